Background: an optimization exercise with open tools, aiming at small area and a short achievable clock period. Do not read the settings as production practice. RTL that was checked went through simulation tests only; none was proved equivalent to the original. Runs are listed by start time; runs that overlapped did not see each other's results, and the first one shown may already differ from the original design. The series may have gaps, and a smaller design here may also do less where the tests do not look. Function not checked in runs 2 to 8, 25 to 31, 33 to 43, 46, 52 and 53: the RTL went through the layout flow alone. Power is estimated from default activity; no workload was simulated. The clock port is modelled as an ideal driver; clocking choices that lean on that would not hold on a real chip.

### flow/design.v
module decoder (
    input  logic [2:0] q,
    output logic [7:0] data_t
);
    always_comb begin
        case (q)
            3'b000: data_t = 8'b10101010;
            3'b001: data_t = 8'b01010101;
            3'b010: data_t = 8'b11110000;
            3'b011: data_t = 8'b00001111;
            3'b100: data_t = 8'b00000000;
            3'b101: data_t = 8'b11111111;
            3'b110: data_t = 8'b11001100;
            default: data_t = 8'b00110011;
        endcase
    end
endmodule
module multiplexer #(parameter WIDTH = 8) (
    input  logic [WIDTH-1:0] normal_in,
    input  logic [WIDTH-1:0] bist_in,
    input  logic             NbarT,
    output logic [WIDTH-1:0] out
);
    assign out = NbarT ? bist_in : normal_in;
endmodule
module sram (
    input  logic [5:0] ramaddr,
    input  logic [7:0] ramin,
    input  logic       rwbar,
    input  logic       clk,
    input  logic       cs,
    output logic [7:0] ramout
);
    logic [7:0] ram [0:63];
    logic [5:0] addr_reg;
    always_ff @(posedge clk) begin
        if (cs) begin
            addr_reg <= ramaddr;
            if (!rwbar)
                ram[ramaddr] <= ramin;
        end
    end
    assign ramout = (cs && rwbar) ? ram[addr_reg] : 8'h00;
endmodule
module controller (
    input  logic clk,
    input  logic rst,
    input  logic start,
    input  logic cout,
    output logic NbarT,
    output logic ld
);
    typedef enum logic {RESET = 1'b0, TEST = 1'b1} state_t;
    state_t state;
    always_ff @(posedge clk) begin
        if (rst)
            state <= RESET;
        else begin
            case (state)
                RESET: state <= start ? TEST : RESET;
                TEST:  state <= cout  ? RESET : TEST;
            endcase
        end
    end
    assign NbarT = (state == TEST);
    assign ld    = (state == RESET);
endmodule
module comparator (
    input  logic [7:0] data_t,
    input  logic [7:0] ramout,
    output logic       gt,
    output logic       eq,
    output logic       lt
);
    assign gt = (data_t > ramout);
    assign eq = (data_t == ramout);
    assign lt = (data_t < ramout);
endmodule
module counter #(parameter length = 10) (
    input  logic              clk,
    input  logic              cen,
    input  logic              ld,
    input  logic              u_d,
    input  logic [length-1:0] d_in,
    output logic [length-1:0] q,
    output logic              cout
);
    always_ff @(posedge clk) begin
        if (cen) begin
            if (ld)
                q <= d_in;
            else if (u_d)
                q <= q + 1;
            else
                q <= q - 1;
        end
    end
    assign cout = (u_d) ? (&q) : (~|q);
endmodule
module bist #(
    parameter size   = 6,
    parameter length = 8
) (
    input  logic             clk,
    input  logic             rst,
    input  logic             start,
    input  logic             csin,
    input  logic             rwbarin,
    input  logic             opr,
    input  logic [size-1:0]  address,
    input  logic [length-1:0] datain,
    output logic [length-1:0] dataout,
    output logic              fail
);
    logic       cen;    
    logic       u_d;    
    logic [9:0] d_in;   
    assign cen  = 1'b1;
    assign u_d  = 1'b1;
    assign d_in = 10'b0;
    logic [9:0] q;
    logic       cout;
    logic       NbarT;
    logic       ld;
    logic [7:0] data_t;
    logic [5:0] addr_mux;
    logic [7:0] data_mux;
    logic [7:0] ramout;
    logic       eq, gt, lt;
    logic rwbar_temp;  
    logic cs_wire;     
    assign rwbar_temp = NbarT ? q[6] : rwbarin;
    assign cs_wire    = NbarT ? 1'b1 : csin;
    controller ctrl (
        .clk   (clk),
        .rst   (rst),
        .start (start),
        .cout  (cout),
        .NbarT (NbarT),
        .ld    (ld)
    );
    counter #(.length(10)) cnt (
        .clk  (clk),
        .cen  (cen),
        .ld   (ld),
        .u_d  (u_d),
        .d_in (d_in),
        .q    (q),
        .cout (cout)
    );
    decoder dec (
        .q      (q[9:7]),
        .data_t (data_t)
    );
    multiplexer #(.WIDTH(size)) mux_a (
        .normal_in (address),
        .bist_in   (q[5:0]),
        .NbarT     (NbarT),
        .out       (addr_mux)
    );
    multiplexer #(.WIDTH(length)) mux_d (
        .normal_in (datain),
        .bist_in   (data_t),
        .NbarT     (NbarT),
        .out       (data_mux)
    );
    sram mem (
        .clk     (clk),
        .cs      (cs_wire),
        .rwbar   (rwbar_temp),
        .ramaddr (addr_mux),
        .ramin   (data_mux),
        .ramout  (ramout)
    );
    comparator cmp (
        .data_t (data_t),
        .ramout (ramout),
        .gt     (gt),
        .eq     (eq),
        .lt     (lt)
    );
    always_ff @(posedge clk) begin
        if (NbarT && rwbar_temp && ~eq && opr)
            fail <= 1'b1;
        else
            fail <= 1'b0;
    end
    assign dataout = ramout;
endmodule
### flow/run.sh
#!/bin/bash
# synth_recipe.tcl (not shown) runs the flow's synth.tcl, then flattens the netlist and writes it again
# the make line also repeats each setting of config.mk as NAME=value (left out here)
make -C /OpenROAD-flow-scripts/flow DESIGN_CONFIG=/design/flow/config.mk WORK_HOME=/design/flow/orfs CLKGATE_MAP_FILE= SYNTH_SCRIPT=/design/flow/synth_recipe.tcl finish
### flow/config.mk
export PLATFORM = sky130hd
export DESIGN_NAME = bist
export DESIGN_NICKNAME = bist
export VERILOG_FILES = /design/flow/design.v
export SDC_FILE = /design/flow/constraint.sdc
export NUM_CORES = 4
export LEC_CHECK = 0
export CAP_MARGIN = 20
export CORE_MARGIN = 2
export CORE_UTILIZATION = 40
export SLEW_MARGIN = 20
### flow/constraint.sdc
create_clock -name core_clock -period 5.5 [get_ports {clk}]
set_input_delay 1.1000 -clock core_clock [delete_from_list [all_inputs] [get_ports {clk}]]
set_output_delay 1.1000 -clock core_clock [all_outputs]
set_load 0.01 [all_outputs]
==> results_tabular.tex, run 1 <==
\begin{tabular}{lr}
\hline
Metric & Value \\
\hline
\multicolumn{2}{l}{\textbf{Yosys}} \\
Main synth FF type & edfxtp\_1 \\
Number of standard cells after synthesis & approximately 1100 \\
Number of warnings issued by yosys & 5 \\
Unique masters post-synth & 54 \\
Syn avg cell area & 19.98 um2 \\
Leading cell types by count after synthesis & 518 x edfxtp\_1, 131 x mux4\_2, 89 x nor2\_1 \\
Post-synth top area cell & edfxtp\_1 \\
Synthesized Nets & 1087 \\
Area contributors post-synth & edfxtp\_1 73\%, mux4\_2 14\%, mux2i\_1 1.9\% \\
Cell with the most instances after synthesis & edfxtp\_1 \\
Share of synthesized flip-flops with an asynchronous set or reset & 0\% \\
Synthesis-stage register bit count & $\sim$540 \\
Sequential-to-total area share from yosys stat & 74.73\% \\
Count of flip-flops with a built-in enable after synthesis & a little over 500 \\
Yosys top cell area share & between 70\% and 80\% \\
Area of the mapped netlist & roughly 21000 um2 \\
\multicolumn{2}{l}{\textbf{STA}} \\
Final clock skew & approximately 0.009 ns \\
Worst hold slack & between 0.4 and 0.5 ns \\
Shortest clock period the worst path allows after layout & between 5 and 6 ns \\
Least-Margin Pin Slew & 1.089 ns \\
Final hold violations & 0 \\
\# setup viols final & 0 \\
Share of the clock period used by the worst path & 92.49\% \\
Maximum frequency from static timing analysis & just under 200 MHz \\
Sum Neg Setup Slack & 0 ns \\
Final max-slew violation count & 0 \\
Worst max-slew margin expressed relative to the limit & a little over a quarter \\
RSZ-0062 raised after global routing & no \\
\multicolumn{2}{l}{\textbf{Final layout}} \\
Area Overhead vs Synth & 13.24\% \\
Ratio of cells with drive above 1 in the final layout & a little over a fifth \\
Post-route core utilization & 45.89\% \\
Inserted Diodes & 0 \\
Max reg flops & 512 \\
Nets & 1143 \\
Total non-filler cell area in the finished layout & between 20000 and 25000 um2 \\
\multicolumn{2}{l}{\textbf{Setup path}} \\
Number of buffer and inverter instances along the worst setup path & 3 \\
Gate family responsible for the most delay along the worst path & buffers and inverters \\
Required time of the critical path & approximately 4.4 ns \\
Reg-to-reg slack, setup & $\sim$1.6 ns \\
Startpoint type of the worst setup path & flop \\
Critical Path Sink Type & output port \\
Biggest fanout along the worst timing path & 40 \\
Arrival time worst endpoint & 3.99 ns \\
Cell with the biggest individual delay on the critical path & dfxtp\_4 \\
Reg-to-reg critical path endpoint & fail \\
Reg2Reg Depth & 8 \\
WS Path Type & reg2out \\
Biggest cell delay along the critical path & approximately 0.89 ns \\
Cell chain of the critical path & buf\_12 > mux4\_2 > mux2i\_1 > a21oi\_1 > a32oi\_1 > inv\_1 > clkdlybuf4s50\_1 \\
\multicolumn{2}{l}{\textbf{Power and ir drop}} \\
Worst IR drop on VDD & $\sim$0.00022 V \\
Leakage & roughly 7.5 nW \\
Power, Total & $\sim$8.9 mW \\
Power density over cell area & about 370 nW/um2 \\
\multicolumn{2}{l}{\textbf{Placement}} \\
Quantity of I/O buffers inserted on ports & 28 \\
Routability congestion estimate & between 0.8 and 0.9 \\
Total placed instance area & between 20000 and 25000 um2 \\
Total half-perimeter wirelength after legalization and detailed placement & between 30 and 40 mm \\
\multicolumn{2}{l}{\textbf{Detailed routing}} \\
Post-route ant nets & 0 \\
Average detailed-routed wire length per instance & around 27 um \\
Total wire length & about 50 mm \\
Number of vias in the routed layout & around 10000 \\
TritonRoute pass-1 iters & 5 \\
Via-to-Cell Ratio & $\sim$5.6 \\
DRT iter0 DRCs & $\sim$1200 \\
Number of remaining DRC errors & 0 \\
\multicolumn{2}{l}{\textbf{Floorplan}} \\
Effective utilization at floorplan & between 40 and 50\% \\
Cell row count & 84 \\
Full die area & 55100 um2 \\
Width of the die & 234.7 um \\
Placeable core region & about 53000 um2 \\
Floorplan die height & $\sim$230 um \\
I/O pin count & 29 \\
\multicolumn{2}{l}{\textbf{Clock tree}} \\
H-tree levels & 2 \\
Quantity of gates resized following cts & 0 \\
Total of hold buffers inserted after clock tree synthesis & 0 \\
Latest clock arrival within the worst-skew pair & a little under 0.6 ns \\
TritonCTS sink count & 536 \\
Post-CTS setup buffer count & 0 \\
TritonCTS clock tree & done \\
Number of buffers created by CTS & between 50 and 60 \\
Cell chosen for the clock root & clkbuf\_16 \\
Clock transition time at the flip-flop clock pins of the worst setup and hold paths & 0.06 ns \\
Buffer levels on the longest clock path & 3 \\
\multicolumn{2}{l}{\textbf{Min path}} \\
Count of cells along the worst hold path & 2 \\
Worst Hold Class & reg2reg \\
Critical hold path startpoint & mem.addr\_reg[2] \\
\multicolumn{2}{l}{\textbf{Outcome}} \\
Status & timing/DRC/antenna clean \\
\multicolumn{2}{l}{\textbf{Global route}} \\
Wire length of the first global-routing pass & 73.46 mm \\
Overall fraction of global-route tracks in use & 18.18\% \\
Number of antenna violations at the first check in global routing & 0 \\
Aggregate global routing overflow & 0 \\
Largest net degree at the start of global routing & between 60 and 70 \\
Vias in the first global route & about 11000 \\
\multicolumn{2}{l}{\textbf{Run}} \\
Max-cap violations & 0 \\
\hline
\end{tabular}
[kinds of logic (layout without fill, tap and decap cells)]
family / after synthesis / count (layout) / share of synthesized area (%)
xor gates and xnor gates: 18 / 18 / 0.7403
AOI/OAI and AO/OA: 81 / 81 / 2.597
adders and majority gates: 1 / 1 / 0.05874
buffers and inverters: 61 / 157 / 1.528
DFF: 536 / 536 / 74.73
and+or+nand+nor: 192 / 192 / 4.224
muxes: 177 / 177 / 16.12
[metal layers]
| layer | share of wire, % | vias up | GRT usage [%] |
|---|---|---|---|
| li1 | - | 4503 | - |
| met1 | 43 | 5508 | 26.00 |
| met2 | 48 | 343 | 28.81 |
| met3 | 6.0 | 64 | 3.219 |
| met4 | 2.4 | 0 | 5.102 |
| met5 | 0 | - | 0 |
[where the power goes]
group / internal, mW / switching, mW / total [mW]
clock network: 2.01 / 1.47 / 3.48
registers: 4.54 / 0.0848 / 4.63
logic: 0.341 / 0.457 / 0.798
total: 6.90 / 2.01 / 8.90
[per-stage QoR]
step / std cells / worst slack [ns]
2_1_floorplan: 1066 / 1.882
3_3_place_gp: 1754 / 0.8698
3_5_place_dp: 1754 / 0.8321
4_1_cts: 1850 / 0.2570
5_1_grt: 1850 / 0.08661
6_report: 1850 / 0.4131
[placed cells by master, fill, tap and decap left out, types with 3 or more instances in the layout]
| cell type | n |
|---|---|
| dfxtp_1 | 14 |
| nor2_1 | 89 |
| edfxtp_1 | 518 |
| clkdlybuf4s50_1 | 28 |
| a21boi_0 | 3 |
| a211oi_1 | 7 |
| mux4_2 | 131 |
| clkinv_2 | 6 |
| xnor2_1 | 15 |
| clkbuf_1 | 15 |
| nand3_1 | 19 |
| a21oi_4 | 5 |
| nand3b_1 | 4 |
| and3b_1 | 3 |
| clkbuf_16 | 57 |
| a21oi_1 | 16 |
| nand2b_1 | 3 |
| nor2b_1 | 9 |
| o211ai_1 | 3 |
| o22ai_1 | 9 |
| clkbuf_8 | 3 |
| mux2_2 | 4 |
| buf_12 | 4 |
| a22oi_1 | 21 |
| and2_1 | 12 |
| and3_1 | 4 |
| inv_1 | 10 |
| buf_4 | 19 |
| dfxtp_4 | 3 |
| xor2_1 | 3 |
| nand2_1 | 32 |
| mux2i_1 | 40 |
| o21ai_0 | 3 |
| clkinv_1 | 11 |
[worst min-delay path, stage by stage (launching register included)]
cell and delay [ns]:
edfxtp_1 0.32, nor2_1 0.04, a21oi_1 0.09
[cell type report]
cell class                 count  area [um2]
fill                        4427       28430
timing repair buffer          51       503.0
tap                          688       860.8
clock inverter                21       146.4
inverter                      10       37.54
multi-input combinational    469        5116
sequential                   536       15930
clock buffer                  75        1524
[how the worst max path moves through the flow]
stage	from	to	cells past startpoint
2_1_floorplan	ctrl.state	mem.ram[0][1]	5
3_3_place_gp	csin	dataout[6]	7
3_5_place_dp	rwbarin	dataout[6]	7
4_1_cts	flop	dataout[6]	6
5_1_grt	flop	dataout[7]	7
6_report	flop	dataout[7]	7
==> run 2: changes to the inputs <==
==> flow/design.v (replaced) <==
module bist #(
    parameter size   = 6,
    parameter length = 8
) (
    input  logic             clk,
    input  logic             rst,
    input  logic             start,
    input  logic             csin,
    input  logic             rwbarin,
    input  logic             opr,
    input  logic [size-1:0]  address,
    input  logic [length-1:0] datain,
    output logic [length-1:0] dataout,
    output logic              fail
);
    logic       test;
    logic [9:0] k;
    always_ff @(posedge clk) begin
        if (rst)
            test <= 1'b0;
        else if (!test)
            test <= start;
        else if (&k)
            test <= 1'b0;
        k <= test ? k + 10'd1 : 10'd0;
    end
    logic [7:0] pat;
    always_comb begin
        case (k[9:7])
            3'd0: pat = 8'hAA;
            3'd1: pat = 8'h55;
            3'd2: pat = 8'hF0;
            3'd3: pat = 8'h0F;
            3'd4: pat = 8'h00;
            3'd5: pat = 8'hFF;
            3'd6: pat = 8'hCC;
            default: pat = 8'h33;
        endcase
    end
    logic       cs, rw;
    logic [5:0] addr;
    logic [7:0] din;
    assign cs   = test | csin;
    assign rw   = test ? k[6] : rwbarin;
    assign addr = test ? k[5:0] : address;
    assign din  = test ? pat : datain;
    logic [63:0] sel;
    always_comb
        for (int w = 0; w < 64; w++)
            sel[w] = (addr == w[5:0]);
    logic [7:0] mem [0:63];
    always_ff @(posedge clk)
        for (int w = 0; w < 64; w++)
            if (cs && !rw && sel[w])
                mem[w] <= din;
    logic [7:0] rd;
    always_comb begin
        rd = 8'h00;
        for (int w = 0; w < 64; w++)
            rd = rd | (mem[w] & {8{sel[w]}});
    end
    logic [7:0] rdata;
    always_ff @(posedge clk)
        if (cs)
            rdata <= rw ? rd : din;
    assign dataout = (cs && rw) ? rdata : 8'h00;
    always_ff @(posedge clk)
        fail <= test && k[6] && opr && (rdata != pat);
endmodule
==> results_tabular.tex, run 2 <==
\begin{tabular}{lr}
\hline
Metric & Value \\
\hline
\multicolumn{2}{l}{\textbf{Power and ir drop}} \\
Leakage & about 7.8 nW \\
Worst IR drop on VDD & around 0.00022 V \\
Cell-internal power & just under 7 mW \\
Switching fraction of total power & between 20\% and 30\% \\
Power share of the sequential group & roughly 51\% \\
Switching power & approximately 2 mW \\
\multicolumn{2}{l}{\textbf{Global route}} \\
Wire length of the first global-routing pass & roughly 120 mm \\
Largest net degree at the start of global routing & 66 \\
Overall fraction of global-route tracks in use & 31.44\% \\
Vias in the first global route & about 14000 \\
Number of antenna violations at the first check in global routing & 4 \\
Aggregate global routing overflow & 0 \\
\multicolumn{2}{l}{\textbf{STA}} \\
Final clock skew & approximately 0.028 ns \\
Maximum frequency from static timing analysis & $\sim$230 MHz \\
Worst hold slack & 0.5681 ns \\
Final max-slew violation count & 0 \\
\# setup viols final & 0 \\
Share of the clock period used by the worst path & 78.45\% \\
Final hold violations & 0 \\
\multicolumn{2}{l}{\textbf{Final layout}} \\
Footprint of the flip-flops and latches & 15860 um2 \\
Most frequent standard cell in the layout excluding fill and tap cells & edfxtp\_1 \\
Max reg flops & 512 \\
Number of fillers in the final layout & approximately 4400 \\
Inserted Diodes & 0 \\
Total area of multi-input combinational cells & 4775 um2 \\
Area Overhead vs Synth & 17.66\% \\
Nets & 1468 \\
\multicolumn{2}{l}{\textbf{Floorplan}} \\
Placeable core region & between 50000 and 60000 um2 \\
Effective utilization at floorplan & 40.62\% \\
Floorplan die height & 232.9 um \\
I/O pin count & 29 \\
Width of the die & about 230 um \\
Cell row count & between 80 and 90 \\
Full die area & roughly 54000 um2 \\
\multicolumn{2}{l}{\textbf{Detailed routing}} \\
Post-route ant nets & 0 \\
Average detailed-routed wire length per instance & 38.97 um \\
Number of vias in the routed layout & about 15000 \\
DRT iter0 DRCs & 3419 \\
Total wire length & 84.60 mm \\
Via-to-Cell Ratio & $\sim$7 \\
\multicolumn{2}{l}{\textbf{Setup path}} \\
Startpoint type of the worst setup path & primary input \\
WS Path Type & in2reg \\
Arrival time worst endpoint & approximately 4.7 ns \\
Biggest fanout along the worst timing path & 11 \\
Critical Path Sink Type & flop \\
\multicolumn{2}{l}{\textbf{Outcome}} \\
Status & timing/DRC/antenna clean \\
\multicolumn{2}{l}{\textbf{Clock tree}} \\
Quantity of gates resized following cts & 0 \\
H-tree levels & 2 \\
TritonCTS clock tree & done \\
Number of buffers created by CTS & 54 \\
Total of hold buffers inserted after clock tree synthesis & 0 \\
Buffer levels on the longest clock path & 3 \\
TritonCTS sink count & 532 \\
Post-CTS setup buffer count & 0 \\
\multicolumn{2}{l}{\textbf{Yosys}} \\
Synthesized Nets & roughly 1300 \\
Sequential-to-total area share from yosys stat & $\sim$76\% \\
Compound-Gate Fraction of Synth Area & a little over an eighth \\
Area contributors post-synth & edfxtp\_1 74\%, a22oi\_1 4.0\%, a22o\_1 1.9\% \\
Number of standard cells after synthesis & between 1000 and 1500 \\
Synthesis-stage register bit count & around 530 \\
Area of the mapped netlist & about 21000 um2 \\
XOR/XNOR share of the synthesized area & less than 1\% \\
Syn avg cell area & 15.99 um2 \\
Main synth FF type & edfxtp\_1 \\
Yosys top cell area share & roughly three quarters \\
Number of warnings issued by yosys & 2 \\
Simple-Gate Fraction of Synth Area & 7.967\% \\
Post-synth top area cell & edfxtp\_1 \\
\multicolumn{2}{l}{\textbf{Run}} \\
Max-cap violations & 0 \\
\multicolumn{2}{l}{\textbf{Placement}} \\
Total half-perimeter wirelength after legalization and detailed placement & approximately 58 mm \\
Quantity of I/O buffers inserted on ports & 28 \\
\hline
\end{tabular}
run 2: cell types whose count changed after synthesis, moves of 17 or more:
cell / delta
mux4_2: -131
nand2_1: +37
a22o_1: +45
a222oi_1: +34
a221oi_1: +41
a32oi_1: +22
mux2i_1: -38
and2_1: +17
nand4_1: +34
and3_1: +19
nor2_1: -24
clkbuf_1: +33
a22oi_1: +91
run 2: path summary, 6_finish.rpt:
path	startpoint	endpoint	slack, ns	cells past startpoint
worst max-delay path	address[4]	rdata[0]	1.19	9
worst min-delay path	k[0]	k[0]	0.57	1
worst max register to register	test	rdata[0]	1.31	8
worst min register to register	k[0]	k[0]	0.57	1
run 2: cell type report:
class | instances | area share [%]
clock buffers | 68 | 5.777
clock inverters | 33 | 1.501
inverters | 7 | 0.1065
multi-input cells | 686 | 19.36
flip-flops and latches | 532 | 64.29
well taps | 680 | 3.449
repair buffers | 165 | 5.519
run 2: metal layers:
| layer | track usage, % | wire length [um] |
|---|---|---|
| met2 | 44.26 | 35180 |
| met4 | 20.00 | 6515 |
| met5 | 0 | 36 |
| met3 | 10.45 | 12750 |
| met1 | 41.68 | 30110 |
run 2: worst max-delay path, cell delays in order:
cell and delay [ns]:
clkdlybuf4s50_1 0.45, nand3b_1 0.42, nand2_1 0.55, buf_4 0.39, a22o_1 0.26, a32oi_1 0.34
nand4_1 0.29, or4_1 0.58, o32a_1 0.29
run 2: power by group through the flow:
stage / Combinational, mW / Clock, mW / Sequential (mW)
final: 0.529 / 3.78 / 4.55
after global routing: 0.534 / 3.95 / 4.55
after CTS: 0.502 / 3.79 / 4.55
after detailed placement: 0.501 / 0 / 4.63
after global placement: 0.492 / 0 / 4.63
after floorplan: 0.237 / 0 / 4.62
run 2: per-stage QoR:
step                      instances  instance area [um2]  total power, mW  util (%)  setup slack, ns
after global placement         2068                22820            5.123     44.22           0.6219
after detailed placement       2070                22870            5.132     44.30           0.6886
after CTS                      2171                24660            8.833     47.78            1.092
after global routing           2171                24670            9.029     47.79            1.177
after floorplan                1311                20970            4.852         -            1.797
final                          2171                24670            8.855     47.79            1.186
run 2: cells by family after synthesis:
kind of cell             Yosys count
AND/OR/NAND/NOR                  319
adder cells (fa/ha/maj)            2
buffers and inverters             93
flip-flops                       532
AO/OA/AOI/OAI                    345
multiplexers                       5
XOR/XNOR                          15
==> run 3: changes to the inputs <==
--- a/flow/design.v
+++ b/flow/design.v
@@ -1,2 +1,17 @@
+module decoder (
+    input  logic [5:0]  addr,
+    output logic [63:0] sel
+);
+    always_comb
+        for (int w = 0; w < 64; w++)
+            sel[w] = (addr == w[5:0]);
+endmodule
+module multiplexer (
+    input  logic [63:0] d,
+    input  logic [63:0] sel,
+    output logic        out
+);
+    assign out = |(d & sel);
+endmodule
 module bist #(
     parameter size   = 6,
@@ -46,7 +61,5 @@
     assign din  = test ? pat : datain;
     logic [63:0] sel;
-    always_comb
-        for (int w = 0; w < 64; w++)
-            sel[w] = (addr == w[5:0]);
+    decoder dec (.addr(addr), .sel(sel));
     logic [7:0] mem [0:63];
     always_ff @(posedge clk)
@@ -55,8 +68,10 @@
                 mem[w] <= din;
     logic [7:0] rd;
-    always_comb begin
-        rd = 8'h00;
-        for (int w = 0; w < 64; w++)
-            rd = rd | (mem[w] & {8{sel[w]}});
+    for (genvar b = 0; b < 8; b++) begin : g_rd
+        logic [63:0] col;
+        for (genvar w = 0; w < 64; w++) begin : g_w
+            assign col[w] = mem[w][b];
+        end
+        multiplexer mux (.d(col), .sel(sel), .out(rd[b]));
     end
     logic [7:0] rdata;
--- a/flow/config.mk
+++ b/flow/config.mk
@@ -9,3 +9,6 @@
 export CORE_MARGIN = 2
 export CORE_UTILIZATION = 40
+export CTS_BUF_LIST = sky130_fd_sc_hd__clkbuf_4 sky130_fd_sc_hd__clkbuf_8
+export SETUP_SLACK_MARGIN = 2.5
 export SLEW_MARGIN = 20
+export SYNTH_HIERARCHICAL = 1
==> results_tabular.tex, run 3 <==
\begin{tabular}{lr}
\hline
Metric & Value \\
\hline
\multicolumn{2}{l}{\textbf{Yosys}} \\
Post-synth top area cell & edfxtp\_1 \\
Sequential-to-total area share from yosys stat & a little under 80\% \\
Number of standard cells after synthesis & 1117 \\
Simple-Gate Fraction of Synth Area & 6.841\% \\
XOR/XNOR share of the synthesized area & 0.7243\% \\
Synth Area in Adders & less than 1\% \\
Leading cell types by count after synthesis & 520 x edfxtp\_1, 129 x a22o\_1, 81 x and2\_1 \\
Compound-Gate Fraction of Synth Area & $\sim$14\% \\
Largest family of logic cells by synthesized area & compound AO/OA/AOI/OAI gates \\
Yosys top cell area share & between 70\% and 80\% \\
Synthesized Nets & approximately 1100 \\
Main synth FF type & edfxtp\_1 \\
Cell with the most instances after synthesis & edfxtp\_1 \\
Area contributors post-synth & edfxtp\_1 76\%, a22o\_1 5.5\%, a221oi\_2 4.7\% \\
Unique masters post-synth & 47 \\
Share of synthesized flip-flops with an asynchronous set or reset & 0\% \\
\multicolumn{2}{l}{\textbf{Setup path}} \\
Critical Path Sink Type & flop \\
WS Path Type & in2reg \\
Arrival time worst endpoint & 3.72 ns \\
Reg-to-reg critical path startpoint & test \\
Cell chain of the critical path & buf\_8 > mux2\_4 > or4b\_4 > nor2\_4 > a22o\_1 > a221oi\_2 > nand4\_1 > or4\_4 > mux2\_4 \\
Number of buffer and inverter instances along the worst setup path & 1 \\
Startpoint type of the worst setup path & primary input \\
Gate family responsible for the most delay along the worst path & simple AND/OR/NAND/NOR gates \\
CP most frequent cell & mux2\_4 \\
\multicolumn{2}{l}{\textbf{Floorplan}} \\
Width of the die & around 230 um \\
Floorplan die height & about 230 um \\
Full die area & 53220 um2 \\
Effective utilization at floorplan & between 40\% and 50\% \\
Cell row count & between 80 and 90 \\
I/O pin count & 29 \\
\multicolumn{2}{l}{\textbf{Global route}} \\
Global Route met1 Usage & 26.44\% \\
Vias in the first global route & roughly 12000 \\
Largest net degree at the start of global routing & between 60 and 70 \\
GRT met2 Usage & roughly 30\% \\
Number of antenna violations at the first check in global routing & 0 \\
Overall fraction of global-route tracks in use & 19.49\% \\
\multicolumn{2}{l}{\textbf{Clock tree}} \\
Buffer levels on the longest clock path & 3 \\
Latest clock arrival within the worst-skew pair & 0.65 ns \\
TritonCTS clock tree & done \\
Total of hold buffers inserted after clock tree synthesis & 0 \\
TritonCTS sink count & 532 \\
\multicolumn{2}{l}{\textbf{Min path}} \\
Critical hold path startpoint & k[0] \\
Worst Hold Class & reg2reg \\
\multicolumn{2}{l}{\textbf{Final layout}} \\
Footprint of the flip-flops and latches & approximately 16000 um2 \\
Leading cell types in the layout, fill and taps excluded & 520 x edfxtp\_1, 128 x a22o\_1, 102 x a221oi\_2 \\
Ratio of cells with drive above 1 in the final layout & approximately a third \\
Nets & around 1300 \\
Most frequent standard cell in the layout excluding fill and tap cells & edfxtp\_1 \\
Area Overhead vs Synth & 20.40\% \\
Max reg flops & slightly above 500 \\
Number of fillers in the final layout & 4311 \\
\multicolumn{2}{l}{\textbf{STA}} \\
RSZ-0062 raised after global routing & yes \\
Share of the clock period used by the worst path & between 60\% and 70\% \\
Final max-slew violation count & 0 \\
\# setup viols final & 0 \\
Final hold violations & 0 \\
\multicolumn{2}{l}{\textbf{Power and ir drop}} \\
Switching fraction of total power & around 23\% \\
Switching power & $\sim$1.9 mW \\
Power density over cell area & approximately 340 nW/um2 \\
Gate power share & 6.3\% \\
Power share of the sequential group & 54.6\% \\
\multicolumn{2}{l}{\textbf{Detailed routing}} \\
TritonRoute pass-1 iters & 5 \\
Number of vias in the routed layout & roughly 12000 \\
Average detailed-routed wire length per instance & approximately 26 um \\
Total wire length & about 53 mm \\
DRT iter0 DRCs & 970 \\
Number of remaining DRC errors & 0 \\
\multicolumn{2}{l}{\textbf{Outcome}} \\
Status & timing/DRC/antenna clean \\
\multicolumn{2}{l}{\textbf{Run}} \\
Max-cap violations & 0 \\
\multicolumn{2}{l}{\textbf{Placement}} \\
Total half-perimeter wirelength after legalization and detailed placement & around 31 mm \\
\hline
\end{tabular}
==> run 3: cell count changes after synthesis, moves of 23 or more <==
cell | previous run | this run
and2_1 | 29 | 81
nand3_1 | 28 | 5
nand2_1 | 69 | 4
a22o_1 | 45 | 129
a32oi_1 | 23 | 0
a222oi_1 | 34 | 0
a221oi_2 | 0 | 64
clkbuf_1 | 47 | 18
a22oi_1 | 112 | 0
==> run 3: kinds of logic after synthesis <==
| group | count (synthesis) |
|---|---|
| xor+xnor | 17 |
| flops | 532 |
| buf+inv | 32 |
| fa+ha+maj | 2 |
| simple gates | 241 |
| mux | 17 |
| compound gates | 276 |
==> run 3: per-stage QoR <==
stage / setup slack, ns / cell area [um2] / cells / utilization, % / power (mW)
global placement: 0.9005 / 21910 / 1816 / 42.88 / 5.042
floorplan: 2.033 / 20740 / 1117 / - / 4.853
detailed placement: 0.8875 / 21910 / 1816 / 42.88 / 5.048
CTS: 2.286 / 24510 / 2009 / 47.96 / 8.376
global route: 2.250 / 24750 / 2019 / 48.44 / 8.608
finish: 2.176 / 24750 / 2020 / 48.44 / 8.336
==> run 3: layout make-up <==
| cell class | count | area share [%] |
|---|---|---|
| well taps | 680 | 3.438 |
| repair buffers | 90 | 3.660 |
| flip-flops and latches | 532 | 64.08 |
| inverters | 5 | 0.07583 |
| diodes | 1 | 0.01011 |
| clock buffers | 111 | 5.667 |
| clock inverters | 38 | 0.8746 |
| multi-input cells | 563 | 22.20 |
==> run 3: metal layers <==
metal	vias to the layer above	part of all wire, %
met5	-	0
met4	0	2.5
met3	79	7.7
met2	435	46
met1	5965	44
li1	5116	-
==> run 3: power by group through the flow <==
stage	Sequential, mW	Clock (mW)	Combinational, mW
after detailed placement	4.64	0	0.406
after global placement	4.64	0	0.401
after floorplan	4.63	0	0.226
final	4.55	3.25	0.527
after CTS	4.55	3.33	0.496
after global routing	4.55	3.50	0.553
==> run 3: final timing paths <==
kind / end / slack [ns] / cells after the start
max: rdata[7] / 2.18 / 9
min: k[0] / 0.49 / 1
max reg2reg: rdata[7] / 2.25 / 10
min reg2reg: k[0] / 0.49 / 1
==> run 3: timing repair <==
item	CTS	global route
pin swaps	43	27
setup buffers	36	7
gates cloned	8	3
endpoints found under the setup margin	528	113
hold endpoints to repair	0	0
resized for setup	188	43
==> run 3: modules after synthesis (local to each module, per instance) <==
module       times used  flops+latches  cell area (um2)  cells inside
decoder               1              0            465.4            95
bist                  1            532            17190           726
multiplexer           8              0            362.8            37
==> run 4: changes to the inputs <==
--- a/flow/config.mk
+++ b/flow/config.mk
@@ -9,6 +9,5 @@
 export CORE_MARGIN = 2
 export CORE_UTILIZATION = 40
-export CTS_BUF_LIST = sky130_fd_sc_hd__clkbuf_4 sky130_fd_sc_hd__clkbuf_8
-export SETUP_SLACK_MARGIN = 2.5
+export SETUP_SLACK_MARGIN = 1.5
 export SLEW_MARGIN = 20
 export SYNTH_HIERARCHICAL = 1
==> results_tabular.tex, run 4 <==
\begin{tabular}{lr}
\hline
Metric & Value \\
\hline
\multicolumn{2}{l}{\textbf{Setup path}} \\
Critical Path Sink Type & flop \\
Required time of the critical path & 5.85 ns \\
Arrival time worst endpoint & 4.32 ns \\
Reg-to-reg critical path startpoint & test \\
Cell with the biggest individual delay on the critical path & or4\_1 \\
Biggest fanout along the worst timing path & 16 \\
CP most frequent cell & mux2\_2 \\
Reg2Reg Depth & 8 \\
WS Path Type & in2reg \\
Reg-to-reg critical path endpoint & rdata[3] \\
Cell chain of the critical path & clkdlybuf4s50\_1 > mux2\_2 > or4b\_1 > nor2\_1 > a22o\_1 > a221oi\_2 > nand4\_1 > or4\_1 > mux2\_2 \\
\multicolumn{2}{l}{\textbf{Power and ir drop}} \\
Leakage & 7.363 nW \\
Clock power share & slightly above 40\% \\
Power share of the sequential group & a little over half \\
Power density over cell area & around 360 nW/um2 \\
Switching fraction of total power & between 20\% and 30\% \\
Gate power share & 4.8\% \\
Switching power & around 1.8 mW \\
\multicolumn{2}{l}{\textbf{Clock tree}} \\
Number of buffers created by CTS & 51 \\
TritonCTS clock tree & done \\
Cell chosen for the clock root & clkbuf\_16 \\
H-tree levels & 2 \\
Buffer levels on the longest clock path & 3 \\
\multicolumn{2}{l}{\textbf{Min path}} \\
Critical hold path startpoint & k[0] \\
Count of cells along the worst hold path & 1 \\
\multicolumn{2}{l}{\textbf{STA}} \\
Final clock skew & 0.02354 ns \\
\# setup viols final & 0 \\
Least-Margin Pin Slew & roughly 1.1 ns \\
Final max-slew violation count & 0 \\
Worst hold slack & around 0.46 ns \\
Sum Neg Setup Slack & 0 ns \\
RSZ-0062 raised after global routing & yes \\
Maximum frequency from static timing analysis & between 200 and 300 MHz \\
Final hold violations & 0 \\
Shortest clock period the worst path allows after layout & slightly below 4 ns \\
\multicolumn{2}{l}{\textbf{Final layout}} \\
Area Overhead vs Synth & 14.64\% \\
Leading cell types in the layout, fill and taps excluded & 520 x edfxtp\_1, 128 x a22o\_1, 81 x and2\_1 \\
Ratio of cells with drive above 1 in the final layout & between 15 and 20\% \\
Max reg flops & a little over 500 \\
\multicolumn{2}{l}{\textbf{Detailed routing}} \\
Post-route ant nets & 0 \\
Via-to-Cell Ratio & between 5 and 6 \\
Number of vias in the routed layout & between 10000 and 15000 \\
Average detailed-routed wire length per instance & roughly 26 um \\
DRT iter0 DRCs & $\sim$1300 \\
\multicolumn{2}{l}{\textbf{Yosys}} \\
Area of the mapped netlist & just over 20000 um2 \\
Cell with the most instances after synthesis & edfxtp\_1 \\
Unique masters post-synth & 47 \\
Count of flip-flops with a built-in enable after synthesis & 520 \\
Synthesized Nets & around 1100 \\
Main synth FF type & edfxtp\_1 \\
Area contributors post-synth & edfxtp\_1 76\%, a22o\_1 5.5\%, a221oi\_2 4.7\% \\
Number of standard cells after synthesis & 1117 \\
Synthesis-stage register bit count & approximately 530 \\
Leading cell types by count after synthesis & 520 x edfxtp\_1, 129 x a22o\_1, 81 x and2\_1 \\
Number of warnings issued by yosys & 9 \\
Share of synthesized flip-flops with an asynchronous set or reset & 0\% \\
Sequential-to-total area share from yosys stat & between 70\% and 80\% \\
Syn avg cell area & about 18 um2 \\
\multicolumn{2}{l}{\textbf{Global route}} \\
Wire length of the first global-routing pass & 73.27 mm \\
Aggregate global routing overflow & 0 \\
Overall fraction of global-route tracks in use & between 10\% and 20\% \\
Vias in the first global route & approximately 11000 \\
\multicolumn{2}{l}{\textbf{Placement}} \\
Total half-perimeter wirelength after legalization and detailed placement & approximately 32 mm \\
Quantity of I/O buffers inserted on ports & 28 \\
Routability congestion estimate & $\sim$0.84 \\
\multicolumn{2}{l}{\textbf{Floorplan}} \\
Floorplan die height & 230.7 um \\
Cell row count & 83 \\
Effective utilization at floorplan & between 40\% and 50\% \\
Full die area & roughly 53000 um2 \\
Width of the die & around 230 um \\
\multicolumn{2}{l}{\textbf{Outcome}} \\
Status & timing/DRC/antenna clean \\
\hline
\end{tabular}
==> run 4: cell counts after synthesis <==
No cell type changed its count.
==> run 4: layout make-up <==
type                            instances  share of cell area [%]
Sequential cell                       532                   67.29
Multi-Input combinational cell        553                   20.10
Clock buffer                           66                   5.654
Tap cell                              680                   3.610
Timing Repair Buffer                   52                   2.092
Clock inverter                         27                   1.173
Inverter                                5                 0.07964
==> run 4: cell families after synthesis <==
kind of cell,synth area share (%)
mux,0.9373
simple gates,6.841
compound gates,13.58
flops,77.13
xor+xnor,0.7243
buf+inv,0.6695
fa+ha+maj,0.1217
==> run 4: power groups by stage <==
stage / Sequential, mW / Combinational [mW] / Clock (mW)
floorplan: 4.63 / 0.208 / 0
global placement: 4.64 / 0.392 / 0
detailed placement: 4.64 / 0.398 / 0
CTS: 4.55 / 0.401 / 3.48
global route: 4.56 / 0.431 / 3.63
finish: 4.56 / 0.405 / 3.42
==> run 4: what timing repair did <==
action,4_1_cts,5_1_grt
resized for setup,6,13
buffers inserted,1,0
setup endpoints to repair,8,12
pin swaps,2,1
hold buffers,0,0
==> run 4: layer usage <==
layer  up-vias  GRT usage (%)  share of wire [%]
met3        73          3.730                6.5
li1       4921              -                  -
met2       335          28.81                 47
met1      5720          26.79                 45
met5         -              0                  0
met4         0          5.746                2.2
==> run 4: through the flow <==
step / cells / worst slack, ns / util, % / instance area (um2) / power (mW)
after floorplan: 1117 / 1.889 / - / 20560 / 4.838
after global placement: 1819 / 0.7493 / 42.72 / 21830 / 5.033
after detailed placement: 1819 / 0.7606 / 42.72 / 21830 / 5.040
after CTS: 1913 / 1.504 / 45.93 / 23470 / 8.432
after global routing: 1915 / 1.496 / 46.12 / 23570 / 8.621
final: 1915 / 1.531 / 46.12 / 23570 / 8.386
==> run 4: per-module statistics from Yosys, one instance, submodules excluded <==
module,area (um2),flops+latches
decoder,465.4,0
bist,17190,532
multiplexer,362.8,0
==> run 4: worst max-delay path by stage <==
stage / from / to / slack [ns] / cells after the start
global placement: address[1] / rdata[3] / 0.75 / 9
finish: address[4] / rdata[3] / 1.53 / 9
global route: address[1] / rdata[3] / 1.50 / 9
detailed placement: address[1] / rdata[3] / 0.76 / 9
floorplan: address[0] / rdata[5] / 1.89 / 10
CTS: address[1] / rdata[7] / 1.50 / 10
==> run 4: critical path, delay by kind of cell <==
kind            cells  cell delay, ns
simple gates        4            1.44
mux                 2            0.62
compound gates      2            0.62
buf+inv             1            0.53
==> run 5: changes to the inputs <==
==> flow/design.v (replaced) <==
module mux2i_gate (
    input  logic s,
    input  logic a0,
    input  logic a1,
    output logic y
);
    assign y = ~(s ? a1 : a0);
endmodule
module inv_gate (
    input  logic a,
    output logic y
);
    assign y = ~a;
endmodule
module predecoder (
    input  logic       test,
    input  logic [6:0] k,          
    input  logic       csin,
    input  logic       rwbarin,
    input  logic [5:0] address,
    output logic       wr,         
    output logic       idle,       
    output logic [7:0] lo_n,       
    output logic [7:0] hir_n,      
    output logic [7:0] hiw_n       
);
    logic       rd;
    logic [5:0] a, a_n;
    for (genvar i = 0; i < 6; i++) begin : g_a
        mux2i_gate m (.s(test), .a0(address[i]), .a1(k[i]), .y(a_n[i]));
        inv_gate   n (.a(a_n[i]), .y(a[i]));
    end
    rdwr rw (.test(test), .k6(k[6]), .csin(csin), .rwbarin(rwbarin),
             .rd(rd), .wr(wr), .idle(idle));
    for (genvar i = 0; i < 8; i++) begin : g_l
        nand3_gate l (
            .a(i[0] ? a[0] : a_n[0]),
            .b(i[1] ? a[1] : a_n[1]),
            .c(i[2] ? a[2] : a_n[2]),
            .y(lo_n[i])
        );
        nand4_gate r (
            .a(rd),
            .b(i[0] ? a[3] : a_n[3]),
            .c(i[1] ? a[4] : a_n[4]),
            .d(i[2] ? a[5] : a_n[5]),
            .y(hir_n[i])
        );
        nand4_gate w (
            .a(wr),
            .b(i[0] ? a[3] : a_n[3]),
            .c(i[1] ? a[4] : a_n[4]),
            .d(i[2] ? a[5] : a_n[5]),
            .y(hiw_n[i])
        );
    end
endmodule
module rdwr (
    input  logic test,
    input  logic k6,
    input  logic csin,
    input  logic rwbarin,
    output logic rd,
    output logic wr,
    output logic idle
);
    logic cs, rw;
    assign cs   = test | csin;
    assign rw   = test ? k6 : rwbarin;
    assign rd   = cs & rw;
    assign wr   = cs & ~rw;
    assign idle = ~cs;
endmodule
module decoder (
    input  logic [7:0]  lo_n,
    input  logic [7:0]  hir_n,
    input  logic [7:0]  hiw_n,
    output logic [63:0] rsel,      
    output logic [63:0] we         
);
    for (genvar w = 0; w < 64; w++) begin : g_w
        nor2_gate u_r (.a(hir_n[w / 8]), .b(lo_n[w % 8]), .y(rsel[w]));
        nor2_gate u_w (.a(hiw_n[w / 8]), .b(lo_n[w % 8]), .y(we[w]));
    end
endmodule
module aoi222_gate (
    input  logic a1, a2, b1, b2, c1, c2,
    output logic y
);
    assign y = ~((a1 & a2) | (b1 & b2) | (c1 & c2));
endmodule
module nand4_gate (
    input  logic a, b, c, d,
    output logic y
);
    assign y = ~(a & b & c & d);
endmodule
module nand2_gate (
    input  logic a, b,
    output logic y
);
    assign y = ~(a & b);
endmodule
module nand3_gate (
    input  logic a, b, c,
    output logic y
);
    assign y = ~(a & b & c);
endmodule
module nor2_gate (
    input  logic a,
    input  logic b,
    output logic y
);
    assign y = ~(a | b);
endmodule
module multiplexer (
    input  logic [63:0] d,
    input  logic [63:0] rsel,
    input  logic        din,
    input  logic        wr,
    input  logic        q,
    input  logic        idle,
    output logic        out
);
    logic [65:0] s, v;
    assign s = {idle, wr, rsel};
    assign v = {q, din, d};
    logic [21:0] t;      
    for (genvar i = 0; i < 22; i++) begin : g_t
        aoi222_gate u (
            .a1(s[3*i]),   .a2(v[3*i]),
            .b1(s[3*i+1]), .b2(v[3*i+1]),
            .c1(s[3*i+2]), .c2(v[3*i+2]),
            .y(t[i])
        );
    end
    logic [5:0] u;       
    for (genvar i = 0; i < 5; i++) begin : g_u
        nand4_gate g (.a(t[4*i]), .b(t[4*i+1]), .c(t[4*i+2]), .d(t[4*i+3]), .y(u[i]));
    end
    nand2_gate g_u5 (.a(t[20]), .b(t[21]), .y(u[5]));
    logic [2:0] x;       
    for (genvar i = 0; i < 3; i++) begin : g_x
        nor2_gate g (.a(u[2*i]), .b(u[2*i+1]), .y(x[i]));
    end
    nand3_gate g_out (.a(x[0]), .b(x[1]), .c(x[2]), .y(out));
endmodule
module bist #(
    parameter size   = 6,
    parameter length = 8
) (
    input  logic             clk,
    input  logic             rst,
    input  logic             start,
    input  logic             csin,
    input  logic             rwbarin,
    input  logic             opr,
    input  logic [size-1:0]  address,
    input  logic [length-1:0] datain,
    output logic [length-1:0] dataout,
    output logic              fail
);
    logic       test;
    logic [9:0] k;
    always_ff @(posedge clk) begin
        if (rst)
            test <= 1'b0;
        else if (!test)
            test <= start;
        else if (&k)
            test <= 1'b0;
        k <= test ? k + 10'd1 : 10'd0;
    end
    logic [7:0] pat;
    always_comb begin
        case (k[9:7])
            3'd0: pat = 8'hAA;
            3'd1: pat = 8'h55;
            3'd2: pat = 8'hF0;
            3'd3: pat = 8'h0F;
            3'd4: pat = 8'h00;
            3'd5: pat = 8'hFF;
            3'd6: pat = 8'hCC;
            default: pat = 8'h33;
        endcase
    end
    logic        wr, idle;
    logic [7:0]  lo_n, hir_n, hiw_n;
    logic [63:0] rsel, we;
    logic [7:0]  din;
    predecoder pdec (
        .test    (test),
        .k       (k[6:0]),
        .csin    (csin),
        .rwbarin (rwbarin),
        .address (address),
        .wr      (wr),
        .idle    (idle),
        .lo_n    (lo_n),
        .hir_n   (hir_n),
        .hiw_n   (hiw_n)
    );
    decoder dec (
        .lo_n  (lo_n),
        .hir_n (hir_n),
        .hiw_n (hiw_n),
        .rsel  (rsel),
        .we    (we)
    );
    assign din = test ? pat : datain;
    logic [7:0] mem [0:63];
    always_ff @(posedge clk)
        for (int w = 0; w < 64; w++)
            if (we[w])
                mem[w] <= din;
    logic [7:0] rdata, rdata_nx;
    for (genvar b = 0; b < 8; b++) begin : g_rd
        logic [63:0] col;
        for (genvar w = 0; w < 64; w++) begin : g_w
            assign col[w] = mem[w][b];
        end
        multiplexer mux (
            .d    (col),
            .rsel (rsel),
            .din  (din[b]),
            .wr   (wr),
            .q    (rdata[b]),
            .idle (idle),
            .out  (rdata_nx[b])
        );
    end
    always_ff @(posedge clk)
        rdata <= rdata_nx;
    logic rd;
    assign rd = test ? k[6] : (csin & rwbarin);
    assign dataout = rd ? rdata : 8'h00;
    always_ff @(posedge clk)
        fail <= test && k[6] && opr && (rdata != pat);
endmodule
--- a/flow/config.mk
+++ b/flow/config.mk
@@ -9,5 +9,7 @@
 export CORE_MARGIN = 2
 export CORE_UTILIZATION = 40
-export SETUP_SLACK_MARGIN = 1.5
+export CTS_CLUSTER_DIAMETER = 100
+export CTS_CLUSTER_SIZE = 30
+export SETUP_SLACK_MARGIN = 2.5
 export SLEW_MARGIN = 20
 export SYNTH_HIERARCHICAL = 1
==> results_tabular.tex, run 5 <==
\begin{tabular}{lr}
\hline
Metric & Value \\
\hline
\multicolumn{2}{l}{\textbf{Detailed routing}} \\
Number of remaining DRC errors & 0 \\
Number of vias in the routed layout & approximately 12000 \\
DRT iter0 DRCs & $\sim$2500 \\
TritonRoute pass-1 iters & 9 \\
Average detailed-routed wire length per instance & 28.92 um \\
Post-route ant nets & 0 \\
\multicolumn{2}{l}{\textbf{Yosys}} \\
Number of standard cells after synthesis & between 1000 and 1500 \\
Area of the mapped netlist & between 15000 and 20000 um2 \\
Count of flip-flops with a built-in enable after synthesis & 512 \\
Post-synth top area cell & edfxtp\_1 \\
Number of warnings issued by yosys & 8 \\
Cell with the most instances after synthesis & edfxtp\_1 \\
Synthesis-stage register bit count & $\sim$530 \\
Share of synthesized flip-flops with an asynchronous set or reset & 0\% \\
Sequential-to-total area share from yosys stat & slightly above 80\% \\
\multicolumn{2}{l}{\textbf{Global route}} \\
Global Route met1 Usage & 29.62\% \\
Number of antenna violations at the first check in global routing & 1 \\
Wire length of the first global-routing pass & 75.38 mm \\
GRT met2 Usage & about 32\% \\
Aggregate global routing overflow & 0 \\
Global Route met3 Usage & about 3.5\% \\
Overall fraction of global-route tracks in use & approximately a fifth \\
\multicolumn{2}{l}{\textbf{Clock tree}} \\
TritonCTS clock tree & done \\
Buffer levels on the longest clock path & 3 \\
Number of buffers created by CTS & 22 \\
Cell chosen for the clock root & clkbuf\_16 \\
Clock transition time at the flip-flop clock pins of the worst setup and hold paths & about 0.12 ns \\
TritonCTS sink count & 532 \\
Total of hold buffers inserted after clock tree synthesis & 0 \\
Latest clock arrival within the worst-skew pair & $\sim$0.57 ns \\
\multicolumn{2}{l}{\textbf{Power and ir drop}} \\
Leakage & 7.062 nW \\
Power density over cell area & roughly 300 nW/um2 \\
Power, Total & 7.063 mW \\
\multicolumn{2}{l}{\textbf{Setup path}} \\
Biggest fanout along the worst timing path & 3 \\
Reg-to-reg slack, setup & $\sim$2.6 ns \\
Reg-to-reg critical path startpoint & test \\
Reg-to-reg critical path endpoint & rdata[5] \\
Critical Path Sink Type & output port \\
\multicolumn{2}{l}{\textbf{Floorplan}} \\
Effective utilization at floorplan & 40.58\% \\
Cell row count & 80 \\
Full die area & around 50000 um2 \\
Floorplan die height & approximately 220 um \\
Placeable core region & between 40000 and 50000 um2 \\
\multicolumn{2}{l}{\textbf{Final layout}} \\
Footprint of the flip-flops and latches & $\sim$16000 um2 \\
Area Overhead vs Synth & 19.16\% \\
Total area of multi-input combinational cells & roughly 4200 um2 \\
Ratio of cells with drive above 1 in the final layout & approximately 27\% \\
Number of fillers in the final layout & 3882 \\
Total non-filler cell area in the finished layout & roughly 23000 um2 \\
Post-route core utilization & 48.36\% \\
Most frequent standard cell in the layout excluding fill and tap cells & edfxtp\_1 \\
Leading cell types in the layout, fill and taps excluded & 512 x edfxtp\_1, 176 x a222oi\_1, 114 x nor2\_2 \\
Post-Layout Cell Count & about 1900 \\
\multicolumn{2}{l}{\textbf{Placement}} \\
Total placed instance area & approximately 21000 um2 \\
Routability congestion estimate & roughly 0.82 \\
Placed Cells incl. Taps & approximately 1700 \\
Quantity of I/O buffers inserted on ports & 28 \\
Post-place setup slack & a little under 1 ns \\
Total half-perimeter wirelength after legalization and detailed placement & approximately 33 mm \\
\multicolumn{2}{l}{\textbf{STA}} \\
Final max-slew violation count & 0 \\
Maximum frequency from static timing analysis & about 330 MHz \\
Final hold violations & 0 \\
Final worst-path setup slack & roughly 2.4 ns \\
RSZ-0062 raised after global routing & yes \\
Worst hold slack & 0.5413 ns \\
Share of the clock period used by the worst path & between 50\% and 60\% \\
Shortest clock period the worst path allows after layout & 3.065 ns \\
\multicolumn{2}{l}{\textbf{Outcome}} \\
Status & timing/DRC/antenna clean \\
\multicolumn{2}{l}{\textbf{Run}} \\
Max-cap violations & 0 \\
\multicolumn{2}{l}{\textbf{Min path}} \\
End point of the worst hold path & k[0] \\
Count of cells along the worst hold path & 1 \\
\hline
\end{tabular}
run 5: cell types whose count changed after synthesis, moves of 22 or more:
cell      previous run  this run
a221oi_1            64         1
a221oi_2            64         0
a222oi_1             0       176
a22o_1             129         0
and2_1              81        15
nand4_1             35        57
nor2_1              72       162
run 5: cells by family (layout without fill, tap and decap cells):
| group | after synthesis | in the layout | synth area share (%) |
|---|---|---|---|
| DFF | 532 | 532 | 81.42 |
| AOI/OAI and AO/OA | 198 | 199 | 9.860 |
| muxes | 11 | 11 | 0.5876 |
| and+or+nand+nor | 287 | 287 | 6.858 |
| adders and majority gates | 5 | 5 | 0.3229 |
| xor gates and xnor gates | 13 | 13 | 0.5876 |
| buffers and inverters | 15 | 205 | 0.3681 |
run 5: Yosys stat by module (local to each module, per instance), a selection:
module / flops+latches / cells / area [um2]
nand3_gate: 0 / 1 / 5.005
mux2i_gate: 0 / 1 / 10.01
inv_gate: 0 / 1 / 3.754
bist: 532 / 635 / 16470
nand4_gate: 0 / 1 / 6.256
nand2_gate: 0 / 1 / 3.754
nor2_gate: 0 / 1 / 3.754
rdwr: 0 / 6 / 32.53
run 5: cell type report:
class	count	area share, %
Timing Repair Buffer	155	7.012
Tap cell	615	3.333
Multi-Input combinational cell	515	18.13
Clock inverter	3	0.1572
Inverter	10	0.2113
Clock buffer	37	2.813
Sequential cell	532	68.35
run 5: report_power, final:
group          internal [mW]  leakage, nW  total, mW  switching [mW]
Combinational          0.166         1.97      0.468           0.302
Clock                  0.838        0.331       2.05            1.21
Sequential              4.50         4.76       4.54          0.0427
Total                   5.51         7.06       7.06            1.56
run 5: how the worst max path moves through the flow:
stage	cells after the start	to	slack, ns	from
finish	8	dataout[2]	2.44	rwbarin
detailed placement	9	rdata[6]	0.97	address[4]
CTS	5	mem[50][6]	2.31	rwbarin
floorplan	7	rdata[5]	2.55	test
global placement	9	rdata[1]	1.06	address[4]
global route	8	dataout[2]	2.42	rwbarin
run 5: per-layer routing:
metal / share of wire, % / wire length [um]
met1: 40 / 21800
met2: 46 / 25060
met3: 11 / 5709
met4: 2.6 / 1407
met5: 0.017 / 9
run 5: worst max-delay path, cell delays in order:
cell and delay (ns):
buf_8 0.10, nand2_4 0.06, o21ai_2 0.06, buf_6 0.13, buf_6 0.13, buf_12 0.12
and2_4 0.15, buf_6 0.11
run 5: repair_timing:
action,in CTS,in global routing
setup endpoints to repair,545,275
pin swaps,43,49
gates cloned,2,2
setup buffers,52,42
resized for setup,177,94
==> run 6: changes to the inputs <==
--- a/flow/design.v
+++ b/flow/design.v
@@ -146,4 +146,13 @@
     end
     nand3_gate g_out (.a(x[0]), .b(x[1]), .c(x[2]), .y(out));
+endmodule
+module dout_gate (
+    input  logic t,
+    input  logic n,
+    input  logic csin,
+    input  logic rwbarin,
+    output logic y
+);
+    assign y = t | (n & csin & rwbarin);
 endmodule
 module bist #(
@@ -233,7 +242,11 @@
     always_ff @(posedge clk)
         rdata <= rdata_nx;
-    logic rd;
-    assign rd = test ? k[6] : (csin & rwbarin);
-    assign dataout = rd ? rdata : 8'h00;
+    logic [7:0] rdata_t, rdata_n;
+    assign rdata_t = rdata & {8{test & k[6]}};
+    assign rdata_n = rdata & {8{~test}};
+    for (genvar b = 0; b < 8; b++) begin : g_out
+        dout_gate u (.t(rdata_t[b]), .n(rdata_n[b]), .csin(csin), .rwbarin(rwbarin),
+                     .y(dataout[b]));
+    end
     always_ff @(posedge clk)
         fail <= test && k[6] && opr && (rdata != pat);
--- a/flow/config.mk
+++ b/flow/config.mk
@@ -8,8 +8,9 @@
 export CAP_MARGIN = 20
 export CORE_MARGIN = 2
-export CORE_UTILIZATION = 40
-export CTS_CLUSTER_DIAMETER = 100
-export CTS_CLUSTER_SIZE = 30
-export SETUP_SLACK_MARGIN = 2.5
+export CORE_UTILIZATION = 50
+export CTS_BUF_LIST = sky130_fd_sc_hd__clkbuf_8
+export CTS_CLUSTER_DIAMETER = 60
+export CTS_CLUSTER_SIZE = 20
+export SETUP_SLACK_MARGIN = 2.8
 export SLEW_MARGIN = 20
 export SYNTH_HIERARCHICAL = 1
==> results_tabular.tex, run 6 <==
\begin{tabular}{lr}
\hline
Metric & Value \\
\hline
\multicolumn{2}{l}{\textbf{Final layout}} \\
Max reg flops & between 500 and 600 \\
Number of fillers in the final layout & approximately 2900 \\
Inserted Diodes & 0 \\
Leading cell types in the layout, fill and taps excluded & 512 x edfxtp\_1, 176 x a222oi\_1, 76 x nor2\_2, 76 x buf\_4, 59 x nor2\_1 \\
Nets & 1290 \\
Ratio of cells with drive above 1 in the final layout & between 20\% and 30\% \\
\multicolumn{2}{l}{\textbf{Power and ir drop}} \\
Worst IR drop on VDD & 0.0002083 V \\
Power density over cell area & approximately 300 nW/um2 \\
\multicolumn{2}{l}{\textbf{Setup path}} \\
Critical Path Stages & 11 \\
Arrival time worst endpoint & 3.37 ns \\
Required time of the critical path & between 6 and 7 ns \\
Startpoint type of the worst setup path & primary input \\
Reg-to-reg critical path startpoint & test \\
Biggest fanout along the worst timing path & 7 \\
Biggest cell delay along the critical path & slightly above 0.6 ns \\
Cell with the biggest individual delay on the critical path & a222oi\_1 \\
Reg-to-reg critical path endpoint & rdata[2] \\
Number of buffer and inverter instances along the worst setup path & 4 \\
Gate family responsible for the most delay along the worst path & simple AND/OR/NAND/NOR gates \\
\multicolumn{2}{l}{\textbf{Detailed routing}} \\
Number of vias in the routed layout & around 12000 \\
DRT iter0 DRCs & about 2400 \\
Total wire length & about 52 mm \\
Average detailed-routed wire length per instance & $\sim$29 um \\
Number of remaining DRC errors & 0 \\
Post-route ant nets & 0 \\
Via-to-Cell Ratio & 6.688 \\
\multicolumn{2}{l}{\textbf{Min path}} \\
Worst Hold Class & reg2reg \\
End point of the worst hold path & k[0] \\
Critical hold path startpoint & k[0] \\
\multicolumn{2}{l}{\textbf{Yosys}} \\
Count of flip-flops with a built-in enable after synthesis & around 500 \\
Synthesized Nets & around 1100 \\
Number of standard cells after synthesis & around 1100 \\
Number of warnings issued by yosys & 8 \\
Share of synthesized flip-flops with an asynchronous set or reset & 0\% \\
Area contributors post-synth & edfxtp\_1 79\%, a222oi\_1 9.0\%, nor2\_1 3.1\% \\
Unique masters post-synth & between 40 and 50 \\
Area of the mapped netlist & 19530 um2 \\
Post-synth top area cell & edfxtp\_1 \\
Leading cell types by count after synthesis & 512 x edfxtp\_1, 176 x a222oi\_1, 163 x nor2\_1 \\
\multicolumn{2}{l}{\textbf{Floorplan}} \\
Full die area & approximately 41000 um2 \\
Width of the die & between 200 and 250 um \\
I/O pin count & 29 \\
Placeable core region & approximately 39000 um2 \\
Effective utilization at floorplan & about half \\
\multicolumn{2}{l}{\textbf{STA}} \\
Shortest clock period the worst path allows after layout & about 2.9 ns \\
Final max-slew violation count & 0 \\
\# setup viols final & 0 \\
Final clock skew & approximately 0.016 ns \\
Worst max-slew margin expressed relative to the limit & a little under a third \\
Sum Neg Setup Slack & 0 ns \\
Share of the clock period used by the worst path & between 50\% and 60\% \\
RSZ-0062 raised after global routing & yes \\
Final worst-path setup slack & 2.638 ns \\
\multicolumn{2}{l}{\textbf{Global route}} \\
Global Route met1 Usage & 35.79\% \\
GRT met2 Usage & between 30\% and 40\% \\
Global route hottest layer & met2 \\
Global Route met3 Usage & 4.600\% \\
Overall fraction of global-route tracks in use & between 20\% and 30\% \\
Aggregate global routing overflow & 0 \\
Number of antenna violations at the first check in global routing & 0 \\
\multicolumn{2}{l}{\textbf{Outcome}} \\
Status & timing/DRC/antenna clean \\
\multicolumn{2}{l}{\textbf{Clock tree}} \\
Latest clock arrival within the worst-skew pair & 0.62 ns \\
Clock transition time at the flip-flop clock pins of the worst setup and hold paths & roughly 0.11 ns \\
TritonCTS clock tree & done \\
Number of buffers created by CTS & 36 \\
Total of hold buffers inserted after clock tree synthesis & 0 \\
TritonCTS sink count & 532 \\
Cell chosen for the clock root & clkbuf\_8 \\
\multicolumn{2}{l}{\textbf{Placement}} \\
Routability congestion estimate & $\sim$0.84 \\
Quantity of I/O buffers inserted on ports & 28 \\
Total half-perimeter wirelength after legalization and detailed placement & about 30 mm \\
\hline
\end{tabular}
run 6: cell types whose count changed after synthesis, moves of 2 or more:
cell / previous run / this run
o21bai_1: 2 / 0
and2_1: 15 / 7
nor2b_1: 1 / 12
and3_1: 0 / 10
a31o_1: 0 / 8
clkbuf_1: 2 / 5
o21a_1: 0 / 2
nand2_1: 19 / 13
run 6: modules after synthesis (local to each module, per instance), a selection:
module	cells inside	flops+latches	times used	area (um2)
inv_gate	1	0	6	3.754
rdwr	6	0	1	32.53
aoi222_gate	1	0	176	10.01
nor2_gate	1	0	152	3.754
nand2_gate	1	0	8	3.754
nand3_gate	1	0	16	5.005
bist	650	532	1	16550
dout_gate	1	0	8	8.758
mux2i_gate	1	0	6	10.01
run 6: logic make-up after synthesis:
group / synth area share (%)
AND/OR/NAND/NOR: 7.093
XOR/XNOR: 0.4934
flip-flops: 80.78
AO/OA/AOI/OAI: 10.25
adder cells (fa/ha/maj): 0.3203
multiplexers: 0.6343
buffers and inverters: 0.4292
run 6: stage by stage:
stage	hold WS, ns	cells	instance area, um2	utilization, %
CTS	0.5156	1776	22610	58.63
floorplan	0.4452	1084	19650	-
detailed placement	0.4749	1643	20730	53.77
global route	0.5703	1803	23120	59.97
finish	0.5196	1803	23120	59.97
global placement	0.4677	1643	20730	53.77
run 6: cell type report:
class                   count  area (um2)  area share [%]
flip-flops and latches    532       15780           68.26
multi-input cells         534        4384           18.96
well taps                 518       648.1           2.803
clock buffers              38       523.0           2.262
repair buffers            149        1536           6.645
inverters                  12       58.81          0.2543
clock inverters            20       187.7          0.8117
run 6: report_power, final:
group	leakage (nW)	switching, mW	total (mW)	internal (mW)
Combinational	1.99	0.306	0.475	0.169
Sequential	4.76	0.0343	4.54	4.50
Clock	0.370	1.23	2.00	0.763
run 6: repair_timing:
item | 4_1_cts | 5_1_grt
pin swaps | 61 | 76
setup buffers | 71 | 25
resized for setup | 185 | 80
cloned | 4 | 1
setup endpoints to repair | 606 | 322
run 6: how the worst max path moves through the flow:
stage,slack [ns],to,startpoint
2_1_floorplan,2.61,mem[0][0],rwbarin
3_5_place_dp,1.08,rdata[2],address[1]
4_1_cts,2.51,mem[43][7],rwbarin
5_1_grt,2.60,rdata[2],test
6_report,2.64,rdata[2],address[3]
3_3_place_gp,1.12,rdata[2],address[2]
run 6: layer usage:
layer	routed length (um)	up-vias
li1	-	5090
met1	20850	6097
met2	23610	774
met3	5424	98
met4	1722	0
met5	0	-
==> run 7: changes to the inputs <==
==> flow/config.mk (replaced) <==
export PLATFORM = sky130hd
export DESIGN_NAME = bist
export DESIGN_NICKNAME = bist
export VERILOG_FILES = /design/flow/design.v
export SDC_FILE = /design/flow/constraint.sdc
export NUM_CORES = 4
export LEC_CHECK = 0
export CAP_MARGIN = 20
export CORE_MARGIN = 2
export CORE_UTILIZATION = 40
export CTS_CLUSTER_DIAMETER = 100
export CTS_CLUSTER_SIZE = 30
export SETUP_SLACK_MARGIN = 2.5
export SLEW_MARGIN = 20
export SYNTH_HIERARCHICAL = 1
==> results_tabular.tex, run 7 <==
\begin{tabular}{lr}
\hline
Metric & Value \\
\hline
\multicolumn{2}{l}{\textbf{Yosys}} \\
Syn avg cell area & about 18 um2 \\
Yosys top cell area share & about four fifths \\
Unique masters post-synth & 43 \\
Synthesized Nets & about 1100 \\
Post-synth top area cell & edfxtp\_1 \\
Leading cell types by count after synthesis & 512 x edfxtp\_1, 176 x a222oi\_1, 163 x nor2\_1 \\
Area of the mapped netlist & about 20000 um2 \\
Cell with the most instances after synthesis & edfxtp\_1 \\
Main synth FF type & edfxtp\_1 \\
Sequential-to-total area share from yosys stat & between 80\% and 90\% \\
\multicolumn{2}{l}{\textbf{Floorplan}} \\
Floorplan die height & 225.0 um \\
Cell row count & 80 \\
I/O pin count & 29 \\
Full die area & 50600 um2 \\
Effective utilization at floorplan & between 40\% and 50\% \\
Width of the die & between 200 and 250 um \\
Placeable core region & roughly 48000 um2 \\
\multicolumn{2}{l}{\textbf{Setup path}} \\
Critical Path Sink Type & flop \\
Biggest cell delay along the critical path & about 0.42 ns \\
Required time of the critical path & around 6 ns \\
Gate family responsible for the most delay along the worst path & compound AO/OA/AOI/OAI gates \\
Biggest fanout along the worst timing path & 44 \\
Arrival time worst endpoint & between 3 and 4 ns \\
WS Path Type & reg2reg \\
Number of buffer and inverter instances along the worst setup path & 2 \\
Cell chain of the critical path & inv\_1 > ha\_1 > nor2\_4 > a221oi\_2 > a21oi\_4 > buf\_4 > a222oi\_1 > nand2\_1 > nor2\_1 > nand3\_1 \\
\multicolumn{2}{l}{\textbf{Clock tree}} \\
TritonCTS clock tree & done \\
Clock transition time at the flip-flop clock pins of the worst setup and hold paths & 0.11 ns \\
Buffer levels on the longest clock path & 3 \\
Cell chosen for the clock root & clkbuf\_16 \\
Number of buffers created by CTS & 21 \\
Total of hold buffers inserted after clock tree synthesis & 0 \\
\multicolumn{2}{l}{\textbf{Final layout}} \\
Post-Layout Cell Count & around 1800 \\
Nets & around 1200 \\
Max reg flops & between 500 and 600 \\
Inserted Diodes & 0 \\
Most frequent standard cell in the layout excluding fill and tap cells & edfxtp\_1 \\
Area Overhead vs Synth & 15.86\% \\
Number of fillers in the final layout & $\sim$4000 \\
\multicolumn{2}{l}{\textbf{Detailed routing}} \\
Total wire length & approximately 50 mm \\
Via-to-Cell Ratio & approximately 6.3 \\
Average detailed-routed wire length per instance & 27.52 um \\
Number of remaining DRC errors & 0 \\
DRT iter0 DRCs & 2050 \\
Post-route ant nets & 0 \\
TritonRoute pass-1 iters & 8 \\
\multicolumn{2}{l}{\textbf{STA}} \\
Final max-slew violation count & 0 \\
Sum Neg Setup Slack & 0 ns \\
Final worst-path setup slack & about 2.5 ns \\
Worst max-slew margin expressed relative to the limit & about a third \\
Share of the clock period used by the worst path & between 50\% and 60\% \\
Shortest clock period the worst path allows after layout & 2.955 ns \\
\# setup viols final & 0 \\
Maximum frequency from static timing analysis & between 300 and 400 MHz \\
Final hold violations & 0 \\
\multicolumn{2}{l}{\textbf{Placement}} \\
Quantity of I/O buffers inserted on ports & 28 \\
Total half-perimeter wirelength after legalization and detailed placement & 31.28 mm \\
Placed Cells incl. Taps & $\sim$1700 \\
Post-place setup slack & just over 0.8 ns \\
Total placed instance area & between 20000 and 25000 um2 \\
Routability congestion estimate & between 0.8 and 0.9 \\
\multicolumn{2}{l}{\textbf{Min path}} \\
Worst Hold Class & reg2reg \\
\multicolumn{2}{l}{\textbf{Outcome}} \\
Status & timing/DRC/antenna clean \\
\multicolumn{2}{l}{\textbf{Global route}} \\
Largest net degree at the start of global routing & 66 \\
Aggregate global routing overflow & 0 \\
Overall fraction of global-route tracks in use & 19.60\% \\
Number of antenna violations at the first check in global routing & 0 \\
\multicolumn{2}{l}{\textbf{Power and ir drop}} \\
Power density over cell area & between 300 and 400 nW/um2 \\
Power, Total & between 6 and 7 mW \\
Worst IR drop on VDD & 0.0002042 V \\
\multicolumn{2}{l}{\textbf{Run}} \\
Max-cap violations & 0 \\
\hline
\end{tabular}
run 7: layer usage:
metal / track usage, % / share of wire [%] / vias to the layer above / wire [um]
met5: 0 / 0 / - / 0
met4: 5.084 / 2.0 / 0 / 1019
met3: 2.099 / 8.1 / 54 / 4111
met2: 32.17 / 49 / 562 / 24920
met1: 28.12 / 41 / 5995 / 20810
li1: - / - / 4989 / -
run 7: cell type report:
| class | instances | area (um2) | share of cell area, % |
|---|---|---|---|
| clock buffers | 36 | 581.8 | 2.571 |
| inverters | 12 | 52.55 | 0.2322 |
| clock inverters | 1 | 8.758 | 0.03871 |
| multi-input cells | 533 | 4248 | 18.77 |
| repair buffers | 119 | 1181 | 5.220 |
| flip-flops and latches | 532 | 15790 | 69.76 |
| well taps | 615 | 769.5 | 3.401 |
run 7: path summary, 6_finish.rpt:
check	start	end	slack, ns	cells past startpoint
worst max-delay path	k[7]	rdata[4]	2.54	10
worst min-delay path	k[0]	k[0]	0.53	1
worst max register to register	k[7]	rdata[4]	2.54	10
worst min register to register	k[0]	k[0]	0.53	1
run 7: where the power goes:
| group | internal, mW | total (mW) | switching (mW) |
|---|---|---|---|
| Combinational | 0.141 | 0.432 | 0.291 |
| Clock | 0.738 | 1.86 | 1.13 |
| Sequential | 4.50 | 4.54 | 0.0360 |
run 7: cells by family (layout without fill, tap and decap cells):
| logic type | Yosys count | count (layout) | synth area share [%] |
|---|---|---|---|
| fa+ha+maj | 5 | 5 | 0.3203 |
| xor+xnor | 11 | 11 | 0.4934 |
| mux | 12 | 12 | 0.6343 |
| buf+inv | 20 | 168 | 0.4292 |
| compound gates | 209 | 209 | 10.25 |
| simple gates | 295 | 296 | 7.093 |
| flops | 532 | 532 | 80.78 |
run 7: timing repair:
| action | CTS | global route |
|---|---|---|
| buffers inserted | 48 | 14 |
| setup endpoints to repair | 528 | 78 |
| hold endpoints to repair | 0 | 0 |
| resized for setup | 169 | 53 |
| cloned | 2 | 1 |
| pin swaps | 52 | 28 |
run 7: modules after synthesis, one instance, submodules excluded, excerpt:
module / area, um2 / flip-flops and latches / cells inside
nand2_gate: 3.754 / 0 / 1
mux2i_gate: 10.01 / 0 / 1
rdwr: 32.53 / 0 / 6
nand3_gate: 5.005 / 0 / 1
nand4_gate: 6.256 / 0 / 1
inv_gate: 3.754 / 0 / 1
aoi222_gate: 10.01 / 0 / 1
dout_gate: 8.758 / 0 / 1
bist: 16550 / 532 / 650
==> run 8: changes to the inputs <==
--- a/flow/design.v
+++ b/flow/design.v
@@ -19,5 +19,6 @@
     input  logic       rwbarin,
     input  logic [5:0] address,
-    output logic       wr,         
+    output logic       wrt,        
+    output logic       wrn,        
     output logic       idle,       
     output logic [7:0] lo_n,       
@@ -25,5 +26,5 @@
     output logic [7:0] hiw_n       
 );
-    logic       rd;
+    logic       rd, wr;
     logic [5:0] a, a_n;
     for (genvar i = 0; i < 6; i++) begin : g_a
@@ -32,5 +33,5 @@
     end
     rdwr rw (.test(test), .k6(k[6]), .csin(csin), .rwbarin(rwbarin),
-             .rd(rd), .wr(wr), .idle(idle));
+             .rd(rd), .wr(wr), .wrt(wrt), .wrn(wrn), .idle(idle));
     for (genvar i = 0; i < 8; i++) begin : g_l
         nand3_gate l (
@@ -63,12 +64,38 @@
     output logic rd,
     output logic wr,
-    output logic idle
-);
-    logic cs, rw;
-    assign cs   = test | csin;
-    assign rw   = test ? k6 : rwbarin;
-    assign rd   = cs & rw;
-    assign wr   = cs & ~rw;
-    assign idle = ~cs;
+    output logic wrt,      
+    output logic wrn,      
+    output logic idle      
+);
+    assign rd   = test ? k6 : (csin & rwbarin);
+    assign wrt  = test & ~k6;
+    assign wrn  = ~test & csin & ~rwbarin;
+    assign wr   = test ? ~k6 : (csin & ~rwbarin);
+    assign idle = ~test & ~csin;
+endmodule
+module pattern (
+    input  logic [2:0] k,
+    output logic [7:0] pat
+);
+    always_comb begin
+        case (k)
+            3'd0: pat = 8'hAA;
+            3'd1: pat = 8'h55;
+            3'd2: pat = 8'hF0;
+            3'd3: pat = 8'h0F;
+            3'd4: pat = 8'h00;
+            3'd5: pat = 8'hFF;
+            3'd6: pat = 8'hCC;
+            default: pat = 8'h33;
+        endcase
+    end
+endmodule
+module dinmux (
+    input  logic       test,
+    input  logic [7:0] pat,
+    input  logic [7:0] datain,
+    output logic [7:0] din
+);
+    assign din = test ? pat : datain;
 endmodule
 module decoder (
@@ -90,4 +117,10 @@
     assign y = ~((a1 & a2) | (b1 & b2) | (c1 & c2));
 endmodule
+module aoi22_gate (
+    input  logic a1, a2, b1, b2,
+    output logic y
+);
+    assign y = ~((a1 & a2) | (b1 & b2));
+endmodule
 module nand4_gate (
     input  logic a, b, c, d,
@@ -96,4 +129,10 @@
     assign y = ~(a & b & c & d);
 endmodule
+module nand3_gate (
+    input  logic a, b, c,
+    output logic y
+);
+    assign y = ~(a & b & c);
+endmodule
 module nand2_gate (
     input  logic a, b,
@@ -102,9 +141,9 @@
     assign y = ~(a & b);
 endmodule
-module nand3_gate (
+module nor3_gate (
     input  logic a, b, c,
     output logic y
 );
-    assign y = ~(a & b & c);
+    assign y = ~(a | b | c);
 endmodule
 module nor2_gate (
@@ -115,35 +154,62 @@
     assign y = ~(a | b);
 endmodule
-module multiplexer (
+module multiplexer #(
+    parameter AOI3 = 1
+) (
     input  logic [63:0] d,
     input  logic [63:0] rsel,
-    input  logic        din,
-    input  logic        wr,
+    input  logic        pat,
+    input  logic        wrt,
+    input  logic        datain,
+    input  logic        wrn,
     input  logic        q,
     input  logic        idle,
     output logic        out
 );
-    logic [65:0] s, v;
-    assign s = {idle, wr, rsel};
-    assign v = {q, din, d};
-    logic [21:0] t;      
-    for (genvar i = 0; i < 22; i++) begin : g_t
-        aoi222_gate u (
-            .a1(s[3*i]),   .a2(v[3*i]),
-            .b1(s[3*i+1]), .b2(v[3*i+1]),
-            .c1(s[3*i+2]), .c2(v[3*i+2]),
-            .y(t[i])
-        );
-    end
-    logic [5:0] u;       
-    for (genvar i = 0; i < 5; i++) begin : g_u
-        nand4_gate g (.a(t[4*i]), .b(t[4*i+1]), .c(t[4*i+2]), .d(t[4*i+3]), .y(u[i]));
-    end
-    nand2_gate g_u5 (.a(t[20]), .b(t[21]), .y(u[5]));
-    logic [2:0] x;       
-    for (genvar i = 0; i < 3; i++) begin : g_x
-        nor2_gate g (.a(u[2*i]), .b(u[2*i+1]), .y(x[i]));
-    end
-    nand3_gate g_out (.a(x[0]), .b(x[1]), .c(x[2]), .y(out));
+    logic [66:0] s, v;
+    assign s = {idle, wrn, wrt, rsel};
+    assign v = {q, datain, pat, d};
+    if (AOI3) begin : g_aoi3
+        logic [22:0] t;      
+        for (genvar i = 0; i < 22; i++) begin : g_t
+            aoi222_gate u (
+                .a1(s[3*i]),   .a2(v[3*i]),
+                .b1(s[3*i+1]), .b2(v[3*i+1]),
+                .c1(s[3*i+2]), .c2(v[3*i+2]),
+                .y(t[i])
+            );
+        end
+        nand2_gate g_t22 (.a(s[66]), .b(v[66]), .y(t[22]));
+        logic [5:0] u;       
+        for (genvar i = 0; i < 5; i++) begin : g_u
+            nand4_gate g (.a(t[4*i]), .b(t[4*i+1]), .c(t[4*i+2]), .d(t[4*i+3]), .y(u[i]));
+        end
+        nand3_gate g_u5 (.a(t[20]), .b(t[21]), .c(t[22]), .y(u[5]));
+        logic [2:0] x;       
+        for (genvar i = 0; i < 3; i++) begin : g_x
+            nor2_gate g (.a(u[2*i]), .b(u[2*i+1]), .y(x[i]));
+        end
+        nand3_gate g_out (.a(x[0]), .b(x[1]), .c(x[2]), .y(out));
+    end else begin : g_aoi2
+        logic [33:0] t;      
+        for (genvar i = 0; i < 33; i++) begin : g_t
+            aoi22_gate u (
+                .a1(s[2*i]),   .a2(v[2*i]),
+                .b1(s[2*i+1]), .b2(v[2*i+1]),
+                .y(t[i])
+            );
+        end
+        nand2_gate g_t33 (.a(s[66]), .b(v[66]), .y(t[33]));
+        logic [8:0] u;       
+        for (genvar i = 0; i < 8; i++) begin : g_u
+            nand4_gate g (.a(t[4*i]), .b(t[4*i+1]), .c(t[4*i+2]), .d(t[4*i+3]), .y(u[i]));
+        end
+        nand2_gate g_u8 (.a(t[32]), .b(t[33]), .y(u[8]));
+        logic [2:0] x;       
+        for (genvar i = 0; i < 3; i++) begin : g_x
+            nor3_gate g (.a(u[3*i]), .b(u[3*i+1]), .c(u[3*i+2]), .y(x[i]));
+        end
+        nand3_gate g_out (.a(x[0]), .b(x[1]), .c(x[2]), .y(out));
+    end
 endmodule
 module dout_gate (
@@ -158,5 +224,6 @@
 module bist #(
     parameter size   = 6,
-    parameter length = 8
+    parameter length = 8,
+    parameter AOI3   = 0       
 ) (
     input  logic             clk,
@@ -183,17 +250,6 @@
     end
     logic [7:0] pat;
-    always_comb begin
-        case (k[9:7])
-            3'd0: pat = 8'hAA;
-            3'd1: pat = 8'h55;
-            3'd2: pat = 8'hF0;
-            3'd3: pat = 8'h0F;
-            3'd4: pat = 8'h00;
-            3'd5: pat = 8'hFF;
-            3'd6: pat = 8'hCC;
-            default: pat = 8'h33;
-        endcase
-    end
-    logic        wr, idle;
+    pattern pgen (.k(k[9:7]), .pat(pat));
+    logic        wrt, wrn, idle;
     logic [7:0]  lo_n, hir_n, hiw_n;
     logic [63:0] rsel, we;
@@ -205,5 +261,6 @@
         .rwbarin (rwbarin),
         .address (address),
-        .wr      (wr),
+        .wrt     (wrt),
+        .wrn     (wrn),
         .idle    (idle),
         .lo_n    (lo_n),
@@ -218,5 +275,5 @@
         .we    (we)
     );
-    assign din = test ? pat : datain;
+    dinmux dmux (.test(test), .pat(pat), .datain(datain), .din(din));
     logic [7:0] mem [0:63];
     always_ff @(posedge clk)
@@ -230,9 +287,11 @@
             assign col[w] = mem[w][b];
         end
-        multiplexer mux (
+        multiplexer #(.AOI3(AOI3)) mux (
             .d    (col),
             .rsel (rsel),
-            .din  (din[b]),
-            .wr   (wr),
+            .pat    (pat[b]),
+            .wrt    (wrt),
+            .datain (datain[b]),
+            .wrn    (wrn),
             .q    (rdata[b]),
             .idle (idle),
==> results_tabular.tex, run 8 <==
\begin{tabular}{lr}
\hline
Metric & Value \\
\hline
\multicolumn{2}{l}{\textbf{Outcome}} \\
Status & timing/DRC/antenna clean \\
\multicolumn{2}{l}{\textbf{STA}} \\
Sum Neg Setup Slack & 0 ns \\
Shortest clock period the worst path allows after layout & about 3.1 ns \\
Least-Margin Pin Slew & a little over 0.9 ns \\
Final hold violations & 0 \\
\# setup viols final & 0 \\
\multicolumn{2}{l}{\textbf{Power and ir drop}} \\
Leakage & roughly 6.8 nW \\
Power density over cell area & between 200 and 300 nW/um2 \\
Worst IR drop on VDD & 0.0001849 V \\
\multicolumn{2}{l}{\textbf{Final layout}} \\
Inserted Diodes & 0 \\
Most frequent standard cell in the layout excluding fill and tap cells & edfxtp\_1 \\
Post-route core utilization & roughly 46\% \\
Nets & 1299 \\
Max reg flops & approximately 510 \\
Number of fillers in the final layout & between 4000 and 5000 \\
Post-Layout Cell Count & between 1500 and 2000 \\
Footprint of the flip-flops and latches & approximately 16000 um2 \\
Total area of multi-input combinational cells & $\sim$6200 um2 \\
\multicolumn{2}{l}{\textbf{Placement}} \\
Placed Cells incl. Taps & 1900 \\
Routability congestion estimate & a little under 0.9 \\
\multicolumn{2}{l}{\textbf{Yosys}} \\
Count of flip-flops with a built-in enable after synthesis & between 500 and 600 \\
Area contributors post-synth & edfxtp\_1 72\%, a22oi\_2 16\%, nand4\_1 2.4\% \\
Sequential-to-total area share from yosys stat & 74.05\% \\
Number of standard cells after synthesis & 1178 \\
Leading cell types by count after synthesis & 512 x edfxtp\_1, 264 x a22oi\_2, 135 x nor2\_1 \\
Share of synthesized flip-flops with an asynchronous set or reset & 0\% \\
Synthesized Nets & between 1000 and 1500 \\
Syn avg cell area & roughly 18 um2 \\
Cell with the most instances after synthesis & edfxtp\_1 \\
Area of the mapped netlist & around 21000 um2 \\
Number of warnings issued by yosys & 9 \\
Yosys top cell area share & between 70 and 80\% \\
Unique masters post-synth & 33 \\
\multicolumn{2}{l}{\textbf{Global route}} \\
Overall fraction of global-route tracks in use & between 10\% and 20\% \\
Wire length of the first global-routing pass & 79.29 mm \\
Largest net degree at the start of global routing & 65 \\
Aggregate global routing overflow & 0 \\
Vias in the first global route & $\sim$11000 \\
\multicolumn{2}{l}{\textbf{Setup path}} \\
Reg2Reg Depth & 5 \\
Cell chain of the critical path & clkdlybuf4s50\_1 > mux2i\_4 > inv\_4 > nand3\_4 > buf\_4 > nor2\_4 > a22oi\_2 > nand4\_1 > nor3\_2 > nand3\_1 \\
Cell with the biggest individual delay on the critical path & clkdlybuf4s50\_1 \\
Launching instance or port of the critical path & address[0] \\
Reg-to-reg critical path endpoint & mem[45][3] \\
Biggest fanout along the worst timing path & 8 \\
WS Path Type & in2reg \\
Critical Path Sink Type & flop \\
Required time of the critical path & slightly below 6 ns \\
Critical Path Stages & 10 \\
Reg-to-reg slack, setup & about 2.4 ns \\
\multicolumn{2}{l}{\textbf{Detailed routing}} \\
Routed metal-1 wirelength & 23.96 mm \\
Total wire length & $\sim$54 mm \\
Number of remaining DRC errors & 0 \\
DRT iter0 DRCs & approximately 1300 \\
TritonRoute pass-1 iters & 6 \\
Highest signal layer in the routed design & met4 \\
Average detailed-routed wire length per instance & about 27 um \\
Via-to-Cell Ratio & slightly below 6 \\
Total length of routed met3 wires & 3.470 mm \\
\multicolumn{2}{l}{\textbf{Min path}} \\
Worst Hold Class & reg2reg \\
Count of cells along the worst hold path & 2 \\
\multicolumn{2}{l}{\textbf{Clock tree}} \\
Clock transition time at the flip-flop clock pins of the worst setup and hold paths & about 0.11 ns \\
Total of hold buffers inserted after clock tree synthesis & 0 \\
Number of buffers created by CTS & 21 \\
TritonCTS clock tree & done \\
\multicolumn{2}{l}{\textbf{Floorplan}} \\
Effective utilization at floorplan & about two fifths \\
Placeable core region & 52660 um2 \\
Full die area & 55120 um2 \\
Floorplan die height & around 230 um \\
Cell row count & between 80 and 90 \\
I/O pin count & 29 \\
\multicolumn{2}{l}{\textbf{Run}} \\
Max-cap violations & 0 \\
\hline
\end{tabular}
## run 8: how the worst min path moves through the flow
| stage | from | endpoint | slack [ns] |
|---|---|---|---|
| after floorplan | k[0] | k[0] | 0.45 |
| after global placement | k[0] | k[0] | 0.53 |
| after detailed placement | k[0] | k[0] | 0.51 |
| after CTS | k[0] | k[0] | 0.58 |
| after global routing | k[0] | k[0] | 0.60 |
| final | k[6] | fail | 0.58 |
## run 8: Yosys stat by module (local to each module, per instance), excerpt
module      flip-flops and latches  copies in the design  cells inside
bist                           532                     1           601
rdwr                             0                     1             7
dout_gate                        0                     8             1
nand3_gate                       0                    16             1
aoi22_gate                       0                   264             1
nor2_gate                        0                   128             1
nand4_gate                       0                    80             1
inv_gate                         0                     6             1
mux2i_gate                       0                     6             1
nor3_gate                        0                    24             1
nand2_gate                       0                    16             1
## run 8: logic make-up after synthesis
family,count (synthesis),share of synthesized area (%)
AO/OA/AOI/OAI,282,16.08
XOR/XNOR,18,0.7753
adder cells (fa/ha/maj),1,0.05872
buffers and inverters,15,0.3347
flip-flops,532,74.05
multiplexers,15,0.8928
AND/OR/NAND/NOR,315,7.806
## run 8: worst reg2reg max path: stages, from the launching register on
cell	delay, ns
dfxtp_4	0.44
buf_12	0.20
nor2b_4	0.37
or2_1	0.39
nand4_1	0.58
nor2_1	0.73
## run 8: what timing repair did
item                                    CTS  global route
endpoints found under the setup margin  528           208
buffers inserted                         36             7
endpoints found under the hold margin     0             0
pin swaps                                23            16
gates resized for setup                 144            54
## run 8: layout make-up
class                   count  share of cell area, %
flip-flops and latches    532                  65.04
repair buffers             83                  3.454
clock inverters             1                0.03609
well taps                 688                  3.547
multi-input cells         631                  25.36
clock buffers              36                  2.397
inverters                   9                 0.1701
## run 8: power by group
group,internal (mW),switching (mW)
combinational,0.118,0.283
sequential,4.49,0.0342
clock,0.739,1.16
## run 8: through the flow
step | area, um2 | worst slack (ns) | hold WS [ns]
finish | 24270 | 2.392 | 0.5823
global route | 24270 | 2.325 | 0.5954
CTS | 24010 | 2.417 | 0.5780
detailed placement | 22660 | 0.9393 | 0.5144
global placement | 22660 | 0.9832 | 0.5253
floorplan | 21460 | 2.503 | 0.4507
## run 8: per-layer routing
layer | up-vias | global-route usage, %
li1 | 5086 | -
met1 | 6119 | 28.29
met2 | 467 | 30.75
met3 | 57 | 2.091
met4 | 0 | 4.028
met5 | - | 0
==> run 9: changes to the inputs <==
--- a/flow/design.v
+++ b/flow/design.v
@@ -225,5 +225,5 @@
     parameter size   = 6,
     parameter length = 8,
-    parameter AOI3   = 0       
+    parameter AOI3   = 1       
 ) (
     input  logic             clk,
--- a/flow/config.mk
+++ b/flow/config.mk
@@ -8,8 +8,9 @@
 export CAP_MARGIN = 20
 export CORE_MARGIN = 2
-export CORE_UTILIZATION = 40
+export CORE_UTILIZATION = 60
 export CTS_CLUSTER_DIAMETER = 100
 export CTS_CLUSTER_SIZE = 30
-export SETUP_SLACK_MARGIN = 2.5
+export PLACE_DENSITY = 0.8
+export SETUP_SLACK_MARGIN = 2.7
 export SLEW_MARGIN = 20
 export SYNTH_HIERARCHICAL = 1
==> results_tabular.tex, run 9 <==
\begin{tabular}{lr}
\hline
Metric & Value \\
\hline
\multicolumn{2}{l}{\textbf{Outcome}} \\
Status & timing/DRC/antenna clean \\
\multicolumn{2}{l}{\textbf{Detailed routing}} \\
Average detailed-routed wire length per instance & 31.46 um \\
Number of remaining DRC errors & 0 \\
TritonRoute pass-1 iters & 9 \\
Post-route ant nets & 0 \\
Routed metal-1 wirelength & 17.72 mm \\
DRT iter0 DRCs & roughly 3000 \\
Total length of routed met3 wires & around 7.3 mm \\
Total wire length & 51.47 mm \\
Number of vias in the routed layout & around 13000 \\
Highest signal layer in the routed design & met4 \\
Length of routed met2 wiring & around 24 mm \\
Via-to-Cell Ratio & around 7.7 \\
\multicolumn{2}{l}{\textbf{Final layout}} \\
Post-Layout Cell Count & 1636 \\
Ratio of cells with drive above 1 in the final layout & between 20\% and 30\% \\
Leading cell types in the layout, fill and taps excluded & 512 x edfxtp\_1, 176 x a222oi\_1, 89 x nor2\_2 \\
Inserted Diodes & 0 \\
Area Overhead vs Synth & 15.12\% \\
Max reg flops & around 510 \\
Register containing the most flip-flops in the final layout & mem \\
Most frequent standard cell in the layout excluding fill and tap cells & edfxtp\_1 \\
Nets & between 1000 and 1500 \\
\multicolumn{2}{l}{\textbf{Setup path}} \\
Required time of the critical path & 5.93 ns \\
Reg-to-reg slack, setup & 2.44 ns \\
WS Path Type & reg2reg \\
Arrival time worst endpoint & roughly 3.5 ns \\
Critical Path Sink Type & flop \\
Biggest fanout along the worst timing path & 8 \\
Startpoint type of the worst setup path & flop \\
\multicolumn{2}{l}{\textbf{Global route}} \\
Aggregate global routing overflow & 0 \\
Overall fraction of global-route tracks in use & between 20\% and 30\% \\
Number of antenna violations at the first check in global routing & 0 \\
Vias in the first global route & 11370 \\
Wire length of the first global-routing pass & $\sim$73 mm \\
Largest net degree at the start of global routing & 65 \\
\multicolumn{2}{l}{\textbf{Yosys}} \\
Sequential-to-total area share from yosys stat & 81.02\% \\
Area contributors post-synth & edfxtp\_1 79\%, a222oi\_1 9.0\%, nor2\_1 3.1\% \\
Count of flip-flops with a built-in enable after synthesis & a little over 500 \\
Post-synth top area cell & edfxtp\_1 \\
Number of standard cells after synthesis & 1066 \\
Share of synthesized flip-flops with an asynchronous set or reset & 0\% \\
Cell with the most instances after synthesis & edfxtp\_1 \\
Leading cell types by count after synthesis & 512 x edfxtp\_1, 176 x a222oi\_1, 159 x nor2\_1 \\
Yosys top cell area share & 78.96\% \\
Number of warnings issued by yosys & 9 \\
Unique masters post-synth & 32 \\
Synthesized Nets & about 1100 \\
Synthesis-stage register bit count & between 500 and 600 \\
Syn avg cell area & between 15 and 20 um2 \\
Area of the mapped netlist & around 19000 um2 \\
Main synth FF type & edfxtp\_1 \\
\multicolumn{2}{l}{\textbf{Clock tree}} \\
Total of hold buffers inserted after clock tree synthesis & 0 \\
Clock transition time at the flip-flop clock pins of the worst setup and hold paths & 0.12 ns \\
Latest clock arrival within the worst-skew pair & between 0.5 and 0.6 ns \\
Number of buffers created by CTS & 21 \\
H-tree levels & 1 \\
Cell chosen for the clock root & clkbuf\_16 \\
TritonCTS clock tree & done \\
TritonCTS sink count & $\sim$530 \\
Buffer levels on the longest clock path & 3 \\
\multicolumn{2}{l}{\textbf{STA}} \\
Maximum frequency from static timing analysis & roughly 330 MHz \\
Least-Margin Pin Slew & 0.8463 ns \\
Final max-slew violation count & 0 \\
Final worst-path setup slack & approximately 2.4 ns \\
\# setup viols final & 0 \\
Final clock skew & 0.01905 ns \\
Worst max-slew margin expressed relative to the limit & between 40 and 50\% \\
Shortest clock period the worst path allows after layout & roughly 3.1 ns \\
Sum Neg Setup Slack & 0 ns \\
RSZ-0062 raised after global routing & yes \\
Final hold violations & 0 \\
Share of the clock period used by the worst path & $\sim$56\% \\
\multicolumn{2}{l}{\textbf{Power and ir drop}} \\
Power density over cell area & 304.1 nW/um2 \\
Worst IR drop on VDD & 0.0002377 V \\
Power, Total & 6.815 mW \\
Leakage & around 6.9 nW \\
\multicolumn{2}{l}{\textbf{Placement}} \\
Placed Cells incl. Taps & roughly 1500 \\
Routability congestion estimate & slightly below 0.9 \\
Quantity of I/O buffers inserted on ports & 28 \\
Total half-perimeter wirelength after legalization and detailed placement & 28.00 mm \\
Post-place setup slack & 1.074 ns \\
\multicolumn{2}{l}{\textbf{Floorplan}} \\
Effective utilization at floorplan & about three fifths \\
Full die area & around 34000 um2 \\
Cell row count & 65 \\
Floorplan die height & 184.1 um \\
Placeable core region & around 32000 um2 \\
Width of the die & roughly 180 um \\
I/O pin count & 29 \\
\multicolumn{2}{l}{\textbf{Min path}} \\
Worst Hold Class & reg2reg \\
\multicolumn{2}{l}{\textbf{Run}} \\
Max-cap violations & 0 \\
\hline
\end{tabular}
run 9: path summary, 6_finish.rpt:
path	startpoint	end	cells after the start
max	test	rdata[1]	12
min	k[0]	k[0]	1
max reg2reg	test	rdata[1]	12
min reg2reg	k[0]	k[0]	1
run 9: area by class of cell:
type	instances	area (um2)
Fill cell	1778	9303
Inverter	9	41.29
Tap cell	402	503.0
Clock buffer	36	581.8
Timing Repair Buffer	135	1277
Multi-Input combinational cell	520	4213
Sequential cell	532	15780
Clock inverter	2	17.52
run 9: per-stage QoR:
stage	utilization [%]	hold WS, ns	area (um2)
final	70.67	0.5503	22420
after detailed placement	64.13	0.4890	20340
after floorplan	-	0.4507	19480
after global routing	70.67	0.5850	22420
after global placement	64.13	0.4712	20340
after CTS	69.53	0.5411	22050
run 9: what timing repair did:
action	in CTS	in global routing
pin swaps	69	57
cloned	2	0
buffers inserted	58	33
endpoints found under the setup margin	528	357
resized for setup	206	48
run 9: report_power, final:
part | internal, mW | switching [mW]
Clock | 0.741 | 1.13
Combinational | 0.139 | 0.285
Sequential | 4.49 | 0.0296
run 9: per-layer routing:
metal,GRT usage [%],vias up
li1,-,4975
met1,40.79,6099
met2,45.65,1230
met3,6.837,244
met4,9.920,0
met5,0,-
run 9: critical path, stage by stage (launching register included):
cell and delay, ns:
dfxtp_4 0.38, buf_12 0.13, buf_16 0.12, mux2i_4 0.28, clkinvlp_4 0.18, buf_4 0.18, nand3_4 0.20, buf_4 0.17
nor2_2 0.09, a222oi_1 0.46, nand4_1 0.26, nor2_1 0.36, nand3_2 0.12
run 9: cell families (layout without fill, tap and decap cells):
family / count (synthesis) / after routing / synth area share, %
compound gates: 194 / 194 / 9.677
xor+xnor: 18 / 18 / 0.8482
fa+ha+maj: 1 / 1 / 0.06425
buf+inv: 15 / 182 / 0.3662
flops: 532 / 532 / 81.02
mux: 15 / 15 / 0.9768
simple gates: 291 / 292 / 7.049
run 9: per-module statistics from Yosys (local to each module, per instance), excerpt:
module       area [um2]  cells inside  flops+latches
dinmux            131.4             9              0
bist              16200           601            532
pattern           103.8            13              0
inv_gate          3.754             1              0
nand3_gate        5.005             1              0
aoi222_gate       10.01             1              0
mux2i_gate        10.01             1              0
nor2_gate         3.754             1              0
nand4_gate        6.256             1              0
nand2_gate        3.754             1              0
==> run 10: changes to the inputs <==
--- a/flow/config.mk
+++ b/flow/config.mk
@@ -12,5 +12,5 @@
 export CTS_CLUSTER_SIZE = 30
 export PLACE_DENSITY = 0.8
-export SETUP_SLACK_MARGIN = 2.7
+export SETUP_SLACK_MARGIN = 2.5
 export SLEW_MARGIN = 20
 export SYNTH_HIERARCHICAL = 1
==> results_tabular.tex, run 10 <==
\begin{tabular}{lr}
\hline
Metric & Value \\
\hline
\multicolumn{2}{l}{\textbf{Min path}} \\
Worst Hold Class & reg2reg \\
Count of cells along the worst hold path & 1 \\
Critical hold path startpoint & k[0] \\
End point of the worst hold path & k[0] \\
\multicolumn{2}{l}{\textbf{STA}} \\
Worst max-slew margin expressed relative to the limit & between 40 and 50\% \\
Least-Margin Pin Slew & roughly 0.86 ns \\
RSZ-0062 raised after global routing & yes \\
Final clock skew & 0.02132 ns \\
Final hold violations & 0 \\
Shortest clock period the worst path allows after layout & around 3.1 ns \\
\# setup viols final & 0 \\
\multicolumn{2}{l}{\textbf{Setup path}} \\
Reg-to-reg slack, setup & around 2.5 ns \\
Arrival time worst endpoint & around 3.6 ns \\
Reg2Reg Depth & 13 \\
Biggest fanout along the worst timing path & 8 \\
Critical Path Sink Type & flop \\
WS Path Type & in2reg \\
Startpoint type of the worst setup path & primary input \\
Reg-to-reg critical path startpoint & test \\
Required time of the critical path & roughly 6 ns \\
\multicolumn{2}{l}{\textbf{Global route}} \\
Global route hottest layer & met2 \\
GRT met2 Usage & 44.18\% \\
Aggregate global routing overflow & 0 \\
Global Route met3 Usage & between 6 and 7\% \\
Global Route met1 Usage & roughly two fifths \\
\multicolumn{2}{l}{\textbf{Power and ir drop}} \\
Leakage & about 7 nW \\
Gate power share & 6.6\% \\
Switching power & 1.461 mW \\
Power drawn by the sequential cells & 4.52 mW \\
Comb. pwr & roughly 0.45 mW \\
Worst IR drop on VDD & $\sim$0.00025 V \\
P\_clk & approximately 1.9 mW \\
Switching fraction of total power & approximately a fifth \\
Power group with the largest share & registers \\
\multicolumn{2}{l}{\textbf{Yosys}} \\
Syn avg cell area & between 15 and 20 um2 \\
Number of standard cells after synthesis & 1066 \\
Unique masters post-synth & 32 \\
Leading cell types by count after synthesis & 512 x edfxtp\_1, 176 x a222oi\_1, 159 x nor2\_1 \\
Count of flip-flops with a built-in enable after synthesis & 512 \\
Sequential-to-total area share from yosys stat & 81.02\% \\
Area of the mapped netlist & 19470 um2 \\
Area contributors post-synth & edfxtp\_1 79\%, a222oi\_1 9.0\%, nor2\_1 3.1\% \\
Number of warnings issued by yosys & 9 \\
Post-synth top area cell & edfxtp\_1 \\
\multicolumn{2}{l}{\textbf{Placement}} \\
Total half-perimeter wirelength after legalization and detailed placement & around 29 mm \\
Routability congestion estimate & about 1 \\
Placed Cells incl. Taps & around 1500 \\
Total placed instance area & 20330 um2 \\
Post-place setup slack & approximately 0.83 ns \\
\multicolumn{2}{l}{\textbf{Floorplan}} \\
Full die area & approximately 34000 um2 \\
Floorplan die height & 184.1 um \\
Effective utilization at floorplan & about three fifths \\
\multicolumn{2}{l}{\textbf{Detailed routing}} \\
DRT iter0 DRCs & 3269 \\
Post-route ant nets & 0 \\
Number of vias in the routed layout & approximately 13000 \\
Via-to-Cell Ratio & a little under 8 \\
Total wire length & $\sim$53 mm \\
\multicolumn{2}{l}{\textbf{Final layout}} \\
Nets & 1251 \\
Post-route core utilization & between 70\% and 80\% \\
Register containing the most flip-flops in the final layout & mem \\
Max reg flops & 512 \\
Total non-filler cell area in the finished layout & around 23000 um2 \\
Post-Layout Cell Count & $\sim$1600 \\
Ratio of cells with drive above 1 in the final layout & 24.38\% \\
Inserted Diodes & 0 \\
\multicolumn{2}{l}{\textbf{Clock tree}} \\
TritonCTS clock tree & done \\
TritonCTS sink count & approximately 530 \\
Latest clock arrival within the worst-skew pair & between 0.5 and 0.6 ns \\
Clock transition time at the flip-flop clock pins of the worst setup and hold paths & about 0.12 ns \\
\multicolumn{2}{l}{\textbf{Run}} \\
Max-cap violations & 0 \\
\multicolumn{2}{l}{\textbf{Outcome}} \\
Status & timing/DRC/antenna clean \\
\hline
\end{tabular}
## run 10: cell types whose count changed in the layout (fill, tap and decap cells not counted), moves of 3 or more
| cell | previous run | this run |
|---|---|---|
| buf_4 | 79 | 95 |
| buf_6 | 15 | 3 |
| buf_12 | 11 | 18 |
| nor2_1 | 41 | 34 |
| nor2_4 | 29 | 36 |
| dlygate4sd2_1 | 4 | 10 |
| buf_2 | 5 | 0 |
| clkbuf_2 | 5 | 0 |
| nand3_2 | 4 | 0 |
| nand3_4 | 5 | 9 |
| dlymetal6s2s_1 | 0 | 3 |
| inv_2 | 4 | 1 |
## run 10: cells by family after synthesis
group | synth area share [%]
AND/OR/NAND/NOR | 7.049
buffers and inverters | 0.3662
flip-flops | 81.02
AO/OA/AOI/OAI | 9.677
adder cells (fa/ha/maj) | 0.06425
XOR/XNOR | 0.8482
multiplexers | 0.9768
## run 10: per-layer routing
metal	share of wire [%]	vias up	wire, um
met1	33	6157	17730
li1	-	4990	-
met5	0	-	0
met2	45	1336	23780
met4	5.8	0	3101
met3	16	277	8449
## run 10: final cells by class
type / instances / area, um2 / share of cell area, %
Clock inverter: 2 / 12.51 / 0.05518
Clock buffer: 34 / 574.3 / 2.533
Sequential cell: 532 / 15780 / 69.59
Inverter: 9 / 52.55 / 0.2318
Multi-Input combinational cell: 520 / 4309 / 19.00
Tap cell: 402 / 503.0 / 2.218
Timing Repair Buffer: 146 / 1443 / 6.362
## run 10: how the worst max path moves through the flow
stage / from / end / slack, ns / cells after the start
CTS: address[0] / rdata[7] / 2.50 / 10
floorplan: address[5] / rdata[0] / 2.64 / 8
global placement: rwbarin / rdata[5] / 0.43 / 9
finish: address[3] / rdata[1] / 2.36 / 13
global route: address[2] / rdata[5] / 2.32 / 10
detailed placement: address[5] / rdata[7] / 0.83 / 9
## run 10: critical path, stage by stage
cell and delay (ns):
dlygate4sd2_1 0.23, mux2i_1 0.12, buf_4 0.18, clkinvlp_4 0.17, buf_4 0.18, nand4_1 0.06
buf_4 0.17, buf_4 0.14, nor2_1 0.13, a222oi_1 0.45, nand3_1 0.20, nor2_2 0.31
nand3_1 0.14
## run 10: repair_timing
action / CTS / global route
gates cloned: 0 / 3
hold buffers: 0 / 0
gates resized for setup: 216 / 51
setup endpoints to repair: 528 / 8
pin swaps: 53 / 51
buffers inserted: 47 / 54
==> run 11: changes to the inputs <==
--- a/flow/config.mk
+++ b/flow/config.mk
@@ -8,8 +8,7 @@
 export CAP_MARGIN = 20
 export CORE_MARGIN = 2
-export CORE_UTILIZATION = 60
+export CORE_UTILIZATION = 40
 export CTS_CLUSTER_DIAMETER = 100
 export CTS_CLUSTER_SIZE = 30
-export PLACE_DENSITY = 0.8
 export SETUP_SLACK_MARGIN = 2.5
 export SLEW_MARGIN = 20
==> results_tabular.tex, run 11 <==
\begin{tabular}{lr}
\hline
Metric & Value \\
\hline
\multicolumn{2}{l}{\textbf{Clock tree}} \\
Cell chosen for the clock root & clkbuf\_16 \\
H-tree levels & 1 \\
Buffer levels on the longest clock path & 3 \\
Clock transition time at the flip-flop clock pins of the worst setup and hold paths & 0.12 ns \\
Latest clock arrival within the worst-skew pair & 0.58 ns \\
\multicolumn{2}{l}{\textbf{Final layout}} \\
Post-Layout Cell Count & 1811 \\
Ratio of cells with drive above 1 in the final layout & 21.66\% \\
Max reg flops & 512 \\
Register containing the most flip-flops in the final layout & mem \\
Leading cell types in the layout, fill and taps excluded & 512 x edfxtp\_1, 176 x a222oi\_1, 97 x nor2\_2 \\
Inserted Diodes & 0 \\
Area Overhead vs Synth & 15.29\% \\
\multicolumn{2}{l}{\textbf{Global route}} \\
Aggregate global routing overflow & 0 \\
Wire length of the first global-routing pass & 73.59 mm \\
Number of antenna violations at the first check in global routing & 0 \\
Vias in the first global route & about 11000 \\
Largest net degree at the start of global routing & 65 \\
\multicolumn{2}{l}{\textbf{Yosys}} \\
Number of warnings issued by yosys & 9 \\
Synth Area in Adders & less than 1\% \\
Main synth FF type & edfxtp\_1 \\
Number of standard cells after synthesis & approximately 1100 \\
Post-synth top area cell & edfxtp\_1 \\
Simple-Gate Fraction of Synth Area & between 7 and 8\% \\
Largest family of logic cells by synthesized area & compound AO/OA/AOI/OAI gates \\
Compound-Gate Fraction of Synth Area & under 10\% \\
Yosys top cell area share & about 80\% \\
Area contributors post-synth & edfxtp\_1 79\%, a222oi\_1 9.0\%, nor2\_1 3.1\% \\
Count of flip-flops with a built-in enable after synthesis & slightly above 500 \\
Synthesis-stage register bit count & 532 \\
Cell with the most instances after synthesis & edfxtp\_1 \\
Mux share of post-synthesis cell area & less than 1\% \\
\multicolumn{2}{l}{\textbf{Setup path}} \\
Biggest cell delay along the critical path & approximately 0.58 ns \\
Reg2Reg Depth & 11 \\
Required time of the critical path & just under 6 ns \\
Startpoint type of the worst setup path & primary input \\
Arrival time worst endpoint & 3.40 ns \\
Reg-to-reg critical path startpoint & test \\
Critical Path Sink Type & flop \\
Cell chain of the critical path & dlygate4sd2\_1 > mux2i\_4 > inv\_2 > nand3\_4 > buf\_6 > nor2\_1 > a222oi\_1 > nand4\_1 > nor2\_4 > nand3\_2 \\
WS Path Type & in2reg \\
\multicolumn{2}{l}{\textbf{Floorplan}} \\
Width of the die & roughly 220 um \\
Full die area & 50460 um2 \\
Floorplan die height & 224.6 um \\
I/O pin count & 29 \\
Placeable core region & about 48000 um2 \\
\multicolumn{2}{l}{\textbf{Detailed routing}} \\
TritonRoute pass-1 iters & 9 \\
Number of vias in the routed layout & 11730 \\
Post-route ant nets & 0 \\
Total wire length & 50.89 mm \\
DRT iter0 DRCs & 2261 \\
Number of remaining DRC errors & 0 \\
\multicolumn{2}{l}{\textbf{Power and ir drop}} \\
Comb. pwr & 0.404 mW \\
Switching fraction of total power & between 20\% and 30\% \\
P\_clk & approximately 1.9 mW \\
Power group with the largest share & registers \\
Switching power & about 1.4 mW \\
Leakage & about 6.8 nW \\
Worst IR drop on VDD & $\sim$0.00018 V \\
\multicolumn{2}{l}{\textbf{STA}} \\
Maximum frequency from static timing analysis & approximately 340 MHz \\
Sum Neg Setup Slack & 0 ns \\
Worst max-slew margin expressed relative to the limit & about two fifths \\
Final max-slew violation count & 0 \\
Shortest clock period the worst path allows after layout & 2.938 ns \\
Least-Margin Pin Slew & between 0.8 and 0.9 ns \\
\multicolumn{2}{l}{\textbf{Placement}} \\
Placed Cells incl. Taps & 1715 \\
\multicolumn{2}{l}{\textbf{Min path}} \\
Worst Hold Class & reg2reg \\
Count of cells along the worst hold path & 1 \\
Critical hold path startpoint & k[0] \\
End point of the worst hold path & k[0] \\
\multicolumn{2}{l}{\textbf{Outcome}} \\
Status & timing/DRC/antenna clean \\
\multicolumn{2}{l}{\textbf{Run}} \\
Max-cap violations & 0 \\
\hline
\end{tabular}
[run 11: cells by family after synthesis]
kind of cell,after synthesis
AOI/OAI and AO/OA,194
and+or+nand+nor,291
xor gates and xnor gates,18
DFF,532
adders and majority gates,1
muxes,15
buffers and inverters,15
[run 11: routing by layer]
metal	vias to the layer above	track usage [%]	wire length, um
met1	6009	28.45	20510
li1	4909	-	-
met3	83	3.070	5136
met4	0	5.576	1462
met2	729	31.31	23790
met5	-	0	0
[run 11: timing repair]
action	CTS	global route
hold buffers	0	0
gates resized for setup	190	46
cloned	1	0
buffers inserted	50	15
pin swaps	41	17
setup endpoints to repair	528	224
[run 11: cell type report]
cell class	count	area (um2)	area share, %
Sequential cell	532	15790	70.33
Multi-Input combinational cell	519	4188	18.65
Timing Repair Buffer	106	1095	4.877
Tap cell	615	769.5	3.428
Clock buffer	29	555.5	2.475
Inverter	9	43.79	0.1951
Clock inverter	1	8.758	0.03901
[run 11: worst max path at each step]
stage	start	to	slack (ns)	cells past startpoint
5_1_grt	test	mem[33][4]	2.51	6
3_5_place_dp	rwbarin	rdata[7]	0.46	9
3_3_place_gp	rwbarin	rdata[5]	0.51	9
2_1_floorplan	address[5]	rdata[0]	2.64	8
4_1_cts	test	mem[46][7]	2.28	5
6_report	address[1]	rdata[4]	2.56	10
[run 11: Yosys stat by module (local to each module, per instance), a selection]
module	cells inside	flip-flops and latches	area, um2
inv_gate	1	0	3.754
mux2i_gate	1	0	10.01
dinmux	9	0	131.4
bist	601	532	16200
pattern	13	0	103.8
nand3_gate	1	0	5.005
aoi222_gate	1	0	10.01
nand2_gate	1	0	3.754
[run 11: critical path, delay by kind of cell]
kind                   cells  cell delay [ns]
buffers and inverters      3             0.59
muxes                      1             0.21
and+or+nand+nor            5             0.89
AOI/OAI and AO/OA          1             0.58
[run 11: metrics by stage]
step | setup slack [ns] | hold WS, ns | utilization, % | power, mW | area [um2]
2_1_floorplan | 2.641 | 0.4507 | - | 4.739 | 19470
3_3_place_gp | 0.5146 | 0.4773 | 43.00 | 4.910 | 20570
3_5_place_dp | 0.4611 | 0.4805 | 43.00 | 4.915 | 20570
4_1_cts | 2.278 | 0.5375 | 46.37 | 6.794 | 22190
5_1_grt | 2.511 | 0.5742 | 46.92 | 6.977 | 22450
6_report | 2.562 | 0.5294 | 46.92 | 6.784 | 22450
==> run 12: changes to the inputs <==
--- a/flow/config.mk
+++ b/flow/config.mk
@@ -11,5 +11,5 @@
 export CTS_CLUSTER_DIAMETER = 100
 export CTS_CLUSTER_SIZE = 30
-export SETUP_SLACK_MARGIN = 2.5
+export SETUP_SLACK_MARGIN = 2.7
 export SLEW_MARGIN = 20
 export SYNTH_HIERARCHICAL = 1
==> results_tabular.tex, run 12 <==
\begin{tabular}{lr}
\hline
Metric & Value \\
\hline
\multicolumn{2}{l}{\textbf{Final layout}} \\
Ratio of cells with drive above 1 in the final layout & around 25\% \\
Post-Layout Cell Count & between 1500 and 2000 \\
Nets & 1254 \\
Post-route core utilization & roughly 48\% \\
Area Overhead vs Synth & 17.22\% \\
Max reg flops & 512 \\
Register containing the most flip-flops in the final layout & mem \\
\multicolumn{2}{l}{\textbf{Floorplan}} \\
Effective utilization at floorplan & between 40 and 50\% \\
Placeable core region & 47850 um2 \\
Cell row count & 80 \\
Floorplan die height & $\sim$220 um \\
I/O pin count & 29 \\
\multicolumn{2}{l}{\textbf{Detailed routing}} \\
TritonRoute pass-1 iters & 9 \\
Average detailed-routed wire length per instance & around 27 um \\
Number of vias in the routed layout & between 10000 and 15000 \\
Via-to-Cell Ratio & 6.330 \\
Total wire length & roughly 51 mm \\
Post-route ant nets & 0 \\
Number of remaining DRC errors & 0 \\
DRT iter0 DRCs & around 2000 \\
\multicolumn{2}{l}{\textbf{STA}} \\
Maximum frequency from static timing analysis & about 350 MHz \\
Share of the clock period used by the worst path & between 50\% and 60\% \\
RSZ-0062 raised after global routing & yes \\
Sum Neg Setup Slack & 0 ns \\
Final clock skew & roughly 0.015 ns \\
\multicolumn{2}{l}{\textbf{Power and ir drop}} \\
Cell-internal power & around 5.4 mW \\
Power, Total & 6.829 mW \\
P\_clk & 1.87 mW \\
Power density over cell area & roughly 300 nW/um2 \\
Leakage & between 6 and 7 nW \\
Power drawn by the sequential cells & roughly 4.5 mW \\
Switching power & about 1.5 mW \\
Power share of the sequential group & between 60\% and 70\% \\
Comb. pwr & 0.434 mW \\
\multicolumn{2}{l}{\textbf{Clock tree}} \\
H-tree levels & 1 \\
Clock transition time at the flip-flop clock pins of the worst setup and hold paths & $\sim$0.11 ns \\
TritonCTS sink count & 532 \\
Number of buffers created by CTS & 21 \\
\multicolumn{2}{l}{\textbf{Global route}} \\
Largest net degree at the start of global routing & 65 \\
Vias in the first global route & 11180 \\
GRT met2 Usage & 31.23\% \\
Global Route met3 Usage & about 2.7\% \\
Number of antenna violations at the first check in global routing & 0 \\
Aggregate global routing overflow & 0 \\
\multicolumn{2}{l}{\textbf{Setup path}} \\
Startpoint type of the worst setup path & flop \\
Reg-to-reg critical path startpoint & test \\
Biggest fanout along the worst timing path & 8 \\
Reg-to-reg critical path endpoint & rdata[7] \\
Arrival time worst endpoint & about 3.3 ns \\
Reg-to-reg slack, setup & 2.63 ns \\
Reg2Reg Depth & 12 \\
\multicolumn{2}{l}{\textbf{Yosys}} \\
Area contributors post-synth & edfxtp\_1 79\%, a222oi\_1 9.0\%, nor2\_1 3.1\% \\
Area of the mapped netlist & about 20000 um2 \\
Yosys top cell area share & a little under 80\% \\
Share of synthesized flip-flops with an asynchronous set or reset & 0\% \\
Unique masters post-synth & 32 \\
Synthesized Nets & 1087 \\
Number of warnings issued by yosys & 9 \\
Sequential-to-total area share from yosys stat & between 80\% and 90\% \\
Synthesis-stage register bit count & between 500 and 600 \\
Cell with the most instances after synthesis & edfxtp\_1 \\
Post-synth top area cell & edfxtp\_1 \\
Main synth FF type & edfxtp\_1 \\
\multicolumn{2}{l}{\textbf{Placement}} \\
Total half-perimeter wirelength after legalization and detailed placement & a little under 30 mm \\
Routability congestion estimate & between 0.8 and 0.9 \\
Quantity of I/O buffers inserted on ports & 28 \\
\multicolumn{2}{l}{\textbf{Min path}} \\
Count of cells along the worst hold path & 1 \\
Worst Hold Class & reg2reg \\
Critical hold path startpoint & k[0] \\
\multicolumn{2}{l}{\textbf{Outcome}} \\
Status & timing/DRC/antenna clean \\
\multicolumn{2}{l}{\textbf{Run}} \\
Max-cap violations & 0 \\
\hline
\end{tabular}
-- run 12: cell counts after synthesis --
Identical to the previous run, type by type.
-- run 12: worst max path at each step --
stage / startpoint / end / slack (ns)
global placement: csin / mem[8][0] / 1.04
floorplan: address[0] / rdata[0] / 2.72
CTS: rwbarin / dataout[7] / 2.71
finish: test / rdata[7] / 2.63
detailed placement: csin / mem[8][0] / 0.95
global route: test / rdata[7] / 2.55
-- run 12: layout make-up --
class,instances,area [um2],share of cell area [%]
multi-input cells,519,4219,18.48
clock inverters,2,12.51,0.05482
well taps,615,769.5,3.371
inverters,9,47.55,0.2083
repair buffers,150,1414,6.195
clock buffers,35,578.1,2.533
flip-flops and latches,532,15780,69.15
-- run 12: per-stage QoR --
| stage | hold slack [ns] | cell area, um2 | worst slack, ns |
|---|---|---|---|
| 4_1_cts | 0.5518 | 22560 | 2.706 |
| 2_1_floorplan | 0.4507 | 19480 | 2.716 |
| 6_report | 0.5353 | 22820 | 2.631 |
| 3_3_place_gp | 0.4956 | 20620 | 1.043 |
| 5_1_grt | 0.5625 | 22820 | 2.554 |
| 3_5_place_dp | 0.4978 | 20620 | 0.9461 |
-- run 12: Yosys stat by module, one instance, submodules excluded, a selection --
| module | cells inside | flops+latches |
|---|---|---|
| nor2_gate | 1 | 0 |
| bist | 601 | 532 |
| aoi222_gate | 1 | 0 |
| dinmux | 9 | 0 |
| nand2_gate | 1 | 0 |
| dout_gate | 1 | 0 |
-- run 12: critical path: stages (launching register included) --
cell,delay [ns]
dfxtp_4,0.38
buf_12,0.14
buf_6,0.13
mux2i_4,0.20
buf_4,0.16
buf_4,0.14
nand3_4,0.16
buf_8,0.17
nor2_2,0.09
a222oi_1,0.51
nand4_1,0.29
nor2_2,0.25
nand3_1,0.11
-- run 12: timing repair --
action / in CTS / in global routing
pin swaps: 74 / 53
resized for setup: 244 / 32
cloned: 2 / 0
endpoints found under the setup margin: 528 / 433
buffers inserted: 80 / 24
-- run 12: cells by family (layout without fill, tap and decap cells) --
family,after synthesis,after routing,share of synthesized area (%)
buf+inv,15,196,0.3662
simple gates,291,291,7.049
xor+xnor,18,18,0.8482
mux,15,15,0.9768
flops,532,532,81.02
compound gates,194,194,9.677
fa+ha+maj,1,1,0.06425
==> run 13: changes to the inputs <==
==> flow/flow/run.sh (new file) <==
#!/bin/bash
# The standard layout (standard.sh), with plain buffers on the ports instead of
# the delay cells buffer_ports picks by default, and no dummy clock loads in CTS.
set -euo pipefail
export BUFFER_PORTS_ARGS="-buffer_cell sky130_fd_sc_hd__buf_2"
export CTS_ARGS="-sink_clustering_enable -repair_clock_nets -sink_clustering_size 30 -sink_clustering_max_diameter 100 -dont_use_dummy_load"
bash standard.sh > standard.log 2>&1
==> flow/standard.sh (new file) <==
#!/bin/bash
# synth_recipe.tcl (not shown) runs the flow's synth.tcl, then flattens the netlist and writes it again
# the make line also repeats each setting of config.mk as NAME=value (left out here)
make -C /OpenROAD-flow-scripts/flow DESIGN_CONFIG=/design/flow/config.mk WORK_HOME=/design/flow/orfs CLKGATE_MAP_FILE= SYNTH_SCRIPT=/design/flow/synth_recipe.tcl "${@:-finish}"
--- a/flow/config.mk
+++ b/flow/config.mk
@@ -11,5 +11,5 @@
 export CTS_CLUSTER_DIAMETER = 100
 export CTS_CLUSTER_SIZE = 30
-export SETUP_SLACK_MARGIN = 2.7
+export SETUP_SLACK_MARGIN = 2.5
 export SLEW_MARGIN = 20
 export SYNTH_HIERARCHICAL = 1
removed: flow/run.sh
==> results_tabular.tex, run 13 <==
\begin{tabular}{lr}
\hline
Metric & Value \\
\hline
\multicolumn{2}{l}{\textbf{Global route}} \\
Largest net degree at the start of global routing & 65 \\
Overall fraction of global-route tracks in use & 19.35\% \\
Wire length of the first global-routing pass & $\sim$73 mm \\
\multicolumn{2}{l}{\textbf{Power and ir drop}} \\
Switching fraction of total power & 20.98\% \\
Gate power share & between 5 and 6\% \\
Leakage & about 6.5 nW \\
Worst IR drop on VDD & about 0.00022 V \\
Cell-internal power & roughly 5.3 mW \\
P\_clk & between 1.5 and 2 mW \\
Power drawn by the sequential cells & 4.53 mW \\
Clock power share & between 20\% and 30\% \\
Power density over cell area & 307.7 nW/um2 \\
Power share of the sequential group & around 68\% \\
\multicolumn{2}{l}{\textbf{Floorplan}} \\
I/O pin count & 29 \\
Width of the die & between 200 and 250 um \\
Placeable core region & 47850 um2 \\
Cell row count & 80 \\
Floorplan die height & 224.6 um \\
Full die area & just over 50000 um2 \\
\multicolumn{2}{l}{\textbf{Clock tree}} \\
TritonCTS sink count & 532 \\
TritonCTS clock tree & done \\
Cell chosen for the clock root & clkbuf\_16 \\
Clock transition time at the flip-flop clock pins of the worst setup and hold paths & around 0.11 ns \\
H-tree levels & 1 \\
Number of buffers created by CTS & 22 \\
Total of hold buffers inserted after clock tree synthesis & 0 \\
\multicolumn{2}{l}{\textbf{Run}} \\
Max-cap violations & 0 \\
\multicolumn{2}{l}{\textbf{Setup path}} \\
Reg-to-reg critical path startpoint & test \\
Required time of the critical path & $\sim$6.0 ns \\
Cell chain of the critical path & buf\_2 > mux2i\_4 > inv\_2 > nand3\_4 > buf\_4 > nor2\_1 > a222oi\_1 > nand4\_1 > nor2\_1 > nand3\_1 \\
Arrival time worst endpoint & around 3.4 ns \\
Cell with the biggest individual delay on the critical path & a222oi\_1 \\
Gate family responsible for the most delay along the worst path & simple AND/OR/NAND/NOR gates \\
CP most frequent cell & nor2\_1 \\
Number of buffer and inverter instances along the worst setup path & 3 \\
Launching instance or port of the critical path & address[1] \\
Critical Path Sink Type & flop \\
\multicolumn{2}{l}{\textbf{Detailed routing}} \\
Number of remaining DRC errors & 0 \\
DRT iter0 DRCs & roughly 2100 \\
Via-to-Cell Ratio & 6.449 \\
Number of vias in the routed layout & approximately 11000 \\
Post-route ant nets & 0 \\
\multicolumn{2}{l}{\textbf{Yosys}} \\
Sequential-to-total area share from yosys stat & about four fifths \\
Post-synth top area cell & edfxtp\_1 \\
Cell with the most instances after synthesis & edfxtp\_1 \\
Synthesized Nets & about 1100 \\
Yosys top cell area share & just under 80\% \\
Area of the mapped netlist & a little under 20000 um2 \\
Number of standard cells after synthesis & 1066 \\
Share of synthesized flip-flops with an asynchronous set or reset & 0\% \\
Count of flip-flops with a built-in enable after synthesis & $\sim$510 \\
Synthesis-stage register bit count & about 530 \\
Number of warnings issued by yosys & 9 \\
\multicolumn{2}{l}{\textbf{Final layout}} \\
Ratio of cells with drive above 1 in the final layout & a little under a fifth \\
Area Overhead vs Synth & 11.99\% \\
Inserted Diodes & 0 \\
Nets & roughly 1200 \\
Most frequent standard cell in the layout excluding fill and tap cells & edfxtp\_1 \\
Number of fillers in the final layout & a little over 4000 \\
\multicolumn{2}{l}{\textbf{Outcome}} \\
Status & timing/DRC/antenna clean \\
\multicolumn{2}{l}{\textbf{STA}} \\
Sum Neg Setup Slack & 0 ns \\
Worst hold slack & roughly 0.56 ns \\
Share of the clock period used by the worst path & between 50 and 60\% \\
RSZ-0062 raised after global routing & yes \\
Final max-slew violation count & 0 \\
Worst max-slew margin expressed relative to the limit & roughly 42\% \\
Shortest clock period the worst path allows after layout & about 3 ns \\
Final hold violations & 0 \\
\multicolumn{2}{l}{\textbf{Placement}} \\
Quantity of I/O buffers inserted on ports & 28 \\
\multicolumn{2}{l}{\textbf{Min path}} \\
Worst Hold Class & reg2reg \\
Count of cells along the worst hold path & 1 \\
\hline
\end{tabular}
[run 13: changes by cell type in the layout (fill, tap and decap cells not counted), sizes merged]
cell           before  now
buf               130   85
bufbuf              2    0
clkbuf             37   22
clkdlybuf4s15       3    0
clkdlybuf4s50      12    0
clkinv              1    0
clkinvlp            2    1
dlygate4sd2         1    0
[run 13: cell type report]
| type | count | area [um2] | share of cell area (%) |
|---|---|---|---|
| inverter | 9 | 37.54 | 0.1721 |
| tap | 615 | 769.5 | 3.529 |
| timing repair buffer | 85 | 628.1 | 2.880 |
| sequential | 532 | 15780 | 72.36 |
| multi-input combinational | 519 | 4041 | 18.53 |
| clock buffer | 22 | 550.5 | 2.525 |
[run 13: what timing repair did]
item | CTS | global route
setup endpoints to repair | 528 | 354
buffers inserted | 16 | 24
gates resized for setup | 68 | 61
pin swaps | 17 | 26
[run 13: cell families (layout without fill, tap and decap cells)]
logic type,Yosys count,after routing,share of synthesized area [%]
DFF,532,532,81.02
xor gates and xnor gates,18,18,0.8482
and+or+nand+nor,291,291,7.049
AOI/OAI and AO/OA,194,194,9.677
buffers and inverters,15,116,0.3662
muxes,15,15,0.9768
adders and majority gates,1,1,0.06425
[run 13: worst paths after layout]
path	to
setup reg to reg	rdata[6]
hold / removal	k[0]
setup / recovery	rdata[1]
hold reg to reg	k[0]
[run 13: worst register-to-register path: stages, from the launching register on]
cell	delay [ns]
dfxtp_4	0.39
buf_8	0.19
mux2i_4	0.27
inv_1	0.16
nand3_2	0.24
buf_6	0.23
nor2_1	0.19
a222oi_1	0.58
nand4_1	0.27
nor2_4	0.21
nand3_1	0.11
[run 13: per-stage QoR]
| stage | instances | instance area, um2 | util (%) | power [mW] | worst slack, ns |
|---|---|---|---|---|---|
| 2_1_floorplan | 1066 | 19470 | - | 4.739 | 2.641 |
| 3_3_place_gp | 1720 | 20470 | 42.79 | 4.894 | 1.396 |
| 3_5_place_dp | 1720 | 20470 | 42.79 | 4.901 | 1.360 |
| 4_1_cts | 1758 | 21420 | 44.76 | 6.716 | 2.226 |
| 5_1_grt | 1782 | 21810 | 45.58 | 6.897 | 2.427 |
| 6_report | 1782 | 21810 | 45.58 | 6.710 | 2.538 |
[run 13: metal layers]
layer	track usage [%]	share of wire, %
met5	0	0
met4	4.700	2.1
met3	2.051	8.8
met2	30.62	47
met1	28.91	42
==> run 14: changes to the inputs <==
--- a/flow/design.v
+++ b/flow/design.v
@@ -15,16 +15,10 @@
 module predecoder (
     input  logic       test,
-    input  logic [6:0] k,          
-    input  logic       csin,
-    input  logic       rwbarin,
+    input  logic [5:0] k,          
     input  logic [5:0] address,
-    output logic       wrt,        
-    output logic       wrn,        
-    output logic       idle,       
+    input  logic       en,
     output logic [7:0] lo_n,       
-    output logic [7:0] hir_n,      
-    output logic [7:0] hiw_n       
+    output logic [7:0] hi_n        
 );
-    logic       rd, wr;
     logic [5:0] a, a_n;
     for (genvar i = 0; i < 6; i++) begin : g_a
@@ -32,6 +26,4 @@
         inv_gate   n (.a(a_n[i]), .y(a[i]));
     end
-    rdwr rw (.test(test), .k6(k[6]), .csin(csin), .rwbarin(rwbarin),
-             .rd(rd), .wr(wr), .wrt(wrt), .wrn(wrn), .idle(idle));
     for (genvar i = 0; i < 8; i++) begin : g_l
         nand3_gate l (
@@ -41,17 +33,10 @@
             .y(lo_n[i])
         );
-        nand4_gate r (
-            .a(rd),
-            .b(i[0] ? a[3] : a_n[3]),
-            .c(i[1] ? a[4] : a_n[4]),
-            .d(i[2] ? a[5] : a_n[5]),
-            .y(hir_n[i])
-        );
-        nand4_gate w (
-            .a(wr),
+        nand4_gate h (
+            .a(en),
             .b(i[0] ? a[3] : a_n[3]),
             .c(i[1] ? a[4] : a_n[4]),
             .d(i[2] ? a[5] : a_n[5]),
-            .y(hiw_n[i])
+            .y(hi_n[i])
         );
     end
@@ -100,13 +85,26 @@
 endmodule
 module decoder (
-    input  logic [7:0]  lo_n,
-    input  logic [7:0]  hir_n,
-    input  logic [7:0]  hiw_n,
+    input  logic        test,
+    input  logic [6:0]  k,         
+    input  logic        csin,
+    input  logic        rwbarin,
+    input  logic [5:0]  address,
+    output logic        wrt,       
+    output logic        wrn,       
+    output logic        idle,      
     output logic [63:0] rsel,      
     output logic [63:0] we         
 );
+    logic       rd, wr;
+    logic [7:0] lor_n, low_n, hir_n, hiw_n;
+    rdwr rw (.test(test), .k6(k[6]), .csin(csin), .rwbarin(rwbarin),
+             .rd(rd), .wr(wr), .wrt(wrt), .wrn(wrn), .idle(idle));
+    predecoder pr (.test(test), .k(k[5:0]), .address(address), .en(rd),
+                   .lo_n(lor_n), .hi_n(hir_n));
+    predecoder pw (.test(test), .k(k[5:0]), .address(address), .en(wr),
+                   .lo_n(low_n), .hi_n(hiw_n));
     for (genvar w = 0; w < 64; w++) begin : g_w
-        nor2_gate u_r (.a(hir_n[w / 8]), .b(lo_n[w % 8]), .y(rsel[w]));
-        nor2_gate u_w (.a(hiw_n[w / 8]), .b(lo_n[w % 8]), .y(we[w]));
+        nor2_gate u_r (.a(hir_n[w / 8]), .b(lor_n[w % 8]), .y(rsel[w]));
+        nor2_gate u_w (.a(hiw_n[w / 8]), .b(low_n[w % 8]), .y(we[w]));
     end
 endmodule
@@ -252,8 +250,7 @@
     pattern pgen (.k(k[9:7]), .pat(pat));
     logic        wrt, wrn, idle;
-    logic [7:0]  lo_n, hir_n, hiw_n;
     logic [63:0] rsel, we;
     logic [7:0]  din;
-    predecoder pdec (
+    decoder dec (
         .test    (test),
         .k       (k[6:0]),
@@ -264,14 +261,6 @@
         .wrn     (wrn),
         .idle    (idle),
-        .lo_n    (lo_n),
-        .hir_n   (hir_n),
-        .hiw_n   (hiw_n)
-    );
-    decoder dec (
-        .lo_n  (lo_n),
-        .hir_n (hir_n),
-        .hiw_n (hiw_n),
-        .rsel  (rsel),
-        .we    (we)
+        .rsel    (rsel),
+        .we      (we)
     );
     dinmux dmux (.test(test), .pat(pat), .datain(datain), .din(din));
--- a/flow/config.mk
+++ b/flow/config.mk
@@ -9,7 +9,5 @@
 export CORE_MARGIN = 2
 export CORE_UTILIZATION = 40
-export CTS_CLUSTER_DIAMETER = 100
-export CTS_CLUSTER_SIZE = 30
-export SETUP_SLACK_MARGIN = 2.5
+export SETUP_SLACK_MARGIN = 2.7
 export SLEW_MARGIN = 20
 export SYNTH_HIERARCHICAL = 1
==> results_tabular.tex, run 14 <==
\begin{tabular}{lr}
\hline
Metric & Value \\
\hline
\multicolumn{2}{l}{\textbf{Yosys}} \\
Count of flip-flops with a built-in enable after synthesis & slightly above 500 \\
Synthesized Nets & roughly 1100 \\
Unique masters post-synth & 32 \\
Area contributors post-synth & edfxtp\_1 78\%, a222oi\_1 9.0\%, nor2\_1 3.0\% \\
Post-synth top area cell & edfxtp\_1 \\
Sequential-to-total area share from yosys stat & 80.51\% \\
Leading cell types by count after synthesis & 512 x edfxtp\_1, 176 x a222oi\_1, 159 x nor2\_1 \\
Number of warnings issued by yosys & 9 \\
Cell with the most instances after synthesis & edfxtp\_1 \\
Yosys top cell area share & 78.47\% \\
Number of standard cells after synthesis & 1086 \\
Share of synthesized flip-flops with an asynchronous set or reset & 0\% \\
\multicolumn{2}{l}{\textbf{STA}} \\
Least-Margin Pin Slew & 1.006 ns \\
Share of the clock period used by the worst path & between 50\% and 60\% \\
Worst hold slack & roughly 0.58 ns \\
RSZ-0062 raised after global routing & yes \\
Worst max-slew margin expressed relative to the limit & 32.73\% \\
Final hold violations & 0 \\
Shortest clock period the worst path allows after layout & between 2 and 3 ns \\
Final max-slew violation count & 0 \\
Final clock skew & 0.04175 ns \\
Final worst-path setup slack & 2.501 ns \\
\multicolumn{2}{l}{\textbf{Global route}} \\
Number of antenna violations at the first check in global routing & 0 \\
Wire length of the first global-routing pass & 74.07 mm \\
Global Route met3 Usage & 2.764\% \\
GRT met2 Usage & 30.75\% \\
Overall fraction of global-route tracks in use & slightly below 20\% \\
Vias in the first global route & approximately 11000 \\
\multicolumn{2}{l}{\textbf{Power and ir drop}} \\
Comb. pwr & 0.393 mW \\
Switching fraction of total power & about a fifth \\
Worst IR drop on VDD & between 0.0002 and 0.00025 V \\
Power group with the largest share & registers \\
Clock power share & 26.9\% \\
Power drawn by the sequential cells & 4.52 mW \\
Gate power share & approximately 5.8\% \\
Power share of the sequential group & 67.2\% \\
\multicolumn{2}{l}{\textbf{Placement}} \\
Total half-perimeter wirelength after legalization and detailed placement & $\sim$32 mm \\
Post-place setup slack & between 1.5 and 2 ns \\
Quantity of I/O buffers inserted on ports & 28 \\
Routability congestion estimate & $\sim$0.86 \\
\multicolumn{2}{l}{\textbf{Clock tree}} \\
Number of buffers created by CTS & 21 \\
Latest clock arrival within the worst-skew pair & roughly 0.57 ns \\
Buffer levels on the longest clock path & 3 \\
TritonCTS clock tree & done \\
H-tree levels & 1 \\
Cell chosen for the clock root & clkbuf\_16 \\
Clock transition time at the flip-flop clock pins of the worst setup and hold paths & 0.12 ns \\
TritonCTS sink count & approximately 530 \\
\multicolumn{2}{l}{\textbf{Setup path}} \\
Arrival time worst endpoint & approximately 3.4 ns \\
Launching instance or port of the critical path & test \\
Worst setup path end & rdata[5] \\
Startpoint type of the worst setup path & flop \\
Required time of the critical path & 5.94 ns \\
Reg-to-reg critical path startpoint & test \\
\multicolumn{2}{l}{\textbf{Final layout}} \\
Inserted Diodes & 0 \\
Ratio of cells with drive above 1 in the final layout & between 20\% and 30\% \\
Most frequent standard cell in the layout excluding fill and tap cells & edfxtp\_1 \\
Area Overhead vs Synth & 14.09\% \\
Leading cell types in the layout, fill and taps excluded & 512 x edfxtp\_1, 176 x a222oi\_1, 80 x nor2\_2 \\
\multicolumn{2}{l}{\textbf{Detailed routing}} \\
Total wire length & 52.26 mm \\
Number of remaining DRC errors & 0 \\
TritonRoute pass-1 iters & 7 \\
Average detailed-routed wire length per instance & about 29 um \\
Highest signal layer in the routed design & met4 \\
Length of routed met2 wiring & $\sim$25 mm \\
\multicolumn{2}{l}{\textbf{Floorplan}} \\
Placeable core region & about 49000 um2 \\
Floorplan die height & roughly 230 um \\
Full die area & 50770 um2 \\
Width of the die & $\sim$230 um \\
\multicolumn{2}{l}{\textbf{Min path}} \\
Worst Hold Class & reg2reg \\
\multicolumn{2}{l}{\textbf{Outcome}} \\
Status & timing/DRC/antenna clean \\
\hline
\end{tabular}
## run 14: changes by cell type in the layout (fill, tap and decap cells not counted), moves of 4 or more
cell and change:
mux2i_1 +4, nor2_2 +22, buf_6 +8, nor2_4 +9, inv_1 +5, buf_12 +4
nor2_1 -31, buf_2 -5
## run 14: critical path, stage by stage (launching register included)
cell	delay (ns)
dfxtp_4	0.39
buf_4	0.16
clkbuf_16	0.15
buf_6	0.12
mux2i_4	0.20
buf_6	0.15
nand4_1	0.09
buf_6	0.16
buf_6	0.11
nor2_4	0.06
a222oi_1	0.68
nand4_1	0.24
nor2_2	0.24
nand3_1	0.10
## run 14: worst min path at each step
stage | startpoint | to | slack (ns) | cells after the start
after floorplan | k[0] | k[0] | 0.46 | 1
after global placement | k[0] | k[0] | 0.51 | 1
after detailed placement | k[0] | k[0] | 0.52 | 1
after CTS | k[0] | k[0] | 0.57 | 1
after global routing | k[0] | k[0] | 0.60 | 1
final | k[0] | k[0] | 0.58 | 1
## run 14: modules after synthesis (local to each module, per instance), excerpt
| module | flops+latches | cells | times used |
|---|---|---|---|
| bist | 532 | 601 | 1 |
| pattern | 0 | 13 | 1 |
| rdwr | 0 | 7 | 1 |
| dout_gate | 0 | 1 | 8 |
| nand4_gate | 0 | 1 | 56 |
| nand2_gate | 0 | 1 | 8 |
| nor2_gate | 0 | 1 | 152 |
## run 14: cells by family (layout without fill, tap and decap cells)
logic type               Yosys count  in the layout  synth area share (%)
AO/OA/AOI/OAI                    194            194                 9.617
XOR/XNOR                          18             18                0.8429
adder cells (fa/ha/maj)            1              1               0.06385
buffers and inverters             21            128                0.4789
flip-flops                       532            532                 80.51
multiplexers                      21             21                 1.277
AND/OR/NAND/NOR                  299            299                 7.209
## run 14: metrics by stage
stage	utilization [%]	std cells	area, um2	total power [mW]
after global routing	45.95	1815	22350	6.908
after CTS	44.64	1779	21710	6.696
after floorplan	-	1086	19590	4.748
after detailed placement	42.14	1733	20500	4.898
after global placement	42.14	1733	20500	4.891
final	45.95	1815	22350	6.720
## run 14: cell type report
cell class / instances / area [um2]
fillers: 4070 / 26290
repair buffers: 92 / 830.8
clock buffers: 21 / 525.5
multi-input cells: 533 / 4383
flip-flops and latches: 532 / 15780
inverters: 15 / 56.30
well taps: 622 / 778.2
## run 14: repair_timing
item,CTS,global route
gates resized for setup,117,85
pin swaps,28,37
hold buffers,0,0
endpoints found under the setup margin,528,353
setup buffers,24,33
gates cloned,1,3
==> run 15: changes to the inputs <==
--- a/flow/config.mk
+++ b/flow/config.mk
@@ -9,5 +9,5 @@
 export CORE_MARGIN = 2
 export CORE_UTILIZATION = 40
-export SETUP_SLACK_MARGIN = 2.7
+export SETUP_SLACK_MARGIN = 2.9
 export SLEW_MARGIN = 20
 export SYNTH_HIERARCHICAL = 1
==> results_tabular.tex, run 15 <==
\begin{tabular}{lr}
\hline
Metric & Value \\
\hline
\multicolumn{2}{l}{\textbf{Outcome}} \\
Status & timing/DRC/antenna clean \\
\multicolumn{2}{l}{\textbf{Setup path}} \\
Reg-to-reg critical path endpoint & rdata[5] \\
Reg2Reg Depth & 11 \\
Biggest fanout along the worst timing path & 5 \\
Gate family responsible for the most delay along the worst path & flip-flops \\
Required time of the critical path & 4.40 ns \\
Critical Path Sink Type & output port \\
Worst setup path end & dataout[4] \\
Number of buffer and inverter instances along the worst setup path & 3 \\
Biggest cell delay along the critical path & 0.39 ns \\
Startpoint type of the worst setup path & flop \\
\multicolumn{2}{l}{\textbf{Yosys}} \\
Syn avg cell area & 18.04 um2 \\
Mux share of post-synthesis cell area & $\sim$1.3\% \\
Simple-Gate Fraction of Synth Area & 7.209\% \\
Leading cell types by count after synthesis & 512 x edfxtp\_1, 176 x a222oi\_1, 159 x nor2\_1 \\
Main synth FF type & edfxtp\_1 \\
Largest family of logic cells by synthesized area & compound AO/OA/AOI/OAI gates \\
Area of the mapped netlist & between 15000 and 20000 um2 \\
XOR/XNOR share of the synthesized area & less than 1\% \\
Post-synth top area cell & edfxtp\_1 \\
Number of warnings issued by yosys & 9 \\
Share of synthesized flip-flops with an asynchronous set or reset & 0\% \\
Yosys top cell area share & approximately four fifths \\
\multicolumn{2}{l}{\textbf{Placement}} \\
Post-place setup slack & about 1.4 ns \\
Placed Cells incl. Taps & around 1700 \\
Quantity of I/O buffers inserted on ports & 28 \\
\multicolumn{2}{l}{\textbf{Detailed routing}} \\
Via-to-Cell Ratio & 6.507 \\
Number of vias in the routed layout & 11990 \\
Length of routed met2 wiring & around 24 mm \\
Total length of routed met3 wires & approximately 4.6 mm \\
TritonRoute pass-1 iters & 9 \\
DRT iter0 DRCs & between 2000 and 2500 \\
\multicolumn{2}{l}{\textbf{STA}} \\
Final hold violations & 0 \\
Share of the clock period used by the worst path & between 50\% and 60\% \\
Final max-slew violation count & 0 \\
Sum Neg Setup Slack & 0 ns \\
Least-Margin Pin Slew & 0.8413 ns \\
Shortest clock period the worst path allows after layout & between 2 and 3 ns \\
Final worst-path setup slack & 2.678 ns \\
\multicolumn{2}{l}{\textbf{Global route}} \\
Global Route met1 Usage & 29.00\% \\
Global Route met3 Usage & under 10\% \\
Overall fraction of global-route tracks in use & about a fifth \\
Vias in the first global route & approximately 11000 \\
GRT met2 Usage & 31.40\% \\
Aggregate global routing overflow & 0 \\
Wire length of the first global-routing pass & 74.74 mm \\
\multicolumn{2}{l}{\textbf{Floorplan}} \\
Placeable core region & just under 50000 um2 \\
Effective utilization at floorplan & between 40 and 50\% \\
Cell row count & 81 \\
Floorplan die height & between 200 and 250 um \\
I/O pin count & 29 \\
Width of the die & 225.3 um \\
Full die area & approximately 50000 um2 \\
\multicolumn{2}{l}{\textbf{Clock tree}} \\
TritonCTS sink count & 532 \\
H-tree levels & 1 \\
Clock transition time at the flip-flop clock pins of the worst setup and hold paths & 0.11 ns \\
Number of buffers created by CTS & 22 \\
Total of hold buffers inserted after clock tree synthesis & 0 \\
\multicolumn{2}{l}{\textbf{Power and ir drop}} \\
Worst IR drop on VDD & around 0.00019 V \\
Clock power share & between 20 and 30\% \\
Power, Total & 6.813 mW \\
Leakage & about 6.9 nW \\
Cell-internal power & $\sim$5.3 mW \\
Switching fraction of total power & between 20 and 25\% \\
Switching power & $\sim$1.5 mW \\
Power share of the sequential group & between 60\% and 70\% \\
\multicolumn{2}{l}{\textbf{Final layout}} \\
Leading cell types in the layout, fill and taps excluded & 512 x edfxtp\_1, 176 x a222oi\_1, 78 x nor2\_4 \\
Inserted Diodes & 0 \\
Max reg flops & about 510 \\
Register containing the most flip-flops in the final layout & mem \\
\multicolumn{2}{l}{\textbf{Run}} \\
Max-cap violations & 0 \\
\hline
\end{tabular}
[run 15: changes by cell type in the layout (fill, tap and decap cells not counted), moves of 3 or more]
| cell | before | now |
|---|---|---|
| nand3_1 | 23 | 19 |
| mux2i_1 | 7 | 4 |
| buf_4 | 47 | 56 |
| nor2_1 | 51 | 26 |
| buf_6 | 10 | 17 |
| nor2_4 | 28 | 78 |
| buf_12 | 7 | 21 |
| nor2_2 | 80 | 55 |
| nand3_2 | 5 | 1 |
| nand3_4 | 8 | 16 |
[run 15: logic make-up after synthesis]
kind of cell / after synthesis
flip-flops: 532
AND/OR/NAND/NOR: 299
AO/OA/AOI/OAI: 194
buffers and inverters: 21
multiplexers: 21
XOR/XNOR: 18
adder cells (fa/ha/maj): 1
[run 15: area by class of cell]
cell class / count / area [um2]
timing repair buffer: 118 / 1185
tap: 622 / 778.2
multi-input combinational: 533 / 4837
sequential: 532 / 15780
clock buffer: 22 / 550.5
fill: 4003 / 25450
inverter: 15 / 61.31
[run 15: power by group through the flow]
| stage | clock [mW] | combinational, mW | sequential (mW) |
|---|---|---|---|
| after floorplan | 0 | 0.151 | 4.60 |
| after global placement | 0 | 0.278 | 4.61 |
| after detailed placement | 0 | 0.282 | 4.61 |
| after CTS | 1.88 | 0.366 | 4.52 |
| after global routing | 2.00 | 0.465 | 4.52 |
| final | 1.85 | 0.444 | 4.52 |
[run 15: modules after synthesis, one instance, submodules excluded, excerpt]
| module | area, um2 | times used |
|---|---|---|
| dout_gate | 8.758 | 8 |
| nor2_gate | 3.754 | 152 |
| mux2i_gate | 10.01 | 12 |
| aoi222_gate | 10.01 | 176 |
| nand4_gate | 6.256 | 56 |
| pattern | 103.8 | 1 |
| bist | 16200 | 1 |
| nand2_gate | 3.754 | 8 |
| nand3_gate | 5.005 | 32 |
| dinmux | 131.4 | 1 |
| rdwr | 48.80 | 1 |
| inv_gate | 3.754 | 12 |
[run 15: how the worst min path moves through the flow]
stage,start,end,slack [ns],cells past startpoint
finish,k[9],k[9],0.60,2
global route,k[0],k[0],0.62,1
CTS,k[0],k[0],0.56,1
global placement,k[0],k[0],0.50,1
floorplan,k[0],k[0],0.46,1
detailed placement,k[0],k[0],0.51,1
[run 15: timing repair]
action	CTS	global route
buffers inserted	44	44
gates resized for setup	206	111
pin swaps	29	70
cloned	0	1
setup endpoints to repair	528	532
==> run 16: changes to the inputs <==
==> flow/run.sh (new file) <==
#!/bin/bash
# synth_recipe.tcl (not shown) runs the flow's synth.tcl, then flattens the netlist and writes it again
# the make line also repeats each setting of config.mk as NAME=value (left out here)
make -C /OpenROAD-flow-scripts/flow DESIGN_CONFIG=/design/flow/config.mk WORK_HOME=/design/flow/orfs CLKGATE_MAP_FILE= SYNTH_SCRIPT=/design/flow/synth_recipe.tcl finish
--- a/flow/config.mk
+++ b/flow/config.mk
@@ -9,5 +9,7 @@
 export CORE_MARGIN = 2
 export CORE_UTILIZATION = 40
-export SETUP_SLACK_MARGIN = 2.9
+export CTS_CLUSTER_DIAMETER = 100
+export CTS_CLUSTER_SIZE = 30
+export SETUP_SLACK_MARGIN = 2.7
 export SLEW_MARGIN = 20
 export SYNTH_HIERARCHICAL = 1
removed: flow/flow/run.sh
removed: flow/standard.sh
==> results_tabular.tex, run 16 <==
\begin{tabular}{lr}
\hline
Metric & Value \\
\hline
\multicolumn{2}{l}{\textbf{Clock tree}} \\
Clock transition time at the flip-flop clock pins of the worst setup and hold paths & around 0.12 ns \\
Cell chosen for the clock root & clkbuf\_16 \\
Number of buffers created by CTS & 21 \\
Quantity of gates resized following cts & approximately 220 \\
Post-CTS setup buffer count & 36 \\
TritonCTS clock tree & done \\
Total of hold buffers inserted after clock tree synthesis & 0 \\
\multicolumn{2}{l}{\textbf{Global route}} \\
Wire length of the first global-routing pass & slightly below 80 mm \\
Largest net degree at the start of global routing & 65 \\
Number of antenna violations at the first check in global routing & 0 \\
\multicolumn{2}{l}{\textbf{STA}} \\
Least-Margin Pin Slew & approximately 0.96 ns \\
Worst max-slew margin expressed relative to the limit & between 30 and 40\% \\
RSZ-0062 raised after global routing & yes \\
Final max-slew violation count & 0 \\
Sum Neg Setup Slack & 0 ns \\
Maximum frequency from static timing analysis & roughly 350 MHz \\
Final clock skew & $\sim$0.029 ns \\
\multicolumn{2}{l}{\textbf{Setup path}} \\
Reg2Reg Depth & 10 \\
CP most frequent cell & nand4\_1 \\
Reg-to-reg critical path startpoint & test \\
Number of buffer and inverter instances along the worst setup path & 2 \\
Biggest fanout along the worst timing path & 11 \\
Cell with the biggest individual delay on the critical path & nor2\_1 \\
Gate family responsible for the most delay along the worst path & simple AND/OR/NAND/NOR gates \\
WS Path Type & in2reg \\
Arrival time worst endpoint & roughly 3.4 ns \\
Critical Path Stages & 10 \\
Critical Path Sink Type & flop \\
Launching instance or port of the critical path & csin \\
\multicolumn{2}{l}{\textbf{Detailed routing}} \\
TritonRoute pass-1 iters & 9 \\
Post-route ant nets & 0 \\
Number of remaining DRC errors & 0 \\
Total wire length & 54.75 mm \\
Average detailed-routed wire length per instance & 30.12 um \\
\multicolumn{2}{l}{\textbf{Floorplan}} \\
Effective utilization at floorplan & approximately two fifths \\
Floorplan die height & roughly 230 um \\
Placeable core region & just under 50000 um2 \\
Width of the die & 225.3 um \\
\multicolumn{2}{l}{\textbf{Final layout}} \\
Max reg flops & approximately 510 \\
Ratio of cells with drive above 1 in the final layout & 19.31\% \\
Leading cell types in the layout, fill and taps excluded & 512 x edfxtp\_1, 176 x a222oi\_1, 79 x nor2\_2 \\
Most frequent standard cell in the layout excluding fill and tap cells & edfxtp\_1 \\
Post-route core utilization & between 40\% and 50\% \\
Inserted Diodes & 0 \\
Footprint of the flip-flops and latches & 15790 um2 \\
Nets & roughly 1200 \\
\multicolumn{2}{l}{\textbf{Power and ir drop}} \\
Switching fraction of total power & approximately 22\% \\
Worst IR drop on VDD & approximately 0.00018 V \\
Clock power share & 27.6\% \\
Leakage & about 6.6 nW \\
Gate power share & around 6.1\% \\
Power share of the sequential group & between 60\% and 70\% \\
Cell-internal power & between 5 and 6 mW \\
Power density over cell area & slightly above 300 nW/um2 \\
\multicolumn{2}{l}{\textbf{Yosys}} \\
Number of warnings issued by yosys & 9 \\
Synthesis-stage register bit count & roughly 530 \\
Syn avg cell area & 18.04 um2 \\
Area contributors post-synth & edfxtp\_1 78\%, a222oi\_1 9.0\%, nor2\_1 3.0\% \\
Main synth FF type & edfxtp\_1 \\
Leading cell types by count after synthesis & 512 x edfxtp\_1, 176 x a222oi\_1, 159 x nor2\_1 \\
Count of flip-flops with a built-in enable after synthesis & around 500 \\
Unique masters post-synth & 32 \\
Sequential-to-total area share from yosys stat & 80.51\% \\
Cell with the most instances after synthesis & edfxtp\_1 \\
Post-synth top area cell & edfxtp\_1 \\
Number of standard cells after synthesis & 1086 \\
\multicolumn{2}{l}{\textbf{Min path}} \\
Critical hold path startpoint & k[0] \\
Count of cells along the worst hold path & 1 \\
Worst Hold Class & reg2reg \\
\multicolumn{2}{l}{\textbf{Run}} \\
Max-cap violations & 0 \\
\multicolumn{2}{l}{\textbf{Outcome}} \\
Status & timing/DRC/antenna clean \\
\hline
\end{tabular}
run 16: changes by cell type in the layout (fill, tap and decap cells not counted), sizes merged:
cell and delta:
clkdlybuf4s50 +12, clkbuf +15, clkdlybuf4s15 +1, inv +1
buf -53
run 16: cell families (layout without fill, tap and decap cells):
group	after synthesis	after routing	share of synthesized area (%)
DFF	532	532	80.51
and+or+nand+nor	299	299	7.209
AOI/OAI and AO/OA	194	194	9.617
muxes	21	21	1.277
buffers and inverters	21	131	0.4789
xor gates and xnor gates	18	18	0.8429
adders and majority gates	1	1	0.06385
run 16: worst paths after layout:
path	to	slack (ns)
max	rdata[3]	2.65
min	k[0]	0.57
min reg2reg	k[0]	0.57
max reg2reg	rdata[3]	2.66
run 16: worst register-to-register path: cells and delay by family, from the launching register on:
family                 cells  cell delay, ns
AOI/OAI and AO/OA          1            0.54
muxes                      1            0.33
and+or+nand+nor            5            0.95
DFF                        1            0.43
buffers and inverters      3            0.49
run 16: power groups by stage:
stage | clock network [mW] | logic (mW) | registers, mW
after CTS | 1.92 | 0.398 | 4.53
after detailed placement | 0 | 0.319 | 4.62
final | 1.89 | 0.415 | 4.53
after floorplan | 0 | 0.151 | 4.60
after global placement | 0 | 0.317 | 4.62
after global routing | 2.06 | 0.432 | 4.53
run 16: modules after synthesis, one instance, submodules excluded, excerpt:
module       cells  flops+latches  area [um2]
inv_gate         1              0       3.754
bist           601            532       16200
aoi222_gate      1              0       10.01
pattern         13              0       103.8
mux2i_gate       1              0       10.01
nand4_gate       1              0       6.256
nand2_gate       1              0       3.754
nand3_gate       1              0       5.005
nor2_gate        1              0       3.754
dout_gate        1              0       8.758
rdwr             7              0       48.80
run 16: cell type report:
type,count,area share (%)
sequential,532,70.82
multi-input combinational,533,19.37
tap,622,3.491
timing repair buffer,79,3.401
clock buffer,36,2.610
inverter,15,0.2638
clock inverter,1,0.03929
run 16: per-layer routing:
metal | GRT usage, % | share of wire, % | up-vias
met2 | 33.55 | 47 | 808
met4 | 7.456 | 3.3 | 0
met5 | 0 | 0 | -
met3 | 3.507 | 10 | 110
met1 | 29.75 | 40 | 6089
li1 | - | - | 4923
run 16: stage by stage:
stage               hold WS (ns)  worst slack, ns  total power, mW  cells
detailed placement        0.4955           0.8618            4.939   1732
global route              0.6012            2.616            7.021   1818
finish                    0.5660            2.650            6.832   1818
CTS                       0.5573            2.683            6.843   1806
global placement          0.5079           0.7816            4.938   1732
floorplan                 0.4616            2.722            4.748   1086
==> run 17: changes to the inputs <==
--- a/flow/config.mk
+++ b/flow/config.mk
@@ -8,7 +8,8 @@
 export CAP_MARGIN = 20
 export CORE_MARGIN = 2
-export CORE_UTILIZATION = 40
+export CORE_UTILIZATION = 50
 export CTS_CLUSTER_DIAMETER = 100
 export CTS_CLUSTER_SIZE = 30
+export PLACE_DENSITY = 0.65
 export SETUP_SLACK_MARGIN = 2.7
 export SLEW_MARGIN = 20
==> results_tabular.tex, run 17 <==
\begin{tabular}{lr}
\hline
Metric & Value \\
\hline
\multicolumn{2}{l}{\textbf{Final layout}} \\
Footprint of the flip-flops and latches & 15780 um2 \\
Inserted Diodes & 0 \\
Register containing the most flip-flops in the final layout & mem \\
Area Overhead vs Synth & 14.43\% \\
Nets & $\sim$1200 \\
Most frequent standard cell in the layout excluding fill and tap cells & edfxtp\_1 \\
Number of fillers in the final layout & about 2900 \\
Ratio of cells with drive above 1 in the final layout & $\sim$23\% \\
Post-route core utilization & about 58\% \\
\multicolumn{2}{l}{\textbf{Yosys}} \\
Largest family of logic cells by synthesized area & compound AO/OA/AOI/OAI gates \\
Sequential-to-total area share from yosys stat & 80.51\% \\
Number of warnings issued by yosys & 9 \\
Number of standard cells after synthesis & around 1100 \\
Area contributors post-synth & edfxtp\_1 78\%, a222oi\_1 9.0\%, nor2\_1 3.0\% \\
Leading cell types by count after synthesis & 512 x edfxtp\_1, 176 x a222oi\_1, 159 x nor2\_1 \\
Simple-Gate Fraction of Synth Area & roughly 7.2\% \\
Post-synth top area cell & edfxtp\_1 \\
Area of the mapped netlist & roughly 20000 um2 \\
Synthesized Nets & about 1100 \\
Mux share of post-synthesis cell area & 1.277\% \\
Synthesis-stage register bit count & roughly 530 \\
Main synth FF type & edfxtp\_1 \\
Syn avg cell area & between 15 and 20 um2 \\
Yosys top cell area share & approximately four fifths \\
\multicolumn{2}{l}{\textbf{Detailed routing}} \\
Total wire length & roughly 50 mm \\
Number of remaining DRC errors & 0 \\
Number of vias in the routed layout & approximately 12000 \\
Via-to-Cell Ratio & $\sim$7 \\
Average detailed-routed wire length per instance & around 29 um \\
Post-route ant nets & 0 \\
\multicolumn{2}{l}{\textbf{Setup path}} \\
Startpoint type of the worst setup path & primary input \\
Arrival time worst endpoint & roughly 3.3 ns \\
WS Path Type & in2reg \\
Biggest fanout along the worst timing path & 8 \\
Reg-to-reg critical path startpoint & test \\
Reg-to-reg slack, setup & $\sim$2.7 ns \\
\multicolumn{2}{l}{\textbf{Clock tree}} \\
TritonCTS sink count & 532 \\
Number of buffers created by CTS & 21 \\
Cell chosen for the clock root & clkbuf\_16 \\
Total of hold buffers inserted after clock tree synthesis & 0 \\
Clock transition time at the flip-flop clock pins of the worst setup and hold paths & roughly 0.12 ns \\
TritonCTS clock tree & done \\
H-tree levels & 1 \\
\multicolumn{2}{l}{\textbf{STA}} \\
Shortest clock period the worst path allows after layout & 2.811 ns \\
Final worst-path setup slack & between 2 and 3 ns \\
RSZ-0062 raised after global routing & no \\
Final hold violations & 0 \\
Worst max-slew margin expressed relative to the limit & roughly 46\% \\
Maximum frequency from static timing analysis & 355.7 MHz \\
\multicolumn{2}{l}{\textbf{Run}} \\
Max-cap violations & 0 \\
\multicolumn{2}{l}{\textbf{Global route}} \\
Aggregate global routing overflow & 0 \\
Wire length of the first global-routing pass & 73.30 mm \\
Largest net degree at the start of global routing & 65 \\
Number of antenna violations at the first check in global routing & 0 \\
Vias in the first global route & 11120 \\
\multicolumn{2}{l}{\textbf{Power and ir drop}} \\
Gate power share & 6.0\% \\
Worst IR drop on VDD & between 0.0002 and 0.00025 V \\
Cell-internal power & around 5.3 mW \\
Power share of the sequential group & roughly two thirds \\
Leakage & roughly 6.7 nW \\
Switching power & 1.454 mW \\
\multicolumn{2}{l}{\textbf{Outcome}} \\
Status & timing/DRC/antenna clean \\
\multicolumn{2}{l}{\textbf{Floorplan}} \\
I/O pin count & 29 \\
Width of the die & just over 200 um \\
Placeable core region & approximately 39000 um2 \\
\multicolumn{2}{l}{\textbf{Min path}} \\
Critical hold path startpoint & k[0] \\
Worst Hold Class & reg2reg \\
\multicolumn{2}{l}{\textbf{Placement}} \\
Routability congestion estimate & 0.8476 \\
Post-place setup slack & about 0.81 ns \\
Quantity of I/O buffers inserted on ports & 28 \\
Total half-perimeter wirelength after legalization and detailed placement & $\sim$31 mm \\
\hline
\end{tabular}
-- run 17: cell counts after synthesis --
Identical to the previous run, type by type.
-- run 17: worst max-delay path: stages --
cell,delay (ns)
clkdlybuf4s15_1,0.24
mux2i_4,0.23
inv_4,0.10
nand3_4,0.15
buf_6,0.18
nor2_2,0.10
a222oi_1,0.58
nand4_1,0.25
nor2_2,0.21
nand3_1,0.10
-- run 17: worst paths after layout --
| check | end | cells past startpoint |
|---|---|---|
| setup / recovery | rdata[0] | 10 |
| hold / removal | k[0] | 1 |
| setup reg to reg | rdata[1] | 11 |
| hold reg to reg | k[0] | 1 |
-- run 17: layout make-up --
cell class / instances / area share, %
flip-flops and latches: 532 / 70.38
multi-input cells: 533 / 20.25
repair buffers: 89 / 3.560
well taps: 518 / 2.891
clock buffers: 36 / 2.595
inverters: 15 / 0.2846
clock inverters: 1 / 0.03906
-- run 17: power by group through the flow --
stage | clock [mW] | sequential [mW] | combinational [mW]
after global placement | 0 | 4.61 | 0.293
after floorplan | 0 | 4.60 | 0.151
after CTS | 1.89 | 4.52 | 0.385
final | 1.87 | 4.52 | 0.406
after global routing | 2.02 | 4.52 | 0.423
after detailed placement | 0 | 4.62 | 0.298
-- run 17: what timing repair did --
item / CTS / global route
resized for setup: 277 / 31
setup buffers: 39 / 16
pin swaps: 45 / 22
setup endpoints to repair: 528 / 165
-- run 17: per-module statistics from Yosys, one instance, submodules excluded, excerpt --
module,cells inside,cell area [um2],copies in the design,flops+latches
dinmux,9,131.4,1,0
inv_gate,1,3.754,12,0
rdwr,7,48.80,1,0
nand2_gate,1,3.754,8,0
aoi222_gate,1,10.01,176,0
bist,601,16200,1,532
mux2i_gate,1,10.01,12,0
dout_gate,1,8.758,8,0
nand3_gate,1,5.005,32,0
-- run 17: stage by stage --
stage | hold WS [ns] | total power [mW] | std cells
2_1_floorplan | 0.4616 | 4.748 | 1086
3_3_place_gp | 0.4912 | 4.907 | 1632
3_5_place_dp | 0.5374 | 4.913 | 1632
4_1_cts | 0.5988 | 6.795 | 1708
5_1_grt | 0.6210 | 6.967 | 1724
6_report | 0.5802 | 6.795 | 1724
-- run 17: per-layer routing --
layer / wire length, um / global-route usage (%)
met1: 20900 / 36.16
met5: 0 / 0
met4: 1241 / 6.355
met3: 4901 / 3.467
met2: 23760 / 38.03
==> run 18: changes to the inputs <==
==> flow/design.v (replaced) <==
module mux2i_gate (
    input  logic s,
    input  logic a0,
    input  logic a1,
    output logic y
);
    assign y = ~(s ? a1 : a0);
endmodule
module predecoder (
    input  logic       test,
    input  logic [5:0] k,          
    input  logic [5:0] address,
    input  logic       en,
    output logic [7:0] lo_n,       
    output logic [7:0] hi_n        
);
    logic [5:0] a, a_n;
    for (genvar i = 0; i < 6; i++) begin : g_a
        mux2i_gate m (.s(test), .a0(address[i]), .a1(k[i]), .y(a_n[i]));
        inv_gate   n (.a(a_n[i]), .y(a[i]));
    end
    for (genvar i = 0; i < 8; i++) begin : g_l
        nand3_gate l (
            .a(i[0] ? a[0] : a_n[0]),
            .b(i[1] ? a[1] : a_n[1]),
            .c(i[2] ? a[2] : a_n[2]),
            .y(lo_n[i])
        );
        nand4_gate h (
            .a(en),
            .b(i[0] ? a[3] : a_n[3]),
            .c(i[1] ? a[4] : a_n[4]),
            .d(i[2] ? a[5] : a_n[5]),
            .y(hi_n[i])
        );
    end
endmodule
module rdwr (
    input  logic test,
    input  logic k6,
    input  logic csin,
    input  logic rwbarin,
    output logic rd,
    output logic wr,
    output logic wrt_n,    
    output logic wrn_n,    
    output logic idle_n    
);
    assign rd   = test ? k6 : (csin & rwbarin);
    assign wrt_n  = ~(test & ~k6);
    assign wrn_n  = ~(~test & csin & ~rwbarin);
    assign wr   = test ? ~k6 : (csin & ~rwbarin);
    assign idle_n = test | csin;
endmodule
module pattern (
    input  logic [2:0] k,
    output logic [7:0] pat,
    output logic [7:0] pat_n
);
    assign pat_n = ~pat;
    always_comb begin
        case (k)
            3'd0: pat = 8'hAA;
            3'd1: pat = 8'h55;
            3'd2: pat = 8'hF0;
            3'd3: pat = 8'h0F;
            3'd4: pat = 8'h00;
            3'd5: pat = 8'hFF;
            3'd6: pat = 8'hCC;
            default: pat = 8'h33;
        endcase
    end
endmodule
module dinmux (
    input  logic       test,
    input  logic [7:0] pat,
    input  logic [7:0] datain,
    output logic [7:0] din_n
);
    for (genvar b = 0; b < 8; b++) begin : g_b
        mux2i_gate m (.s(test), .a0(datain[b]), .a1(pat[b]), .y(din_n[b]));
    end
endmodule
module decoder (
    input  logic        test,
    input  logic [6:0]  k,         
    input  logic        csin,
    input  logic        rwbarin,
    input  logic [5:0]  address,
    output logic        wrt_n,     
    output logic        wrn_n,     
    output logic        idle_n,    
    output logic [63:0] rsel_n,    
    output logic [63:0] we         
);
    logic       rd, wr;
    logic [7:0] lor_n, low_n, hir_n, hiw_n, lor, hir;
    rdwr rw (.test(test), .k6(k[6]), .csin(csin), .rwbarin(rwbarin),
             .rd(rd), .wr(wr), .wrt_n(wrt_n), .wrn_n(wrn_n), .idle_n(idle_n));
    predecoder pr (.test(test), .k(k[5:0]), .address(address), .en(rd),
                   .lo_n(lor_n), .hi_n(hir_n));
    predecoder pw (.test(test), .k(k[5:0]), .address(address), .en(wr),
                   .lo_n(low_n), .hi_n(hiw_n));
    for (genvar i = 0; i < 8; i++) begin : g_i
        inv_gate u_l (.a(lor_n[i]), .y(lor[i]));
        inv_gate u_h (.a(hir_n[i]), .y(hir[i]));
    end
    for (genvar w = 0; w < 64; w++) begin : g_w
        nand2_gate u_r (.a(hir[w / 8]), .b(lor[w % 8]), .y(rsel_n[w]));
        nor2_gate u_w (.a(hiw_n[w / 8]), .b(low_n[w % 8]), .y(we[w]));
    end
endmodule
module nand4_gate (
    input  logic a, b, c, d,
    output logic y
);
    assign y = ~(a & b & c & d);
endmodule
module nand3_gate (
    input  logic a, b, c,
    output logic y
);
    assign y = ~(a & b & c);
endmodule
module nand2_gate (
    input  logic a, b,
    output logic y
);
    assign y = ~(a & b);
endmodule
module nor2_gate (
    input  logic a,
    input  logic b,
    output logic y
);
    assign y = ~(a | b);
endmodule
module oai22_gate (
    input  logic a1, a2, b1, b2,
    output logic y
);
    assign y = ~((a1 | a2) & (b1 | b2));
endmodule
module inv_gate (
    input  logic a,
    output logic y
);
    assign y = ~a;
endmodule
module multiplexer (
    input  logic [63:0] d_n,       
    input  logic [63:0] rsel_n,
    input  logic        pat_n,
    input  logic        wrt_n,
    input  logic        datain_n,
    input  logic        wrn_n,
    input  logic        q_n,       
    input  logic        idle_n,
    output logic        out
);
    logic [66:0] s_n, v_n;
    assign s_n = {idle_n, wrn_n, wrt_n, rsel_n};
    assign v_n = {q_n, datain_n, pat_n, d_n};
    logic [33:0] t;      
    for (genvar i = 0; i < 33; i++) begin : g_t
        oai22_gate u (
            .a1(s_n[2*i]),   .a2(v_n[2*i]),
            .b1(s_n[2*i+1]), .b2(v_n[2*i+1]),
            .y(t[i])
        );
    end
    nor2_gate g_t33 (.a(s_n[66]), .b(v_n[66]), .y(t[33]));
    logic [16:0] x_n;    
    for (genvar i = 0; i < 17; i++) begin : g_x
        nor2_gate g (.a(t[2*i]), .b(t[2*i+1]), .y(x_n[i]));
    end
    logic [4:0] u;       
    for (genvar i = 0; i < 3; i++) begin : g_u
        nand4_gate g (.a(x_n[4*i]), .b(x_n[4*i+1]), .c(x_n[4*i+2]), .d(x_n[4*i+3]), .y(u[i]));
    end
    nand3_gate g_u3 (.a(x_n[12]), .b(x_n[13]), .c(x_n[14]), .y(u[3]));
    nand2_gate g_u4 (.a(x_n[15]), .b(x_n[16]), .y(u[4]));
    logic [2:0] y_n;     
    nor2_gate g_y0 (.a(u[0]), .b(u[1]), .y(y_n[0]));
    nor2_gate g_y1 (.a(u[2]), .b(u[3]), .y(y_n[1]));
    inv_gate  g_y2 (.a(u[4]), .y(y_n[2]));
    nand3_gate g_out (.a(y_n[0]), .b(y_n[1]), .c(y_n[2]), .y(out));
endmodule
module dout_gate (
    input  logic t,
    input  logic n,
    input  logic csin,
    input  logic rwbarin,
    output logic y
);
    assign y = t | (n & csin & rwbarin);
endmodule
module bist #(
    parameter size   = 6,
    parameter length = 8
) (
    input  logic             clk,
    input  logic             rst,
    input  logic             start,
    input  logic             csin,
    input  logic             rwbarin,
    input  logic             opr,
    input  logic [size-1:0]  address,
    input  logic [length-1:0] datain,
    output logic [length-1:0] dataout,
    output logic              fail
);
    logic       test;
    logic [9:0] k;
    always_ff @(posedge clk) begin
        if (rst)
            test <= 1'b0;
        else if (!test)
            test <= start;
        else if (&k)
            test <= 1'b0;
        k <= test ? k + 10'd1 : 10'd0;
    end
    logic [7:0] pat, pat_n;
    pattern pgen (.k(k[9:7]), .pat(pat), .pat_n(pat_n));
    logic        wrt_n, wrn_n, idle_n;
    logic [63:0] rsel_n, we;
    logic [7:0]  din_n;
    decoder dec (
        .test    (test),
        .k       (k[6:0]),
        .csin    (csin),
        .rwbarin (rwbarin),
        .address (address),
        .wrt_n   (wrt_n),
        .wrn_n   (wrn_n),
        .idle_n  (idle_n),
        .rsel_n  (rsel_n),
        .we      (we)
    );
    dinmux dmux (.test(test), .pat(pat), .datain(datain), .din_n(din_n));
    logic [7:0] mem_n [0:63];
    always_ff @(posedge clk)
        for (int w = 0; w < 64; w++)
            if (we[w])
                mem_n[w] <= din_n;
    logic [7:0] datain_n, rdata, rdata_n, rdata_nx;
    assign rdata_n = ~rdata;
    for (genvar b = 0; b < 8; b++) begin : g_rd
        logic [63:0] col_n;
        for (genvar w = 0; w < 64; w++) begin : g_w
            assign col_n[w] = mem_n[w][b];
        end
        inv_gate ui (.a(datain[b]), .y(datain_n[b]));
        multiplexer mux (
            .d_n      (col_n),
            .rsel_n   (rsel_n),
            .pat_n    (pat_n[b]),
            .wrt_n    (wrt_n),
            .datain_n (datain_n[b]),
            .wrn_n    (wrn_n),
            .q_n      (rdata_n[b]),
            .idle_n   (idle_n),
            .out      (rdata_nx[b])
        );
    end
    always_ff @(posedge clk)
        rdata <= rdata_nx;
    logic [7:0] rdata_t, rdata_i;
    assign rdata_t = rdata & {8{test & k[6]}};
    assign rdata_i = rdata & {8{~test}};
    for (genvar b = 0; b < 8; b++) begin : g_out
        dout_gate u (.t(rdata_t[b]), .n(rdata_i[b]), .csin(csin), .rwbarin(rwbarin),
                     .y(dataout[b]));
    end
    always_ff @(posedge clk)
        fail <= test && k[6] && opr && (rdata != pat);
endmodule
--- a/flow/config.mk
+++ b/flow/config.mk
@@ -8,8 +8,7 @@
 export CAP_MARGIN = 20
 export CORE_MARGIN = 2
-export CORE_UTILIZATION = 50
+export CORE_UTILIZATION = 40
 export CTS_CLUSTER_DIAMETER = 100
 export CTS_CLUSTER_SIZE = 30
-export PLACE_DENSITY = 0.65
 export SETUP_SLACK_MARGIN = 2.7
 export SLEW_MARGIN = 20
==> results_tabular.tex, run 18 <==
\begin{tabular}{lr}
\hline
Metric & Value \\
\hline
\multicolumn{2}{l}{\textbf{Yosys}} \\
Number of warnings issued by yosys & 9 \\
Synthesized Nets & between 1000 and 1500 \\
Share of synthesized flip-flops with an asynchronous set or reset & 0\% \\
Area of the mapped netlist & between 20000 and 25000 um2 \\
Synthesis-stage register bit count & 532 \\
Unique masters post-synth & 32 \\
Post-synth top area cell & edfxtp\_1 \\
Cell with the most instances after synthesis & edfxtp\_1 \\
Number of standard cells after synthesis & roughly 1300 \\
Main synth FF type & edfxtp\_1 \\
Yosys top cell area share & between 70\% and 80\% \\
Area contributors post-synth & edfxtp\_1 77\%, o22ai\_1 8.3\%, nor2\_1 4.6\% \\
Syn avg cell area & about 15 um2 \\
Leading cell types by count after synthesis & 512 x edfxtp\_1, 264 x o22ai\_1, 247 x nor2\_1 \\
Sequential-to-total area share from yosys stat & about four fifths \\
Count of flip-flops with a built-in enable after synthesis & 512 \\
\multicolumn{2}{l}{\textbf{Floorplan}} \\
Effective utilization at floorplan & between 40\% and 50\% \\
Placeable core region & around 49000 um2 \\
I/O pin count & 29 \\
Floorplan die height & roughly 230 um \\
Cell row count & 81 \\
Width of the die & 227.6 um \\
Full die area & a little over 50000 um2 \\
\multicolumn{2}{l}{\textbf{Power and ir drop}} \\
Leakage & 7.172 nW \\
Worst IR drop on VDD & about 0.00021 V \\
Power density over cell area & roughly 300 nW/um2 \\
Power, Total & $\sim$6.8 mW \\
\multicolumn{2}{l}{\textbf{Final layout}} \\
Max reg flops & $\sim$510 \\
Area Overhead vs Synth & 15.97\% \\
Post-Layout Cell Count & 2118 \\
Ratio of cells with drive above 1 in the final layout & 18.09\% \\
Leading cell types in the layout, fill and taps excluded & 512 x edfxtp\_1, 264 x o22ai\_1, 170 x nor2\_1 \\
Inserted Diodes & 0 \\
Most frequent standard cell in the layout excluding fill and tap cells & edfxtp\_1 \\
Number of fillers in the final layout & 4163 \\
Total non-filler cell area in the finished layout & roughly 23000 um2 \\
Register containing the most flip-flops in the final layout & mem\_n \\
Post-route core utilization & 47.20\% \\
Nets & approximately 1500 \\
\multicolumn{2}{l}{\textbf{Setup path}} \\
Arrival time worst endpoint & 3.28 ns \\
Biggest cell delay along the critical path & slightly above 0.3 ns \\
Critical Path Sink Type & flop \\
Cell chain of the critical path & dlygate4sd2\_1 > mux2i\_4 > buf\_12 > nand3\_1 > clkinvlp\_4 > buf\_12 > nand2\_2 > o22ai\_1 > nor2\_1 > nand4\_1 > nor2\_2 > nand3\_1 \\
Biggest fanout along the worst timing path & 8 \\
WS Path Type & in2reg \\
Reg2Reg Depth & 12 \\
Startpoint type of the worst setup path & primary input \\
Cell with the biggest individual delay on the critical path & dlygate4sd2\_1 \\
Required time of the critical path & between 5 and 6 ns \\
\multicolumn{2}{l}{\textbf{STA}} \\
Least-Margin Pin Slew & between 0.9 and 1 ns \\
RSZ-0062 raised after global routing & no \\
Final hold violations & 0 \\
Maximum frequency from static timing analysis & around 350 MHz \\
\# setup viols final & 0 \\
Final max-slew violation count & 0 \\
Final worst-path setup slack & $\sim$2.7 ns \\
Worst max-slew margin expressed relative to the limit & just under 40\% \\
Final clock skew & between 0.02 and 0.025 ns \\
Share of the clock period used by the worst path & around half \\
Worst hold slack & roughly 0.55 ns \\
Sum Neg Setup Slack & 0 ns \\
Shortest clock period the worst path allows after layout & 2.826 ns \\
\multicolumn{2}{l}{\textbf{Placement}} \\
Total placed instance area & about 21000 um2 \\
Placed Cells incl. Taps & 2042 \\
Post-place setup slack & roughly 1.4 ns \\
Total half-perimeter wirelength after legalization and detailed placement & approximately 32 mm \\
Quantity of I/O buffers inserted on ports & 28 \\
Routability congestion estimate & 0.8666 \\
\multicolumn{2}{l}{\textbf{Clock tree}} \\
TritonCTS clock tree & done \\
Number of buffers created by CTS & 21 \\
Latest clock arrival within the worst-skew pair & around 0.57 ns \\
H-tree levels & 1 \\
Cell chosen for the clock root & clkbuf\_16 \\
TritonCTS sink count & between 500 and 600 \\
Clock transition time at the flip-flop clock pins of the worst setup and hold paths & between 0.1 and 0.15 ns \\
Buffer levels on the longest clock path & 3 \\
Total of hold buffers inserted after clock tree synthesis & 0 \\
\multicolumn{2}{l}{\textbf{Run}} \\
Max-cap violations & 0 \\
\multicolumn{2}{l}{\textbf{Detailed routing}} \\
Post-route ant nets & 0 \\
TritonRoute pass-1 iters & 5 \\
Average detailed-routed wire length per instance & between 20 and 25 um \\
Total wire length & 51.82 mm \\
Via-to-Cell Ratio & 5.776 \\
DRT iter0 DRCs & between 1000 and 1500 \\
Number of remaining DRC errors & 0 \\
Number of vias in the routed layout & 12230 \\
\multicolumn{2}{l}{\textbf{Global route}} \\
Number of antenna violations at the first check in global routing & 0 \\
Overall fraction of global-route tracks in use & around 20\% \\
Wire length of the first global-routing pass & 76.07 mm \\
Aggregate global routing overflow & 0 \\
Vias in the first global route & $\sim$12000 \\
Largest net degree at the start of global routing & 65 \\
\multicolumn{2}{l}{\textbf{Min path}} \\
Count of cells along the worst hold path & 2 \\
Worst Hold Class & reg2reg \\
\multicolumn{2}{l}{\textbf{Outcome}} \\
Status & timing/DRC/antenna clean \\
\hline
\end{tabular}
-- run 18: worst max-delay path, delay by kind of cell --
kind,cells,cell delay (ns)
mux,1,0.13
simple gates,6,1.17
buf+inv,4,0.76
compound gates,1,0.11
-- run 18: Yosys stat by module (local to each module, per instance), excerpt --
module      flip-flops and latches  cells inside
nand2_gate                       0             1
inv_gate                         0             1
pattern                          0            22
nand4_gate                       0             1
nand3_gate                       0             1
mux2i_gate                       0             1
nor2_gate                        0             1
bist                           532           608
-- run 18: final timing paths --
kind                   start       end  slack (ns)
setup / recovery  address[2]  rdata[5]        2.67
hold / removal          k[6]      fail        0.55
setup reg to reg        test  rdata[5]        2.82
hold reg to reg         k[6]      fail        0.55
-- run 18: power breakdown --
part           internal (mW)  switching, mW  leakage (nW)
Clock                  0.738           1.14         0.281
Sequential              4.49         0.0179          4.77
Combinational          0.132          0.329          2.12
Total                   5.36           1.49          7.17
-- run 18: area by class of cell --
type,count,area (um2),share of cell area (%)
clock inverter,1,8.758,0.03775
timing repair buffer,79,912.1,3.932
inverter,58,262.8,1.133
clock buffer,36,581.8,2.508
sequential,532,15780,68.03
tap,664,830.8,3.581
multi-input combinational,748,4821,20.78
-- run 18: kinds of logic (layout without fill, tap and decap cells) --
kind of cell,after synthesis,after routing,synth area share (%)
buffers and inverters,62,174,1.207
AND/OR/NAND/NOR,421,421,8.932
flip-flops,532,532,78.86
AO/OA/AOI/OAI,281,281,8.844
multiplexers,21,22,1.051
adder cells (fa/ha/maj),1,1,0.06254
XOR/XNOR,23,23,1.045
-- run 18: timing repair --
item                       4_1_cts  5_1_grt
setup endpoints to repair      566      140
gates resized for setup        222       45
pin swaps                       12       15
cloned                           2        0
buffers inserted                33        3
-- run 18: layer usage --
metal	share of wire [%]	global-route usage [%]	up-vias
li1	-	-	5450
met1	42	28.33	6137
met2	46	32.25	561
met3	8.6	2.815	85
met4	3.3	6.620	0
met5	0	0	-
==> run 19: changes to the inputs <==
==> flow/flow/run.sh (new file) <==
#!/bin/bash
# The standard layout (standard.sh), with plain buffers on the ports instead of
# the delay cells buffer_ports picks by default, and no dummy clock loads in CTS.
set -euo pipefail
export BUFFER_PORTS_ARGS="-buffer_cell sky130_fd_sc_hd__buf_2"
export CTS_ARGS="-sink_clustering_enable -repair_clock_nets -sink_clustering_size 30 -sink_clustering_max_diameter 100 -dont_use_dummy_load"
bash standard.sh > standard.log 2>&1
==> flow/standard.sh (new file) <==
#!/bin/bash
# synth_recipe.tcl (not shown) runs the flow's synth.tcl, then flattens the netlist and writes it again
# the make line also repeats each setting of config.mk as NAME=value (left out here)
make -C /OpenROAD-flow-scripts/flow DESIGN_CONFIG=/design/flow/config.mk WORK_HOME=/design/flow/orfs CLKGATE_MAP_FILE= SYNTH_SCRIPT=/design/flow/synth_recipe.tcl "${@:-finish}"
--- a/flow/config.mk
+++ b/flow/config.mk
@@ -9,7 +9,5 @@
 export CORE_MARGIN = 2
 export CORE_UTILIZATION = 40
-export CTS_CLUSTER_DIAMETER = 100
-export CTS_CLUSTER_SIZE = 30
-export SETUP_SLACK_MARGIN = 2.7
+export SETUP_SLACK_MARGIN = 2.9
 export SLEW_MARGIN = 20
 export SYNTH_HIERARCHICAL = 1
removed: flow/run.sh
==> results_tabular.tex, run 19 <==
\begin{tabular}{lr}
\hline
Metric & Value \\
\hline
\multicolumn{2}{l}{\textbf{Power and ir drop}} \\
Power density over cell area & $\sim$290 nW/um2 \\
Leakage & approximately 7.3 nW \\
Worst IR drop on VDD & between 0.0002 and 0.00025 V \\
\multicolumn{2}{l}{\textbf{Floorplan}} \\
Width of the die & 227.6 um \\
Floorplan die height & 227.6 um \\
Placeable core region & about 49000 um2 \\
Effective utilization at floorplan & slightly above 40\% \\
Full die area & between 50000 and 60000 um2 \\
I/O pin count & 29 \\
Cell row count & 81 \\
\multicolumn{2}{l}{\textbf{Detailed routing}} \\
Number of vias in the routed layout & between 10000 and 15000 \\
Total wire length & 53.19 mm \\
TritonRoute pass-1 iters & 5 \\
DRT iter0 DRCs & 1395 \\
Average detailed-routed wire length per instance & 25.16 um \\
Post-route ant nets & 0 \\
Via-to-Cell Ratio & between 5 and 6 \\
Number of remaining DRC errors & 0 \\
\multicolumn{2}{l}{\textbf{Run}} \\
Max-cap violations & 0 \\
\multicolumn{2}{l}{\textbf{Yosys}} \\
Unique masters post-synth & 32 \\
Main synth FF type & edfxtp\_1 \\
Leading cell types by count after synthesis & 512 x edfxtp\_1, 264 x o22ai\_1, 247 x nor2\_1 \\
Sequential-to-total area share from yosys stat & between 70\% and 80\% \\
Syn avg cell area & 14.92 um2 \\
Area contributors post-synth & edfxtp\_1 77\%, o22ai\_1 8.3\%, nor2\_1 4.6\% \\
Share of synthesized flip-flops with an asynchronous set or reset & 0\% \\
Count of flip-flops with a built-in enable after synthesis & about 510 \\
Yosys top cell area share & between 70\% and 80\% \\
Synthesis-stage register bit count & 532 \\
Cell with the most instances after synthesis & edfxtp\_1 \\
Number of standard cells after synthesis & approximately 1300 \\
Synthesized Nets & roughly 1400 \\
Area of the mapped netlist & between 20000 and 25000 um2 \\
Post-synth top area cell & edfxtp\_1 \\
Number of warnings issued by yosys & 9 \\
\multicolumn{2}{l}{\textbf{Setup path}} \\
Startpoint type of the worst setup path & primary input \\
Gate family responsible for the most delay along the worst path & simple AND/OR/NAND/NOR gates \\
Biggest cell delay along the critical path & around 0.37 ns \\
Cell chain of the critical path & buf\_12 > buf\_6 > buf\_6 > nand2\_4 > o21ai\_4 > nand4\_1 > bufinv\_16 > nand2\_8 > o22ai\_1 > nor2\_1 > nand4\_1 > nor2\_2 > nand3\_1 \\
Required time of the critical path & roughly 6.0 ns \\
Biggest fanout along the worst timing path & 8 \\
Critical Path Sink Type & flop \\
Number of buffer and inverter instances along the worst setup path & 4 \\
WS Path Type & in2reg \\
Cell with the biggest individual delay on the critical path & bufinv\_16 \\
Arrival time worst endpoint & 3.28 ns \\
\multicolumn{2}{l}{\textbf{Global route}} \\
Vias in the first global route & around 12000 \\
Wire length of the first global-routing pass & 75.90 mm \\
Overall fraction of global-route tracks in use & 20.06\% \\
Largest net degree at the start of global routing & 65 \\
Aggregate global routing overflow & 0 \\
Number of antenna violations at the first check in global routing & 0 \\
\multicolumn{2}{l}{\textbf{Final layout}} \\
Inserted Diodes & 0 \\
Most frequent standard cell in the layout excluding fill and tap cells & edfxtp\_1 \\
Register containing the most flip-flops in the final layout & mem\_n \\
Max reg flops & $\sim$510 \\
Ratio of cells with drive above 1 in the final layout & 22.69\% \\
Leading cell types in the layout, fill and taps excluded & 512 x edfxtp\_1, 244 x o22ai\_1, 162 x nor2\_1 \\
Area Overhead vs Synth & 18.56\% \\
Post-Layout Cell Count & approximately 2100 \\
Nets & approximately 1500 \\
\multicolumn{2}{l}{\textbf{STA}} \\
Share of the clock period used by the worst path & 50.26\% \\
Sum Neg Setup Slack & 0 ns \\
\# setup viols final & 0 \\
Final worst-path setup slack & approximately 2.7 ns \\
Final clock skew & 0.02982 ns \\
Least-Margin Pin Slew & about 1 ns \\
Final hold violations & 0 \\
Maximum frequency from static timing analysis & roughly 360 MHz \\
Final max-slew violation count & 0 \\
Worst max-slew margin expressed relative to the limit & a little under a third \\
Shortest clock period the worst path allows after layout & 2.764 ns \\
RSZ-0062 raised after global routing & yes \\
\multicolumn{2}{l}{\textbf{Clock tree}} \\
Latest clock arrival within the worst-skew pair & 0.57 ns \\
TritonCTS sink count & roughly 530 \\
Number of buffers created by CTS & 21 \\
Buffer levels on the longest clock path & 3 \\
H-tree levels & 1 \\
Cell chosen for the clock root & clkbuf\_16 \\
TritonCTS clock tree & done \\
Clock transition time at the flip-flop clock pins of the worst setup and hold paths & approximately 0.12 ns \\
\multicolumn{2}{l}{\textbf{Placement}} \\
Placed Cells incl. Taps & between 2000 and 2500 \\
Routability congestion estimate & 0.8502 \\
Total half-perimeter wirelength after legalization and detailed placement & 33.80 mm \\
Post-place setup slack & 1.571 ns \\
Quantity of I/O buffers inserted on ports & 28 \\
\multicolumn{2}{l}{\textbf{Min path}} \\
Worst Hold Class & reg2reg \\
\multicolumn{2}{l}{\textbf{Outcome}} \\
Status & timing/DRC/antenna clean \\
\hline
\end{tabular}
[run 19: cell counts after synthesis]
No cell type changed its count.
[run 19: what timing repair did]
action	in CTS	in global routing
hold buffers	0	0
pin swaps	16	30
resized for setup	200	141
endpoints found under the setup margin	739	343
setup buffers	39	11
gates cloned	2	1
[run 19: tightest hold or removal path, cell delays in order (launching register included)]
cell,delay [ns]
dfxtp_4,0.39
nand3_1,0.07
a21oi_1,0.04
[run 19: final timing paths]
check / start / endpoint / slack [ns] / cells after the start
worst max-delay path: csin / rdata[5] / 2.74 / 13
worst min-delay path: k[6] / fail / 0.53 / 2
worst max register to register: test / rdata[5] / 2.86 / 11
worst min register to register: k[6] / fail / 0.53 / 2
[run 19: through the flow]
stage | total power, mW | util, % | hold WS, ns | cell area (um2)
5_1_grt | 6.986 | 48.25 | 0.5506 | 23720
4_1_cts | 6.791 | 46.59 | 0.5315 | 22900
6_report | 6.803 | 48.25 | 0.5322 | 23720
3_5_place_dp | 4.937 | 43.08 | 0.4932 | 21180
3_3_place_gp | 4.927 | 43.02 | 0.4858 | 21150
2_1_floorplan | 4.758 | - | 0.4616 | 20060
[run 19: area by class of cell]
type,count,area (um2)
multi-input cells,748,5353
well taps,664,830.8
inverters,58,299.0
clock buffers,21,525.5
repair buffers,91,925.9
flip-flops and latches,532,15780
fillers,4111,25440
[run 19: per-module statistics from Yosys, one instance, submodules excluded, excerpt]
module,cells inside,flops+latches
dout_gate,1,0
bist,608,532
inv_gate,1,0
nand4_gate,1,0
rdwr,7,0
nand3_gate,1,0
mux2i_gate,1,0
nor2_gate,1,0
oai22_gate,1,0
pattern,22,0
nand2_gate,1,0
[run 19: power by group]
group	leakage [nW]	internal [mW]	switching [mW]
sequential	4.77	4.49	0.0218
combinational	2.31	0.136	0.340
clock	0.259	0.693	1.12
total	7.34	5.32	1.49
[run 19: cell families after synthesis]
family / count (synthesis) / share of synthesized area, %
xor gates and xnor gates: 23 / 1.045
adders and majority gates: 1 / 0.06254
DFF: 532 / 78.86
AOI/OAI and AO/OA: 281 / 8.844
and+or+nand+nor: 421 / 8.932
muxes: 21 / 1.051
buffers and inverters: 62 / 1.207
[run 19: layer usage]
metal,share of wire (%),global-route usage (%),up-vias
met2,46,31.28,584
met3,8.9,4.114,71
met1,42,28.47,6228
met5,0,0,-
li1,-,-,5458
met4,2.9,6.156,0
==> run 20: changes to the inputs <==
--- a/flow/config.mk
+++ b/flow/config.mk
@@ -8,5 +8,6 @@
 export CAP_MARGIN = 20
 export CORE_MARGIN = 2
-export CORE_UTILIZATION = 40
+export CORE_UTILIZATION = 50
+export PLACE_DENSITY = 0.65
 export SETUP_SLACK_MARGIN = 2.9
 export SLEW_MARGIN = 20
==> results_tabular.tex, run 20 <==
\begin{tabular}{lr}
\hline
Metric & Value \\
\hline
\multicolumn{2}{l}{\textbf{Detailed routing}} \\
DRT iter0 DRCs & around 1400 \\
Average detailed-routed wire length per instance & 25.92 um \\
Total wire length & $\sim$51 mm \\
Length of routed met2 wiring & around 23 mm \\
Routed metal-1 wirelength & 21.29 mm \\
\multicolumn{2}{l}{\textbf{Min path}} \\
End point of the worst hold path & fail \\
Count of cells along the worst hold path & 2 \\
Critical hold path startpoint & k[6] \\
\multicolumn{2}{l}{\textbf{Floorplan}} \\
Cell row count & between 70 and 80 \\
Floorplan die height & 204.0 um \\
Effective utilization at floorplan & approximately half \\
Well-tap cell count & 525 \\
Full die area & $\sim$42000 um2 \\
Width of the die & 204.0 um \\
\multicolumn{2}{l}{\textbf{STA}} \\
Worst max-slew margin expressed relative to the limit & around a quarter \\
\# setup viols final & 0 \\
Final clock skew & roughly 0.027 ns \\
Least-Margin Pin Slew & approximately 1.1 ns \\
Final hold violations & 0 \\
Sum Neg Setup Slack & 0 ns \\
RSZ-0062 raised after global routing & yes \\
Final max-slew violation count & 0 \\
\multicolumn{2}{l}{\textbf{Final layout}} \\
Register containing the most flip-flops in the final layout & mem\_n \\
Leading cell types in the layout, fill and taps excluded & 512 x edfxtp\_1, 264 x o22ai\_1, 161 x nor2\_1 \\
Number of clock buffers in the layout & 21 \\
\#MultiIn Comb & $\sim$750 \\
Non-clock buffer count & 84 \\
Ratio of cells with drive above 1 in the final layout & 20.37\% \\
Most frequent standard cell in the layout excluding fill and tap cells & edfxtp\_1 \\
Area Overhead vs Synth & 13.80\% \\
Inserted Diodes & 0 \\
Sequential portion of the cell area & 69.32\% \\
\multicolumn{2}{l}{\textbf{Clock tree}} \\
Total of hold buffers inserted after clock tree synthesis & 0 \\
Cell chosen for the clock root & clkbuf\_16 \\
Number of buffers created by CTS & 21 \\
Buffer levels on the longest clock path & 3 \\
Latest clock arrival within the worst-skew pair & $\sim$0.56 ns \\
H-tree levels & 1 \\
\multicolumn{2}{l}{\textbf{Yosys}} \\
Count of flip-flops with a built-in enable after synthesis & just over 500 \\
Post-synth top area cell & edfxtp\_1 \\
Synthesis-stage register bit count & 532 \\
Area contributors post-synth & edfxtp\_1 77\%, o22ai\_1 8.3\%, nor2\_1 4.6\% \\
Number of standard cells after synthesis & between 1000 and 1500 \\
Sequential-to-total area share from yosys stat & around 80\% \\
Cell with the most instances after synthesis & edfxtp\_1 \\
Main synth FF type & edfxtp\_1 \\
Area of the mapped netlist & 20000 um2 \\
Synthesized Nets & 1362 \\
Unique masters post-synth & 32 \\
Yosys top cell area share & between 70\% and 80\% \\
Syn avg cell area & between 10 and 15 um2 \\
Leading cell types by count after synthesis & 512 x edfxtp\_1, 264 x o22ai\_1, 247 x nor2\_1 \\
\multicolumn{2}{l}{\textbf{Run}} \\
Max-cap violations & 0 \\
\multicolumn{2}{l}{\textbf{Placement}} \\
Total placed instance area & $\sim$21000 um2 \\
Routability congestion estimate & 0.9497 \\
Total half-perimeter wirelength after legalization and detailed placement & between 30 and 40 mm \\
Quantity of I/O buffers inserted on ports & 28 \\
\multicolumn{2}{l}{\textbf{Setup path}} \\
Reg-to-reg slack, setup & between 2 and 3 ns \\
Cell chain of the critical path & clkbuf\_4 > a31o\_1 > buf\_2 \\
Number of buffer and inverter instances along the worst setup path & 2 \\
Reg2Reg Depth & 12 \\
Startpoint type of the worst setup path & primary input \\
Biggest fanout along the worst timing path & 11 \\
Gate family responsible for the most delay along the worst path & buffers and inverters \\
\multicolumn{2}{l}{\textbf{Outcome}} \\
Status & timing/DRC/antenna clean \\
\multicolumn{2}{l}{\textbf{Power and ir drop}} \\
Power, Total & roughly 6.7 mW \\
Power density over cell area & 295.9 nW/um2 \\
Leakage & 7.081 nW \\
\multicolumn{2}{l}{\textbf{Global route}} \\
Largest net degree at the start of global routing & 65 \\
Vias in the first global route & between 10000 and 15000 \\
Aggregate global routing overflow & 0 \\
\hline
\end{tabular}
==> run 20: cell counts after synthesis <==
Identical to the previous run, type by type.
==> run 20: kinds of logic (layout without fill, tap and decap cells) <==
group,after synthesis,count (layout),share of synthesized area (%)
flip-flops,532,532,78.86
AND/OR/NAND/NOR,421,421,8.932
AO/OA/AOI/OAI,281,281,8.844
XOR/XNOR,23,23,1.045
buffers and inverters,62,163,1.207
adder cells (fa/ha/maj),1,1,0.06254
multiplexers,21,22,1.051
==> run 20: how the worst max path moves through the flow <==
stage,from,end,depth (start not counted)
final,csin,dataout[3],3
after global routing,test,dataout[5],5
after detailed placement,csin,rdata[7],11
after CTS,test,dataout[3],5
after floorplan,datain[0],mem_n[0][0],1
after global placement,csin,rdata[4],11
==> run 20: per-module statistics from Yosys, one instance, submodules excluded, a selection <==
module / times used / cells inside
bist: 1 / 608
inv_gate: 44 / 1
mux2i_gate: 20 / 1
nand2_gate: 72 / 1
nand3_gate: 32 / 1
nor2_gate: 224 / 1
oai22_gate: 264 / 1
pattern: 1 / 22
rdwr: 1 / 7
==> run 20: per-stage QoR <==
step           utilization, %  hold slack, ns  setup slack [ns]
2_1_floorplan               -          0.4616             2.774
6_report                57.43          0.5800             2.812
4_1_cts                 56.62          0.5693             2.628
3_3_place_gp            52.89          0.5018             1.754
5_1_grt                 57.43          0.6126             2.768
3_5_place_dp            52.89          0.5077             1.710
==> run 20: power breakdown <==
part	switching, mW	leakage, nW	internal, mW	total [mW]
registers	0.0232	4.77	4.49	4.51
clock network	1.10	0.259	0.692	1.80
logic	0.313	2.05	0.115	0.428
total	1.44	7.08	5.30	6.74
==> run 20: per-layer routing <==
| layer | global-route usage (%) | vias up |
|---|---|---|
| met5 | 0 | - |
| met1 | 36.88 | 6257 |
| li1 | - | 5428 |
| met4 | 6.884 | 0 |
| met3 | 3.858 | 89 |
| met2 | 36.97 | 642 |
==> run 20: worst reg2reg max path: stages, from the launching register on <==
cell and delay, ns:
dfxtp_4 0.44, buf_6 0.17, mux2i_4 0.29, inv_2 0.10, nand3_1 0.15, clkinvlp_4 0.21
buf_6 0.20, nand2_4 0.12, o22ai_1 0.09, nor2_1 0.15, nand4_1 0.27, nor2_2 0.25
nand3_1 0.10
==> run 20: what timing repair did <==
item                       4_1_cts  5_1_grt
cloned                           1        1
hold endpoints to repair         0        0
setup endpoints to repair      778      125
buffers inserted                33       13
gates resized for setup        179       51
pin swaps                       11       13
==> run 21: changes to the inputs <==
--- a/flow/config.mk
+++ b/flow/config.mk
@@ -10,5 +10,5 @@
 export CORE_UTILIZATION = 50
 export PLACE_DENSITY = 0.65
-export SETUP_SLACK_MARGIN = 2.9
+export SETUP_SLACK_MARGIN = 3.1
 export SLEW_MARGIN = 20
 export SYNTH_HIERARCHICAL = 1
==> results_tabular.tex, run 21 <==
\begin{tabular}{lr}
\hline
Metric & Value \\
\hline
\multicolumn{2}{l}{\textbf{Outcome}} \\
Status & timing/DRC/antenna clean \\
\multicolumn{2}{l}{\textbf{Floorplan}} \\
Width of the die & $\sim$200 um \\
Cell row count & 73 \\
I/O pin count & 29 \\
Placeable core region & between 30000 and 40000 um2 \\
Well-tap cell count & 525 \\
Full die area & around 42000 um2 \\
\multicolumn{2}{l}{\textbf{Setup path}} \\
Reg-to-reg critical path endpoint & rdata[7] \\
Startpoint type of the worst setup path & flop \\
Reg-to-reg slack, setup & 2.86 ns \\
Required time of the critical path & approximately 4.4 ns \\
Reg2Reg Depth & 14 \\
Arrival time worst endpoint & roughly 1.6 ns \\
Critical Path Sink Type & output port \\
WS Path Type & reg2out \\
\multicolumn{2}{l}{\textbf{Clock tree}} \\
Latest clock arrival within the worst-skew pair & around 0.55 ns \\
Post-CTS setup buffer count & 37 \\
Number of buffers created by CTS & 21 \\
TritonCTS clock tree & done \\
Quantity of gates resized following cts & $\sim$230 \\
TritonCTS sink count & approximately 530 \\
\multicolumn{2}{l}{\textbf{Yosys}} \\
Main synth FF type & edfxtp\_1 \\
Count of flip-flops with a built-in enable after synthesis & about 510 \\
Number of standard cells after synthesis & 1341 \\
Sequential-to-total area share from yosys stat & approximately 80\% \\
Area of the mapped netlist & about 20000 um2 \\
Leading cell types by count after synthesis & 512 x edfxtp\_1, 264 x o22ai\_1, 247 x nor2\_1 \\
Cell with the most instances after synthesis & edfxtp\_1 \\
Number of warnings issued by yosys & 9 \\
Synthesized Nets & $\sim$1400 \\
Share of synthesized flip-flops with an asynchronous set or reset & 0\% \\
Post-synth top area cell & edfxtp\_1 \\
Area contributors post-synth & edfxtp\_1 77\%, o22ai\_1 8.3\%, nor2\_1 4.6\% \\
Syn avg cell area & 14.92 um2 \\
\multicolumn{2}{l}{\textbf{Min path}} \\
Worst Hold Class & reg2reg \\
Count of cells along the worst hold path & 1 \\
\multicolumn{2}{l}{\textbf{Detailed routing}} \\
Post-route ant nets & 0 \\
Number of remaining DRC errors & 0 \\
DRT iter0 DRCs & about 1700 \\
Number of vias in the routed layout & 13030 \\
Average detailed-routed wire length per instance & around 28 um \\
\multicolumn{2}{l}{\textbf{STA}} \\
Sum Neg Setup Slack & 0 ns \\
Least-Margin Pin Slew & a little under 0.9 ns \\
\# setup viols final & 0 \\
Final max-slew violation count & 0 \\
Final clock skew & about 0.012 ns \\
Maximum frequency from static timing analysis & roughly 370 MHz \\
\multicolumn{2}{l}{\textbf{Final layout}} \\
Layout sequential cell count & 532 \\
Inserted Diodes & 0 \\
Count of non-CTS inverters in the layout & just under 60 \\
Area Overhead vs Synth & 25.36\% \\
Ratio of cells with drive above 1 in the final layout & a little under a third \\
Number of clock buffers in the layout & 21 \\
Footprint of the flip-flops and latches & between 15000 and 20000 um2 \\
Max reg flops & $\sim$500 \\
NonClk Buf Share & 6.546\% \\
Biggest Area Class & registers \\
Nets & roughly 1500 \\
Most frequent standard cell in the layout excluding fill and tap cells & edfxtp\_1 \\
\multicolumn{2}{l}{\textbf{Global route}} \\
Aggregate global routing overflow & 0 \\
Largest net degree at the start of global routing & 65 \\
Vias in the first global route & 12010 \\
Wire length of the first global-routing pass & roughly 80 mm \\
Global Route met1 Usage & a little over a third \\
Number of antenna violations at the first check in global routing & 1 \\
\multicolumn{2}{l}{\textbf{Placement}} \\
Quantity of I/O buffers inserted on ports & 28 \\
Routability congestion estimate & roughly 0.95 \\
\multicolumn{2}{l}{\textbf{Run}} \\
Max-cap violations & 0 \\
\multicolumn{2}{l}{\textbf{Power and ir drop}} \\
Leakage & between 7 and 8 nW \\
Worst IR drop on VDD & 0.0002072 V \\
Power density over cell area & around 280 nW/um2 \\
\hline
\end{tabular}
run 21: cell counts after synthesis:
Identical to the previous run, type by type.
run 21: per-stage QoR:
stage | setup WS (ns) | utilization (%) | power (mW) | hold WS [ns]
3_5_place_dp | 1.816 | 53.17 | 4.951 | 0.5344
6_report | 2.808 | 63.26 | 6.917 | 0.6253
5_1_grt | 2.786 | 63.26 | 7.071 | 0.6302
3_3_place_gp | 1.891 | 53.02 | 4.938 | 0.5055
4_1_cts | 2.832 | 57.73 | 6.780 | 0.5781
2_1_floorplan | 2.802 | - | 4.765 | 0.4616
run 21: cell families (layout without fill, tap and decap cells):
| logic type | after synthesis | after routing | share of synthesized area, % |
|---|---|---|---|
| fa+ha+maj | 1 | 1 | 0.06254 |
| flops | 532 | 532 | 78.86 |
| simple gates | 421 | 422 | 8.932 |
| mux | 21 | 24 | 1.051 |
| xor+xnor | 23 | 23 | 1.045 |
| compound gates | 281 | 281 | 8.844 |
| buf+inv | 62 | 224 | 1.207 |
run 21: modules after synthesis, one instance, submodules excluded, a selection:
module | area, um2 | times used | flops+latches
bist | 16190 | 1 | 532
dout_gate | 8.758 | 8 | 0
inv_gate | 3.754 | 44 | 0
mux2i_gate | 10.01 | 20 | 0
nand2_gate | 3.754 | 72 | 0
nand4_gate | 6.256 | 40 | 0
nor2_gate | 3.754 | 224 | 0
pattern | 163.9 | 1 | 0
rdwr | 43.79 | 1 | 0
run 21: per-layer routing:
metal | share of wire, % | vias up
met2 | 47 | 767
met4 | 4.9 | 0
li1 | - | 5585
met3 | 10 | 142
met5 | 0 | -
met1 | 38 | 6539
run 21: power breakdown:
part / internal (mW) / leakage, nW / total (mW) / switching (mW)
Sequential: 4.49 / 4.77 / 4.52 / 0.0339
Clock: 0.693 / 0.259 / 1.82 / 1.12
Combinational: 0.184 / 2.91 / 0.575 / 0.391
Total: 5.37 / 7.94 / 6.92 / 1.55
run 21: worst max path at each step:
stage / cells after the start / end / slack [ns]
2_1_floorplan: 4 / mem_n[0][0] / 2.80
3_3_place_gp: 5 / mem_n[30][4] / 1.89
3_5_place_dp: 5 / mem_n[50][4] / 1.82
4_1_cts: 3 / dataout[2] / 2.83
5_1_grt: 5 / dataout[4] / 2.79
6_report: 5 / dataout[4] / 2.81
run 21: worst max-delay path, stage by stage, from the launching register on:
cell and delay (ns):
dfxtp_4 0.41, buf_12 0.16, nand2_4 0.10, nor2_2 0.05, a31o_4 0.20, buf_6 0.11
==> run 22: changes to the inputs <==
--- a/flow/config.mk
+++ b/flow/config.mk
@@ -8,7 +8,7 @@
 export CAP_MARGIN = 20
 export CORE_MARGIN = 2
-export CORE_UTILIZATION = 50
-export PLACE_DENSITY = 0.65
-export SETUP_SLACK_MARGIN = 3.1
+export CORE_UTILIZATION = 60
+export PLACE_DENSITY = 0.7
+export SETUP_SLACK_MARGIN = 2.9
 export SLEW_MARGIN = 20
 export SYNTH_HIERARCHICAL = 1
==> results_tabular.tex, run 22 <==
\begin{tabular}{lr}
\hline
Metric & Value \\
\hline
\multicolumn{2}{l}{\textbf{Outcome}} \\
Status & timing/DRC/antenna clean \\
\multicolumn{2}{l}{\textbf{Final layout}} \\
Most frequent standard cell in the layout excluding fill and tap cells & edfxtp\_1 \\
Area Overhead vs Synth & 18.28\% \\
Number of fillers in the final layout & around 2000 \\
Register containing the most flip-flops in the final layout & mem\_n \\
Footprint of the flip-flops and latches & 15780 um2 \\
Leading cell types in the layout, fill and taps excluded & 512 x edfxtp\_1, 247 x o22ai\_1, 147 x nor2\_1 \\
Post-Layout Cell Count & $\sim$1900 \\
Nets & between 1000 and 1500 \\
Ratio of cells with drive above 1 in the final layout & between 20\% and 30\% \\
Total area of multi-input combinational cells & approximately 5400 um2 \\
Total non-filler cell area in the finished layout & 23660 um2 \\
\multicolumn{2}{l}{\textbf{Power and ir drop}} \\
Power share of the sequential group & about two thirds \\
Worst IR drop on VDD & 0.0002601 V \\
Comb. pwr & about 0.49 mW \\
P\_clk & between 1.5 and 2 mW \\
Power group with the largest share & registers \\
Switching fraction of total power & between 20\% and 30\% \\
Clock power share & a little over a quarter \\
Power, Total & just under 7 mW \\
Power density over cell area & between 200 and 300 nW/um2 \\
\multicolumn{2}{l}{\textbf{Placement}} \\
Total placed instance area & 20860 um2 \\
Post-place setup slack & 1.740 ns \\
Quantity of I/O buffers inserted on ports & 28 \\
Placed Cells incl. Taps & between 1500 and 2000 \\
Total half-perimeter wirelength after legalization and detailed placement & approximately 32 mm \\
Routability congestion estimate & just over 0.9 \\
\multicolumn{2}{l}{\textbf{STA}} \\
Final clock skew & approximately 0.019 ns \\
Shortest clock period the worst path allows after layout & about 2.8 ns \\
Final max-slew violation count & 0 \\
\# setup viols final & 0 \\
Worst max-slew margin expressed relative to the limit & about 46\% \\
Least-Margin Pin Slew & 0.7963 ns \\
Share of the clock period used by the worst path & a little over 50\% \\
Final worst-path setup slack & about 2.7 ns \\
Maximum frequency from static timing analysis & approximately 350 MHz \\
\multicolumn{2}{l}{\textbf{Yosys}} \\
Unique masters post-synth & 32 \\
Synthesized Nets & between 1000 and 1500 \\
Post-synth top area cell & edfxtp\_1 \\
Leading cell types by count after synthesis & 512 x edfxtp\_1, 264 x o22ai\_1, 247 x nor2\_1 \\
Main synth FF type & edfxtp\_1 \\
Yosys top cell area share & between 70\% and 80\% \\
Area of the mapped netlist & about 20000 um2 \\
\multicolumn{2}{l}{\textbf{Global route}} \\
Vias in the first global route & roughly 12000 \\
Wire length of the first global-routing pass & 76.02 mm \\
Largest net degree at the start of global routing & a little under 50 \\
\multicolumn{2}{l}{\textbf{Setup path}} \\
Launching instance or port of the critical path & test \\
Reg2Reg Depth & 13 \\
Reg-to-reg critical path startpoint & test \\
WS Path Type & reg2reg \\
Required time of the critical path & about 6 ns \\
Biggest fanout along the worst timing path & 8 \\
Critical Path Sink Type & flop \\
\multicolumn{2}{l}{\textbf{Clock tree}} \\
H-tree levels & 1 \\
TritonCTS clock tree & done \\
Clock transition time at the flip-flop clock pins of the worst setup and hold paths & $\sim$0.11 ns \\
TritonCTS sink count & around 530 \\
Latest clock arrival within the worst-skew pair & between 0.5 and 0.6 ns \\
Buffer levels on the longest clock path & 3 \\
Number of buffers created by CTS & 21 \\
\multicolumn{2}{l}{\textbf{Run}} \\
Max-cap violations & 0 \\
\multicolumn{2}{l}{\textbf{Floorplan}} \\
Cell row count & 66 \\
I/O pin count & 29 \\
Width of the die & roughly 190 um \\
Placeable core region & 32700 um2 \\
\multicolumn{2}{l}{\textbf{Detailed routing}} \\
DRT iter0 DRCs & between 1500 and 2000 \\
Average detailed-routed wire length per instance & 28.26 um \\
Number of vias in the routed layout & roughly 13000 \\
Total wire length & about 54 mm \\
TritonRoute pass-1 iters & 6 \\
\multicolumn{2}{l}{\textbf{Min path}} \\
Count of cells along the worst hold path & 2 \\
\hline
\end{tabular}
==> run 22: cell families (layout without fill, tap and decap cells) <==
logic type	Yosys count	count (layout)	share of synthesized area, %
flip-flops	532	532	78.86
multiplexers	21	25	1.051
AO/OA/AOI/OAI	281	281	8.844
XOR/XNOR	23	23	1.045
adder cells (fa/ha/maj)	1	1	0.06254
other	0	1	0
AND/OR/NAND/NOR	421	421	8.932
buffers and inverters	62	192	1.207
==> run 22: final timing paths <==
path / to / slack (ns)
worst min register to register: fail / 0.54
worst min-delay path: fail / 0.54
worst max-delay path: rdata[0] / 2.67
worst max register to register: rdata[0] / 2.67
==> run 22: routing by layer <==
layer,vias to the layer above,routed length (um),track usage [%]
met5,-,0,0
met4,0,2797,11.51
met3,184,5674,5.003
met2,782,25570,46.30
met1,6499,20170,42.25
li1,5526,-,-
==> run 22: modules after synthesis (local to each module, per instance), excerpt <==
module | times used | flip-flops and latches | cells inside | cell area (um2)
bist | 1 | 532 | 608 | 16190
pattern | 1 | 0 | 22 | 163.9
rdwr | 1 | 0 | 7 | 43.79
mux2i_gate | 20 | 0 | 1 | 10.01
dout_gate | 8 | 0 | 1 | 8.758
nand4_gate | 40 | 0 | 1 | 6.256
oai22_gate | 264 | 0 | 1 | 6.256
nand3_gate | 32 | 0 | 1 | 5.005
inv_gate | 44 | 0 | 1 | 3.754
nand2_gate | 72 | 0 | 1 | 3.754
nor2_gate | 224 | 0 | 1 | 3.754
==> run 22: repair_timing <==
action	in CTS	in global routing
hold endpoints to repair	0	0
setup endpoints to repair	828	656
gates resized for setup	143	213
gates cloned	2	2
pin swaps	17	68
setup buffers	50	26
==> run 22: layout make-up <==
type / count / share of cell area (%)
flip-flops and latches: 532 / 66.70
multi-input cells: 751 / 23.01
repair buffers: 113 / 4.558
well taps: 442 / 2.337
clock buffers: 21 / 2.221
inverters: 58 / 1.163
diodes: 1 / 0.01058
==> run 22: critical path: stages, from the launching register on <==
cell and delay, ns:
dfxtp_4 0.39, buf_12 0.14, buf_4 0.12, buf_8 0.10, buf_6 0.10, mux2i_4 0.32
nand4_1 0.35, inv_4 0.35, nand2_4 0.13, o22ai_1 0.28, nor2_1 0.12, nand4_1 0.24
nor2_4 0.08, nand3_2 0.07
==> run 23: changes to the inputs <==
--- a/flow/config.mk
+++ b/flow/config.mk
@@ -8,7 +8,7 @@
 export CAP_MARGIN = 20
 export CORE_MARGIN = 2
-export CORE_UTILIZATION = 60
-export PLACE_DENSITY = 0.7
-export SETUP_SLACK_MARGIN = 2.9
+export CORE_UTILIZATION = 50
+export PLACE_DENSITY = 0.65
+export SETUP_SLACK_MARGIN = 2.8
 export SLEW_MARGIN = 20
 export SYNTH_HIERARCHICAL = 1
==> results_tabular.tex, run 23 <==
\begin{tabular}{lr}
\hline
Metric & Value \\
\hline
\multicolumn{2}{l}{\textbf{Detailed routing}} \\
Number of vias in the routed layout & $\sim$12000 \\
Via-to-Cell Ratio & about 6.2 \\
DRT iter0 DRCs & 1852 \\
Post-route ant nets & 0 \\
Average detailed-routed wire length per instance & 25.81 um \\
Number of remaining DRC errors & 0 \\
TritonRoute pass-1 iters & 5 \\
Total wire length & 51.29 mm \\
\multicolumn{2}{l}{\textbf{Clock tree}} \\
Latest clock arrival within the worst-skew pair & roughly 0.56 ns \\
Clock transition time at the flip-flop clock pins of the worst setup and hold paths & 0.11 ns \\
TritonCTS clock tree & done \\
Buffer levels on the longest clock path & 3 \\
Number of buffers created by CTS & 21 \\
Cell chosen for the clock root & clkbuf\_16 \\
TritonCTS sink count & about 530 \\
H-tree levels & 1 \\
\multicolumn{2}{l}{\textbf{Global route}} \\
Overall fraction of global-route tracks in use & approximately 24\% \\
Vias in the first global route & around 12000 \\
Wire length of the first global-routing pass & roughly 74 mm \\
Largest net degree at the start of global routing & 65 \\
Aggregate global routing overflow & 0 \\
Number of antenna violations at the first check in global routing & 0 \\
\multicolumn{2}{l}{\textbf{Setup path}} \\
WS Path Type & reg2reg \\
Reg-to-reg critical path startpoint & test \\
Arrival time worst endpoint & roughly 3.3 ns \\
Reg-to-reg slack, setup & 2.63 ns \\
Startpoint type of the worst setup path & flop \\
Critical Path Sink Type & flop \\
Reg-to-reg critical path endpoint & rdata[3] \\
Required time of the critical path & $\sim$5.9 ns \\
Launching instance or port of the critical path & test \\
Reg2Reg Depth & 15 \\
Biggest fanout along the worst timing path & 8 \\
\multicolumn{2}{l}{\textbf{Floorplan}} \\
Width of the die & between 200 and 250 um \\
I/O pin count & 29 \\
Cell row count & 73 \\
Full die area & 41620 um2 \\
Floorplan die height & about 200 um \\
Effective utilization at floorplan & 50.46\% \\
Placeable core region & 39640 um2 \\
\multicolumn{2}{l}{\textbf{Min path}} \\
Worst Hold Class & reg2reg \\
Critical hold path startpoint & k[0] \\
End point of the worst hold path & k[0] \\
Count of cells along the worst hold path & 1 \\
\multicolumn{2}{l}{\textbf{Outcome}} \\
Status & timing/DRC/antenna clean \\
\multicolumn{2}{l}{\textbf{Run}} \\
Max-cap violations & 0 \\
\multicolumn{2}{l}{\textbf{Final layout}} \\
Most frequent standard cell in the layout excluding fill and tap cells & edfxtp\_1 \\
Post-Layout Cell Count & a little under 2000 \\
Leading cell types in the layout, fill and taps excluded & 512 x edfxtp\_1, 256 x o22ai\_1, 144 x nor2\_1 \\
Max reg flops & slightly above 500 \\
Ratio of cells with drive above 1 in the final layout & about 24\% \\
Nets & around 1500 \\
Inserted Diodes & 0 \\
Register containing the most flip-flops in the final layout & mem\_n \\
Number of fillers in the final layout & 2940 \\
Area Overhead vs Synth & 16.42\% \\
\multicolumn{2}{l}{\textbf{Yosys}} \\
Number of warnings issued by yosys & 9 \\
Share of synthesized flip-flops with an asynchronous set or reset & 0\% \\
Syn avg cell area & roughly 15 um2 \\
Synthesis-stage register bit count & approximately 530 \\
Sequential-to-total area share from yosys stat & between 70\% and 80\% \\
Leading cell types by count after synthesis & 512 x edfxtp\_1, 264 x o22ai\_1, 247 x nor2\_1 \\
Area of the mapped netlist & around 20000 um2 \\
Post-synth top area cell & edfxtp\_1 \\
Main synth FF type & edfxtp\_1 \\
Area contributors post-synth & edfxtp\_1 77\%, o22ai\_1 8.3\%, nor2\_1 4.6\% \\
Count of flip-flops with a built-in enable after synthesis & 512 \\
Cell with the most instances after synthesis & edfxtp\_1 \\
Unique masters post-synth & 32 \\
Yosys top cell area share & between 70\% and 80\% \\
Synthesized Nets & roughly 1400 \\
Number of standard cells after synthesis & roughly 1300 \\
\multicolumn{2}{l}{\textbf{STA}} \\
Final max-slew violation count & 0 \\
Shortest clock period the worst path allows after layout & 2.866 ns \\
Share of the clock period used by the worst path & between 50\% and 60\% \\
Worst max-slew margin expressed relative to the limit & a little under half \\
\# setup viols final & 0 \\
Least-Margin Pin Slew & $\sim$0.8 ns \\
Final clock skew & between 0.02 and 0.025 ns \\
Maximum frequency from static timing analysis & around 350 MHz \\
Sum Neg Setup Slack & 0 ns \\
Final hold violations & 0 \\
RSZ-0062 raised after global routing & yes \\
Worst hold slack & just over 0.6 ns \\
\multicolumn{2}{l}{\textbf{Placement}} \\
Placed Cells incl. Taps & roughly 1900 \\
Total half-perimeter wirelength after legalization and detailed placement & 31.89 mm \\
Routability congestion estimate & $\sim$0.95 \\
Quantity of I/O buffers inserted on ports & 28 \\
\multicolumn{2}{l}{\textbf{Power and ir drop}} \\
Worst IR drop on VDD & about 0.00018 V \\
Leakage & 7.384 nW \\
Power density over cell area & between 200 and 300 nW/um2 \\
Power, Total & slightly below 7 mW \\
\hline
\end{tabular}
-- run 23: how the worst max path moves through the flow --
stage               slack [ns]           end
global route              2.62      rdata[0]
finish                    2.63      rdata[3]
global placement          1.55      rdata[3]
detailed placement        1.47      rdata[3]
floorplan                 2.77   mem_n[0][0]
CTS                       2.62  mem_n[50][2]
-- run 23: modules after synthesis (local to each module, per instance), excerpt --
module,cells inside,cell area (um2)
rdwr,7,43.79
nand2_gate,1,3.754
dout_gate,1,8.758
mux2i_gate,1,10.01
inv_gate,1,3.754
pattern,22,163.9
nor2_gate,1,3.754
oai22_gate,1,6.256
nand4_gate,1,6.256
nand3_gate,1,5.005
bist,608,16190
-- run 23: kinds of logic after synthesis --
| family | share of synthesized area [%] |
|---|---|
| fa+ha+maj | 0.06254 |
| flops | 78.86 |
| buf+inv | 1.207 |
| simple gates | 8.932 |
| xor+xnor | 1.045 |
| mux | 1.051 |
| compound gates | 8.844 |
-- run 23: layout make-up --
cell class	instances	area, um2	share of cell area, %
clock buffer	21	525.5	2.256
inverter	58	287.8	1.236
multi-input combinational	748	5097	21.89
sequential	532	15780	67.77
tap	525	656.9	2.821
timing repair buffer	103	938.4	4.029
-- run 23: critical path, cell delays in order (launching register included) --
cell        delay (ns)
dfxtp_4           0.42
buf_8             0.12
buf_4             0.10
buf_6             0.10
buf_6             0.10
mux2i_4           0.27
inv_2             0.11
nand3_2           0.09
clkinvlp_4        0.26
buf_12            0.22
nand2_8           0.08
o22ai_2           0.08
nor2_1            0.09
nand4_1           0.32
nor2_2            0.28
nand3_1           0.09
-- run 23: metrics by stage --
stage / setup WS, ns / instance area [um2] / util, %
global placement: 1.552 / 20950 / 52.84
global route: 2.621 / 23290 / 58.75
CTS: 2.623 / 22370 / 56.43
finish: 2.634 / 23290 / 58.75
floorplan: 2.774 / 20040 / -
detailed placement: 1.466 / 20950 / 52.84
-- run 23: timing repair --
action | CTS | global route
setup endpoints to repair | 651 | 258
cloned | 2 | 0
gates resized for setup | 158 | 154
hold buffers | 0 | 0
buffers inserted | 39 | 26
pin swaps | 13 | 54
-- run 23: routing by layer --
layer  routed length (um)  part of all wire [%]  global-route usage, %
met1                21520                    42                  35.48
met2                22680                    44                  36.02
met3                 5425                    11                  5.835
met4                 1666                   3.2                  7.453
met5                    0                     0                      0
-- run 23: where the power goes --
group	internal, mW	switching [mW]
Clock	0.692	1.09
Combinational	0.133	0.329
Sequential	4.49	0.0301
==> run 24: changes to the inputs <==
--- a/flow/flow/run.sh
+++ b/flow/flow/run.sh
@@ -5,3 +5,4 @@
 export BUFFER_PORTS_ARGS="-buffer_cell sky130_fd_sc_hd__buf_2"
 export CTS_ARGS="-sink_clustering_enable -repair_clock_nets -sink_clustering_size 30 -sink_clustering_max_diameter 100 -dont_use_dummy_load"
+export RECOVER_POWER=100
 bash standard.sh > standard.log 2>&1
--- a/flow/config.mk
+++ b/flow/config.mk
@@ -10,5 +10,5 @@
 export CORE_UTILIZATION = 50
 export PLACE_DENSITY = 0.65
-export SETUP_SLACK_MARGIN = 2.8
+export SETUP_SLACK_MARGIN = 2.9
 export SLEW_MARGIN = 20
 export SYNTH_HIERARCHICAL = 1
==> results_tabular.tex, run 24 <==
\begin{tabular}{lr}
\hline
Metric & Value \\
\hline
\multicolumn{2}{l}{\textbf{Clock tree}} \\
TritonCTS sink count & approximately 530 \\
Number of buffers created by CTS & 21 \\
Latest clock arrival within the worst-skew pair & between 0.5 and 0.6 ns \\
TritonCTS clock tree & done \\
H-tree levels & 1 \\
\multicolumn{2}{l}{\textbf{Yosys}} \\
Largest family of logic cells by synthesized area & simple AND/OR/NAND/NOR gates \\
Synth Area in Adders & less than 1\% \\
Leading cell types by count after synthesis & 512 x edfxtp\_1, 264 x o22ai\_1, 247 x nor2\_1 \\
Simple-Gate Fraction of Synth Area & under 10\% \\
XOR/XNOR share of the synthesized area & about 1.0\% \\
Compound-Gate Fraction of Synth Area & slightly below 9\% \\
Synthesized Nets & 1362 \\
Unique masters post-synth & 32 \\
Main synth FF type & edfxtp\_1 \\
Area of the mapped netlist & around 20000 um2 \\
Post-synth top area cell & edfxtp\_1 \\
Syn avg cell area & 14.92 um2 \\
Mux share of post-synthesis cell area & 1.051\% \\
Cell with the most instances after synthesis & edfxtp\_1 \\
Share of synthesized flip-flops with an asynchronous set or reset & 0\% \\
Yosys top cell area share & just under 80\% \\
\multicolumn{2}{l}{\textbf{Setup path}} \\
Cell chain of the critical path & clkbuf\_1 > clkbuf\_1 > mux2i\_1 > buf\_6 \\
CP most frequent cell & clkbuf\_1 \\
WS Path Type & reg2reg \\
Cell with the biggest individual delay on the critical path & mux2i\_1 \\
Biggest fanout along the worst timing path & 48 \\
Biggest cell delay along the critical path & about 1.5 ns \\
Required time of the critical path & roughly 5.8 ns \\
Arrival time worst endpoint & between 4 and 5 ns \\
\multicolumn{2}{l}{\textbf{Floorplan}} \\
Cell row count & 73 \\
Effective utilization at floorplan & between 50\% and 60\% \\
Width of the die & roughly 200 um \\
Floorplan die height & just over 200 um \\
I/O pin count & 29 \\
\multicolumn{2}{l}{\textbf{Final layout}} \\
Leading cell types in the layout, fill and taps excluded & 512 x edfxtp\_1, 264 x o22ai\_1, 228 x nor2\_1 \\
Max reg flops & a little over 500 \\
Ratio of cells with drive above 1 in the final layout & 13.17\% \\
Nets & around 1500 \\
\multicolumn{2}{l}{\textbf{Placement}} \\
Post-place setup slack & 1.710 ns \\
Quantity of I/O buffers inserted on ports & 28 \\
Total half-perimeter wirelength after legalization and detailed placement & 31.64 mm \\
Routability congestion estimate & about 0.95 \\
\multicolumn{2}{l}{\textbf{STA}} \\
Worst hold slack & around 0.55 ns \\
Worst max-slew margin expressed relative to the limit & -19.19\% \\
Final max-slew violation count & 163 \\
Sum Neg Setup Slack & 0 ns \\
RSZ-0062 raised after global routing & yes \\
Share of the clock period used by the worst path & between 60\% and 70\% \\
Maximum frequency from static timing analysis & approximately 260 MHz \\
\multicolumn{2}{l}{\textbf{Power and ir drop}} \\
Leakage & 6.968 nW \\
Gate power share & roughly 5.9\% \\
Cell-internal power & around 5.3 mW \\
Switching fraction of total power & between 20\% and 30\% \\
Power density over cell area & 301.4 nW/um2 \\
Clock power share & 26.8\% \\
Power share of the sequential group & 67.3\% \\
Worst IR drop on VDD & $\sim$0.00021 V \\
Switching power & 1.425 mW \\
\multicolumn{2}{l}{\textbf{Global route}} \\
Number of antenna violations at the first check in global routing & 0 \\
Largest net degree at the start of global routing & 65 \\
Wire length of the first global-routing pass & around 74 mm \\
Vias in the first global route & 11570 \\
Aggregate global routing overflow & 0 \\
\multicolumn{2}{l}{\textbf{Detailed routing}} \\
TritonRoute pass-1 iters & 7 \\
Number of vias in the routed layout & about 12000 \\
Via-to-Cell Ratio & 6.256 \\
Number of remaining DRC errors & 0 \\
\multicolumn{2}{l}{\textbf{Min path}} \\
Worst Hold Class & reg2reg \\
\multicolumn{2}{l}{\textbf{Outcome}} \\
Failed Checks & capacitance limit, slew limit \\
Status & failed layout checks \\
\multicolumn{2}{l}{\textbf{Run}} \\
Max-cap violations & 4 \\
\hline
\end{tabular}
-- run 24: cell count changes in the layout (fill, tap and decap cells not counted), sizes merged --
cell      before  now
buf          102   56
bufinv         1    0
clkbuf        21   49
nand2         80   79
inv           45   47
mux2i         21   22
bufbuf         1    0
clkinvlp      11   10
-- run 24: cells by family after synthesis --
group | count (synthesis)
buffers and inverters | 62
adder cells (fa/ha/maj) | 1
AND/OR/NAND/NOR | 421
multiplexers | 21
AO/OA/AOI/OAI | 281
flip-flops | 532
XOR/XNOR | 23
-- run 24: layout make-up --
cell class              count  area [um2]
clock buffers              21       525.5
fillers                  3123       17380
inverters                  58       257.7
well taps                 525       656.9
flip-flops and latches    532       15780
multi-input cells         748        4451
repair buffers             84       590.6
-- run 24: modules after synthesis, one instance, submodules excluded, a selection --
module	area, um2	flops+latches	cells
dout_gate	8.758	0	1
pattern	163.9	0	22
bist	16190	532	608
nand4_gate	6.256	0	1
nand2_gate	3.754	0	1
mux2i_gate	10.01	0	1
rdwr	43.79	0	7
nor2_gate	3.754	0	1
nand3_gate	5.005	0	1
-- run 24: power groups by stage --
stage	logic (mW)	clock network [mW]	registers [mW]
3_5_place_dp	0.316	0	4.61
4_1_cts	0.390	1.82	4.51
5_1_grt	0.414	1.95	4.52
6_report	0.394	1.80	4.52
3_3_place_gp	0.309	0	4.61
2_1_floorplan	0.156	0	4.60
-- run 24: metrics by stage --
stage	utilization (%)	std cells	area (um2)	power [mW]
after global routing	56.15	1968	22260	6.883
after CTS	56.62	1954	22450	6.724
final	56.15	1968	22260	6.708
after detailed placement	52.89	1899	20970	4.922
after global placement	52.89	1899	20970	4.915
after floorplan	-	1341	20060	4.758
-- run 24: metal layers --
layer / track usage, % / wire [um] / vias to the layer above
met5: 0 / 0 / -
met4: 6.884 / 1317 / 0
met3: 3.858 / 5195 / 72
met2: 36.97 / 23240 / 617
met1: 36.88 / 21410 / 6201
li1: - / - / 5422
-- run 24: timing repair --
item                       CTS  global route
hold buffers                 0             0
setup buffers               33            13
gates resized for setup    179            51
setup endpoints to repair  778           125
pin swaps                   11            13
gates cloned                 1             1
-- run 24: worst min-delay path, stage by stage, from the launching register on --
cell	delay [ns]
dfxtp_2	0.38
nand3_1	0.09
a21oi_1	0.05
-- run 24: final timing paths --
kind	startpoint	end	slack, ns	cells past startpoint
max	test	mem_n[36][3]	1.69	4
min	k[6]	fail	0.55	2
max reg2reg	test	mem_n[36][3]	1.69	4
min reg2reg	k[6]	fail	0.55	2
==> run 25: changes to the inputs <==
--- a/flow/design.v
+++ b/flow/design.v
@@ -43,11 +43,9 @@
     output logic rd,
     output logic wr,
-    output logic wrt_n,    
-    output logic wrn_n,    
+    output logic wr_n,     
     output logic idle_n    
 );
     assign rd   = test ? k6 : (csin & rwbarin);
-    assign wrt_n  = ~(test & ~k6);
-    assign wrn_n  = ~(~test & csin & ~rwbarin);
+    assign wr_n   = test ? k6 : ~(csin & ~rwbarin);
     assign wr   = test ? ~k6 : (csin & ~rwbarin);
     assign idle_n = test | csin;
@@ -55,8 +53,6 @@
 module pattern (
     input  logic [2:0] k,
-    output logic [7:0] pat,
-    output logic [7:0] pat_n
-);
-    assign pat_n = ~pat;
+    output logic [7:0] pat
+);
     always_comb begin
         case (k)
@@ -88,6 +84,5 @@
     input  logic        rwbarin,
     input  logic [5:0]  address,
-    output logic        wrt_n,     
-    output logic        wrn_n,     
+    output logic        wr_n,      
     output logic        idle_n,    
     output logic [63:0] rsel_n,    
@@ -97,5 +92,5 @@
     logic [7:0] lor_n, low_n, hir_n, hiw_n, lor, hir;
     rdwr rw (.test(test), .k6(k[6]), .csin(csin), .rwbarin(rwbarin),
-             .rd(rd), .wr(wr), .wrt_n(wrt_n), .wrn_n(wrn_n), .idle_n(idle_n));
+             .rd(rd), .wr(wr), .wr_n(wr_n), .idle_n(idle_n));
     predecoder pr (.test(test), .k(k[5:0]), .address(address), .en(rd),
                    .lo_n(lor_n), .hi_n(hir_n));
@@ -151,16 +146,14 @@
     input  logic [63:0] d_n,       
     input  logic [63:0] rsel_n,
-    input  logic        pat_n,
-    input  logic        wrt_n,
-    input  logic        datain_n,
-    input  logic        wrn_n,
+    input  logic        din_n,     
+    input  logic        wr_n,
     input  logic        q_n,       
     input  logic        idle_n,
     output logic        out
 );
-    logic [66:0] s_n, v_n;
-    assign s_n = {idle_n, wrn_n, wrt_n, rsel_n};
-    assign v_n = {q_n, datain_n, pat_n, d_n};
-    logic [33:0] t;      
+    logic [65:0] s_n, v_n;
+    assign s_n = {idle_n, wr_n, rsel_n};
+    assign v_n = {q_n, din_n, d_n};
+    logic [32:0] t;      
     for (genvar i = 0; i < 33; i++) begin : g_t
         oai22_gate u (
@@ -170,9 +163,9 @@
         );
     end
-    nor2_gate g_t33 (.a(s_n[66]), .b(v_n[66]), .y(t[33]));
     logic [16:0] x_n;    
-    for (genvar i = 0; i < 17; i++) begin : g_x
+    for (genvar i = 0; i < 16; i++) begin : g_x
         nor2_gate g (.a(t[2*i]), .b(t[2*i+1]), .y(x_n[i]));
     end
+    inv_gate g_x16 (.a(t[32]), .y(x_n[16]));
     logic [4:0] u;       
     for (genvar i = 0; i < 3; i++) begin : g_u
@@ -222,7 +215,7 @@
         k <= test ? k + 10'd1 : 10'd0;
     end
-    logic [7:0] pat, pat_n;
-    pattern pgen (.k(k[9:7]), .pat(pat), .pat_n(pat_n));
-    logic        wrt_n, wrn_n, idle_n;
+    logic [7:0] pat;
+    pattern pgen (.k(k[9:7]), .pat(pat));
+    logic        wr_n, idle_n;
     logic [63:0] rsel_n, we;
     logic [7:0]  din_n;
@@ -233,6 +226,5 @@
         .rwbarin (rwbarin),
         .address (address),
-        .wrt_n   (wrt_n),
-        .wrn_n   (wrn_n),
+        .wr_n    (wr_n),
         .idle_n  (idle_n),
         .rsel_n  (rsel_n),
@@ -245,5 +237,5 @@
             if (we[w])
                 mem_n[w] <= din_n;
-    logic [7:0] datain_n, rdata, rdata_n, rdata_nx;
+    logic [7:0] rdata, rdata_n, rdata_nx;
     assign rdata_n = ~rdata;
     for (genvar b = 0; b < 8; b++) begin : g_rd
@@ -252,12 +244,9 @@
             assign col_n[w] = mem_n[w][b];
         end
-        inv_gate ui (.a(datain[b]), .y(datain_n[b]));
         multiplexer mux (
             .d_n      (col_n),
             .rsel_n   (rsel_n),
-            .pat_n    (pat_n[b]),
-            .wrt_n    (wrt_n),
-            .datain_n (datain_n[b]),
-            .wrn_n    (wrn_n),
+            .din_n    (din_n[b]),
+            .wr_n     (wr_n),
             .q_n      (rdata_n[b]),
             .idle_n   (idle_n),
--- a/flow/flow/run.sh
+++ b/flow/flow/run.sh
@@ -5,4 +5,3 @@
 export BUFFER_PORTS_ARGS="-buffer_cell sky130_fd_sc_hd__buf_2"
 export CTS_ARGS="-sink_clustering_enable -repair_clock_nets -sink_clustering_size 30 -sink_clustering_max_diameter 100 -dont_use_dummy_load"
-export RECOVER_POWER=100
 bash standard.sh > standard.log 2>&1
==> results_tabular.tex, run 25 <==
\begin{tabular}{lr}
\hline
Metric & Value \\
\hline
\multicolumn{2}{l}{\textbf{Outcome}} \\
Status & timing/DRC/antenna clean \\
\multicolumn{2}{l}{\textbf{Final layout}} \\
Area Overhead vs Synth & 14.81\% \\
Most frequent standard cell in the layout excluding fill and tap cells & edfxtp\_1 \\
Nets & between 1000 and 1500 \\
Max reg flops & approximately 510 \\
Post-Layout Cell Count & approximately 2000 \\
Leading cell types in the layout, fill and taps excluded & 512 x edfxtp\_1, 265 x o22ai\_1, 144 x nor2\_1 \\
Post-route core utilization & roughly 58\% \\
Ratio of cells with drive above 1 in the final layout & about 22\% \\
\multicolumn{2}{l}{\textbf{Yosys}} \\
Sequential-to-total area share from yosys stat & around 79\% \\
Synthesized Nets & between 1000 and 1500 \\
Cell with the most instances after synthesis & edfxtp\_1 \\
Share of synthesized flip-flops with an asynchronous set or reset & 0\% \\
Area contributors post-synth & edfxtp\_1 77\%, o22ai\_1 8.3\%, nor2\_1 4.4\% \\
Synth Area in Adders & less than 1\% \\
XOR/XNOR share of the synthesized area & less than 1\% \\
Simple-Gate Fraction of Synth Area & 8.605\% \\
Synthesis-stage register bit count & roughly 530 \\
Yosys top cell area share & 77.29\% \\
Leading cell types by count after synthesis & 512 x edfxtp\_1, 265 x o22ai\_1, 231 x nor2\_1 \\
Number of warnings issued by yosys & 9 \\
Post-synth top area cell & edfxtp\_1 \\
Largest family of logic cells by synthesized area & compound AO/OA/AOI/OAI gates \\
Area of the mapped netlist & between 15000 and 20000 um2 \\
\multicolumn{2}{l}{\textbf{Placement}} \\
Routability congestion estimate & 0.9056 \\
Total half-perimeter wirelength after legalization and detailed placement & 30.51 mm \\
Quantity of I/O buffers inserted on ports & 28 \\
\multicolumn{2}{l}{\textbf{Power and ir drop}} \\
Cell-internal power & about 5.3 mW \\
Switching power & between 1 and 1.5 mW \\
Power density over cell area & around 300 nW/um2 \\
Gate power share & 6.9\% \\
Power share of the sequential group & 66.7\% \\
Clock power share & between 20\% and 30\% \\
\multicolumn{2}{l}{\textbf{Setup path}} \\
Gate family responsible for the most delay along the worst path & simple AND/OR/NAND/NOR gates \\
Arrival time worst endpoint & between 3 and 4 ns \\
Biggest fanout along the worst timing path & 8 \\
Cell chain of the critical path & buf\_2 > mux2i\_1 > nand3\_2 > nor2\_2 \\
Reg-to-reg critical path startpoint & test \\
Biggest cell delay along the critical path & $\sim$0.67 ns \\
Number of buffer and inverter instances along the worst setup path & 1 \\
Required time of the critical path & $\sim$5.7 ns \\
WS Path Type & in2reg \\
Startpoint type of the worst setup path & primary input \\
Launching instance or port of the critical path & address[1] \\
\multicolumn{2}{l}{\textbf{Run}} \\
Max-cap violations & 0 \\
\multicolumn{2}{l}{\textbf{STA}} \\
\# setup viols final & 0 \\
Maximum frequency from static timing analysis & 356.7 MHz \\
Worst max-slew margin expressed relative to the limit & 35.03\% \\
Sum Neg Setup Slack & 0 ns \\
Final clock skew & around 0.011 ns \\
\multicolumn{2}{l}{\textbf{Floorplan}} \\
I/O pin count & 29 \\
Cell row count & 73 \\
Placeable core region & about 39000 um2 \\
Effective utilization at floorplan & around half \\
Width of the die & about 200 um \\
Full die area & about 41000 um2 \\
\multicolumn{2}{l}{\textbf{Clock tree}} \\
TritonCTS clock tree & done \\
H-tree levels & 1 \\
Latest clock arrival within the worst-skew pair & about 0.55 ns \\
TritonCTS sink count & approximately 530 \\
Number of buffers created by CTS & 21 \\
\multicolumn{2}{l}{\textbf{Detailed routing}} \\
Total wire length & between 50 and 60 mm \\
Number of vias in the routed layout & 12280 \\
TritonRoute pass-1 iters & 6 \\
Via-to-Cell Ratio & between 6 and 7 \\
\multicolumn{2}{l}{\textbf{Min path}} \\
Worst Hold Class & reg2reg \\
Critical hold path startpoint & k[0] \\
\multicolumn{2}{l}{\textbf{Global route}} \\
Wire length of the first global-routing pass & 73.00 mm \\
Vias in the first global route & between 10000 and 15000 \\
Largest net degree at the start of global routing & between 60 and 70 \\
Number of antenna violations at the first check in global routing & 4 \\
\hline
\end{tabular}
## run 25: cell types whose count changed in the layout (fill, tap and decap cells not counted), sizes merged, moves of 2 or more
cell    previous run  this run
buf               56        98
clkbuf            49        21
nor2             247       231
xnor2             13         6
xor2              10        12
## run 25: per-module statistics from Yosys (local to each module, per instance), excerpt
module / times used / flip-flops and latches
nand4_gate: 40 / 0
inv_gate: 44 / 0
nand3_gate: 32 / 0
nand2_gate: 72 / 0
bist: 1 / 532
pattern: 1 / 0
rdwr: 1 / 0
oai22_gate: 264 / 0
nor2_gate: 208 / 0
mux2i_gate: 20 / 0
dout_gate: 8 / 0
## run 25: through the flow
stage	hold slack (ns)	instance area (um2)	total power, mW	setup slack [ns]
after floorplan	0.4616	20000	4.766	2.866
after global placement	0.4971	20880	4.934	2.009
after detailed placement	0.5257	20880	4.938	1.945
after CTS	0.5475	22190	6.740	2.697
after global routing	0.6009	22840	6.949	2.676
final	0.5796	22840	6.762	2.696
## run 25: cell type report
type / instances / area (um2)
clock buffer: 21 / 525.5
antenna: 1 / 2.502
timing repair buffer: 98 / 945.9
multi-input combinational: 727 / 4677
sequential: 532 / 15780
fill: 3011 / 16620
inverter: 57 / 247.7
tap: 525 / 656.9
## run 25: power groups by stage
stage                     Sequential [mW]  Clock (mW)  Combinational [mW]
final                                4.51        1.78               0.468
after global routing                 4.51        1.95               0.490
after CTS                            4.51        1.82               0.405
after detailed placement             4.61           0               0.325
after global placement               4.61           0               0.322
after floorplan                      4.60           0               0.163
## run 25: worst paths after layout
check / cells past startpoint / end / slack (ns)
setup / recovery: 4 / mem_n[56][1] / 2.70
hold / removal: 1 / k[0] / 0.58
setup reg to reg: 4 / mem_n[56][1] / 2.71
hold reg to reg: 1 / k[0] / 0.58
## run 25: cell families (layout without fill, tap and decap cells)
family                   Yosys count  in the layout
flip-flops                       532            532
AND/OR/NAND/NOR                  402            403
AO/OA/AOI/OAI                    283            283
buffers and inverters             60            176
multiplexers                      21             22
XOR/XNOR                          18             18
adder cells (fa/ha/maj)            1              1
other                              0              1
## run 25: routing by layer
layer / track usage (%) / up-vias / routed length, um
met4: 7.299 / 6 / 1453
met2: 38.90 / 666 / 24110
met5: 0 / - / 43
met1: 33.96 / 6115 / 20290
met3: 3.963 / 95 / 4990
li1: - / 5398 / -
## run 25: what timing repair did
item	in CTS	in global routing
hold buffers	0	0
pin swaps	13	22
setup endpoints to repair	528	434
gates resized for setup	131	106
gates cloned	3	1
setup buffers	31	24
==> run 26: changes to the inputs <==
--- a/flow/config.mk
+++ b/flow/config.mk
@@ -10,5 +10,6 @@
 export CORE_UTILIZATION = 50
 export PLACE_DENSITY = 0.65
-export SETUP_SLACK_MARGIN = 2.9
+export SETUP_SLACK_MARGIN = 3.0
 export SLEW_MARGIN = 20
 export SYNTH_HIERARCHICAL = 1
+export TNS_END_PERCENT = 10
==> results_tabular.tex, run 26 <==
\begin{tabular}{lr}
\hline
Metric & Value \\
\hline
\multicolumn{2}{l}{\textbf{STA}} \\
RSZ-0062 raised after global routing & yes \\
\# setup viols final & 0 \\
Final clock skew & between 0.015 and 0.02 ns \\
Worst hold slack & approximately 0.56 ns \\
Shortest clock period the worst path allows after layout & 2.733 ns \\
Worst max-slew margin expressed relative to the limit & a little over a fifth \\
Final max-slew violation count & 0 \\
Maximum frequency from static timing analysis & $\sim$370 MHz \\
Final worst-path setup slack & approximately 2.8 ns \\
Sum Neg Setup Slack & 0 ns \\
\multicolumn{2}{l}{\textbf{Setup path}} \\
Gate family responsible for the most delay along the worst path & simple AND/OR/NAND/NOR gates \\
WS Path Type & reg2reg \\
Critical Path Sink Type & flop \\
Biggest cell delay along the critical path & roughly 0.47 ns \\
Cell with the biggest individual delay on the critical path & dfxtp\_4 \\
Cell chain of the critical path & buf\_8 > mux2i\_4 > inv\_1 > nand3\_1 > clkinvlp\_4 > buf\_4 > nand2\_2 > o22ai\_1 > nor2\_1 > nand4\_1 > nor2\_1 > nand3\_1 \\
Reg-to-reg slack, setup & about 2.8 ns \\
Launching instance or port of the critical path & test \\
Biggest fanout along the worst timing path & 8 \\
Critical Path Stages & 12 \\
Worst setup path end & rdata[3] \\
Reg-to-reg critical path startpoint & test \\
Startpoint type of the worst setup path & flop \\
\multicolumn{2}{l}{\textbf{Yosys}} \\
Yosys top cell area share & 77.29\% \\
Largest family of logic cells by synthesized area & compound AO/OA/AOI/OAI gates \\
Area contributors post-synth & edfxtp\_1 77\%, o22ai\_1 8.3\%, nor2\_1 4.4\% \\
Simple-Gate Fraction of Synth Area & around 8.6\% \\
Share of synthesized flip-flops with an asynchronous set or reset & 0\% \\
Count of flip-flops with a built-in enable after synthesis & between 500 and 600 \\
Unique masters post-synth & 31 \\
Syn avg cell area & between 15 and 20 um2 \\
Sequential-to-total area share from yosys stat & between 70\% and 80\% \\
Compound-Gate Fraction of Synth Area & roughly 9\% \\
Leading cell types by count after synthesis & 512 x edfxtp\_1, 265 x o22ai\_1, 231 x nor2\_1 \\
Synth Area in Adders & less than 1\% \\
Main synth FF type & edfxtp\_1 \\
Number of standard cells after synthesis & 1317 \\
Synthesis-stage register bit count & 532 \\
Area of the mapped netlist & 19890 um2 \\
Number of warnings issued by yosys & 9 \\
Cell with the most instances after synthesis & edfxtp\_1 \\
XOR/XNOR share of the synthesized area & less than 1\% \\
\multicolumn{2}{l}{\textbf{Final layout}} \\
Leading cell types in the layout, fill and taps excluded & 512 x edfxtp\_1, 265 x o22ai\_1, 155 x nor2\_1 \\
Max reg flops & between 500 and 600 \\
Number of fillers in the final layout & 3024 \\
Area Overhead vs Synth & 14.52\% \\
Inserted Diodes & 0 \\
Ratio of cells with drive above 1 in the final layout & between 20 and 25\% \\
\multicolumn{2}{l}{\textbf{Detailed routing}} \\
Number of remaining DRC errors & 0 \\
Via-to-Cell Ratio & $\sim$6.3 \\
Total wire length & 52.54 mm \\
Number of vias in the routed layout & 12320 \\
Post-route ant nets & 0 \\
Average detailed-routed wire length per instance & 26.87 um \\
\multicolumn{2}{l}{\textbf{Clock tree}} \\
H-tree levels & 1 \\
Cell chosen for the clock root & clkbuf\_16 \\
Clock transition time at the flip-flop clock pins of the worst setup and hold paths & around 0.11 ns \\
TritonCTS clock tree & done \\
\multicolumn{2}{l}{\textbf{Floorplan}} \\
Full die area & slightly above 40000 um2 \\
Cell row count & 73 \\
\multicolumn{2}{l}{\textbf{Global route}} \\
Number of antenna violations at the first check in global routing & 0 \\
Aggregate global routing overflow & 0 \\
Vias in the first global route & 11820 \\
Overall fraction of global-route tracks in use & $\sim$25\% \\
\multicolumn{2}{l}{\textbf{Power and ir drop}} \\
Power density over cell area & 297.3 nW/um2 \\
Clock power share & a little over a quarter \\
Switching power & about 1.5 mW \\
\multicolumn{2}{l}{\textbf{Placement}} \\
Post-place setup slack & roughly 2 ns \\
\multicolumn{2}{l}{\textbf{Outcome}} \\
Status & timing/DRC/antenna clean \\
\multicolumn{2}{l}{\textbf{Min path}} \\
Worst Hold Class & reg2reg \\
\multicolumn{2}{l}{\textbf{Run}} \\
Max-cap violations & 0 \\
\hline
\end{tabular}
-- run 26: cell counts after synthesis --
Identical to the previous run, type by type.
-- run 26: tightest hold or removal path, stage by stage, from the launching register on --
cell and delay, ns:
dfxtp_4 0.40, nand3_1 0.08, a21oi_1 0.05
-- run 26: final cells by class --
type | count | area, um2 | area share, %
sequential | 532 | 15780 | 69.29
multi-input combinational | 727 | 4716 | 20.70
timing repair buffer | 93 | 850.8 | 3.735
tap | 525 | 656.9 | 2.884
clock buffer | 21 | 525.5 | 2.307
inverter | 57 | 247.7 | 1.087
-- run 26: through the flow --
stage	util, %	instances	power (mW)
2_1_floorplan	-	1317	4.766
3_3_place_gp	52.98	1880	4.941
3_5_place_dp	53.05	1881	4.948
4_1_cts	57.00	1944	6.762
5_1_grt	57.73	1955	6.946
6_report	57.73	1955	6.773
-- run 26: per-module statistics from Yosys, one instance, submodules excluded, excerpt --
| module | copies in the design | flops+latches | cells inside |
|---|---|---|---|
| oai22_gate | 264 | 0 | 1 |
| nand4_gate | 40 | 0 | 1 |
| rdwr | 1 | 0 | 8 |
| bist | 1 | 532 | 608 |
| nand2_gate | 72 | 0 | 1 |
| pattern | 1 | 0 | 13 |
-- run 26: power by group through the flow --
stage	logic, mW	registers, mW	clock network, mW
finish	0.465	4.51	1.79
global route	0.484	4.52	1.95
CTS	0.435	4.51	1.82
detailed placement	0.340	4.61	0
global placement	0.332	4.61	0
floorplan	0.164	4.60	0
-- run 26: worst min path at each step --
stage | from | end | slack, ns | cells after the start
2_1_floorplan | k[0] | k[0] | 0.46 | 1
3_3_place_gp | k[0] | k[0] | 0.49 | 1
3_5_place_dp | k[0] | k[0] | 0.51 | 1
4_1_cts | k[6] | fail | 0.57 | 2
5_1_grt | k[6] | fail | 0.59 | 2
6_report | k[6] | fail | 0.56 | 2
-- run 26: what timing repair did --
item / CTS / global route
gates resized for setup: 180 / 48
pin swaps: 17 / 14
hold buffers: 0 / 0
setup buffers: 40 / 10
cloned: 2 / 0
endpoints found under the setup margin: 848 / 616
-- run 26: layer usage --
metal	track usage, %	part of all wire (%)	wire [um]	vias up
li1	-	-	-	5394
met1	35.84	40	20780	6088
met2	39.33	46	24170	704
met3	3.643	9.7	5112	134
met4	9.802	4.7	2478	0
met5	0.5952	0	0	-
==> run 27: changes to the inputs <==
--- a/flow/config.mk
+++ b/flow/config.mk
@@ -10,6 +10,6 @@
 export CORE_UTILIZATION = 50
 export PLACE_DENSITY = 0.65
-export SETUP_SLACK_MARGIN = 3.0
+export SETUP_SLACK_MARGIN = 2.9
 export SLEW_MARGIN = 20
 export SYNTH_HIERARCHICAL = 1
-export TNS_END_PERCENT = 10
+export TNS_END_PERCENT = 0
==> results_tabular.tex, run 27 <==
\begin{tabular}{lr}
\hline
Metric & Value \\
\hline
\multicolumn{2}{l}{\textbf{STA}} \\
Final max-slew violation count & 0 \\
Shortest clock period the worst path allows after layout & 2.737 ns \\
Maximum frequency from static timing analysis & between 300 and 400 MHz \\
Sum Neg Setup Slack & 0 ns \\
Final hold violations & 0 \\
RSZ-0062 raised after global routing & yes \\
Worst max-slew margin expressed relative to the limit & 30.80\% \\
Worst hold slack & 0.5873 ns \\
Final clock skew & about 0.043 ns \\
\multicolumn{2}{l}{\textbf{Yosys}} \\
Number of standard cells after synthesis & roughly 1300 \\
Unique masters post-synth & 31 \\
Cell with the most instances after synthesis & edfxtp\_1 \\
Area contributors post-synth & edfxtp\_1 77\%, o22ai\_1 8.3\%, nor2\_1 4.4\% \\
XOR/XNOR share of the synthesized area & less than 1\% \\
Synth Area in Adders & less than 1\% \\
Compound-Gate Fraction of Synth Area & about 9.0\% \\
Area of the mapped netlist & 19890 um2 \\
Largest family of logic cells by synthesized area & compound AO/OA/AOI/OAI gates \\
Syn avg cell area & around 15 um2 \\
Leading cell types by count after synthesis & 512 x edfxtp\_1, 265 x o22ai\_1, 231 x nor2\_1 \\
Share of synthesized flip-flops with an asynchronous set or reset & 0\% \\
\multicolumn{2}{l}{\textbf{Power and ir drop}} \\
Power, Total & about 6.7 mW \\
Worst IR drop on VDD & roughly 0.00018 V \\
Switching fraction of total power & a little over a fifth \\
Power density over cell area & approximately 300 nW/um2 \\
Switching power & approximately 1.4 mW \\
Gate power share & 6.4\% \\
\multicolumn{2}{l}{\textbf{Clock tree}} \\
Latest clock arrival within the worst-skew pair & between 0.5 and 0.6 ns \\
Number of buffers created by CTS & 21 \\
Cell chosen for the clock root & clkbuf\_16 \\
H-tree levels & 1 \\
Clock transition time at the flip-flop clock pins of the worst setup and hold paths & $\sim$0.11 ns \\
TritonCTS clock tree & done \\
Buffer levels on the longest clock path & 3 \\
\multicolumn{2}{l}{\textbf{Final layout}} \\
Max reg flops & between 500 and 600 \\
Leading cell types in the layout, fill and taps excluded & 512 x edfxtp\_1, 265 x o22ai\_1, 165 x nor2\_1 \\
Ratio of cells with drive above 1 in the final layout & about 17\% \\
Area Overhead vs Synth & 12.81\% \\
Inserted Diodes & 0 \\
Total non-filler cell area in the finished layout & around 22000 um2 \\
Post-Layout Cell Count & 1939 \\
\multicolumn{2}{l}{\textbf{Global route}} \\
Wire length of the first global-routing pass & about 73 mm \\
Number of antenna violations at the first check in global routing & 0 \\
Largest net degree at the start of global routing & 66 \\
\multicolumn{2}{l}{\textbf{Min path}} \\
Worst Hold Class & reg2reg \\
End point of the worst hold path & fail \\
\multicolumn{2}{l}{\textbf{Placement}} \\
Total half-perimeter wirelength after legalization and detailed placement & $\sim$31 mm \\
Routability congestion estimate & $\sim$0.93 \\
Post-place setup slack & $\sim$1.9 ns \\
Placed Cells incl. Taps & between 1500 and 2000 \\
Quantity of I/O buffers inserted on ports & 28 \\
\multicolumn{2}{l}{\textbf{Setup path}} \\
Reg2Reg Depth & 14 \\
Reg-to-reg slack, setup & about 2.8 ns \\
Critical Path Sink Type & output port \\
Arrival time worst endpoint & around 1.6 ns \\
Reg-to-reg critical path startpoint & test \\
Startpoint type of the worst setup path & primary input \\
Launching instance or port of the critical path & rwbarin \\
Biggest fanout along the worst timing path & 11 \\
Worst setup path end & dataout[3] \\
\multicolumn{2}{l}{\textbf{Outcome}} \\
Status & timing/DRC/antenna clean \\
\multicolumn{2}{l}{\textbf{Floorplan}} \\
Effective utilization at floorplan & between 50\% and 60\% \\
Cell row count & 73 \\
Full die area & roughly 41000 um2 \\
Placeable core region & between 30000 and 40000 um2 \\
\multicolumn{2}{l}{\textbf{Detailed routing}} \\
Total wire length & roughly 51 mm \\
Average detailed-routed wire length per instance & 26.24 um \\
Number of remaining DRC errors & 0 \\
Post-route ant nets & 0 \\
TritonRoute pass-1 iters & 5 \\
DRT iter0 DRCs & between 1500 and 2000 \\
\hline
\end{tabular}
-- run 27: cell types whose count changed in the layout (fill, tap and decap cells not counted), moves of 2 or more --
cell     delta
nand2_1    +19
nand2_4    -19
buf_4      -15
nor2_2     -14
nor2_1     +10
inv_1       +4
inv_2       -4
nor2_4      +4
mux2i_4     -3
buf_2       +2
mux2i_2     +2
-- run 27: layer usage --
metal / vias up / routed length, um / track usage, %
met3: 133 / 4384 / 3.579
met1: 6057 / 20750 / 34.43
li1: 5363 / - / -
met2: 616 / 23670 / 38.27
met4: 0 / 2071 / 9.437
met5: - / 0 / 0
-- run 27: timing repair --
item / in CTS / in global routing
setup endpoints to repair: 763 / 765
pin swaps: 1 / 2
buffers inserted: 8 / 28
cloned: 0 / 1
resized for setup: 83 / 85
-- run 27: per-module statistics from Yosys (local to each module, per instance), excerpt --
module / copies in the design / cell area (um2) / flops+latches
rdwr: 1 / 51.30 / 0
inv_gate: 44 / 3.754 / 0
bist: 1 / 16190 / 532
pattern: 1 / 103.8 / 0
nand2_gate: 72 / 3.754 / 0
dout_gate: 8 / 8.758 / 0
mux2i_gate: 20 / 10.01 / 0
nand3_gate: 32 / 5.005 / 0
nand4_gate: 40 / 6.256 / 0
oai22_gate: 264 / 6.256 / 0
nor2_gate: 208 / 3.754 / 0
-- run 27: layout make-up --
| type | count | area, um2 |
|---|---|---|
| multi-input cells | 726 | 4521 |
| fillers | 3089 | 17020 |
| flip-flops and latches | 532 | 15780 |
| clock buffers | 21 | 525.5 |
| well taps | 525 | 656.9 |
| repair buffers | 78 | 709.4 |
| inverters | 57 | 247.7 |
-- run 27: cell families after synthesis --
group | Yosys count
compound gates | 283
xor+xnor | 18
flops | 532
simple gates | 402
mux | 21
buf+inv | 60
fa+ha+maj | 1
-- run 27: power groups by stage --
stage | registers (mW) | logic (mW) | clock network [mW]
6_report | 4.51 | 0.433 | 1.78
5_1_grt | 4.52 | 0.454 | 1.93
4_1_cts | 4.51 | 0.358 | 1.81
3_5_place_dp | 4.61 | 0.335 | 0
3_3_place_gp | 4.61 | 0.331 | 0
2_1_floorplan | 4.60 | 0.163 | 0
-- run 27: worst max-delay path, cell delays in order --
cell	delay, ns
buf_2	0.17
a31o_1	0.24
buf_2	0.13
==> run 28: changes to the inputs <==
--- a/flow/config.mk
+++ b/flow/config.mk
@@ -10,5 +10,5 @@
 export CORE_UTILIZATION = 50
 export PLACE_DENSITY = 0.65
-export SETUP_SLACK_MARGIN = 2.9
+export SETUP_SLACK_MARGIN = 3.2
 export SLEW_MARGIN = 20
 export SYNTH_HIERARCHICAL = 1
==> results_tabular.tex, run 28 <==
\begin{tabular}{lr}
\hline
Metric & Value \\
\hline
\multicolumn{2}{l}{\textbf{Outcome}} \\
Status & timing/DRC/antenna clean \\
\multicolumn{2}{l}{\textbf{Yosys}} \\
Synthesis-stage register bit count & 532 \\
Syn avg cell area & between 15 and 20 um2 \\
Share of synthesized flip-flops with an asynchronous set or reset & 0\% \\
Area contributors post-synth & edfxtp\_1 77\%, o22ai\_1 8.3\%, nor2\_1 4.4\% \\
Area of the mapped netlist & 19890 um2 \\
Number of standard cells after synthesis & 1317 \\
Main synth FF type & edfxtp\_1 \\
Yosys top cell area share & about 77\% \\
Count of flip-flops with a built-in enable after synthesis & around 510 \\
Number of warnings issued by yosys & 9 \\
Post-synth top area cell & edfxtp\_1 \\
Leading cell types by count after synthesis & 512 x edfxtp\_1, 265 x o22ai\_1, 231 x nor2\_1 \\
Synthesized Nets & 1338 \\
\multicolumn{2}{l}{\textbf{Placement}} \\
Post-place setup slack & approximately 1.9 ns \\
Routability congestion estimate & $\sim$0.9 \\
Total half-perimeter wirelength after legalization and detailed placement & 31.75 mm \\
\multicolumn{2}{l}{\textbf{Setup path}} \\
Cell with the biggest individual delay on the critical path & dfxtp\_4 \\
Biggest fanout along the worst timing path & 8 \\
Arrival time worst endpoint & about 3.2 ns \\
Number of buffer and inverter instances along the worst setup path & 5 \\
Required time of the critical path & between 5 and 6 ns \\
Cell chain of the critical path & buf\_12 > buf\_8 > mux2i\_4 > inv\_2 > nand4\_1 > clkinvlp\_4 > buf\_6 > nand2\_4 > o22ai\_1 > nor2\_1 > nand4\_1 > nor2\_1 > nand3\_1 \\
\multicolumn{2}{l}{\textbf{Min path}} \\
Worst Hold Class & reg2reg \\
\multicolumn{2}{l}{\textbf{STA}} \\
Maximum frequency from static timing analysis & roughly 370 MHz \\
Worst max-slew margin expressed relative to the limit & $\sim$33\% \\
Worst hold slack & about 0.58 ns \\
Final clock skew & 0.03189 ns \\
Least-Margin Pin Slew & 0.9871 ns \\
Final worst-path setup slack & 2.794 ns \\
Final max-slew violation count & 0 \\
Shortest clock period the worst path allows after layout & between 2 and 3 ns \\
\multicolumn{2}{l}{\textbf{Final layout}} \\
Leading cell types in the layout, fill and taps excluded & 512 x edfxtp\_1, 265 x o22ai\_1, 152 x nor2\_1 \\
Inserted Diodes & 0 \\
Post-route core utilization & a little under three fifths \\
Register containing the most flip-flops in the final layout & mem\_n \\
Nets & about 1400 \\
Number of fillers in the final layout & between 3000 and 4000 \\
Max reg flops & around 510 \\
Total non-filler cell area in the finished layout & approximately 23000 um2 \\
Most frequent standard cell in the layout excluding fill and tap cells & edfxtp\_1 \\
\multicolumn{2}{l}{\textbf{Power and ir drop}} \\
Cell-internal power & 5.306 mW \\
Leakage & a little over 7 nW \\
Switching fraction of total power & between 20\% and 30\% \\
Worst IR drop on VDD & 0.0002652 V \\
Gate power share & 6.7\% \\
Power, Total & 6.761 mW \\
Power density over cell area & between 200 and 300 nW/um2 \\
\multicolumn{2}{l}{\textbf{Clock tree}} \\
H-tree levels & 1 \\
Cell chosen for the clock root & clkbuf\_16 \\
Buffer levels on the longest clock path & 3 \\
Number of buffers created by CTS & 21 \\
TritonCTS clock tree & done \\
\multicolumn{2}{l}{\textbf{Detailed routing}} \\
Number of remaining DRC errors & 0 \\
Via-to-Cell Ratio & around 6.3 \\
Post-route ant nets & 0 \\
DRT iter0 DRCs & around 1800 \\
TritonRoute pass-1 iters & 6 \\
Total wire length & between 50 and 60 mm \\
Number of vias in the routed layout & around 12000 \\
Average detailed-routed wire length per instance & between 20 and 30 um \\
\multicolumn{2}{l}{\textbf{Floorplan}} \\
Effective utilization at floorplan & between 50\% and 60\% \\
I/O pin count & 29 \\
Floorplan die height & 203.5 um \\
Width of the die & 203.5 um \\
Placeable core region & around 39000 um2 \\
Full die area & a little over 40000 um2 \\
\multicolumn{2}{l}{\textbf{Global route}} \\
Overall fraction of global-route tracks in use & approximately 25\% \\
Largest net degree at the start of global routing & 43 \\
Vias in the first global route & between 10000 and 15000 \\
\multicolumn{2}{l}{\textbf{Run}} \\
Max-cap violations & 0 \\
\hline
\end{tabular}
==> run 28: cell counts after synthesis <==
Identical to the previous run, type by type.
==> run 28: timing repair <==
action / 4_1_cts / 5_1_grt
endpoints found under the setup margin: 862 / 753
buffers inserted: 26 / 16
cloned: 1 / 0
hold buffers: 0 / 0
gates resized for setup: 142 / 75
endpoints found under the hold margin: 0 / 0
pin swaps: 6 / 17
==> run 28: per-module statistics from Yosys (local to each module, per instance), a selection <==
module,flip-flops and latches,copies in the design
bist,532,1
dout_gate,0,8
inv_gate,0,44
mux2i_gate,0,20
nand2_gate,0,72
nand3_gate,0,32
nand4_gate,0,40
nor2_gate,0,208
oai22_gate,0,264
pattern,0,1
rdwr,0,1
==> run 28: metal layers <==
layer	vias to the layer above	share of wire, %	global-route usage (%)
li1	5379	-	-
met1	6104	40	35.70
met3	119	9.8	4.298
met4	0	3.8	8.811
met2	675	46	38.71
met5	-	0	0
==> run 28: worst paths after layout <==
| check | startpoint | end | slack, ns | cells past startpoint |
|---|---|---|---|---|
| max | test | rdata[6] | 2.79 | 13 |
| min | k[0] | k[0] | 0.58 | 1 |
| max reg2reg | test | rdata[6] | 2.79 | 13 |
| min reg2reg | k[0] | k[0] | 0.58 | 1 |
==> run 28: layout make-up <==
cell class	count	area (um2)	area share, %
sequential	532	15780	69.51
multi-input combinational	726	4656	20.51
timing repair buffer	86	824.5	3.632
tap	525	656.9	2.893
clock buffer	21	525.5	2.315
inverter	57	259.0	1.141
==> run 28: cells by family after synthesis <==
kind of cell / after synthesis / synth area share [%]
compound gates: 283 / 8.970
xor+xnor: 18 / 0.8303
fa+ha+maj: 1 / 0.06289
buf+inv: 60 / 1.170
flops: 532 / 79.31
mux: 21 / 1.057
simple gates: 402 / 8.605
==> run 28: power by group through the flow <==
| stage | clock, mW | sequential, mW | combinational (mW) |
|---|---|---|---|
| 2_1_floorplan | 0 | 4.60 | 0.164 |
| 6_report | 1.80 | 4.51 | 0.453 |
| 3_3_place_gp | 0 | 4.61 | 0.332 |
| 5_1_grt | 1.94 | 4.52 | 0.473 |
| 3_5_place_dp | 0 | 4.61 | 0.346 |
| 4_1_cts | 1.82 | 4.51 | 0.408 |
==> run 29: changes to the inputs <==
--- a/flow/config.mk
+++ b/flow/config.mk
@@ -10,5 +10,5 @@
 export CORE_UTILIZATION = 50
 export PLACE_DENSITY = 0.65
-export SETUP_SLACK_MARGIN = 3.2
+export SETUP_SLACK_MARGIN = 3.0
 export SLEW_MARGIN = 20
 export SYNTH_HIERARCHICAL = 1
==> results_tabular.tex, run 29 <==
\begin{tabular}{lr}
\hline
Metric & Value \\
\hline
\multicolumn{2}{l}{\textbf{Final layout}} \\
Register containing the most flip-flops in the final layout & mem\_n \\
Inserted Diodes & 0 \\
Nets & $\sim$1500 \\
Total non-filler cell area in the finished layout & $\sim$23000 um2 \\
Leading cell types in the layout, fill and taps excluded & 512 x edfxtp\_1, 265 x o22ai\_1, 151 x nor2\_1 \\
Max reg flops & between 500 and 600 \\
Post-route core utilization & between 50\% and 60\% \\
\multicolumn{2}{l}{\textbf{Placement}} \\
Total placed instance area & roughly 21000 um2 \\
Quantity of I/O buffers inserted on ports & 28 \\
\multicolumn{2}{l}{\textbf{Yosys}} \\
Share of synthesized flip-flops with an asynchronous set or reset & 0\% \\
Area of the mapped netlist & about 20000 um2 \\
Cell with the most instances after synthesis & edfxtp\_1 \\
Yosys top cell area share & 77.29\% \\
Unique masters post-synth & 31 \\
Leading cell types by count after synthesis & 512 x edfxtp\_1, 265 x o22ai\_1, 231 x nor2\_1 \\
Synthesized Nets & roughly 1300 \\
Sequential-to-total area share from yosys stat & between 70\% and 80\% \\
Synthesis-stage register bit count & $\sim$530 \\
Count of flip-flops with a built-in enable after synthesis & between 500 and 600 \\
Post-synth top area cell & edfxtp\_1 \\
\multicolumn{2}{l}{\textbf{Detailed routing}} \\
Number of remaining DRC errors & 0 \\
Via-to-Cell Ratio & between 6 and 7 \\
TritonRoute pass-1 iters & 5 \\
Post-route ant nets & 0 \\
Average detailed-routed wire length per instance & about 27 um \\
Total wire length & around 52 mm \\
\multicolumn{2}{l}{\textbf{Setup path}} \\
Critical Path Sink Type & flop \\
Required time of the critical path & approximately 6.0 ns \\
Reg-to-reg critical path endpoint & rdata[5] \\
Cell with the biggest individual delay on the critical path & dfxtp\_4 \\
Reg-to-reg slack, setup & about 2.8 ns \\
Cell chain of the critical path & bufbuf\_16 > mux2i\_4 > inv\_1 > nand3\_1 > clkinvlp\_4 > buf\_12 > nand2\_4 > o22ai\_1 > nor2\_1 > nand4\_1 > nor2\_1 > nand3\_1 \\
Biggest fanout along the worst timing path & 8 \\
WS Path Type & reg2reg \\
\multicolumn{2}{l}{\textbf{Power and ir drop}} \\
Power share of the sequential group & roughly 67\% \\
Cell-internal power & roughly 5.3 mW \\
Gate power share & 6.9\% \\
Power group with the largest share & registers \\
Leakage & approximately 7 nW \\
Switching fraction of total power & between 20\% and 30\% \\
Worst IR drop on VDD & around 0.00019 V \\
P\_clk & between 1.5 and 2 mW \\
\multicolumn{2}{l}{\textbf{STA}} \\
Worst hold slack & slightly below 0.6 ns \\
Least-Margin Pin Slew & 0.9538 ns \\
\# setup viols final & 0 \\
Final hold violations & 0 \\
Share of the clock period used by the worst path & 48.92\% \\
Final clock skew & a little under 0.04 ns \\
Sum Neg Setup Slack & 0 ns \\
Shortest clock period the worst path allows after layout & 2.691 ns \\
Final max-slew violation count & 0 \\
Maximum frequency from static timing analysis & 371.6 MHz \\
\multicolumn{2}{l}{\textbf{Floorplan}} \\
Placeable core region & slightly below 40000 um2 \\
Effective utilization at floorplan & 50.41\% \\
Width of the die & 203.5 um \\
Floorplan die height & 203.5 um \\
Full die area & 41390 um2 \\
\multicolumn{2}{l}{\textbf{Min path}} \\
Critical hold path startpoint & k[0] \\
End point of the worst hold path & k[0] \\
Count of cells along the worst hold path & 1 \\
\multicolumn{2}{l}{\textbf{Outcome}} \\
Status & timing/DRC/antenna clean \\
\multicolumn{2}{l}{\textbf{Clock tree}} \\
H-tree levels & 1 \\
Clock transition time at the flip-flop clock pins of the worst setup and hold paths & 0.11 ns \\
Number of buffers created by CTS & 21 \\
Buffer levels on the longest clock path & 3 \\
Cell chosen for the clock root & clkbuf\_16 \\
TritonCTS sink count & 532 \\
\multicolumn{2}{l}{\textbf{Run}} \\
Max-cap violations & 0 \\
\multicolumn{2}{l}{\textbf{Global route}} \\
Largest net degree at the start of global routing & 66 \\
Vias in the first global route & 11710 \\
Overall fraction of global-route tracks in use & between 20\% and 30\% \\
\hline
\end{tabular}
[run 29: cell type report]
| type | instances | area, um2 | share of cell area (%) |
|---|---|---|---|
| well taps | 525 | 656.9 | 2.894 |
| multi-input cells | 727 | 4666 | 20.56 |
| clock buffers | 21 | 525.5 | 2.315 |
| flip-flops and latches | 532 | 15780 | 69.53 |
| inverters | 57 | 255.2 | 1.125 |
| repair buffers | 90 | 813.3 | 3.583 |
[run 29: worst max-delay path, delay by kind of cell, from the launching register on]
| family | cells | cell delay (ns) |
|---|---|---|
| buffers and inverters | 4 | 0.77 |
| AND/OR/NAND/NOR | 6 | 1.05 |
| AO/OA/AOI/OAI | 1 | 0.10 |
| flip-flops | 1 | 0.41 |
| multiplexers | 1 | 0.26 |
[run 29: stage by stage]
stage | setup WS (ns) | instances | power [mW]
after detailed placement | 1.924 | 1881 | 4.945
after CTS | 2.793 | 1929 | 6.720
after floorplan | 2.614 | 1317 | 4.766
after global placement | 1.951 | 1881 | 4.941
final | 2.809 | 1952 | 6.763
after global routing | 2.744 | 1952 | 6.931
[run 29: kinds of logic (layout without fill, tap and decap cells)]
group / Yosys count / in the layout / synth area share [%]
flops: 532 / 532 / 79.31
simple gates: 402 / 402 / 8.605
compound gates: 283 / 283 / 8.970
buf+inv: 60 / 168 / 1.170
mux: 21 / 23 / 1.057
xor+xnor: 18 / 18 / 0.8303
fa+ha+maj: 1 / 1 / 0.06289
[run 29: worst max path at each step]
stage	startpoint	endpoint	slack, ns	cells after the start
floorplan	datain[6]	rdata[6]	2.61	6
global placement	rwbarin	rdata[5]	1.95	11
detailed placement	address[0]	mem_n[26][0]	1.92	4
CTS	test	dataout[4]	2.79	5
global route	test	rdata[1]	2.74	13
finish	test	rdata[5]	2.81	12
[run 29: metal layers]
metal	GRT usage [%]	wire length, um	part of all wire (%)
met5	0	0	0
met4	8.785	2054	3.9
met3	4.219	5034	9.7
met2	38.94	24090	46
met1	34.95	20940	40
[run 29: timing repair]
item | CTS | global route
pin swaps | 3 | 21
gates resized for setup | 136 | 79
setup endpoints to repair | 794 | 701
hold buffers | 0 | 0
buffers inserted | 26 | 20
gates cloned | 1 | 3
[run 29: Yosys stat by module, one instance, submodules excluded, excerpt]
module,flops+latches,area [um2],copies in the design
rdwr,0,51.30,1
oai22_gate,0,6.256,264
nand3_gate,0,5.005,32
bist,532,16190,1
nand2_gate,0,3.754,72
inv_gate,0,3.754,44
nor2_gate,0,3.754,208
dout_gate,0,8.758,8
==> run 30: changes to the inputs <==
--- a/flow/design.v
+++ b/flow/design.v
@@ -12,5 +12,5 @@
     input  logic [5:0] address,
     input  logic       en,
-    output logic [7:0] lo_n,       
+    output logic [15:0] lo_n,      
     output logic [7:0] hi_n        
 );
@@ -21,10 +21,12 @@
     end
     for (genvar i = 0; i < 8; i++) begin : g_l
-        nand3_gate l (
-            .a(i[0] ? a[0] : a_n[0]),
-            .b(i[1] ? a[1] : a_n[1]),
-            .c(i[2] ? a[2] : a_n[2]),
-            .y(lo_n[i])
-        );
+        for (genvar c = 0; c < 2; c++) begin : g_c
+            nand3_gate l (
+                .a(i[0] ? a[0] : a_n[0]),
+                .b(i[1] ? a[1] : a_n[1]),
+                .c(i[2] ? a[2] : a_n[2]),
+                .y(lo_n[8*c+i])
+            );
+        end
         nand4_gate h (
             .a(en),
@@ -90,5 +92,6 @@
 );
     logic       rd, wr;
-    logic [7:0] lor_n, low_n, hir_n, hiw_n, lor, hir;
+    logic [15:0] lor_n, low_n, lor;
+    logic [7:0]  hir_n, hiw_n, hir;
     rdwr rw (.test(test), .k6(k[6]), .csin(csin), .rwbarin(rwbarin),
              .rd(rd), .wr(wr), .wr_n(wr_n), .idle_n(idle_n));
@@ -97,11 +100,13 @@
     predecoder pw (.test(test), .k(k[5:0]), .address(address), .en(wr),
                    .lo_n(low_n), .hi_n(hiw_n));
-    for (genvar i = 0; i < 8; i++) begin : g_i
+    for (genvar i = 0; i < 16; i++) begin : g_l
         inv_gate u_l (.a(lor_n[i]), .y(lor[i]));
+    end
+    for (genvar i = 0; i < 8; i++) begin : g_h
         inv_gate u_h (.a(hir_n[i]), .y(hir[i]));
     end
     for (genvar w = 0; w < 64; w++) begin : g_w
-        nand2_gate u_r (.a(hir[w / 8]), .b(lor[w % 8]), .y(rsel_n[w]));
-        nor2_gate u_w (.a(hiw_n[w / 8]), .b(low_n[w % 8]), .y(we[w]));
+        nand2_gate u_r (.a(hir[w / 8]), .b(lor[(w / 32) * 8 + w % 8]), .y(rsel_n[w]));
+        nor2_gate u_w (.a(hiw_n[w / 8]), .b(low_n[(w / 32) * 8 + w % 8]), .y(we[w]));
     end
 endmodule
--- a/flow/config.mk
+++ b/flow/config.mk
@@ -13,3 +13,3 @@
 export SLEW_MARGIN = 20
 export SYNTH_HIERARCHICAL = 1
-export TNS_END_PERCENT = 0
+export TNS_END_PERCENT = 10
==> results_tabular.tex, run 30 <==
\begin{tabular}{lr}
\hline
Metric & Value \\
\hline
\multicolumn{2}{l}{\textbf{Outcome}} \\
Status & timing/DRC/antenna clean \\
\multicolumn{2}{l}{\textbf{Setup path}} \\
Reg-to-reg critical path startpoint & test \\
Cell with the biggest individual delay on the critical path & dfxtp\_4 \\
Cell chain of the critical path & buf\_12 > buf\_4 > mux2i\_4 > inv\_4 > nand3\_2 > clkinvlp\_4 > buf\_12 > nand2\_4 > o22ai\_1 > nor2\_1 > nand4\_1 > nor2\_1 > nand3\_1 \\
Critical Path Stages & 13 \\
Launching instance or port of the critical path & test \\
Biggest fanout along the worst timing path & 8 \\
Startpoint type of the worst setup path & flop \\
Reg-to-reg critical path endpoint & rdata[5] \\
Arrival time worst endpoint & about 3.1 ns \\
Gate family responsible for the most delay along the worst path & simple AND/OR/NAND/NOR gates \\
Biggest cell delay along the critical path & around 0.44 ns \\
Reg2Reg Depth & 13 \\
\multicolumn{2}{l}{\textbf{Clock tree}} \\
H-tree levels & 1 \\
Cell chosen for the clock root & clkbuf\_16 \\
Latest clock arrival within the worst-skew pair & around 0.56 ns \\
TritonCTS clock tree & done \\
Number of buffers created by CTS & 21 \\
Total of hold buffers inserted after clock tree synthesis & 0 \\
Post-CTS setup buffer count & 28 \\
\multicolumn{2}{l}{\textbf{Yosys}} \\
Number of standard cells after synthesis & around 1300 \\
Main synth FF type & edfxtp\_1 \\
Leading cell types by count after synthesis & 512 x edfxtp\_1, 265 x o22ai\_1, 231 x nor2\_1 \\
Sequential-to-total area share from yosys stat & slightly below 80\% \\
Number of warnings issued by yosys & 9 \\
Post-synth top area cell & edfxtp\_1 \\
Cell with the most instances after synthesis & edfxtp\_1 \\
Synthesis-stage register bit count & 532 \\
Count of flip-flops with a built-in enable after synthesis & roughly 510 \\
Syn avg cell area & 14.92 um2 \\
Yosys top cell area share & 76.87\% \\
Unique masters post-synth & 31 \\
\multicolumn{2}{l}{\textbf{Final layout}} \\
Nets & roughly 1500 \\
Inserted Diodes & 0 \\
Register containing the most flip-flops in the final layout & mem\_n \\
Total non-filler cell area in the finished layout & between 20000 and 25000 um2 \\
Leading cell types in the layout, fill and taps excluded & 512 x edfxtp\_1, 256 x o22ai\_1, 146 x nor2\_1 \\
Area Overhead vs Synth & 15.19\% \\
Ratio of cells with drive above 1 in the final layout & 22.39\% \\
\multicolumn{2}{l}{\textbf{Floorplan}} \\
Cell row count & 73 \\
Floorplan die height & just over 200 um \\
Effective utilization at floorplan & 50.46\% \\
Placeable core region & approximately 40000 um2 \\
\multicolumn{2}{l}{\textbf{Min path}} \\
Count of cells along the worst hold path & 2 \\
Critical hold path startpoint & k[6] \\
End point of the worst hold path & k[6] \\
\multicolumn{2}{l}{\textbf{Global route}} \\
GRT met2 Usage & approximately 40\% \\
Number of antenna violations at the first check in global routing & 2 \\
Aggregate global routing overflow & 0 \\
Overall fraction of global-route tracks in use & 24.98\% \\
Vias in the first global route & roughly 12000 \\
\multicolumn{2}{l}{\textbf{Power and ir drop}} \\
Power density over cell area & approximately 300 nW/um2 \\
Worst IR drop on VDD & $\sim$0.00018 V \\
\multicolumn{2}{l}{\textbf{Run}} \\
Max-cap violations & 0 \\
\multicolumn{2}{l}{\textbf{STA}} \\
Worst max-slew margin expressed relative to the limit & between 30\% and 40\% \\
\# setup viols final & 0 \\
Maximum frequency from static timing analysis & 371.3 MHz \\
Share of the clock period used by the worst path & between 40\% and 50\% \\
Final hold violations & 0 \\
\multicolumn{2}{l}{\textbf{Detailed routing}} \\
DRT iter0 DRCs & 1761 \\
Total length of routed met3 wires & 4.847 mm \\
Via-to-Cell Ratio & around 6.4 \\
Number of remaining DRC errors & 0 \\
Length of routed met2 wiring & $\sim$24 mm \\
TritonRoute pass-1 iters & 6 \\
Routed metal-1 wirelength & $\sim$21 mm \\
Highest signal layer in the routed design & met4 \\
Number of vias in the routed layout & 12600 \\
\multicolumn{2}{l}{\textbf{Placement}} \\
Total half-perimeter wirelength after legalization and detailed placement & between 30 and 40 mm \\
Routability congestion estimate & a little under 1 \\
Total placed instance area & about 21000 um2 \\
\hline
\end{tabular}
## run 30: cell count changes in the layout (fill, tap and decap cells not counted), moves of 4 or more
cell	previous run	this run
nand2_4	13	31
nand3_1	28	42
nand2_1	26	14
nand2_2	37	28
o22ai_1	265	256
nand3_2	0	8
buf_4	45	38
nand3_4	8	2
o22ai_2	0	6
nor2_1	151	146
dfxtp_1	17	13
inv_2	3	7
## run 30: worst register-to-register path, cell delays in order (launching register included)
cell,delay (ns)
dfxtp_4,0.44
buf_12,0.17
buf_4,0.14
mux2i_4,0.32
inv_4,0.11
nand3_2,0.11
clkinvlp_4,0.11
buf_12,0.16
nand2_4,0.11
o22ai_1,0.10
nor2_1,0.28
nand4_1,0.16
nor2_1,0.27
nand3_1,0.11
## run 30: area by class of cell
cell class / count / area, um2
clock buffers: 21 / 525.5
fillers: 3011 / 16600
inverters: 65 / 286.5
multi-input cells: 743 / 4987
flip-flops and latches: 532 / 15790
well taps: 525 / 656.9
repair buffers: 86 / 795.8
## run 30: modules after synthesis, one instance, submodules excluded, excerpt
module	cells	times used
pattern	13	1
dout_gate	1	8
bist	608	1
nand2_gate	1	72
oai22_gate	1	264
nand3_gate	1	48
nor2_gate	1	208
nand4_gate	1	40
rdwr	8	1
mux2i_gate	1	20
inv_gate	1	52
## run 30: worst max path at each step
| stage | to | slack [ns] |
|---|---|---|
| after global routing | dataout[1] | 2.79 |
| final | rdata[5] | 2.81 |
| after global placement | mem_n[36][0] | 1.65 |
| after detailed placement | mem_n[37][0] | 1.64 |
| after CTS | dataout[7] | 2.84 |
| after floorplan | mem_n[0][0] | 2.86 |
## run 30: logic make-up after synthesis
family	synth area share, %
compound gates	8.920
xor+xnor	0.8257
fa+ha+maj	0.06254
buf+inv	1.314
flops	78.87
mux	1.051
simple gates	8.958
## run 30: metrics by stage
step | std cells | utilization (%) | total power, mW | setup WS [ns] | hold slack (ns)
after floorplan | 1341 | - | 4.776 | 2.864 | 0.4616
final | 1972 | 58.12 | 6.778 | 2.807 | 0.5891
after global placement | 1900 | 52.85 | 4.940 | 1.647 | 0.4989
after global routing | 1972 | 58.12 | 6.953 | 2.786 | 0.6189
after detailed placement | 1900 | 52.85 | 4.944 | 1.636 | 0.4992
after CTS | 1953 | 56.76 | 6.754 | 2.839 | 0.5359
## run 30: power breakdown
group	internal, mW	switching [mW]	total, mW
clock	0.692	1.11	1.80
combinational	0.125	0.329	0.454
sequential	4.49	0.0294	4.52
==> run 31: changes to the inputs <==
--- a/flow/config.mk
+++ b/flow/config.mk
@@ -13,3 +13,3 @@
 export SLEW_MARGIN = 20
 export SYNTH_HIERARCHICAL = 1
-export TNS_END_PERCENT = 10
+export TNS_END_PERCENT = 0
==> results_tabular.tex, run 31 <==
\begin{tabular}{lr}
\hline
Metric & Value \\
\hline
\multicolumn{2}{l}{\textbf{Outcome}} \\
Status & timing/DRC/antenna clean \\
\multicolumn{2}{l}{\textbf{Final layout}} \\
Total non-filler cell area in the finished layout & around 23000 um2 \\
Area Overhead vs Synth & 13.29\% \\
Nets & around 1500 \\
Ratio of cells with drive above 1 in the final layout & 18.12\% \\
Post-Layout Cell Count & 1962 \\
Most frequent standard cell in the layout excluding fill and tap cells & edfxtp\_1 \\
Max reg flops & 512 \\
Register containing the most flip-flops in the final layout & mem\_n \\
Leading cell types in the layout, fill and taps excluded & 512 x edfxtp\_1, 263 x o22ai\_1, 158 x nor2\_1 \\
\multicolumn{2}{l}{\textbf{Clock tree}} \\
Clock transition time at the flip-flop clock pins of the worst setup and hold paths & 0.12 ns \\
Latest clock arrival within the worst-skew pair & between 0.5 and 0.6 ns \\
TritonCTS sink count & approximately 530 \\
Buffer levels on the longest clock path & 3 \\
Quantity of gates resized following cts & 140 \\
Cell chosen for the clock root & clkbuf\_16 \\
TritonCTS clock tree & done \\
H-tree levels & 1 \\
Total of hold buffers inserted after clock tree synthesis & 0 \\
Post-CTS setup buffer count & 16 \\
Number of buffers created by CTS & 21 \\
\multicolumn{2}{l}{\textbf{Setup path}} \\
Critical Path Sink Type & flop \\
WS Path Type & reg2reg \\
Startpoint type of the worst setup path & flop \\
Biggest fanout along the worst timing path & 9 \\
Required time of the critical path & 5.72 ns \\
Arrival time worst endpoint & about 3 ns \\
\multicolumn{2}{l}{\textbf{Detailed routing}} \\
Average detailed-routed wire length per instance & about 26 um \\
Total wire length & between 50 and 60 mm \\
Number of remaining DRC errors & 0 \\
Number of vias in the routed layout & roughly 13000 \\
DRT iter0 DRCs & roughly 1700 \\
Post-route ant nets & 0 \\
Via-to-Cell Ratio & between 6 and 7 \\
TritonRoute pass-1 iters & 8 \\
\multicolumn{2}{l}{\textbf{Floorplan}} \\
Full die area & $\sim$42000 um2 \\
Effective utilization at floorplan & about half \\
Cell row count & 73 \\
I/O pin count & 29 \\
Floorplan die height & a little over 200 um \\
Width of the die & about 200 um \\
Placeable core region & 39640 um2 \\
\multicolumn{2}{l}{\textbf{Yosys}} \\
Unique masters post-synth & 31 \\
Cell with the most instances after synthesis & edfxtp\_1 \\
Number of warnings issued by yosys & 9 \\
Area contributors post-synth & edfxtp\_1 77\%, o22ai\_1 8.3\%, nor2\_1 4.3\% \\
Leading cell types by count after synthesis & 512 x edfxtp\_1, 265 x o22ai\_1, 231 x nor2\_1 \\
Count of flip-flops with a built-in enable after synthesis & between 500 and 600 \\
Main synth FF type & edfxtp\_1 \\
Share of synthesized flip-flops with an asynchronous set or reset & 0\% \\
Yosys top cell area share & 76.87\% \\
Area of the mapped netlist & about 20000 um2 \\
Post-synth top area cell & edfxtp\_1 \\
Number of standard cells after synthesis & around 1300 \\
Synthesis-stage register bit count & roughly 530 \\
Synthesized Nets & 1362 \\
Syn avg cell area & between 10 and 15 um2 \\
Sequential-to-total area share from yosys stat & approximately four fifths \\
\multicolumn{2}{l}{\textbf{Power and ir drop}} \\
Worst IR drop on VDD & 0.0002063 V \\
Leakage & approximately 7.2 nW \\
Power density over cell area & roughly 300 nW/um2 \\
\multicolumn{2}{l}{\textbf{STA}} \\
Maximum frequency from static timing analysis & 369.7 MHz \\
Least-Margin Pin Slew & slightly below 1 ns \\
Worst max-slew margin expressed relative to the limit & 34.33\% \\
Sum Neg Setup Slack & 0 ns \\
RSZ-0062 raised after global routing & yes \\
\# setup viols final & 0 \\
Shortest clock period the worst path allows after layout & around 2.7 ns \\
Final hold violations & 0 \\
Final clock skew & between 0.02 and 0.03 ns \\
Share of the clock period used by the worst path & just under 50\% \\
Final max-slew violation count & 0 \\
\multicolumn{2}{l}{\textbf{Global route}} \\
Largest net degree at the start of global routing & between 60 and 70 \\
Vias in the first global route & 11960 \\
Overall fraction of global-route tracks in use & between 20\% and 30\% \\
Number of antenna violations at the first check in global routing & 2 \\
Aggregate global routing overflow & 0 \\
Wire length of the first global-routing pass & about 75 mm \\
\multicolumn{2}{l}{\textbf{Min path}} \\
Worst Hold Class & reg2reg \\
\multicolumn{2}{l}{\textbf{Run}} \\
Max-cap violations & 0 \\
\multicolumn{2}{l}{\textbf{Placement}} \\
Routability congestion estimate & 0.9841 \\
Quantity of I/O buffers inserted on ports & 28 \\
Placed Cells incl. Taps & 1900 \\
Total half-perimeter wirelength after legalization and detailed placement & between 30 and 40 mm \\
Total placed instance area & about 21000 um2 \\
\hline
\end{tabular}
## run 31: cell counts after synthesis
No cell type changed its count.
## run 31: routing by layer
metal / share of wire [%] / vias up / global-route usage, %
li1: - / 5441 / -
met1: 41 / 6305 / 35.20
met2: 46 / 697 / 38.45
met3: 9.7 / 119 / 4.002
met4: 3.6 / 0 / 8.282
met5: 0 / - / 0
## run 31: power by group
part / switching (mW) / internal (mW)
clock network: 1.11 / 0.692
registers: 0.0291 / 4.49
logic: 0.311 / 0.113
total: 1.45 / 5.30
## run 31: final cells by class
| class | instances | area, um2 |
|---|---|---|
| well taps | 525 | 656.9 |
| inverters | 65 | 277.8 |
| flip-flops and latches | 532 | 15780 |
| multi-input cells | 742 | 4703 |
| clock buffers | 21 | 525.5 |
| diodes | 2 | 5.005 |
| repair buffers | 75 | 708.2 |
| fillers | 3049 | 16980 |
## run 31: cells by family after synthesis
kind of cell | synth area share (%)
AOI/OAI and AO/OA | 8.920
xor gates and xnor gates | 0.8257
adders and majority gates | 0.06254
buffers and inverters | 1.314
DFF | 78.87
muxes | 1.051
and+or+nand+nor | 8.958
## run 31: modules after synthesis (local to each module, per instance), a selection
module | flip-flops and latches | times used
bist | 532 | 1
dout_gate | 0 | 8
inv_gate | 0 | 52
mux2i_gate | 0 | 20
nand4_gate | 0 | 40
nor2_gate | 0 | 208
pattern | 0 | 1
rdwr | 0 | 1
## run 31: through the flow
stage | power [mW] | utilization [%] | worst slack, ns | hold slack, ns
2_1_floorplan | 4.776 | - | 2.864 | 0.4616
3_3_place_gp | 4.940 | 52.85 | 1.647 | 0.4989
3_5_place_dp | 4.944 | 52.85 | 1.636 | 0.4992
4_1_cts | 6.725 | 55.82 | 2.839 | 0.5359
5_1_grt | 6.924 | 57.17 | 2.753 | 0.5583
6_report | 6.744 | 57.17 | 2.795 | 0.5383
## run 31: path summary, 6_finish.rpt
check | startpoint | endpoint | slack (ns) | cells after the start
min reg2reg | k[6] | fail | 0.54 | 2
max reg2reg | test | mem_n[47][2] | 2.80 | 6
min | k[6] | fail | 0.54 | 2
max | test | mem_n[47][2] | 2.80 | 6
## run 31: worst max-delay path: stages (launching register included)
cell and delay, ns:
dfxtp_4 0.40, buf_12 0.16, buf_4 0.14, mux2i_2 0.23, inv_1 0.28, nand3_1 0.64, nor2_4 0.49
==> run 32: changes to the inputs <==
==> flow/design.v: back to that of run 18 <==
--- a/flow/config.mk
+++ b/flow/config.mk
@@ -13,3 +13,3 @@
 export SLEW_MARGIN = 20
 export SYNTH_HIERARCHICAL = 1
-export TNS_END_PERCENT = 0
+export TNS_END_PERCENT = 10
==> results_tabular.tex, run 32 <==
\begin{tabular}{lr}
\hline
Metric & Value \\
\hline
\multicolumn{2}{l}{\textbf{Outcome}} \\
Status & timing/DRC/antenna clean \\
\multicolumn{2}{l}{\textbf{Global route}} \\
Global Route met3 Usage & between 4 and 5\% \\
Largest net degree at the start of global routing & 65 \\
Global route hottest layer & met2 \\
Vias in the first global route & 12000 \\
GRT met2 Usage & between 30\% and 40\% \\
\multicolumn{2}{l}{\textbf{Setup path}} \\
Biggest cell delay along the critical path & 0.29 ns \\
Reg-to-reg slack, setup & between 2 and 3 ns \\
Startpoint type of the worst setup path & primary input \\
Cell with the biggest individual delay on the critical path & nand4\_1 \\
Reg-to-reg critical path endpoint & rdata[5] \\
Gate family responsible for the most delay along the worst path & simple AND/OR/NAND/NOR gates \\
Critical Path Sink Type & flop \\
Reg-to-reg critical path startpoint & test \\
Arrival time worst endpoint & approximately 3.2 ns \\
\multicolumn{2}{l}{\textbf{Floorplan}} \\
Full die area & about 42000 um2 \\
Floorplan die height & around 200 um \\
Effective utilization at floorplan & between 50\% and 60\% \\
Cell row count & 73 \\
Width of the die & around 200 um \\
\multicolumn{2}{l}{\textbf{Clock tree}} \\
Buffer levels on the longest clock path & 3 \\
Number of buffers created by CTS & 22 \\
Cell chosen for the clock root & clkbuf\_16 \\
TritonCTS clock tree & done \\
Total of hold buffers inserted after clock tree synthesis & 0 \\
Post-CTS setup buffer count & 46 \\
H-tree levels & 1 \\
TritonCTS sink count & approximately 530 \\
Quantity of gates resized following cts & about 270 \\
\multicolumn{2}{l}{\textbf{Final layout}} \\
Number of fillers in the final layout & 2966 \\
Inserted Diodes & 0 \\
Footprint of the flip-flops and latches & around 16000 um2 \\
Area Overhead vs Synth & 16.83\% \\
Most frequent standard cell in the layout excluding fill and tap cells & edfxtp\_1 \\
Total area of multi-input combinational cells & roughly 5200 um2 \\
Leading cell types in the layout, fill and taps excluded & 512 x edfxtp\_1, 255 x o22ai\_1, 162 x nor2\_1 \\
Nets & between 1000 and 1500 \\
\multicolumn{2}{l}{\textbf{Power and ir drop}} \\
Worst IR drop on VDD & 0.0001721 V \\
Leakage & roughly 7.3 nW \\
Power density over cell area & about 290 nW/um2 \\
\multicolumn{2}{l}{\textbf{Min path}} \\
End point of the worst hold path & k[0] \\
Count of cells along the worst hold path & 1 \\
Critical hold path startpoint & k[0] \\
\multicolumn{2}{l}{\textbf{STA}} \\
Sum Neg Setup Slack & 0 ns \\
Final clock skew & 0.04185 ns \\
Worst max-slew margin expressed relative to the limit & 33.35\% \\
Final hold violations & 0 \\
Final max-slew violation count & 0 \\
Maximum frequency from static timing analysis & $\sim$360 MHz \\
Share of the clock period used by the worst path & 50.09\% \\
Shortest clock period the worst path allows after layout & roughly 2.8 ns \\
RSZ-0062 raised after global routing & yes \\
\multicolumn{2}{l}{\textbf{Yosys}} \\
Main synth FF type & edfxtp\_1 \\
Yosys top cell area share & about three quarters \\
Sequential-to-total area share from yosys stat & 78.86\% \\
Number of standard cells after synthesis & around 1300 \\
Synthesis-stage register bit count & 532 \\
Syn avg cell area & 14.92 um2 \\
Area of the mapped netlist & roughly 20000 um2 \\
Unique masters post-synth & 32 \\
Synthesized Nets & 1362 \\
Post-synth top area cell & edfxtp\_1 \\
Number of warnings issued by yosys & 9 \\
Count of flip-flops with a built-in enable after synthesis & about 510 \\
\multicolumn{2}{l}{\textbf{Detailed routing}} \\
Total wire length & 52.75 mm \\
Post-route ant nets & 0 \\
TritonRoute pass-1 iters & 8 \\
Length of routed met2 wiring & approximately 23 mm \\
Total length of routed met3 wires & between 5 and 6 mm \\
Routed metal-1 wirelength & around 21 mm \\
DRT iter0 DRCs & approximately 1700 \\
\hline
\end{tabular}
==> run 32: changes by cell type after synthesis, moves of 2 or more <==
cell and delta:
inv_1 -8, nand3_1 -16, nor2_1 +16, xnor2_1 +7, xor2_1 -2
==> run 32: cells by family after synthesis <==
kind of cell,after synthesis,synth area share [%]
xor+xnor,23,1.045
buf+inv,62,1.207
fa+ha+maj,1,0.06254
mux,21,1.051
simple gates,421,8.932
flops,532,78.86
compound gates,281,8.844
==> run 32: power breakdown <==
part,leakage (nW),switching [mW],internal [mW]
logic,2.26,0.337,0.131
clock network,0.271,1.12,0.723
registers,4.77,0.0249,4.49
==> run 32: per-stage QoR <==
stage | cells | setup WS [ns] | util (%) | total power [mW]
final | 1982 | 2.745 | 58.96 | 6.823
after global routing | 1982 | 2.739 | 58.96 | 7.001
after CTS | 1969 | 2.732 | 58.02 | 6.818
after detailed placement | 1900 | 1.614 | 52.91 | 4.932
after floorplan | 1341 | 2.556 | - | 4.757
after global placement | 1899 | 1.661 | 52.84 | 4.924
==> run 32: layout make-up <==
cell class	instances	share of cell area (%)
Clock buffer	22	2.356
Inverter	58	1.258
Multi-Input combinational cell	748	22.29
Sequential cell	532	67.53
Tap cell	525	2.811
Timing Repair Buffer	97	3.753
==> run 32: worst reg2reg max path: cells and delay by family (launching register included) <==
family	cells	cell delay [ns]
flip-flops	1	0.41
buffers and inverters	6	0.81
multiplexers	1	0.27
AO/OA/AOI/OAI	1	0.09
AND/OR/NAND/NOR	6	1.07
==> run 32: worst max path at each step <==
stage                          start           end  slack, ns  cells past startpoint
after floorplan                 test   mem_n[0][0]       2.56                      1
after global placement          csin      rdata[6]       1.66                     11
after detailed placement        csin      rdata[6]       1.61                     11
after CTS                       csin  mem_n[63][3]       2.73                      5
after global routing            test      rdata[6]       2.74                     13
final                     address[2]      rdata[3]       2.75                     12
==> run 32: Yosys stat by module (local to each module, per instance), a selection <==
module	cells	times used	area, um2	flip-flops and latches
nand3_gate	1	32	5.005	0
bist	608	1	16190	532
oai22_gate	1	264	6.256	0
nand2_gate	1	72	3.754	0
rdwr	7	1	43.79	0
pattern	22	1	163.9	0
dout_gate	1	8	8.758	0
nand4_gate	1	40	6.256	0
nor2_gate	1	224	3.754	0
inv_gate	1	44	3.754	0
mux2i_gate	1	20	10.01	0
==> run 33: changes to the inputs <==
==> flow/design.v: back to that of run 25 <==
--- a/flow/config.mk
+++ b/flow/config.mk
@@ -9,4 +9,5 @@
 export CORE_MARGIN = 2
 export CORE_UTILIZATION = 50
+export GPL_ROUTABILITY_DRIVEN = 0
 export PLACE_DENSITY = 0.65
 export SETUP_SLACK_MARGIN = 3.0
==> results_tabular.tex, run 33 <==
\begin{tabular}{lr}
\hline
Metric & Value \\
\hline
\multicolumn{2}{l}{\textbf{Setup path}} \\
Required time of the critical path & roughly 6 ns \\
Gate family responsible for the most delay along the worst path & simple AND/OR/NAND/NOR gates \\
Critical Path Stages & 12 \\
Reg-to-reg slack, setup & 2.77 ns \\
WS Path Type & reg2reg \\
Reg-to-reg critical path endpoint & rdata[3] \\
Number of buffer and inverter instances along the worst setup path & 4 \\
Biggest cell delay along the critical path & between 0.4 and 0.5 ns \\
Cell chain of the critical path & buf\_8 > mux2i\_4 > inv\_1 > nand3\_1 > clkinvlp\_4 > buf\_4 > nand2\_2 > o22ai\_1 > nor2\_1 > nand4\_1 > nor2\_1 > nand3\_1 \\
Reg-to-reg critical path startpoint & test \\
Worst setup path end & rdata[3] \\
Cell with the biggest individual delay on the critical path & dfxtp\_4 \\
\multicolumn{2}{l}{\textbf{STA}} \\
Final max-slew violation count & 0 \\
Sum Neg Setup Slack & 0 ns \\
Worst max-slew margin expressed relative to the limit & approximately 22\% \\
Maximum frequency from static timing analysis & approximately 370 MHz \\
Shortest clock period the worst path allows after layout & 2.733 ns \\
\# setup viols final & 0 \\
Final clock skew & between 0.015 and 0.02 ns \\
RSZ-0062 raised after global routing & yes \\
Final worst-path setup slack & around 2.8 ns \\
\multicolumn{2}{l}{\textbf{Detailed routing}} \\
Number of vias in the routed layout & between 10000 and 15000 \\
Post-route ant nets & 0 \\
Total wire length & between 50 and 60 mm \\
TritonRoute pass-1 iters & 7 \\
Average detailed-routed wire length per instance & $\sim$27 um \\
\multicolumn{2}{l}{\textbf{Min path}} \\
End point of the worst hold path & fail \\
Critical hold path startpoint & k[6] \\
Count of cells along the worst hold path & 2 \\
Worst Hold Class & reg2reg \\
\multicolumn{2}{l}{\textbf{Final layout}} \\
Most frequent standard cell in the layout excluding fill and tap cells & edfxtp\_1 \\
Register containing the most flip-flops in the final layout & mem\_n \\
Number of fillers in the final layout & about 3000 \\
Ratio of cells with drive above 1 in the final layout & between 20\% and 30\% \\
Nets & around 1500 \\
Inserted Diodes & 0 \\
Max reg flops & a little over 500 \\
\multicolumn{2}{l}{\textbf{Clock tree}} \\
Cell chosen for the clock root & clkbuf\_16 \\
TritonCTS clock tree & done \\
Clock transition time at the flip-flop clock pins of the worst setup and hold paths & $\sim$0.11 ns \\
Total of hold buffers inserted after clock tree synthesis & 0 \\
TritonCTS sink count & around 530 \\
H-tree levels & 1 \\
\multicolumn{2}{l}{\textbf{Floorplan}} \\
Cell row count & 73 \\
Width of the die & 203.5 um \\
I/O pin count & 29 \\
Placeable core region & approximately 39000 um2 \\
Full die area & 41390 um2 \\
\multicolumn{2}{l}{\textbf{Yosys}} \\
Syn avg cell area & around 15 um2 \\
Leading cell types by count after synthesis & 512 x edfxtp\_1, 265 x o22ai\_1, 231 x nor2\_1 \\
Number of warnings issued by yosys & 9 \\
Share of synthesized flip-flops with an asynchronous set or reset & 0\% \\
Area contributors post-synth & edfxtp\_1 77\%, o22ai\_1 8.3\%, nor2\_1 4.4\% \\
Synthesis-stage register bit count & around 530 \\
Sequential-to-total area share from yosys stat & slightly below 80\% \\
Cell with the most instances after synthesis & edfxtp\_1 \\
Unique masters post-synth & 31 \\
Count of flip-flops with a built-in enable after synthesis & around 510 \\
\multicolumn{2}{l}{\textbf{Global route}} \\
Vias in the first global route & roughly 12000 \\
Number of antenna violations at the first check in global routing & 0 \\
Largest net degree at the start of global routing & 66 \\
Wire length of the first global-routing pass & approximately 76 mm \\
\multicolumn{2}{l}{\textbf{Power and ir drop}} \\
Gate power share & $\sim$6.9\% \\
Switching fraction of total power & 21.50\% \\
Power density over cell area & 297.3 nW/um2 \\
Switching power & $\sim$1.5 mW \\
Leakage & approximately 7.2 nW \\
Cell-internal power & between 5 and 6 mW \\
\multicolumn{2}{l}{\textbf{Outcome}} \\
Status & timing/DRC/antenna clean \\
\multicolumn{2}{l}{\textbf{Placement}} \\
Quantity of I/O buffers inserted on ports & 28 \\
\multicolumn{2}{l}{\textbf{Run}} \\
Max-cap violations & 0 \\
\hline
\end{tabular}
run 33: final cells by class:
type,count,area [um2],area share (%)
Clock buffer,21,525.5,2.307
Inverter,57,247.7,1.087
Multi-Input combinational cell,727,4716,20.70
Sequential cell,532,15780,69.29
Tap cell,525,656.9,2.884
Timing Repair Buffer,93,850.8,3.735
run 33: Yosys stat by module (local to each module, per instance), excerpt:
module	cell area, um2	flops+latches
nand2_gate	3.754	0
oai22_gate	6.256	0
nor2_gate	3.754	0
pattern	103.8	0
rdwr	51.30	0
nand3_gate	5.005	0
bist	16190	532
mux2i_gate	10.01	0
inv_gate	3.754	0
nand4_gate	6.256	0
dout_gate	8.758	0
run 33: logic make-up (layout without fill, tap and decap cells):
group / after synthesis / after routing / share of synthesized area, %
adder cells (fa/ha/maj): 1 / 1 / 0.06289
XOR/XNOR: 18 / 18 / 0.8303
flip-flops: 532 / 532 / 79.31
buffers and inverters: 60 / 171 / 1.170
AO/OA/AOI/OAI: 283 / 283 / 8.970
multiplexers: 21 / 23 / 1.057
AND/OR/NAND/NOR: 402 / 402 / 8.605
run 33: metal layers:
| layer | up-vias | share of wire (%) | track usage, % | wire (um) |
|---|---|---|---|---|
| met5 | - | 0 | 0.5952 | 0 |
| met4 | 0 | 4.7 | 9.802 | 2478 |
| met3 | 134 | 9.7 | 3.643 | 5112 |
| met2 | 704 | 46 | 39.33 | 24170 |
| met1 | 6088 | 40 | 35.84 | 20780 |
| li1 | 5394 | - | - | - |
run 33: through the flow:
step / hold slack (ns) / cell area (um2) / power [mW] / utilization, %
after CTS: 0.5731 / 22490 / 6.762 / 57.00
after floorplan: 0.4616 / 19990 / 4.766 / -
final: 0.5632 / 22780 / 6.773 / 57.73
after detailed placement: 0.5077 / 20930 / 4.948 / 53.05
after global placement: 0.4944 / 20910 / 4.941 / 52.98
after global routing: 0.5879 / 22780 / 6.946 / 57.73
run 33: power by group through the flow:
stage                     Clock (mW)  Sequential [mW]  Combinational [mW]
final                           1.79             4.51               0.465
after CTS                       1.82             4.51               0.435
after detailed placement           0             4.61               0.340
after floorplan                    0             4.60               0.164
after global routing            1.95             4.52               0.484
after global placement             0             4.61               0.332
run 33: repair_timing:
| action | 4_1_cts | 5_1_grt |
|---|---|---|
| gates cloned | 2 | 0 |
| endpoints found under the setup margin | 848 | 616 |
| setup buffers | 40 | 10 |
| pin swaps | 17 | 14 |
| resized for setup | 180 | 48 |
==> run 34: changes to the inputs <==
--- a/flow/design.v
+++ b/flow/design.v
@@ -43,11 +43,9 @@
     output logic rd,
     output logic wr,
-    output logic wr_n,     
-    output logic idle_n    
+    output logic idle      
 );
     assign rd   = test ? k6 : (csin & rwbarin);
-    assign wr_n   = test ? k6 : ~(csin & ~rwbarin);
     assign wr   = test ? ~k6 : (csin & ~rwbarin);
-    assign idle_n = test | csin;
+    assign idle = ~(test | csin);
 endmodule
 module pattern (
@@ -72,9 +70,7 @@
     input  logic [7:0] pat,
     input  logic [7:0] datain,
-    output logic [7:0] din_n
-);
-    for (genvar b = 0; b < 8; b++) begin : g_b
-        mux2i_gate m (.s(test), .a0(datain[b]), .a1(pat[b]), .y(din_n[b]));
-    end
+    output logic [7:0] din
+);
+    assign din = test ? pat : datain;
 endmodule
 module decoder (
@@ -84,23 +80,19 @@
     input  logic        rwbarin,
     input  logic [5:0]  address,
-    output logic        wr_n,      
-    output logic        idle_n,    
-    output logic [63:0] rsel_n,    
+    output logic        wr,        
+    output logic        idle,      
+    output logic [63:0] rsel,      
     output logic [63:0] we         
 );
-    logic       rd, wr;
-    logic [7:0] lor_n, low_n, hir_n, hiw_n, lor, hir;
+    logic       rd;
+    logic [7:0] lor_n, low_n, hir_n, hiw_n;
     rdwr rw (.test(test), .k6(k[6]), .csin(csin), .rwbarin(rwbarin),
-             .rd(rd), .wr(wr), .wr_n(wr_n), .idle_n(idle_n));
+             .rd(rd), .wr(wr), .idle(idle));
     predecoder pr (.test(test), .k(k[5:0]), .address(address), .en(rd),
                    .lo_n(lor_n), .hi_n(hir_n));
     predecoder pw (.test(test), .k(k[5:0]), .address(address), .en(wr),
                    .lo_n(low_n), .hi_n(hiw_n));
-    for (genvar i = 0; i < 8; i++) begin : g_i
-        inv_gate u_l (.a(lor_n[i]), .y(lor[i]));
-        inv_gate u_h (.a(hir_n[i]), .y(hir[i]));
-    end
     for (genvar w = 0; w < 64; w++) begin : g_w
-        nand2_gate u_r (.a(hir[w / 8]), .b(lor[w % 8]), .y(rsel_n[w]));
+        nor2_gate u_r (.a(hir_n[w / 8]), .b(lor_n[w % 8]), .y(rsel[w]));
         nor2_gate u_w (.a(hiw_n[w / 8]), .b(low_n[w % 8]), .y(we[w]));
     end
@@ -131,10 +123,4 @@
     assign y = ~(a | b);
 endmodule
-module oai22_gate (
-    input  logic a1, a2, b1, b2,
-    output logic y
-);
-    assign y = ~((a1 | a2) & (b1 | b2));
-endmodule
 module inv_gate (
     input  logic a,
@@ -143,39 +129,41 @@
     assign y = ~a;
 endmodule
+module aoi222_gate (
+    input  logic a1, a2, b1, b2, c1, c2,
+    output logic y
+);
+    assign y = ~((a1 & a2) | (b1 & b2) | (c1 & c2));
+endmodule
 module multiplexer (
-    input  logic [63:0] d_n,       
-    input  logic [63:0] rsel_n,
-    input  logic        din_n,     
-    input  logic        wr_n,
-    input  logic        q_n,       
-    input  logic        idle_n,
+    input  logic [63:0] d,         
+    input  logic [63:0] rsel,
+    input  logic        din,       
+    input  logic        wr,
+    input  logic        q,         
+    input  logic        idle,
     output logic        out
 );
-    logic [65:0] s_n, v_n;
-    assign s_n = {idle_n, wr_n, rsel_n};
-    assign v_n = {q_n, din_n, d_n};
-    logic [32:0] t;      
-    for (genvar i = 0; i < 33; i++) begin : g_t
-        oai22_gate u (
-            .a1(s_n[2*i]),   .a2(v_n[2*i]),
-            .b1(s_n[2*i+1]), .b2(v_n[2*i+1]),
-            .y(t[i])
-        );
-    end
-    logic [16:0] x_n;    
-    for (genvar i = 0; i < 16; i++) begin : g_x
-        nor2_gate g (.a(t[2*i]), .b(t[2*i+1]), .y(x_n[i]));
-    end
-    inv_gate g_x16 (.a(t[32]), .y(x_n[16]));
-    logic [4:0] u;       
-    for (genvar i = 0; i < 3; i++) begin : g_u
-        nand4_gate g (.a(x_n[4*i]), .b(x_n[4*i+1]), .c(x_n[4*i+2]), .d(x_n[4*i+3]), .y(u[i]));
-    end
-    nand3_gate g_u3 (.a(x_n[12]), .b(x_n[13]), .c(x_n[14]), .y(u[3]));
-    nand2_gate g_u4 (.a(x_n[15]), .b(x_n[16]), .y(u[4]));
+    logic [65:0] s, v;
+    assign s = {idle, wr, rsel};
+    assign v = {q, din, d};
+    logic [21:0] t_n;    
+    for (genvar i = 0; i < 22; i++) begin : g_t
+        aoi222_gate u (
+            .a1(s[3*i]),   .a2(v[3*i]),
+            .b1(s[3*i+1]), .b2(v[3*i+1]),
+            .c1(s[3*i+2]), .c2(v[3*i+2]),
+            .y(t_n[i])
+        );
+    end
+    logic [5:0] u;       
+    for (genvar i = 0; i < 4; i++) begin : g_u
+        nand4_gate g (.a(t_n[4*i]), .b(t_n[4*i+1]), .c(t_n[4*i+2]), .d(t_n[4*i+3]), .y(u[i]));
+    end
+    nand3_gate g_u4 (.a(t_n[16]), .b(t_n[17]), .c(t_n[18]), .y(u[4]));
+    nand3_gate g_u5 (.a(t_n[19]), .b(t_n[20]), .c(t_n[21]), .y(u[5]));
     logic [2:0] y_n;     
-    nor2_gate g_y0 (.a(u[0]), .b(u[1]), .y(y_n[0]));
-    nor2_gate g_y1 (.a(u[2]), .b(u[3]), .y(y_n[1]));
-    inv_gate  g_y2 (.a(u[4]), .y(y_n[2]));
+    for (genvar i = 0; i < 3; i++) begin : g_y
+        nor2_gate g (.a(u[2*i]), .b(u[2*i+1]), .y(y_n[i]));
+    end
     nand3_gate g_out (.a(y_n[0]), .b(y_n[1]), .c(y_n[2]), .y(out));
 endmodule
@@ -217,7 +205,7 @@
     logic [7:0] pat;
     pattern pgen (.k(k[9:7]), .pat(pat));
-    logic        wr_n, idle_n;
-    logic [63:0] rsel_n, we;
-    logic [7:0]  din_n;
+    logic        wr, idle;
+    logic [63:0] rsel, we;
+    logic [7:0]  din;
     decoder dec (
         .test    (test),
@@ -226,29 +214,28 @@
         .rwbarin (rwbarin),
         .address (address),
-        .wr_n    (wr_n),
-        .idle_n  (idle_n),
-        .rsel_n  (rsel_n),
+        .wr      (wr),
+        .idle    (idle),
+        .rsel    (rsel),
         .we      (we)
     );
-    dinmux dmux (.test(test), .pat(pat), .datain(datain), .din_n(din_n));
-    logic [7:0] mem_n [0:63];
+    dinmux dmux (.test(test), .pat(pat), .datain(datain), .din(din));
+    logic [7:0] mem [0:63];
     always_ff @(posedge clk)
         for (int w = 0; w < 64; w++)
             if (we[w])
-                mem_n[w] <= din_n;
-    logic [7:0] rdata, rdata_n, rdata_nx;
-    assign rdata_n = ~rdata;
+                mem[w] <= din;
+    logic [7:0] rdata, rdata_nx;
     for (genvar b = 0; b < 8; b++) begin : g_rd
-        logic [63:0] col_n;
+        logic [63:0] col;
         for (genvar w = 0; w < 64; w++) begin : g_w
-            assign col_n[w] = mem_n[w][b];
+            assign col[w] = mem[w][b];
         end
         multiplexer mux (
-            .d_n      (col_n),
-            .rsel_n   (rsel_n),
-            .din_n    (din_n[b]),
-            .wr_n     (wr_n),
-            .q_n      (rdata_n[b]),
-            .idle_n   (idle_n),
+            .d        (col),
+            .rsel     (rsel),
+            .din      (din[b]),
+            .wr       (wr),
+            .q        (rdata[b]),
+            .idle     (idle),
             .out      (rdata_nx[b])
         );
--- a/flow/config.mk
+++ b/flow/config.mk
@@ -9,5 +9,4 @@
 export CORE_MARGIN = 2
 export CORE_UTILIZATION = 50
-export GPL_ROUTABILITY_DRIVEN = 0
 export PLACE_DENSITY = 0.65
 export SETUP_SLACK_MARGIN = 3.0
==> results_tabular.tex, run 34 <==
\begin{tabular}{lr}
\hline
Metric & Value \\
\hline
\multicolumn{2}{l}{\textbf{Power and ir drop}} \\
Power density over cell area & 300.9 nW/um2 \\
Worst IR drop on VDD & 0.0002233 V \\
Leakage & 6.680 nW \\
Power, Total & 6.720 mW \\
\multicolumn{2}{l}{\textbf{Setup path}} \\
Startpoint type of the worst setup path & flop \\
Critical Path Sink Type & output port \\
Reg-to-reg critical path startpoint & test \\
Arrival time worst endpoint & roughly 1.7 ns \\
WS Path Type & reg2out \\
Reg-to-reg critical path endpoint & mem[26][5] \\
Biggest fanout along the worst timing path & 9 \\
Required time of the critical path & around 4.4 ns \\
Worst setup path end & dataout[6] \\
Reg-to-reg slack, setup & 2.73 ns \\
Reg2Reg Depth & 5 \\
Launching instance or port of the critical path & test \\
\multicolumn{2}{l}{\textbf{Detailed routing}} \\
Post-route ant nets & 0 \\
TritonRoute pass-1 iters & 8 \\
Number of remaining DRC errors & 0 \\
Average detailed-routed wire length per instance & 29.58 um \\
DRT iter0 DRCs & approximately 2300 \\
Total wire length & about 50 mm \\
Number of vias in the routed layout & about 12000 \\
Via-to-Cell Ratio & roughly 6.9 \\
\multicolumn{2}{l}{\textbf{Placement}} \\
Total placed instance area & a little over 20000 um2 \\
Placed Cells incl. Taps & approximately 1600 \\
Routability congestion estimate & roughly 0.88 \\
Post-place setup slack & roughly 1.3 ns \\
Total half-perimeter wirelength after legalization and detailed placement & a little over 30 mm \\
Quantity of I/O buffers inserted on ports & 28 \\
\multicolumn{2}{l}{\textbf{Yosys}} \\
Count of flip-flops with a built-in enable after synthesis & just over 500 \\
Syn avg cell area & between 15 and 20 um2 \\
Yosys top cell area share & between 70\% and 80\% \\
Cell with the most instances after synthesis & edfxtp\_1 \\
Area contributors post-synth & edfxtp\_1 79\%, a222oi\_1 9.0\%, nor2\_1 3.1\% \\
Synthesized Nets & 1098 \\
Post-synth top area cell & edfxtp\_1 \\
Leading cell types by count after synthesis & 512 x edfxtp\_1, 176 x a222oi\_1, 159 x nor2\_1 \\
Number of warnings issued by yosys & 9 \\
Area of the mapped netlist & slightly below 20000 um2 \\
Unique masters post-synth & 30 \\
Synthesis-stage register bit count & 532 \\
Share of synthesized flip-flops with an asynchronous set or reset & 0\% \\
Sequential-to-total area share from yosys stat & about four fifths \\
Main synth FF type & edfxtp\_1 \\
Number of standard cells after synthesis & approximately 1100 \\
\multicolumn{2}{l}{\textbf{STA}} \\
Share of the clock period used by the worst path & 50.71\% \\
Worst max-slew margin expressed relative to the limit & 43.46\% \\
Sum Neg Setup Slack & 0 ns \\
Final max-slew violation count & 0 \\
Maximum frequency from static timing analysis & approximately 360 MHz \\
Final hold violations & 0 \\
RSZ-0062 raised after global routing & yes \\
Least-Margin Pin Slew & approximately 0.85 ns \\
\# setup viols final & 0 \\
Worst hold slack & 0.5976 ns \\
Shortest clock period the worst path allows after layout & 2.789 ns \\
Final clock skew & roughly 0.030 ns \\
Final worst-path setup slack & 2.711 ns \\
\multicolumn{2}{l}{\textbf{Final layout}} \\
Post-Layout Cell Count & 1707 \\
Most frequent standard cell in the layout excluding fill and tap cells & edfxtp\_1 \\
Register containing the most flip-flops in the final layout & mem \\
Leading cell types in the layout, fill and taps excluded & 512 x edfxtp\_1, 176 x a222oi\_1, 101 x nor2\_2 \\
Total non-filler cell area in the finished layout & about 22000 um2 \\
Nets & between 1000 and 1500 \\
Inserted Diodes & 0 \\
Max reg flops & around 500 \\
Area Overhead vs Synth & 14.33\% \\
Post-route core utilization & 57.80\% \\
Ratio of cells with drive above 1 in the final layout & 25.65\% \\
\multicolumn{2}{l}{\textbf{Floorplan}} \\
Width of the die & 201.7 um \\
Floorplan die height & just over 200 um \\
Full die area & around 41000 um2 \\
Cell row count & just over 70 \\
Placeable core region & approximately 39000 um2 \\
Effective utilization at floorplan & between 50\% and 60\% \\
I/O pin count & 29 \\
\multicolumn{2}{l}{\textbf{Outcome}} \\
Status & timing/DRC/antenna clean \\
\multicolumn{2}{l}{\textbf{Clock tree}} \\
TritonCTS sink count & 532 \\
Total of hold buffers inserted after clock tree synthesis & 0 \\
Clock transition time at the flip-flop clock pins of the worst setup and hold paths & between 0.1 and 0.15 ns \\
H-tree levels & 1 \\
Latest clock arrival within the worst-skew pair & between 0.5 and 0.6 ns \\
Number of buffers created by CTS & 21 \\
Buffer levels on the longest clock path & 3 \\
TritonCTS clock tree & done \\
Cell chosen for the clock root & clkbuf\_16 \\
\multicolumn{2}{l}{\textbf{Global route}} \\
Number of antenna violations at the first check in global routing & 0 \\
Largest net degree at the start of global routing & 66 \\
Overall fraction of global-route tracks in use & $\sim$24\% \\
Aggregate global routing overflow & 0 \\
Wire length of the first global-routing pass & $\sim$74 mm \\
Vias in the first global route & 11190 \\
\multicolumn{2}{l}{\textbf{Min path}} \\
Worst Hold Class & reg2reg \\
\multicolumn{2}{l}{\textbf{Run}} \\
Max-cap violations & 0 \\
\hline
\end{tabular}
[run 34: per-layer routing]
layer	GRT usage, %	routed length [um]	vias up
met4	7.852	1762	0
met3	4.065	5660	103
met5	0	0	-
met2	38.26	23770	779
met1	35.57	19310	5965
li1	-	-	4914
[run 34: how the worst min path moves through the flow]
stage	startpoint	endpoint	slack, ns	cells after the start
after CTS	k[0]	k[0]	0.56	1
after floorplan	k[0]	k[0]	0.46	1
after global placement	k[0]	k[0]	0.49	1
after detailed placement	k[0]	k[0]	0.49	1
after global routing	k[0]	k[0]	0.61	1
final	k[0]	k[0]	0.60	1
[run 34: cell families (layout without fill, tap and decap cells)]
group / after synthesis / in the layout / share of synthesized area, %
compound gates: 194 / 194 / 9.645
flops: 532 / 532 / 80.74
mux: 22 / 22 / 1.332
fa+ha+maj: 1 / 1 / 0.06403
simple gates: 289 / 289 / 6.891
buf+inv: 21 / 133 / 0.4803
xor+xnor: 18 / 18 / 0.8453
[run 34: layout make-up]
cell class | count | area (um2)
repair buffers | 97 | 810.8
inverters | 15 | 56.30
well taps | 518 | 648.1
flip-flops and latches | 532 | 15780
clock buffers | 21 | 525.5
fillers | 2829 | 16310
multi-input cells | 524 | 4514
[run 34: timing repair]
item,CTS,global route
pin swaps,57,1
cloned,1,1
buffers inserted,66,0
endpoints found under the setup margin,528,520
gates resized for setup,218,19
[run 34: Yosys stat by module, one instance, submodules excluded, excerpt]
module	flip-flops and latches	cell area, um2
bist	532	16200
dinmux	0	131.4
pattern	0	103.8
rdwr	0	32.53
aoi222_gate	0	10.01
mux2i_gate	0	10.01
dout_gate	0	8.758
nand4_gate	0	6.256
nand3_gate	0	5.005
inv_gate	0	3.754
nor2_gate	0	3.754
[run 34: report_power, final]
part           internal, mW  switching, mW  total, mW
clock                 0.691           1.09       1.78
sequential             4.49         0.0346       4.53
combinational         0.117          0.293      0.410
[run 34: critical path, stage by stage, from the launching register on]
cell and delay (ns):
dfxtp_4 0.37, buf_6 0.13, buf_12 0.13, and3_4 0.17
a31o_1 0.20, buf_2 0.14
==> run 35: changes to the inputs <==
--- a/flow/config.mk
+++ b/flow/config.mk
@@ -13,3 +13,3 @@
 export SLEW_MARGIN = 20
 export SYNTH_HIERARCHICAL = 1
-export TNS_END_PERCENT = 10
+export TNS_END_PERCENT = 0
==> results_tabular.tex, run 35 <==
\begin{tabular}{lr}
\hline
Metric & Value \\
\hline
\multicolumn{2}{l}{\textbf{Setup path}} \\
Reg-to-reg critical path endpoint & rdata[2] \\
Biggest fanout along the worst timing path & 8 \\
Startpoint type of the worst setup path & primary input \\
Reg2Reg Depth & 9 \\
WS Path Type & in2reg \\
Reg-to-reg slack, setup & roughly 2.7 ns \\
Critical Path Sink Type & flop \\
Reg-to-reg critical path startpoint & test \\
\multicolumn{2}{l}{\textbf{Final layout}} \\
Nets & roughly 1200 \\
Most frequent standard cell in the layout excluding fill and tap cells & edfxtp\_1 \\
Post-Layout Cell Count & between 1500 and 2000 \\
Max reg flops & roughly 500 \\
Ratio of cells with drive above 1 in the final layout & a little under a quarter \\
Register containing the most flip-flops in the final layout & mem \\
Area Overhead vs Synth & 13.03\% \\
Post-route core utilization & roughly 57\% \\
Inserted Diodes & 0 \\
Total area of multi-input combinational cells & roughly 4300 um2 \\
\multicolumn{2}{l}{\textbf{Yosys}} \\
Simple-Gate Fraction of Synth Area & roughly 7\% \\
Sequential-to-total area share from yosys stat & 80.74\% \\
XOR/XNOR share of the synthesized area & less than 1\% \\
Main synth FF type & edfxtp\_1 \\
Number of warnings issued by yosys & 9 \\
Cell with the most instances after synthesis & edfxtp\_1 \\
Post-synth top area cell & edfxtp\_1 \\
Compound-Gate Fraction of Synth Area & under 10\% \\
Unique masters post-synth & 30 \\
Syn avg cell area & 18.14 um2 \\
Synth Area in Adders & less than 1\% \\
Count of flip-flops with a built-in enable after synthesis & between 500 and 600 \\
Synthesized Nets & around 1100 \\
Area contributors post-synth & edfxtp\_1 79\%, a222oi\_1 9.0\%, nor2\_1 3.1\% \\
Leading cell types by count after synthesis & 512 x edfxtp\_1, 176 x a222oi\_1, 159 x nor2\_1 \\
\multicolumn{2}{l}{\textbf{Global route}} \\
Largest net degree at the start of global routing & 66 \\
\multicolumn{2}{l}{\textbf{STA}} \\
Worst hold slack & 0.5967 ns \\
Share of the clock period used by the worst path & around 52\% \\
Sum Neg Setup Slack & 0 ns \\
Worst max-slew margin expressed relative to the limit & a little under half \\
Final max-slew violation count & 0 \\
Final clock skew & 0.02378 ns \\
Maximum frequency from static timing analysis & around 350 MHz \\
Final worst-path setup slack & 2.642 ns \\
\multicolumn{2}{l}{\textbf{Detailed routing}} \\
Via-to-Cell Ratio & between 6 and 7 \\
Average detailed-routed wire length per instance & roughly 29 um \\
DRT iter0 DRCs & $\sim$2300 \\
TritonRoute pass-1 iters & 8 \\
Post-route ant nets & 0 \\
Number of vias in the routed layout & approximately 12000 \\
Number of remaining DRC errors & 0 \\
Total wire length & slightly below 50 mm \\
\multicolumn{2}{l}{\textbf{Clock tree}} \\
Clock transition time at the flip-flop clock pins of the worst setup and hold paths & 0.11 ns \\
H-tree levels & 1 \\
TritonCTS clock tree & done \\
TritonCTS sink count & around 530 \\
Total of hold buffers inserted after clock tree synthesis & 0 \\
Number of buffers created by CTS & 21 \\
Latest clock arrival within the worst-skew pair & 0.55 ns \\
\multicolumn{2}{l}{\textbf{Floorplan}} \\
Full die area & around 41000 um2 \\
Floorplan die height & a little over 200 um \\
I/O pin count & 29 \\
Width of the die & 201.7 um \\
Effective utilization at floorplan & between 50\% and 60\% \\
Cell row count & 72 \\
\multicolumn{2}{l}{\textbf{Placement}} \\
Routability congestion estimate & slightly above 0.9 \\
Total placed instance area & slightly above 20000 um2 \\
\multicolumn{2}{l}{\textbf{Power and ir drop}} \\
Power, Total & between 6 and 7 mW \\
Power density over cell area & 303.7 nW/um2 \\
Worst IR drop on VDD & 0.0001853 V \\
\multicolumn{2}{l}{\textbf{Min path}} \\
Worst Hold Class & reg2reg \\
Critical hold path startpoint & mem[31][0] \\
\multicolumn{2}{l}{\textbf{Outcome}} \\
Status & timing/DRC/antenna clean \\
\hline
\end{tabular}
==> run 35: changes by cell type in the layout (fill, tap and decap cells not counted), moves of 6 or more <==
cell | before | now
nor2_4 | 39 | 19
nor2_1 | 19 | 41
nand3_4 | 14 | 8
nand3_2 | 2 | 8
buf_4 | 59 | 48
==> run 35: logic make-up (layout without fill, tap and decap cells) <==
logic type / count (synthesis) / in the layout
DFF: 532 / 532
buffers and inverters: 21 / 125
AOI/OAI and AO/OA: 194 / 194
and+or+nand+nor: 289 / 289
xor gates and xnor gates: 18 / 18
muxes: 22 / 22
adders and majority gates: 1 / 1
==> run 35: how the worst min path moves through the flow <==
stage                     endpoint  slack [ns]  cells past startpoint
after global routing      rdata[0]        0.64                      4
after detailed placement      k[0]        0.55                      1
after global placement        k[0]        0.52                      1
after floorplan               k[0]        0.46                      1
final                     rdata[0]        0.60                      4
after CTS                 rdata[0]        0.61                      4
==> run 35: routing by layer <==
metal	GRT usage, %	part of all wire, %	wire length [um]
met1	34.83	40	19860
met4	5.856	2.6	1260
met5	0	0	0
met2	37.01	47	22940
met3	4.616	11	5199
==> run 35: area by class of cell <==
| type | count | share of cell area (%) |
|---|---|---|
| flip-flops and latches | 532 | 71.46 |
| well taps | 518 | 2.935 |
| clock buffers | 21 | 2.380 |
| repair buffers | 89 | 3.422 |
| multi-input cells | 524 | 19.55 |
| inverters | 15 | 0.2550 |
==> run 35: modules after synthesis, one instance, submodules excluded, excerpt <==
module / copies in the design / area, um2
nor2_gate: 152 / 3.754
aoi222_gate: 176 / 10.01
rdwr: 1 / 32.53
inv_gate: 12 / 3.754
nand4_gate: 48 / 6.256
nand3_gate: 40 / 5.005
pattern: 1 / 103.8
dout_gate: 8 / 8.758
mux2i_gate: 12 / 10.01
==> run 35: repair_timing <==
item / in CTS / in global routing
setup buffers: 39 / 20
gates cloned: 0 / 1
gates resized for setup: 155 / 34
endpoints found under the setup margin: 528 / 583
pin swaps: 20 / 20
==> run 35: report_power, final <==
part	switching [mW]	internal [mW]
Sequential	0.0353	4.49
Combinational	0.284	0.111
Clock	1.09	0.692
==> run 35: worst max-delay path, stage by stage <==
cell and delay, ns:
buf_2 0.13, mux2i_4 0.22, inv_2 0.15, nand3_4 0.24, nor2_2 0.16, a222oi_1 0.57, nand4_1 0.32, nor2_2 0.27
nand3_1 0.11
==> run 36: changes to the inputs <==
==> flow/design.v: back to that of run 25 <==
==> flow/flow/run.sh (replaced) <==
#!/bin/bash
# The standard layout (standard.sh), with plain buffers on the ports instead of
# the delay cells buffer_ports picks by default, and no dummy clock loads in CTS.
set -euo pipefail
export BUFFER_PORTS_ARGS="-buffer_cell sky130_fd_sc_hd__buf_2"
export CTS_ARGS="-sink_clustering_enable -repair_clock_nets -sink_clustering_size 30 -sink_clustering_max_diameter 70 -dont_use_dummy_load"
bash standard.sh > standard.log 2>&1
--- a/flow/config.mk
+++ b/flow/config.mk
@@ -13,3 +13,3 @@
 export SLEW_MARGIN = 20
 export SYNTH_HIERARCHICAL = 1
-export TNS_END_PERCENT = 0
+export TNS_END_PERCENT = 10
==> results_tabular.tex, run 36 <==
\begin{tabular}{lr}
\hline
Metric & Value \\
\hline
\multicolumn{2}{l}{\textbf{Clock tree}} \\
Cell chosen for the clock root & clkbuf\_16 \\
Latest clock arrival within the worst-skew pair & 0.60 ns \\
H-tree levels & 1 \\
Total of hold buffers inserted after clock tree synthesis & 0 \\
Number of buffers created by CTS & 27 \\
Buffer levels on the longest clock path & 3 \\
TritonCTS sink count & about 530 \\
Clock transition time at the flip-flop clock pins of the worst setup and hold paths & around 0.11 ns \\
\multicolumn{2}{l}{\textbf{STA}} \\
Share of the clock period used by the worst path & between 40\% and 50\% \\
\# setup viols final & 0 \\
Worst max-slew margin expressed relative to the limit & about 29\% \\
Sum Neg Setup Slack & 0 ns \\
RSZ-0062 raised after global routing & yes \\
Final clock skew & approximately 0.048 ns \\
Final hold violations & 0 \\
Least-Margin Pin Slew & 1.040 ns \\
\multicolumn{2}{l}{\textbf{Setup path}} \\
Reg-to-reg slack, setup & roughly 2.8 ns \\
Critical Path Sink Type & flop \\
Startpoint type of the worst setup path & flop \\
Arrival time worst endpoint & between 2 and 3 ns \\
WS Path Type & reg2reg \\
Biggest fanout along the worst timing path & 8 \\
\multicolumn{2}{l}{\textbf{Final layout}} \\
Ratio of cells with drive above 1 in the final layout & 20.42\% \\
Register containing the most flip-flops in the final layout & mem\_n \\
Number of fillers in the final layout & around 3000 \\
Max reg flops & slightly above 500 \\
Post-Layout Cell Count & 1960 \\
Area Overhead vs Synth & 15.45\% \\
Inserted Diodes & 0 \\
Most frequent standard cell in the layout excluding fill and tap cells & edfxtp\_1 \\
\multicolumn{2}{l}{\textbf{Yosys}} \\
Yosys top cell area share & about 77\% \\
Post-synth top area cell & edfxtp\_1 \\
Number of standard cells after synthesis & 1317 \\
Synthesized Nets & 1338 \\
Area contributors post-synth & edfxtp\_1 77\%, o22ai\_1 8.3\%, nor2\_1 4.4\% \\
Synthesis-stage register bit count & 532 \\
Cell with the most instances after synthesis & edfxtp\_1 \\
Share of synthesized flip-flops with an asynchronous set or reset & 0\% \\
Unique masters post-synth & 31 \\
Area of the mapped netlist & 19890 um2 \\
Count of flip-flops with a built-in enable after synthesis & $\sim$500 \\
Main synth FF type & edfxtp\_1 \\
\multicolumn{2}{l}{\textbf{Power and ir drop}} \\
Switching power & approximately 1.5 mW \\
Worst IR drop on VDD & approximately 0.00022 V \\
Switching fraction of total power & 21.05\% \\
Power density over cell area & $\sim$300 nW/um2 \\
Gate power share & under 10\% \\
\multicolumn{2}{l}{\textbf{Min path}} \\
Worst Hold Class & reg2reg \\
\multicolumn{2}{l}{\textbf{Global route}} \\
Global Route met1 Usage & between 30\% and 40\% \\
Global Route met3 Usage & under 10\% \\
Global route hottest layer & met2 \\
Vias in the first global route & roughly 12000 \\
Largest net degree at the start of global routing & 66 \\
Overall fraction of global-route tracks in use & 24.71\% \\
\multicolumn{2}{l}{\textbf{Detailed routing}} \\
Average detailed-routed wire length per instance & about 27 um \\
TritonRoute pass-1 iters & 6 \\
Number of remaining DRC errors & 0 \\
Total wire length & 52.00 mm \\
Post-route ant nets & 0 \\
Total length of routed met3 wires & 4.797 mm \\
Routed metal-1 wirelength & approximately 21 mm \\
\multicolumn{2}{l}{\textbf{Placement}} \\
Routability congestion estimate & about 0.95 \\
Placed Cells incl. Taps & $\sim$1900 \\
Quantity of I/O buffers inserted on ports & 28 \\
Total half-perimeter wirelength after legalization and detailed placement & about 32 mm \\
\multicolumn{2}{l}{\textbf{Floorplan}} \\
Floorplan die height & slightly above 200 um \\
Effective utilization at floorplan & a little over 50\% \\
Width of the die & just over 200 um \\
Placeable core region & between 30000 and 40000 um2 \\
\multicolumn{2}{l}{\textbf{Outcome}} \\
Status & timing/DRC/antenna clean \\
\multicolumn{2}{l}{\textbf{Run}} \\
Max-cap violations & 0 \\
\hline
\end{tabular}
-- run 36: changes by cell type in the layout (fill, tap and decap cells not counted), sizes merged, moves of 11 or more --
cell,change
o22ai,+265
clkinvlp,+11
nor2,+72
nand2,+72
inv,+31
a222oi,-176
-- run 36: critical path: stages, from the launching register on --
cell     delay [ns]
dfxtp_4        0.45
buf_12         0.18
mux2i_2        0.55
nand3_2        0.55
nor2_2         0.57
-- run 36: repair_timing --
| item | in CTS | in global routing |
|---|---|---|
| cloned | 2 | 1 |
| pin swaps | 7 | 27 |
| setup buffers | 27 | 20 |
| endpoints found under the setup margin | 838 | 596 |
| resized for setup | 140 | 77 |
-- run 36: cell families (layout without fill, tap and decap cells) --
family	Yosys count	after routing	share of synthesized area, %
multiplexers	21	21	1.057
XOR/XNOR	18	18	0.8303
buffers and inverters	60	178	1.170
flip-flops	532	532	79.31
AO/OA/AOI/OAI	283	283	8.970
AND/OR/NAND/NOR	402	402	8.605
adder cells (fa/ha/maj)	1	1	0.06289
-- run 36: metrics by stage --
stage	utilization (%)	worst slack [ns]	area [um2]	power, mW
after detailed placement	53.05	1.957	20930	4.948
after global placement	52.98	1.984	20910	4.941
final	58.20	2.830	22960	6.968
after global routing	58.20	2.752	22960	7.156
after CTS	56.66	2.841	22360	6.943
after floorplan	-	2.864	19990	4.766
-- run 36: worst paths after layout --
check,cells past startpoint,endpoint,startpoint
min,2,fail,k[6]
max,4,mem_n[46][7],test
min reg2reg,2,fail,k[6]
max reg2reg,4,mem_n[46][7],test
-- run 36: area by class of cell --
type                            count  area, um2  share of cell area [%]
Clock buffer                       27      675.6                   2.942
Sequential cell                   532      15780                   68.73
Inverter                           57      255.2                   1.111
Multi-Input combinational cell    725       4628                   20.15
Timing Repair Buffer               94      965.9                   4.206
Tap cell                          525      656.9                   2.860
-- run 36: modules after synthesis, one instance, submodules excluded, a selection --
| module | flops+latches | cell area [um2] |
|---|---|---|
| oai22_gate | 0 | 6.256 |
| nand4_gate | 0 | 6.256 |
| nand2_gate | 0 | 3.754 |
| rdwr | 0 | 51.30 |
| pattern | 0 | 103.8 |
| bist | 532 | 16190 |
| nor2_gate | 0 | 3.754 |
| inv_gate | 0 | 3.754 |
| dout_gate | 0 | 8.758 |
| mux2i_gate | 0 | 10.01 |
| nand3_gate | 0 | 5.005 |
==> run 37: changes to the inputs <==
==> flow/flow/run.sh (replaced) <==
#!/bin/bash
# The standard layout (standard.sh), with plain buffers on the ports instead of
# the delay cells buffer_ports picks by default, and no dummy clock loads in CTS.
set -euo pipefail
export BUFFER_PORTS_ARGS="-buffer_cell sky130_fd_sc_hd__buf_2"
export CTS_ARGS="-sink_clustering_enable -repair_clock_nets -sink_clustering_size 34 -sink_clustering_max_diameter 80 -dont_use_dummy_load"
bash standard.sh > standard.log 2>&1
==> results_tabular.tex, run 37 <==
\begin{tabular}{lr}
\hline
Metric & Value \\
\hline
\multicolumn{2}{l}{\textbf{Outcome}} \\
Status & timing/DRC/antenna clean \\
\multicolumn{2}{l}{\textbf{Power and ir drop}} \\
Power density over cell area & 299.3 nW/um2 \\
Leakage & a little over 7 nW \\
Power, Total & between 6 and 7 mW \\
Worst IR drop on VDD & between 0.0002 and 0.00025 V \\
\multicolumn{2}{l}{\textbf{Detailed routing}} \\
Post-route ant nets & 0 \\
Total wire length & roughly 52 mm \\
Length of routed met2 wiring & around 24 mm \\
Average detailed-routed wire length per instance & about 27 um \\
Highest signal layer in the routed design & met4 \\
TritonRoute pass-1 iters & 7 \\
Number of remaining DRC errors & 0 \\
Number of vias in the routed layout & 12340 \\
Via-to-Cell Ratio & around 6.3 \\
\multicolumn{2}{l}{\textbf{Yosys}} \\
Count of flip-flops with a built-in enable after synthesis & 512 \\
Main synth FF type & edfxtp\_1 \\
Synthesis-stage register bit count & $\sim$530 \\
Yosys top cell area share & approximately 77\% \\
Unique masters post-synth & 31 \\
Post-synth top area cell & edfxtp\_1 \\
Area of the mapped netlist & between 15000 and 20000 um2 \\
Cell with the most instances after synthesis & edfxtp\_1 \\
Share of synthesized flip-flops with an asynchronous set or reset & 0\% \\
Area contributors post-synth & edfxtp\_1 77\%, o22ai\_1 8.3\%, nor2\_1 4.4\% \\
Sequential-to-total area share from yosys stat & around 80\% \\
Synthesized Nets & 1338 \\
\multicolumn{2}{l}{\textbf{Global route}} \\
Global route hottest layer & met2 \\
GRT met2 Usage & 38.49\% \\
Number of antenna violations at the first check in global routing & 0 \\
Wire length of the first global-routing pass & between 70 and 80 mm \\
Aggregate global routing overflow & 0 \\
Overall fraction of global-route tracks in use & approximately a quarter \\
Largest net degree at the start of global routing & 66 \\
\multicolumn{2}{l}{\textbf{Clock tree}} \\
Clock transition time at the flip-flop clock pins of the worst setup and hold paths & around 0.11 ns \\
H-tree levels & 1 \\
Latest clock arrival within the worst-skew pair & roughly 0.6 ns \\
TritonCTS sink count & between 500 and 600 \\
Buffer levels on the longest clock path & 3 \\
\multicolumn{2}{l}{\textbf{STA}} \\
Final clock skew & between 0.05 and 0.06 ns \\
Least-Margin Pin Slew & slightly above 1 ns \\
\# setup viols final & 0 \\
Maximum frequency from static timing analysis & 362.7 MHz \\
Final hold violations & 0 \\
Worst hold slack & between 0.5 and 0.6 ns \\
Final max-slew violation count & 0 \\
\multicolumn{2}{l}{\textbf{Floorplan}} \\
Placeable core region & a little under 40000 um2 \\
Full die area & approximately 41000 um2 \\
Cell row count & 73 \\
I/O pin count & 29 \\
Effective utilization at floorplan & 50.41\% \\
\multicolumn{2}{l}{\textbf{Placement}} \\
Total placed instance area & 20930 um2 \\
Placed Cells incl. Taps & 1881 \\
Total half-perimeter wirelength after legalization and detailed placement & 32.10 mm \\
Quantity of I/O buffers inserted on ports & 28 \\
\multicolumn{2}{l}{\textbf{Final layout}} \\
Nets & 1447 \\
Max reg flops & a little over 500 \\
Area Overhead vs Synth & 14.61\% \\
Leading cell types in the layout, fill and taps excluded & 512 x edfxtp\_1, 265 x o22ai\_1, 153 x nor2\_1 \\
Post-Layout Cell Count & between 1500 and 2000 \\
Total non-filler cell area in the finished layout & 22800 um2 \\
Register containing the most flip-flops in the final layout & mem\_n \\
Most frequent standard cell in the layout excluding fill and tap cells & edfxtp\_1 \\
\multicolumn{2}{l}{\textbf{Setup path}} \\
Arrival time worst endpoint & approximately 3.0 ns \\
Startpoint type of the worst setup path & primary input \\
Worst setup path end & mem\_n[46][2] \\
Reg-to-reg critical path endpoint & mem\_n[27][4] \\
Launching instance or port of the critical path & address[0] \\
Critical Path Sink Type & flop \\
Reg-to-reg slack, setup & 2.82 ns \\
Reg-to-reg critical path startpoint & test \\
\multicolumn{2}{l}{\textbf{Min path}} \\
Worst Hold Class & reg2reg \\
\hline
\end{tabular}
-- run 37: cell counts after synthesis --
Identical to the previous run, type by type.
-- run 37: logic make-up after synthesis --
kind of cell,share of synthesized area (%)
multiplexers,1.057
adder cells (fa/ha/maj),0.06289
AO/OA/AOI/OAI,8.970
flip-flops,79.31
AND/OR/NAND/NOR,8.605
buffers and inverters,1.170
XOR/XNOR,0.8303
-- run 37: metrics by stage --
stage          setup WS, ns  utilization (%)
4_1_cts               2.785            56.03
5_1_grt               2.704            57.78
3_5_place_dp          1.957            53.05
3_3_place_gp          1.984            52.98
6_report              2.743            57.78
2_1_floorplan         2.864                -
-- run 37: area by class of cell --
class                   count  area (um2)  area share, %
flip-flops and latches    532       15780          69.23
multi-input cells         725        4666          20.47
repair buffers             87       862.1          3.782
well taps                 525       656.9          2.881
clock buffers              23       575.6          2.525
inverters                  57       255.2          1.120
-- run 37: repair_timing --
item	in CTS	in global routing
pin swaps	5	28
setup endpoints to repair	863	611
buffers inserted	24	19
gates resized for setup	113	113
-- run 37: modules after synthesis (local to each module, per instance), a selection --
module / flip-flops and latches / cells inside / copies in the design / area, um2
bist: 532 / 608 / 1 / 16190
pattern: 0 / 13 / 1 / 103.8
rdwr: 0 / 8 / 1 / 51.30
mux2i_gate: 0 / 1 / 20 / 10.01
dout_gate: 0 / 1 / 8 / 8.758
nand4_gate: 0 / 1 / 40 / 6.256
oai22_gate: 0 / 1 / 264 / 6.256
nand3_gate: 0 / 1 / 32 / 5.005
inv_gate: 0 / 1 / 44 / 3.754
nand2_gate: 0 / 1 / 72 / 3.754
nor2_gate: 0 / 1 / 208 / 3.754
-- run 37: worst min-delay path by stage --
stage               startpoint    to  slack, ns  depth (start not counted)
finish                    k[0]  k[0]       0.60                          1
global route              k[0]  k[0]       0.61                          1
detailed placement        k[0]  k[0]       0.51                          1
floorplan                 k[0]  k[0]       0.46                          1
CTS                       k[0]  k[0]       0.54                          1
global placement          k[0]  k[0]       0.49                          1
-- run 37: where the power goes --
group	switching, mW	internal (mW)
Sequential	0.0213	4.49
Clock	1.10	0.751
Combinational	0.323	0.133
-- run 37: critical path: stages --
cell	delay, ns
buf_2	0.14
mux2i_2	0.55
nand3_2	0.57
nor2_2	0.57
==> run 38: changes to the inputs <==
--- a/flow/design.v
+++ b/flow/design.v
@@ -8,5 +8,5 @@
 endmodule
 module predecoder (
-    input  logic       test,
+    input  logic       ntest,
     input  logic [5:0] k,          
     input  logic [5:0] address,
@@ -17,5 +17,5 @@
     logic [5:0] a, a_n;
     for (genvar i = 0; i < 6; i++) begin : g_a
-        mux2i_gate m (.s(test), .a0(address[i]), .a1(k[i]), .y(a_n[i]));
+        mux2i_gate m (.s(ntest), .a0(k[i]), .a1(address[i]), .y(a_n[i]));
         inv_gate   n (.a(a_n[i]), .y(a[i]));
     end
@@ -69,5 +69,5 @@
 endmodule
 module dinmux (
-    input  logic       test,
+    input  logic       ntest,
     input  logic [7:0] pat,
     input  logic [7:0] datain,
@@ -75,9 +75,10 @@
 );
     for (genvar b = 0; b < 8; b++) begin : g_b
-        mux2i_gate m (.s(test), .a0(datain[b]), .a1(pat[b]), .y(din_n[b]));
+        mux2i_gate m (.s(ntest), .a0(pat[b]), .a1(datain[b]), .y(din_n[b]));
     end
 endmodule
 module decoder (
     input  logic        test,
+    input  logic        ntest,     
     input  logic [6:0]  k,         
     input  logic        csin,
@@ -93,7 +94,7 @@
     rdwr rw (.test(test), .k6(k[6]), .csin(csin), .rwbarin(rwbarin),
              .rd(rd), .wr(wr), .wr_n(wr_n), .idle_n(idle_n));
-    predecoder pr (.test(test), .k(k[5:0]), .address(address), .en(rd),
+    predecoder pr (.ntest(ntest), .k(k[5:0]), .address(address), .en(rd),
                    .lo_n(lor_n), .hi_n(hir_n));
-    predecoder pw (.test(test), .k(k[5:0]), .address(address), .en(wr),
+    predecoder pw (.ntest(ntest), .k(k[5:0]), .address(address), .en(wr),
                    .lo_n(low_n), .hi_n(hiw_n));
     for (genvar i = 0; i < 8; i++) begin : g_i
@@ -204,13 +205,17 @@
     output logic              fail
 );
-    logic       test;
+    logic       test, ntest, test_nx;
     logic [9:0] k;
+    always_comb begin
+        if (rst)
+            test_nx = 1'b0;
+        else if (!test)
+            test_nx = start;
+        else
+            test_nx = ~&k;
+    end
     always_ff @(posedge clk) begin
-        if (rst)
-            test <= 1'b0;
-        else if (!test)
-            test <= start;
-        else if (&k)
-            test <= 1'b0;
+        test  <= test_nx;
+        ntest <= ~test_nx;
         k <= test ? k + 10'd1 : 10'd0;
     end
@@ -222,4 +227,5 @@
     decoder dec (
         .test    (test),
+        .ntest   (ntest),
         .k       (k[6:0]),
         .csin    (csin),
@@ -231,5 +237,5 @@
         .we      (we)
     );
-    dinmux dmux (.test(test), .pat(pat), .datain(datain), .din_n(din_n));
+    dinmux dmux (.ntest(ntest), .pat(pat), .datain(datain), .din_n(din_n));
     logic [7:0] mem_n [0:63];
     always_ff @(posedge clk)
==> flow/flow/run.sh (replaced) <==
#!/bin/bash
# The standard layout (standard.sh), with plain buffers on the ports instead of
# the delay cells buffer_ports picks by default, and no dummy clock loads in CTS.
set -euo pipefail
export BUFFER_PORTS_ARGS="-buffer_cell sky130_fd_sc_hd__buf_2"
export CTS_ARGS="-sink_clustering_enable -repair_clock_nets -sink_clustering_size 30 -sink_clustering_max_diameter 100 -dont_use_dummy_load"
bash standard.sh > standard.log 2>&1
--- a/flow/config.mk
+++ b/flow/config.mk
@@ -13,3 +13,3 @@
 export SLEW_MARGIN = 20
 export SYNTH_HIERARCHICAL = 1
-export TNS_END_PERCENT = 10
+export TNS_END_PERCENT = 0
==> results_tabular.tex, run 38 <==
\begin{tabular}{lr}
\hline
Metric & Value \\
\hline
\multicolumn{2}{l}{\textbf{Outcome}} \\
Status & timing/DRC/antenna clean \\
\multicolumn{2}{l}{\textbf{Setup path}} \\
Startpoint type of the worst setup path & primary input \\
Biggest fanout along the worst timing path & 8 \\
Number of buffer and inverter instances along the worst setup path & 4 \\
Reg-to-reg critical path endpoint & rdata[3] \\
Cell chain of the critical path & buf\_2 > mux2i\_2 > inv\_1 > nand3\_1 > clkinvlp\_4 > buf\_4 > nand2\_2 > o22ai\_1 > nor2\_1 > nand4\_1 > nor2\_4 > nand3\_1 \\
Reg-to-reg slack, setup & between 2 and 3 ns \\
Reg2Reg Depth & 10 \\
Cell with the biggest individual delay on the critical path & mux2i\_2 \\
Critical Path Sink Type & flop \\
Biggest cell delay along the critical path & approximately 0.26 ns \\
\multicolumn{2}{l}{\textbf{Final layout}} \\
Leading cell types in the layout, fill and taps excluded & 512 x edfxtp\_1, 264 x o22ai\_1, 163 x nor2\_1 \\
Ratio of cells with drive above 1 in the final layout & between 15 and 20\% \\
Area Overhead vs Synth & 11.65\% \\
Nets & between 1000 and 1500 \\
Post-Layout Cell Count & between 1500 and 2000 \\
\multicolumn{2}{l}{\textbf{Global route}} \\
Number of antenna violations at the first check in global routing & 1 \\
Overall fraction of global-route tracks in use & between 20\% and 30\% \\
Aggregate global routing overflow & 0 \\
Vias in the first global route & 11420 \\
Wire length of the first global-routing pass & roughly 72 mm \\
\multicolumn{2}{l}{\textbf{Floorplan}} \\
Floorplan die height & $\sim$200 um \\
Full die area & about 41000 um2 \\
I/O pin count & 29 \\
Effective utilization at floorplan & $\sim$50\% \\
Cell row count & 73 \\
Placeable core region & between 30000 and 40000 um2 \\
\multicolumn{2}{l}{\textbf{Yosys}} \\
Unique masters post-synth & 32 \\
Cell with the most instances after synthesis & edfxtp\_1 \\
Synthesis-stage register bit count & approximately 530 \\
Area of the mapped netlist & $\sim$20000 um2 \\
Post-synth top area cell & edfxtp\_1 \\
Leading cell types by count after synthesis & 512 x edfxtp\_1, 265 x o22ai\_1, 232 x nor2\_1 \\
Synthesized Nets & between 1000 and 1500 \\
Share of synthesized flip-flops with an asynchronous set or reset & 0\% \\
Main synth FF type & edfxtp\_1 \\
Number of warnings issued by yosys & 9 \\
Count of flip-flops with a built-in enable after synthesis & between 500 and 600 \\
Syn avg cell area & roughly 15 um2 \\
Sequential-to-total area share from yosys stat & approximately four fifths \\
Area contributors post-synth & edfxtp\_1 77\%, o22ai\_1 8.3\%, nor2\_1 4.4\% \\
\multicolumn{2}{l}{\textbf{STA}} \\
Maximum frequency from static timing analysis & approximately 360 MHz \\
Final clock skew & approximately 0.028 ns \\
Worst max-slew margin expressed relative to the limit & between 20\% and 30\% \\
\# setup viols final & 0 \\
RSZ-0062 raised after global routing & yes \\
Least-Margin Pin Slew & $\sim$1.1 ns \\
Final max-slew violation count & 0 \\
Shortest clock period the worst path allows after layout & approximately 2.8 ns \\
Final worst-path setup slack & around 2.7 ns \\
Worst hold slack & $\sim$0.56 ns \\
Sum Neg Setup Slack & 0 ns \\
Share of the clock period used by the worst path & 50.08\% \\
\multicolumn{2}{l}{\textbf{Detailed routing}} \\
TritonRoute pass-1 iters & 6 \\
Number of remaining DRC errors & 0 \\
Via-to-Cell Ratio & just over 6 \\
\multicolumn{2}{l}{\textbf{Clock tree}} \\
Number of buffers created by CTS & 21 \\
Buffer levels on the longest clock path & 3 \\
Latest clock arrival within the worst-skew pair & $\sim$0.56 ns \\
TritonCTS clock tree & done \\
Clock transition time at the flip-flop clock pins of the worst setup and hold paths & $\sim$0.11 ns \\
TritonCTS sink count & 533 \\
\multicolumn{2}{l}{\textbf{Min path}} \\
Critical hold path startpoint & k[0] \\
End point of the worst hold path & k[0] \\
Count of cells along the worst hold path & 1 \\
\multicolumn{2}{l}{\textbf{Run}} \\
Max-cap violations & 0 \\
\multicolumn{2}{l}{\textbf{Power and ir drop}} \\
Worst IR drop on VDD & between 0.0002 and 0.0003 V \\
Leakage & about 6.8 nW \\
\multicolumn{2}{l}{\textbf{Placement}} \\
Routability congestion estimate & between 0.8 and 0.9 \\
Total half-perimeter wirelength after legalization and detailed placement & about 31 mm \\
Placed Cells incl. Taps & between 1500 and 2000 \\
\hline
\end{tabular}
[run 38: layer usage]
layer	share of wire, %	vias to the layer above	GRT usage, %
met5	0	-	0
met4	4.2	0	9.437
met3	9.7	109	3.691
met2	45	700	37.27
met1	41	5895	34.99
li1	-	5353	-
[run 38: Yosys stat by module, one instance, submodules excluded, excerpt]
module      flip-flops and latches  area [um2]
nand4_gate                       0       6.256
dout_gate                        0       8.758
bist                           533       16220
mux2i_gate                       0       10.01
inv_gate                         0       3.754
oai22_gate                       0       6.256
[run 38: per-stage QoR]
step | total power, mW | instance area, um2
6_report | 6.706 | 22240
5_1_grt | 6.874 | 22240
4_1_cts | 6.689 | 21940
3_5_place_dp | 4.943 | 20880
3_3_place_gp | 4.941 | 20880
2_1_floorplan | 4.770 | 20020
[run 38: cell families (layout without fill, tap and decap cells)]
| family | Yosys count | in the layout | synth area share (%) |
|---|---|---|---|
| AO/OA/AOI/OAI | 285 | 285 | 9.043 |
| flip-flops | 533 | 533 | 79.28 |
| adder cells (fa/ha/maj) | 1 | 1 | 0.06279 |
| other | 0 | 1 | 0 |
| multiplexers | 21 | 22 | 1.055 |
| XOR/XNOR | 18 | 18 | 0.8290 |
| buffers and inverters | 60 | 148 | 1.168 |
| AND/OR/NAND/NOR | 401 | 401 | 8.560 |
[run 38: layout make-up]
cell class | count | area, um2
fill | 3065 | 17310
sequential | 533 | 15800
multi-input combinational | 727 | 4434
tap | 525 | 656.9
timing repair buffer | 70 | 573.1
clock buffer | 21 | 525.5
inverter | 57 | 247.7
antenna | 1 | 2.502
[run 38: repair_timing]
action | CTS | global route
buffers inserted | 22 | 9
pin swaps | 6 | 3
gates cloned | 1 | 0
gates resized for setup | 93 | 58
setup endpoints to repair | 600 | 579
[run 38: power breakdown]
| group | total [mW] | switching [mW] | internal, mW |
|---|---|---|---|
| registers | 4.52 | 0.0233 | 4.50 |
| clock network | 1.78 | 1.09 | 0.691 |
| logic | 0.406 | 0.303 | 0.103 |
| total | 6.71 | 1.42 | 5.29 |
[run 38: worst max path at each step]
stage | start | to | cells after the start
after floorplan | csin | mem_n[0][0] | 4
after global placement | csin | mem_n[54][5] | 5
after detailed placement | address[2] | rdata[5] | 11
after CTS | csin | mem_n[61][2] | 5
after global routing | address[1] | rdata[5] | 12
final | address[1] | rdata[1] | 12
==> run 39: changes to the inputs <==
--- a/flow/config.mk
+++ b/flow/config.mk
@@ -13,3 +13,3 @@
 export SLEW_MARGIN = 20
 export SYNTH_HIERARCHICAL = 1
-export TNS_END_PERCENT = 0
+export TNS_END_PERCENT = 10
==> results_tabular.tex, run 39 <==
\begin{tabular}{lr}
\hline
Metric & Value \\
\hline
\multicolumn{2}{l}{\textbf{Power and ir drop}} \\
Worst IR drop on VDD & around 0.00027 V \\
Power, Total & between 6 and 7 mW \\
Power density over cell area & about 300 nW/um2 \\
Leakage & 6.880 nW \\
\multicolumn{2}{l}{\textbf{Final layout}} \\
Max reg flops & around 510 \\
Nets & between 1000 and 1500 \\
Area Overhead vs Synth & 12.37\% \\
Total non-filler cell area in the finished layout & about 22000 um2 \\
Most frequent standard cell in the layout excluding fill and tap cells & edfxtp\_1 \\
Inserted Diodes & 0 \\
Ratio of cells with drive above 1 in the final layout & a little under a fifth \\
Register containing the most flip-flops in the final layout & mem\_n \\
\multicolumn{2}{l}{\textbf{Setup path}} \\
Startpoint type of the worst setup path & primary input \\
Number of buffer and inverter instances along the worst setup path & 4 \\
CP most frequent cell & nand3\_1 \\
Cell chain of the critical path & buf\_2 > mux2i\_2 > inv\_1 > nand3\_1 > clkinvlp\_4 > buf\_12 > nand2\_2 > o22ai\_1 > nor2\_1 > nand4\_1 > nor2\_4 > nand3\_1 \\
Biggest cell delay along the critical path & approximately 0.28 ns \\
Cell with the biggest individual delay on the critical path & mux2i\_2 \\
Critical Path Sink Type & flop \\
Gate family responsible for the most delay along the worst path & simple AND/OR/NAND/NOR gates \\
Arrival time worst endpoint & 3.20 ns \\
Required time of the critical path & 5.94 ns \\
Biggest fanout along the worst timing path & 8 \\
\multicolumn{2}{l}{\textbf{Yosys}} \\
Mux share of post-synthesis cell area & under 10\% \\
Cell with the most instances after synthesis & edfxtp\_1 \\
Number of warnings issued by yosys & 9 \\
Yosys top cell area share & approximately 77\% \\
XOR/XNOR share of the synthesized area & 0.8290\% \\
Synthesis-stage register bit count & about 530 \\
Main synth FF type & edfxtp\_1 \\
Number of standard cells after synthesis & 1319 \\
Sequential-to-total area share from yosys stat & roughly four fifths \\
Share of synthesized flip-flops with an asynchronous set or reset & 0\% \\
Area contributors post-synth & edfxtp\_1 77\%, o22ai\_1 8.3\%, nor2\_1 4.4\% \\
Simple-Gate Fraction of Synth Area & under 10\% \\
Largest family of logic cells by synthesized area & compound AO/OA/AOI/OAI gates \\
Unique masters post-synth & 32 \\
Synth Area in Adders & 0.06280\% \\
\multicolumn{2}{l}{\textbf{Clock tree}} \\
Number of buffers created by CTS & 21 \\
Buffer levels on the longest clock path & 3 \\
Cell chosen for the clock root & clkbuf\_16 \\
H-tree levels & 1 \\
TritonCTS clock tree & done \\
Clock transition time at the flip-flop clock pins of the worst setup and hold paths & approximately 0.11 ns \\
Latest clock arrival within the worst-skew pair & 0.56 ns \\
\multicolumn{2}{l}{\textbf{Global route}} \\
Global route hottest layer & met2 \\
Global Route met3 Usage & 3.691\% \\
Global Route met1 Usage & about a third \\
Number of antenna violations at the first check in global routing & 0 \\
Wire length of the first global-routing pass & 72.59 mm \\
\multicolumn{2}{l}{\textbf{Detailed routing}} \\
Post-route ant nets & 0 \\
Number of vias in the routed layout & between 10000 and 15000 \\
Number of remaining DRC errors & 0 \\
DRT iter0 DRCs & approximately 1500 \\
TritonRoute pass-1 iters & 5 \\
\multicolumn{2}{l}{\textbf{Placement}} \\
Total placed instance area & roughly 21000 um2 \\
Routability congestion estimate & roughly 0.90 \\
\multicolumn{2}{l}{\textbf{Floorplan}} \\
Cell row count & 73 \\
Placeable core region & 39550 um2 \\
I/O pin count & 29 \\
Full die area & 41460 um2 \\
Effective utilization at floorplan & 50.37\% \\
\multicolumn{2}{l}{\textbf{STA}} \\
RSZ-0062 raised after global routing & yes \\
\# setup viols final & 0 \\
Final max-slew violation count & 0 \\
Final hold violations & 0 \\
Share of the clock period used by the worst path & roughly half \\
Worst hold slack & $\sim$0.56 ns \\
\multicolumn{2}{l}{\textbf{Min path}} \\
Worst Hold Class & reg2reg \\
\multicolumn{2}{l}{\textbf{Run}} \\
Max-cap violations & 0 \\
\multicolumn{2}{l}{\textbf{Outcome}} \\
Status & timing/DRC/antenna clean \\
\hline
\end{tabular}
[run 39: layer usage]
metal	part of all wire, %	vias up
li1	-	5366
met3	9.4	126
met5	0	-
met1	41	5869
met4	4.5	0
met2	45	669
[run 39: metrics by stage]
| stage | setup WS (ns) | instances |
|---|---|---|
| 2_1_floorplan | 2.866 | 1319 |
| 3_3_place_gp | 1.403 | 1879 |
| 3_5_place_dp | 1.838 | 1879 |
| 4_1_cts | 2.690 | 1932 |
| 5_1_grt | 2.677 | 1942 |
| 6_report | 2.737 | 1942 |
[run 39: report_power, final]
group	leakage [nW]	switching, mW	internal [mW]
Sequential	4.78	0.0236	4.50
Clock	0.259	1.08	0.691
Combinational	1.84	0.306	0.111
Total	6.88	1.41	5.30
[run 39: cell type report]
type                       count  area (um2)
clock buffer                  21       525.5
fill                        3055       17160
inverter                      57       247.7
multi-input combinational    727        4472
sequential                   533       15810
tap                          525       656.9
timing repair buffer          79       679.4
[run 39: timing repair]
action | 4_1_cts | 5_1_grt
setup buffers | 31 | 8
endpoints found under the setup margin | 600 | 579
gates cloned | 1 | 1
endpoints found under the hold margin | 0 | 0
pin swaps | 7 | 4
resized for setup | 128 | 42
[run 39: final timing paths]
kind | start | end | slack, ns | depth (start not counted)
worst max-delay path | address[0] | rdata[5] | 2.74 | 12
worst min-delay path | k[6] | fail | 0.56 | 2
worst max register to register | ntest | rdata[5] | 2.76 | 12
worst min register to register | k[6] | fail | 0.56 | 2
[run 39: cells by family after synthesis]
family / after synthesis
AO/OA/AOI/OAI: 285
XOR/XNOR: 18
adder cells (fa/ha/maj): 1
buffers and inverters: 60
flip-flops: 533
multiplexers: 21
AND/OR/NAND/NOR: 401
[run 39: modules after synthesis (local to each module, per instance), excerpt]
module,copies in the design,area (um2)
nor2_gate,208,3.754
pattern,1,103.8
inv_gate,44,3.754
bist,1,16220
rdwr,1,51.30
oai22_gate,264,6.256
dout_gate,8,8.758
nand2_gate,72,3.754
nand4_gate,40,6.256
[run 39: worst register-to-register path: stages (launching register included)]
cell and delay, ns:
dfxtp_4 0.47, buf_4 0.15, mux2i_2 0.32, inv_1 0.15, nand3_1 0.16, clkinvlp_4 0.13
buf_12 0.17, nand2_2 0.15, o22ai_1 0.11, nor2_1 0.17, nand4_1 0.28, nor2_4 0.26
nand3_1 0.11
==> run 40: changes to the inputs <==
--- a/flow/config.mk
+++ b/flow/config.mk
@@ -8,6 +8,6 @@
 export CAP_MARGIN = 20
 export CORE_MARGIN = 2
-export CORE_UTILIZATION = 50
-export PLACE_DENSITY = 0.65
+export CORE_UTILIZATION = 60
+export PLACE_DENSITY = 0.7
 export SETUP_SLACK_MARGIN = 3.0
 export SLEW_MARGIN = 20
==> results_tabular.tex, run 40 <==
\begin{tabular}{lr}
\hline
Metric & Value \\
\hline
\multicolumn{2}{l}{\textbf{Placement}} \\
Post-place setup slack & about 1.5 ns \\
Routability congestion estimate & slightly above 0.9 \\
Quantity of I/O buffers inserted on ports & 28 \\
Total half-perimeter wirelength after legalization and detailed placement & 30.04 mm \\
\multicolumn{2}{l}{\textbf{Detailed routing}} \\
DRT iter0 DRCs & $\sim$1700 \\
Average detailed-routed wire length per instance & 28.01 um \\
Post-route ant nets & 0 \\
Number of remaining DRC errors & 0 \\
Total wire length & 52.86 mm \\
TritonRoute pass-1 iters & 5 \\
\multicolumn{2}{l}{\textbf{Clock tree}} \\
Number of buffers created by CTS & 21 \\
H-tree levels & 1 \\
Latest clock arrival within the worst-skew pair & about 0.56 ns \\
TritonCTS sink count & approximately 530 \\
TritonCTS clock tree & done \\
Clock transition time at the flip-flop clock pins of the worst setup and hold paths & 0.11 ns \\
Cell chosen for the clock root & clkbuf\_16 \\
\multicolumn{2}{l}{\textbf{Floorplan}} \\
Cell row count & 66 \\
Placeable core region & between 30000 and 40000 um2 \\
I/O pin count & 29 \\
Width of the die & 186.2 um \\
Full die area & between 30000 and 40000 um2 \\
Floorplan die height & roughly 190 um \\
\multicolumn{2}{l}{\textbf{Power and ir drop}} \\
Worst IR drop on VDD & between 0.0002 and 0.0003 V \\
\multicolumn{2}{l}{\textbf{Setup path}} \\
Required time of the critical path & roughly 5.7 ns \\
Biggest cell delay along the critical path & between 0.5 and 0.6 ns \\
WS Path Type & in2reg \\
Arrival time worst endpoint & slightly below 3 ns \\
Gate family responsible for the most delay along the worst path & simple AND/OR/NAND/NOR gates \\
Biggest fanout along the worst timing path & 8 \\
Startpoint type of the worst setup path & primary input \\
Cell with the biggest individual delay on the critical path & nand3\_2 \\
Cell chain of the critical path & buf\_2 > mux2i\_2 > inv\_1 > nand3\_2 > nor2\_2 \\
\multicolumn{2}{l}{\textbf{Yosys}} \\
Syn avg cell area & roughly 15 um2 \\
Synthesis-stage register bit count & approximately 530 \\
Post-synth top area cell & edfxtp\_1 \\
Leading cell types by count after synthesis & 512 x edfxtp\_1, 265 x o22ai\_1, 232 x nor2\_1 \\
Unique masters post-synth & 32 \\
Area contributors post-synth & edfxtp\_1 77\%, o22ai\_1 8.3\%, nor2\_1 4.4\% \\
Cell with the most instances after synthesis & edfxtp\_1 \\
Area of the mapped netlist & 19920 um2 \\
Number of warnings issued by yosys & 9 \\
Number of standard cells after synthesis & 1319 \\
Synthesized Nets & roughly 1300 \\
Count of flip-flops with a built-in enable after synthesis & around 510 \\
Yosys top cell area share & between 70 and 80\% \\
Sequential-to-total area share from yosys stat & between 70\% and 80\% \\
\multicolumn{2}{l}{\textbf{Global route}} \\
Aggregate global routing overflow & 0 \\
Largest net degree at the start of global routing & 66 \\
Overall fraction of global-route tracks in use & between 20\% and 30\% \\
Vias in the first global route & approximately 11000 \\
Wire length of the first global-routing pass & 72.29 mm \\
Number of antenna violations at the first check in global routing & 1 \\
\multicolumn{2}{l}{\textbf{STA}} \\
Sum Neg Setup Slack & 0 ns \\
Maximum frequency from static timing analysis & between 300 and 400 MHz \\
Least-Margin Pin Slew & around 0.97 ns \\
Worst hold slack & 0.5630 ns \\
Final max-slew violation count & 0 \\
Final clock skew & between 0.02 and 0.03 ns \\
Shortest clock period the worst path allows after layout & roughly 2.7 ns \\
\multicolumn{2}{l}{\textbf{Final layout}} \\
Number of fillers in the final layout & $\sim$2000 \\
Max reg flops & roughly 500 \\
Area Overhead vs Synth & 19.06\% \\
Most frequent standard cell in the layout excluding fill and tap cells & edfxtp\_1 \\
Total area of multi-input combinational cells & 5514 um2 \\
Register containing the most flip-flops in the final layout & mem\_n \\
Footprint of the flip-flops and latches & 15810 um2 \\
Ratio of cells with drive above 1 in the final layout & between 20\% and 30\% \\
\multicolumn{2}{l}{\textbf{Min path}} \\
Worst Hold Class & reg2reg \\
\multicolumn{2}{l}{\textbf{Outcome}} \\
Status & timing/DRC/antenna clean \\
\multicolumn{2}{l}{\textbf{Run}} \\
Max-cap violations & 0 \\
\hline
\end{tabular}
-- run 40: modules after synthesis (local to each module, per instance), a selection --
module,cell area [um2],copies in the design,flip-flops and latches,cells inside
nor2_gate,3.754,208,0,1
rdwr,51.30,1,0,8
nand3_gate,5.005,32,0,1
inv_gate,3.754,44,0,1
oai22_gate,6.256,264,0,1
mux2i_gate,10.01,20,0,1
nand2_gate,3.754,72,0,1
dout_gate,8.758,8,0,1
pattern,103.8,1,0,13
bist,16220,1,533,610
nand4_gate,6.256,40,0,1
-- run 40: logic make-up after synthesis --
logic type      share of synthesized area, %
mux                                    1.055
buf+inv                                1.168
fa+ha+maj                            0.06279
flops                                  79.28
simple gates                           8.560
compound gates                         9.043
xor+xnor                              0.8290
-- run 40: worst paths after layout --
kind	from	to	slack [ns]
setup reg to reg	ntest	mem_n[63][2]	2.79
hold reg to reg	k[6]	fail	0.56
hold / removal	k[6]	fail	0.56
setup / recovery	address[1]	mem_n[7][3]	2.77
-- run 40: report_power, final --
group / switching, mW / internal, mW / leakage, nW / total (mW)
clock: 1.07 / 0.690 / 0.259 / 1.76
sequential: 0.0255 / 4.50 / 4.78 / 4.52
combinational: 0.355 / 0.148 / 2.25 / 0.503
-- run 40: final cells by class --
cell class | count | share of cell area (%)
Clock buffer | 21 | 2.215
Tap cell | 442 | 2.331
Sequential cell | 533 | 66.64
Antenna cell | 1 | 0.01055
Multi-Input combinational cell | 728 | 23.25
Inverter | 57 | 1.129
Timing Repair Buffer | 105 | 4.431
-- run 40: worst reg2reg max path: cells and delay by family (launching register included) --
family                 cells  cell delay, ns
AND/OR/NAND/NOR            2            0.72
buffers and inverters      2            0.55
flip-flops                 1            0.46
multiplexers               1            0.69
-- run 40: per-layer routing --
metal | global-route usage, % | up-vias | part of all wire, %
met5 | 0 | - | 0
met4 | 11.59 | 0 | 4.9
met3 | 4.225 | 142 | 9.9
met2 | 47.49 | 762 | 47
met1 | 40.89 | 6079 | 38
li1 | - | 5433 | -
-- run 40: what timing repair did --
item                                    4_1_cts  5_1_grt
gates cloned                                  2        1
hold buffers                                  0        0
setup buffers                                29       36
endpoints found under the setup margin      668      574
pin swaps                                     8       90
resized for setup                           126      244
-- run 40: through the flow --
stage          area, um2  utilization, %  instances
3_5_place_dp       20860           63.95       1797
4_1_cts            22090           67.72       1849
3_3_place_gp       20800           63.78       1795
2_1_floorplan      20020               -       1319
5_1_grt            23720           72.71       1886
6_report           23720           72.72       1887
==> run 41: changes to the inputs <==
--- a/flow/config.mk
+++ b/flow/config.mk
@@ -8,6 +8,6 @@
 export CAP_MARGIN = 20
 export CORE_MARGIN = 2
-export CORE_UTILIZATION = 60
-export PLACE_DENSITY = 0.7
+export CORE_UTILIZATION = 55
+export PLACE_DENSITY = 0.62
 export SETUP_SLACK_MARGIN = 3.0
 export SLEW_MARGIN = 20
==> results_tabular.tex, run 41 <==
\begin{tabular}{lr}
\hline
Metric & Value \\
\hline
\multicolumn{2}{l}{\textbf{Setup path}} \\
WS Path Type & in2out \\
Reg-to-reg slack, setup & between 2 and 3 ns \\
Reg-to-reg critical path startpoint & k[2] \\
Critical Path Sink Type & output port \\
Biggest cell delay along the critical path & 0.24 ns \\
Cell chain of the critical path & clkbuf\_4 > a31o\_1 > buf\_2 \\
Biggest fanout along the worst timing path & 11 \\
Reg2Reg Depth & 4 \\
Startpoint type of the worst setup path & primary input \\
\multicolumn{2}{l}{\textbf{Yosys}} \\
Area of the mapped netlist & 19920 um2 \\
Leading cell types by count after synthesis & 512 x edfxtp\_1, 265 x o22ai\_1, 232 x nor2\_1 \\
Sequential-to-total area share from yosys stat & 79.28\% \\
Area contributors post-synth & edfxtp\_1 77\%, o22ai\_1 8.3\%, nor2\_1 4.4\% \\
Post-synth top area cell & edfxtp\_1 \\
Yosys top cell area share & between 70\% and 80\% \\
Unique masters post-synth & 32 \\
\multicolumn{2}{l}{\textbf{Placement}} \\
Post-place setup slack & 1.942 ns \\
Routability congestion estimate & approximately 0.95 \\
Total half-perimeter wirelength after legalization and detailed placement & roughly 32 mm \\
Total placed instance area & roughly 21000 um2 \\
Placed Cells incl. Taps & $\sim$1800 \\
\multicolumn{2}{l}{\textbf{Detailed routing}} \\
Average detailed-routed wire length per instance & 28.08 um \\
Via-to-Cell Ratio & 6.593 \\
Number of vias in the routed layout & $\sim$12000 \\
Number of remaining DRC errors & 0 \\
TritonRoute pass-1 iters & 18 \\
\multicolumn{2}{l}{\textbf{STA}} \\
Sum Neg Setup Slack & 0 ns \\
Maximum frequency from static timing analysis & $\sim$360 MHz \\
Final worst-path setup slack & around 2.8 ns \\
Final clock skew & between 0.05 and 0.06 ns \\
\# setup viols final & 0 \\
Worst max-slew margin expressed relative to the limit & 33.73\% \\
Least-Margin Pin Slew & just under 1 ns \\
Share of the clock period used by the worst path & between 40 and 50\% \\
RSZ-0062 raised after global routing & yes \\
\multicolumn{2}{l}{\textbf{Final layout}} \\
Nets & $\sim$1500 \\
Number of fillers in the final layout & between 2000 and 3000 \\
Leading cell types in the layout, fill and taps excluded & 512 x edfxtp\_1, 260 x o22ai\_1, 157 x nor2\_1 \\
Most frequent standard cell in the layout excluding fill and tap cells & edfxtp\_1 \\
Post-route core utilization & a little under two thirds \\
Ratio of cells with drive above 1 in the final layout & a little over a fifth \\
Max reg flops & about 500 \\
Post-Layout Cell Count & around 1900 \\
\multicolumn{2}{l}{\textbf{Clock tree}} \\
Total of hold buffers inserted after clock tree synthesis & 0 \\
Clock transition time at the flip-flop clock pins of the worst setup and hold paths & 0.11 ns \\
H-tree levels & 1 \\
TritonCTS clock tree & done \\
TritonCTS sink count & $\sim$530 \\
Cell chosen for the clock root & clkbuf\_16 \\
\multicolumn{2}{l}{\textbf{Outcome}} \\
Status & timing/DRC/antenna clean \\
\multicolumn{2}{l}{\textbf{Floorplan}} \\
Effective utilization at floorplan & a little under three fifths \\
I/O pin count & 29 \\
Floorplan die height & about 190 um \\
Placeable core region & between 30000 and 40000 um2 \\
Full die area & about 38000 um2 \\
Width of the die & 194.3 um \\
Cell row count & 69 \\
\multicolumn{2}{l}{\textbf{Power and ir drop}} \\
Switching fraction of total power & 21.63\% \\
Leakage & a little over 7 nW \\
Worst IR drop on VDD & between 0.0002 and 0.0003 V \\
Cell-internal power & 5.306 mW \\
Power, Total & 6.770 mW \\
Clock power share & 26.7\% \\
Power share of the sequential group & 66.8\% \\
\multicolumn{2}{l}{\textbf{Global route}} \\
Global Route met3 Usage & under 10\% \\
GRT met2 Usage & 42.33\% \\
Overall fraction of global-route tracks in use & between 20\% and 30\% \\
Vias in the first global route & 11380 \\
Largest net degree at the start of global routing & 66 \\
\multicolumn{2}{l}{\textbf{Min path}} \\
Count of cells along the worst hold path & 2 \\
End point of the worst hold path & fail \\
\hline
\end{tabular}
[run 41: changes by cell type in the layout (fill, tap and decap cells not counted), sizes merged]
cell      change
clkinvlp      -5
inv           +3
bufinv        +1
buf          -12
diode         +1
clkinv        +1
[run 41: area by class of cell]
class,count,area (um2),area share [%]
sequential,533,15810,69.34
multi-input combinational,728,4818,21.14
timing repair buffer,93,778.2,3.414
tap,461,576.8,2.530
clock buffer,21,525.5,2.305
inverter,57,285.3,1.252
antenna,2,5.005,0.02196
[run 41: metal layers]
layer | routed length, um | vias to the layer above
met4 | 2013 | 0
met2 | 24310 | 746
met5 | 0 | -
met1 | 21800 | 6223
li1 | - | 5400
met3 | 5097 | 125
[run 41: worst max path at each step]
stage,start,to,slack (ns),cells after the start
after detailed placement,csin,rdata[1],1.94,11
final,rwbarin,dataout[3],2.76,3
after global routing,test,dataout[0],2.71,4
after CTS,address[0],mem_n[0][5],2.56,4
after global placement,csin,rdata[7],1.98,11
after floorplan,csin,mem_n[0][0],2.87,4
[run 41: logic make-up (layout without fill, tap and decap cells)]
group | count (synthesis) | after routing | synth area share, %
fa+ha+maj | 1 | 1 | 0.06279
flops | 533 | 533 | 79.28
compound gates | 285 | 285 | 9.043
buf+inv | 60 | 171 | 1.168
mux | 21 | 23 | 1.055
xor+xnor | 18 | 18 | 0.8290
other cells | 0 | 2 | 0
simple gates | 401 | 401 | 8.560
[run 41: critical path: cells and delay by family]
kind                   cells  cell delay [ns]
buffers and inverters      2             0.31
AOI/OAI and AO/OA          1             0.24
[run 41: what timing repair did]
action / 4_1_cts / 5_1_grt
pin swaps: 1 / 30
gates resized for setup: 43 / 210
gates cloned: 0 / 2
setup endpoints to repair: 665 / 719
setup buffers: 11 / 42
[run 41: Yosys stat by module (local to each module, per instance), excerpt]
module,flops+latches,cell area (um2),copies in the design,cells inside
bist,533,16220,1,610
dout_gate,0,8.758,8,1
mux2i_gate,0,10.01,20,1
nand2_gate,0,3.754,72,1
nand3_gate,0,5.005,32,1
nand4_gate,0,6.256,40,1
nor2_gate,0,3.754,208,1
oai22_gate,0,6.256,264,1
[run 41: power groups by stage]
stage,clock [mW],combinational (mW),sequential (mW)
after floorplan,0,0.162,4.61
after global placement,0,0.322,4.62
after detailed placement,0,0.325,4.62
after CTS,1.83,0.349,4.52
after global routing,1.97,0.455,4.53
final,1.81,0.438,4.52
==> run 42: changes to the inputs <==
==> flow/config.mk (replaced) <==
export PLATFORM = sky130hd
export DESIGN_NAME = bist
export DESIGN_NICKNAME = bist
export VERILOG_FILES = /design/flow/design.v
export SDC_FILE = /design/flow/constraint.sdc
export NUM_CORES = 4
export LEC_CHECK = 0
export CAP_MARGIN = 0
export CORE_MARGIN = 2
export CORE_UTILIZATION = 50
export PLACE_DENSITY = 0.65
export SETUP_SLACK_MARGIN = 3.0
export SLEW_MARGIN = 0
export SYNTH_HIERARCHICAL = 1
export TNS_END_PERCENT = 10
==> results_tabular.tex, run 42 <==
\begin{tabular}{lr}
\hline
Metric & Value \\
\hline
\multicolumn{2}{l}{\textbf{Floorplan}} \\
I/O pin count & 29 \\
Effective utilization at floorplan & 50.37\% \\
Placeable core region & a little under 40000 um2 \\
Cell row count & 73 \\
Full die area & roughly 41000 um2 \\
Floorplan die height & roughly 200 um \\
Width of the die & $\sim$200 um \\
\multicolumn{2}{l}{\textbf{Final layout}} \\
Nets & 1459 \\
Register containing the most flip-flops in the final layout & mem\_n \\
Most frequent standard cell in the layout excluding fill and tap cells & edfxtp\_1 \\
Total area of multi-input combinational cells & around 4700 um2 \\
Number of fillers in the final layout & 3022 \\
Area Overhead vs Synth & 14.09\% \\
Ratio of cells with drive above 1 in the final layout & a little over a fifth \\
Leading cell types in the layout, fill and taps excluded & 512 x edfxtp\_1, 261 x o22ai\_1, 159 x nor2\_1 \\
Footprint of the flip-flops and latches & 15800 um2 \\
\multicolumn{2}{l}{\textbf{Clock tree}} \\
TritonCTS clock tree & done \\
Cell chosen for the clock root & clkbuf\_16 \\
Total of hold buffers inserted after clock tree synthesis & 0 \\
Latest clock arrival within the worst-skew pair & 0.56 ns \\
Clock transition time at the flip-flop clock pins of the worst setup and hold paths & about 0.12 ns \\
TritonCTS sink count & roughly 530 \\
Number of buffers created by CTS & 21 \\
H-tree levels & 1 \\
\multicolumn{2}{l}{\textbf{Yosys}} \\
Leading cell types by count after synthesis & 512 x edfxtp\_1, 265 x o22ai\_1, 232 x nor2\_1 \\
Share of synthesized flip-flops with an asynchronous set or reset & 0\% \\
Syn avg cell area & between 15 and 20 um2 \\
Area of the mapped netlist & approximately 20000 um2 \\
Post-synth top area cell & edfxtp\_1 \\
Synthesized Nets & between 1000 and 1500 \\
Unique masters post-synth & 32 \\
Yosys top cell area share & 77.17\% \\
Cell with the most instances after synthesis & edfxtp\_1 \\
Sequential-to-total area share from yosys stat & 79.28\% \\
Number of warnings issued by yosys & 9 \\
\multicolumn{2}{l}{\textbf{Setup path}} \\
Critical Path Sink Type & output port \\
Reg-to-reg critical path endpoint & mem\_n[7][6] \\
Gate family responsible for the most delay along the worst path & buffers and inverters \\
Arrival time worst endpoint & $\sim$1.6 ns \\
Cell chain of the critical path & clkbuf\_4 > a31o\_1 > buf\_2 \\
Critical Path Stages & 3 \\
Biggest fanout along the worst timing path & 11 \\
WS Path Type & in2out \\
Reg2Reg Depth & 4 \\
Launching instance or port of the critical path & rwbarin \\
Cell with the biggest individual delay on the critical path & a31o\_1 \\
Reg-to-reg slack, setup & 2.83 ns \\
\multicolumn{2}{l}{\textbf{Placement}} \\
Total half-perimeter wirelength after legalization and detailed placement & 30.52 mm \\
Quantity of I/O buffers inserted on ports & 28 \\
Routability congestion estimate & roughly 0.90 \\
\multicolumn{2}{l}{\textbf{STA}} \\
Shortest clock period the worst path allows after layout & between 2 and 3 ns \\
Final hold violations & 0 \\
Sum Neg Setup Slack & 0 ns \\
Maximum frequency from static timing analysis & between 300 and 400 MHz \\
Final max-slew violation count & 0 \\
\# setup viols final & 0 \\
\multicolumn{2}{l}{\textbf{Power and ir drop}} \\
Leakage & between 7 and 8 nW \\
Worst IR drop on VDD & roughly 0.00023 V \\
Power density over cell area & 296.6 nW/um2 \\
\multicolumn{2}{l}{\textbf{Global route}} \\
Overall fraction of global-route tracks in use & between 20\% and 30\% \\
Vias in the first global route & 11350 \\
\multicolumn{2}{l}{\textbf{Run}} \\
Max-cap violations & 0 \\
\multicolumn{2}{l}{\textbf{Min path}} \\
Critical hold path startpoint & k[6] \\
Count of cells along the worst hold path & 2 \\
Worst Hold Class & reg2reg \\
\multicolumn{2}{l}{\textbf{Detailed routing}} \\
Via-to-Cell Ratio & 6.175 \\
Post-route ant nets & 0 \\
Total wire length & approximately 51 mm \\
DRT iter0 DRCs & roughly 1600 \\
Average detailed-routed wire length per instance & $\sim$26 um \\
\multicolumn{2}{l}{\textbf{Outcome}} \\
Status & timing/DRC/antenna clean \\
\hline
\end{tabular}
## run 42: report_power, final
group / switching, mW / internal [mW] / total (mW) / leakage (nW)
clock network: 1.09 / 0.691 / 1.78 / 0.259
logic: 0.315 / 0.122 / 0.438 / 2.14
registers: 0.0251 / 4.50 / 4.52 / 4.78
total: 1.43 / 5.31 / 6.74 / 7.18
## run 42: worst max-delay path by stage
| stage | endpoint |
|---|---|
| final | dataout[6] |
| after global routing | dataout[1] |
| after CTS | mem_n[6][6] |
| after detailed placement | mem_n[52][6] |
| after global placement | mem_n[54][5] |
| after floorplan | mem_n[0][0] |
## run 42: metrics by stage
step / power [mW] / util, % / hold WS, ns / setup slack, ns / instance area (um2)
finish: 6.741 / 57.47 / 0.5715 / 2.758 / 22730
global route: 6.919 / 57.47 / 0.5662 / 2.715 / 22730
CTS: 6.684 / 55.39 / 0.5373 / 2.646 / 21910
detailed placement: 4.943 / 52.79 / 0.5128 / 1.496 / 20880
global placement: 4.941 / 52.79 / 0.4970 / 1.403 / 20880
floorplan: 4.770 / - / 0.4611 / 2.866 / 20020
## run 42: final cells by class
type | count | share of cell area, %
clock buffers | 21 | 2.312
inverters | 57 | 1.150
well taps | 525 | 2.890
flip-flops and latches | 533 | 69.53
multi-input cells | 727 | 20.49
repair buffers | 98 | 3.605
diodes | 2 | 0.02202
## run 42: worst reg2reg max path, cell delays in order, from the launching register on
cell and delay (ns):
dfxtp_1 0.56, mux2i_2 0.28, inv_1 0.35, nand3_2 0.55, nor2_2 0.56
## run 42: what timing repair did
item	CTS	global route
endpoints found under the setup margin	600	588
cloned	0	1
setup buffers	22	38
pin swaps	4	22
gates resized for setup	91	129
## run 42: cell families after synthesis
kind of cell,after synthesis,share of synthesized area [%]
buf+inv,60,1.168
compound gates,285,9.043
fa+ha+maj,1,0.06279
mux,21,1.055
simple gates,401,8.560
flops,533,79.28
xor+xnor,18,0.8290
## run 42: per-module statistics from Yosys, one instance, submodules excluded, excerpt
module	times used	area, um2	flops+latches
rdwr	1	51.30	0
nand3_gate	32	5.005	0
pattern	1	103.8	0
mux2i_gate	20	10.01	0
nand4_gate	40	6.256	0
bist	1	16220	533
nor2_gate	208	3.754	0
nand2_gate	72	3.754	0
## run 42: per-layer routing
metal | track usage, % | vias up | wire length, um
met5 | 0 | - | 0
li1 | - | 5423 | -
met4 | 9.541 | 0 | 2255
met1 | 34.73 | 5885 | 20340
met3 | 3.611 | 124 | 5244
met2 | 36.92 | 690 | 23120
==> run 43: changes to the inputs <==
==> flow/design.v: back to that of run 25 <==
==> results_tabular.tex, run 43 <==
\begin{tabular}{lr}
\hline
Metric & Value \\
\hline
\multicolumn{2}{l}{\textbf{Outcome}} \\
Status & timing/DRC/antenna clean \\
\multicolumn{2}{l}{\textbf{Yosys}} \\
Sequential-to-total area share from yosys stat & about 80\% \\
Synthesized Nets & between 1000 and 1500 \\
Syn avg cell area & around 15 um2 \\
Number of standard cells after synthesis & 1317 \\
Area of the mapped netlist & 19890 um2 \\
Unique masters post-synth & 31 \\
Main synth FF type & edfxtp\_1 \\
Number of warnings issued by yosys & 9 \\
Cell with the most instances after synthesis & edfxtp\_1 \\
Yosys top cell area share & between 70\% and 80\% \\
Count of flip-flops with a built-in enable after synthesis & between 500 and 600 \\
Post-synth top area cell & edfxtp\_1 \\
Area contributors post-synth & edfxtp\_1 77\%, o22ai\_1 8.3\%, nor2\_1 4.4\% \\
Synthesis-stage register bit count & approximately 530 \\
\multicolumn{2}{l}{\textbf{Placement}} \\
Post-place setup slack & between 1.5 and 2 ns \\
Routability congestion estimate & approximately 0.95 \\
Total placed instance area & 20910 um2 \\
Quantity of I/O buffers inserted on ports & 28 \\
Placed Cells incl. Taps & between 1500 and 2000 \\
\multicolumn{2}{l}{\textbf{Final layout}} \\
Post-Layout Cell Count & approximately 2000 \\
Total non-filler cell area in the finished layout & between 20000 and 25000 um2 \\
Register containing the most flip-flops in the final layout & mem\_n \\
Post-route core utilization & 58.93\% \\
Ratio of cells with drive above 1 in the final layout & 23.10\% \\
Inserted Diodes & 0 \\
Area Overhead vs Synth & 16.90\% \\
Most frequent standard cell in the layout excluding fill and tap cells & edfxtp\_1 \\
Leading cell types in the layout, fill and taps excluded & 512 x edfxtp\_1, 261 x o22ai\_1, 147 x nor2\_1 \\
\multicolumn{2}{l}{\textbf{STA}} \\
Final hold violations & 0 \\
Final worst-path setup slack & 2.719 ns \\
RSZ-0062 raised after global routing & yes \\
Final max-slew violation count & 0 \\
Final clock skew & approximately 0.019 ns \\
Worst hold slack & about 0.58 ns \\
Least-Margin Pin Slew & about 1.1 ns \\
\# setup viols final & 0 \\
\multicolumn{2}{l}{\textbf{Floorplan}} \\
Effective utilization at floorplan & 50.41\% \\
Placeable core region & 39460 um2 \\
Floorplan die height & roughly 200 um \\
\multicolumn{2}{l}{\textbf{Setup path}} \\
CP most frequent cell & buf\_12 \\
Biggest fanout along the worst timing path & 8 \\
WS Path Type & reg2reg \\
Arrival time worst endpoint & $\sim$3.0 ns \\
Reg2Reg Depth & 5 \\
Biggest cell delay along the critical path & roughly 0.6 ns \\
Required time of the critical path & between 5 and 6 ns \\
Cell chain of the critical path & buf\_12 > buf\_12 > mux2i\_2 > nand3\_2 > nor2\_2 \\
Number of buffer and inverter instances along the worst setup path & 2 \\
Gate family responsible for the most delay along the worst path & simple AND/OR/NAND/NOR gates \\
Reg-to-reg critical path endpoint & mem\_n[27][4] \\
\multicolumn{2}{l}{\textbf{Global route}} \\
Wire length of the first global-routing pass & roughly 75 mm \\
Overall fraction of global-route tracks in use & 24.68\% \\
Aggregate global routing overflow & 0 \\
Largest net degree at the start of global routing & 66 \\
\multicolumn{2}{l}{\textbf{Detailed routing}} \\
TritonRoute pass-1 iters & 5 \\
Post-route ant nets & 0 \\
Total wire length & between 50 and 60 mm \\
Average detailed-routed wire length per instance & approximately 27 um \\
DRT iter0 DRCs & around 1600 \\
Number of remaining DRC errors & 0 \\
\multicolumn{2}{l}{\textbf{Power and ir drop}} \\
Power, Total & a little under 7 mW \\
Worst IR drop on VDD & approximately 0.00027 V \\
Leakage & between 7 and 8 nW \\
\multicolumn{2}{l}{\textbf{Clock tree}} \\
Clock transition time at the flip-flop clock pins of the worst setup and hold paths & around 0.11 ns \\
TritonCTS clock tree & done \\
Buffer levels on the longest clock path & 3 \\
Total of hold buffers inserted after clock tree synthesis & 0 \\
TritonCTS sink count & approximately 530 \\
\multicolumn{2}{l}{\textbf{Min path}} \\
Worst Hold Class & reg2reg \\
\multicolumn{2}{l}{\textbf{Run}} \\
Max-cap violations & 0 \\
\hline
\end{tabular}
-- run 43: cell types whose count changed in the layout (fill, tap and decap cells not counted), moves of 3 or more --
| cell | delta |
|---|---|
| inv_4 | -3 |
| nand3_1 | -5 |
| nor2_4 | +13 |
| nand2_8 | +17 |
| nand3_2 | +4 |
| nand2_2 | -11 |
| buf_12 | +9 |
| nand2_1 | -9 |
| nand2_4 | +3 |
| buf_4 | -9 |
| nor2_1 | -12 |
-- run 43: how the worst max path moves through the flow --
| stage | from | to | depth (start not counted) |
|---|---|---|---|
| 6_report | test | mem_n[27][4] | 5 |
| 3_5_place_dp | address[1] | rdata[7] | 11 |
| 4_1_cts | address[0] | mem_n[46][6] | 4 |
| 3_3_place_gp | address[1] | rdata[7] | 11 |
| 2_1_floorplan | csin | mem_n[0][0] | 4 |
| 5_1_grt | test | mem_n[49][0] | 4 |
-- run 43: per-layer routing --
layer	wire (um)	vias up	global-route usage, %
met1	20940	6159	35.62
met3	5311	147	2.876
met4	2270	0	9.567
met5	0	-	0
li1	-	5412	-
met2	24680	780	38.92
-- run 43: report_power, final --
group | switching, mW | internal (mW) | total, mW
Clock | 1.09 | 0.691 | 1.78
Sequential | 0.0210 | 4.49 | 4.51
Combinational | 0.351 | 0.143 | 0.494
Total | 1.46 | 5.33 | 6.79
-- run 43: what timing repair did --
action / in CTS / in global routing
setup endpoints to repair: 911 / 699
pin swaps: 1 / 38
setup buffers: 32 / 27
resized for setup: 127 / 176
gates cloned: 0 / 2
-- run 43: cell families (layout without fill, tap and decap cells) --
logic type	after synthesis	after routing	synth area share [%]
DFF	532	532	79.31
and+or+nand+nor	402	402	8.605
AOI/OAI and AO/OA	283	283	8.970
buffers and inverters	60	178	1.170
muxes	21	23	1.057
xor gates and xnor gates	18	18	0.8303
adders and majority gates	1	1	0.06289
-- run 43: modules after synthesis, one instance, submodules excluded, excerpt --
module | flip-flops and latches | copies in the design | cells
nand2_gate | 0 | 72 | 1
bist | 532 | 1 | 608
nor2_gate | 0 | 208 | 1
inv_gate | 0 | 44 | 1
pattern | 0 | 1 | 13
mux2i_gate | 0 | 20 | 1
rdwr | 0 | 1 | 8
-- run 43: cell type report --
class,instances,area [um2]
fillers,2933,16210
flip-flops and latches,532,15780
clock buffers,21,525.5
well taps,525,656.9
inverters,57,286.5
multi-input cells,727,5041
repair buffers,100,962.2
==> run 44: changes to the inputs <==
--- a/flow/design.v
+++ b/flow/design.v
@@ -87,8 +87,9 @@
     output logic        idle_n,    
     output logic [63:0] rsel_n,    
-    output logic [63:0] we         
+    output logic [63:0] we,        
+    output logic [63:0] we_n       
 );
     logic       rd, wr;
-    logic [7:0] lor_n, low_n, hir_n, hiw_n, lor, hir;
+    logic [7:0] lor_n, low_n, hir_n, hiw_n, lor, hir, low, hiw;
     rdwr rw (.test(test), .k6(k[6]), .csin(csin), .rwbarin(rwbarin),
              .rd(rd), .wr(wr), .wr_n(wr_n), .idle_n(idle_n));
@@ -100,8 +101,11 @@
         inv_gate u_l (.a(lor_n[i]), .y(lor[i]));
         inv_gate u_h (.a(hir_n[i]), .y(hir[i]));
+        inv_gate v_l (.a(low_n[i]), .y(low[i]));
+        inv_gate v_h (.a(hiw_n[i]), .y(hiw[i]));
     end
     for (genvar w = 0; w < 64; w++) begin : g_w
         nand2_gate u_r (.a(hir[w / 8]), .b(lor[w % 8]), .y(rsel_n[w]));
         nor2_gate u_w (.a(hiw_n[w / 8]), .b(low_n[w % 8]), .y(we[w]));
+        nand2_gate v_w (.a(hiw[w / 8]), .b(low[w % 8]), .y(we_n[w]));
     end
 endmodule
@@ -130,4 +134,10 @@
 );
     assign y = ~(a | b);
+endmodule
+module ao22_gate (
+    input  logic a1, a2, b1, b2,
+    output logic y
+);
+    assign y = (a1 & a2) | (b1 & b2);
 endmodule
 module oai22_gate (
@@ -218,5 +228,5 @@
     pattern pgen (.k(k[9:7]), .pat(pat));
     logic        wr_n, idle_n;
-    logic [63:0] rsel_n, we;
+    logic [63:0] rsel_n, we, we_n;
     logic [7:0]  din_n;
     decoder dec (
@@ -229,12 +239,19 @@
         .idle_n  (idle_n),
         .rsel_n  (rsel_n),
-        .we      (we)
+        .we      (we),
+        .we_n    (we_n)
     );
     dinmux dmux (.test(test), .pat(pat), .datain(datain), .din_n(din_n));
     logic [7:0] mem_n [0:63];
+    logic [7:0] mem_n_nx [0:63];
+    for (genvar w = 0; w < 64; w++) begin : g_m
+        for (genvar b = 0; b < 8; b++) begin : g_b
+            ao22_gate u (.a1(mem_n[w][b]), .a2(we_n[w]), .b1(din_n[b]), .b2(we[w]),
+                         .y(mem_n_nx[w][b]));
+        end
+    end
     always_ff @(posedge clk)
         for (int w = 0; w < 64; w++)
-            if (we[w])
-                mem_n[w] <= din_n;
+            mem_n[w] <= mem_n_nx[w];
     logic [7:0] rdata, rdata_n, rdata_nx;
     assign rdata_n = ~rdata;
--- a/flow/config.mk
+++ b/flow/config.mk
@@ -6,10 +6,10 @@
 export NUM_CORES = 4
 export LEC_CHECK = 0
-export CAP_MARGIN = 0
+export CAP_MARGIN = 20
 export CORE_MARGIN = 2
 export CORE_UTILIZATION = 50
 export PLACE_DENSITY = 0.65
 export SETUP_SLACK_MARGIN = 3.0
-export SLEW_MARGIN = 0
+export SLEW_MARGIN = 20
 export SYNTH_HIERARCHICAL = 1
-export TNS_END_PERCENT = 10
+export TNS_END_PERCENT = 0
==> results_tabular.tex, run 44 <==
\begin{tabular}{lr}
\hline
Metric & Value \\
\hline
\multicolumn{2}{l}{\textbf{Placement}} \\
Placed Cells incl. Taps & around 2500 \\
Total half-perimeter wirelength after legalization and detailed placement & a little over 40 mm \\
Quantity of I/O buffers inserted on ports & 28 \\
Total placed instance area & 20600 um2 \\
Routability congestion estimate & 0.9216 \\
\multicolumn{2}{l}{\textbf{Global route}} \\
Largest net degree at the start of global routing & 66 \\
Overall fraction of global-route tracks in use & a little under a third \\
Wire length of the first global-routing pass & just under 100 mm \\
Number of antenna violations at the first check in global routing & 0 \\
Aggregate global routing overflow & 0 \\
Vias in the first global route & 15600 \\
\multicolumn{2}{l}{\textbf{Setup path}} \\
WS Path Type & in2reg \\
Required time of the critical path & a little under 6 ns \\
Critical Path Sink Type & flop \\
Reg-to-reg slack, setup & around 2.8 ns \\
Arrival time worst endpoint & 3.26 ns \\
Startpoint type of the worst setup path & primary input \\
Biggest fanout along the worst timing path & 8 \\
\multicolumn{2}{l}{\textbf{Power and ir drop}} \\
Switching fraction of total power & 26.04\% \\
Power density over cell area & around 370 nW/um2 \\
Cell-internal power & roughly 5.9 mW \\
Clock power share & a little under a quarter \\
Gate power share & roughly 15\% \\
Leakage & 8.493 nW \\
Worst IR drop on VDD & $\sim$0.00024 V \\
Power share of the sequential group & between 60\% and 70\% \\
Switching power & slightly above 2 mW \\
\multicolumn{2}{l}{\textbf{Floorplan}} \\
I/O pin count & 29 \\
Width of the die & about 200 um \\
Placeable core region & between 30000 and 40000 um2 \\
Effective utilization at floorplan & between 50\% and 60\% \\
Cell row count & 72 \\
Floorplan die height & slightly above 200 um \\
Full die area & 40700 um2 \\
\multicolumn{2}{l}{\textbf{Clock tree}} \\
Buffer levels on the longest clock path & 3 \\
H-tree levels & 1 \\
Cell chosen for the clock root & clkbuf\_16 \\
Number of buffers created by CTS & 21 \\
TritonCTS clock tree & done \\
Latest clock arrival within the worst-skew pair & around 0.57 ns \\
TritonCTS sink count & 532 \\
Clock transition time at the flip-flop clock pins of the worst setup and hold paths & between 0.1 and 0.15 ns \\
\multicolumn{2}{l}{\textbf{Yosys}} \\
Count of flip-flops with a built-in enable after synthesis & 0 \\
Yosys top cell area share & 54.47\% \\
Number of standard cells after synthesis & $\sim$1900 \\
Share of synthesized flip-flops with an asynchronous set or reset & 0\% \\
Area contributors post-synth & dfxtp\_1 54\%, a22o\_1 23\%, o22ai\_1 8.5\% \\
Number of warnings issued by yosys & 11 \\
Synthesized Nets & slightly below 2000 \\
Leading cell types by count after synthesis & 532 x dfxtp\_1, 512 x a22o\_1, 265 x o22ai\_1 \\
Post-synth top area cell & dfxtp\_1 \\
Synthesis-stage register bit count & between 500 and 600 \\
Cell with the most instances after synthesis & dfxtp\_1 \\
Area of the mapped netlist & 19550 um2 \\
Unique masters post-synth & 31 \\
Main synth FF type & dfxtp\_1 \\
Syn avg cell area & between 10 and 15 um2 \\
Sequential-to-total area share from yosys stat & roughly 54\% \\
\multicolumn{2}{l}{\textbf{Min path}} \\
Worst Hold Class & reg2reg \\
\multicolumn{2}{l}{\textbf{Detailed routing}} \\
DRT iter0 DRCs & $\sim$1800 \\
Via-to-Cell Ratio & roughly 6.6 \\
Number of vias in the routed layout & around 17000 \\
TritonRoute pass-1 iters & 5 \\
Total wire length & 65.16 mm \\
Post-route ant nets & 0 \\
Average detailed-routed wire length per instance & around 26 um \\
Number of remaining DRC errors & 0 \\
\multicolumn{2}{l}{\textbf{STA}} \\
Worst max-slew margin expressed relative to the limit & between 20\% and 30\% \\
Final clock skew & 0.02336 ns \\
\# setup viols final & 0 \\
Maximum frequency from static timing analysis & 356.2 MHz \\
Sum Neg Setup Slack & 0 ns \\
Shortest clock period the worst path allows after layout & about 2.8 ns \\
Final max-slew violation count & 0 \\
RSZ-0062 raised after global routing & yes \\
Final hold violations & 0 \\
Least-Margin Pin Slew & approximately 1.1 ns \\
Share of the clock period used by the worst path & approximately 50\% \\
\multicolumn{2}{l}{\textbf{Final layout}} \\
Register containing the most flip-flops in the final layout & mem\_n \\
Post-Layout Cell Count & 2535 \\
Ratio of cells with drive above 1 in the final layout & under 10\% \\
Inserted Diodes & 0 \\
Most frequent standard cell in the layout excluding fill and tap cells & dfxtp\_1 \\
Total non-filler cell area in the finished layout & 21790 um2 \\
Nets & 2040 \\
Leading cell types in the layout, fill and taps excluded & 529 x dfxtp\_1, 512 x a22o\_1, 264 x o22ai\_1 \\
Max reg flops & between 500 and 600 \\
Area Overhead vs Synth & 11.44\% \\
Post-route core utilization & $\sim$56\% \\
\multicolumn{2}{l}{\textbf{Run}} \\
Max-cap violations & 0 \\
\multicolumn{2}{l}{\textbf{Outcome}} \\
Status & timing/DRC/antenna clean \\
\hline
\end{tabular}
[run 44: changes by cell type after synthesis]
cell	delta
edfxtp_1	-512
nand2_1	+64
dfxtp_1	+512
inv_1	+16
a22o_1	+512
[run 44: layout make-up]
type | count | area, um2
Timing Repair Buffer | 90 | 714.4
Multi-Input combinational cell | 1301 | 8921
Inverter | 73 | 322.8
Tap cell | 518 | 648.1
Sequential cell | 532 | 10660
Fill cell | 3341 | 16860
Clock buffer | 21 | 525.5
[run 44: cell families (layout without fill, tap and decap cells)]
family          Yosys count  after routing  synth area share (%)
xor+xnor                 18             18                0.8448
simple gates            466            466                 9.983
buf+inv                  76            184                 1.498
flops                   532            532                 54.47
fa+ha+maj                 1              1               0.06399
compound gates          795            795                 32.06
mux                      21             21                 1.075
[run 44: repair_timing]
action / in CTS / in global routing
hold buffers: 0 / 0
endpoints found under the hold margin: 0 / 0
gates resized for setup: 29 / 49
gates cloned: 0 / 0
setup endpoints to repair: 528 / 528
buffers inserted: 23 / 16
pin swaps: 4 / 6
[run 44: stage by stage]
step           hold WS [ns]  power, mW  setup slack (ns)
2_1_floorplan        0.4560      5.731             2.916
3_3_place_gp         0.4665      6.077             1.706
3_5_place_dp         0.4707      6.123             1.576
4_1_cts              0.4950      7.936             2.563
5_1_grt              0.5067      8.276             2.701
6_report             0.4959      7.985             2.692
[run 44: routing by layer]
layer / vias up / global-route usage [%] / wire length [um]
met1: 8103 / 42.52 / 27860
met5: - / 0 / 0
met2: 812 / 46.18 / 28150
li1: 7699 / - / -
met3: 171 / 6.139 / 5670
met4: 0 / 15.44 / 3475
[run 44: path summary, 6_finish.rpt]
kind,from,to,cells after the start
setup / recovery,address[0],rdata[6],10
hold / removal,mem_n[32][3],mem_n[32][3],1
setup reg to reg,test,rdata[6],10
hold reg to reg,mem_n[32][3],mem_n[32][3],1
[run 44: critical path: stages]
cell	delay (ns)
buf_2	0.17
mux2i_4	0.11
nand3_1	0.18
clkinvlp_4	0.42
nand2_1	0.41
o22ai_1	0.17
nor2_1	0.24
nand4_1	0.23
nor2_1	0.14
nand3_1	0.07
[run 44: power by group through the flow]
stage	logic [mW]	clock network, mW	registers, mW
after global routing	1.26	1.99	5.02
after detailed placement	1.11	0	5.01
after CTS	1.14	1.87	4.93
after global placement	1.07	0	5.01
final	1.19	1.85	4.94
after floorplan	0.840	0	4.89
==> run 45: changes to the inputs <==
--- a/flow/config.mk
+++ b/flow/config.mk
@@ -13,3 +13,3 @@
 export SLEW_MARGIN = 20
 export SYNTH_HIERARCHICAL = 1
-export TNS_END_PERCENT = 0
+export TNS_END_PERCENT = 10
==> results_tabular.tex, run 45 <==
\begin{tabular}{lr}
\hline
Metric & Value \\
\hline
\multicolumn{2}{l}{\textbf{Global route}} \\
Wire length of the first global-routing pass & 99.46 mm \\
Global route hottest layer & met1 \\
Vias in the first global route & between 15000 and 20000 \\
Largest net degree at the start of global routing & between 60 and 70 \\
Global Route met1 Usage & between 40 and 50\% \\
Global Route met3 Usage & roughly 6\% \\
Number of antenna violations at the first check in global routing & 0 \\
GRT met2 Usage & $\sim$46\% \\
Aggregate global routing overflow & 0 \\
Overall fraction of global-route tracks in use & between 30\% and 40\% \\
\multicolumn{2}{l}{\textbf{Clock tree}} \\
Total of hold buffers inserted after clock tree synthesis & 0 \\
Cell chosen for the clock root & clkbuf\_16 \\
Post-CTS setup buffer count & 37 \\
Buffer levels on the longest clock path & 3 \\
Latest clock arrival within the worst-skew pair & between 0.5 and 0.6 ns \\
TritonCTS sink count & approximately 530 \\
TritonCTS clock tree & done \\
H-tree levels & 1 \\
\multicolumn{2}{l}{\textbf{Floorplan}} \\
Width of the die & between 200 and 250 um \\
Effective utilization at floorplan & between 50\% and 60\% \\
Cell row count & 72 \\
\multicolumn{2}{l}{\textbf{Power and ir drop}} \\
Power density over cell area & between 300 and 400 nW/um2 \\
Power drawn by the sequential cells & about 5 mW \\
Power group with the largest share & registers \\
Comb. pwr & about 1.2 mW \\
Clock power share & between 20\% and 30\% \\
Leakage & between 8 and 9 nW \\
Power share of the sequential group & between 60\% and 70\% \\
Cell-internal power & 5.927 mW \\
Switching power & roughly 2.2 mW \\
Switching fraction of total power & 26.65\% \\
\multicolumn{2}{l}{\textbf{Yosys}} \\
Unique masters post-synth & 31 \\
Synthesized Nets & about 1900 \\
Yosys top cell area share & roughly 54\% \\
Number of warnings issued by yosys & 11 \\
Syn avg cell area & around 10 um2 \\
Cell with the most instances after synthesis & dfxtp\_1 \\
Sequential-to-total area share from yosys stat & 54.47\% \\
Area contributors post-synth & dfxtp\_1 54\%, a22o\_1 23\%, o22ai\_1 8.5\% \\
\multicolumn{2}{l}{\textbf{Final layout}} \\
Inserted Diodes & 0 \\
Most frequent standard cell in the layout excluding fill and tap cells & dfxtp\_1 \\
Register containing the most flip-flops in the final layout & mem\_n \\
Leading cell types in the layout, fill and taps excluded & 525 x dfxtp\_1, 512 x a22o\_1, 264 x o22ai\_1 \\
Max reg flops & between 500 and 600 \\
Nets & 2048 \\
Total non-filler cell area in the finished layout & between 20000 and 25000 um2 \\
\multicolumn{2}{l}{\textbf{Detailed routing}} \\
Via-to-Cell Ratio & 6.733 \\
Length of routed met2 wiring & about 28 mm \\
Highest signal layer in the routed design & met4 \\
Routed metal-1 wirelength & 28.76 mm \\
Number of vias in the routed layout & about 17000 \\
Number of remaining DRC errors & 0 \\
Total length of routed met3 wires & 6.840 mm \\
Post-route ant nets & 0 \\
\multicolumn{2}{l}{\textbf{STA}} \\
Share of the clock period used by the worst path & roughly half \\
Final clock skew & approximately 0.052 ns \\
Least-Margin Pin Slew & approximately 1 ns \\
Final hold violations & 0 \\
Final max-slew violation count & 0 \\
\multicolumn{2}{l}{\textbf{Setup path}} \\
Required time of the critical path & 4.40 ns \\
Critical Path Sink Type & output port \\
Arrival time worst endpoint & approximately 1.6 ns \\
Biggest fanout along the worst timing path & 10 \\
Startpoint type of the worst setup path & primary input \\
\multicolumn{2}{l}{\textbf{Placement}} \\
Quantity of I/O buffers inserted on ports & 28 \\
Total half-perimeter wirelength after legalization and detailed placement & around 43 mm \\
Total placed instance area & 20630 um2 \\
Routability congestion estimate & around 0.94 \\
\multicolumn{2}{l}{\textbf{Outcome}} \\
Status & timing/DRC/antenna clean \\
\multicolumn{2}{l}{\textbf{Min path}} \\
Worst Hold Class & reg2reg \\
\multicolumn{2}{l}{\textbf{Run}} \\
Max-cap violations & 0 \\
\hline
\end{tabular}
run 45: Yosys stat by module, one instance, submodules excluded, excerpt:
module | area [um2] | cells | copies in the design | flops+latches
nand3_gate | 5.005 | 1 | 32 | 0
mux2i_gate | 10.01 | 1 | 20 | 0
rdwr | 51.30 | 8 | 1 | 0
nand2_gate | 3.754 | 1 | 136 | 0
inv_gate | 3.754 | 1 | 60 | 0
nand4_gate | 6.256 | 1 | 40 | 0
ao22_gate | 8.758 | 1 | 512 | 0
oai22_gate | 6.256 | 1 | 264 | 0
pattern | 103.8 | 13 | 1 | 0
dout_gate | 8.758 | 1 | 8 | 0
nor2_gate | 3.754 | 1 | 208 | 0
bist | 11060 | 608 | 1 | 532
run 45: cells by family (layout without fill, tap and decap cells):
| logic type | count (synthesis) | after routing | share of synthesized area (%) |
|---|---|---|---|
| AO/OA/AOI/OAI | 795 | 795 | 32.06 |
| multiplexers | 21 | 21 | 1.075 |
| XOR/XNOR | 18 | 18 | 0.8448 |
| adder cells (fa/ha/maj) | 1 | 1 | 0.06399 |
| AND/OR/NAND/NOR | 466 | 467 | 9.983 |
| buffers and inverters | 76 | 191 | 1.498 |
| flip-flops | 532 | 532 | 54.47 |
run 45: final timing paths:
check	cells past startpoint	slack, ns	endpoint	startpoint
worst max-delay path	3	2.79	dataout[6]	csin
worst min-delay path	1	0.50	mem_n[23][1]	mem_n[23][1]
worst max register to register	14	2.81	rdata[1]	test
worst min register to register	1	0.50	mem_n[23][1]	mem_n[23][1]
run 45: final cells by class:
| cell class | count | area, um2 |
|---|---|---|
| Sequential cell | 532 | 10660 |
| Timing Repair Buffer | 97 | 843.3 |
| Multi-Input combinational cell | 1302 | 9144 |
| Inverter | 73 | 350.3 |
| Fill cell | 3331 | 16470 |
| Clock buffer | 21 | 525.5 |
| Tap cell | 518 | 648.1 |
run 45: through the flow:
stage | std cells | power, mW | worst slack, ns | hold slack (ns)
after floorplan | 1909 | 5.731 | 2.922 | 0.4560
after global placement | 2478 | 6.121 | 1.842 | 0.4657
after detailed placement | 2478 | 6.159 | 1.860 | 0.4708
after CTS | 2537 | 8.036 | 2.663 | 0.4970
after global routing | 2543 | 8.360 | 2.768 | 0.5088
final | 2543 | 8.080 | 2.790 | 0.4961
run 45: worst max-delay path, stage by stage:
cell	delay (ns)
buf_4	0.15
a31o_1	0.22
buf_2	0.14
==> run 46: changes to the inputs <==
--- a/flow/design.v
+++ b/flow/design.v
@@ -8,5 +8,5 @@
 endmodule
 module predecoder (
-    input  logic       test,
+    input  logic       ntest,
     input  logic [5:0] k,          
     input  logic [5:0] address,
@@ -17,5 +17,5 @@
     logic [5:0] a, a_n;
     for (genvar i = 0; i < 6; i++) begin : g_a
-        mux2i_gate m (.s(test), .a0(address[i]), .a1(k[i]), .y(a_n[i]));
+        mux2i_gate m (.s(ntest), .a0(k[i]), .a1(address[i]), .y(a_n[i]));
         inv_gate   n (.a(a_n[i]), .y(a[i]));
     end
@@ -69,5 +69,5 @@
 endmodule
 module dinmux (
-    input  logic       test,
+    input  logic       ntest,
     input  logic [7:0] pat,
     input  logic [7:0] datain,
@@ -75,9 +75,10 @@
 );
     for (genvar b = 0; b < 8; b++) begin : g_b
-        mux2i_gate m (.s(test), .a0(datain[b]), .a1(pat[b]), .y(din_n[b]));
+        mux2i_gate m (.s(ntest), .a0(pat[b]), .a1(datain[b]), .y(din_n[b]));
     end
 endmodule
 module decoder (
     input  logic        test,
+    input  logic        ntest,     
     input  logic [6:0]  k,         
     input  logic        csin,
@@ -94,7 +95,7 @@
     rdwr rw (.test(test), .k6(k[6]), .csin(csin), .rwbarin(rwbarin),
              .rd(rd), .wr(wr), .wr_n(wr_n), .idle_n(idle_n));
-    predecoder pr (.test(test), .k(k[5:0]), .address(address), .en(rd),
+    predecoder pr (.ntest(ntest), .k(k[5:0]), .address(address), .en(rd),
                    .lo_n(lor_n), .hi_n(hir_n));
-    predecoder pw (.test(test), .k(k[5:0]), .address(address), .en(wr),
+    predecoder pw (.ntest(ntest), .k(k[5:0]), .address(address), .en(wr),
                    .lo_n(low_n), .hi_n(hiw_n));
     for (genvar i = 0; i < 8; i++) begin : g_i
@@ -214,13 +215,17 @@
     output logic              fail
 );
-    logic       test;
+    logic       test, ntest, test_nx;
     logic [9:0] k;
+    always_comb begin
+        if (rst)
+            test_nx = 1'b0;
+        else if (!test)
+            test_nx = start;
+        else
+            test_nx = ~&k;
+    end
     always_ff @(posedge clk) begin
-        if (rst)
-            test <= 1'b0;
-        else if (!test)
-            test <= start;
-        else if (&k)
-            test <= 1'b0;
+        test  <= test_nx;
+        ntest <= ~test_nx;
         k <= test ? k + 10'd1 : 10'd0;
     end
@@ -232,4 +237,5 @@
     decoder dec (
         .test    (test),
+        .ntest   (ntest),
         .k       (k[6:0]),
         .csin    (csin),
@@ -242,5 +248,5 @@
         .we_n    (we_n)
     );
-    dinmux dmux (.test(test), .pat(pat), .datain(datain), .din_n(din_n));
+    dinmux dmux (.ntest(ntest), .pat(pat), .datain(datain), .din_n(din_n));
     logic [7:0] mem_n [0:63];
     logic [7:0] mem_n_nx [0:63];
==> results_tabular.tex, run 46 <==
\begin{tabular}{lr}
\hline
Metric & Value \\
\hline
\multicolumn{2}{l}{\textbf{Placement}} \\
Quantity of I/O buffers inserted on ports & 28 \\
Total half-perimeter wirelength after legalization and detailed placement & $\sim$46 mm \\
Routability congestion estimate & 1.000 \\
Post-place setup slack & roughly 1.7 ns \\
Placed Cells incl. Taps & about 2500 \\
Total placed instance area & just over 20000 um2 \\
\multicolumn{2}{l}{\textbf{Detailed routing}} \\
Post-route ant nets & 0 \\
Number of remaining DRC errors & 0 \\
Total wire length & 70.97 mm \\
TritonRoute pass-1 iters & 6 \\
Average detailed-routed wire length per instance & between 20 and 30 um \\
DRT iter0 DRCs & 2065 \\
Via-to-Cell Ratio & 6.847 \\
Number of vias in the routed layout & $\sim$18000 \\
\multicolumn{2}{l}{\textbf{Clock tree}} \\
Number of buffers created by CTS & 21 \\
Cell chosen for the clock root & clkbuf\_16 \\
TritonCTS sink count & approximately 530 \\
Clock transition time at the flip-flop clock pins of the worst setup and hold paths & about 0.12 ns \\
H-tree levels & 1 \\
Latest clock arrival within the worst-skew pair & $\sim$0.59 ns \\
Buffer levels on the longest clock path & 3 \\
TritonCTS clock tree & done \\
\multicolumn{2}{l}{\textbf{Yosys}} \\
Unique masters post-synth & 32 \\
Number of standard cells after synthesis & between 1500 and 2000 \\
Syn avg cell area & roughly 10 um2 \\
Number of warnings issued by yosys & 11 \\
Post-synth top area cell & dfxtp\_1 \\
Yosys top cell area share & a little over half \\
Area of the mapped netlist & 19580 um2 \\
Count of flip-flops with a built-in enable after synthesis & 0 \\
Cell with the most instances after synthesis & dfxtp\_1 \\
Area contributors post-synth & dfxtp\_1 54\%, a22o\_1 23\%, o22ai\_1 8.5\% \\
Share of synthesized flip-flops with an asynchronous set or reset & 0\% \\
Leading cell types by count after synthesis & 533 x dfxtp\_1, 512 x a22o\_1, 265 x o22ai\_1 \\
Synthesized Nets & 1932 \\
Sequential-to-total area share from yosys stat & between 50\% and 60\% \\
Synthesis-stage register bit count & between 500 and 600 \\
Main synth FF type & dfxtp\_1 \\
\multicolumn{2}{l}{\textbf{Final layout}} \\
Area Overhead vs Synth & 16.78\% \\
Total non-filler cell area in the finished layout & around 23000 um2 \\
Ratio of cells with drive above 1 in the final layout & around 15\% \\
Nets & $\sim$2100 \\
Max reg flops & around 510 \\
Post-Layout Cell Count & roughly 2600 \\
Leading cell types in the layout, fill and taps excluded & 520 x dfxtp\_1, 512 x a22o\_1, 247 x o22ai\_1 \\
Post-route core utilization & approximately three fifths \\
Register containing the most flip-flops in the final layout & mem\_n \\
Most frequent standard cell in the layout excluding fill and tap cells & dfxtp\_1 \\
\multicolumn{2}{l}{\textbf{STA}} \\
Sum Neg Setup Slack & 0 ns \\
Shortest clock period the worst path allows after layout & approximately 2.7 ns \\
Least-Margin Pin Slew & between 1 and 1.5 ns \\
Worst hold slack & just under 0.5 ns \\
\# setup viols final & 0 \\
Maximum frequency from static timing analysis & $\sim$370 MHz \\
Worst max-slew margin expressed relative to the limit & 22.99\% \\
RSZ-0062 raised after global routing & yes \\
Final hold violations & 0 \\
Final max-slew violation count & 0 \\
Final worst-path setup slack & 2.814 ns \\
Final clock skew & 0.05128 ns \\
Share of the clock period used by the worst path & 48.83\% \\
\multicolumn{2}{l}{\textbf{Power and ir drop}} \\
Power, Total & slightly above 8 mW \\
Leakage & between 9 and 10 nW \\
Power density over cell area & about 350 nW/um2 \\
Worst IR drop on VDD & $\sim$0.00025 V \\
\multicolumn{2}{l}{\textbf{Run}} \\
Max-cap violations & 0 \\
\multicolumn{2}{l}{\textbf{Floorplan}} \\
Placeable core region & 38650 um2 \\
I/O pin count & 29 \\
Full die area & 40760 um2 \\
Floorplan die height & 201.9 um \\
Effective utilization at floorplan & around half \\
Cell row count & 72 \\
Width of the die & slightly above 200 um \\
\multicolumn{2}{l}{\textbf{Setup path}} \\
Required time of the critical path & $\sim$4.4 ns \\
Cell with the biggest individual delay on the critical path & dfxtp\_2 \\
WS Path Type & reg2out \\
Arrival time worst endpoint & between 1.5 and 2 ns \\
Number of buffer and inverter instances along the worst setup path & 2 \\
Gate family responsible for the most delay along the worst path & flip-flops \\
Startpoint type of the worst setup path & flop \\
Biggest fanout along the worst timing path & 3 \\
Critical Path Sink Type & output port \\
Reg-to-reg critical path startpoint & ntest \\
Cell chain of the critical path & inv\_1 > nor2\_1 > a31o\_1 > buf\_2 \\
Biggest cell delay along the critical path & roughly 0.48 ns \\
Launching instance or port of the critical path & rdata[6] \\
\multicolumn{2}{l}{\textbf{Global route}} \\
Aggregate global routing overflow & 0 \\
Vias in the first global route & around 16000 \\
Wire length of the first global-routing pass & 103.0 mm \\
Largest net degree at the start of global routing & 56 \\
Overall fraction of global-route tracks in use & roughly a third \\
Number of antenna violations at the first check in global routing & 1 \\
\multicolumn{2}{l}{\textbf{Min path}} \\
Worst Hold Class & reg2reg \\
Critical hold path startpoint & mem\_n[23][4] \\
\multicolumn{2}{l}{\textbf{Outcome}} \\
Status & timing/DRC/antenna clean \\
\hline
\end{tabular}
[run 46: changes by cell type after synthesis, sizes merged]
cell / delta
dfxtp: +1
nor2: +1
nor3: -2
o31a: +1
o31ai: +1
[run 46: worst reg2reg max path, stage by stage, from the launching register on]
cell and delay [ns]:
dfxtp_4 0.42, buf_12 0.18, mux2i_4 0.38, inv_2 0.10, nand4_1 0.17, clkinvlp_4 0.12, buf_12 0.18, nand2_8 0.13
buf_4 0.13, o22ai_2 0.07, nor2_2 0.16, nand4_1 0.24, nor2_4 0.24, nand3_2 0.08
[run 46: area by class of cell]
class | instances | area [um2]
Tap cell | 518 | 648.1
Multi-Input combinational cell | 1305 | 9663
Inverter | 73 | 344.1
Sequential cell | 533 | 10690
Clock buffer | 21 | 525.5
Antenna cell | 1 | 2.502
Timing Repair Buffer | 106 | 991.0
Fill cell | 3266 | 15780
[run 46: path summary, 6_finish.rpt]
kind                   to  slack (ns)  cells past startpoint
min          mem_n[23][4]        0.49                      1
max            dataout[6]        2.81                      4
max reg2reg      rdata[2]        2.83                     13
min reg2reg  mem_n[23][4]        0.49                      1
[run 46: per-layer routing]
layer | routed length (um) | global-route usage, %
met5 | 0 | 0
met3 | 6400 | 6.143
met1 | 30350 | 45.84
met4 | 3944 | 15.41
met2 | 30280 | 49.35
[run 46: cell families after synthesis]
group | share of synthesized area [%]
compound gates | 32.10
xor+xnor | 0.8434
fa+ha+maj | 0.06388
buf+inv | 1.495
flops | 54.49
mux | 1.073
simple gates | 9.935
[run 46: power breakdown]
part	total, mW	internal (mW)	switching [mW]	leakage (nW)
Clock	1.87	0.694	1.18	0.259
Sequential	4.97	4.51	0.461	4.38
Combinational	1.21	0.670	0.538	4.39
Total	8.05	5.88	2.17	9.03
[run 46: what timing repair did]
action                     CTS  global route
setup endpoints to repair  519           528
pin swaps                    5            48
buffers inserted            23            34
resized for setup           38           222
hold buffers                 0             0
cloned                       3             1
==> run 47: changes to the inputs <==
==> flow/design.v: back to that of run 44 <==
--- a/flow/config.mk
+++ b/flow/config.mk
@@ -8,6 +8,6 @@
 export CAP_MARGIN = 20
 export CORE_MARGIN = 2
-export CORE_UTILIZATION = 50
-export PLACE_DENSITY = 0.65
+export CORE_UTILIZATION = 45
+export PLACE_DENSITY = 0.62
 export SETUP_SLACK_MARGIN = 3.0
 export SLEW_MARGIN = 20
==> results_tabular.tex, run 47 <==
\begin{tabular}{lr}
\hline
Metric & Value \\
\hline
\multicolumn{2}{l}{\textbf{Yosys}} \\
Cell with the most instances after synthesis & dfxtp\_1 \\
Syn avg cell area & 10.24 um2 \\
Number of standard cells after synthesis & between 1500 and 2000 \\
XOR/XNOR share of the synthesized area & less than 1\% \\
Area of the mapped netlist & 19550 um2 \\
Sequential-to-total area share from yosys stat & a little over half \\
Main synth FF type & dfxtp\_1 \\
Synthesized Nets & approximately 1900 \\
Yosys top cell area share & a little over half \\
Post-synth top area cell & dfxtp\_1 \\
Synth Area in Adders & less than 1\% \\
Leading cell types by count after synthesis & 532 x dfxtp\_1, 512 x a22o\_1, 265 x o22ai\_1 \\
\multicolumn{2}{l}{\textbf{Setup path}} \\
Reg-to-reg critical path endpoint & rdata[4] \\
Cell with the biggest individual delay on the critical path & dfxtp\_1 \\
Number of buffer and inverter instances along the worst setup path & 2 \\
Critical Path Sink Type & output port \\
WS Path Type & reg2out \\
Cell chain of the critical path & inv\_1 > nor2\_4 > a31o\_1 > buf\_2 \\
Startpoint type of the worst setup path & flop \\
Worst setup path end & dataout[4] \\
Critical Path Stages & 4 \\
\multicolumn{2}{l}{\textbf{Floorplan}} \\
Cell row count & 76 \\
Full die area & about 45000 um2 \\
Effective utilization at floorplan & 45.49\% \\
Width of the die & 212.4 um \\
Placeable core region & 42980 um2 \\
\multicolumn{2}{l}{\textbf{STA}} \\
\# setup viols final & 0 \\
Shortest clock period the worst path allows after layout & between 2 and 3 ns \\
Sum Neg Setup Slack & 0 ns \\
RSZ-0062 raised after global routing & yes \\
Final hold violations & 0 \\
Share of the clock period used by the worst path & 50.70\% \\
Final clock skew & about 0.034 ns \\
Maximum frequency from static timing analysis & approximately 360 MHz \\
Worst max-slew margin expressed relative to the limit & a little over a quarter \\
Final max-slew violation count & 0 \\
\multicolumn{2}{l}{\textbf{Clock tree}} \\
TritonCTS sink count & 532 \\
Number of buffers created by CTS & 21 \\
Buffer levels on the longest clock path & 3 \\
Total of hold buffers inserted after clock tree synthesis & 0 \\
H-tree levels & 1 \\
Latest clock arrival within the worst-skew pair & between 0.5 and 0.6 ns \\
Clock transition time at the flip-flop clock pins of the worst setup and hold paths & about 0.11 ns \\
\multicolumn{2}{l}{\textbf{Detailed routing}} \\
Total wire length & $\sim$67 mm \\
TritonRoute pass-1 iters & 6 \\
Post-route ant nets & 0 \\
Number of vias in the routed layout & 17040 \\
DRT iter0 DRCs & $\sim$2500 \\
Number of remaining DRC errors & 0 \\
Via-to-Cell Ratio & $\sim$6.6 \\
\multicolumn{2}{l}{\textbf{Global route}} \\
Vias in the first global route & around 16000 \\
Wire length of the first global-routing pass & 100.5 mm \\
Number of antenna violations at the first check in global routing & 2 \\
Largest net degree at the start of global routing & between 60 and 70 \\
Overall fraction of global-route tracks in use & 29.25\% \\
Aggregate global routing overflow & 0 \\
\multicolumn{2}{l}{\textbf{Final layout}} \\
Post-Layout Cell Count & between 2000 and 3000 \\
Register containing the most flip-flops in the final layout & mem\_n \\
Area Overhead vs Synth & 12.27\% \\
Leading cell types in the layout, fill and taps excluded & 528 x dfxtp\_1, 512 x a22o\_1, 264 x o22ai\_1 \\
Nets & approximately 2000 \\
Total non-filler cell area in the finished layout & around 22000 um2 \\
\multicolumn{2}{l}{\textbf{Min path}} \\
Worst Hold Class & reg2reg \\
Count of cells along the worst hold path & 1 \\
\multicolumn{2}{l}{\textbf{Power and ir drop}} \\
Power, Total & $\sim$8.0 mW \\
Leakage & around 8.7 nW \\
Worst IR drop on VDD & 0.0002225 V \\
Power density over cell area & roughly 370 nW/um2 \\
\multicolumn{2}{l}{\textbf{Outcome}} \\
Status & timing/DRC/antenna clean \\
\multicolumn{2}{l}{\textbf{Placement}} \\
Routability congestion estimate & 0.9594 \\
Total half-perimeter wirelength after legalization and detailed placement & 43.15 mm \\
\hline
\end{tabular}
-- run 47: changes by cell type after synthesis, sizes merged --
cell / change
o31a: -1
dfxtp: -1
nor3: +2
o31ai: -1
nor2: -1
-- run 47: repair_timing --
action                                  4_1_cts  5_1_grt
cloned                                        1        0
endpoints found under the setup margin      528      528
pin swaps                                     8        2
setup buffers                                35        3
hold endpoints to repair                      0        0
gates resized for setup                      86       10
-- run 47: cells by family after synthesis --
family	count (synthesis)
AOI/OAI and AO/OA	795
and+or+nand+nor	466
muxes	21
adders and majority gates	1
DFF	532
xor gates and xnor gates	18
buffers and inverters	76
-- run 47: routing by layer --
layer | vias up | routed length (um) | GRT usage (%)
li1 | 7693 | - | -
met1 | 8250 | 30330 | 43.37
met2 | 942 | 27660 | 42.27
met3 | 153 | 7185 | 5.805
met4 | 4 | 2262 | 9.525
met5 | - | 19 | 0
-- run 47: stage by stage --
step | worst slack (ns) | util, %
final | 2.712 | 51.07
after CTS | 2.612 | 50.90
after detailed placement | 1.892 | 48.11
after global placement | 1.890 | 48.11
after floorplan | 2.922 | -
after global routing | 2.672 | 51.07
-- run 47: how the worst min path moves through the flow --
stage / start / slack [ns] / end
global placement: mem_n[18][6] / 0.47 / mem_n[18][6]
detailed placement: mem_n[0][3] / 0.47 / mem_n[0][3]
finish: mem_n[40][1] / 0.49 / mem_n[40][1]
CTS: mem_n[40][1] / 0.49 / mem_n[40][1]
floorplan: mem_n[0][0] / 0.46 / mem_n[0][0]
global route: mem_n[20][7] / 0.51 / mem_n[20][7]
-- run 47: cell type report --
type	count	area (um2)
Clock buffer	21	525.5
Sequential cell	532	10660
Multi-Input combinational cell	1302	8989
Fill cell	3919	21030
Inverter	73	317.8
Timing Repair Buffer	88	728.2
Tap cell	585	732.0
-- run 47: power by group --
part	internal (mW)	switching [mW]
logic	0.675	0.523
clock network	0.693	1.17
registers	4.54	0.450
-- run 47: Yosys stat by module, one instance, submodules excluded, a selection --
module	area [um2]	copies in the design	cells
nand3_gate	5.005	32	1
pattern	103.8	1	13
ao22_gate	8.758	512	1
mux2i_gate	10.01	20	1
dout_gate	8.758	8	1
nand4_gate	6.256	40	1
rdwr	51.30	1	8
oai22_gate	6.256	264	1
inv_gate	3.754	60	1
bist	11060	1	608
==> run 48: changes to the inputs <==
--- a/flow/config.mk
+++ b/flow/config.mk
@@ -8,8 +8,8 @@
 export CAP_MARGIN = 20
 export CORE_MARGIN = 2
-export CORE_UTILIZATION = 45
-export PLACE_DENSITY = 0.62
-export SETUP_SLACK_MARGIN = 3.0
+export CORE_UTILIZATION = 50
+export PLACE_DENSITY = 0.65
+export SETUP_SLACK_MARGIN = 2.95
 export SLEW_MARGIN = 20
 export SYNTH_HIERARCHICAL = 1
-export TNS_END_PERCENT = 10
+export TNS_END_PERCENT = 5
==> results_tabular.tex, run 48 <==
\begin{tabular}{lr}
\hline
Metric & Value \\
\hline
\multicolumn{2}{l}{\textbf{Outcome}} \\
Status & timing/DRC/antenna clean \\
\multicolumn{2}{l}{\textbf{Setup path}} \\
Worst setup path end & dataout[6] \\
Reg-to-reg critical path startpoint & test \\
Startpoint type of the worst setup path & flop \\
Launching instance or port of the critical path & test \\
Required time of the critical path & approximately 4.4 ns \\
Arrival time worst endpoint & around 1.7 ns \\
Biggest fanout along the worst timing path & 9 \\
WS Path Type & reg2out \\
\multicolumn{2}{l}{\textbf{Clock tree}} \\
Post-CTS setup buffer count & 36 \\
Latest clock arrival within the worst-skew pair & roughly 0.57 ns \\
Quantity of gates resized following cts & 78 \\
TritonCTS clock tree & done \\
Cell chosen for the clock root & clkbuf\_16 \\
Total of hold buffers inserted after clock tree synthesis & 0 \\
Buffer levels on the longest clock path & 3 \\
TritonCTS sink count & around 530 \\
\multicolumn{2}{l}{\textbf{Detailed routing}} \\
Number of vias in the routed layout & between 15000 and 20000 \\
Average detailed-routed wire length per instance & 27.17 um \\
Number of remaining DRC errors & 0 \\
DRT iter0 DRCs & 1931 \\
Total wire length & between 60 and 70 mm \\
Routed metal-1 wirelength & 28.09 mm \\
\multicolumn{2}{l}{\textbf{Global route}} \\
Vias in the first global route & around 17000 \\
Number of antenna violations at the first check in global routing & 0 \\
Largest net degree at the start of global routing & 66 \\
Overall fraction of global-route tracks in use & 32.77\% \\
Aggregate global routing overflow & 0 \\
Wire length of the first global-routing pass & just over 100 mm \\
\multicolumn{2}{l}{\textbf{Final layout}} \\
Number of fillers in the final layout & roughly 3300 \\
Register containing the most flip-flops in the final layout & mem\_n \\
Most frequent standard cell in the layout excluding fill and tap cells & dfxtp\_1 \\
Leading cell types in the layout, fill and taps excluded & 527 x dfxtp\_1, 512 x a22o\_1, 253 x o22ai\_1 \\
Max reg flops & around 510 \\
\multicolumn{2}{l}{\textbf{Power and ir drop}} \\
Worst IR drop on VDD & $\sim$0.00026 V \\
Power, Total & a little over 8 mW \\
Gate power share & approximately 16\% \\
Clock power share & 22.8\% \\
Leakage & between 9 and 10 nW \\
Cell-internal power & 5.940 mW \\
\multicolumn{2}{l}{\textbf{Min path}} \\
End point of the worst hold path & mem\_n[3][0] \\
Count of cells along the worst hold path & 1 \\
Critical hold path startpoint & mem\_n[3][0] \\
Worst Hold Class & reg2reg \\
\multicolumn{2}{l}{\textbf{Yosys}} \\
Main synth FF type & dfxtp\_1 \\
Compound-Gate Fraction of Synth Area & around a third \\
Unique masters post-synth & 31 \\
Post-synth top area cell & dfxtp\_1 \\
Syn avg cell area & approximately 10 um2 \\
Number of warnings issued by yosys & 11 \\
Share of synthesized flip-flops with an asynchronous set or reset & 0\% \\
Mux share of post-synthesis cell area & 1.075\% \\
Largest family of logic cells by synthesized area & compound AO/OA/AOI/OAI gates \\
Area contributors post-synth & dfxtp\_1 54\%, a22o\_1 23\%, o22ai\_1 8.5\% \\
Number of standard cells after synthesis & 1909 \\
Synth Area in Adders & 0.06400\% \\
Simple-Gate Fraction of Synth Area & roughly 10\% \\
Count of flip-flops with a built-in enable after synthesis & 0 \\
Synthesis-stage register bit count & around 530 \\
\multicolumn{2}{l}{\textbf{Placement}} \\
Quantity of I/O buffers inserted on ports & 28 \\
Total half-perimeter wirelength after legalization and detailed placement & approximately 44 mm \\
\multicolumn{2}{l}{\textbf{STA}} \\
Worst max-slew margin expressed relative to the limit & about 22\% \\
Sum Neg Setup Slack & 0 ns \\
Share of the clock period used by the worst path & 50.20\% \\
Final clock skew & approximately 0.032 ns \\
RSZ-0062 raised after global routing & yes \\
Least-Margin Pin Slew & roughly 1.1 ns \\
\multicolumn{2}{l}{\textbf{Floorplan}} \\
Cell row count & 72 \\
Width of the die & between 200 and 250 um \\
Full die area & 40700 um2 \\
Placeable core region & approximately 39000 um2 \\
\hline
\end{tabular}
-- run 48: cell count changes in the layout (fill, tap and decap cells not counted), sizes merged --
cell / change
buf: +20
inv: -9
mux2i: +1
clkinvlp: +9
nand2: -1
clkbuf: +2
bufbuf: +1
-- run 48: area by class of cell --
type                       count  area (um2)  area share (%)
sequential                   532       10660           46.83
multi-input combinational   1302        9489           41.69
timing repair buffer         111        1089           4.783
tap                          518       648.1           2.848
clock buffer                  21       525.5           2.309
inverter                      73       349.1           1.534
-- run 48: Yosys stat by module (local to each module, per instance), a selection --
module,times used,cell area [um2],cells,flops+latches
bist,1,11060,608,532
pattern,1,103.8,13,0
rdwr,1,51.30,8,0
mux2i_gate,20,10.01,1,0
ao22_gate,512,8.758,1,0
dout_gate,8,8.758,1,0
nand4_gate,40,6.256,1,0
oai22_gate,264,6.256,1,0
nand3_gate,32,5.005,1,0
inv_gate,60,3.754,1,0
nand2_gate,136,3.754,1,0
nor2_gate,208,3.754,1,0
-- run 48: through the flow --
| stage | hold WS (ns) | utilization (%) | cell area (um2) | std cells | setup WS, ns |
|---|---|---|---|---|---|
| after detailed placement | 0.4705 | 53.16 | 20540 | 2467 | 1.545 |
| after CTS | 0.4937 | 56.31 | 21760 | 2526 | 2.772 |
| after floorplan | 0.4560 | - | 19660 | 1909 | 2.922 |
| after global routing | 0.5017 | 58.89 | 22760 | 2557 | 2.684 |
| final | 0.4900 | 58.89 | 22760 | 2557 | 2.739 |
| after global placement | 0.4656 | 53.16 | 20540 | 2467 | 1.575 |
-- run 48: worst max-delay path: stages, from the launching register on --
cell,delay [ns]
dfxtp_4,0.49
buf_12,0.17
nand2_8,0.08
nor2_2,0.12
a31o_1,0.11
buf_2,0.13
-- run 48: cells by family (layout without fill, tap and decap cells) --
logic type,count (synthesis),after routing
AO/OA/AOI/OAI,795,795
flip-flops,532,532
AND/OR/NAND/NOR,466,466
buffers and inverters,76,205
multiplexers,21,22
XOR/XNOR,18,18
adder cells (fa/ha/maj),1,1
-- run 48: routing by layer --
metal  track usage (%)  vias to the layer above
met4             14.89                        0
met1             44.80                     8555
li1                  -                     7730
met3             7.110                      217
met2             49.69                     1046
met5                 0                        -
-- run 48: power groups by stage --
stage          combinational, mW  sequential, mW  clock, mW
6_report                    1.26            5.01       1.85
5_1_grt                     1.33            5.06       2.00
3_3_place_gp                1.07            5.06          0
3_5_place_dp                1.10            5.05          0
2_1_floorplan              0.840            4.89          0
4_1_cts                     1.17            4.97       1.87
==> run 49: changes to the inputs <==
--- a/flow/config.mk
+++ b/flow/config.mk
@@ -10,6 +10,6 @@
 export CORE_UTILIZATION = 50
 export PLACE_DENSITY = 0.65
-export SETUP_SLACK_MARGIN = 2.95
+export SETUP_SLACK_MARGIN = 2.9
 export SLEW_MARGIN = 20
 export SYNTH_HIERARCHICAL = 1
-export TNS_END_PERCENT = 5
+export TNS_END_PERCENT = 10
==> results_tabular.tex, run 49 <==
\begin{tabular}{lr}
\hline
Metric & Value \\
\hline
\multicolumn{2}{l}{\textbf{Setup path}} \\
Cell chain of the critical path & buf\_4 > mux2i\_4 > inv\_1 > nand3\_1 > clkinvlp\_4 > buf\_4 > nand2\_2 > o22ai\_1 > nor2\_1 > nand4\_1 > nor2\_1 > nand3\_1 \\
Startpoint type of the worst setup path & flop \\
Critical Path Stages & 12 \\
Biggest cell delay along the critical path & around 0.41 ns \\
Reg-to-reg slack, setup & 2.70 ns \\
Gate family responsible for the most delay along the worst path & simple AND/OR/NAND/NOR gates \\
Arrival time worst endpoint & about 3.2 ns \\
Cell with the biggest individual delay on the critical path & dfxtp\_4 \\
Critical Path Sink Type & flop \\
Number of buffer and inverter instances along the worst setup path & 4 \\
Required time of the critical path & between 5 and 6 ns \\
Worst setup path end & rdata[3] \\
\multicolumn{2}{l}{\textbf{Yosys}} \\
Synthesis-stage register bit count & about 530 \\
Synthesized Nets & 1930 \\
Post-synth top area cell & dfxtp\_1 \\
Number of standard cells after synthesis & 1909 \\
Area contributors post-synth & dfxtp\_1 54\%, a22o\_1 23\%, o22ai\_1 8.5\% \\
Syn avg cell area & just over 10 um2 \\
Cell with the most instances after synthesis & dfxtp\_1 \\
Yosys top cell area share & roughly 54\% \\
Count of flip-flops with a built-in enable after synthesis & 0 \\
Area of the mapped netlist & around 20000 um2 \\
\multicolumn{2}{l}{\textbf{STA}} \\
Final worst-path setup slack & around 2.7 ns \\
Share of the clock period used by the worst path & between 50\% and 60\% \\
Maximum frequency from static timing analysis & about 360 MHz \\
Shortest clock period the worst path allows after layout & between 2 and 3 ns \\
Worst max-slew margin expressed relative to the limit & 30.30\% \\
Sum Neg Setup Slack & 0 ns \\
Final clock skew & between 0.04 and 0.05 ns \\
Final max-slew violation count & 0 \\
Final hold violations & 0 \\
RSZ-0062 raised after global routing & yes \\
\# setup viols final & 0 \\
\multicolumn{2}{l}{\textbf{Outcome}} \\
Status & timing/DRC/antenna clean \\
\multicolumn{2}{l}{\textbf{Floorplan}} \\
Placeable core region & 38650 um2 \\
Floorplan die height & $\sim$200 um \\
Effective utilization at floorplan & between 50\% and 60\% \\
\multicolumn{2}{l}{\textbf{Placement}} \\
Total half-perimeter wirelength after legalization and detailed placement & between 40 and 50 mm \\
Post-place setup slack & between 1.5 and 2 ns \\
Quantity of I/O buffers inserted on ports & 28 \\
Routability congestion estimate & between 0.9 and 1 \\
\multicolumn{2}{l}{\textbf{Detailed routing}} \\
Post-route ant nets & 0 \\
Number of remaining DRC errors & 0 \\
Via-to-Cell Ratio & between 6 and 7 \\
Average detailed-routed wire length per instance & between 20 and 30 um \\
Number of vias in the routed layout & about 17000 \\
\multicolumn{2}{l}{\textbf{Global route}} \\
Overall fraction of global-route tracks in use & approximately 31\% \\
Vias in the first global route & 16010 \\
Number of antenna violations at the first check in global routing & 0 \\
Aggregate global routing overflow & 0 \\
Largest net degree at the start of global routing & 66 \\
Wire length of the first global-routing pass & 98.12 mm \\
\multicolumn{2}{l}{\textbf{Min path}} \\
Critical hold path startpoint & mem\_n[9][7] \\
Count of cells along the worst hold path & 1 \\
End point of the worst hold path & mem\_n[9][7] \\
\multicolumn{2}{l}{\textbf{Power and ir drop}} \\
Power, Total & about 8 mW \\
Power density over cell area & around 370 nW/um2 \\
Worst IR drop on VDD & 0.0002833 V \\
\multicolumn{2}{l}{\textbf{Final layout}} \\
Most frequent standard cell in the layout excluding fill and tap cells & dfxtp\_1 \\
Register containing the most flip-flops in the final layout & mem\_n \\
Max reg flops & 512 \\
Inserted Diodes & 0 \\
Number of fillers in the final layout & $\sim$3400 \\
\multicolumn{2}{l}{\textbf{Clock tree}} \\
Number of buffers created by CTS & 21 \\
Clock transition time at the flip-flop clock pins of the worst setup and hold paths & about 0.11 ns \\
TritonCTS clock tree & done \\
TritonCTS sink count & 532 \\
Total of hold buffers inserted after clock tree synthesis & 0 \\
Latest clock arrival within the worst-skew pair & between 0.5 and 0.6 ns \\
H-tree levels & 1 \\
\multicolumn{2}{l}{\textbf{Run}} \\
Max-cap violations & 0 \\
\hline
\end{tabular}
[run 49: changes by cell type in the layout (fill, tap and decap cells not counted), sizes merged]
cell / before / now
mux2i: 22 / 21
inv: 53 / 59
clkinvlp: 20 / 14
clkbuf: 23 / 21
buf: 108 / 95
[run 49: Yosys stat by module (local to each module, per instance), a selection]
module / area, um2 / times used
ao22_gate: 8.758 / 512
bist: 11060 / 1
dout_gate: 8.758 / 8
inv_gate: 3.754 / 60
mux2i_gate: 10.01 / 20
nand2_gate: 3.754 / 136
nand3_gate: 5.005 / 32
nand4_gate: 6.256 / 40
nor2_gate: 3.754 / 208
oai22_gate: 6.256 / 264
pattern: 103.8 / 1
rdwr: 51.30 / 1
[run 49: repair_timing]
item	in CTS	in global routing
pin swaps	7	2
gates resized for setup	97	11
gates cloned	1	0
setup buffers	40	5
endpoints found under the setup margin	528	487
[run 49: kinds of logic after synthesis]
group	Yosys count	share of synthesized area [%]
AO/OA/AOI/OAI	795	32.06
flip-flops	532	54.47
AND/OR/NAND/NOR	466	9.983
buffers and inverters	76	1.498
multiplexers	21	1.075
XOR/XNOR	18	0.8448
adder cells (fa/ha/maj)	1	0.06399
[run 49: power breakdown]
group          internal [mW]  leakage (nW)  switching, mW
Clock                  0.693         0.259           1.16
Combinational          0.685          3.91          0.527
Sequential              4.54          4.37          0.400
Total                   5.92          8.54           2.08
[run 49: routing by layer]
| layer | vias up | global-route usage, % | routed length [um] |
|---|---|---|---|
| li1 | 7690 | - | - |
| met2 | 912 | 46.76 | 28040 |
| met1 | 8241 | 44.34 | 28170 |
| met5 | - | 0 | 0 |
| met3 | 161 | 5.070 | 6422 |
| met4 | 0 | 12.79 | 2825 |
[run 49: per-stage QoR]
step,instance area (um2),hold slack (ns),instances,util [%]
after floorplan,19650,0.4560,1909,-
after global placement,20590,0.4662,2474,53.27
after detailed placement,20590,0.4705,2474,53.27
after CTS,21810,0.4971,2536,56.43
after global routing,21900,0.5037,2541,56.67
final,21900,0.4940,2541,56.67
[run 49: final cells by class]
type	instances	area (um2)	area share (%)
clock buffers	21	525.5	2.399
inverters	73	329.1	1.502
flip-flops and latches	532	10660	48.65
repair buffers	96	774.5	3.536
well taps	518	648.1	2.959
multi-input cells	1301	8969	40.95
==> run 50: changes to the inputs <==
==> flow/flow/run.sh (replaced) <==
#!/bin/bash
# The standard layout (standard.sh), with plain buffers on the ports instead of
# the delay cells buffer_ports picks by default, and no dummy clock loads in CTS.
set -euo pipefail
export BUFFER_PORTS_ARGS="-buffer_cell sky130_fd_sc_hd__buf_1"
export CTS_ARGS="-sink_clustering_enable -repair_clock_nets -sink_clustering_size 30 -sink_clustering_max_diameter 100 -dont_use_dummy_load"
bash standard.sh > standard.log 2>&1
--- a/flow/config.mk
+++ b/flow/config.mk
@@ -10,5 +10,5 @@
 export CORE_UTILIZATION = 50
 export PLACE_DENSITY = 0.65
-export SETUP_SLACK_MARGIN = 2.9
+export SETUP_SLACK_MARGIN = 3.0
 export SLEW_MARGIN = 20
 export SYNTH_HIERARCHICAL = 1
==> results_tabular.tex, run 50 <==
\begin{tabular}{lr}
\hline
Metric & Value \\
\hline
\multicolumn{2}{l}{\textbf{Yosys}} \\
Main synth FF type & dfxtp\_1 \\
Area of the mapped netlist & around 20000 um2 \\
Leading cell types by count after synthesis & 532 x dfxtp\_1, 512 x a22o\_1, 265 x o22ai\_1 \\
Number of warnings issued by yosys & 11 \\
Share of synthesized flip-flops with an asynchronous set or reset & 0\% \\
Syn avg cell area & 10.24 um2 \\
Synthesis-stage register bit count & around 530 \\
Post-synth top area cell & dfxtp\_1 \\
Synthesized Nets & 1930 \\
Unique masters post-synth & 31 \\
\multicolumn{2}{l}{\textbf{Placement}} \\
Total half-perimeter wirelength after legalization and detailed placement & 43.21 mm \\
Quantity of I/O buffers inserted on ports & 28 \\
Post-place setup slack & about 1.6 ns \\
Routability congestion estimate & a little under 1 \\
\multicolumn{2}{l}{\textbf{Floorplan}} \\
Cell row count & 72 \\
Width of the die & 201.7 um \\
Placeable core region & between 30000 and 40000 um2 \\
\multicolumn{2}{l}{\textbf{Setup path}} \\
Biggest fanout along the worst timing path & 7 \\
Biggest cell delay along the critical path & roughly 0.4 ns \\
Arrival time worst endpoint & between 1.5 and 2 ns \\
Startpoint type of the worst setup path & flop \\
Required time of the critical path & 4.40 ns \\
Cell with the biggest individual delay on the critical path & dfxtp\_4 \\
Cell chain of the critical path & buf\_12 > buf\_8 > nor2\_2 > a31o\_1 > buf\_2 \\
WS Path Type & reg2out \\
\multicolumn{2}{l}{\textbf{STA}} \\
Least-Margin Pin Slew & about 1.1 ns \\
Final worst-path setup slack & between 2 and 3 ns \\
Maximum frequency from static timing analysis & between 300 and 400 MHz \\
Share of the clock period used by the worst path & approximately 50\% \\
Final clock skew & 0.06232 ns \\
Shortest clock period the worst path allows after layout & about 2.7 ns \\
Final max-slew violation count & 0 \\
RSZ-0062 raised after global routing & yes \\
Worst max-slew margin expressed relative to the limit & between 20 and 30\% \\
Final hold violations & 0 \\
Worst hold slack & between 0.4 and 0.5 ns \\
\multicolumn{2}{l}{\textbf{Global route}} \\
Aggregate global routing overflow & 0 \\
Overall fraction of global-route tracks in use & between 30\% and 40\% \\
Number of antenna violations at the first check in global routing & 0 \\
Largest net degree at the start of global routing & 66 \\
Vias in the first global route & 16170 \\
\multicolumn{2}{l}{\textbf{Detailed routing}} \\
DRT iter0 DRCs & 1717 \\
Post-route ant nets & 0 \\
TritonRoute pass-1 iters & 5 \\
Average detailed-routed wire length per instance & 26.42 um \\
Total wire length & between 60 and 70 mm \\
\multicolumn{2}{l}{\textbf{Final layout}} \\
Nets & between 2000 and 2500 \\
Register containing the most flip-flops in the final layout & mem\_n \\
Number of fillers in the final layout & approximately 3300 \\
Inserted Diodes & 0 \\
Area Overhead vs Synth & 14.90\% \\
Leading cell types in the layout, fill and taps excluded & 529 x dfxtp\_1, 512 x a22o\_1, 261 x o22ai\_1 \\
Ratio of cells with drive above 1 in the final layout & 12.54\% \\
\multicolumn{2}{l}{\textbf{Clock tree}} \\
TritonCTS clock tree & done \\
Latest clock arrival within the worst-skew pair & between 0.5 and 0.6 ns \\
Number of buffers created by CTS & 21 \\
Clock transition time at the flip-flop clock pins of the worst setup and hold paths & 0.11 ns \\
Buffer levels on the longest clock path & 3 \\
Total of hold buffers inserted after clock tree synthesis & 0 \\
Cell chosen for the clock root & clkbuf\_16 \\
H-tree levels & 1 \\
\multicolumn{2}{l}{\textbf{Outcome}} \\
Status & timing/DRC/antenna clean \\
\multicolumn{2}{l}{\textbf{Power and ir drop}} \\
Switching fraction of total power & between 20\% and 30\% \\
Power share of the sequential group & 61.5\% \\
Leakage & between 8 and 9 nW \\
Power density over cell area & about 360 nW/um2 \\
Clock power share & a little under a quarter \\
Cell-internal power & between 5 and 6 mW \\
Worst IR drop on VDD & roughly 0.00023 V \\
\multicolumn{2}{l}{\textbf{Min path}} \\
Worst Hold Class & reg2reg \\
\multicolumn{2}{l}{\textbf{Run}} \\
Max-cap violations & 0 \\
\hline
\end{tabular}
## run 50: routing by layer
metal,global-route usage (%),vias to the layer above,part of all wire (%)
met3,5.572,153,9.6
met1,46.76,8470,44
met5,0,-,0
met2,48.39,882,43
met4,9.874,0,3.6
li1,-,7744,-
## run 50: final cells by class
type	instances	area (um2)	share of cell area, %
flip-flops and latches	532	10660	47.44
multi-input cells	1303	9283	41.32
repair buffers	112	988.4	4.400
well taps	518	648.1	2.885
clock buffers	21	525.5	2.339
inverters	73	364.1	1.621
## run 50: critical path, delay by kind of cell, from the launching register on
family          cells  cell delay, ns
simple gates        1            0.04
compound gates      1            0.17
flops               1            0.40
buf+inv             3            0.44
## run 50: cell families after synthesis
family | count (synthesis) | synth area share (%)
AOI/OAI and AO/OA | 795 | 32.06
xor gates and xnor gates | 18 | 0.8448
adders and majority gates | 1 | 0.06399
buffers and inverters | 76 | 1.498
DFF | 532 | 54.47
muxes | 21 | 1.075
and+or+nand+nor | 466 | 9.983
## run 50: power groups by stage
stage	registers (mW)	clock network, mW	logic, mW
global placement	5.02	0	1.07
finish	4.95	1.84	1.25
detailed placement	5.02	0	1.11
floorplan	4.89	0	0.840
CTS	4.94	1.88	1.19
global route	5.03	2.01	1.33
## run 50: metrics by stage
step	utilization [%]	instances	instance area, um2	power (mW)
6_report	58.13	2559	22470	8.047
5_1_grt	58.13	2559	22470	8.361
4_1_cts	56.64	2542	21890	7.997
3_5_place_dp	53.40	2474	20640	6.135
3_3_place_gp	53.26	2472	20580	6.097
2_1_floorplan	-	1909	19660	5.731
## run 50: path summary, 6_finish.rpt
check / startpoint / end / depth (start not counted)
max reg2reg: test / rdata[3] / 12
max: test / dataout[5] / 5
min reg2reg: mem_n[0][2] / mem_n[0][2] / 1
min: mem_n[0][2] / mem_n[0][2] / 1
## run 50: modules after synthesis (local to each module, per instance), a selection
module / flops+latches / area, um2
bist: 532 / 11060
pattern: 0 / 103.8
rdwr: 0 / 51.30
mux2i_gate: 0 / 10.01
ao22_gate: 0 / 8.758
dout_gate: 0 / 8.758
nand4_gate: 0 / 6.256
oai22_gate: 0 / 6.256
nand3_gate: 0 / 5.005
inv_gate: 0 / 3.754
nand2_gate: 0 / 3.754
nor2_gate: 0 / 3.754
## run 50: timing repair
item | in CTS | in global routing
gates resized for setup | 81 | 112
buffers inserted | 45 | 17
cloned | 2 | 0
setup endpoints to repair | 528 | 486
pin swaps | 13 | 23
==> run 51: changes to the inputs <==
==> flow/flow/run.sh (replaced) <==
#!/bin/bash
# The standard layout (standard.sh), with plain buffers (buf_4) on the ports instead of
# the delay cells buffer_ports picks by default, and no dummy clock loads in CTS.
set -euo pipefail
export BUFFER_PORTS_ARGS="-buffer_cell sky130_fd_sc_hd__buf_4"
export CTS_ARGS="-sink_clustering_enable -repair_clock_nets -sink_clustering_size 30 -sink_clustering_max_diameter 100 -dont_use_dummy_load"
bash standard.sh > standard.log 2>&1
==> results_tabular.tex, run 51 <==
\begin{tabular}{lr}
\hline
Metric & Value \\
\hline
\multicolumn{2}{l}{\textbf{Setup path}} \\
Reg-to-reg critical path startpoint & test \\
Reg2Reg Depth & 13 \\
Number of buffer and inverter instances along the worst setup path & 2 \\
Critical Path Sink Type & output port \\
Startpoint type of the worst setup path & flop \\
Arrival time worst endpoint & between 1.5 and 2 ns \\
\multicolumn{2}{l}{\textbf{Final layout}} \\
Area Overhead vs Synth & 15.49\% \\
Leading cell types in the layout, fill and taps excluded & 524 x dfxtp\_1, 512 x a22o\_1, 264 x o22ai\_1 \\
Max reg flops & a little over 500 \\
Register containing the most flip-flops in the final layout & mem\_n \\
Nets & slightly above 2000 \\
\multicolumn{2}{l}{\textbf{Detailed routing}} \\
Number of vias in the routed layout & roughly 18000 \\
TritonRoute pass-1 iters & 6 \\
DRT iter0 DRCs & between 1500 and 2000 \\
Total wire length & 68.68 mm \\
Number of remaining DRC errors & 0 \\
Post-route ant nets & 0 \\
Average detailed-routed wire length per instance & about 27 um \\
\multicolumn{2}{l}{\textbf{Power and ir drop}} \\
Clock power share & a little under a quarter \\
Power density over cell area & 360.4 nW/um2 \\
Gate power share & $\sim$16\% \\
Power share of the sequential group & around 62\% \\
Worst IR drop on VDD & $\sim$0.00021 V \\
Switching power & about 2.2 mW \\
Switching fraction of total power & 26.89\% \\
Power, Total & between 8 and 9 mW \\
Cell-internal power & between 5 and 6 mW \\
\multicolumn{2}{l}{\textbf{Floorplan}} \\
Effective utilization at floorplan & about half \\
Cell row count & between 70 and 80 \\
I/O pin count & 29 \\
Placeable core region & $\sim$39000 um2 \\
Full die area & 40700 um2 \\
\multicolumn{2}{l}{\textbf{Yosys}} \\
Main synth FF type & dfxtp\_1 \\
Unique masters post-synth & 31 \\
Yosys top cell area share & approximately 54\% \\
Syn avg cell area & 10.24 um2 \\
Synthesis-stage register bit count & between 500 and 600 \\
Cell with the most instances after synthesis & dfxtp\_1 \\
Leading cell types by count after synthesis & 532 x dfxtp\_1, 512 x a22o\_1, 265 x o22ai\_1 \\
Number of standard cells after synthesis & 1909 \\
Area contributors post-synth & dfxtp\_1 54\%, a22o\_1 23\%, o22ai\_1 8.5\% \\
Sequential-to-total area share from yosys stat & 54.47\% \\
Number of warnings issued by yosys & 11 \\
Area of the mapped netlist & $\sim$20000 um2 \\
Synthesized Nets & slightly below 2000 \\
\multicolumn{2}{l}{\textbf{Global route}} \\
Global route hottest layer & met2 \\
Aggregate global routing overflow & 0 \\
Overall fraction of global-route tracks in use & 32.50\% \\
Largest net degree at the start of global routing & 66 \\
Wire length of the first global-routing pass & 102.5 mm \\
Global Route met1 Usage & a little under half \\
\multicolumn{2}{l}{\textbf{Min path}} \\
End point of the worst hold path & mem\_n[58][1] \\
Critical hold path startpoint & mem\_n[58][1] \\
Worst Hold Class & reg2reg \\
\multicolumn{2}{l}{\textbf{Clock tree}} \\
Total of hold buffers inserted after clock tree synthesis & 0 \\
Latest clock arrival within the worst-skew pair & roughly 0.57 ns \\
Buffer levels on the longest clock path & 3 \\
TritonCTS clock tree & done \\
Clock transition time at the flip-flop clock pins of the worst setup and hold paths & between 0.1 and 0.15 ns \\
\multicolumn{2}{l}{\textbf{STA}} \\
Final hold violations & 0 \\
Final clock skew & about 0.034 ns \\
Final max-slew violation count & 0 \\
Sum Neg Setup Slack & 0 ns \\
Worst max-slew margin expressed relative to the limit & between 20\% and 30\% \\
Maximum frequency from static timing analysis & 369.4 MHz \\
Least-Margin Pin Slew & between 1 and 1.5 ns \\
Shortest clock period the worst path allows after layout & 2.707 ns \\
RSZ-0062 raised after global routing & yes \\
\multicolumn{2}{l}{\textbf{Placement}} \\
Quantity of I/O buffers inserted on ports & 28 \\
Total placed instance area & around 21000 um2 \\
\multicolumn{2}{l}{\textbf{Outcome}} \\
Status & timing/DRC/antenna clean \\
\hline
\end{tabular}
[run 51: cell counts after synthesis]
No cell type changed its count.
[run 51: area by class of cell]
type,count,area [um2]
Sequential cell,532,10670
Clock buffer,21,525.5
Fill cell,3284,16070
Multi-Input combinational cell,1302,9224
Inverter,73,341.6
Tap cell,518,648.1
Antenna cell,2,5.005
Timing Repair Buffer,108,1170
[run 51: metrics by stage]
stage               worst slack (ns)  utilization [%]
floorplan                      2.922                -
global placement               1.896            53.54
detailed placement             1.946            53.54
CTS                            2.840            57.08
global route                   2.773            58.41
finish                         2.793            58.42
[run 51: worst max path at each step]
| stage | from | depth (start not counted) | to |
|---|---|---|---|
| CTS | test | 5 | dataout[4] |
| floorplan | datain[0] | 6 | rdata[0] |
| detailed placement | csin | 7 | mem_n[16][3] |
| global route | test | 12 | rdata[5] |
| global placement | csin | 7 | mem_n[19][0] |
| finish | rdata[2] | 4 | dataout[2] |
[run 51: logic make-up (layout without fill, tap and decap cells)]
| family | after synthesis | after routing | share of synthesized area (%) |
|---|---|---|---|
| other | 0 | 2 | 0 |
| xor gates and xnor gates | 18 | 18 | 0.8448 |
| DFF | 532 | 532 | 54.47 |
| muxes | 21 | 21 | 1.075 |
| and+or+nand+nor | 466 | 467 | 9.983 |
| AOI/OAI and AO/OA | 795 | 795 | 32.06 |
| buffers and inverters | 76 | 202 | 1.498 |
| adders and majority gates | 1 | 1 | 0.06399 |
[run 51: per-module statistics from Yosys (local to each module, per instance), a selection]
module | flops+latches | times used | cells inside
ao22_gate | 0 | 512 | 1
bist | 532 | 1 | 608
nor2_gate | 0 | 208 | 1
dout_gate | 0 | 8 | 1
nand4_gate | 0 | 40 | 1
nand2_gate | 0 | 136 | 1
[run 51: timing repair]
item	CTS	global route
setup buffers	40	16
pin swaps	22	25
cloned	2	0
endpoints found under the setup margin	528	519
resized for setup	101	82
[run 51: layer usage]
layer	part of all wire (%)	vias up
li1	-	7735
met2	43	1058
met5	0.020	-
met1	43	8546
met4	4.1	2
met3	11	183
[run 51: power groups by stage]
stage          Sequential [mW]  Clock [mW]  Combinational, mW
2_1_floorplan             4.89           0              0.840
3_3_place_gp              5.09           0               1.08
3_5_place_dp              5.07           0               1.12
4_1_cts                   4.99        1.87               1.20
5_1_grt                   5.07        2.00               1.34
6_report                  5.02        1.85               1.27
==> run 52: changes to the inputs <==
--- a/flow/design.v
+++ b/flow/design.v
@@ -11,7 +11,9 @@
     input  logic [5:0] k,          
     input  logic [5:0] address,
-    input  logic       en,
+    input  logic       rd,
+    input  logic       wr,
     output logic [7:0] lo_n,       
-    output logic [7:0] hi_n        
+    output logic [7:0] hir_n,      
+    output logic [7:0] hiw_n       
 );
     logic [5:0] a, a_n;
@@ -27,10 +29,17 @@
             .y(lo_n[i])
         );
-        nand4_gate h (
-            .a(en),
+        nand4_gate hr (
+            .a(rd),
             .b(i[0] ? a[3] : a_n[3]),
             .c(i[1] ? a[4] : a_n[4]),
             .d(i[2] ? a[5] : a_n[5]),
-            .y(hi_n[i])
+            .y(hir_n[i])
+        );
+        nand4_gate hw (
+            .a(wr),
+            .b(i[0] ? a[3] : a_n[3]),
+            .c(i[1] ? a[4] : a_n[4]),
+            .d(i[2] ? a[5] : a_n[5]),
+            .y(hiw_n[i])
         );
     end
@@ -94,8 +103,9 @@
     rdwr rw (.test(test), .k6(k[6]), .csin(csin), .rwbarin(rwbarin),
              .rd(rd), .wr(wr), .wr_n(wr_n), .idle_n(idle_n));
-    predecoder pr (.test(test), .k(k[5:0]), .address(address), .en(rd),
-                   .lo_n(lor_n), .hi_n(hir_n));
-    predecoder pw (.test(test), .k(k[5:0]), .address(address), .en(wr),
-                   .lo_n(low_n), .hi_n(hiw_n));
+    logic [7:0] lo_n;
+    predecoder pd (.test(test), .k(k[5:0]), .address(address), .rd(rd), .wr(wr),
+                   .lo_n(lo_n), .hir_n(hir_n), .hiw_n(hiw_n));
+    assign lor_n = lo_n;
+    assign low_n = lo_n;
     for (genvar i = 0; i < 8; i++) begin : g_i
         inv_gate u_l (.a(lor_n[i]), .y(lor[i]));
==> flow/flow/run.sh (replaced) <==
#!/bin/bash
# The standard layout (standard.sh), with plain buffers on the ports instead of
# the delay cells buffer_ports picks by default, and no dummy clock loads in CTS.
set -euo pipefail
export BUFFER_PORTS_ARGS="-buffer_cell sky130_fd_sc_hd__buf_2"
export CTS_ARGS="-sink_clustering_enable -repair_clock_nets -sink_clustering_size 30 -sink_clustering_max_diameter 100 -dont_use_dummy_load"
bash standard.sh > standard.log 2>&1
--- a/flow/config.mk
+++ b/flow/config.mk
@@ -13,3 +13,3 @@
 export SLEW_MARGIN = 20
 export SYNTH_HIERARCHICAL = 1
-export TNS_END_PERCENT = 10
+export TNS_END_PERCENT = 0
==> results_tabular.tex, run 52 <==
\begin{tabular}{lr}
\hline
Metric & Value \\
\hline
\multicolumn{2}{l}{\textbf{Clock tree}} \\
TritonCTS clock tree & done \\
TritonCTS sink count & $\sim$530 \\
H-tree levels & 1 \\
Total of hold buffers inserted after clock tree synthesis & 0 \\
Latest clock arrival within the worst-skew pair & 0.56 ns \\
\multicolumn{2}{l}{\textbf{Final layout}} \\
Leading cell types in the layout, fill and taps excluded & 530 x dfxtp\_1, 512 x a22o\_1, 264 x o22ai\_1 \\
Nets & 2032 \\
Max reg flops & around 500 \\
Total non-filler cell area in the finished layout & approximately 22000 um2 \\
\multicolumn{2}{l}{\textbf{Placement}} \\
Quantity of I/O buffers inserted on ports & 28 \\
Post-place setup slack & about 1.6 ns \\
Placed Cells incl. Taps & between 2000 and 2500 \\
Routability congestion estimate & $\sim$0.9 \\
\multicolumn{2}{l}{\textbf{Power and ir drop}} \\
Gate power share & between 10\% and 20\% \\
Power share of the sequential group & between 60 and 70\% \\
Switching fraction of total power & 26.19\% \\
Power density over cell area & about 360 nW/um2 \\
Cell-internal power & around 5.9 mW \\
Switching power & around 2.1 mW \\
\multicolumn{2}{l}{\textbf{Setup path}} \\
Launching instance or port of the critical path & address[4] \\
Required time of the critical path & 5.96 ns \\
Arrival time worst endpoint & about 3.3 ns \\
Reg-to-reg slack, setup & around 2.7 ns \\
WS Path Type & in2reg \\
Startpoint type of the worst setup path & primary input \\
Critical Path Sink Type & flop \\
Reg2Reg Depth & 12 \\
\multicolumn{2}{l}{\textbf{Min path}} \\
Critical hold path startpoint & mem\_n[3][2] \\
Count of cells along the worst hold path & 1 \\
\multicolumn{2}{l}{\textbf{Yosys}} \\
Main synth FF type & dfxtp\_1 \\
Post-synth top area cell & dfxtp\_1 \\
Count of flip-flops with a built-in enable after synthesis & 0 \\
Cell with the most instances after synthesis & dfxtp\_1 \\
Leading cell types by count after synthesis & 532 x dfxtp\_1, 512 x a22o\_1, 265 x o22ai\_1 \\
Yosys top cell area share & 54.82\% \\
XOR/XNOR share of the synthesized area & 0.8501\% \\
Synth Area in Adders & less than 1\% \\
Number of warnings issued by yosys & 11 \\
Compound-Gate Fraction of Synth Area & about a third \\
Syn avg cell area & 10.29 um2 \\
Area of the mapped netlist & roughly 20000 um2 \\
Simple-Gate Fraction of Synth Area & 9.840\% \\
Share of synthesized flip-flops with an asynchronous set or reset & 0\% \\
Unique masters post-synth & 31 \\
Area contributors post-synth & dfxtp\_1 55\%, a22o\_1 23\%, o22ai\_1 8.5\% \\
\multicolumn{2}{l}{\textbf{Detailed routing}} \\
DRT iter0 DRCs & 1663 \\
Via-to-Cell Ratio & approximately 6.8 \\
Post-route ant nets & 0 \\
Total length of routed met3 wires & roughly 6.0 mm \\
Length of routed met2 wiring & a little over 30 mm \\
Number of remaining DRC errors & 0 \\
Highest signal layer in the routed design & met4 \\
Total wire length & 67.38 mm \\
Average detailed-routed wire length per instance & between 20 and 30 um \\
\multicolumn{2}{l}{\textbf{Floorplan}} \\
Placeable core region & about 38000 um2 \\
Full die area & about 40000 um2 \\
Effective utilization at floorplan & 50.51\% \\
Width of the die & slightly above 200 um \\
Cell row count & 72 \\
I/O pin count & 29 \\
\multicolumn{2}{l}{\textbf{STA}} \\
Maximum frequency from static timing analysis & $\sim$360 MHz \\
Share of the clock period used by the worst path & about 51\% \\
RSZ-0062 raised after global routing & yes \\
Final worst-path setup slack & roughly 2.7 ns \\
Final clock skew & about 0.019 ns \\
\multicolumn{2}{l}{\textbf{Global route}} \\
Number of antenna violations at the first check in global routing & 0 \\
Wire length of the first global-routing pass & 101.3 mm \\
Largest net degree at the start of global routing & 53 \\
Vias in the first global route & $\sim$16000 \\
\multicolumn{2}{l}{\textbf{Outcome}} \\
Status & timing/DRC/antenna clean \\
\multicolumn{2}{l}{\textbf{Run}} \\
Max-cap violations & 0 \\
\hline
\end{tabular}
## run 52: cell types whose count changed in the layout (fill, tap and decap cells not counted), moves of 11 or more
cell | before | now
buf_2 | 0 | 27
nor2_2 | 25 | 4
nor2_1 | 204 | 223
buf_4 | 70 | 57
buf_12 | 21 | 9
nand3_1 | 32 | 20
nand2_1 | 87 | 98
## run 52: worst max-delay path by stage
stage / end / slack [ns] / cells past startpoint
detailed placement: rdata[5] / 1.57 / 10
finish: rdata[5] / 2.71 / 12
floorplan: mem_n[0][0] / 2.92 / 6
global route: rdata[5] / 2.67 / 12
CTS: dataout[2] / 2.76 / 5
global placement: rdata[5] / 1.51 / 10
## run 52: cell type report
| class | count | area (um2) |
|---|---|---|
| clock buffer | 21 | 525.5 |
| fill | 3403 | 16490 |
| inverter | 67 | 302.8 |
| multi-input combinational | 1289 | 9015 |
| sequential | 532 | 10660 |
| tap | 518 | 648.1 |
| timing repair buffer | 100 | 829.5 |
## run 52: power by group through the flow
stage / Clock, mW / Combinational (mW) / Sequential, mW
after floorplan: 0 / 0.838 / 4.89
after detailed placement: 0 / 1.09 / 5.02
final: 1.86 / 1.20 / 4.95
after global routing: 2.01 / 1.27 / 5.02
after CTS: 1.88 / 1.16 / 4.94
after global placement: 0 / 1.06 / 5.03
## run 52: stage by stage
| step | utilization, % | total power [mW] | hold WS (ns) |
|---|---|---|---|
| 2_1_floorplan | - | 5.730 | 0.4560 |
| 3_3_place_gp | 53.40 | 6.081 | 0.4663 |
| 3_5_place_dp | 53.40 | 6.111 | 0.4705 |
| 4_1_cts | 56.45 | 7.976 | 0.4965 |
| 5_1_grt | 57.13 | 8.307 | 0.5088 |
| 6_report | 57.13 | 8.019 | 0.4952 |
## run 52: critical path: stages
cell and delay (ns):
buf_2 0.12, mux2i_4 0.27, inv_1 0.21, nand4_1 0.18
clkinvlp_4 0.16, buf_12 0.17, nand2_2 0.16, o22ai_1 0.09
nor2_1 0.13, nand4_1 0.29, nor2_4 0.27, nand3_1 0.09
## run 52: timing repair
action,4_1_cts,5_1_grt
buffers inserted,38,11
endpoints found under the setup margin,528,528
resized for setup,75,34
cloned,2,0
pin swaps,7,7
hold endpoints to repair,0,0
## run 52: layer usage
layer  vias to the layer above  track usage (%)
met2                       844            50.95
met4                         0            11.35
li1                       7634                -
met3                       139            5.361
met5                         -                0
met1                      8484            44.97
==> run 53: changes to the inputs <==
--- a/flow/config.mk
+++ b/flow/config.mk
@@ -13,3 +13,3 @@
 export SLEW_MARGIN = 20
 export SYNTH_HIERARCHICAL = 1
-export TNS_END_PERCENT = 0
+export TNS_END_PERCENT = 10
==> results_tabular.tex, run 53 <==
\begin{tabular}{lr}
\hline
Metric & Value \\
\hline
\multicolumn{2}{l}{\textbf{Outcome}} \\
Status & timing/DRC/antenna clean \\
\multicolumn{2}{l}{\textbf{Final layout}} \\
Number of fillers in the final layout & around 3400 \\
Post-Layout Cell Count & $\sim$2500 \\
Post-route core utilization & between 50\% and 60\% \\
Leading cell types in the layout, fill and taps excluded & 528 x dfxtp\_1, 512 x a22o\_1, 262 x o22ai\_1 \\
Area Overhead vs Synth & 13.70\% \\
Max reg flops & slightly above 500 \\
Total non-filler cell area in the finished layout & roughly 22000 um2 \\
Register containing the most flip-flops in the final layout & mem\_n \\
Inserted Diodes & 0 \\
\multicolumn{2}{l}{\textbf{Clock tree}} \\
TritonCTS clock tree & done \\
Buffer levels on the longest clock path & 3 \\
Total of hold buffers inserted after clock tree synthesis & 0 \\
H-tree levels & 1 \\
Number of buffers created by CTS & 21 \\
\multicolumn{2}{l}{\textbf{STA}} \\
\# setup viols final & 0 \\
Worst max-slew margin expressed relative to the limit & roughly a third \\
RSZ-0062 raised after global routing & yes \\
Final max-slew violation count & 0 \\
Least-Margin Pin Slew & about 0.97 ns \\
Share of the clock period used by the worst path & around half \\
Worst hold slack & approximately 0.5 ns \\
Shortest clock period the worst path allows after layout & $\sim$2.8 ns \\
Final hold violations & 0 \\
\multicolumn{2}{l}{\textbf{Global route}} \\
Vias in the first global route & around 16000 \\
Aggregate global routing overflow & 0 \\
Number of antenna violations at the first check in global routing & 0 \\
Largest net degree at the start of global routing & 58 \\
\multicolumn{2}{l}{\textbf{Yosys}} \\
Synthesized Nets & 1910 \\
XOR/XNOR share of the synthesized area & less than 1\% \\
Share of synthesized flip-flops with an asynchronous set or reset & 0\% \\
Cell with the most instances after synthesis & dfxtp\_1 \\
Post-synth top area cell & dfxtp\_1 \\
Sequential-to-total area share from yosys stat & a little over half \\
Largest family of logic cells by synthesized area & compound AO/OA/AOI/OAI gates \\
Unique masters post-synth & 31 \\
Simple-Gate Fraction of Synth Area & 9.840\% \\
Compound-Gate Fraction of Synth Area & between 30\% and 40\% \\
Yosys top cell area share & a little over half \\
Area contributors post-synth & dfxtp\_1 55\%, a22o\_1 23\%, o22ai\_1 8.5\% \\
Area of the mapped netlist & 19430 um2 \\
Leading cell types by count after synthesis & 532 x dfxtp\_1, 512 x a22o\_1, 265 x o22ai\_1 \\
Number of warnings issued by yosys & 11 \\
Count of flip-flops with a built-in enable after synthesis & 0 \\
Syn avg cell area & roughly 10 um2 \\
Synth Area in Adders & less than 1\% \\
\multicolumn{2}{l}{\textbf{Placement}} \\
Total half-perimeter wirelength after legalization and detailed placement & 43.88 mm \\
Placed Cells incl. Taps & between 2000 and 2500 \\
Quantity of I/O buffers inserted on ports & 28 \\
\multicolumn{2}{l}{\textbf{Power and ir drop}} \\
Clock power share & between 20\% and 30\% \\
Switching fraction of total power & 26.24\% \\
Power share of the sequential group & about three fifths \\
Worst IR drop on VDD & roughly 0.00028 V \\
\multicolumn{2}{l}{\textbf{Detailed routing}} \\
Total length of routed met3 wires & roughly 6 mm \\
Number of remaining DRC errors & 0 \\
Via-to-Cell Ratio & $\sim$6.7 \\
Post-route ant nets & 0 \\
Highest signal layer in the routed design & met4 \\
TritonRoute pass-1 iters & 5 \\
Number of vias in the routed layout & roughly 17000 \\
Length of routed met2 wiring & about 30 mm \\
Routed metal-1 wirelength & 28.67 mm \\
\multicolumn{2}{l}{\textbf{Floorplan}} \\
Cell row count & 72 \\
I/O pin count & 29 \\
Placeable core region & 38470 um2 \\
\multicolumn{2}{l}{\textbf{Setup path}} \\
Biggest cell delay along the critical path & around 0.26 ns \\
Cell chain of the critical path & buf\_2 > a31o\_1 > buf\_2 \\
Cell with the biggest individual delay on the critical path & a31o\_1 \\
Required time of the critical path & 4.40 ns \\
Critical Path Sink Type & output port \\
\multicolumn{2}{l}{\textbf{Min path}} \\
Worst Hold Class & reg2reg \\
\hline
\end{tabular}
-- run 53: cell counts after synthesis --
No cell type changed its count.
-- run 53: power by group through the flow --
stage | logic [mW] | registers, mW | clock network [mW]
5_1_grt | 1.29 | 5.04 | 1.99
4_1_cts | 1.18 | 4.95 | 1.87
3_3_place_gp | 1.07 | 5.04 | 0
2_1_floorplan | 0.842 | 4.89 | 0
6_report | 1.22 | 4.97 | 1.85
3_5_place_dp | 1.10 | 5.03 | 0
-- run 53: Yosys stat by module (local to each module, per instance), a selection --
module	cell area (um2)	cells inside	flops+latches	copies in the design
nand4_gate	6.256	1	0	40
rdwr	51.30	8	0	1
pattern	103.8	13	0	1
mux2i_gate	10.01	1	0	14
nand2_gate	3.754	1	0	136
nand3_gate	5.005	1	0	24
nor2_gate	3.754	1	0	208
bist	11060	608	532	1
oai22_gate	6.256	1	0	264
inv_gate	3.754	1	0	54
dout_gate	8.758	1	0	8
ao22_gate	8.758	1	0	512
-- run 53: final cells by class --
| type | count | area [um2] | share of cell area, % |
|---|---|---|---|
| Multi-Input combinational cell | 1288 | 9009 | 40.78 |
| Sequential cell | 532 | 10660 | 48.24 |
| Timing Repair Buffer | 116 | 940.9 | 4.259 |
| Inverter | 67 | 310.3 | 1.405 |
| Tap cell | 518 | 648.1 | 2.934 |
| Clock buffer | 21 | 525.5 | 2.379 |
-- run 53: final timing paths --
path,from,endpoint,slack [ns],cells after the start
max,rwbarin,dataout[3],2.70,3
min reg2reg,mem_n[21][3],mem_n[21][3],0.49,1
max reg2reg,test,rdata[4],2.74,12
min,mem_n[21][3],mem_n[21][3],0.49,1
-- run 53: cell families (layout without fill, tap and decap cells) --
kind of cell | Yosys count | count (layout)
flip-flops | 532 | 532
AND/OR/NAND/NOR | 458 | 458
XOR/XNOR | 18 | 18
multiplexers | 15 | 16
adder cells (fa/ha/maj) | 1 | 1
AO/OA/AOI/OAI | 795 | 795
buffers and inverters | 70 | 204
-- run 53: repair_timing --
action                                  in CTS  in global routing
pin swaps                                   14                  7
gates resized for setup                     83                 27
setup buffers                               55                 14
endpoints found under the setup margin     528                524
cloned                                       1                  0
-- run 53: per-layer routing --
layer / vias to the layer above / GRT usage [%]
li1: 7686 / -
met1: 8348 / 44.78
met2: 826 / 50.57
met3: 160 / 5.669
met4: 0 / 12.72
met5: - / 0

## static timing again, ports no longer ideal
How much do the figures lean on ideal ports? The routed layouts below were timed once more, with nothing changed but the port constraints. Step 1 (the two cells are an assumption about what drives the block):
set clk [get_ports {clk}]
set_driving_cell -lib_cell sky130_fd_sc_hd__clkbuf_16 $clk
set_driving_cell -lib_cell sky130_fd_sc_hd__buf_2 [delete_from_list [all_inputs] $clk]
Step 2 also shifts input and output timing later by t, the mid clock arrival at the registers, as if the neighbouring blocks saw the same clock. Three values: no drivers, after step 1, after step 2; two values: the first two.
run	shift t [ns]	slack for setup (ns)	slew at the worst register clock pin (ns)	worst data-port slew with drivers (ns)	pins driven straight from the clock port
run 1	0.645	0.413 / 0.356 / 0.820	0.06 / 0.06	0.05	1
run 2	0.666	1.186 / 1.219 / 0.553	0.07 / 0.07	0.04	1
run 3	0.699	2.176 / 2.189 / 1.490	0.06 / 0.06	0.05	1
run 4	0.646	1.531 / 1.556 / 0.910	0.07 / 0.07	0.04	1
run 5	0.617	2.435 / 2.374 / 1.928	0.12 / 0.12	0.07	1
run 6	0.665	2.638 / 2.630 / 1.997	0.12 / 0.12	0.05	1
run 7	0.609	2.545 / 2.545 / 2.126	0.12 / 0.12	0.05	1
run 8	0.610	2.392 / 2.421 / 1.811	0.12 / 0.12	0.05	1
run 9	0.599	2.443 / 2.443 / 1.881	0.12 / 0.12	0.04	1
run 10	0.600	2.356 / 2.383 / 1.783	0.12 / 0.12	0.04	1
run 11	0.611	2.562 / 2.523 / 1.970	0.12 / 0.12	0.05	1
run 12	0.611	2.631 / 2.600 / 2.040	0.12 / 0.12	0.05	1
run 13	0.597	2.538 / 2.564 / 1.967	0.11 / 0.11	0.05	1
run 14	0.604	2.501 / 2.501 / 1.940	0.12 / 0.12	0.04	1
run 15	0.603	2.678 / 2.625 / 2.218	0.12 / 0.12	0.05	1
run 16	0.617	2.650 / 2.661 / 2.053	0.12 / 0.12	0.06	1
run 17	0.594	2.689 / 2.714 / 2.120	0.12 / 0.12	0.05	1
run 18	0.614	2.674 / 2.697 / 2.083	0.11 / 0.11	0.04	1
run 19	0.608	2.736 / 2.721 / 2.120	0.12 / 0.12	0.14	1
run 20	0.598	2.812 / 2.764 / 2.282	0.12 / 0.12	0.05	1
run 21	0.599	2.808 / 2.732 / 2.244	0.11 / 0.11	0.16	1
run 22	0.621	2.673 / 2.658 / 2.065	0.11 / 0.11	0.10	1
run 23	0.603	2.634 / 2.631 / 2.112	0.12 / 0.12	0.04	1
run 24	0.599	1.686 / 1.686 / 1.686	0.12 / 0.12	0.05	1
run 25	0.603	2.696 / 2.686 / 2.083	0.11 / 0.11	0.14	1
run 26	0.609	2.767 / 2.767 / 2.254	0.11 / 0.11	0.04	1
run 27	0.601	2.763 / 2.709 / 2.205	0.11 / 0.11	0.03	1
run 28	0.614	2.794 / 2.760 / 2.209	0.11 / 0.11	0.04	1
run 29	0.605	2.809 / 2.758 / 2.246	0.11 / 0.11	0.04	1
run 30	0.607	2.807 / 2.738 / 2.275	0.12 / 0.12	0.15	1
run 31	0.599	2.795 / 2.735 / 2.200	0.12 / 0.12	0.15	1
run 32	0.601	2.745 / 2.762 / 2.171	0.11 / 0.11	0.05	1
run 33	0.609	2.767 / 2.767 / 2.254	0.11 / 0.11	0.04	1
run 34	0.595	2.711 / 2.658 / 2.150	0.12 / 0.12	0.04	1
run 35	0.589	2.642 / 2.622 / 2.086	0.11 / 0.11	0.03	1
run 36	0.632	2.830 / 2.732 / 2.249	0.11 / 0.11	0.15	1
run 37	0.625	2.743 / 2.733 / 2.154	0.12 / 0.12	0.04	1
run 38	0.603	2.745 / 2.729 / 2.174	0.11 / 0.11	0.09	1
run 39	0.601	2.737 / 2.755 / 2.163	0.11 / 0.11	0.11	1
run 40	0.597	2.767 / 2.773 / 2.176	0.11 / 0.11	0.10	1
run 41	0.598	2.756 / 2.732 / 2.271	0.11 / 0.11	0.12	1
run 42	0.599	2.758 / 2.729 / 2.221	0.12 / 0.12	0.09	1
run 43	0.605	2.719 / 2.706 / 2.154	0.11 / 0.11	0.04	1
run 44	0.619	2.692 / 2.725 / 2.106	0.12 / 0.12	0.04	1
run 45	0.617	2.790 / 2.755 / 2.283	0.12 / 0.12	0.05	1
run 46	0.625	2.814 / 2.757 / 2.259	0.12 / 0.12	0.12	1
run 47	0.620	2.712 / 2.654 / 2.112	0.12 / 0.12	0.12	1
run 48	0.610	2.739 / 2.682 / 2.274	0.12 / 0.12	0.07	1
run 49	0.621	2.701 / 2.701 / 2.127	0.12 / 0.12	0.04	1
run 50	0.615	2.765 / 2.709 / 2.233	0.11 / 0.11	0.09	1
run 51	0.611	2.793 / 2.737 / 2.229	0.12 / 0.12	0.14	1
run 52	0.617	2.711 / 2.686 / 2.129	0.12 / 0.12	0.04	1
run 53	0.616	2.703 / 2.682 / 2.132	0.12 / 0.12	0.03	1
For run 3, which loses most, drivers alone change the setup slack by +0.013 ns; drivers and shift together by -0.686 ns.
